This design comes from an exercise in tuning for small area, a short achievable clock period and few clock cycles on the open sky130 flow, not from production work. The RTL was checked by simulation tests, not by an equivalence proof against the original design. Order is by start time. A run may have started before the one above it ended, and the first run may already hold edits. Not every run is shown, and edits may drop behaviour that the tests do not exercise. Power and IR drop assume default switching activity.

<file path="flow/run.sh">
#!/bin/bash
# synth_recipe.tcl (not shown) runs the flow's synth.tcl, then flattens the netlist and writes it again
# the make line also repeats each setting of config.mk as NAME=value (left out here)
make -C /OpenROAD-flow-scripts/flow DESIGN_CONFIG=/design/flow/config.mk WORK_HOME=/design/flow/orfs CLKGATE_MAP_FILE= SYNTH_SCRIPT=/design/flow/synth_recipe.tcl finish
</file>
<file path="flow/design.v">
module S_BOX1 (
    input [5:0] in_6,
    output reg [3:0] out_4
);
    wire [3:0] x = in_6[4:1];   
    wire [1:0] y = {in_6[5], in_6[0]}; 
    always @(*) begin
        case (y)
            2'b00: begin  
                case (x)
                    4'b0000: out_4 = 4'd14;  
                    4'b0001: out_4 = 4'd4;   
                    4'b0010: out_4 = 4'd13;  
                    4'b0011: out_4 = 4'd1;   
                    4'b0100: out_4 = 4'd2;   
                    4'b0101: out_4 = 4'd15;  
                    4'b0110: out_4 = 4'd11;  
                    4'b0111: out_4 = 4'd8;   
                    4'b1000: out_4 = 4'd3;   
                    4'b1001: out_4 = 4'd10;  
                    4'b1010: out_4 = 4'd6;   
                    4'b1011: out_4 = 4'd12;  
                    4'b1100: out_4 = 4'd5;   
                    4'b1101: out_4 = 4'd9;   
                    4'b1110: out_4 = 4'd0;   
                    4'b1111: out_4 = 4'd7;   
                endcase
            end
            2'b01: begin  
                case (x)
                    4'b0000: out_4 = 4'd0;   
                    4'b0001: out_4 = 4'd15;  
                    4'b0010: out_4 = 4'd7;   
                    4'b0011: out_4 = 4'd4;   
                    4'b0100: out_4 = 4'd14;  
                    4'b0101: out_4 = 4'd2;   
                    4'b0110: out_4 = 4'd13;  
                    4'b0111: out_4 = 4'd1;   
                    4'b1000: out_4 = 4'd10;  
                    4'b1001: out_4 = 4'd6;   
                    4'b1010: out_4 = 4'd12;  
                    4'b1011: out_4 = 4'd11;  
                    4'b1100: out_4 = 4'd9;   
                    4'b1101: out_4 = 4'd5;   
                    4'b1110: out_4 = 4'd3;   
                    4'b1111: out_4 = 4'd8;   
                endcase
            end
            2'b10: begin  
                case (x)
                    4'b0000: out_4 = 4'd4;   
                    4'b0001: out_4 = 4'd1;   
                    4'b0010: out_4 = 4'd14;  
                    4'b0011: out_4 = 4'd8;   
                    4'b0100: out_4 = 4'd13;  
                    4'b0101: out_4 = 4'd6;   
                    4'b0110: out_4 = 4'd2;   
                    4'b0111: out_4 = 4'd11;  
                    4'b1000: out_4 = 4'd15;  
                    4'b1001: out_4 = 4'd12;  
                    4'b1010: out_4 = 4'd9;   
                    4'b1011: out_4 = 4'd7;   
                    4'b1100: out_4 = 4'd3;   
                    4'b1101: out_4 = 4'd10;  
                    4'b1110: out_4 = 4'd5;   
                    4'b1111: out_4 = 4'd0;   
                endcase
            end
            2'b11: begin  
                case (x)
                    4'b0000: out_4 = 4'd15;  
                    4'b0001: out_4 = 4'd12;  
                    4'b0010: out_4 = 4'd8;   
                    4'b0011: out_4 = 4'd2;   
                    4'b0100: out_4 = 4'd4;   
                    4'b0101: out_4 = 4'd9;   
                    4'b0110: out_4 = 4'd1;   
                    4'b0111: out_4 = 4'd7;   
                    4'b1000: out_4 = 4'd5;   
                    4'b1001: out_4 = 4'd11;  
                    4'b1010: out_4 = 4'd3;   
                    4'b1011: out_4 = 4'd14;  
                    4'b1100: out_4 = 4'd10;  
                    4'b1101: out_4 = 4'd0;   
                    4'b1110: out_4 = 4'd6;   
                    4'b1111: out_4 = 4'd13;  
                endcase
            end
        endcase
    end
endmodule
module S_BOX2 (
    input [5:0] in_6,
    output reg [3:0] out_4
);
    wire [3:0] x = in_6[4:1];      
    wire [1:0] y = {in_6[5], in_6[0]};
    always @(*) begin
        case (y)
            2'b00: begin  
                case (x)
                    4'b0000: out_4 = 4'd15;  
                    4'b0001: out_4 = 4'd1;   
                    4'b0010: out_4 = 4'd8;   
                    4'b0011: out_4 = 4'd14;  
                    4'b0100: out_4 = 4'd6;   
                    4'b0101: out_4 = 4'd11;  
                    4'b0110: out_4 = 4'd3;   
                    4'b0111: out_4 = 4'd4;   
                    4'b1000: out_4 = 4'd9;   
                    4'b1001: out_4 = 4'd7;   
                    4'b1010: out_4 = 4'd2;   
                    4'b1011: out_4 = 4'd13;  
                    4'b1100: out_4 = 4'd12;  
                    4'b1101: out_4 = 4'd0;   
                    4'b1110: out_4 = 4'd5;   
                    4'b1111: out_4 = 4'd10;  
                endcase
            end
            2'b01: begin  
                case (x)
                    4'b0000: out_4 = 4'd3;   
                    4'b0001: out_4 = 4'd13;  
                    4'b0010: out_4 = 4'd4;   
                    4'b0011: out_4 = 4'd7;   
                    4'b0100: out_4 = 4'd15;  
                    4'b0101: out_4 = 4'd2;   
                    4'b0110: out_4 = 4'd8;   
                    4'b0111: out_4 = 4'd14;  
                    4'b1000: out_4 = 4'd12;  
                    4'b1001: out_4 = 4'd0;   
                    4'b1010: out_4 = 4'd1;   
                    4'b1011: out_4 = 4'd10;  
                    4'b1100: out_4 = 4'd6;   
                    4'b1101: out_4 = 4'd9;   
                    4'b1110: out_4 = 4'd11;  
                    4'b1111: out_4 = 4'd5;   
                endcase
            end
            2'b10: begin  
                case (x)
                    4'b0000: out_4 = 4'd0;   
                    4'b0001: out_4 = 4'd14;  
                    4'b0010: out_4 = 4'd7;   
                    4'b0011: out_4 = 4'd11;  
                    4'b0100: out_4 = 4'd10;  
                    4'b0101: out_4 = 4'd4;   
                    4'b0110: out_4 = 4'd13;  
                    4'b0111: out_4 = 4'd1;   
                    4'b1000: out_4 = 4'd5;   
                    4'b1001: out_4 = 4'd8;   
                    4'b1010: out_4 = 4'd12;  
                    4'b1011: out_4 = 4'd6;   
                    4'b1100: out_4 = 4'd9;   
                    4'b1101: out_4 = 4'd3;   
                    4'b1110: out_4 = 4'd2;   
                    4'b1111: out_4 = 4'd15;  
                endcase
            end
            2'b11: begin  
                case (x)
                    4'b0000: out_4 = 4'd13;  
                    4'b0001: out_4 = 4'd8;   
                    4'b0010: out_4 = 4'd10;  
                    4'b0011: out_4 = 4'd1;   
                    4'b0100: out_4 = 4'd3;   
                    4'b0101: out_4 = 4'd15;  
                    4'b0110: out_4 = 4'd4;   
                    4'b0111: out_4 = 4'd2;   
                    4'b1000: out_4 = 4'd11;  
                    4'b1001: out_4 = 4'd6;   
                    4'b1010: out_4 = 4'd7;   
                    4'b1011: out_4 = 4'd12;  
                    4'b1100: out_4 = 4'd0;   
                    4'b1101: out_4 = 4'd5;   
                    4'b1110: out_4 = 4'd14;  
                    4'b1111: out_4 = 4'd9;   
                endcase
            end
        endcase
    end
endmodule
module S_BOX3 (
    input [5:0] in_6,    
    output reg [3:0] out_4   
);
    wire [3:0] x = in_6[4:1];   
    wire [1:0] y = {in_6[5], in_6[0]};  
    always @(*) begin
        case (y)   
            2'b00: begin  
                case (x)   
                    4'b0000: out_4 = 4'd10;  
                    4'b0001: out_4 = 4'd0;   
                    4'b0010: out_4 = 4'd9;   
                    4'b0011: out_4 = 4'd14;  
                    4'b0100: out_4 = 4'd6;   
                    4'b0101: out_4 = 4'd3;   
                    4'b0110: out_4 = 4'd15;  
                    4'b0111: out_4 = 4'd5;   
                    4'b1000: out_4 = 4'd1;   
                    4'b1001: out_4 = 4'd13;  
                    4'b1010: out_4 = 4'd12;  
                    4'b1011: out_4 = 4'd7;   
                    4'b1100: out_4 = 4'd11;  
                    4'b1101: out_4 = 4'd4;   
                    4'b1110: out_4 = 4'd2;   
                    4'b1111: out_4 = 4'd8;   
                endcase
            end
            2'b01: begin  
                case (x)
                    4'b0000: out_4 = 4'd13;  
                    4'b0001: out_4 = 4'd7;   
                    4'b0010: out_4 = 4'd0;   
                    4'b0011: out_4 = 4'd9;   
                    4'b0100: out_4 = 4'd3;   
                    4'b0101: out_4 = 4'd4;   
                    4'b0110: out_4 = 4'd6;   
                    4'b0111: out_4 = 4'd10;  
                    4'b1000: out_4 = 4'd2;   
                    4'b1001: out_4 = 4'd8;   
                    4'b1010: out_4 = 4'd5;   
                    4'b1011: out_4 = 4'd14;  
                    4'b1100: out_4 = 4'd12;  
                    4'b1101: out_4 = 4'd11;  
                    4'b1110: out_4 = 4'd15;  
                    4'b1111: out_4 = 4'd1;   
                endcase
            end
            2'b10: begin  
                case (x)
                    4'b0000: out_4 = 4'd13;  
                    4'b0001: out_4 = 4'd6;   
                    4'b0010: out_4 = 4'd4;   
                    4'b0011: out_4 = 4'd9;   
                    4'b0100: out_4 = 4'd8;   
                    4'b0101: out_4 = 4'd15;  
                    4'b0110: out_4 = 4'd3;   
                    4'b0111: out_4 = 4'd0;   
                    4'b1000: out_4 = 4'd11;  
                    4'b1001: out_4 = 4'd1;   
                    4'b1010: out_4 = 4'd2;   
                    4'b1011: out_4 = 4'd12;  
                    4'b1100: out_4 = 4'd5;   
                    4'b1101: out_4 = 4'd10;  
                    4'b1110: out_4 = 4'd14;  
                    4'b1111: out_4 = 4'd7;   
                endcase
            end
            2'b11: begin  
                case (x)
                    4'b0000: out_4 = 4'd1;   
                    4'b0001: out_4 = 4'd10;  
                    4'b0010: out_4 = 4'd13;  
                    4'b0011: out_4 = 4'd0;   
                    4'b0100: out_4 = 4'd6;   
                    4'b0101: out_4 = 4'd9;   
                    4'b0110: out_4 = 4'd8;   
                    4'b0111: out_4 = 4'd7;   
                    4'b1000: out_4 = 4'd4;   
                    4'b1001: out_4 = 4'd15;  
                    4'b1010: out_4 = 4'd14;  
                    4'b1011: out_4 = 4'd3;   
                    4'b1100: out_4 = 4'd11;  
                    4'b1101: out_4 = 4'd5;   
                    4'b1110: out_4 = 4'd2;   
                    4'b1111: out_4 = 4'd12;  
                endcase
            end
        endcase
    end
endmodule
module S_BOX4 (
    input [5:0] in_6,    
    output reg [3:0] out_4   
);
    wire [3:0] x = in_6[4:1]; 
    wire [1:0] y = {in_6[5], in_6[0]}; 
    always @(*) begin
        case (y)   
            2'b00: begin  
                case (x)   
                    4'b0000: out_4 = 4'd7;  
                    4'b0001: out_4 = 4'd13; 
                    4'b0010: out_4 = 4'd14;
                    4'b0011: out_4 = 4'd3;  
                    4'b0100: out_4 = 4'd0; 
                    4'b0101: out_4 = 4'd6; 
                    4'b0110: out_4 = 4'd9; 
                    4'b0111: out_4 = 4'd10; 
                    4'b1000: out_4 = 4'd1; 
                    4'b1001: out_4 = 4'd2;  
                    4'b1010: out_4 = 4'd8; 
                    4'b1011: out_4 = 4'd5;  
                    4'b1100: out_4 = 4'd11; 
                    4'b1101: out_4 = 4'd12;
                    4'b1110: out_4 = 4'd4;  
                    4'b1111: out_4 = 4'd15; 
                endcase
            end
            2'b01: begin  
                case (x)
                    4'b0000: out_4 = 4'd13;
                    4'b0001: out_4 = 4'd8;
                    4'b0010: out_4 = 4'd11;
                    4'b0011: out_4 = 4'd5;
                    4'b0100: out_4 = 4'd6;
                    4'b0101: out_4 = 4'd15;
                    4'b0110: out_4 = 4'd0;
                    4'b0111: out_4 = 4'd3;
                    4'b1000: out_4 = 4'd4;
                    4'b1001: out_4 = 4'd7;
                    4'b1010: out_4 = 4'd2;
                    4'b1011: out_4 = 4'd12;
                    4'b1100: out_4 = 4'd1;
                    4'b1101: out_4 = 4'd10;
                    4'b1110: out_4 = 4'd14;
                    4'b1111: out_4 = 4'd9;
                endcase
            end
            2'b10: begin  
                case (x)
                    4'b0000: out_4 = 4'd10;
                    4'b0001: out_4 = 4'd6;
                    4'b0010: out_4 = 4'd9;
                    4'b0011: out_4 = 4'd0;
                    4'b0100: out_4 = 4'd12;
                    4'b0101: out_4 = 4'd11;
                    4'b0110: out_4 = 4'd7;
                    4'b0111: out_4 = 4'd13;
                    4'b1000: out_4 = 4'd15;
                    4'b1001: out_4 = 4'd1;
                    4'b1010: out_4 = 4'd3;
                    4'b1011: out_4 = 4'd14;
                    4'b1100: out_4 = 4'd5;
                    4'b1101: out_4 = 4'd2;
                    4'b1110: out_4 = 4'd8;
                    4'b1111: out_4 = 4'd4;
                endcase
            end
            2'b11: begin  
                case (x)
                    4'b0000: out_4 = 4'd3;
                    4'b0001: out_4 = 4'd15;
                    4'b0010: out_4 = 4'd0;
                    4'b0011: out_4 = 4'd6;
                    4'b0100: out_4 = 4'd10;
                    4'b0101: out_4 = 4'd1;
                    4'b0110: out_4 = 4'd13;
                    4'b0111: out_4 = 4'd8;
                    4'b1000: out_4 = 4'd9;
                    4'b1001: out_4 = 4'd4;
                    4'b1010: out_4 = 4'd5;
                    4'b1011: out_4 = 4'd11;
                    4'b1100: out_4 = 4'd12;
                    4'b1101: out_4 = 4'd7;
                    4'b1110: out_4 = 4'd2;
                    4'b1111: out_4 = 4'd14;
                endcase
            end
        endcase
    end
endmodule
module S_BOX5 (
    input [5:0] in_6,    
    output reg [3:0] out_4   
);
    wire [3:0] x = in_6[4:1]; 
    wire [1:0] y = {in_6[5], in_6[0]}; 
    always @(*) begin
        case (y)   
            2'b00: begin  
                case (x)   
                    4'b0000: out_4 = 4'd2;    
                    4'b0001: out_4 = 4'd12;   
                    4'b0010: out_4 = 4'd4;    
                    4'b0011: out_4 = 4'd1;    
                    4'b0100: out_4 = 4'd7;    
                    4'b0101: out_4 = 4'd10;   
                    4'b0110: out_4 = 4'd11;   
                    4'b0111: out_4 = 4'd6;    
                    4'b1000: out_4 = 4'd8;    
                    4'b1001: out_4 = 4'd5;    
                    4'b1010: out_4 = 4'd3;    
                    4'b1011: out_4 = 4'd15;   
                    4'b1100: out_4 = 4'd13;   
                    4'b1101: out_4 = 4'd0;    
                    4'b1110: out_4 = 4'd14;   
                    4'b1111: out_4 = 4'd9;    
                endcase
            end
            2'b01: begin  
                case (x)
                    4'b0000: out_4 = 4'd14;
                    4'b0001: out_4 = 4'd11;
                    4'b0010: out_4 = 4'd2;
                    4'b0011: out_4 = 4'd12;
                    4'b0100: out_4 = 4'd4;
                    4'b0101: out_4 = 4'd7;
                    4'b0110: out_4 = 4'd13;
                    4'b0111: out_4 = 4'd1;
                    4'b1000: out_4 = 4'd5;
                    4'b1001: out_4 = 4'd0;
                    4'b1010: out_4 = 4'd15;
                    4'b1011: out_4 = 4'd10;
                    4'b1100: out_4 = 4'd3;
                    4'b1101: out_4 = 4'd9;
                    4'b1110: out_4 = 4'd8;
                    4'b1111: out_4 = 4'd6;
                endcase
            end
            2'b10: begin  
                case (x)
                    4'b0000: out_4 = 4'd4;
                    4'b0001: out_4 = 4'd2;
                    4'b0010: out_4 = 4'd1;
                    4'b0011: out_4 = 4'd11;
                    4'b0100: out_4 = 4'd10;
                    4'b0101: out_4 = 4'd13;
                    4'b0110: out_4 = 4'd7;
                    4'b0111: out_4 = 4'd8;
                    4'b1000: out_4 = 4'd15;
                    4'b1001: out_4 = 4'd9;
                    4'b1010: out_4 = 4'd12;
                    4'b1011: out_4 = 4'd5;
                    4'b1100: out_4 = 4'd6;
                    4'b1101: out_4 = 4'd3;
                    4'b1110: out_4 = 4'd0;
                    4'b1111: out_4 = 4'd14;
                endcase
            end
            2'b11: begin  
                case (x)
                    4'b0000: out_4 = 4'd11;
                    4'b0001: out_4 = 4'd8;
                    4'b0010: out_4 = 4'd12;
                    4'b0011: out_4 = 4'd7;
                    4'b0100: out_4 = 4'd1;
                    4'b0101: out_4 = 4'd14;
                    4'b0110: out_4 = 4'd2;
                    4'b0111: out_4 = 4'd13;
                    4'b1000: out_4 = 4'd6;
                    4'b1001: out_4 = 4'd15;
                    4'b1010: out_4 = 4'd0;
                    4'b1011: out_4 = 4'd9;
                    4'b1100: out_4 = 4'd10;
                    4'b1101: out_4 = 4'd4;
                    4'b1110: out_4 = 4'd5;
                    4'b1111: out_4 = 4'd3;
                endcase
            end
        endcase
    end
endmodule
module S_BOX6 (
    input [5:0] in_6,    
    output reg [3:0] out_4   
);
    wire [3:0] x = in_6[4:1]; 
    wire [1:0] y = {in_6[5], in_6[0]}; 
    always @(*) begin
        case (y)   
            2'b00: begin  
                case (x)   
                    4'b0000: out_4 = 4'd12;   
                    4'b0001: out_4 = 4'd1;    
                    4'b0010: out_4 = 4'd10;   
                    4'b0011: out_4 = 4'd15;   
                    4'b0100: out_4 = 4'd9;    
                    4'b0101: out_4 = 4'd2;    
                    4'b0110: out_4 = 4'd6;    
                    4'b0111: out_4 = 4'd8;    
                    4'b1000: out_4 = 4'd0;    
                    4'b1001: out_4 = 4'd13;   
                    4'b1010: out_4 = 4'd3;    
                    4'b1011: out_4 = 4'd4;    
                    4'b1100: out_4 = 4'd14;   
                    4'b1101: out_4 = 4'd7;    
                    4'b1110: out_4 = 4'd5;    
                    4'b1111: out_4 = 4'd11;   
                endcase
            end
            2'b01: begin  
                case (x)
                    4'b0000: out_4 = 4'd10;
                    4'b0001: out_4 = 4'd15;
                    4'b0010: out_4 = 4'd4;
                    4'b0011: out_4 = 4'd2;
                    4'b0100: out_4 = 4'd7;
                    4'b0101: out_4 = 4'd12;
                    4'b0110: out_4 = 4'd9;
                    4'b0111: out_4 = 4'd5;
                    4'b1000: out_4 = 4'd6;
                    4'b1001: out_4 = 4'd1;
                    4'b1010: out_4 = 4'd13;
                    4'b1011: out_4 = 4'd14;
                    4'b1100: out_4 = 4'd0;
                    4'b1101: out_4 = 4'd11;
                    4'b1110: out_4 = 4'd3;
                    4'b1111: out_4 = 4'd8;
                endcase
            end
            2'b10: begin  
                case (x)
                    4'b0000: out_4 = 4'd9;
                    4'b0001: out_4 = 4'd14;
                    4'b0010: out_4 = 4'd15;
                    4'b0011: out_4 = 4'd5;
                    4'b0100: out_4 = 4'd2;
                    4'b0101: out_4 = 4'd8;
                    4'b0110: out_4 = 4'd12;
                    4'b0111: out_4 = 4'd3;
                    4'b1000: out_4 = 4'd7;
                    4'b1001: out_4 = 4'd0;
                    4'b1010: out_4 = 4'd4;
                    4'b1011: out_4 = 4'd10;
                    4'b1100: out_4 = 4'd1;
                    4'b1101: out_4 = 4'd13;
                    4'b1110: out_4 = 4'd11;
                    4'b1111: out_4 = 4'd6;
                endcase
            end
            2'b11: begin  
                case (x)
                    4'b0000: out_4 = 4'd4;
                    4'b0001: out_4 = 4'd3;
                    4'b0010: out_4 = 4'd2;
                    4'b0011: out_4 = 4'd12;
                    4'b0100: out_4 = 4'd9;
                    4'b0101: out_4 = 4'd5;
                    4'b0110: out_4 = 4'd15;
                    4'b0111: out_4 = 4'd10;
                    4'b1000: out_4 = 4'd11;
                    4'b1001: out_4 = 4'd14;
                    4'b1010: out_4 = 4'd1;
                    4'b1011: out_4 = 4'd7;
                    4'b1100: out_4 = 4'd6;
                    4'b1101: out_4 = 4'd0;
                    4'b1110: out_4 = 4'd8;
                    4'b1111: out_4 = 4'd13;
                endcase
            end
        endcase
    end
endmodule
module S_BOX7 (
    input [5:0] in_6,    
    output reg [3:0] out_4   
);
    wire [3:0] x = in_6[4:1]; 
    wire [1:0] y = {in_6[5], in_6[0]}; 
    always @(*) begin
        case (y)   
            2'b00: begin  
                case (x)   
                    4'b0000: out_4 = 4'd4;    
                    4'b0001: out_4 = 4'd11;   
                    4'b0010: out_4 = 4'd2;    
                    4'b0011: out_4 = 4'd14;   
                    4'b0100: out_4 = 4'd15;   
                    4'b0101: out_4 = 4'd0;    
                    4'b0110: out_4 = 4'd8;    
                    4'b0111: out_4 = 4'd13;   
                    4'b1000: out_4 = 4'd3;    
                    4'b1001: out_4 = 4'd12;   
                    4'b1010: out_4 = 4'd9;    
                    4'b1011: out_4 = 4'd7;    
                    4'b1100: out_4 = 4'd5;    
                    4'b1101: out_4 = 4'd10;   
                    4'b1110: out_4 = 4'd6;    
                    4'b1111: out_4 = 4'd1;    
                endcase
            end
            2'b01: begin  
                case (x)
                    4'b0000: out_4 = 4'd13;
                    4'b0001: out_4 = 4'd0;
                    4'b0010: out_4 = 4'd11;
                    4'b0011: out_4 = 4'd7;
                    4'b0100: out_4 = 4'd4;
                    4'b0101: out_4 = 4'd9;
                    4'b0110: out_4 = 4'd1;
                    4'b0111: out_4 = 4'd10;
                    4'b1000: out_4 = 4'd14;
                    4'b1001: out_4 = 4'd3;
                    4'b1010: out_4 = 4'd5;
                    4'b1011: out_4 = 4'd12;
                    4'b1100: out_4 = 4'd2;
                    4'b1101: out_4 = 4'd15;
                    4'b1110: out_4 = 4'd8;
                    4'b1111: out_4 = 4'd6;
                endcase
            end
            2'b10: begin  
                case (x)
                    4'b0000: out_4 = 4'd1;
                    4'b0001: out_4 = 4'd4;
                    4'b0010: out_4 = 4'd11;
                    4'b0011: out_4 = 4'd13;
                    4'b0100: out_4 = 4'd12;
                    4'b0101: out_4 = 4'd3;
                    4'b0110: out_4 = 4'd7;
                    4'b0111: out_4 = 4'd14;
                    4'b1000: out_4 = 4'd10;
                    4'b1001: out_4 = 4'd15;
                    4'b1010: out_4 = 4'd6;
                    4'b1011: out_4 = 4'd8;
                    4'b1100: out_4 = 4'd0;
                    4'b1101: out_4 = 4'd5;
                    4'b1110: out_4 = 4'd9;
                    4'b1111: out_4 = 4'd2;
                endcase
            end
            2'b11: begin  
                case (x)
                    4'b0000: out_4 = 4'd6;
                    4'b0001: out_4 = 4'd11;
                    4'b0010: out_4 = 4'd13;
                    4'b0011: out_4 = 4'd8;
                    4'b0100: out_4 = 4'd1;
                    4'b0101: out_4 = 4'd4;
                    4'b0110: out_4 = 4'd10;
                    4'b0111: out_4 = 4'd7;
                    4'b1000: out_4 = 4'd9;
                    4'b1001: out_4 = 4'd5;
                    4'b1010: out_4 = 4'd0;
                    4'b1011: out_4 = 4'd15;
                    4'b1100: out_4 = 4'd14;
                    4'b1101: out_4 = 4'd2;
                    4'b1110: out_4 = 4'd3;
                    4'b1111: out_4 = 4'd12;
                endcase
            end
        endcase
    end
endmodule
module S_BOX8 (
    input [5:0] in_6,    
    output reg [3:0] out_4   
);
    wire [3:0] x = in_6[4:1]; 
    wire [1:0] y = {in_6[5], in_6[0]}; 
    always @(*) begin
        case (y)   
            2'b00: begin  
                case (x)   
                    4'b0000: out_4 = 4'd13;   
                    4'b0001: out_4 = 4'd2;    
                    4'b0010: out_4 = 4'd8;    
                    4'b0011: out_4 = 4'd4;    
                    4'b0100: out_4 = 4'd6;    
                    4'b0101: out_4 = 4'd15;   
                    4'b0110: out_4 = 4'd11;   
                    4'b0111: out_4 = 4'd1;    
                    4'b1000: out_4 = 4'd10;   
                    4'b1001: out_4 = 4'd9;    
                    4'b1010: out_4 = 4'd3;    
                    4'b1011: out_4 = 4'd14;   
                    4'b1100: out_4 = 4'd5;    
                    4'b1101: out_4 = 4'd0;    
                    4'b1110: out_4 = 4'd12;   
                    4'b1111: out_4 = 4'd7;    
                endcase
            end
            2'b01: begin  
                case (x)
                    4'b0000: out_4 = 4'd1;
                    4'b0001: out_4 = 4'd15;
                    4'b0010: out_4 = 4'd13;
                    4'b0011: out_4 = 4'd8;
                    4'b0100: out_4 = 4'd10;
                    4'b0101: out_4 = 4'd3;
                    4'b0110: out_4 = 4'd7;
                    4'b0111: out_4 = 4'd4;
                    4'b1000: out_4 = 4'd12;
                    4'b1001: out_4 = 4'd5;
                    4'b1010: out_4 = 4'd6;
                    4'b1011: out_4 = 4'd11;
                    4'b1100: out_4 = 4'd0;
                    4'b1101: out_4 = 4'd14;
                    4'b1110: out_4 = 4'd9;
                    4'b1111: out_4 = 4'd2;
                endcase
            end
            2'b10: begin  
                case (x)
                    4'b0000: out_4 = 4'd7;
                    4'b0001: out_4 = 4'd11;
                    4'b0010: out_4 = 4'd4;
                    4'b0011: out_4 = 4'd1;
                    4'b0100: out_4 = 4'd9;
                    4'b0101: out_4 = 4'd12;
                    4'b0110: out_4 = 4'd14;
                    4'b0111: out_4 = 4'd2;
                    4'b1000: out_4 = 4'd0;
                    4'b1001: out_4 = 4'd6;
                    4'b1010: out_4 = 4'd10;
                    4'b1011: out_4 = 4'd13;
                    4'b1100: out_4 = 4'd15;
                    4'b1101: out_4 = 4'd3;
                    4'b1110: out_4 = 4'd5;
                    4'b1111: out_4 = 4'd8;
                endcase
            end
            2'b11: begin  
                case (x)
                    4'b0000: out_4 = 4'd2;
                    4'b0001: out_4 = 4'd1;
                    4'b0010: out_4 = 4'd14;
                    4'b0011: out_4 = 4'd7;
                    4'b0100: out_4 = 4'd4;
                    4'b0101: out_4 = 4'd10;
                    4'b0110: out_4 = 4'd8;
                    4'b0111: out_4 = 4'd13;
                    4'b1000: out_4 = 4'd15;
                    4'b1001: out_4 = 4'd12;
                    4'b1010: out_4 = 4'd9;
                    4'b1011: out_4 = 4'd0;
                    4'b1100: out_4 = 4'd3;
                    4'b1101: out_4 = 4'd5;
                    4'b1110: out_4 = 4'd6;
                    4'b1111: out_4 = 4'd11;
                endcase
            end
        endcase
    end
endmodule
module F (
    input [31:0] R,
    input [47:0] K,
    output reg[31:0] F_out
);
reg [47:0] R_48, R_48_xor;
reg [3:0] S_result [1:8];
S_BOX1 s1 (
    .in_6(R_48_xor[47:42]),
    .out_4(S_result[1])
);
S_BOX2 s2 (
    .in_6(R_48_xor[41:36]),
    .out_4(S_result[2])
);
S_BOX3 s3 (
    .in_6(R_48_xor[35:30]),
    .out_4(S_result[3])
);
S_BOX4 s4 (
    .in_6(R_48_xor[29:24]),
    .out_4(S_result[4])
);
S_BOX5 s5 (
    .in_6(R_48_xor[23:18]),
    .out_4(S_result[5])
);
S_BOX6 s6 (
    .in_6(R_48_xor[17:12]),
    .out_4(S_result[6])
);
S_BOX7 s7 (
    .in_6(R_48_xor[11:6]),
    .out_4(S_result[7])
);
S_BOX8 s8 (
    .in_6(R_48_xor[5:0]),
    .out_4(S_result[8])
);
always @(*) begin
    R_48 = expansion(R);
    R_48_xor = R_48 ^ K;
    F_out = P({S_result[1], S_result[2], S_result[3], S_result[4], S_result[5], S_result[6], S_result[7], S_result[8]});
end
function [31:0] P;
    input [31:0] in_32; 
    begin
        P[31] = in_32[16];
        P[30] = in_32[25];
        P[29] = in_32[12];
        P[28] = in_32[11];
        P[27] = in_32[3];
        P[26] = in_32[20];
        P[25] = in_32[4];
        P[24] = in_32[15];
        P[23] = in_32[31];
        P[22] = in_32[17];
        P[21] = in_32[9];
        P[20] = in_32[6];
        P[19] = in_32[27];
        P[18] = in_32[14];
        P[17] = in_32[1];
        P[16] = in_32[22];
        P[15] = in_32[30];
        P[14] = in_32[24];
        P[13] = in_32[8];
        P[12] = in_32[18];
        P[11] = in_32[0];
        P[10] = in_32[5];
        P[9]  = in_32[29];
        P[8]  = in_32[23];  
        P[7]  = in_32[13];
        P[6]  = in_32[19];
        P[5]  = in_32[2];
        P[4]  = in_32[26];
        P[3]  = in_32[10];
        P[2]  = in_32[21];
        P[1]  = in_32[28];
        P[0]  = in_32[7];
    end
endfunction
function [47:0] expansion;
    input [31:0] in_32; 
    begin
        expansion[47] = in_32[0];
        expansion[46] = in_32[31];
        expansion[45] = in_32[30];
        expansion[44] = in_32[29];
        expansion[43] = in_32[28];
        expansion[42] = in_32[27];
        expansion[41] = in_32[28];
        expansion[40] = in_32[27]; 
        expansion[39] = in_32[26];
        expansion[38] = in_32[25];
        expansion[37] = in_32[24];
        expansion[36] = in_32[23];
        expansion[35] = in_32[24];
        expansion[34] = in_32[23];
        expansion[33] = in_32[22];
        expansion[32] = in_32[21];
        expansion[31] = in_32[20];
        expansion[30] = in_32[19];
        expansion[29] = in_32[20];
        expansion[28] = in_32[19];
        expansion[27] = in_32[18];
        expansion[26] = in_32[17];
        expansion[25] = in_32[16];
        expansion[24] = in_32[15];
        expansion[23] = in_32[16];
        expansion[22] = in_32[15];
        expansion[21] = in_32[14];
        expansion[20] = in_32[13];
        expansion[19] = in_32[12];
        expansion[18] = in_32[11];
        expansion[17] = in_32[12];
        expansion[16] = in_32[11];
        expansion[15] = in_32[10];
        expansion[14] = in_32[9];
        expansion[13] = in_32[8];
        expansion[12] = in_32[7];
        expansion[11] = in_32[8];
        expansion[10] = in_32[7];
        expansion[9]  = in_32[6];
        expansion[8]  = in_32[5];
        expansion[7]  = in_32[4];
        expansion[6]  = in_32[3];
        expansion[5]  = in_32[4];
        expansion[4]  = in_32[3];
        expansion[3]  = in_32[2];
        expansion[2]  = in_32[1];
        expansion[1]  = in_32[0];
        expansion[0]  = in_32[31];
    end
endfunction
endmodule
module KEY (
    input [63:0] main_key,
    output reg [47:0] K1,
    output reg [47:0] K2,
    output reg [47:0] K3,
    output reg [47:0] K4,
    output reg [47:0] K5,
    output reg [47:0] K6,
    output reg [47:0] K7,
    output reg [47:0] K8,
    output reg [47:0] K9,
    output reg [47:0] K10,
    output reg [47:0] K11,
    output reg [47:0] K12,
    output reg [47:0] K13,
    output reg [47:0] K14,
    output reg [47:0] K15,
    output reg [47:0] K16
);
reg [55:0] cipher_key;
always @(*) begin
    cipher_key = PC1(main_key);
    K1 = PC2({cipher_key[54:28], cipher_key[55], cipher_key[26:0], cipher_key[27]});
    K2 = PC2({cipher_key[53:28], cipher_key[55:54], cipher_key[25:0], cipher_key[27:26]});
    K3 = PC2({cipher_key[51:28], cipher_key[55:52], cipher_key[23:0], cipher_key[27:24]});
    K4 = PC2({cipher_key[49:28], cipher_key[55:50], cipher_key[21:0], cipher_key[27:22]});
    K5 = PC2({cipher_key[47:28], cipher_key[55:48], cipher_key[19:0], cipher_key[27:20]});
    K6 = PC2({cipher_key[45:28], cipher_key[55:46], cipher_key[17:0], cipher_key[27:18]});
    K7 = PC2({cipher_key[43:28], cipher_key[55:44], cipher_key[15:0], cipher_key[27:16]});
    K8 = PC2({cipher_key[41:28], cipher_key[55:42], cipher_key[13:0], cipher_key[27:14]});
    K9 = PC2({cipher_key[40:28], cipher_key[55:41], cipher_key[12:0], cipher_key[27:13]});
    K10 = PC2({cipher_key[38:28], cipher_key[55:39], cipher_key[10:0], cipher_key[27:11]});
    K11 = PC2({cipher_key[36:28], cipher_key[55:37], cipher_key[8:0], cipher_key[27:9]});
    K12 = PC2({cipher_key[34:28], cipher_key[55:35], cipher_key[6:0], cipher_key[27:7]});
    K13 = PC2({cipher_key[32:28], cipher_key[55:33], cipher_key[4:0], cipher_key[27:5]});
    K14 = PC2({cipher_key[30:28], cipher_key[55:31], cipher_key[2:0], cipher_key[27:3]});
    K15 = PC2({cipher_key[28], cipher_key[55:29], cipher_key[0], cipher_key[27:1]});
    K16 = PC2(cipher_key);
end
function [55:0] PC1; 
    input [63:0] in_64;
    begin
        PC1[55] = in_64[7];
        PC1[54] = in_64[15];
        PC1[53] = in_64[23];
        PC1[52] = in_64[31];
        PC1[51] = in_64[39];
        PC1[50] = in_64[47];
        PC1[49] = in_64[55];
        PC1[48] = in_64[63];
        PC1[47] = in_64[6];
        PC1[46] = in_64[14];
        PC1[45] = in_64[22];
        PC1[44] = in_64[30];
        PC1[43] = in_64[38];
        PC1[42] = in_64[46];
        PC1[41] = in_64[54];
        PC1[40] = in_64[62];
        PC1[39] = in_64[5];
        PC1[38] = in_64[13];
        PC1[37] = in_64[21];
        PC1[36] = in_64[29];
        PC1[35] = in_64[37];
        PC1[34] = in_64[45];
        PC1[33] = in_64[53];
        PC1[32] = in_64[61];
        PC1[31] = in_64[4];
        PC1[30] = in_64[12];
        PC1[29] = in_64[20];
        PC1[28] = in_64[28];
        PC1[27] = in_64[1];
        PC1[26] = in_64[9];
        PC1[25] = in_64[17];
        PC1[24] = in_64[25];
        PC1[23] = in_64[33];
        PC1[22] = in_64[41];
        PC1[21] = in_64[49];
        PC1[20] = in_64[57];
        PC1[19] = in_64[2];
        PC1[18] = in_64[10];
        PC1[17] = in_64[18];
        PC1[16] = in_64[26];
        PC1[15] = in_64[34];
        PC1[14] = in_64[42];
        PC1[13] = in_64[50];
        PC1[12] = in_64[58];
        PC1[11] = in_64[3];
        PC1[10] = in_64[11];
        PC1[9]  = in_64[19];
        PC1[8]  = in_64[27];
        PC1[7]  = in_64[35];
        PC1[6]  = in_64[43];
        PC1[5]  = in_64[51];
        PC1[4]  = in_64[59];
        PC1[3]  = in_64[36];
        PC1[2]  = in_64[44];
        PC1[1]  = in_64[52];
        PC1[0]  = in_64[60];
    end
endfunction
function [47:0] PC2;
    input [55:0] in_56;
    begin
        PC2[47] = in_56[42];   
        PC2[46] = in_56[39];   
        PC2[45] = in_56[45];   
        PC2[44] = in_56[32];   
        PC2[43] = in_56[55];   
        PC2[42] = in_56[51];   
        PC2[41] = in_56[53];   
        PC2[40] = in_56[28];   
        PC2[39] = in_56[41];   
        PC2[38] = in_56[50];   
        PC2[37] = in_56[35];   
        PC2[36] = in_56[46];   
        PC2[35] = in_56[33];   
        PC2[34] = in_56[37];   
        PC2[33] = in_56[44];   
        PC2[32] = in_56[52];   
        PC2[31] = in_56[30];   
        PC2[30] = in_56[48];   
        PC2[29] = in_56[40];   
        PC2[28] = in_56[49];   
        PC2[27] = in_56[29];   
        PC2[26] = in_56[36];   
        PC2[25] = in_56[43];   
        PC2[24] = in_56[54];   
        PC2[23] = in_56[15];   
        PC2[22] = in_56[4];    
        PC2[21] = in_56[25];   
        PC2[20] = in_56[19];   
        PC2[19] = in_56[9];    
        PC2[18] = in_56[1];    
        PC2[17] = in_56[26];   
        PC2[16] = in_56[16];   
        PC2[15] = in_56[5];    
        PC2[14] = in_56[11];   
        PC2[13] = in_56[23];   
        PC2[12] = in_56[8];    
        PC2[11] = in_56[12];   
        PC2[10] = in_56[7];    
        PC2[9]  = in_56[17];   
        PC2[8]  = in_56[0];    
        PC2[7]  = in_56[22];   
        PC2[6]  = in_56[3];    
        PC2[5]  = in_56[10];   
        PC2[4]  = in_56[14];   
        PC2[3]  = in_56[6];    
        PC2[2]  = in_56[20];   
        PC2[1]  = in_56[27];   
        PC2[0]  = in_56[24];   
    end
endfunction
endmodule
`timescale 1ns/10ps
module IOTDF( clk, rst, in_en, iot_in, fn_sel, busy, valid, iot_out);
input          clk;
input          rst;
input          in_en;
input  [7:0]   iot_in;
input  [2:0]   fn_sel;
output         busy;
output         valid;
output [127:0] iot_out;
integer i, j;
localparam ENCRYPT = 3'b001;
localparam DECRYPT = 3'b010;
localparam CRC = 3'b011;
localparam TOP2MAX = 3'b100;
localparam LAST2MIN = 3'b101;
localparam BIGGER = 2'd0;
localparam EQUAL = 2'd1;
localparam SMALLER = 2'd2;
reg [7:0] iot_data_r [0:15];
reg [7:0] iot_in_buff;
reg in_en_buff;
reg [2:0]  fn_sel_reg;
reg busy_buff;
reg valid_buff;
reg [63:0] main_key_r;
reg [31:0] R_r, L_r;
reg [5:0] counter;
reg [2:0] crc_r;
reg  iot_dir_r;
reg first_round;
reg start;
reg [7:0] iot_compareA [0:15];
reg [7:0] iot_compareB [0:15];
reg [7:0] counter_compare;
reg [3:0] compare_addr_rd;
reg [3:0] counter_addr_rd;
reg [3:0] counter_addr_wr;
reg data_wen;
reg first_en_r;
reg output_ing, output_end;
reg [1:0] D_A_r;
reg [1:0] D_B_r;
reg en12, en123, en3, en45;
reg n_counter16;
reg [7:0] iot_data_r12, iot_data_r3, iot_data_r45;
reg busy_n;
reg valid_n;
wire [7:0] iot_data_msb = iot_data_r[counter_addr_wr];
reg [5:0] counter_n;
reg [63:0] plaintext_init;
reg [63:0] main_key_pre;
reg [47:0] K1, K2, K3, K4, K5, K6, K7, K8, K9, K10, K11, K12, K13, K14, K15, K16;
reg [47:0] K1_pre, K16_pre;
reg [31:0] R1, L1;
reg [31:0] R_into_F;
reg [31:0] R_n, L_n;
reg [31:0] R_F;
reg [47:0] K_using;
reg [127:0] iot_out_w;
reg [55:0] cipher_key_0;
reg [2:0] crc_n;
reg [7:0] compare1_n, compare2_n;
reg [1:0] D_A;
reg [1:0] D_B;
reg change1, change2, nochange;
wire gclk_10, gclk_123, gclk_3, gclk_45;
wire [127:0] iotA_bus;
wire [127:0] iotB_bus;
assign iotA_bus = {iot_compareA[15], iot_compareA[14], iot_compareA[13], iot_compareA[12],
                   iot_compareA[11], iot_compareA[10], iot_compareA[9],  iot_compareA[8],
                   iot_compareA[7],  iot_compareA[6],  iot_compareA[5],  iot_compareA[4],
                   iot_compareA[3],  iot_compareA[2],  iot_compareA[1],  iot_compareA[0]};
assign iotB_bus = {iot_compareB[15], iot_compareB[14], iot_compareB[13], iot_compareB[12],
                   iot_compareB[11], iot_compareB[10], iot_compareB[9],  iot_compareB[8],
                   iot_compareB[7],  iot_compareB[6],  iot_compareB[5],  iot_compareB[4],
                   iot_compareB[3],  iot_compareB[2],  iot_compareB[1],  iot_compareB[0]};
assign iot_out = iot_out_w;
F f0 (
    .R(R_r),
    .K(K_using),
    .F_out(R_F)
);
KEY u_key (
    .main_key(main_key_r),
    .K1(K1),
    .K2(K2),
    .K3(K3),
    .K4(K4),
    .K5(K5),
    .K6(K6),
    .K7(K7),
    .K8(K8),
    .K9(K9),
    .K10(K10),
    .K11(K11),
    .K12(K12),
    .K13(K13),
    .K14(K14),
    .K15(K15),
    .K16(K16)
);
wire [63:0] plaintext = {
    iot_data_r[7],
    iot_data_r[6],
    iot_data_r[5],
    iot_data_r[4],
    iot_data_r[3],
    iot_data_r[2],
    iot_data_r[1],
    iot_data_r[0]
};
wire [63:0] main_key = {
    iot_data_r[15],
    iot_data_r[14],
    iot_data_r[13],
    iot_data_r[12],
    iot_data_r[11],
    iot_data_r[10],
    iot_data_r[9],
    iot_data_r[8]
};
assign busy = busy_buff;
assign valid = valid_buff;
always @(posedge clk or posedge rst) begin
    if (rst) begin
        iot_in_buff <= 8'd0;
        in_en_buff <= 1'b0;
        fn_sel_reg <= 3'b0;
        busy_buff <= 1'b1;
        valid_buff <= 1'b0;
    end
    else begin
        if (in_en)
            iot_in_buff <= iot_in;
        in_en_buff <= in_en;
        fn_sel_reg <= fn_sel;
        busy_buff <= busy_n;
        valid_buff <= valid_n;
    end
end
assign gclk_10 = clk & en12;
assign gclk_123 = clk & en123;
assign gclk_3 = clk & en3;
assign gclk_45 = clk & en45;
always @(posedge clk or posedge rst) begin
    if (rst) begin
        en12 <= 1'b1;
        en123 <= 1'b1;
        en3 <= 1'b1;
        en45 <= 1'b1;
    end
    else begin
        en12 <= (fn_sel==ENCRYPT || fn_sel==DECRYPT);
        en123 <= (fn_sel==ENCRYPT || fn_sel==DECRYPT || fn_sel==CRC);
        en3 <= (fn_sel==CRC);
        en45 <= (fn_sel_reg==TOP2MAX || fn_sel==LAST2MIN);
    end
end
always @(posedge clk or posedge rst) begin
    if (rst) begin
        counter <= 'd0;
        iot_dir_r <= 1'b0;
    end
    else if (en123) begin
        counter <= counter_n;
        iot_dir_r <= (!n_counter16) ? ~iot_dir_r : iot_dir_r; 
    end
end
always @(posedge clk or posedge rst) begin
    if (rst) begin
        main_key_r <= 56'd0;
        R_r <= 32'd0;
        L_r <= 32'd0;
    end
    else if (en12) begin
        main_key_r <= (counter=='d16 || counter=='d33) ? main_key : main_key_r;    
        R_r <= R_n;
        L_r <= L_n;
    end
end
always @(posedge clk or posedge rst) begin
    if (rst) begin
        crc_r <= 'd0;
        first_round<=1'b1;
        start <= 1'b0;
        n_counter16 <= 1'b1;
    end
    else begin
        crc_r <= crc_n;
        first_round <= (counter=='d16) ? 1'b0 : first_round;
        start <= (in_en) ? 1'b1 : start;
        n_counter16 <= ((counter=='d15) && (fn_sel_reg==CRC)) ? 1'b0 : 1'b1;
    end
end
always @(posedge clk or posedge rst) begin
    if (rst) begin
        for (i=0; i<16; i=i+1 ) begin
            iot_data_r[i] <= 8'd0;
        end
    end
    else if (n_counter16)begin
        iot_data_r[counter_addr_wr] <= iot_in_buff;
    end
end
always @(*) begin
    case (fn_sel_reg)
        ENCRYPT, DECRYPT : counter_addr_wr = (counter[5:0] > 6'd16) ? counter[3:0]-3'd1 : counter[3:0];
        CRC : counter_addr_wr = (!iot_dir_r) ? counter[3:0] : 4'd15-counter[3:0];
        TOP2MAX, LAST2MIN : counter_addr_wr = counter_compare[3:0];
        default : counter_addr_wr = 4'd0;
    endcase
end
always @(posedge clk or posedge rst) begin
    if (rst) begin
        iot_data_r45 <= 8'd0;
    end
    else if (en45) begin
        iot_data_r45 <= iot_in_buff;
    end
end
always @(*) begin
    case (fn_sel_reg)
        ENCRYPT, DECRYPT: begin
            busy_n = (counter[5:0] == 'd13 || counter=='d30);
            valid_n = (counter == 'd32) ? 1'b1 : 1'b0;
            iot_out_w = {main_key_r, {final_permutation({L_r, R_r})}};
        end
        CRC : begin
            busy_n = (counter == 'd13) ? 1'b1 : 1'b0;     
            valid_n = (counter == 'd15 && !first_round) ? 1'b1 : 1'b0;
            iot_out_w = {125'b0, crc_r};
        end
        TOP2MAX, LAST2MIN : begin
            busy_n = (counter_compare==8'd125 || counter_compare==8'd126 || counter_compare==8'd127) ?1'b1 : 1'b0;
            valid_n = (counter_compare==8'd128 || counter_compare==8'd130) ? ~valid_buff : valid_buff;
            iot_out_w = (counter_compare==8'd130) ? iotB_bus : iotA_bus;
        end
        default : begin
            busy_n = 1'b1;
            valid_n = 1'b0;
            iot_out_w = 128'd0;
        end
    endcase
end
always @(*) begin
    plaintext_init = initial_permutation(plaintext);
    if (counter == 'd16 || counter == 'd33)     
        R_n = plaintext_init[31:0];   
    else if (counter[3:0] == 'd0)
        R_n = R_r;
    else
        R_n = R_F ^ L_r; 
    if (counter == 'd16 || counter == 'd33)     
        L_n = plaintext_init[63:32];
    else if (counter[3:0] == 'd0)
        L_n = R_F ^ L_r;
    else
        L_n = R_r;
    if (fn_sel_reg == ENCRYPT) begin     
        case (counter[3:0])
            4'd1: K_using = K1;
            4'd2: K_using = K2;
            4'd3: K_using = K3;
            4'd4: K_using = K4;
            4'd5: K_using = K5;
            4'd6: K_using = K6;
            4'd7: K_using = K7;
            4'd8: K_using = K8;
            4'd9: K_using = K9;
            4'd10: K_using = K10;
            4'd11: K_using = K11;
            4'd12: K_using = K12;
            4'd13: K_using = K13;
            4'd14: K_using = K14;
            4'd15: K_using = K15;
            4'd0: K_using = K16;
        endcase
    end
    else begin                           
        case (counter[3:0])
            4'd1: K_using = K16;
            4'd2: K_using = K15;
            4'd3: K_using = K14;
            4'd4: K_using = K13;
            4'd5: K_using = K12;
            4'd6: K_using = K11;
            4'd7: K_using = K10;
            4'd8: K_using = K9;
            4'd9: K_using = K8;
            4'd10: K_using = K7;
            4'd11: K_using = K6;
            4'd12: K_using = K5;
            4'd13: K_using = K4;
            4'd14: K_using = K3;
            4'd15: K_using = K2;
            4'd0: K_using = K1;
        endcase
    end
end
always @(*) begin
    counter_n = 'd0;
    case (fn_sel_reg)
        ENCRYPT, DECRYPT : begin
            if (counter == 'd33) 
                counter_n = 'd17;
            else if (start) 
                counter_n = counter + 'd1; 
        end
        CRC : begin
            if (counter == 'd16) 
                counter_n = 'd0;
            else if (start)
                counter_n = counter + 'd1; 
        end
    endcase
end
always @(*) begin
    if (counter=='d16) begin
        crc_n = 3'd0;
    end
    else if (counter == 'd15) begin
        crc_n[2] = crc_r[1] ^ crc_r[0] ^ iot_data_msb[6] ^ iot_data_msb[5] ^ iot_data_msb[3] ^ iot_data_msb[2] ^ iot_data_msb[0];
        crc_n[1] = crc_r[2] ^ crc_r[1] ^ iot_data_msb[7] ^ iot_data_msb[6] ^ iot_data_msb[4] ^ iot_data_msb[3] ^ iot_data_msb[1] ^ iot_data_msb[0];
        crc_n[0] = 1'b0;
    end
    else begin 
        crc_n[2] = crc_r[1] ^ crc_r[0] ^ iot_data_msb[6] ^ iot_data_msb[5] ^ iot_data_msb[3] ^ iot_data_msb[2];     
        crc_n[1] = crc_r[2] ^ crc_r[1] ^ iot_data_msb[7] ^ iot_data_msb[6] ^ iot_data_msb[4] ^ iot_data_msb[3] ^ iot_data_msb[1];
        crc_n[0] = iot_data_msb[0];
    end
end
always @(posedge clk or posedge rst) begin
    if (rst) begin
        for (i=0; i<16; i=i+1) begin
            iot_compareA[i] <= 8'd0;
            iot_compareB[i] <= 8'd0;
        end
    end
    else if (en45) begin
        if(output_ing) begin
            for (i=0; i<16; i=i+1) begin
                iot_compareA[i] <= iot_compareA[i];
                iot_compareB[i] <= iot_compareB[i];
            end
        end
        if (counter_compare==8'd0)begin
            for (i=0; i<16; i=i+1) begin
                iot_compareA[i] <= (fn_sel_reg==TOP2MAX) ? 8'd0 : 8'hff;
                iot_compareB[i] <= (fn_sel_reg==TOP2MAX) ? 8'd0 : 8'hff;
            end
        end
        else if (counter_compare[3:0]==4'd0) begin
            if (nochange) begin
                for (i=0; i<16; i=i+1) begin
                    iot_compareA[i] <= iot_compareA[i];             
                    iot_compareB[i] <= iot_compareB[i];     
                end    
            end
            else if (change2) begin
                for (i=0; i<16; i=i+1) begin
                    iot_compareA[i] <= iot_data_r[i];                
                    iot_compareB[i] <= iot_compareA[i];                
                end
            end
            else begin
                for (i=0; i<16; i=i+1) begin
                    iot_compareA[i] <= iot_compareA[i];                
                    iot_compareB[i] <= iot_data_r[i];                
                end
            end
        end
    end
end
always @(posedge clk or posedge rst) begin
    if (rst) begin
        D_A_r <= BIGGER;
        D_B_r <= BIGGER;
    end
    else begin
        if (D_A==BIGGER || (D_A==EQUAL&&D_A_r==BIGGER))
            D_A_r <= BIGGER;
        else if (D_A==EQUAL && D_A_r==EQUAL) 
            D_A_r <= EQUAL;
        else
            D_A_r <= SMALLER;
        if (D_B==BIGGER || (D_B==EQUAL&&D_B_r==BIGGER))
            D_B_r <= BIGGER;
        else if (D_B==EQUAL && D_B_r==EQUAL) 
            D_B_r <= EQUAL;
        else
            D_B_r <= SMALLER;
    end
end
always @(posedge clk or posedge rst) begin
    if (rst) begin
        counter_compare <= 8'd0;
        first_en_r <= 1'b0;
        output_ing <= 1'd0;
        output_end <= 1'd0;
        compare_addr_rd <= 4'd0;
    end
    else if (en45) begin
        first_en_r <= (in_en) ? in_en : first_en_r;          
        if (first_en_r)
            counter_compare <= (counter_compare==8'd130) ? 'd0 : counter_compare + 'd1;
        output_ing <= (counter_compare==8'd128) ? 1'b1 : 1'b0;
        output_end <= (counter_compare==8'd129) ? 1'b1 : 1'b0;
        compare_addr_rd <= counter_compare[3:0];
    end
end
always @(*) begin
    D_A = (iot_data_r45>iot_compareA[compare_addr_rd]) ? BIGGER : (iot_data_r45==iot_compareA[compare_addr_rd]) ? EQUAL : SMALLER;
    D_B = (iot_data_r45>iot_compareB[compare_addr_rd]) ? BIGGER : (iot_data_r45==iot_compareB[compare_addr_rd]) ? EQUAL : SMALLER;
    if (fn_sel_reg == TOP2MAX) begin
        change2 = (D_A==BIGGER) || (D_A==EQUAL&&D_A_r==BIGGER);
        nochange = (D_B==SMALLER) || (D_B==EQUAL&&D_B_r==SMALLER);
        change1 = ~(change2 | nochange);
    end
    else begin
        change2 = (D_A==SMALLER) || (D_A==EQUAL&&D_A_r==SMALLER);
        nochange = (D_B==BIGGER) || (D_B==EQUAL&&D_B_r==BIGGER);
        change1 = ~(change2 | nochange);
    end
end
function [63:0] initial_permutation; 
    input [63:0] in_64; 
    begin
        initial_permutation[63] = in_64[6];
        initial_permutation[62] = in_64[14];
        initial_permutation[61] = in_64[22];
        initial_permutation[60] = in_64[30];
        initial_permutation[59] = in_64[38];
        initial_permutation[58] = in_64[46];
        initial_permutation[57] = in_64[54];
        initial_permutation[56] = in_64[62];
        initial_permutation[55] = in_64[4];
        initial_permutation[54] = in_64[12];
        initial_permutation[53] = in_64[20];
        initial_permutation[52] = in_64[28];
        initial_permutation[51] = in_64[36];
        initial_permutation[50] = in_64[44];
        initial_permutation[49] = in_64[52];
        initial_permutation[48] = in_64[60];
        initial_permutation[47] = in_64[2];
        initial_permutation[46] = in_64[10];
        initial_permutation[45] = in_64[18];
        initial_permutation[44] = in_64[26];
        initial_permutation[43] = in_64[34];
        initial_permutation[42] = in_64[42];
        initial_permutation[41] = in_64[50];
        initial_permutation[40] = in_64[58];
        initial_permutation[39] = in_64[0];
        initial_permutation[38] = in_64[8];
        initial_permutation[37] = in_64[16];
        initial_permutation[36] = in_64[24];
        initial_permutation[35] = in_64[32];
        initial_permutation[34] = in_64[40];
        initial_permutation[33] = in_64[48];
        initial_permutation[32] = in_64[56];
        initial_permutation[31] = in_64[7];
        initial_permutation[30] = in_64[15];
        initial_permutation[29] = in_64[23];
        initial_permutation[28] = in_64[31];
        initial_permutation[27] = in_64[39];
        initial_permutation[26] = in_64[47];
        initial_permutation[25] = in_64[55];
        initial_permutation[24] = in_64[63];
        initial_permutation[23] = in_64[5];
        initial_permutation[22] = in_64[13];
        initial_permutation[21] = in_64[21];
        initial_permutation[20] = in_64[29];
        initial_permutation[19] = in_64[37];
        initial_permutation[18] = in_64[45];
        initial_permutation[17] = in_64[53];
        initial_permutation[16] = in_64[61];
        initial_permutation[15] = in_64[3];
        initial_permutation[14] = in_64[11];
        initial_permutation[13] = in_64[19];
        initial_permutation[12] = in_64[27];
        initial_permutation[11] = in_64[35];
        initial_permutation[10] = in_64[43];
        initial_permutation[9]  = in_64[51];
        initial_permutation[8]  = in_64[59];
        initial_permutation[7]  = in_64[1];
        initial_permutation[6]  = in_64[9];
        initial_permutation[5]  = in_64[17];
        initial_permutation[4]  = in_64[25];
        initial_permutation[3]  = in_64[33];
        initial_permutation[2]  = in_64[41];
        initial_permutation[1]  = in_64[49];
        initial_permutation[0]  = in_64[57];
    end
endfunction
function [63:0] final_permutation;
    input [63:0] in_64; 
    begin
        final_permutation[63] = in_64[24];
        final_permutation[62] = in_64[56];
        final_permutation[61] = in_64[16];
        final_permutation[60] = in_64[48];
        final_permutation[59] = in_64[8];
        final_permutation[58] = in_64[40];
        final_permutation[57] = in_64[0];
        final_permutation[56] = in_64[32];
        final_permutation[55] = in_64[25];
        final_permutation[54] = in_64[57];
        final_permutation[53] = in_64[17];
        final_permutation[52] = in_64[49];
        final_permutation[51] = in_64[9];
        final_permutation[50] = in_64[41];
        final_permutation[49] = in_64[1];
        final_permutation[48] = in_64[33];
        final_permutation[47] = in_64[26];
        final_permutation[46] = in_64[58];
        final_permutation[45] = in_64[18];
        final_permutation[44] = in_64[50];
        final_permutation[43] = in_64[10];
        final_permutation[42] = in_64[42];
        final_permutation[41] = in_64[2];
        final_permutation[40] = in_64[34];
        final_permutation[39] = in_64[27];
        final_permutation[38] = in_64[59];
        final_permutation[37] = in_64[19];
        final_permutation[36] = in_64[51];
        final_permutation[35] = in_64[11];
        final_permutation[34] = in_64[43];
        final_permutation[33] = in_64[3];
        final_permutation[32] = in_64[35];
        final_permutation[31] = in_64[28];
        final_permutation[30] = in_64[60];
        final_permutation[29] = in_64[20];
        final_permutation[28] = in_64[52];
        final_permutation[27] = in_64[12];
        final_permutation[26] = in_64[44];
        final_permutation[25] = in_64[4];
        final_permutation[24] = in_64[36];
        final_permutation[23] = in_64[29];
        final_permutation[22] = in_64[61];
        final_permutation[21] = in_64[21];
        final_permutation[20] = in_64[53];
        final_permutation[19] = in_64[13];
        final_permutation[18] = in_64[45];
        final_permutation[17] = in_64[5];
        final_permutation[16] = in_64[37];
        final_permutation[15] = in_64[30];
        final_permutation[14] = in_64[62];
        final_permutation[13] = in_64[22];
        final_permutation[12] = in_64[54];
        final_permutation[11] = in_64[14];
        final_permutation[10] = in_64[46];
        final_permutation[9]  = in_64[6];
        final_permutation[8]  = in_64[38];
        final_permutation[7]  = in_64[31];
        final_permutation[6]  = in_64[63];
        final_permutation[5]  = in_64[23];
        final_permutation[4]  = in_64[55];
        final_permutation[3]  = in_64[15];
        final_permutation[2]  = in_64[47];
        final_permutation[1]  = in_64[7];
        final_permutation[0]  = in_64[39];
    end
endfunction
function [55:0] PC1; 
    input [63:0] in_64;
    begin
        PC1[55] = in_64[7];
        PC1[54] = in_64[15];
        PC1[53] = in_64[23];
        PC1[52] = in_64[31];
        PC1[51] = in_64[39];
        PC1[50] = in_64[47];
        PC1[49] = in_64[55];
        PC1[48] = in_64[63];
        PC1[47] = in_64[6];
        PC1[46] = in_64[14];
        PC1[45] = in_64[22];
        PC1[44] = in_64[30];
        PC1[43] = in_64[38];
        PC1[42] = in_64[46];
        PC1[41] = in_64[54];
        PC1[40] = in_64[62];
        PC1[39] = in_64[5];
        PC1[38] = in_64[13];
        PC1[37] = in_64[21];
        PC1[36] = in_64[29];
        PC1[35] = in_64[37];
        PC1[34] = in_64[45];
        PC1[33] = in_64[53];
        PC1[32] = in_64[61];
        PC1[31] = in_64[4];
        PC1[30] = in_64[12];
        PC1[29] = in_64[20];
        PC1[28] = in_64[28];
        PC1[27] = in_64[1];
        PC1[26] = in_64[9];
        PC1[25] = in_64[17];
        PC1[24] = in_64[25];
        PC1[23] = in_64[33];
        PC1[22] = in_64[41];
        PC1[21] = in_64[49];
        PC1[20] = in_64[57];
        PC1[19] = in_64[2];
        PC1[18] = in_64[10];
        PC1[17] = in_64[18];
        PC1[16] = in_64[26];
        PC1[15] = in_64[34];
        PC1[14] = in_64[42];
        PC1[13] = in_64[50];
        PC1[12] = in_64[58];
        PC1[11] = in_64[3];
        PC1[10] = in_64[11];
        PC1[9]  = in_64[19];
        PC1[8]  = in_64[27];
        PC1[7]  = in_64[35];
        PC1[6]  = in_64[43];
        PC1[5]  = in_64[51];
        PC1[4]  = in_64[59];
        PC1[3]  = in_64[36];
        PC1[2]  = in_64[44];
        PC1[1]  = in_64[52];
        PC1[0]  = in_64[60];
    end
endfunction
function [47:0] PC2;
    input [55:0] in_56;
    begin
        PC2[47] = in_56[42];   
        PC2[46] = in_56[39];   
        PC2[45] = in_56[45];   
        PC2[44] = in_56[32];   
        PC2[43] = in_56[55];   
        PC2[42] = in_56[51];   
        PC2[41] = in_56[53];   
        PC2[40] = in_56[28];   
        PC2[39] = in_56[41];   
        PC2[38] = in_56[50];   
        PC2[37] = in_56[35];   
        PC2[36] = in_56[46];   
        PC2[35] = in_56[33];   
        PC2[34] = in_56[37];   
        PC2[33] = in_56[44];   
        PC2[32] = in_56[52];   
        PC2[31] = in_56[30];   
        PC2[30] = in_56[48];   
        PC2[29] = in_56[40];   
        PC2[28] = in_56[49];   
        PC2[27] = in_56[29];   
        PC2[26] = in_56[36];   
        PC2[25] = in_56[43];   
        PC2[24] = in_56[54];   
        PC2[23] = in_56[15];   
        PC2[22] = in_56[4];    
        PC2[21] = in_56[25];   
        PC2[20] = in_56[19];   
        PC2[19] = in_56[9];    
        PC2[18] = in_56[1];    
        PC2[17] = in_56[26];   
        PC2[16] = in_56[16];   
        PC2[15] = in_56[5];    
        PC2[14] = in_56[11];   
        PC2[13] = in_56[23];   
        PC2[12] = in_56[8];    
        PC2[11] = in_56[12];   
        PC2[10] = in_56[7];    
        PC2[9]  = in_56[17];   
        PC2[8]  = in_56[0];    
        PC2[7]  = in_56[22];   
        PC2[6]  = in_56[3];    
        PC2[5]  = in_56[10];   
        PC2[4]  = in_56[14];   
        PC2[3]  = in_56[6];    
        PC2[2]  = in_56[20];   
        PC2[1]  = in_56[27];   
        PC2[0]  = in_56[24];   
    end
endfunction
endmodule
</file>
<file path="flow/constraint.sdc">
create_clock -name core_clock -period 7.0 [get_ports {clk}]
set_input_delay 1.4000 -clock core_clock [delete_from_list [all_inputs] [get_ports {clk}]]
set_output_delay 1.4000 -clock core_clock [all_outputs]
set_load 0.01 [all_outputs]
</file>
<file path="flow/config.mk">
export PLATFORM = sky130hd
export DESIGN_NAME = IOTDF
export DESIGN_NICKNAME = IOTDF
export VERILOG_FILES = /design/flow/design.v
export SDC_FILE = /design/flow/constraint.sdc
export NUM_CORES = 4
export LEC_CHECK = 0
export CAP_MARGIN = 20
export CORE_MARGIN = 2
export CORE_UTILIZATION = 40
export SETUP_SLACK_MARGIN = 0.3
export SLEW_MARGIN = 20
</file>
==> results of run 1 <==
-- routing by layer --
| metal | GRT usage | up-vias |
|---|---|---|
| met3 | 0.159 | 1137 |
| met5 | 0.00528 | - |
| li1 | - | 21900 |
| met4 | 0.299 | 14 |
| met1 | 0.531 | 25800 |
| met2 | 0.580 | 4399 |
-- Yosys cell counts, types with 20 or more instances --
cell       instances  area (µm²)
o21ai_0          419        2100
a211oi_1          65         488
dfrtp_1          560       14000
o31ai_1          143        1070
nand2_1          743        2790
nand4_1           52         325
buf_1             42         158
a222oi_1          24         240
a31oi_1           77         482
xnor2_1           66         578
a22o_1            68         596
nor2_1           345        1290
o211ai_1          52         390
a211o_1           29         254
buf_4             34         255
mux4_2            26         586
a311oi_1          34         298
a21oi_1          446        2230
buf_2            121         606
mux2i_1          279        2790
a21o_1            23         173
o22ai_1           97         607
nand2b_1          30         188
buf_6             23         259
or3_1             28         175
clkbuf_1         435        1630
and3_1            43         269
inv_1             81         304
xor2_1            35         307
mux2_2           370        4170
and2_1            23         144
a32oi_1           20         175
a221o_1           23         230
ha_1              87        1090
a22oi_1          218        1640
o2bb2ai_1         48         420
nor3_1            79         395
a221oi_1          84         736
nand3_1          200        1000
a2111oi_0         42         368
-- cell families (layout without fill, tap and decap cells) --
logic type                 count (synthesis)  count (layout)  synth area share
muxes                                    678             678             0.156
other                                      0              11                 0
adders and majority gates                 87              87            0.0224
DFF                                      566             566             0.291
AOI/OAI and AO/OA                       2082            2082             0.288
buffers and inverters                    746             600            0.0669
and+or+nand+nor                         1652            1652             0.153
xor gates and xnor gates                 111             111            0.0217
-- cell usage in the layout (no fill, tap or decap), types with 26 or more instances in the layout --
cell             instances
a21oi_1                445
mux2i_1                279
nor2_1                 341
mux4_2                  26
a211o_1                 29
inv_1                   78
buf_4                  223
a311oi_1                33
nand2_1                740
xnor2_1                 64
o31ai_1                143
a2111oi_0               41
clkdlybuf4s50_1        143
a211oi_1                64
a22o_1                  68
clkbuf_16               62
and3_1                  42
or3_1                   28
o21ai_0                414
nor3_1                  71
nand3_1                199
a22oi_1                218
ha_1                    83
a31oi_1                 76
mux2_2                 370
a221oi_1                82
o22ai_1                 97
o2bb2ai_1               48
o211ai_1                52
nand2b_1                29
dfrtp_1                557
nand4_1                 52
xor2_1                  35
-- power groups by stage --
stage          combinational, mW  sequential, mW  clock, mW
2_1_floorplan               10.3            5.44          0
3_3_place_gp                14.4            6.96          0
3_5_place_dp                14.5            6.99          0
4_1_cts                     14.5            6.93       3.67
5_1_grt                     16.1            7.09       3.80
6_report                    15.1            7.14       3.67
-- metrics by stage --
| stage | setup slack (ns) | instances | hold slack [ns] |
|---|---|---|---|
| floorplan | -2.10 | 5922 | 0.442 |
| global placement | 0.865 | 7265 | 0.461 |
| detailed placement | 0.876 | 7266 | 0.463 |
| CTS | 0.851 | 7382 | 0.477 |
| global route | 0.369 | 7390 | 0.513 |
| finish | 0.574 | 7399 | 0.480 |
-- path summary, 6_finish.rpt --
kind,startpoint,endpoint
max,counter[0],R_r[24]
min,first_en_r,first_en_r
max reg2reg,counter[0],R_r[24]
min reg2reg,first_en_r,first_en_r
max in group asynchronous,rst,iot_data_r45[5]
min in group asynchronous,rst,iot_compareA[15][6]
-- worst register-to-register path, cell delays in order, from the launching register on --
cell and delay (ns):
dfrtp_1 0.59, inv_1 0.26, ha_4 0.43, nor3_2 0.61, nand2_2 0.53, nor2_1 0.29
nor2_1 0.08, a22oi_1 0.58, xnor2_1 0.26, buf_4 0.23, ha_1 0.43, inv_1 0.20
o21ai_0 0.11, o21ai_0 0.10, a2111oi_0 0.55, a2111oi_0 0.14, a31oi_1 0.53, xor2_1 0.13
a221oi_1 0.28
-- final cells by class --
class / instances / area [µm²]
antenna: 11 / 27.5
tap: 1612 / 2020
clock inverter: 38 / 541
sequential: 566 / 14200
multi-input combinational: 4610 / 31500
fill: 11900 / 66300
timing repair buffer: 395 / 3650
clock buffer: 78 / 1700
inverter: 89 / 338
==> metrics list, run 1 <==
- The routed layout has about 53k vias.
- Final worst-path cycle share: 0.918
* Post-Route Skew: roughly 0.048 ns
- In this run the worst hold path is classified as register to register.
- In this run the vertical extent of the chip is 353 µm.
- Dividing the detail-routed via count by the number of cells gives 7.20.
* Total power divided by cell area: 480 nW/µm²
- Detailed placement ended at an HPWL of 191000 µm.
- For the worst flop-to-flop path, the logic depth is 18.
- Largest incremental delay on the critical path: 0.59 ns
- Of the total power, the share spent switching nets is 0.509.
- The number of max-slew violations in the final report was 0.
- Max-cap violations in this run came to 0.
* Required time worst endpoint: 7.58 ns
* Count of final hold-check violations: 0
* Routed wire length: 272000 µm
- Total chip power: around 26 mW
- In the synthesized netlist the dominant register cell turns out to be dfrtp_1.
- Hold buffers post-CTS: 0
- Netlist cell types: 110
- The die covers 124000 µm².
* Max Buffers Root-to-Sink: 3
- In the final routed layout, each cell accounts on average for 36.8 µm.
- Worst-path fanout max: 60
- The initial utilization of the core area, before any placement, comes to 0.405.
* Register bit count reported by yosys: 566
* Nature of the critical path startpoint: register
* Sequential element share of the synthesized area: 0.291
- Of the total power, the clock network draws 0.142.
* ANT nets after route: 0
- Counting flops with a built-in enable in the synthesized netlist gives 0.
- Clock latency of the later-clocked register in the worst-skew pair: 0.69 ns
* DRC violations left: 0
- Worst setup path category: register to register
- Hold depth: 1
- Total stage count of the critical path: 18
* Core area: 120000 µm²
- GR Overflow Total: 0
- Number of design-rule violations left by the first detailed-router iteration: around 10k
- In the detailed route, the total length drawn on met2 is 108000 µm.
- Internal Dissipation: 12.7 mW
- In this run the cell area measured after placement is between 50000 and 60000 µm².
- Among cell families on the critical path, the largest total delay comes from compound AO/OA/AOI/OAI gates.
- Clock sink count: 566
- Routability-driven placement finished with a final weighted congestion of 1.10.
- Clock slew at the register clock pins of the worst setup and hold paths: roughly 0.070 ns
- Routed met3 length: 38600 µm
- The number of gates resized after CTS was 0.
- Post-layout instance area: between 50000 and 60000 µm²
* Cells along the critical path: inv_1, ha_4, nor3_2, nand2_2, nor2_1, nor2_1, a22oi_1, xnor2_1, buf_4, ha_1, inv_1, o21ai_0, o21ai_0, a2111oi_0, a2111oi_0, a31oi_1, xor2_1, a221oi_1
* Share of final-layout standard cells stronger than drive strength 1: 0.151
- The slowest stage of the critical path belongs to the cell dfrtp_1.
- Entering global routing, the biggest net connects 178 pins.
* Cells after Synth: between 5k and 6k
- Chip Width: 353 µm
- Of all flip-flops after synthesis, the portion carrying an async set or reset was 1.00.
- In the global route stage, overall resource usage came out at 0.419.
- The first global-routing pass estimated 381000 µm of wire.
* Number of global-route vias before repair: 48.4k
- Post-CTS Repair Setup Buffers: 0
* Unrepaired setup endpoints after global routing: no
- Static timing analysis puts the maximum clock frequency at 0.156 GHz.
- At the end of the flow the core is filled with cells to 0.448.
* # port buffers: 143
- VDD sags by at most 0.647 mV.
- For this design the top-level I/O count stands at 144.
- STA puts the critical path data arrival time at 7.00 ns.
- The worst path needs 6.43 ns of the cycle, external delays included.
- # rows: 127
- H-tree levels: 2
- Measured slew at the worst slew-check pin: 1.29 ns
* Critical Path End Type: register
- For this block, wires on met1 add up to 100000 µm.
- In this run the power spent charging and discharging nets is 13.2 mW.
- The share of total power dissipated in sequential elements is 0.276.
* Number of clock buffers inserted by TritonCTS: between 60 and 70
- TritonCTS built the clock tree.
- Mapped cell area: 48700 µm²
* Logic gate share of total power: 0.583
* Average instance area after synthesis: 8.22 µm²
* NumNets Final: 5824
* Largest registers in the final layout: iot_compareA x128, iot_compareB x128, iot_data_r x128
* Post-route setup TNS: 0 ns
- Headroom to the max-slew limit came out at 0.120.
- The first detailed-routing pass took 11 iterations.
* Count of yosys warnings during synthesis: 23
- Leak Pwr: about 22 nW
* Status: complete, no violations
- The critical path contains buffers and inverters numbering 3 combined.
- Synthesis produced a netlist with a net count of 6023.
- Clock root buffer master: clkbuf_16
* R2r setup slk: around 0.57 ns
- Setup violations remaining at the end of the flow were counted as 0.
* Relative area change from synthesis to final layout: 10.9%
- Number of antenna violations at the first check in global routing: 14
* Uppermost layer routed: met5
Testbench counts, summed over its fixed seeds: cycles 16,648.
==> inputs of run 2 (changes only) <==
--- a/flow/design.v
+++ b/flow/design.v
@@ -1015,7 +1015,6 @@
     end
 endfunction
 endmodule
-`timescale 1ns/10ps
 module IOTDF( clk, rst, in_en, iot_in, fn_sel, busy, valid, iot_out);
 input          clk;
 input          rst;
@@ -1025,671 +1024,483 @@
 output         busy;
 output         valid;
 output [127:0] iot_out;
-integer i, j;
-localparam ENCRYPT = 3'b001;
-localparam DECRYPT = 3'b010;
-localparam CRC = 3'b011;
-localparam TOP2MAX = 3'b100;
-localparam LAST2MIN = 3'b101;
-localparam BIGGER = 2'd0;
-localparam EQUAL = 2'd1;
-localparam SMALLER = 2'd2;
-reg [7:0] iot_data_r [0:15];
-reg [7:0] iot_in_buff;
-reg in_en_buff;
-reg [2:0]  fn_sel_reg;
-reg busy_buff;
-reg valid_buff;
-reg [63:0] main_key_r;
-reg [31:0] R_r, L_r;
-reg [5:0] counter;
-reg [2:0] crc_r;
-reg  iot_dir_r;
-reg first_round;
-reg start;
-reg [7:0] iot_compareA [0:15];
-reg [7:0] iot_compareB [0:15];
-reg [7:0] counter_compare;
-reg [3:0] compare_addr_rd;
-reg [3:0] counter_addr_rd;
-reg [3:0] counter_addr_wr;
-reg data_wen;
-reg first_en_r;
-reg output_ing, output_end;
-reg [1:0] D_A_r;
-reg [1:0] D_B_r;
-reg en12, en123, en3, en45;
-reg n_counter16;
-reg [7:0] iot_data_r12, iot_data_r3, iot_data_r45;
-reg busy_n;
-reg valid_n;
-wire [7:0] iot_data_msb = iot_data_r[counter_addr_wr];
-reg [5:0] counter_n;
-reg [63:0] plaintext_init;
-reg [63:0] main_key_pre;
-reg [47:0] K1, K2, K3, K4, K5, K6, K7, K8, K9, K10, K11, K12, K13, K14, K15, K16;
-reg [47:0] K1_pre, K16_pre;
-reg [31:0] R1, L1;
-reg [31:0] R_into_F;
-reg [31:0] R_n, L_n;
-reg [31:0] R_F;
-reg [47:0] K_using;
-reg [127:0] iot_out_w;
-reg [55:0] cipher_key_0;
-reg [2:0] crc_n;
-reg [7:0] compare1_n, compare2_n;
-reg [1:0] D_A;
-reg [1:0] D_B;
-reg change1, change2, nochange;
-wire gclk_10, gclk_123, gclk_3, gclk_45;
-wire [127:0] iotA_bus;
-wire [127:0] iotB_bus;
-assign iotA_bus = {iot_compareA[15], iot_compareA[14], iot_compareA[13], iot_compareA[12],
-                   iot_compareA[11], iot_compareA[10], iot_compareA[9],  iot_compareA[8],
-                   iot_compareA[7],  iot_compareA[6],  iot_compareA[5],  iot_compareA[4],
-                   iot_compareA[3],  iot_compareA[2],  iot_compareA[1],  iot_compareA[0]};
-assign iotB_bus = {iot_compareB[15], iot_compareB[14], iot_compareB[13], iot_compareB[12],
-                   iot_compareB[11], iot_compareB[10], iot_compareB[9],  iot_compareB[8],
-                   iot_compareB[7],  iot_compareB[6],  iot_compareB[5],  iot_compareB[4],
-                   iot_compareB[3],  iot_compareB[2],  iot_compareB[1],  iot_compareB[0]};
-assign iot_out = iot_out_w;
-F f0 (
-    .R(R_r),
-    .K(K_using),
-    .F_out(R_F)
-);
-KEY u_key (
-    .main_key(main_key_r),
-    .K1(K1),
-    .K2(K2),
-    .K3(K3),
-    .K4(K4),
-    .K5(K5),
-    .K6(K6),
-    .K7(K7),
-    .K8(K8),
-    .K9(K9),
-    .K10(K10),
-    .K11(K11),
-    .K12(K12),
-    .K13(K13),
-    .K14(K14),
-    .K15(K15),
-    .K16(K16)
-);
-wire [63:0] plaintext = {
-    iot_data_r[7],
-    iot_data_r[6],
-    iot_data_r[5],
-    iot_data_r[4],
-    iot_data_r[3],
-    iot_data_r[2],
-    iot_data_r[1],
-    iot_data_r[0]
-};
-wire [63:0] main_key = {
-    iot_data_r[15],
-    iot_data_r[14],
-    iot_data_r[13],
-    iot_data_r[12],
-    iot_data_r[11],
-    iot_data_r[10],
-    iot_data_r[9],
-    iot_data_r[8]
-};
-assign busy = busy_buff;
-assign valid = valid_buff;
+reg [127:0] A, B, D;
+reg m_des, m_dec, m_crc, m_mm, m_min;
+reg run;
+reg [4:0] cnt;
+reg busy_r, valid_r;
+reg [2:0] blk;
+reg pg, caseY;
+reg oA_a, oA_b, oA_d, oB_a, oB_b, oB_d;
+reg gA, lA, gB, lB;
+reg des_have;
+reg k_lde, k_ldd, k_l1, k_l2, k_r1, k_r2, k_h;
+assign iot_out = A;
+assign busy = busy_r;
+assign valid = valid_r;
+always @(posedge clk) begin
+    m_des <= (fn_sel == 3'd1) | (fn_sel == 3'd2);
+    m_dec <= (fn_sel == 3'd2);
+    m_crc <= (fn_sel == 3'd3);
+    m_mm  <= (fn_sel == 3'd4) | (fn_sel == 3'd5);
+    m_min <= (fn_sel == 3'd5);
+end
+wire adv = run | in_en;
+wire wrap = m_des ? cnt[4] : (cnt[3:0] == 4'd15);
+wire [4:0] cnt_n = adv ? (wrap ? 5'd0 : cnt + 5'd1) : cnt;
 always @(posedge clk or posedge rst) begin
     if (rst) begin
-        iot_in_buff <= 8'd0;
-        in_en_buff <= 1'b0;
-        fn_sel_reg <= 3'b0;
-        busy_buff <= 1'b1;
-        valid_buff <= 1'b0;
-    end
-    else begin
-        if (in_en)
-            iot_in_buff <= iot_in;
-        in_en_buff <= in_en;
-        fn_sel_reg <= fn_sel;
-        busy_buff <= busy_n;
-        valid_buff <= valid_n;
-    end
-end
-assign gclk_10 = clk & en12;
-assign gclk_123 = clk & en123;
-assign gclk_3 = clk & en3;
-assign gclk_45 = clk & en45;
-always @(posedge clk or posedge rst) begin
-    if (rst) begin
-        en12 <= 1'b1;
-        en123 <= 1'b1;
-        en3 <= 1'b1;
-        en45 <= 1'b1;
-    end
-    else begin
-        en12 <= (fn_sel==ENCRYPT || fn_sel==DECRYPT);
-        en123 <= (fn_sel==ENCRYPT || fn_sel==DECRYPT || fn_sel==CRC);
-        en3 <= (fn_sel==CRC);
-        en45 <= (fn_sel_reg==TOP2MAX || fn_sel==LAST2MIN);
-    end
-end
-always @(posedge clk or posedge rst) begin
-    if (rst) begin
-        counter <= 'd0;
-        iot_dir_r <= 1'b0;
-    end
-    else if (en123) begin
-        counter <= counter_n;
-        iot_dir_r <= (!n_counter16) ? ~iot_dir_r : iot_dir_r; 
-    end
-end
-always @(posedge clk or posedge rst) begin
-    if (rst) begin
-        main_key_r <= 56'd0;
-        R_r <= 32'd0;
-        L_r <= 32'd0;
-    end
-    else if (en12) begin
-        main_key_r <= (counter=='d16 || counter=='d33) ? main_key : main_key_r;    
-        R_r <= R_n;
-        L_r <= L_n;
-    end
-end
-always @(posedge clk or posedge rst) begin
-    if (rst) begin
-        crc_r <= 'd0;
-        first_round<=1'b1;
-        start <= 1'b0;
-        n_counter16 <= 1'b1;
-    end
-    else begin
-        crc_r <= crc_n;
-        first_round <= (counter=='d16) ? 1'b0 : first_round;
-        start <= (in_en) ? 1'b1 : start;
-        n_counter16 <= ((counter=='d15) && (fn_sel_reg==CRC)) ? 1'b0 : 1'b1;
-    end
-end
-always @(posedge clk or posedge rst) begin
-    if (rst) begin
-        for (i=0; i<16; i=i+1 ) begin
-            iot_data_r[i] <= 8'd0;
-        end
-    end
-    else if (n_counter16)begin
-        iot_data_r[counter_addr_wr] <= iot_in_buff;
-    end
-end
-always @(*) begin
-    case (fn_sel_reg)
-        ENCRYPT, DECRYPT : counter_addr_wr = (counter[5:0] > 6'd16) ? counter[3:0]-3'd1 : counter[3:0];
-        CRC : counter_addr_wr = (!iot_dir_r) ? counter[3:0] : 4'd15-counter[3:0];
-        TOP2MAX, LAST2MIN : counter_addr_wr = counter_compare[3:0];
-        default : counter_addr_wr = 4'd0;
-    endcase
+        run <= 1'b0;
+        cnt <= 5'd0;
+    end else begin
+        run <= adv;
+        cnt <= cnt_n;
+    end
+end
+always @(posedge clk)
+    D <= {iot_in, D[127:8]};
+wire [7:0] at = ({8{oA_a}} & A[7:0]) | ({8{oA_b}} & B[7:0]) | ({8{oA_d}} & D[7:0]);
+wire [7:0] bt = ({8{oB_a}} & A[7:0]) | ({8{oB_b}} & B[7:0]) | ({8{oB_d}} & D[7:0]);
+wire first = (cnt[3:0] == 4'd0);
+wire gtA = iot_in > at;
+wire ltA = iot_in < at;
+wire gtB = iot_in > bt;
+wire ltB = iot_in < bt;
+wire fgA = gtA | (~ltA & ~first & gA);
+wire flA = ltA | (~gtA & ~first & lA);
+wire fgB = gtB | (~ltB & ~first & gB);
+wire flB = ltB | (~gtB & ~first & lB);
+wire betA = m_min ? flA : fgA;
+wire betB = m_min ? flB : fgB;
+wire dec_t = m_mm & adv & (cnt[3:0] == 4'd15);
+always @(posedge clk) begin
+    gA <= fgA;
+    lA <= flA;
+    gB <= fgB;
+    lB <= flB;
 end
 always @(posedge clk or posedge rst) begin
     if (rst) begin
-        iot_data_r45 <= 8'd0;
-    end
-    else if (en45) begin
-        iot_data_r45 <= iot_in_buff;
-    end
-end
-always @(*) begin
-    case (fn_sel_reg)
-        ENCRYPT, DECRYPT: begin
-            busy_n = (counter[5:0] == 'd13 || counter=='d30);
-            valid_n = (counter == 'd32) ? 1'b1 : 1'b0;
-            iot_out_w = {main_key_r, {final_permutation({L_r, R_r})}};
-        end
-        CRC : begin
-            busy_n = (counter == 'd13) ? 1'b1 : 1'b0;     
-            valid_n = (counter == 'd15 && !first_round) ? 1'b1 : 1'b0;
-            iot_out_w = {125'b0, crc_r};
-        end
-        TOP2MAX, LAST2MIN : begin
-            busy_n = (counter_compare==8'd125 || counter_compare==8'd126 || counter_compare==8'd127) ?1'b1 : 1'b0;
-            valid_n = (counter_compare==8'd128 || counter_compare==8'd130) ? ~valid_buff : valid_buff;
-            iot_out_w = (counter_compare==8'd130) ? iotB_bus : iotA_bus;
-        end
-        default : begin
-            busy_n = 1'b1;
-            valid_n = 1'b0;
-            iot_out_w = 128'd0;
-        end
-    endcase
-end
-always @(*) begin
-    plaintext_init = initial_permutation(plaintext);
-    if (counter == 'd16 || counter == 'd33)     
-        R_n = plaintext_init[31:0];   
-    else if (counter[3:0] == 'd0)
-        R_n = R_r;
-    else
-        R_n = R_F ^ L_r; 
-    if (counter == 'd16 || counter == 'd33)     
-        L_n = plaintext_init[63:32];
-    else if (counter[3:0] == 'd0)
-        L_n = R_F ^ L_r;
-    else
-        L_n = R_r;
-    if (fn_sel_reg == ENCRYPT) begin     
-        case (counter[3:0])
-            4'd1: K_using = K1;
-            4'd2: K_using = K2;
-            4'd3: K_using = K3;
-            4'd4: K_using = K4;
-            4'd5: K_using = K5;
-            4'd6: K_using = K6;
-            4'd7: K_using = K7;
-            4'd8: K_using = K8;
-            4'd9: K_using = K9;
-            4'd10: K_using = K10;
-            4'd11: K_using = K11;
-            4'd12: K_using = K12;
-            4'd13: K_using = K13;
-            4'd14: K_using = K14;
-            4'd15: K_using = K15;
-            4'd0: K_using = K16;
-        endcase
-    end
-    else begin                           
-        case (counter[3:0])
-            4'd1: K_using = K16;
-            4'd2: K_using = K15;
-            4'd3: K_using = K14;
-            4'd4: K_using = K13;
-            4'd5: K_using = K12;
-            4'd6: K_using = K11;
-            4'd7: K_using = K10;
-            4'd8: K_using = K9;
-            4'd9: K_using = K8;
-            4'd10: K_using = K7;
-            4'd11: K_using = K6;
-            4'd12: K_using = K5;
-            4'd13: K_using = K4;
-            4'd14: K_using = K3;
-            4'd15: K_using = K2;
-            4'd0: K_using = K1;
+        {oA_a, oA_b, oA_d, oB_a, oB_b, oB_d} <= 6'd0;
+        blk <= 3'd0;
+        pg <= 1'b0;
+        caseY <= 1'b0;
+    end else if (dec_t) begin
+        blk <= blk + 3'd1;
+        if (blk == 3'd7) begin
+            pg <= 1'b1;
+            caseY <= betA;
+        end
+        case (blk)
+            3'd0: {oA_a, oA_b, oA_d, oB_a, oB_b, oB_d} <= 6'b010_001;
+            3'd1: {oA_a, oA_b, oA_d, oB_a, oB_b, oB_d} <= betB ? 6'b001_010 : 6'b010_001;
+            3'd7: {oA_a, oA_b, oA_d, oB_a, oB_b, oB_d} <= betA ? 6'b001_100 : (betB ? 6'b001_010 : 6'b010_010);
+            default: {oA_a, oA_b, oA_d, oB_a, oB_b, oB_d} <= betA ? 6'b001_100 : (betB ? 6'b100_001 : 6'b100_010);
         endcase
     end
 end
-always @(*) begin
-    counter_n = 'd0;
-    case (fn_sel_reg)
-        ENCRYPT, DECRYPT : begin
-            if (counter == 'd33) 
-                counter_n = 'd17;
-            else if (start) 
-                counter_n = counter + 'd1; 
-        end
-        CRC : begin
-            if (counter == 'd16) 
-                counter_n = 'd0;
-            else if (start)
-                counter_n = counter + 'd1; 
-        end
-    endcase
-end
-always @(*) begin
-    if (counter=='d16) begin
-        crc_n = 3'd0;
-    end
-    else if (counter == 'd15) begin
-        crc_n[2] = crc_r[1] ^ crc_r[0] ^ iot_data_msb[6] ^ iot_data_msb[5] ^ iot_data_msb[3] ^ iot_data_msb[2] ^ iot_data_msb[0];
-        crc_n[1] = crc_r[2] ^ crc_r[1] ^ iot_data_msb[7] ^ iot_data_msb[6] ^ iot_data_msb[4] ^ iot_data_msb[3] ^ iot_data_msb[1] ^ iot_data_msb[0];
-        crc_n[0] = 1'b0;
-    end
-    else begin 
-        crc_n[2] = crc_r[1] ^ crc_r[0] ^ iot_data_msb[6] ^ iot_data_msb[5] ^ iot_data_msb[3] ^ iot_data_msb[2];     
-        crc_n[1] = crc_r[2] ^ crc_r[1] ^ iot_data_msb[7] ^ iot_data_msb[6] ^ iot_data_msb[4] ^ iot_data_msb[3] ^ iot_data_msb[1];
-        crc_n[0] = iot_data_msb[0];
-    end
-end
+always @(posedge clk)
+    B <= {bt, B[127:8]};
+wire [63:0] RL = IPf(A[63:0]);
+wire [31:0] Rr = RL[63:32];
+wire [31:0] Lr = RL[31:0];
+wire [55:0] ck = PC1f(A[127:64]);
+wire [27:0] Cc = ck[55:28];
+wire [27:0] Dc = ck[27:0];
+wire [47:0] K = PC2f(ck);
+wire [31:0] fo;
+F f0 (.R(Rr), .K(K), .F_out(fo));
+wire [63:0] ipt = IPf(D[63:0]);
+wire [63:0] lr_next = k_ldd | k_lde ? FPf({ipt[31:0], ipt[63:32]}) : FPf({Lr ^ fo, Rr});
+wire [55:0] ckD = PC1f(D[127:64]);
+wire [55:0] ck_next =
+      ({56{k_ldd}} & ckD)
+    | ({56{k_lde}} & {ckD[54:28], ckD[55], ckD[26:0], ckD[27]})
+    | ({56{k_l1}}  & {Cc[26:0], Cc[27], Dc[26:0], Dc[27]})
+    | ({56{k_l2}}  & {Cc[25:0], Cc[27:26], Dc[25:0], Dc[27:26]})
+    | ({56{k_r1}}  & {Cc[0], Cc[27:1], Dc[0], Dc[27:1]})
+    | ({56{k_r2}}  & {Cc[1:0], Cc[27:2], Dc[1:0], Dc[27:2]})
+    | ({56{k_h}}   & ck);
+wire [63:0] par_mask = 64'h0101010101010101;
+wire [63:0] key_next = invPC1(ck_next) | (par_mask & ((k_ldd | k_lde) ? D[127:64] : A[127:64]));
+wire [3:0] c4 = cnt_n[3:0];
+wire ks1 = (c4 == 4'd0) | (c4 == 4'd7) | (c4 == 4'd14);
+wire ke15 = (c4 == 4'd15);
 always @(posedge clk or posedge rst) begin
     if (rst) begin
-        for (i=0; i<16; i=i+1) begin
-            iot_compareA[i] <= 8'd0;
-            iot_compareB[i] <= 8'd0;
-        end
-    end
-    else if (en45) begin
-        if(output_ing) begin
-            for (i=0; i<16; i=i+1) begin
-                iot_compareA[i] <= iot_compareA[i];
-                iot_compareB[i] <= iot_compareB[i];
-            end
-        end
-        if (counter_compare==8'd0)begin
-            for (i=0; i<16; i=i+1) begin
-                iot_compareA[i] <= (fn_sel_reg==TOP2MAX) ? 8'd0 : 8'hff;
-                iot_compareB[i] <= (fn_sel_reg==TOP2MAX) ? 8'd0 : 8'hff;
-            end
-        end
-        else if (counter_compare[3:0]==4'd0) begin
-            if (nochange) begin
-                for (i=0; i<16; i=i+1) begin
-                    iot_compareA[i] <= iot_compareA[i];             
-                    iot_compareB[i] <= iot_compareB[i];     
-                end    
-            end
-            else if (change2) begin
-                for (i=0; i<16; i=i+1) begin
-                    iot_compareA[i] <= iot_data_r[i];                
-                    iot_compareB[i] <= iot_compareA[i];                
-                end
-            end
-            else begin
-                for (i=0; i<16; i=i+1) begin
-                    iot_compareA[i] <= iot_compareA[i];                
-                    iot_compareB[i] <= iot_data_r[i];                
-                end
-            end
-        end
-    end
-end
-always @(posedge clk or posedge rst) begin
-    if (rst) begin
-        D_A_r <= BIGGER;
-        D_B_r <= BIGGER;
-    end
-    else begin
-        if (D_A==BIGGER || (D_A==EQUAL&&D_A_r==BIGGER))
-            D_A_r <= BIGGER;
-        else if (D_A==EQUAL && D_A_r==EQUAL) 
-            D_A_r <= EQUAL;
-        else
-            D_A_r <= SMALLER;
-        if (D_B==BIGGER || (D_B==EQUAL&&D_B_r==BIGGER))
-            D_B_r <= BIGGER;
-        else if (D_B==EQUAL && D_B_r==EQUAL) 
-            D_B_r <= EQUAL;
-        else
-            D_B_r <= SMALLER;
-    end
-end
-always @(posedge clk or posedge rst) begin
-    if (rst) begin
-        counter_compare <= 8'd0;
-        first_en_r <= 1'b0;
-        output_ing <= 1'd0;
-        output_end <= 1'd0;
-        compare_addr_rd <= 4'd0;
-    end
-    else if (en45) begin
-        first_en_r <= (in_en) ? in_en : first_en_r;          
-        if (first_en_r)
-            counter_compare <= (counter_compare==8'd130) ? 'd0 : counter_compare + 'd1;
-        output_ing <= (counter_compare==8'd128) ? 1'b1 : 1'b0;
-        output_end <= (counter_compare==8'd129) ? 1'b1 : 1'b0;
-        compare_addr_rd <= counter_compare[3:0];
-    end
+        des_have <= 1'b0;
+        busy_r <= 1'b0;
+        valid_r <= 1'b0;
+    end else begin
+        if (m_des & cnt[4])
+            des_have <= 1'b1;
+        busy_r <= m_des & (cnt_n == 5'd15);
+        valid_r <= m_mm ? dec_t & (((blk == 3'd7) & ~betA) | ((blk == 3'd0) & pg) | ((blk == 3'd1) & pg & caseY))
+                 : m_crc ? (cnt[3:0] == 4'd15)
+                 : m_des & des_have & (cnt == 5'd15);
+    end
+end
+always @(posedge clk) begin
+    k_ldd <= m_des & m_dec & cnt_n[4];
+    k_lde <= m_des & ~m_dec & cnt_n[4];
+    k_l1 <= ~m_dec & ~cnt_n[4] & ks1;
+    k_l2 <= ~m_dec & ~cnt_n[4] & ~ks1 & ~ke15;
+    k_h  <= ~m_dec & ~cnt_n[4] & ke15;
+    k_r1 <= m_dec & ~cnt_n[4] & (ks1 | ke15);
+    k_r2 <= m_dec & ~cnt_n[4] & ~ks1 & ~ke15;
+end
+wire [1:0] crc_next = (first ? 2'b00 : A[2:1]) ^ crcf(cnt[3:0], iot_in);
+always @(posedge clk) begin
+    if (m_des)
+        A <= {key_next, lr_next};
+    else if (m_crc)
+        A <= {8'd0, A[127:11], crc_next, A[8]};
+    else
+        A <= {at, A[127:8]};
 end
-always @(*) begin
-    D_A = (iot_data_r45>iot_compareA[compare_addr_rd]) ? BIGGER : (iot_data_r45==iot_compareA[compare_addr_rd]) ? EQUAL : SMALLER;
-    D_B = (iot_data_r45>iot_compareB[compare_addr_rd]) ? BIGGER : (iot_data_r45==iot_compareB[compare_addr_rd]) ? EQUAL : SMALLER;
-    if (fn_sel_reg == TOP2MAX) begin
-        change2 = (D_A==BIGGER) || (D_A==EQUAL&&D_A_r==BIGGER);
-        nochange = (D_B==SMALLER) || (D_B==EQUAL&&D_B_r==SMALLER);
-        change1 = ~(change2 | nochange);
+function [63:0] IPf;
+    input [63:0] x;
+    begin
+        IPf[0] = x[57];
+        IPf[1] = x[49];
+        IPf[2] = x[41];
+        IPf[3] = x[33];
+        IPf[4] = x[25];
+        IPf[5] = x[17];
+        IPf[6] = x[9];
+        IPf[7] = x[1];
+        IPf[8] = x[59];
+        IPf[9] = x[51];
+        IPf[10] = x[43];
+        IPf[11] = x[35];
+        IPf[12] = x[27];
+        IPf[13] = x[19];
+        IPf[14] = x[11];
+        IPf[15] = x[3];
+        IPf[16] = x[61];
+        IPf[17] = x[53];
+        IPf[18] = x[45];
+        IPf[19] = x[37];
+        IPf[20] = x[29];
+        IPf[21] = x[21];
+        IPf[22] = x[13];
+        IPf[23] = x[5];
+        IPf[24] = x[63];
+        IPf[25] = x[55];
+        IPf[26] = x[47];
+        IPf[27] = x[39];
+        IPf[28] = x[31];
+        IPf[29] = x[23];
+        IPf[30] = x[15];
+        IPf[31] = x[7];
+        IPf[32] = x[56];
+        IPf[33] = x[48];
+        IPf[34] = x[40];
+        IPf[35] = x[32];
+        IPf[36] = x[24];
+        IPf[37] = x[16];
+        IPf[38] = x[8];
+        IPf[39] = x[0];
+        IPf[40] = x[58];
+        IPf[41] = x[50];
+        IPf[42] = x[42];
+        IPf[43] = x[34];
+        IPf[44] = x[26];
+        IPf[45] = x[18];
+        IPf[46] = x[10];
+        IPf[47] = x[2];
+        IPf[48] = x[60];
+        IPf[49] = x[52];
+        IPf[50] = x[44];
+        IPf[51] = x[36];
+        IPf[52] = x[28];
+        IPf[53] = x[20];
+        IPf[54] = x[12];
+        IPf[55] = x[4];
+        IPf[56] = x[62];
+        IPf[57] = x[54];
+        IPf[58] = x[46];
+        IPf[59] = x[38];
+        IPf[60] = x[30];
+        IPf[61] = x[22];
+        IPf[62] = x[14];
+        IPf[63] = x[6];
     end
-    else begin
-        change2 = (D_A==SMALLER) || (D_A==EQUAL&&D_A_r==SMALLER);
-        nochange = (D_B==BIGGER) || (D_B==EQUAL&&D_B_r==BIGGER);
-        change1 = ~(change2 | nochange);
+endfunction
+function [63:0] FPf;
+    input [63:0] x;
+    begin
+        FPf[0] = x[39];
+        FPf[1] = x[7];
+        FPf[2] = x[47];
+        FPf[3] = x[15];
+        FPf[4] = x[55];
+        FPf[5] = x[23];
+        FPf[6] = x[63];
+        FPf[7] = x[31];
+        FPf[8] = x[38];
+        FPf[9] = x[6];
+        FPf[10] = x[46];
+        FPf[11] = x[14];
+        FPf[12] = x[54];
+        FPf[13] = x[22];
+        FPf[14] = x[62];
+        FPf[15] = x[30];
+        FPf[16] = x[37];
+        FPf[17] = x[5];
+        FPf[18] = x[45];
+        FPf[19] = x[13];
+        FPf[20] = x[53];
+        FPf[21] = x[21];
+        FPf[22] = x[61];
+        FPf[23] = x[29];
+        FPf[24] = x[36];
+        FPf[25] = x[4];
+        FPf[26] = x[44];
+        FPf[27] = x[12];
+        FPf[28] = x[52];
+        FPf[29] = x[20];
+        FPf[30] = x[60];
+        FPf[31] = x[28];
+        FPf[32] = x[35];
+        FPf[33] = x[3];
+        FPf[34] = x[43];
+        FPf[35] = x[11];
+        FPf[36] = x[51];
+        FPf[37] = x[19];
+        FPf[38] = x[59];
+        FPf[39] = x[27];
+        FPf[40] = x[34];
+        FPf[41] = x[2];
+        FPf[42] = x[42];
+        FPf[43] = x[10];
+        FPf[44] = x[50];
+        FPf[45] = x[18];
+        FPf[46] = x[58];
+        FPf[47] = x[26];
+        FPf[48] = x[33];
+        FPf[49] = x[1];
+        FPf[50] = x[41];
+        FPf[51] = x[9];
+        FPf[52] = x[49];
+        FPf[53] = x[17];
+        FPf[54] = x[57];
+        FPf[55] = x[25];
+        FPf[56] = x[32];
+        FPf[57] = x[0];
+        FPf[58] = x[40];
+        FPf[59] = x[8];
+        FPf[60] = x[48];
+        FPf[61] = x[16];
+        FPf[62] = x[56];
+        FPf[63] = x[24];
     end
-end
-function [63:0] initial_permutation; 
-    input [63:0] in_64; 
+endfunction
+function [55:0] PC1f;
+    input [63:0] x;
     begin
-        initial_permutation[63] = in_64[6];
-        initial_permutation[62] = in_64[14];
-        initial_permutation[61] = in_64[22];
-        initial_permutation[60] = in_64[30];
-        initial_permutation[59] = in_64[38];
-        initial_permutation[58] = in_64[46];
-        initial_permutation[57] = in_64[54];
-        initial_permutation[56] = in_64[62];
-        initial_permutation[55] = in_64[4];
-        initial_permutation[54] = in_64[12];
-        initial_permutation[53] = in_64[20];
-        initial_permutation[52] = in_64[28];
-        initial_permutation[51] = in_64[36];
-        initial_permutation[50] = in_64[44];
-        initial_permutation[49] = in_64[52];
-        initial_permutation[48] = in_64[60];
-        initial_permutation[47] = in_64[2];
-        initial_permutation[46] = in_64[10];
-        initial_permutation[45] = in_64[18];
-        initial_permutation[44] = in_64[26];
-        initial_permutation[43] = in_64[34];
-        initial_permutation[42] = in_64[42];
-        initial_permutation[41] = in_64[50];
-        initial_permutation[40] = in_64[58];
-        initial_permutation[39] = in_64[0];
-        initial_permutation[38] = in_64[8];
-        initial_permutation[37] = in_64[16];
-        initial_permutation[36] = in_64[24];
-        initial_permutation[35] = in_64[32];
-        initial_permutation[34] = in_64[40];
-        initial_permutation[33] = in_64[48];
-        initial_permutation[32] = in_64[56];
-        initial_permutation[31] = in_64[7];
-        initial_permutation[30] = in_64[15];
-        initial_permutation[29] = in_64[23];
-        initial_permutation[28] = in_64[31];
-        initial_permutation[27] = in_64[39];
-        initial_permutation[26] = in_64[47];
-        initial_permutation[25] = in_64[55];
-        initial_permutation[24] = in_64[63];
-        initial_permutation[23] = in_64[5];
-        initial_permutation[22] = in_64[13];
-        initial_permutation[21] = in_64[21];
-        initial_permutation[20] = in_64[29];
-        initial_permutation[19] = in_64[37];
-        initial_permutation[18] = in_64[45];
-        initial_permutation[17] = in_64[53];
-        initial_permutation[16] = in_64[61];
-        initial_permutation[15] = in_64[3];
-        initial_permutation[14] = in_64[11];
-        initial_permutation[13] = in_64[19];
-        initial_permutation[12] = in_64[27];
-        initial_permutation[11] = in_64[35];
-        initial_permutation[10] = in_64[43];
-        initial_permutation[9]  = in_64[51];
-        initial_permutation[8]  = in_64[59];
-        initial_permutation[7]  = in_64[1];
-        initial_permutation[6]  = in_64[9];
-        initial_permutation[5]  = in_64[17];
-        initial_permutation[4]  = in_64[25];
-        initial_permutation[3]  = in_64[33];
-        initial_permutation[2]  = in_64[41];
-        initial_permutation[1]  = in_64[49];
-        initial_permutation[0]  = in_64[57];
+        PC1f[0] = x[60];
+        PC1f[1] = x[52];
+        PC1f[2] = x[44];
+        PC1f[3] = x[36];
+        PC1f[4] = x[59];
+        PC1f[5] = x[51];
+        PC1f[6] = x[43];
+        PC1f[7] = x[35];
+        PC1f[8] = x[27];
+        PC1f[9] = x[19];
+        PC1f[10] = x[11];
+        PC1f[11] = x[3];
+        PC1f[12] = x[58];
+        PC1f[13] = x[50];
+        PC1f[14] = x[42];
+        PC1f[15] = x[34];
+        PC1f[16] = x[26];
+        PC1f[17] = x[18];
+        PC1f[18] = x[10];
+        PC1f[19] = x[2];
+        PC1f[20] = x[57];
+        PC1f[21] = x[49];
+        PC1f[22] = x[41];
+        PC1f[23] = x[33];
+        PC1f[24] = x[25];
+        PC1f[25] = x[17];
+        PC1f[26] = x[9];
+        PC1f[27] = x[1];
+        PC1f[28] = x[28];
+        PC1f[29] = x[20];
+        PC1f[30] = x[12];
+        PC1f[31] = x[4];
+        PC1f[32] = x[61];
+        PC1f[33] = x[53];
+        PC1f[34] = x[45];
+        PC1f[35] = x[37];
+        PC1f[36] = x[29];
+        PC1f[37] = x[21];
+        PC1f[38] = x[13];
+        PC1f[39] = x[5];
+        PC1f[40] = x[62];
+        PC1f[41] = x[54];
+        PC1f[42] = x[46];
+        PC1f[43] = x[38];
+        PC1f[44] = x[30];
+        PC1f[45] = x[22];
+        PC1f[46] = x[14];
+        PC1f[47] = x[6];
+        PC1f[48] = x[63];
+        PC1f[49] = x[55];
+        PC1f[50] = x[47];
+        PC1f[51] = x[39];
+        PC1f[52] = x[31];
+        PC1f[53] = x[23];
+        PC1f[54] = x[15];
+        PC1f[55] = x[7];
     end
 endfunction
-function [63:0] final_permutation;
-    input [63:0] in_64; 
+function [47:0] PC2f;
+    input [55:0] x;
     begin
-        final_permutation[63] = in_64[24];
-        final_permutation[62] = in_64[56];
-        final_permutation[61] = in_64[16];
-        final_permutation[60] = in_64[48];
-        final_permutation[59] = in_64[8];
-        final_permutation[58] = in_64[40];
-        final_permutation[57] = in_64[0];
-        final_permutation[56] = in_64[32];
-        final_permutation[55] = in_64[25];
-        final_permutation[54] = in_64[57];
-        final_permutation[53] = in_64[17];
-        final_permutation[52] = in_64[49];
-        final_permutation[51] = in_64[9];
-        final_permutation[50] = in_64[41];
-        final_permutation[49] = in_64[1];
-        final_permutation[48] = in_64[33];
-        final_permutation[47] = in_64[26];
-        final_permutation[46] = in_64[58];
-        final_permutation[45] = in_64[18];
-        final_permutation[44] = in_64[50];
-        final_permutation[43] = in_64[10];
-        final_permutation[42] = in_64[42];
-        final_permutation[41] = in_64[2];
-        final_permutation[40] = in_64[34];
-        final_permutation[39] = in_64[27];
-        final_permutation[38] = in_64[59];
-        final_permutation[37] = in_64[19];
-        final_permutation[36] = in_64[51];
-        final_permutation[35] = in_64[11];
-        final_permutation[34] = in_64[43];
-        final_permutation[33] = in_64[3];
-        final_permutation[32] = in_64[35];
-        final_permutation[31] = in_64[28];
-        final_permutation[30] = in_64[60];
-        final_permutation[29] = in_64[20];
-        final_permutation[28] = in_64[52];
-        final_permutation[27] = in_64[12];
-        final_permutation[26] = in_64[44];
-        final_permutation[25] = in_64[4];
-        final_permutation[24] = in_64[36];
-        final_permutation[23] = in_64[29];
-        final_permutation[22] = in_64[61];
-        final_permutation[21] = in_64[21];
-        final_permutation[20] = in_64[53];
-        final_permutation[19] = in_64[13];
-        final_permutation[18] = in_64[45];
-        final_permutation[17] = in_64[5];
-        final_permutation[16] = in_64[37];
-        final_permutation[15] = in_64[30];
-        final_permutation[14] = in_64[62];
-        final_permutation[13] = in_64[22];
-        final_permutation[12] = in_64[54];
-        final_permutation[11] = in_64[14];
-        final_permutation[10] = in_64[46];
-        final_permutation[9]  = in_64[6];
-        final_permutation[8]  = in_64[38];
-        final_permutation[7]  = in_64[31];
-        final_permutation[6]  = in_64[63];
-        final_permutation[5]  = in_64[23];
-        final_permutation[4]  = in_64[55];
-        final_permutation[3]  = in_64[15];
-        final_permutation[2]  = in_64[47];
-        final_permutation[1]  = in_64[7];
-        final_permutation[0]  = in_64[39];
+        PC2f[0] = x[24];
+        PC2f[1] = x[27];
+        PC2f[2] = x[20];
+        PC2f[3] = x[6];
+        PC2f[4] = x[14];
+        PC2f[5] = x[10];
+        PC2f[6] = x[3];
+        PC2f[7] = x[22];
+        PC2f[8] = x[0];
+        PC2f[9] = x[17];
+        PC2f[10] = x[7];
+        PC2f[11] = x[12];
+        PC2f[12] = x[8];
+        PC2f[13] = x[23];
+        PC2f[14] = x[11];
+        PC2f[15] = x[5];
+        PC2f[16] = x[16];
+        PC2f[17] = x[26];
+        PC2f[18] = x[1];
+        PC2f[19] = x[9];
+        PC2f[20] = x[19];
+        PC2f[21] = x[25];
+        PC2f[22] = x[4];
+        PC2f[23] = x[15];
+        PC2f[24] = x[54];
+        PC2f[25] = x[43];
+        PC2f[26] = x[36];
+        PC2f[27] = x[29];
+        PC2f[28] = x[49];
+        PC2f[29] = x[40];
+        PC2f[30] = x[48];
+        PC2f[31] = x[30];
+        PC2f[32] = x[52];
+        PC2f[33] = x[44];
+        PC2f[34] = x[37];
+        PC2f[35] = x[33];
+        PC2f[36] = x[46];
+        PC2f[37] = x[35];
+        PC2f[38] = x[50];
+        PC2f[39] = x[41];
+        PC2f[40] = x[28];
+        PC2f[41] = x[53];
+        PC2f[42] = x[51];
+        PC2f[43] = x[55];
+        PC2f[44] = x[32];
+        PC2f[45] = x[45];
+        PC2f[46] = x[39];
+        PC2f[47] = x[42];
     end
 endfunction
-function [55:0] PC1; 
-    input [63:0] in_64;
+function [63:0] invPC1;
+    input [55:0] x;
     begin
-        PC1[55] = in_64[7];
-        PC1[54] = in_64[15];
-        PC1[53] = in_64[23];
-        PC1[52] = in_64[31];
-        PC1[51] = in_64[39];
-        PC1[50] = in_64[47];
-        PC1[49] = in_64[55];
-        PC1[48] = in_64[63];
-        PC1[47] = in_64[6];
-        PC1[46] = in_64[14];
-        PC1[45] = in_64[22];
-        PC1[44] = in_64[30];
-        PC1[43] = in_64[38];
-        PC1[42] = in_64[46];
-        PC1[41] = in_64[54];
-        PC1[40] = in_64[62];
-        PC1[39] = in_64[5];
-        PC1[38] = in_64[13];
-        PC1[37] = in_64[21];
-        PC1[36] = in_64[29];
-        PC1[35] = in_64[37];
-        PC1[34] = in_64[45];
-        PC1[33] = in_64[53];
-        PC1[32] = in_64[61];
-        PC1[31] = in_64[4];
-        PC1[30] = in_64[12];
-        PC1[29] = in_64[20];
-        PC1[28] = in_64[28];
-        PC1[27] = in_64[1];
-        PC1[26] = in_64[9];
-        PC1[25] = in_64[17];
-        PC1[24] = in_64[25];
-        PC1[23] = in_64[33];
-        PC1[22] = in_64[41];
-        PC1[21] = in_64[49];
-        PC1[20] = in_64[57];
-        PC1[19] = in_64[2];
-        PC1[18] = in_64[10];
-        PC1[17] = in_64[18];
-        PC1[16] = in_64[26];
-        PC1[15] = in_64[34];
-        PC1[14] = in_64[42];
-        PC1[13] = in_64[50];
-        PC1[12] = in_64[58];
-        PC1[11] = in_64[3];
-        PC1[10] = in_64[11];
-        PC1[9]  = in_64[19];
-        PC1[8]  = in_64[27];
-        PC1[7]  = in_64[35];
-        PC1[6]  = in_64[43];
-        PC1[5]  = in_64[51];
-        PC1[4]  = in_64[59];
-        PC1[3]  = in_64[36];
-        PC1[2]  = in_64[44];
-        PC1[1]  = in_64[52];
-        PC1[0]  = in_64[60];
+        invPC1[0] = 1'b0;
+        invPC1[1] = x[27];
+        invPC1[2] = x[19];
+        invPC1[3] = x[11];
+        invPC1[4] = x[31];
+        invPC1[5] = x[39];
+        invPC1[6] = x[47];
+        invPC1[7] = x[55];
+        invPC1[8] = 1'b0;
+        invPC1[9] = x[26];
+        invPC1[10] = x[18];
+        invPC1[11] = x[10];
+        invPC1[12] = x[30];
+        invPC1[13] = x[38];
+        invPC1[14] = x[46];
+        invPC1[15] = x[54];
+        invPC1[16] = 1'b0;
+        invPC1[17] = x[25];
+        invPC1[18] = x[17];
+        invPC1[19] = x[9];
+        invPC1[20] = x[29];
+        invPC1[21] = x[37];
+        invPC1[22] = x[45];
+        invPC1[23] = x[53];
+        invPC1[24] = 1'b0;
+        invPC1[25] = x[24];
+        invPC1[26] = x[16];
+        invPC1[27] = x[8];
+        invPC1[28] = x[28];
+        invPC1[29] = x[36];
+        invPC1[30] = x[44];
+        invPC1[31] = x[52];
+        invPC1[32] = 1'b0;
+        invPC1[33] = x[23];
+        invPC1[34] = x[15];
+        invPC1[35] = x[7];
+        invPC1[36] = x[3];
+        invPC1[37] = x[35];
+        invPC1[38] = x[43];
+        invPC1[39] = x[51];
+        invPC1[40] = 1'b0;
+        invPC1[41] = x[22];
+        invPC1[42] = x[14];
+        invPC1[43] = x[6];
+        invPC1[44] = x[2];
+        invPC1[45] = x[34];
+        invPC1[46] = x[42];
+        invPC1[47] = x[50];
+        invPC1[48] = 1'b0;
+        invPC1[49] = x[21];
+        invPC1[50] = x[13];
+        invPC1[51] = x[5];
+        invPC1[52] = x[1];
+        invPC1[53] = x[33];
+        invPC1[54] = x[41];
+        invPC1[55] = x[49];
+        invPC1[56] = 1'b0;
+        invPC1[57] = x[20];
+        invPC1[58] = x[12];
+        invPC1[59] = x[4];
+        invPC1[60] = x[0];
+        invPC1[61] = x[32];
+        invPC1[62] = x[40];
+        invPC1[63] = x[48];
     end
 endfunction
-function [47:0] PC2;
-    input [55:0] in_56;
+function [1:0] crcf;
+    input [3:0] p;
+    input [7:0] b;
     begin
-        PC2[47] = in_56[42];   
-        PC2[46] = in_56[39];   
-        PC2[45] = in_56[45];   
-        PC2[44] = in_56[32];   
-        PC2[43] = in_56[55];   
-        PC2[42] = in_56[51];   
-        PC2[41] = in_56[53];   
-        PC2[40] = in_56[28];   
-        PC2[39] = in_56[41];   
-        PC2[38] = in_56[50];   
-        PC2[37] = in_56[35];   
-        PC2[36] = in_56[46];   
-        PC2[35] = in_56[33];   
-        PC2[34] = in_56[37];   
-        PC2[33] = in_56[44];   
-        PC2[32] = in_56[52];   
-        PC2[31] = in_56[30];   
-        PC2[30] = in_56[48];   
-        PC2[29] = in_56[40];   
-        PC2[28] = in_56[49];   
-        PC2[27] = in_56[29];   
-        PC2[26] = in_56[36];   
-        PC2[25] = in_56[43];   
-        PC2[24] = in_56[54];   
-        PC2[23] = in_56[15];   
-        PC2[22] = in_56[4];    
-        PC2[21] = in_56[25];   
-        PC2[20] = in_56[19];   
-        PC2[19] = in_56[9];    
-        PC2[18] = in_56[1];    
-        PC2[17] = in_56[26];   
-        PC2[16] = in_56[16];   
-        PC2[15] = in_56[5];    
-        PC2[14] = in_56[11];   
-        PC2[13] = in_56[23];   
-        PC2[12] = in_56[8];    
-        PC2[11] = in_56[12];   
-        PC2[10] = in_56[7];    
-        PC2[9]  = in_56[17];   
-        PC2[8]  = in_56[0];    
-        PC2[7]  = in_56[22];   
-        PC2[6]  = in_56[3];    
-        PC2[5]  = in_56[10];   
-        PC2[4]  = in_56[14];   
-        PC2[3]  = in_56[6];    
-        PC2[2]  = in_56[20];   
-        PC2[1]  = in_56[27];   
-        PC2[0]  = in_56[24];   
+        case (p)
+            4'd0: crcf = {^(b & 8'd109), ^(b & 8'd219)};
+            4'd1: crcf = {^(b & 8'd219), ^(b & 8'd182)};
+            4'd2: crcf = {^(b & 8'd182), ^(b & 8'd109)};
+            4'd3: crcf = {^(b & 8'd109), ^(b & 8'd219)};
+            4'd4: crcf = {^(b & 8'd219), ^(b & 8'd182)};
+            4'd5: crcf = {^(b & 8'd182), ^(b & 8'd109)};
+            4'd6: crcf = {^(b & 8'd109), ^(b & 8'd219)};
+            4'd7: crcf = {^(b & 8'd219), ^(b & 8'd182)};
+            4'd8: crcf = {^(b & 8'd182), ^(b & 8'd109)};
+            4'd9: crcf = {^(b & 8'd109), ^(b & 8'd219)};
+            4'd10: crcf = {^(b & 8'd219), ^(b & 8'd182)};
+            4'd11: crcf = {^(b & 8'd182), ^(b & 8'd109)};
+            4'd12: crcf = {^(b & 8'd109), ^(b & 8'd219)};
+            4'd13: crcf = {^(b & 8'd219), ^(b & 8'd182)};
+            4'd14: crcf = {^(b & 8'd182), ^(b & 8'd109)};
+            4'd15: crcf = {^(b & 8'd109), ^(b & 8'd219)};
+        endcase
     end
 endfunction
 endmodule
==> run 2 against run 1 <==
Net effect: die area shrank 59%; routed wire length shrank 77%; final cell count shrank 63%; sequential cell count shrank 146; first-iteration DRC count shrank 81%; cell area shrank 58%; fmax grew 73%; critical endpoint is now A[14]; largest cell class unchanged.
==> metrics list, run 2 <==
- The run finished with no timing, DRC or antenna violations.
* # setup viols final: 0
- The count of buffers added on input and output ports is 143.
- Counting every net in the synthesized netlist gives 2138.
- First drt pass iteration count: 10
- The number of max-slew violations in the final report came to 0.
- Largest incremental delay on the critical path: between 0.8 and 0.9 ns
- After synthesis, the netlist uses 80 different library cells.
* Pin count of the biggest net entering global routing: 72
* Source of the worst hold timing path: B[48]
- During synthesis, Yosys emitted a total of 19 warnings.
* Worst setup path category: register to register
* Total stage count of the critical path: 9
- Synth Flop Type: dfxtp_1
- Top cells by instance count after synthesis: dfxtp_1 (392), nand2_1 (242), a22oi_1 (116), clkbuf_1 (104), nor2_1 (104)
* Number of design-rule violations left by the first detailed-router iteration: about 1.9k
- Sequential element share of the synthesized area: 0.438
* Via total after detailed routing: 16.4k
* Arrival time of the worst setup path: 4.19 ns
- Adding up every negative setup slack in the final design gives 0 ns.
- In this run the post-CTS setup repair buffer count came out at 0.
* Cells after Synth: 2039
- Relative area change from synthesis to final layout: 16.9%
- Largest registers in the final layout: A x128, B x128, D x128
- Of the total synthesized cell area, the portion taken by XOR and XNOR cells is 0.0664.
- Per-cell routed wire length: 22.9 µm
* Most common library cell in the layout ignoring fill and taps: dfxtp_1
* Register bit count reported by yosys: 420
- # rows: a little over 80
- Of the available clock period, the critical path in the final layout requires 0.530.
- Post-detailed-placement half-perimeter wirelength: 43600 µm
- Synthesized-area fraction occupied by and/or/nand/nor cells: 0.119
- First-pass GRT wire length: 94900 µm
* Shortest period the worst path allows: about 3.7 ns
- Mapped cell area: 19600 µm²
* Nature of the critical path startpoint: register
- For the pin with the worst max-slew slack, the measured transition is 1.17 ns.
- Headroom to the max-slew limit came out at 0.212.
- Critical path startpoint: A[101]
- TritonCTS clock tree: yes
- Hold crit path type: register to register
* Ant diodes: 0
* Number of flops mapped to enable cells by yosys: 8
* GRT Util Overall: 0.242
* Total die area: 50800 µm²
- The tree is rooted in a clkbuf_16.
* DRC violations left: 0
- Number of vias per cell: 5.96
- The later pin in the worst-skew pair is clocked with a latency of 0.60 ns.
- Launching point of the worst reg2reg path: A[101]
- Among all cell types in the netlist, the one instantiated most often is dfxtp_1.
- Core area: about 49000 µm²
* Top-area cell type share of the netlist area: 0.400
- Gates resized during post-CTS repair numbered 0.
* Average instance area after synthesis: 9.62 µm²
* Weighted congestion at the end of routability-driven global placement: 0.890
- The H-tree was split into 2 levels.
- Max Buffers Root-to-Sink: 3
* Number of antenna violations at the first check in global routing: 0
- For this configuration, the core starts out at a cell density of 0.403.
* Chip Width: 225 µm
- Async SR Flop Fraction: 0.0476
- The number of failing hold endpoints at the final stage came to 0.
- Traced cell by cell, the critical path runs through xnor2_1, inv_1, ha_1, inv_1, mux4_2, mux4_2, xnor2_1, a21oi_1, a21o_1.
- The biggest area contributor in the post-synthesis netlist is dfxtp_1.
- Measured along the y axis, the die boundary spans 225 µm.
* Category of cells accounting for the largest share of critical-path delay: XOR/XNOR gates
- The share of the synthesized area in compound gates (AO/OA/AOI/OAI) came to 0.195.
* ANT nets after route: 0
- In the final layout, the share of cells above drive strength 1 is 0.0943.
- In this run the worst path has a maximum fanout of 14.
* Fmax: between 0.2 and 0.3 GHz
- At the worst endpoint, the required time is 7.48 ns.
* Post-Route Skew: 0.0275 ns
- Max-cap violation count: 0
- The slowest stage of the critical path belongs to the cell xnor2_1.
* Critical Path End Type: register
- The critical path contains buffers and inverters numbering 2 combined.
- The total overflow left after global routing is 0.
- In the post-synthesis netlist, the biggest area contributors are dfxtp_1 (40%), ha_1 (5.4%), nand2_1 (4.6%), a22oi_1 (4.4%), mux4_2 (3.7%).
- The portion of synthesized area spent on multiplexers is 0.0789.
* Highest-count cells in the layout ignoring fill and taps: dfxtp_1 (385), nand2_1 (242), clkdlybuf4s50_1 (143), a22oi_1 (116), nor2_1 (103)
- I/O pin total: 144
* Hold buffers post-CTS: 0
- The tree built by TritonCTS fans out to 420 sinks.
* R2R depth: 9
- Hold depth: 0
- Number of global-route vias before repair: 15.3k
- For this block, the routed nets add up to ~63000 µm of wire.
* Unrepaired setup endpoints after global routing: no
- Adder-cell share of the synthesized area: 0.0548
* NumNets Final: 2186
- Clock slew at the register clock pins of the worst setup and hold paths: 0.06 ns
- Dominant combinational cell family by area after synthesis: compound AO/OA/AOI/OAI gates
* Number of clock buffers inserted by TritonCTS: 46
run 2: cell types whose count changed in the layout (fill, tap and decap cells not counted), moves of 86 or more:
cell     change
dfxtp_1    +385
a22oi_1    -102
nor2_1     -238
o31ai_1    -134
nand3_1    -151
mux2i_1    -220
o21ai_0    -324
dfrtp_1    -537
o22ai_1     -86
buf_4      -204
nand2_1    -498
a21oi_1    -374
mux2_2     -356
run 2: final cells by class:
type	instances	area, µm²
Multi-Input combinational cell	1388	10100
Clock buffer	62	1320
Tap cell	622	778
Inverter	69	260
Timing Repair Buffer	162	1570
Sequential cell	420	8600
Fill cell	4558	25700
Clock inverter	21	253
run 2: metrics by stage:
stage	cell area, µm²	utilization	hold slack (ns)	std cells	worst slack (ns)
6_report	22900	0.471	0.322	2744	3.29
5_1_grt	22900	0.471	0.327	2744	3.08
4_1_cts	22900	0.470	0.325	2744	3.32
3_5_place_dp	21300	0.438	0.312	2661	3.08
3_3_place_gp	21300	0.438	0.310	2661	3.28
2_1_floorplan	19600	-	0.310	2039	3.88
run 2: path summary, 6_finish.rpt:
kind                       endpoint  slack, ns
max                           A[14]       3.29
min                           B[40]       0.32
max reg2reg                   A[14]       3.29
min reg2reg                   B[40]       0.32
max in group asynchronous      oB_b       5.25
min in group asynchronous       run       1.25
run 2: cells by family (layout without fill, tap and decap cells):
| group | after synthesis | after routing |
|---|---|---|
| buf+inv | 231 | 314 |
| fa+ha+maj | 86 | 86 |
| flops | 420 | 420 |
| compound gates | 541 | 541 |
| simple gates | 524 | 524 |
| mux | 108 | 108 |
| xor+xnor | 129 | 129 |
run 2: per-layer routing:
layer,vias up,GRT usage,wire length (µm)
met1,8005,0.336,27700
li1,7529,-,-
met5,-,0,0
met4,0,0.0923,2150
met3,122,0.0349,4390
met2,701,0.382,28600
Testbench counts for the RTL of run 2, summed over its fixed seeds: cycles 16,352.
Power of run 2 is not shown: the default activity estimate is doubtful for this run.
==> inputs of run 3 (changes only) <==
--- a/flow/config.mk
+++ b/flow/config.mk
@@ -8,5 +8,5 @@
 export CAP_MARGIN = 20
 export CORE_MARGIN = 2
 export CORE_UTILIZATION = 40
-export SETUP_SLACK_MARGIN = 0.3
+export SETUP_SLACK_MARGIN = 4.0
 export SLEW_MARGIN = 20
==> run 3 against run 2 <==
Net effect: utilization grew 2.2 points; register-to-register slack better by 0.69 ns; clock-buffer cell count fell by 3; largest cell class unchanged.
==> metrics list, run 3 <==
* Status: complete, no violations
* Highest-count cells in the layout ignoring fill and taps: dfxtp_1 (278), nand2_1 (241), a22oi_1 (116), nor2_1 (101), clkdlybuf4s50_1 (88)
- Largest incremental delay on the critical path: approximately 0.47 ns
* Number of antenna violations at the first check in global routing: 2
- For this design, the slowest cell found on the critical path is dfxtp_4.
* Post-detailed-placement half-perimeter wirelength: 43700 µm
- First drt pass iteration count: 8
* Shortest period the worst path allows: 3.02 ns
- Worst-path fanout max: 12
* Count of yosys warnings during synthesis: 19
- In this run, synthesis produced a sequential element count of 420.
* Weighted congestion at the end of routability-driven global placement: 0.899
- Once detail routing completed, the nets flagged for antenna violations numbered 0.
- Of all flip-flops after synthesis, the portion carrying an async set or reset was 0.0476.
- NumNets Final: 2243
- Number of vias per cell: 5.94
- Synthesis produced a netlist with a net count of ~2.1k.
* Number of global-route vias before repair: 15.5k
- Worst setup path category: register to register
- The first routing iteration left 1879 violations.
- TritonCTS built the clock tree.
* Required time worst endpoint: about 7.5 ns
- The library cell used most frequently in the layout, excluding fill and tap cells, is dfxtp_1.
- Pin placement for this block handled 144 I/O pins.
* Ant diodes: 0
- The number of max-slew violations in the final report came to 0.
- Average instance area after synthesis: between 9 and 10 µm²
* Clock latency of the later-clocked register in the worst-skew pair: 0.60 ns
- Setup violations remaining at the end of the flow were counted as 0.
* Largest area contributor in the netlist: dfxtp_1
* Hold crit path type: register to register
* First-pass GRT wire length: 97300 µm
- Across the routed clock network, the largest skew measured is 0.0325 ns.
* GR Overflow Total: 0
- At the worst endpoint, the arrival time is 3.50 ns.
* Top-area cell type share of the netlist area: 0.400
* Nature of the critical path startpoint: register
- The clock tree synthesis step divided the H-tree into 2 levels.
- Buffers & Inverters on Critical Path: 1
- In the final timing run, aggregate negative setup slack is 0 ns.
* Chip Width: 225 µm
- The die is 225 µm tall.
- The initial utilization of the core area, before any placement, comes to 0.403.
- The count of buffers added on input and output ports is ~140.
- In the final layout, the registers with the most flip-flops are A x128, B x128, D x128.
- Synth Flop Type: dfxtp_1
- Most common cell in the synthesized netlist: dfxtp_1
- After detailed routing, the average wire length per cell comes to 23.0 µm.
- # rows: 81
* Via total after detailed routing: 16.6k
- Final worst-path cycle share: 0.431
* DRC violations left: 0
* Clock root buffer master: clkbuf_16
- Max_slew headroom: 0.307
* Netlist cell types: 80
- CTS saw 420 sinks.
- Across the run, the number of max-cap violations was 0.
- Clock-pin slew was measured on the worst setup and hold paths at 0.07 ns.
- Entering global routing, the biggest net connects 80 pins.
- Number of flops mapped to enable cells by yosys: 8
- Counting instances in the post-synthesis netlist gives the leading cell types as dfxtp_1 (392), nand2_1 (242), a22oi_1 (116), clkbuf_1 (104), nor2_1 (104).
- Sorting the synthesized cells by area gives the leading types as dfxtp_1 (40%), ha_1 (5.4%), nand2_1 (4.6%), a22oi_1 (4.4%), mux4_2 (3.7%).
* Sequential element share of the synthesized area: 0.438
- The number of failing hold endpoints at the final stage is 0.
- The worst setup path is captured at a register.
- Number of clock buffers inserted by TritonCTS: 44
- Share of final-layout standard cells stronger than drive strength 1: 0.181
- The filler cells instantiated in the layout total 4493.
- The kind of cell with the highest combined delay along the critical path is compound AO/OA/AOI/OAI gates.
* Hold buffers post-CTS: 0
- The synthesized netlist occupies a cell area of ~20000 µm².
- The die covers between 50000 and 60000 µm².
- R2r setup slk: 3.98 ns
- No sink is reached through more buffers than the 3 on the longest clock path.
* Measured slew at the worst slew-check pin: about 1.0 ns
* Unrepaired setup endpoints after global routing: yes
- Cells along the critical path: xor2_4, ha_1, inv_1, maj3_1, a221oi_1, o221ai_1, xor2_1, a21oi_1, a31oi_1
- Cells after Synth: 2039
- Timing would allow up to around 0.33 GHz.
* Routed wire length: approximately 64000 µm
- For this run, the total global-route usage over all layers was measured as 0.249.
- The total area inside the core boundary comes to 48600 µm².
* Relative area change from synthesis to final layout: 22.3%
run 3: cell counts after synthesis:
No cell type changed its count.
run 3: what timing repair did:
item                       4_1_cts  5_1_grt
buffers inserted                45       12
setup endpoints to repair      140       44
gates resized for setup        230       52
pin swaps                        7        5
run 3: kinds of logic after synthesis:
group	synth area share
AO/OA/AOI/OAI	0.195
AND/OR/NAND/NOR	0.119
flip-flops	0.438
buffers and inverters	0.0477
XOR/XNOR	0.0664
multiplexers	0.0789
adder cells (fa/ha/maj)	0.0548
run 3: final timing paths:
| kind | from | endpoint | cells past startpoint |
|---|---|---|---|
| worst max-delay path | A[125] | A[2] | 9 |
| worst min-delay path | B[20] | B[12] | 0 |
| worst max register to register | A[125] | A[2] | 9 |
| worst min register to register | B[20] | B[12] | 0 |
| max in group asynchronous | rst | cnt[0] | 2 |
| min in group asynchronous | rst | blk[2] | 2 |
run 3: area by class of cell:
| type | count | area (µm²) | area share |
|---|---|---|---|
| sequential | 420 | 8910 | 0.372 |
| timing repair buffer | 221 | 2070 | 0.0862 |
| multi-input combinational | 1388 | 10500 | 0.436 |
| inverter | 69 | 260 | 0.0109 |
| tap | 622 | 778 | 0.0325 |
| clock buffer | 59 | 1240 | 0.0516 |
| clock inverter | 19 | 258 | 0.0108 |
run 3: per-layer routing:
layer | GRT usage | up-vias | wire, µm
li1 | - | 7646 | -
met1 | 0.339 | 8169 | 27500
met4 | 0.0850 | 0 | 2020
met3 | 0.0501 | 100 | 5280
met5 | 0 | - | 0
met2 | 0.394 | 709 | 29600
run 3: metrics by stage:
step | worst slack, ns | util | hold WS, ns | instance area [µm²] | cells
finish | 3.98 | 0.493 | 0.320 | 24000 | 2798
global route | 3.90 | 0.493 | 0.326 | 24000 | 2798
CTS | 3.90 | 0.484 | 0.320 | 23500 | 2785
detailed placement | 3.25 | 0.438 | 0.312 | 21300 | 2662
global placement | 3.33 | 0.438 | 0.310 | 21300 | 2662
floorplan | 4.01 | - | 0.310 | 19600 | 2039
Power of run 3 is not shown: the default activity estimate is doubtful for this run.
==> inputs of run 4 (changes only) <==
--- a/flow/config.mk
+++ b/flow/config.mk
@@ -8,5 +8,5 @@
 export CAP_MARGIN = 20
 export CORE_MARGIN = 2
 export CORE_UTILIZATION = 40
-export SETUP_SLACK_MARGIN = 4.0
+export SETUP_SLACK_MARGIN = 4.8
 export SLEW_MARGIN = 20
==> run 4 against run 3 <==
Net effect: largest cell class unchanged; global-route usage increased by 3.1 points; first-iteration DRC count up 19%; die area is the same; sequential cell count unchanged; critical endpoint is now oB_b; still clean; routed wire length rose by 14%; cell area increased by 21%; area after synthesis is the same.
==> metrics list, run 4 <==
- The Yosys step of the flow raised 19 warnings.
* Die outline height: 225 µm
* Number of fill cells: 3912
- Highest-count cells in the layout ignoring fill and taps: buf_4 (322), dfxtp_1 (265), nand2_1 (234), buf_6 (169), a22oi_1 (116)
- Hold buffers post-CTS: 0
- Measured slew at the worst slew-check pin: about 1.3 ns
- The area growth from synthesis to layout is 48.5%.
- Final Max Tran Viols: 0
- The worst hold path belongs to the class register to register.
- Counting instances, the worst hold path has a depth of 0.
- Average instance area after synthesis: slightly below 10 µm²
- Synth Flop Type: dfxtp_1
- After synthesis, the share of flip-flops with an asynchronous set or reset is 0.0476.
- # port buffers: 143
* TritonCTS clock tree: yes
* # setup viols final: 0
- At the worst endpoint, the required time is ~7.5 ns.
* Place WS: 3.22 ns
- dfxtp_1 is the most common cell in the netlist.
- Post-route setup TNS: 0 ns
- H-tree levels: 2
- Number of clock buffers inserted by TritonCTS: 44
* Cells after Synth: 2039
- The initial utilization of the core area, before any placement, comes to 0.403.
- Of the available clock period, the critical path in the final layout requires 0.384.
- After synthesis, the most frequently instantiated cells are dfxtp_1 (392), nand2_1 (242), a22oi_1 (116), clkbuf_1 (104), nor2_1 (104).
- First drt pass iteration count: 7
- Of the cells placed in the final design, the portion with a size suffix greater than 1 is 0.421.
- The initial antenna violation count is 3.
- After the first detailed-routing iteration, the DRC count stood at 2228.
- Core area: 48600 µm²
- Clock-pin slew was measured on the worst setup and hold paths at ~0.070 ns.
- GRT Util Overall: 0.280
- Weighted congestion at the end of routability-driven global placement: around 0.9
- Largest registers in the final layout: A x128, B x128, D x128
- Most common library cell in the layout ignoring fill and taps: buf_4
- The share of synthesized area in the top cell type comes to 0.400.
- The tree is rooted in a clkbuf_16.
- Max Buffers Root-to-Sink: 3
- NumNets Final: 2576
- Yosys attributes the largest share of cell area to dfxtp_1 (40%), ha_1 (5.4%), nand2_1 (4.6%), a22oi_1 (4.4%), mux4_2 (3.7%).
* Count of final hold-check violations: 0
- For this design, the sink count on the clock tree is 420.
- Across the run, the number of max-cap violations was 0.
- The synthesized netlist occupies a cell area of ~20000 µm².
- Netlist cell types: 80
- Clock latency of the later-clocked register in the worst-skew pair: 0.61 ns
* Unrepaired setup endpoints after global routing: yes
* Worst setup margin: 4.31 ns
- The worst setup path is captured at a register.
- For the final database, setup skew stands at around 0.042 ns.
* DRC violations left: 0
* Worst-path fanout max: 7
- Shortest period the worst path allows: 2.69 ns
* Sequential element share of the synthesized area: 0.438
- The number of nets in the synthesized netlist is 2138.
* Register bit count reported by yosys: 420
* Chip Width: roughly 230 µm
- Nature of the critical path startpoint: register
* Per-cell routed wire length: 23.4 µm
- The final layout contains routed wiring with a total length of 73400 µm.
- For this run, the top clock speed supported by timing is 0.372 GHz.
- Status: complete, no violations
- Number of global-route vias before repair: 17.6k
* Arrival time of the worst setup path: 3.20 ns
- The detail route stage leaves a number of antenna-violating nets equal to 0.
- R2R depth: 10
- After legalization and detailed placement, the total HPWL measured 44600 µm.
- GR Overflow Total: 0
* Number of flops mapped to enable cells by yosys: 8
- Largest area contributor in the netlist: dfxtp_1
- Entering global routing, the biggest net connects 82 pins.
- The first global-routing pass estimated around 110000 µm of wire.
- Worst setup path category: register to register
* I/O pin total: ~140
- Max_slew headroom: 0.135
- Via total after detailed routing: 18.5k
* Total die area: 50800 µm²
- After floorplanning, the core was divided into 81 placement rows.
- Number of vias per cell: 5.90
## run 4: cell counts after synthesis
Identical to the previous run, type by type.
## run 4: kinds of logic (layout without fill, tap and decap cells)
family / Yosys count / in the layout / share of synthesized area
AO/OA/AOI/OAI: 541 / 541 / 0.195
XOR/XNOR: 129 / 130 / 0.0664
adder cells (fa/ha/maj): 86 / 86 / 0.0548
buffers and inverters: 231 / 703 / 0.0477
flip-flops: 420 / 420 / 0.438
multiplexers: 108 / 108 / 0.0789
other: 0 / 1 / 0
AND/OR/NAND/NOR: 524 / 525 / 0.119
## run 4: layout make-up
class                      count  area (µm²)  area share
inverter                      69         344      0.0118
clock inverter                14         149     0.00511
multi-input combinational   1390       12200       0.419
clock buffer                  68        1330      0.0458
antenna                        1        2.50   0.0000859
timing repair buffer         552        5270       0.181
tap                          622         778      0.0267
sequential                   420        9040       0.310
## run 4: worst paths after layout
kind                       slack [ns]  endpoint  startpoint
max                              4.31      oB_b        oB_a
min                              0.32     B[12]       B[20]
max reg2reg                      4.31      oB_b        oB_a
min reg2reg                      0.32     B[12]       B[20]
max in group asynchronous        5.11      oB_b         rst
min in group asynchronous        1.28       run         rst
## run 4: worst max-delay path, stage by stage (launching register included)
cell	delay, ns
dfrtp_2	0.46
buf_4	0.16
a222oi_1	0.33
buf_4	0.22
ha_4	0.22
a21oi_1	0.24
a21oi_2	0.11
o21ai_2	0.22
mux2i_4	0.13
or3b_4	0.39
a31oi_1	0.13
## run 4: routing by layer
layer | vias to the layer above | global-route usage | share of wire
met5 | - | 0 | 0.00039
met4 | 2 | 0.137 | 0.058
met3 | 218 | 0.0523 | 0.083
met2 | 902 | 0.444 | 0.45
met1 | 9041 | 0.367 | 0.41
li1 | 8324 | - | -
## run 4: through the flow
step           instances  area (µm²)   util  hold WS, ns
2_1_floorplan       2039       20500      -        0.310
3_3_place_gp        2658       22000  0.452        0.310
3_5_place_dp        2658       22000  0.453        0.312
4_1_cts             3055       28000  0.575        0.324
5_1_grt             3135       29100  0.599        0.327
6_report            3136       29100  0.599        0.320
## run 4: timing repair
action | 4_1_cts | 5_1_grt
pin swaps | 118 | 94
setup endpoints to repair | 280 | 215
setup buffers | 315 | 78
gates cloned | 0 | 2
resized for setup | 1148 | 112
Power of run 4 is not shown: the default activity estimate is doubtful for this run.
==> inputs of run 5 (changes only) <==
--- a/flow/design.v
+++ b/flow/design.v
@@ -1024,7 +1024,8 @@
 output         busy;
 output         valid;
 output [127:0] iot_out;
-reg [127:0] A, B, D;
+reg [127:0] A, B;
+reg [135:0] D;    
 reg m_des, m_dec, m_crc, m_mm, m_min;
 reg run;
 reg [4:0] cnt;
@@ -1058,21 +1059,28 @@
     end
 end
 always @(posedge clk)
-    D <= {iot_in, D[127:8]};
+    D <= {iot_in, D[135:8]};
 wire [7:0] at = ({8{oA_a}} & A[7:0]) | ({8{oA_b}} & B[7:0]) | ({8{oA_d}} & D[7:0]);
 wire [7:0] bt = ({8{oB_a}} & A[7:0]) | ({8{oB_b}} & B[7:0]) | ({8{oB_d}} & D[7:0]);
 wire first = (cnt[3:0] == 4'd0);
-wire gtA = iot_in > at;
-wire ltA = iot_in < at;
-wire gtB = iot_in > bt;
-wire ltB = iot_in < bt;
-wire fgA = gtA | (~ltA & ~first & gA);
-wire flA = ltA | (~gtA & ~first & lA);
-wire fgB = gtB | (~ltB & ~first & gB);
-wire flB = ltB | (~gtB & ~first & lB);
+wire cfirst = (cnt[3:0] == 4'd1);
+reg gta, lta, gtb, ltb, gtd, ltd;
+always @(posedge clk) begin
+    {gta, lta} <= cmp8(iot_in, A[15:8]);
+    {gtb, ltb} <= cmp8(iot_in, B[15:8]);
+    {gtd, ltd} <= cmp8(iot_in, D[15:8]);
+end
+wire gtA = (oA_a & gta) | (oA_b & gtb) | (oA_d & gtd);
+wire ltA = (oA_a & lta) | (oA_b & ltb) | (oA_d & ltd);
+wire gtB = (oB_a & gta) | (oB_b & gtb) | (oB_d & gtd);
+wire ltB = (oB_a & lta) | (oB_b & ltb) | (oB_d & ltd);
+wire fgA = gtA | (~ltA & ~cfirst & gA);
+wire flA = ltA | (~gtA & ~cfirst & lA);
+wire fgB = gtB | (~ltB & ~cfirst & gB);
+wire flB = ltB | (~gtB & ~cfirst & lB);
 wire betA = m_min ? flA : fgA;
 wire betB = m_min ? flB : fgB;
-wire dec_t = m_mm & adv & (cnt[3:0] == 4'd15);
+wire dec_t = m_mm & run & first;
 always @(posedge clk) begin
     gA <= fgA;
     lA <= flA;
@@ -1110,9 +1118,10 @@
 wire [47:0] K = PC2f(ck);
 wire [31:0] fo;
 F f0 (.R(Rr), .K(K), .F_out(fo));
-wire [63:0] ipt = IPf(D[63:0]);
-wire [63:0] lr_next = k_ldd | k_lde ? FPf({ipt[31:0], ipt[63:32]}) : FPf({Lr ^ fo, Rr});
-wire [55:0] ckD = PC1f(D[127:64]);
+wire [63:0] ipt = IPf(D[71:8]);
+wire [63:0] lr_round = FPf({Lr ^ fo, Rr});
+wire [63:0] lr_load = FPf({ipt[31:0], ipt[63:32]});
+wire [55:0] ckD = PC1f(D[135:72]);
 wire [55:0] ck_next =
       ({56{k_ldd}} & ckD)
     | ({56{k_lde}} & {ckD[54:28], ckD[55], ckD[26:0], ckD[27]})
@@ -1122,7 +1131,8 @@
     | ({56{k_r2}}  & {Cc[1:0], Cc[27:2], Dc[1:0], Dc[27:2]})
     | ({56{k_h}}   & ck);
 wire [63:0] par_mask = 64'h0101010101010101;
-wire [63:0] key_next = invPC1(ck_next) | (par_mask & ((k_ldd | k_lde) ? D[127:64] : A[127:64]));
+wire [63:0] par_rot = {A[64], 7'd0, A[120:72]};
+wire [63:0] key_next = invPC1(ck_next) | (par_mask & ((k_ldd | k_lde) ? D[135:72] : par_rot));
 wire [3:0] c4 = cnt_n[3:0];
 wire ks1 = (c4 == 4'd0) | (c4 == 4'd7) | (c4 == 4'd14);
 wire ke15 = (c4 == 4'd15);
@@ -1150,14 +1160,41 @@
     k_r2 <= m_dec & ~cnt_n[4] & ~ks1 & ~ke15;
 end
 wire [1:0] crc_next = (first ? 2'b00 : A[2:1]) ^ crcf(cnt[3:0], iot_in);
+reg sel_rnd, sel_ld;
+always @(posedge clk) begin
+    sel_rnd <= m_des & ~cnt_n[4];
+    sel_ld <= m_des & cnt_n[4];
+end
+wire [127:0] A_ring = m_crc ? {8'd0, A[127:11], crc_next, A[8]} : {at, A[127:8]};
+wire [63:0] lr_other = sel_ld ? lr_load : A_ring[63:0];
 always @(posedge clk) begin
-    if (m_des)
-        A <= {key_next, lr_next};
-    else if (m_crc)
-        A <= {8'd0, A[127:11], crc_next, A[8]};
-    else
-        A <= {at, A[127:8]};
+    A[63:0] <= sel_rnd ? lr_round : lr_other;
+    A[127:64] <= m_des ? key_next : A_ring[127:64];
 end
+function [1:0] cmp8;
+    input [7:0] a;
+    input [7:0] b;
+    reg [7:0] g1, l1;
+    reg [3:0] g2, l2;
+    reg [1:0] g3, l3;
+    integer i;
+    begin
+        for (i = 0; i < 8; i = i + 1) begin
+            g1[i] = a[i] & ~b[i];
+            l1[i] = ~a[i] & b[i];
+        end
+        for (i = 0; i < 4; i = i + 1) begin
+            g2[i] = g1[2*i+1] | (~l1[2*i+1] & g1[2*i]);
+            l2[i] = l1[2*i+1] | (~g1[2*i+1] & l1[2*i]);
+        end
+        for (i = 0; i < 2; i = i + 1) begin
+            g3[i] = g2[2*i+1] | (~l2[2*i+1] & g2[2*i]);
+            l3[i] = l2[2*i+1] | (~g2[2*i+1] & l2[2*i]);
+        end
+        cmp8[1] = g3[1] | (~l3[1] & g3[0]);
+        cmp8[0] = l3[1] | (~g3[1] & l3[0]);
+    end
+endfunction
 function [63:0] IPf;
     input [63:0] x;
     begin
--- a/flow/config.mk
+++ b/flow/config.mk
@@ -8,5 +8,5 @@
 export CAP_MARGIN = 20
 export CORE_MARGIN = 2
 export CORE_UTILIZATION = 40
-export SETUP_SLACK_MARGIN = 4.8
+export SETUP_SLACK_MARGIN = 4.1
 export SLEW_MARGIN = 20
==> run 5 against run 4 <==
Net effect: first-iteration DRC count shrank 15%; clock-buffer cell count shrank 5; area after synthesis grew 1.8%; utilization shrank 10 points; critical path type is now register to output pin; highest routed layer is now met4; via count shrank 10%; register-to-register slack lost 0.07 ns; largest cell class unchanged; hold slack lost 0.00084 ns; routed wire length shrank 12%.
==> metrics list, run 5 <==
- Static timing analysis puts the maximum clock frequency at 0.346 GHz.
- Of the total synthesized cell area, the portion taken by XOR and XNOR cells is 0.0699.
- Largest incremental delay on the critical path: ~0.5 ns
* First drt pass iteration count: 7
- Via total after detailed routing: 16.5k
- Routed wire length: 64500 µm
* Initial Utilization: 0.406
- Shortest period the worst path allows: 2.89 ns
* Cells after Synth: 2030
- Number of design-rule violations left by the first detailed-router iteration: 1888
- Hold buffers post-CTS: 0
- At the end of routability-driven placement, the weighted congestion stood at about 0.93.
* Post-detailed-placement half-perimeter wirelength: 44100 µm
* Max-cap violation count: 0
* First-pass GRT wire length: 97700 µm
* DRC violations left: 0
- Clock sink count: 436
* NumNets Final: 2218
- STA puts the critical path data arrival time at 1.49 ns.
- For the final database, setup skew stands at ~0.023 ns.
* Max Buffers Root-to-Sink: 3
- Largest area contributor in the netlist: dfxtp_1
- Status: complete, no violations
- Average instance area after synthesis: slightly below 10 µm²
* Buffers & Inverters on Critical Path: 1
* Number of global-route vias before repair: 15.5k
- For this run, the total global-route usage over all layers was measured as 0.247.
- Async SR Flop Fraction: 0.0459
- Setup violations remaining at the end of the flow were counted as 0.
- Number of flops mapped to enable cells by yosys: 0
* Final Max Tran Viols: 0
- Clock latency of the later-clocked register in the worst-skew pair: around 0.60 ns
- Compound-cell area share of the yosys netlist: 0.211
- Synthesized netlist net count: 2115
- The worst pin sits at a relative slew slack of 0.270.
- The floorplan step defined a die boundary enclosing a little over 50000 µm².
* Most common library cell in the layout ignoring fill and taps: dfxtp_1
- Largest reg by FF count: D
- Count of yosys warnings during synthesis: 19
- In the post-synthesis netlist, the biggest area contributors are dfxtp_1 (42%), a22oi_1 (6.2%), ha_1 (4.4%), mux2i_1 (4.2%), xnor2_1 (3.7%).
- The top cell types in the final layout, fill and taps aside, are dfxtp_1 (302), a22oi_1 (164), dlygate4sd2_1 (124), nand2_1 (122), nand3_1 (93).
- Dominant combinational cell family by area after synthesis: compound AO/OA/AOI/OAI gates
- Buffers placed on the I/O ports in this run total 143.
* # rows: 81
- Sequential element share of the synthesized area: 0.442
* TritonCTS clock tree: yes
- Along the worst path, the maximum fanout reaches 5.
- Most common cell in the synthesized netlist: dfxtp_1
- Cells along the critical path: dlygate4sd2_1
- Required time worst endpoint: ~5.6 ns
- The largest registers in the layout are D x136, A x128, B x128.
- Netlist cell types: between 70 and 80
- Of the cells placed in the final design, the portion with a size suffix greater than 1 is 0.167.
- Hold crit path type: register to register
- I/O pin total: 144
* Top cells by instance count after synthesis: dfxtp_1 (416), a22oi_1 (164), nand2_1 (122), clkbuf_1 (95), nand3_1 (93)
* Measured slew at the worst slew-check pin: between 1 and 1.5 ns
* Placed cells: 2704
- The cell family contributing the most delay on the critical path is flip-flops.
* Per-cell routed wire length: 22.7 µm
- In this run the cell area of the synthesized design comes to 20000 µm².
- The register with the most flip-flops in the layout has 136 of them.
- The initial antenna violation count is 5.
- The root buffer cell chosen for the clock tree is clkbuf_16.
* Non-filler instance count after layout: approximately 2.8k
- STA classifies the critical path endpoint as an output pin.
- Die outline height: 227 µm
* Number of vias per cell: 5.84
- Relative area change from synthesis to final layout: 22.1%
- The number of clock buffers added by TritonCTS is 46.
- Hold timing on the final database bottoms out at a slack of 0.319 ns.
- Count of final hold-check violations: 0
* Final worst-path cycle share: 0.413
* H-tree levels: 2
* Unrepaired setup endpoints after global routing: yes
- Of the total synthesized cell area, the portion taken by AND, OR, NAND and NOR gates is 0.0996.
* Chip Width: 227 µm
- Nature of the critical path startpoint: register
- After floorplanning, the core was sized to cover 49200 µm².
- Of the total synthesized cell area, the portion taken by full adders, half adders and majority gates is 0.0550.
- By startpoint and endpoint, the worst setup path is classified as register to output pin.
- Cell at the slowest stage of the critical path: dfxtp_1
- Clock slew at the register clock pins of the worst setup and hold paths: 0.06 ns
* Synth Flop Type: dfxtp_1
* Pin count of the biggest net entering global routing: between 100 and 150
- In this run the remaining antenna-violating nets after routing total 0.
* Register bit count reported by yosys: 436
* Top-area cell type share of the netlist area: 0.417
* Share of synthesized area spent on multiplexers: 0.0756
- Post-route setup TNS: 0 ns
- GR Overflow Total: 0
-- run 5: worst paths after layout --
check,start,end,slack [ns],cells past startpoint
setup / recovery,A[26],iot_out[26],4.11,1
hold / removal,B[60],B[52],0.32,0
setup reg to reg,A[115],A[30],4.24,8
hold reg to reg,B[60],B[52],0.32,0
max in group asynchronous,rst,blk[2],5.25,2
min in group asynchronous,rst,cnt[0],1.25,2
-- run 5: cell type report --
type,instances,area [µm²]
diodes,2,5.00
fillers,4542,24800
inverters,73,278
flip-flops and latches,436,9140
multi-input cells,1363,10600
well taps,664,831
clock inverters,21,334
repair buffers,213,1840
clock buffers,63,1370
-- run 5: repair_timing --
| item | 4_1_cts | 5_1_grt |
|---|---|---|
| setup endpoints to repair | 161 | 31 |
| gates resized for setup | 314 | 42 |
| setup buffers | 31 | 14 |
| pin swaps | 0 | 3 |
-- run 5: per-layer routing --
layer  GRT usage  wire length [µm]  vias up
li1            -                 -     7669
met1       0.344             28300     8141
met2       0.385             29300      649
met3      0.0439              4850       89
met4      0.0837              2080        0
met5           0                 0        -
-- run 5: cells by family (layout without fill, tap and decap cells) --
kind of cell	after synthesis	in the layout
XOR/XNOR	147	147
multiplexers	119	119
AO/OA/AOI/OAI	589	589
flip-flops	436	436
buffers and inverters	231	370
other	0	2
adder cells (fa/ha/maj)	92	92
AND/OR/NAND/NOR	416	416
-- run 5: stage by stage --
step                      area [µm²]  setup slack, ns   util
after global routing           24400             4.07  0.496
after CTS                      24000             3.90  0.488
after floorplan                20000             4.10      -
final                          24400             4.11  0.496
after global placement         21800             3.42  0.443
after detailed placement       21800             3.38  0.443
-- run 5: worst reg2reg max path: stages (launching register included) --
cell and delay [ns]:
dfxtp_4 0.37, buf_4 0.17, xnor2_1 0.72, o21ai_0 0.19, nand2_1 0.11, o221ai_1 0.12, o311ai_1 0.58, xor2_1 0.22
a21oi_1 0.09
Testbench counts for the RTL of run 5, summed over its fixed seeds: cycles 16,368.
Power of run 5 is not shown: the default activity estimate is doubtful for this run.
==> inputs of run 6 (changes only) <==
==> flow/config.mk (replaced) <==
export PLATFORM = sky130hd
export DESIGN_NAME = IOTDF
export DESIGN_NICKNAME = IOTDF
export VERILOG_FILES = /design/flow/design.v
export SDC_FILE = /design/flow/constraint.sdc
export NUM_CORES = 4
export LEC_CHECK = 0
export ABC_AREA = 1
export CAP_MARGIN = 20
export CORE_MARGIN = 2
export CORE_UTILIZATION = 60
export CTS_CLUSTER_DIAMETER = 100
export CTS_CLUSTER_SIZE = 25
export SETUP_SLACK_MARGIN = 4.4
export SLEW_MARGIN = 20
==> run 6 against run 5 <==
Net effect: via count is 22% higher; critical path depth stayed put; critical endpoint is now iot_out[28]; non-clock buffer count up 34; still clean on timing, DRC and antenna; sequential share of layout area increased by 1.6 points; largest cell class unchanged; hold slack better by 0.0047 ns.
==> metrics list, run 6 <==
- OpenSTA, run right after detailed placement, puts the worst setup slack at 3.81 ns.
* # rows: 67
* Synth Flop Type: dfxtp_1
- The worst hold path belongs to the class register to register.
- Dividing the detail-routed via count by the number of cells gives 5.99.
* Shortest period the worst path allows: 2.59 ns
- Dominant combinational cell family by area after synthesis: simple AND/OR/NAND/NOR gates
- Number of antenna violations at the first check in global routing: 4
* Post-layout instance area: 23700 µm²
* Critical path startpoint: A[28]
- Routed wire length: 67900 µm
* Largest cells by area after synthesis: dfxtp_1 (41%), nand2_1 (15%), nand3_1 (6.3%), o21ai_0 (4.8%), inv_1 (4.7%)
* # setup viols final: 0
* Relative area change from synthesis to final layout: 15.3%
- Average instance area after synthesis: approximately 7.4 µm²
* R2R depth: 4
* NumNets Final: 3007
- Cell at the slowest stage of the critical path: dfxtp_4
- The number of max-slew violations in the final report is 0.
* Clock sink count: about 440
- Number of clock buffers inserted by TritonCTS: 21
* Compound-cell area share of the yosys netlist: 0.150
- Clock slew at the register clock pins of the worst setup and hold paths: 0.10 ns
* Worst-path fanout max: 2
- The largest registers in the layout are D x136, A x128, B x128.
* Most common library cell in the layout ignoring fill and taps: nand2_1
- Post-Route Skew: 0.0294 ns
- I/O pin total: 144
* Nature of the critical path startpoint: register
- Fmax: 0.386 GHz
* Share of synthesized area spent on multiplexers: 0.00384
- For hold timing, the worst endpoint is B[91].
- Number of flip-flops in the largest register: between 100 and 150
* First-pass GRT wire length: 104000 µm
- The startpoint identified for the worst register-to-register timing path is m_des.
- Adder-cell share of the synthesized area: 0.0432
* Initial Utilization: 0.611
* Top-area cell type share of the netlist area: 0.405
* Core area: 33600 µm²
- Measured slew at the worst slew-check pin: 1.19 ns
- Number of global-route vias before repair: 18.2k
- For this run the aggregate overflow at the end of global routing stands at 0.
- R2r setup slk: roughly 4.5 ns
- Buffers & Inverters on Critical Path: 1
- In the routed design, unresolved DRC markers number 0.
* Worst flop-to-flop path endpoint: A[81]
- The startpoint identified for the worst hold timing path is B[99].
- For this run, the number of Yosys warnings is 19.
- In this run the horizontal extent of the chip is 189 µm.
- Largest incremental delay on the critical path: between 0.3 and 0.4 ns
* Die outline height: 189 µm
* Number of flops mapped to enable cells by yosys: 0
- Of the total synthesized cell area, the portion taken by AND, OR, NAND and NOR gates is 0.260.
- By count the netlist is led by nand2_1 (848), dfxtp_1 (416), nand3_1 (257), inv_1 (256), o21ai_0 (199).
- Per-cell routed wire length: 20.1 µm
* Arrival time of the worst setup path: 1.19 ns
* Via total after detailed routing: 20.2k
- Largest area contributor in the netlist: dfxtp_1
- Required time worst endpoint: around 5.6 ns
- Once routing completed, OpenROAD measured the worst setup slack at 4.41 ns.
- Clock latency of the later-clocked register in the worst-skew pair: 0.56 ns
* Xor/xnor share of the synthesized area: 0.0339
- The run finished with no timing, DRC or antenna violations.
- Max-cap violation count: 0
* Register bit count reported by yosys: 436
- Highest-count cells in the layout ignoring fill and taps: nand2_1 (846), dfxtp_1 (292), nand3_1 (257), inv_1 (255), o21ai_0 (199)
* Cells after Synth: approximately 2.8k
- Clock root buffer master: clkbuf_16
* Max_slew headroom: 0.209
* Most common cell in the synthesized netlist: nand2_1
- Final worst-path cycle share: 0.370
* First drt pass iteration count: 7
- Weighted congestion at the end of routability-driven global placement: approximately 1
* Share of final-layout standard cells stronger than drive strength 1: 0.133
- Total die area: around 36000 µm²
- Detailed placement finished with a half-perimeter wire length of 47900 µm.
- Worst setup path category: register to output pin
- Hold depth: 0
* Sequential element share of the synthesized area: 0.430
- Entering global routing, the biggest net connects 95 pins.
* Category of cells accounting for the largest share of critical-path delay: flip-flops
* TritonCTS clock tree: yes
- Once detail routing completed, the nets flagged for antenna violations numbered 0.
* GRT Util Overall: 0.369
- Largest reg by FF count: D
* H-tree levels: 1
- Setup repair after global routing could not meet its margin everywhere.
* Critical Path End Type: output pin
- Netlist cell types: 49
- The count of buffers added on input and output ports is 143.
- Cells along the critical path: dlygate4sd2_1
- Counting every net in the synthesized netlist gives approximately 2.9k.
* Mapped cell area: about 21000 µm²
* Post-route setup TNS: 0 ns
- Async SR Flop Fraction: 0.0459
- Cell area after placement: 22000 µm²
* Number of design-rule violations left by the first detailed-router iteration: 3009
- The number of failing hold endpoints at the final stage is 0.
- Counting along the longest clock path gives a buffer depth of 3.
-- run 6: kinds of logic (layout without fill, tap and decap cells) --
group / after synthesis / in the layout
flip-flops: 436 / 436
AND/OR/NAND/NOR: 1294 / 1295
AO/OA/AOI/OAI: 511 / 511
other: 0 / 2
adder cells (fa/ha/maj): 71 / 71
XOR/XNOR: 68 / 68
multiplexers: 7 / 7
buffers and inverters: 390 / 540
-- run 6: worst max path at each step --
stage	end	cells after the start
6_report	iot_out[28]	1
3_5_place_dp	A[2]	14
2_1_floorplan	k_r1	10
4_1_cts	iot_out[65]	1
3_3_place_gp	A[2]	14
5_1_grt	k_r2	10
-- run 6: final cells by class --
cell class	instances	area, µm²
Sequential cell	436	9260
Fill cell	2735	9920
Inverter	264	991
Clock inverter	3	25.0
Clock buffer	26	544
Timing Repair Buffer	247	2030
Antenna cell	2	5.00
Tap cell	448	561
Multi-Input combinational cell	1952	10300
-- run 6: metrics by stage --
stage | hold WS [ns] | util | std cells
finish | 0.324 | 0.705 | 3378
global route | 0.333 | 0.705 | 3376
CTS | 0.327 | 0.697 | 3348
detailed placement | 0.312 | 0.655 | 3253
global placement | 0.310 | 0.655 | 3253
floorplan | 0.310 | - | 2777
-- run 6: repair_timing --
item / 4_1_cts / 5_1_grt
pin swaps: 0 / 2
gates resized for setup: 487 / 101
hold buffers: 0 / 0
setup endpoints to repair: 140 / 111
gates cloned: 0 / 1
setup buffers: 66 / 27
-- run 6: metal layers --
layer,routed length (µm),up-vias,GRT usage
li1,-,9425,-
met4,3380,2,0.156
met3,8490,182,0.0775
met2,29000,1243,0.558
met5,11,-,0
met1,27000,9374,0.514
Power of run 6 is not shown: the default activity estimate is doubtful for this run.
==> inputs of run 7 (changes only) <==
==> flow/flow/run.sh (new file) <==
#!/bin/bash
# The standard layout (standard.sh, standard synthesis unchanged), except that the
# port buffers that buffer_ports inserts are plain sky130 buf_2 cells instead of the
# resizer's default pick (a slow delay cell). Every input and output still gets a buffer.
set -uo pipefail
export BUFFER_PORTS_ARGS="-buffer_cell sky130_fd_sc_hd__buf_2"
bash standard.sh > standard_flow.log 2>&1
==> flow/standard.sh (new file) <==
#!/bin/bash
# synth_recipe.tcl (not shown) runs the flow's synth.tcl, then flattens the netlist and writes it again
# the make line also repeats each setting of config.mk as NAME=value (left out here)
make -C /OpenROAD-flow-scripts/flow DESIGN_CONFIG=/design/flow/config.mk WORK_HOME=/design/flow/orfs CLKGATE_MAP_FILE= SYNTH_SCRIPT=/design/flow/synth_recipe.tcl "${@:-finish}"
removed: flow/run.sh
==> run 7 against run 6 <==
Net effect: clock-buffer cell count grew 1; utilization shrank 4.0 points; via count shrank 1.7%; fmax shrank 0.72%; critical path depth is the same; global-route usage shrank 1.2 points; clock skew grew 0.0090 ns; final cell count shrank 2.4%; non-clock buffer count shrank 80; sequential cell count is the same.
==> metrics list, run 7 <==
* Top cells by instance count after synthesis: nand2_1 (848), dfxtp_1 (416), nand3_1 (257), inv_1 (256), o21ai_0 (199)
* Top-area cell type share of the netlist area: 0.405
* Clock root buffer master: clkbuf_16
- The floorplan has 67 rows.
* Nature of the critical path startpoint: register
* First drt pass iteration count: 10
- For this run, the top clock speed supported by timing is 0.384 GHz.
* Routed wire length: 65900 µm
- After synthesis, the share of flip-flops with an asynchronous set or reset is 0.0459.
- CTS built an H-tree with a depth of 1.
* TritonCTS clock tree: yes
- For this run, the number of Yosys warnings is 19.
- Of all cell types, the one taking the most synthesized area is dfxtp_1.
- Global routing finished with a remaining overflow of 0.
- STA classifies the critical path endpoint as an output pin.
* Highest-count cells in the layout ignoring fill and taps: nand2_1 (848), dfxtp_1 (314), nand3_1 (257), inv_1 (254), o21ai_0 (199)
- Unrepaired setup endpoints after global routing: yes
- Post-detailed-placement half-perimeter wirelength: 48600 µm
- Entering global routing, the biggest net connects 96 pins.
- After floorplanning, the core was sized to cover 33600 µm².
- Counting both buffers and inverters, the worst setup path holds a total of 1.
- For this configuration, the core starts out at a cell density of 0.611.
- Status: complete, no violations
* Cells along the critical path: buf_2
- Summing all flip-flop and latch instances after layout gives 9080 µm².
- Hold buffers post-CTS: 0
* Average instance area after synthesis: ~7.4 µm²
- When the netlist entered floorplanning its net count stood at 2862.
* I/O pin total: 144
* Arrival time of the worst setup path: 1.21 ns
* First-pass GRT wire length: 100000 µm
- Number of antenna violations at the first check in global routing: 1
* Required time worst endpoint: 5.60 ns
- Clock latency of the later-clocked register in the worst-skew pair: 0.57 ns
* ANT nets after route: 0
- NumNets Final: 2928
- At the end of the flow the core is filled with cells to 0.665.
- Total die area: approximately 36000 µm²
- The clock net in this run drives a total of 436 sinks.
- For this run, design rule violations remaining after detail routing come to 0.
* Shortest period the worst path allows: ~2.6 ns
* Per-cell routed wire length: around 20 µm
- By instance count, the leading cell after synthesis is nand2_1.
- Setup violations remaining at the end of the flow were counted as 0.
- Most common library cell in the layout ignoring fill and taps: nand2_1
* Worst-path fanout max: 6
- Summed over all failing endpoints, the final setup total negative slack is 0 ns.
* Max Buffers Root-to-Sink: 3
- Compared with the post-synthesis result, the final layout area differs by 8.80%.
- Broken down by cell family, the worst path's largest delay share belongs to flip-flops.
* Chip Width: approximately 190 µm
- Post-Route Skew: 0.0384 ns
* Number of fill cells: 2873
- GRT Util Overall: 0.358
- Among all flip-flop cells after synthesis, the most frequent one is dfxtp_1.
- By area the synthesized netlist is led by dfxtp_1 (41%), nand2_1 (15%), nand3_1 (6.3%), o21ai_0 (4.8%), inv_1 (4.7%).
* Number of vias per cell: roughly 6.0
- The number of max-slew violations in the final report was 0.
- Count of final hold-check violations: 0
- Final worst-path cycle share: 0.372
* Cells after Synth: 2777
* Share of final-layout standard cells stronger than drive strength 1: 0.123
* # port buffers: 143
- In the final layout, the registers with the most flip-flops are D x136, A x128, B x128.
- The setup path with the least slack is of type register to output pin.
- In this run the cell area of the synthesized design comes to 20500 µm².
- The via count of the first global-routing pass was 17.9k.
- Number of flops mapped to enable cells by yosys: 0
* Number of flip-flops in the largest register: 136
* Hold crit path type: register to register
- Largest reg by FF count: D
- After synthesis the netlist holds a flip-flop and latch count of 436.
- At the pin with the least slew margin, the transition time is 1.05 ns.
- Clock slew at the register clock pins of the worst setup and hold paths: ~0.11 ns
- Number of clock buffers inserted by TritonCTS: 22
- The netlist uses 49 different library cells.
- Number of design-rule violations left by the first detailed-router iteration: 2479
* Weighted congestion at the end of routability-driven global placement: 1.00
* Area used by multi-input combinational logic: 10200 µm²
* Cell at the slowest stage of the critical path: dfxtp_2
* Ant diodes: 0
- The tool flagged a number of max-cap violations equal to 0.
- Max_slew headroom: 0.298
- For this run, the slowest stage of the critical path takes 0.47 ns.
* Sequential element share of the synthesized area: 0.430
- Die outline height: 189 µm
* Via total after detailed routing: 19.9k
## run 7: path summary, 6_finish.rpt
| check | startpoint | end | slack, ns | depth (start not counted) |
|---|---|---|---|---|
| max | A[115] | iot_out[115] | 4.39 | 1 |
| min | B[59] | B[51] | 0.32 | 0 |
| max reg2reg | A[125] | A[2] | 4.56 | 13 |
| min reg2reg | B[59] | B[51] | 0.32 | 0 |
| max in group asynchronous | rst | valid_r | 5.56 | 2 |
| min in group asynchronous | rst | caseY | 0.95 | 2 |
## run 7: cell type report
type / count / share of cell area
Clock buffer: 27 / 0.0264
Clock inverter: 4 / 0.00207
Inverter: 264 / 0.0446
Multi-Input combinational cell: 1952 / 0.455
Sequential cell: 436 / 0.406
Tap cell: 448 / 0.0251
Timing Repair Buffer: 167 / 0.0410
## run 7: metal layers
| layer | vias up | global-route usage | part of all wire |
|---|---|---|---|
| met5 | - | 0 | 0.00020 |
| met4 | 2 | 0.159 | 0.050 |
| met3 | 196 | 0.0606 | 0.12 |
| met2 | 1277 | 0.536 | 0.42 |
| met1 | 9158 | 0.507 | 0.41 |
| li1 | 9253 | - | - |
## run 7: cells by family (layout without fill, tap and decap cells)
| kind of cell | Yosys count | in the layout | share of synthesized area |
|---|---|---|---|
| compound gates | 511 | 511 | 0.150 |
| xor+xnor | 68 | 68 | 0.0339 |
| fa+ha+maj | 71 | 71 | 0.0432 |
| buf+inv | 390 | 462 | 0.0788 |
| flops | 436 | 436 | 0.430 |
| mux | 7 | 7 | 0.00384 |
| simple gates | 1294 | 1295 | 0.260 |
## run 7: what timing repair did
item / 4_1_cts / 5_1_grt
pin swaps: 1 / 0
gates resized for setup: 134 / 27
hold endpoints to repair: 0 / 0
setup endpoints to repair: 92 / 43
setup buffers: 6 / 6
gates cloned: 1 / 0
## run 7: through the flow
stage                     std cells  setup slack, ns  instance area, µm²  hold slack (ns)
after detailed placement       3254             4.22               21300            0.312
final                          3298             4.39               22400            0.317
after global placement         3254             4.32               21300            0.310
after floorplan                2777             4.54               20500            0.310
after CTS                      3292             4.33               22200            0.319
after global routing           3298             4.38               22400            0.330
## run 7: worst register-to-register path, delay by kind of cell (launching register included)
kind                     cells  cell delay (ns)
AND/OR/NAND/NOR              9             0.94
flip-flops                   1             0.37
adder cells (fa/ha/maj)      1             0.34
XOR/XNOR                     1             0.41
buffers and inverters        2             0.29
Power of run 7 is not shown: the default activity estimate is doubtful for this run.
==> inputs of run 8 (changes only) <==
==> flow/design.v (replaced) <==
module S_BOX1(in_6, out_4);
  input [5:0] in_6;
  wire [5:0] in_6;
  output [3:0] out_4;
  wire [3:0] out_4;
  wire _000_;
  wire _001_;
  wire _002_;
  wire _003_;
  wire _004_;
  wire _005_;
  wire _006_;
  wire _007_;
  wire _008_;
  wire _009_;
  wire _010_;
  wire _011_;
  wire _012_;
  wire _013_;
  wire _014_;
  wire _015_;
  wire _016_;
  wire _017_;
  wire _018_;
  wire _019_;
  wire _020_;
  wire _021_;
  wire _022_;
  wire _023_;
  wire _024_;
  wire _025_;
  wire _026_;
  wire _027_;
  wire _028_;
  wire _029_;
  wire _030_;
  wire _031_;
  wire _032_;
  wire _033_;
  wire _034_;
  wire _035_;
  wire _036_;
  wire _037_;
  wire _038_;
  wire _039_;
  wire _040_;
  wire _041_;
  wire _042_;
  wire _043_;
  wire _044_;
  wire _045_;
  wire _046_;
  wire _047_;
  wire _048_;
  wire _049_;
  wire _050_;
  wire _051_;
  wire _052_;
  wire _053_;
  wire _054_;
  wire _055_;
  wire _056_;
  wire _057_;
  wire _058_;
  wire _059_;
  wire _060_;
  wire _061_;
  wire _062_;
  wire _063_;
  wire _064_;
  wire _065_;
  wire _066_;
  wire _067_;
  wire _068_;
  wire _069_;
  wire _070_;
  wire _071_;
  wire _072_;
  wire _073_;
  wire _074_;
  wire _075_;
  wire _076_;
  wire _077_;
  wire _078_;
  wire _079_;
  wire _080_;
  wire _081_;
  wire _082_;
  wire _083_;
  wire _084_;
  wire _085_;
  wire _086_;
  wire _087_;
  wire _088_;
  wire _089_;
  wire _090_;
  wire _091_;
  wire _092_;
  wire _093_;
  wire _094_;
  wire _095_;
  assign _010_ = in_6[3] & in_6[1];
  assign _011_ = in_6[1] ? in_6[2] : in_6[3];
  assign _012_ = _010_ | ~(_011_);
  assign _013_ = in_6[3] & ~(in_6[2]);
  assign _014_ = _012_ & ~(_013_);
  assign _015_ = ~in_6[4];
  assign _016_ = _014_ | _015_;
  assign _017_ = ~(in_6[2] | in_6[1]);
  assign _018_ = in_6[3] ? in_6[1] : _017_;
  assign _019_ = ~(_016_ & _018_);
  assign _020_ = _011_ & ~(_015_);
  assign _021_ = _020_ | in_6[5];
  assign _022_ = _019_ & ~(_021_);
  assign _023_ = ~(in_6[0] | in_6[5]);
  assign _024_ = _022_ | _023_;
  assign _025_ = in_6[0] & in_6[5];
  assign _026_ = in_6[2] | ~(in_6[1]);
  assign _027_ = _026_ & ~(_010_);
  assign _028_ = _015_ & ~(_013_);
  assign _029_ = ~(_027_ ^ _028_);
  assign _030_ = _029_ & ~(_017_);
  assign _031_ = in_6[2] & in_6[1];
  assign _032_ = _017_ & ~(in_6[3]);
  assign _033_ = ~(_031_ | _032_);
  assign _034_ = in_6[3] & in_6[2];
  assign _035_ = _033_ & ~(_034_);
  assign _036_ = in_6[4] ? _035_ : _030_;
  assign _037_ = _025_ & ~(_036_);
  assign _038_ = _024_ | _037_;
  assign _039_ = in_6[5] & ~(in_6[0]);
  assign _040_ = _035_ | _015_;
  assign _041_ = ~in_6[1];
  assign _042_ = _034_ | _041_;
  assign _043_ = ~(_042_ | _028_);
  assign _044_ = _040_ & ~(_043_);
  assign _045_ = _044_ | _010_;
  assign _046_ = _015_ & ~(_034_);
  assign _047_ = in_6[1] & ~(in_6[3]);
  assign _048_ = _046_ & ~(_047_);
  assign _049_ = _045_ & ~(_048_);
  assign _050_ = _039_ & ~(_049_);
  assign _051_ = _038_ | _050_;
  assign _052_ = ~in_6[2];
  assign _053_ = in_6[1] ? _052_ : _034_;
  assign _054_ = ~(_053_ | _032_);
  assign _055_ = ~(_054_ & in_6[4]);
  assign _056_ = _015_ & ~(_011_);
  assign _057_ = ~_023_;
  assign _058_ = _056_ | _057_;
  assign _059_ = _055_ & ~(_058_);
  assign out_4[2] = _051_ & ~(_059_);
  assign _060_ = _042_ ^ _028_;
  assign _061_ = _023_ & ~(_060_);
  assign _062_ = in_6[0] & ~(in_6[5]);
  assign _063_ = _053_ ^ _028_;
  assign _064_ = _062_ & ~(_063_);
  assign _065_ = _061_ | _064_;
  assign _066_ = _054_ | in_6[4];
  assign _067_ = ~_039_;
  assign _068_ = _020_ | _067_;
  assign _069_ = _066_ & ~(_068_);
  assign _070_ = _065_ | _069_;
  assign _071_ = in_6[2] ? _041_ : _018_;
  assign _072_ = _015_ ? _011_ : _071_;
  assign _073_ = _025_ & ~(_072_);
  assign out_4[3] = _070_ | _073_;
  assign _074_ = in_6[3] & ~(in_6[1]);
  assign _075_ = _074_ | _017_;
  assign _076_ = _028_ & ~(_075_);
  assign _077_ = _076_ | _057_;
  assign _078_ = _016_ & ~(_077_);
  assign _079_ = _015_ ? _033_ : _018_;
  assign _080_ = _025_ & ~(_079_);
  assign _081_ = _078_ | _080_;
  assign _082_ = ~_033_;
  assign _083_ = in_6[3] ? _052_ : _082_;
  assign _084_ = _083_ | _015_;
  assign _085_ = in_6[1] ? in_6[3] : in_6[2];
  assign _086_ = _015_ & ~(_085_);
  assign _087_ = _086_ | _067_;
  assign _088_ = _084_ & ~(_087_);
  assign _089_ = _081_ | _088_;
  assign _090_ = _035_ & ~(in_6[4]);
  assign _091_ = _045_ & ~(_090_);
  assign _092_ = _062_ & ~(_091_);
  assign out_4[1] = _089_ | _092_;
  assign _093_ = _046_ & ~(_018_);
  assign _094_ = _093_ | ~(_025_);
  assign _095_ = _016_ & ~(_094_);
  assign _000_ = _039_ & ~(_029_);
  assign _001_ = _095_ | _000_;
  assign _002_ = in_6[4] & ~(_018_);
  assign _003_ = _002_ & ~(_017_);
  assign _004_ = _023_ & ~(_003_);
  assign _005_ = _015_ & ~(_030_);
  assign _006_ = _004_ & ~(_005_);
  assign _007_ = _001_ | _006_;
  assign _008_ = in_6[4] ? _014_ : _083_;
  assign _009_ = _062_ & ~(_008_);
  assign out_4[0] = _007_ | _009_;
endmodule
module S_BOX2(in_6, out_4);
  input [5:0] in_6;
  wire [5:0] in_6;
  output [3:0] out_4;
  wire [3:0] out_4;
  wire _000_;
  wire _001_;
  wire _002_;
  wire _003_;
  wire _004_;
  wire _005_;
  wire _006_;
  wire _007_;
  wire _008_;
  wire _009_;
  wire _010_;
  wire _011_;
  wire _012_;
  wire _013_;
  wire _014_;
  wire _015_;
  wire _016_;
  wire _017_;
  wire _018_;
  wire _019_;
  wire _020_;
  wire _021_;
  wire _022_;
  wire _023_;
  wire _024_;
  wire _025_;
  wire _026_;
  wire _027_;
  wire _028_;
  wire _029_;
  wire _030_;
  wire _031_;
  wire _032_;
  wire _033_;
  wire _034_;
  wire _035_;
  wire _036_;
  wire _037_;
  wire _038_;
  wire _039_;
  wire _040_;
  wire _041_;
  wire _042_;
  wire _043_;
  wire _044_;
  wire _045_;
  wire _046_;
  wire _047_;
  wire _048_;
  wire _049_;
  wire _050_;
  wire _051_;
  wire _052_;
  wire _053_;
  wire _054_;
  wire _055_;
  wire _056_;
  wire _057_;
  wire _058_;
  wire _059_;
  wire _060_;
  wire _061_;
  wire _062_;
  wire _063_;
  wire _064_;
  wire _065_;
  wire _066_;
  wire _067_;
  wire _068_;
  wire _069_;
  wire _070_;
  wire _071_;
  wire _072_;
  wire _073_;
  wire _074_;
  wire _075_;
  wire _076_;
  wire _077_;
  wire _078_;
  wire _079_;
  wire _080_;
  wire _081_;
  wire _082_;
  wire _083_;
  wire _084_;
  wire _085_;
  wire _086_;
  wire _087_;
  wire _088_;
  wire _089_;
  wire _090_;
  wire _091_;
  wire _092_;
  wire _093_;
  wire _094_;
  wire _095_;
  wire _096_;
  wire _097_;
  wire _098_;
  wire _099_;
  wire _100_;
  wire _101_;
  wire _102_;
  wire _103_;
  wire _104_;
  wire _105_;
  wire _106_;
  wire _107_;
  wire _108_;
  wire _109_;
  wire _110_;
  wire _111_;
  wire _112_;
  wire _113_;
  wire _114_;
  wire _115_;
  wire _116_;
  wire _117_;
  wire _118_;
  wire _119_;
  wire _120_;
  wire _121_;
  wire _122_;
  wire _123_;
  wire _124_;
  wire _125_;
  wire _126_;
  wire _127_;
  wire _128_;
  wire _129_;
  wire _130_;
  wire _131_;
  wire _132_;
  wire _133_;
  wire _134_;
  wire _135_;
  wire _136_;
  wire _137_;
  wire _138_;
  wire _139_;
  wire _140_;
  wire _141_;
  wire _142_;
  wire _143_;
  wire _144_;
  wire _145_;
  wire _146_;
  wire _147_;
  wire _148_;
  wire _149_;
  wire _150_;
  wire _151_;
  wire _152_;
  wire _153_;
  wire _154_;
  wire _155_;
  wire _156_;
  wire _157_;
  wire _158_;
  wire _159_;
  wire _160_;
  wire _161_;
  wire _162_;
  wire _163_;
  wire _164_;
  wire _165_;
  wire _166_;
  wire _167_;
  wire _168_;
  wire _169_;
  wire _170_;
  wire _171_;
  wire _172_;
  wire _173_;
  wire _174_;
  wire _175_;
  wire _176_;
  wire _177_;
  wire _178_;
  wire _179_;
  wire _180_;
  wire _181_;
  wire _182_;
  wire _183_;
  wire _184_;
  wire _185_;
  wire _186_;
  wire _187_;
  wire _188_;
  wire _189_;
  wire _190_;
  wire _191_;
  wire _192_;
  wire _193_;
  wire _194_;
  wire _195_;
  wire _196_;
  wire _197_;
  wire _198_;
  wire _199_;
  wire _200_;
  wire _201_;
  wire _202_;
  wire _203_;
  wire _204_;
  wire _205_;
  wire _206_;
  wire _207_;
  wire _208_;
  wire _209_;
  wire _210_;
  wire _211_;
  wire _212_;
  wire _213_;
  wire _214_;
  wire _215_;
  wire _216_;
  wire _217_;
  wire _218_;
  wire _219_;
  wire _220_;
  wire _221_;
  wire _222_;
  wire _223_;
  wire _224_;
  wire _225_;
  wire _226_;
  wire _227_;
  wire _228_;
  wire _229_;
  wire _230_;
  wire _231_;
  wire _232_;
  wire _233_;
  wire _234_;
  wire _235_;
  wire _236_;
  wire _237_;
  wire _238_;
  wire _239_;
  wire _240_;
  wire _241_;
  wire _242_;
  wire _243_;
  wire _244_;
  wire _245_;
  wire _246_;
  wire _247_;
  wire _248_;
  wire _249_;
  wire _250_;
  wire _251_;
  wire _252_;
  wire _253_;
  wire _254_;
  wire _255_;
  wire _256_;
  wire _257_;
  wire _258_;
  wire _259_;
  wire _260_;
  wire _261_;
  wire _262_;
  wire _263_;
  wire _264_;
  wire _265_;
  wire _266_;
  wire _267_;
  wire _268_;
  wire _269_;
  wire _270_;
  wire _271_;
  wire _272_;
  wire _273_;
  wire _274_;
  wire _275_;
  wire _276_;
  wire _277_;
  wire _278_;
  wire _279_;
  wire _280_;
  wire _281_;
  wire _282_;
  wire _283_;
  wire _284_;
  wire _285_;
  wire _286_;
  wire _287_;
  wire _288_;
  wire _289_;
  wire _290_;
  wire _291_;
  wire _292_;
  wire _293_;
  wire _294_;
  wire _295_;
  wire _296_;
  wire _297_;
  wire _298_;
  wire _299_;
  wire _300_;
  wire _301_;
  wire _302_;
  wire _303_;
  wire _304_;
  wire _305_;
  wire _306_;
  wire _307_;
  wire _308_;
  wire _309_;
  wire _310_;
  wire _311_;
  wire _312_;
  wire _313_;
  wire _314_;
  wire _315_;
  wire _316_;
  wire _317_;
  wire _318_;
  wire _319_;
  wire _320_;
  wire _321_;
  wire _322_;
  wire _323_;
  wire _324_;
  wire _325_;
  wire _326_;
  wire _327_;
  wire _328_;
  wire _329_;
  wire _330_;
  wire _331_;
  wire _332_;
  wire _333_;
  assign _041_ = _074_ & _075_;
  assign _074_ = ~in_6[5];
  assign _075_ = ~in_6[0];
  assign _002_ = ~in_6[1];
  assign _003_ = _076_ & _077_;
  assign _076_ = ~in_6[2];
  assign _077_ = ~in_6[4];
  assign _000_ = ~in_6[4];
  assign _001_ = _078_ & _079_;
  assign _078_ = ~in_6[2];
  assign _079_ = ~in_6[1];
  assign _004_ = _080_ & _081_;
  assign _080_ = ~_000_;
  assign _081_ = ~_001_;
  assign _086_ = _082_ & _083_;
  assign _087_ = _084_ & _085_;
  assign _005_ = _086_ | _087_;
  assign _082_ = ~_002_;
  assign _083_ = ~_004_;
  assign _084_ = ~_003_;
  assign _085_ = ~_004_;
  assign _012_ = ~_005_;
  assign _007_ = ~in_6[3];
  assign _006_ = ~in_6[2];
  assign _008_ = _088_ & _089_;
  assign _088_ = ~_006_;
  assign _089_ = ~_002_;
  assign _093_ = _090_ & _091_;
  assign _010_ = _093_ & _092_;
  assign _090_ = ~_007_;
  assign _091_ = ~_001_;
  assign _092_ = ~_008_;
  assign _009_ = _094_ & _095_;
  assign _094_ = ~_001_;
  assign _095_ = ~_008_;
  assign _011_ = _096_ & _097_;
  assign _096_ = ~in_6[3];
  assign _097_ = ~_009_;
  assign _013_ = _010_ | _011_;
  assign _014_ = _098_ & _099_;
  assign _098_ = ~_012_;
  assign _099_ = ~_013_;
  assign _015_ = ~_014_;
  assign _016_ = _100_ | _101_;
  assign _100_ = ~_013_;
  assign _101_ = ~in_6[4];
  assign _047_ = _102_ | _103_;
  assign _102_ = ~_015_;
  assign _103_ = ~_016_;
  assign _017_ = _104_ & _105_;
  assign _104_ = ~in_6[1];
  assign _105_ = ~in_6[3];
  assign _019_ = _106_ & _107_;
  assign _106_ = ~_006_;
  assign _107_ = ~_017_;
  assign _018_ = _108_ & _109_;
  assign _108_ = ~_002_;
  assign _109_ = ~_007_;
  assign _020_ = _110_ & _111_;
  assign _110_ = ~_017_;
  assign _111_ = ~_018_;
  assign _120_ = _112_ & _113_;
  assign _121_ = _114_ & _115_;
  assign _122_ = _116_ & _117_;
  assign _123_ = _118_ & _119_;
  assign _124_ = _120_ | _121_;
  assign _125_ = _124_ | _122_;
  assign _021_ = _125_ | _123_;
  assign _112_ = ~_000_;
  assign _113_ = ~_020_;
  assign _114_ = ~_000_;
  assign _115_ = ~_003_;
  assign _116_ = ~_019_;
  assign _117_ = ~_020_;
  assign _118_ = ~_019_;
  assign _119_ = ~_003_;
  assign _022_ = _126_ & _127_;
  assign _126_ = ~_011_;
  assign _127_ = ~_021_;
  assign _023_ = _128_ | _129_;
  assign _128_ = ~_020_;
  assign _129_ = ~_003_;
  assign _133_ = _130_ & _131_;
  assign _038_ = _133_ | _132_;
  assign _130_ = ~_003_;
  assign _131_ = ~_022_;
  assign _132_ = ~_023_;
  assign _024_ = _134_ & _135_;
  assign _134_ = ~_000_;
  assign _135_ = ~_018_;
  assign _025_ = ~_019_;
  assign _039_ = _136_ | _137_;
  assign _136_ = ~_024_;
  assign _137_ = ~_025_;
  assign _026_ = ~in_6[5];
  assign _040_ = _138_ & _139_;
  assign _138_ = ~in_6[0];
  assign _139_ = ~_026_;
  assign _027_ = _140_ & _141_;
  assign _140_ = ~in_6[2];
  assign _141_ = ~in_6[3];
  assign _028_ = _142_ & _143_;
  assign _142_ = ~in_6[1];
  assign _143_ = ~_006_;
  assign _147_ = _144_ & _145_;
  assign _035_ = _147_ & _146_;
  assign _144_ = ~_000_;
  assign _145_ = ~_027_;
  assign _146_ = ~_028_;
  assign _029_ = ~in_6[0];
  assign _030_ = _148_ & _149_;
  assign _148_ = ~_026_;
  assign _149_ = ~_029_;
  assign _036_ = ~_030_;
  assign _031_ = ~_010_;
  assign _154_ = _150_ & _151_;
  assign _155_ = _152_ & _153_;
  assign _032_ = _154_ | _155_;
  assign _150_ = ~_007_;
  assign _151_ = ~_019_;
  assign _152_ = ~_001_;
  assign _153_ = ~_019_;
  assign _033_ = _156_ | _157_;
  assign _156_ = ~_031_;
  assign _157_ = ~_032_;
  assign _034_ = _158_ & _159_;
  assign _158_ = ~_027_;
  assign _159_ = ~_033_;
  assign _163_ = _160_ & _161_;
  assign _037_ = _163_ & _162_;
  assign _160_ = ~in_6[4];
  assign _161_ = ~_018_;
  assign _162_ = ~_034_;
  assign _167_ = _164_ & _165_;
  assign _042_ = _167_ & _166_;
  assign _164_ = ~_035_;
  assign _165_ = ~_036_;
  assign _166_ = ~_037_;
  assign _177_ = _168_ & _169_;
  assign _178_ = _177_ & _170_;
  assign _179_ = _171_ & _172_;
  assign _180_ = _179_ & _173_;
  assign _181_ = _174_ & _175_;
  assign _182_ = _181_ & _176_;
  assign _183_ = _178_ | _180_;
  assign _048_ = _183_ | _182_;
  assign _168_ = ~_038_;
  assign _169_ = ~_041_;
  assign _170_ = ~_042_;
  assign _171_ = ~_039_;
  assign _172_ = ~_041_;
  assign _173_ = ~_042_;
  assign _174_ = ~_040_;
  assign _175_ = ~_041_;
  assign _176_ = ~_042_;
  assign _043_ = ~_020_;
  assign _187_ = _184_ & _185_;
  assign _044_ = _187_ | _186_;
  assign _184_ = ~_043_;
  assign _185_ = ~_027_;
  assign _186_ = ~_038_;
  assign _045_ = _188_ & _189_;
  assign _188_ = ~in_6[5];
  assign _189_ = ~_029_;
  assign _194_ = _190_ | _191_;
  assign _195_ = _194_ | _192_;
  assign _046_ = _195_ | _193_;
  assign _190_ = ~_002_;
  assign _191_ = ~_000_;
  assign _192_ = ~in_6[2];
  assign _193_ = ~in_6[3];
  assign _199_ = _196_ | _197_;
  assign _049_ = _199_ | _198_;
  assign _196_ = ~_044_;
  assign _197_ = ~_045_;
  assign _198_ = ~_046_;
  assign _208_ = _200_ & _201_;
  assign _209_ = _202_ & _203_;
  assign _210_ = _204_ & _205_;
  assign _211_ = _206_ & _207_;
  assign _212_ = _208_ | _209_;
  assign _213_ = _212_ | _210_;
  assign out_4[1] = _213_ | _211_;
  assign _200_ = ~_041_;
  assign _201_ = ~_048_;
  assign _202_ = ~_041_;
  assign _203_ = ~_049_;
  assign _204_ = ~_047_;
  assign _205_ = ~_048_;
  assign _206_ = ~_047_;
  assign _207_ = ~_049_;
  assign _218_ = _214_ & _215_;
  assign _219_ = _218_ | _216_;
  assign _054_ = _219_ | _217_;
  assign _214_ = ~in_6[3];
  assign _215_ = ~_005_;
  assign _216_ = ~in_6[0];
  assign _217_ = ~_031_;
  assign _050_ = _220_ & _221_;
  assign _220_ = ~in_6[4];
  assign _221_ = ~_009_;
  assign _051_ = _222_ & _223_;
  assign _222_ = ~_000_;
  assign _223_ = ~_043_;
  assign _227_ = _224_ & _225_;
  assign _055_ = _227_ | _226_;
  assign _224_ = ~_050_;
  assign _225_ = ~_051_;
  assign _226_ = ~_029_;
  assign _231_ = _228_ & _229_;
  assign _052_ = _231_ & _230_;
  assign _228_ = ~_000_;
  assign _229_ = ~_017_;
  assign _230_ = ~_008_;
  assign _235_ = _232_ & _233_;
  assign _053_ = _235_ | _234_;
  assign _232_ = ~_052_;
  assign _233_ = ~_050_;
  assign _234_ = ~_029_;
  assign _240_ = _236_ & _237_;
  assign _241_ = _238_ & _239_;
  assign _056_ = _240_ | _241_;
  assign _236_ = ~_053_;
  assign _237_ = ~_026_;
  assign _238_ = ~_054_;
  assign _239_ = ~_026_;
  assign _248_ = _242_ & _243_;
  assign _249_ = _244_ & _245_;
  assign _250_ = _246_ & _247_;
  assign _251_ = _248_ | _249_;
  assign out_4[2] = _251_ | _250_;
  assign _242_ = ~_026_;
  assign _243_ = ~_056_;
  assign _244_ = ~_054_;
  assign _245_ = ~_056_;
  assign _246_ = ~_055_;
  assign _247_ = ~_056_;
  assign _057_ = ~_022_;
  assign _058_ = _252_ | _253_;
  assign _252_ = ~_016_;
  assign _253_ = ~_057_;
  assign _060_ = _254_ | _255_;
  assign _254_ = ~_058_;
  assign _255_ = ~_045_;
  assign _260_ = _256_ & _257_;
  assign _261_ = _260_ | _258_;
  assign _061_ = _261_ | _259_;
  assign _256_ = ~in_6[4];
  assign _257_ = ~_020_;
  assign _258_ = ~_040_;
  assign _259_ = ~_016_;
  assign _267_ = _262_ & _263_;
  assign _268_ = _267_ & _264_;
  assign _269_ = _268_ | _265_;
  assign _062_ = _269_ | _266_;
  assign _262_ = ~_000_;
  assign _263_ = ~_001_;
  assign _264_ = ~_008_;
  assign _265_ = ~_041_;
  assign _266_ = ~_057_;
  assign _273_ = _270_ & _271_;
  assign _059_ = _273_ | _272_;
  assign _270_ = ~in_6[4];
  assign _271_ = ~_001_;
  assign _272_ = ~_032_;
  assign _278_ = _274_ & _275_;
  assign _279_ = _278_ | _276_;
  assign _063_ = _279_ | _277_;
  assign _274_ = ~in_6[4];
  assign _275_ = ~_025_;
  assign _276_ = ~_030_;
  assign _277_ = ~_059_;
  assign _284_ = _280_ | _281_;
  assign _285_ = _284_ | _282_;
  assign out_4[3] = _285_ | _283_;
  assign _280_ = ~_060_;
  assign _281_ = ~_061_;
  assign _282_ = ~_062_;
  assign _283_ = ~_063_;
  assign _064_ = _286_ & _287_;
  assign _286_ = ~_036_;
  assign _287_ = ~_051_;
  assign _291_ = _288_ | _289_;
  assign _070_ = _291_ | _290_;
  assign _288_ = ~_015_;
  assign _289_ = ~_046_;
  assign _290_ = ~_064_;
  assign _295_ = _292_ & _293_;
  assign _065_ = _295_ | _294_;
  assign _292_ = ~_006_;
  assign _293_ = ~in_6[1];
  assign _294_ = ~_024_;
  assign _299_ = _296_ & _297_;
  assign _066_ = _299_ | _298_;
  assign _296_ = ~_028_;
  assign _297_ = ~_018_;
  assign _298_ = ~_000_;
  assign _303_ = _300_ | _301_;
  assign _071_ = _303_ | _302_;
  assign _300_ = ~_065_;
  assign _301_ = ~_026_;
  assign _302_ = ~_066_;
  assign _067_ = ~_001_;
  assign _308_ = _304_ & _305_;
  assign _309_ = _306_ & _307_;
  assign _068_ = _308_ | _309_;
  assign _304_ = ~_024_;
  assign _305_ = ~_003_;
  assign _306_ = ~_067_;
  assign _307_ = ~_003_;
  assign _313_ = _310_ & _311_;
  assign _072_ = _313_ | _312_;
  assign _310_ = ~_026_;
  assign _311_ = ~_068_;
  assign _312_ = ~_029_;
  assign _318_ = _314_ & _315_;
  assign _319_ = _316_ & _317_;
  assign _069_ = _318_ | _319_;
  assign _314_ = ~in_6[1];
  assign _315_ = ~_034_;
  assign _316_ = ~_068_;
  assign _317_ = ~_034_;
  assign _323_ = _320_ & _321_;
  assign _073_ = _323_ & _322_;
  assign _320_ = ~in_6[5];
  assign _321_ = ~in_6[0];
  assign _322_ = ~_069_;
  assign _330_ = _324_ & _325_;
  assign _331_ = _326_ & _327_;
  assign _332_ = _328_ & _329_;
  assign _333_ = _330_ | _331_;
  assign out_4[0] = _333_ | _332_;
  assign _324_ = ~_070_;
  assign _325_ = ~_073_;
  assign _326_ = ~_071_;
  assign _327_ = ~_073_;
  assign _328_ = ~_072_;
  assign _329_ = ~_073_;
endmodule
module S_BOX3(in_6, out_4);
  input [5:0] in_6;
  wire [5:0] in_6;
  output [3:0] out_4;
  wire [3:0] out_4;
  wire _000_;
  wire _001_;
  wire _002_;
  wire _003_;
  wire _004_;
  wire _005_;
  wire _006_;
  wire _007_;
  wire _008_;
  wire _009_;
  wire _010_;
  wire _011_;
  wire _012_;
  wire _013_;
  wire _014_;
  wire _015_;
  wire _016_;
  wire _017_;
  wire _018_;
  wire _019_;
  wire _020_;
  wire _021_;
  wire _022_;
  wire _023_;
  wire _024_;
  wire _025_;
  wire _026_;
  wire _027_;
  wire _028_;
  wire _029_;
  wire _030_;
  wire _031_;
  wire _032_;
  wire _033_;
  wire _034_;
  wire _035_;
  wire _036_;
  wire _037_;
  wire _038_;
  wire _039_;
  wire _040_;
  wire _041_;
  wire _042_;
  wire _043_;
  wire _044_;
  wire _045_;
  wire _046_;
  wire _047_;
  wire _048_;
  wire _049_;
  wire _050_;
  wire _051_;
  wire _052_;
  wire _053_;
  wire _054_;
  wire _055_;
  wire _056_;
  wire _057_;
  wire _058_;
  wire _059_;
  wire _060_;
  wire _061_;
  wire _062_;
  wire _063_;
  wire _064_;
  wire _065_;
  wire _066_;
  wire _067_;
  wire _068_;
  wire _069_;
  wire _070_;
  wire _071_;
  wire _072_;
  wire _073_;
  wire _074_;
  wire _075_;
  wire _076_;
  assign _000_ = in_6[0] & in_6[5];
  assign _001_ = ~_000_;
  assign _002_ = ~in_6[4];
  assign _003_ = ~(in_6[3] | in_6[1]);
  assign _004_ = _002_ & ~(_003_);
  assign _005_ = in_6[3] & in_6[1];
  assign _006_ = _004_ & ~(_005_);
  assign _007_ = _001_ | _006_;
  assign _008_ = in_6[3] & in_6[2];
  assign _009_ = ~(_008_ | _003_);
  assign _010_ = in_6[4] & ~(_009_);
  assign _011_ = in_6[0] & ~(in_6[5]);
  assign _012_ = ~_011_;
  assign _013_ = ~(in_6[0] | in_6[5]);
  assign _014_ = ~_013_;
  assign _015_ = in_6[1] ? in_6[3] : in_6[2];
  assign _016_ = _015_ ^ in_6[4];
  assign _017_ = _016_ ? _014_ : _012_;
  assign _018_ = ~((_007_ | _010_) & _017_);
  assign _019_ = ~(in_6[1] ^ in_6[2]);
  assign _020_ = ~in_6[3];
  assign _021_ = _019_ ^ _020_;
  assign _022_ = in_6[5] & ~(in_6[0]);
  assign _023_ = ~_022_;
  assign _024_ = ~((_021_ & _002_) | _023_);
  assign _025_ = in_6[1] ? in_6[2] : in_6[3];
  assign _026_ = _025_ & ~(_002_);
  assign _027_ = _015_ & ~(_002_);
  assign _028_ = ~_019_;
  assign _029_ = ~((_026_ | _027_) & (_028_ | _020_));
  assign _030_ = _024_ & _029_;
  assign out_4[0] = _018_ | _030_;
  assign _031_ = _003_ | _019_;
  assign _032_ = _002_ & ~(_031_);
  assign _033_ = _032_ | _001_;
  assign _034_ = in_6[1] & in_6[2];
  assign _035_ = ~_034_;
  assign _036_ = _003_ & ~(in_6[2]);
  assign _037_ = _036_ | in_6[4];
  assign _038_ = _035_ & ~(_037_);
  assign _039_ = _002_ & ~(_008_);
  assign _040_ = _019_ | in_6[3];
  assign _041_ = _039_ & _040_;
  assign _042_ = _025_ & ~(_005_);
  assign _043_ = ~(_041_ | _042_);
  assign _044_ = ~(_038_ | _043_);
  assign _045_ = ~((_020_ & in_6[2]) | _002_);
  assign _046_ = _042_ | ~(_045_);
  assign _047_ = _046_ & ~(_012_);
  assign _048_ = _037_ | ~(_031_);
  assign _049_ = _002_ & ~(_025_);
  assign _050_ = _049_ | _014_;
  assign _051_ = in_6[2] | ~(in_6[1]);
  assign _052_ = _045_ & _051_;
  assign _053_ = ~(_049_ | _026_);
  assign _054_ = ~((_050_ | _052_) & (_053_ | _023_));
  assign _055_ = ~((_047_ & _048_) | _054_);
  assign out_4[2] = ~((_033_ | _044_) & _055_);
  assign _056_ = ~((_019_ & _002_) | _001_);
  assign _057_ = _005_ | ~(in_6[2]);
  assign _058_ = ~((_057_ & _004_) | _014_);
  assign _059_ = ~(_056_ | _058_);
  assign _060_ = in_6[4] & ~(_021_);
  assign _061_ = _011_ & ~(_038_);
  assign _062_ = _010_ | _027_;
  assign _063_ = ~(_062_ & _031_);
  assign _064_ = _060_ | _041_;
  assign _065_ = ~((_061_ & _063_) | (_064_ & _022_));
  assign out_4[3] = ~((_059_ | _060_) & _065_);
  assign _066_ = in_6[2] & ~(in_6[4]);
  assign _067_ = ~(_066_ | _005_);
  assign _068_ = _036_ | ~(_067_);
  assign _069_ = _066_ & _005_;
  assign _070_ = _068_ & ~(_069_);
  assign _071_ = ~((_070_ | _001_) & (_043_ | _014_));
  assign _072_ = ~((_062_ | _032_) & _022_);
  assign _073_ = _071_ | ~(_072_);
  assign _074_ = ~((_035_ & _006_) | _060_);
  assign _075_ = ~_069_;
  assign _076_ = ~((_074_ & _075_) | _012_);
  assign out_4[1] = _073_ | _076_;
endmodule
module S_BOX4(in_6, out_4);
  input [5:0] in_6;
  wire [5:0] in_6;
  output [3:0] out_4;
  wire [3:0] out_4;
  wire _000_;
  wire _001_;
  wire _002_;
  wire _003_;
  wire _004_;
  wire _005_;
  wire _006_;
  wire _007_;
  wire _008_;
  wire _009_;
  wire _010_;
  wire _011_;
  wire _012_;
  wire _013_;
  wire _014_;
  wire _015_;
  wire _016_;
  wire _017_;
  wire _018_;
  wire _019_;
  wire _020_;
  wire _021_;
  wire _022_;
  wire _023_;
  wire _024_;
  wire _025_;
  wire _026_;
  wire _027_;
  wire _028_;
  wire _029_;
  wire _030_;
  wire _031_;
  wire _032_;
  wire _033_;
  wire _034_;
  wire _035_;
  wire _036_;
  wire _037_;
  wire _038_;
  wire _039_;
  wire _040_;
  wire _041_;
  wire _042_;
  wire _043_;
  wire _044_;
  wire _045_;
  wire _046_;
  wire _047_;
  wire _048_;
  wire _049_;
  wire _050_;
  wire _051_;
  wire _052_;
  wire _053_;
  wire _054_;
  wire _055_;
  wire _056_;
  wire _057_;
  wire _058_;
  wire _059_;
  wire _060_;
  wire _061_;
  wire _062_;
  wire _063_;
  wire _064_;
  wire _065_;
  wire _066_;
  wire _067_;
  wire _068_;
  wire _069_;
  wire _070_;
  wire _071_;
  assign _000_ = ~(in_6[0] | in_6[5]);
  assign _001_ = ~_000_;
  assign _002_ = in_6[1] & ~(in_6[2]);
  assign _003_ = _002_ | in_6[4];
  assign _004_ = ~(in_6[1] | in_6[3]);
  assign _005_ = _003_ | _004_;
  assign _006_ = in_6[2] & in_6[3];
  assign _007_ = in_6[4] & ~(_006_);
  assign _008_ = ~(in_6[2] | in_6[3]);
  assign _009_ = in_6[1] & ~(_008_);
  assign _010_ = _007_ & ~(_009_);
  assign _011_ = _005_ & ~(_010_);
  assign _012_ = _001_ | _011_;
  assign _013_ = in_6[1] & ~(in_6[3]);
  assign _014_ = ~in_6[1];
  assign _015_ = ~(_006_ & _014_);
  assign _016_ = _013_ | ~(_015_);
  assign _017_ = _016_ | _008_;
  assign _018_ = ~in_6[4];
  assign _019_ = _017_ | _018_;
  assign _020_ = ~in_6[2];
  assign _021_ = _013_ & ~(_020_);
  assign _022_ = _018_ & ~(_021_);
  assign _023_ = _020_ & ~(_013_);
  assign _024_ = _022_ & ~(_023_);
  assign _025_ = _019_ & ~(_024_);
  assign _026_ = in_6[0] & ~(_025_);
  assign _027_ = _026_ | in_6[5];
  assign _028_ = in_6[0] & in_6[5];
  assign _029_ = _002_ | _018_;
  assign _030_ = _029_ & _016_;
  assign _031_ = _019_ & ~(_030_);
  assign _032_ = _028_ & ~(_031_);
  assign _033_ = in_6[5] & ~(in_6[0]);
  assign _034_ = _014_ ? in_6[3] : _008_;
  assign _035_ = ~(_034_ | _006_);
  assign _036_ = _018_ & ~(_035_);
  assign _037_ = in_6[1] | ~(in_6[2]);
  assign _038_ = _037_ & ~(_029_);
  assign _039_ = ~(_036_ | _038_);
  assign _040_ = _033_ & ~(_039_);
  assign _041_ = _032_ | _040_;
  assign _042_ = _027_ & ~(_041_);
  assign out_4[2] = _012_ & ~(_042_);
  assign _043_ = _028_ & ~(_039_);
  assign _044_ = _000_ & ~(_025_);
  assign _045_ = _043_ | _044_;
  assign _046_ = _031_ & _033_;
  assign _047_ = in_6[0] & ~(in_6[5]);
  assign _048_ = _047_ & _011_;
  assign _049_ = _046_ | _048_;
  assign out_4[3] = _045_ | _049_;
  assign _050_ = _020_ & ~(_009_);
  assign _051_ = _022_ & ~(_050_);
  assign _052_ = _051_ | _010_;
  assign _053_ = _028_ & ~(_052_);
  assign _054_ = _008_ | _003_;
  assign _055_ = _015_ & ~(_054_);
  assign _056_ = in_6[4] & ~(_035_);
  assign _057_ = ~(_055_ | _056_);
  assign _058_ = _057_ & _033_;
  assign _059_ = _053_ | _058_;
  assign _060_ = ~(_034_ ^ _007_);
  assign _061_ = _060_ & ~(_001_);
  assign _062_ = _017_ & ~(in_6[4]);
  assign _063_ = _062_ | _038_;
  assign _064_ = _047_ & ~(_063_);
  assign _065_ = _061_ | _064_;
  assign out_4[1] = _059_ | _065_;
  assign _066_ = _063_ | _001_;
  assign _067_ = _047_ & ~(_060_);
  assign _068_ = _066_ & ~(_067_);
  assign _069_ = _033_ & ~(_052_);
  assign _070_ = _028_ & ~(_057_);
  assign _071_ = _069_ | _070_;
  assign out_4[0] = _068_ & ~(_071_);
endmodule
module S_BOX5(in_6, out_4);
  input [5:0] in_6;
  wire [5:0] in_6;
  output [3:0] out_4;
  wire [3:0] out_4;
  wire _000_;
  wire _001_;
  wire _002_;
  wire _003_;
  wire _004_;
  wire _005_;
  wire _006_;
  wire _007_;
  wire _008_;
  wire _009_;
  wire _010_;
  wire _011_;
  wire _012_;
  wire _013_;
  wire _014_;
  wire _015_;
  wire _016_;
  wire _017_;
  wire _018_;
  wire _019_;
  wire _020_;
  wire _021_;
  wire _022_;
  wire _023_;
  wire _024_;
  wire _025_;
  wire _026_;
  wire _027_;
  wire _028_;
  wire _029_;
  wire _030_;
  wire _031_;
  wire _032_;
  wire _033_;
  wire _034_;
  wire _035_;
  wire _036_;
  wire _037_;
  wire _038_;
  wire _039_;
  wire _040_;
  wire _041_;
  wire _042_;
  wire _043_;
  wire _044_;
  wire _045_;
  wire _046_;
  wire _047_;
  wire _048_;
  wire _049_;
  wire _050_;
  wire _051_;
  wire _052_;
  wire _053_;
  wire _054_;
  wire _055_;
  wire _056_;
  wire _057_;
  wire _058_;
  wire _059_;
  wire _060_;
  wire _061_;
  wire _062_;
  wire _063_;
  wire _064_;
  wire _065_;
  wire _066_;
  wire _067_;
  wire _068_;
  wire _069_;
  wire _070_;
  wire _071_;
  wire _072_;
  wire _073_;
  wire _074_;
  wire _075_;
  wire _076_;
  wire _077_;
  wire _078_;
  wire _079_;
  wire _080_;
  wire _081_;
  wire _082_;
  wire _083_;
  wire _084_;
  wire _085_;
  wire _086_;
  wire _087_;
  wire _088_;
  wire _089_;
  wire _090_;
  wire _091_;
  wire _092_;
  wire _093_;
  wire _094_;
  wire _095_;
  wire _096_;
  assign _010_ = ~(in_6[2] & in_6[1]);
  assign _012_ = in_6[2] | in_6[1];
  assign _013_ = _010_ & _012_;
  assign _014_ = ~in_6[3];
  assign _015_ = _013_ & ~(_014_);
  assign _016_ = in_6[2] & ~(in_6[3]);
  assign _017_ = ~(_015_ | _016_);
  assign _018_ = ~in_6[4];
  assign _019_ = ~(_017_ & _018_);
  assign _020_ = in_6[5] & ~(in_6[0]);
  assign _021_ = ~(in_6[1] ^ in_6[3]);
  assign _022_ = _021_ & ~(in_6[2]);
  assign _023_ = in_6[1] & ~(in_6[3]);
  assign _024_ = in_6[4] & ~(_023_);
  assign _025_ = _022_ | ~(_024_);
  assign _026_ = ~(_020_ & _025_);
  assign _027_ = _019_ & ~(_026_);
  assign _028_ = ~(in_6[2] & in_6[3]);
  assign _029_ = ~(_028_ & _024_);
  assign _030_ = in_6[2] ? in_6[3] : in_6[1];
  assign _031_ = ~(_030_ & _018_);
  assign _032_ = ~(_031_ & in_6[0]);
  assign _033_ = _029_ & ~(_032_);
  assign _034_ = ~(_033_ | in_6[5]);
  assign _035_ = _027_ | _034_;
  assign _036_ = ~(in_6[4] | in_6[3]);
  assign _037_ = _036_ & _013_;
  assign _038_ = ~(in_6[0] & in_6[5]);
  assign _039_ = ~(_037_ | _038_);
  assign _040_ = _010_ & ~(_033_);
  assign _041_ = _039_ & ~(_040_);
  assign _042_ = _035_ | _041_;
  assign _043_ = ~(_022_ | _015_);
  assign _044_ = ~(_043_ & in_6[4]);
  assign _045_ = ~_021_;
  assign _046_ = ~(in_6[2] | in_6[3]);
  assign _047_ = _046_ | in_6[4];
  assign _048_ = _045_ & ~(_047_);
  assign _049_ = ~(in_6[0] | in_6[5]);
  assign _050_ = ~_049_;
  assign _051_ = _048_ | _050_;
  assign _052_ = _044_ & ~(_051_);
  assign out_4[0] = _042_ & ~(_052_);
  assign _053_ = _030_ & _010_;
  assign _054_ = _018_ ? _043_ : _053_;
  assign _055_ = _020_ & ~(_054_);
  assign _056_ = in_6[2] & ~(in_6[4]);
  assign _057_ = _056_ ^ _021_;
  assign _058_ = _049_ & ~(_057_);
  assign _059_ = _055_ | _058_;
  assign _060_ = _046_ | _044_;
  assign _061_ = in_6[3] ? in_6[1] : in_6[2];
  assign _062_ = _018_ & ~(_061_);
  assign _063_ = _062_ | _038_;
  assign _064_ = _060_ & ~(_063_);
  assign _065_ = _059_ | _064_;
  assign _066_ = in_6[0] & ~(in_6[5]);
  assign _067_ = _045_ ? _047_ : _054_;
  assign _068_ = _066_ & ~(_067_);
  assign out_4[2] = _065_ | _068_;
  assign _069_ = ~(_048_ | _038_);
  assign _070_ = in_6[3] & ~(_012_);
  assign _071_ = _024_ & ~(_070_);
  assign _072_ = _069_ & ~(_071_);
  assign _073_ = _072_ | _049_;
  assign _074_ = _056_ ? _045_ : _036_;
  assign _075_ = in_6[4] & ~(_017_);
  assign _076_ = ~(_074_ | _075_);
  assign _077_ = _066_ & ~(_076_);
  assign _078_ = _073_ | _077_;
  assign _079_ = ~(_053_ & in_6[4]);
  assign _080_ = _079_ & ~(_071_);
  assign _081_ = _080_ | _015_;
  assign _082_ = in_6[2] & ~(in_6[1]);
  assign _083_ = ~(_082_ | _047_);
  assign _084_ = _081_ & ~(_083_);
  assign _085_ = _020_ & ~(_084_);
  assign _086_ = _078_ | _085_;
  assign _087_ = ~(in_6[1] & in_6[4]);
  assign _088_ = ~(_087_ & _053_);
  assign _089_ = in_6[4] & ~(_013_);
  assign _090_ = _089_ | _050_;
  assign _091_ = _088_ & ~(_090_);
  assign out_4[3] = _086_ & ~(_091_);
  assign _092_ = _019_ | _014_;
  assign _093_ = _075_ | ~(_039_);
  assign _094_ = _092_ & ~(_093_);
  assign _095_ = _021_ | in_6[4];
  assign _096_ = _024_ & ~(_082_);
  assign _000_ = _095_ & ~(_096_);
  assign _001_ = _020_ & ~(_000_);
  assign _002_ = _094_ | _001_;
  assign _003_ = ~(_054_ & _014_);
  assign _004_ = _096_ | _050_;
  assign _005_ = _003_ & ~(_004_);
  assign _006_ = _002_ | _005_;
  assign _007_ = in_6[1] ? in_6[2] : in_6[3];
  assign _008_ = _018_ & ~(_007_);
  assign _009_ = _060_ & ~(_008_);
  assign _011_ = _066_ & ~(_009_);
  assign out_4[1] = _006_ | _011_;
endmodule
module S_BOX6(in_6, out_4);
  input [5:0] in_6;
  wire [5:0] in_6;
  output [3:0] out_4;
  wire [3:0] out_4;
  wire _000_;
  wire _001_;
  wire _002_;
  wire _003_;
  wire _004_;
  wire _005_;
  wire _006_;
  wire _007_;
  wire _008_;
  wire _009_;
  wire _010_;
  wire _011_;
  wire _012_;
  wire _013_;
  wire _014_;
  wire _015_;
  wire _016_;
  wire _017_;
  wire _018_;
  wire _019_;
  wire _020_;
  wire _021_;
  wire _022_;
  wire _023_;
  wire _024_;
  wire _025_;
  wire _026_;
  wire _027_;
  wire _028_;
  wire _029_;
  wire _030_;
  wire _031_;
  wire _032_;
  wire _033_;
  wire _034_;
  wire _035_;
  wire _036_;
  wire _037_;
  wire _038_;
  wire _039_;
  wire _040_;
  wire _041_;
  wire _042_;
  wire _043_;
  wire _044_;
  wire _045_;
  wire _046_;
  wire _047_;
  wire _048_;
  wire _049_;
  wire _050_;
  wire _051_;
  wire _052_;
  wire _053_;
  wire _054_;
  wire _055_;
  wire _056_;
  wire _057_;
  wire _058_;
  wire _059_;
  wire _060_;
  wire _061_;
  wire _062_;
  wire _063_;
  wire _064_;
  wire _065_;
  wire _066_;
  wire _067_;
  wire _068_;
  wire _069_;
  wire _070_;
  wire _071_;
  wire _072_;
  wire _073_;
  wire _074_;
  wire _075_;
  wire _076_;
  wire _077_;
  wire _078_;
  wire _079_;
  wire _080_;
  wire _081_;
  wire _082_;
  wire _083_;
  wire _084_;
  wire _085_;
  wire _086_;
  wire _087_;
  wire _088_;
  wire _089_;
  wire _090_;
  wire _091_;
  wire _092_;
  wire _093_;
  wire _094_;
  assign _009_ = ~in_6[0];
  assign _010_ = in_6[5] & ~(_009_);
  assign _011_ = ~(in_6[1] & in_6[2]);
  assign _012_ = ~(in_6[1] | in_6[2]);
  assign _013_ = _011_ & ~(_012_);
  assign _014_ = _013_ ^ in_6[3];
  assign _015_ = _014_ & ~(in_6[4]);
  assign _016_ = _010_ & ~(_015_);
  assign _017_ = ~(_013_ & in_6[3]);
  assign _018_ = ~in_6[4];
  assign _019_ = _011_ & ~(_018_);
  assign _020_ = ~in_6[3];
  assign _021_ = in_6[1] | ~(_020_);
  assign _022_ = ~(_019_ & _021_);
  assign _023_ = in_6[1] | ~(in_6[3]);
  assign _024_ = in_6[1] & ~(in_6[2]);
  assign _025_ = _018_ & ~(_024_);
  assign _026_ = ~_025_;
  assign _027_ = _023_ & ~(_026_);
  assign _028_ = _022_ & ~(_027_);
  assign _029_ = ~(_028_ & _020_);
  assign _030_ = ~(_017_ & _029_);
  assign _031_ = ~(_030_ & _019_);
  assign _032_ = ~(_016_ & _031_);
  assign _033_ = in_6[3] & ~(_013_);
  assign _034_ = ~(_033_ & _018_);
  assign _035_ = in_6[5] & ~(in_6[0]);
  assign _036_ = in_6[1] & ~(in_6[3]);
  assign _037_ = _036_ | ~(_023_);
  assign _038_ = ~(_037_ & in_6[4]);
  assign _039_ = ~(_035_ & _038_);
  assign _040_ = _034_ & ~(_039_);
  assign _041_ = _018_ & ~(_014_);
  assign _042_ = in_6[2] | ~(_041_);
  assign _043_ = ~(_040_ & _042_);
  assign _044_ = ~(_037_ | _012_);
  assign _045_ = ~(_044_ | _033_);
  assign _046_ = _018_ & ~(_045_);
  assign _047_ = _029_ & ~(_046_);
  assign _048_ = in_6[0] & ~(in_6[5]);
  assign _049_ = _047_ | ~(_048_);
  assign _050_ = ~(_043_ & _049_);
  assign _051_ = _032_ & ~(_050_);
  assign _052_ = ~(in_6[0] | in_6[5]);
  assign _053_ = ~(_047_ & _011_);
  assign _054_ = ~(_036_ & in_6[2]);
  assign _055_ = ~(_053_ & _054_);
  assign _056_ = ~(_052_ & _055_);
  assign out_4[2] = ~(_051_ & _056_);
  assign _057_ = ~(_030_ & _052_);
  assign _058_ = _019_ & ~(_044_);
  assign _059_ = ~(_058_ | in_6[5]);
  assign _060_ = ~(_053_ & _025_);
  assign _061_ = ~(_059_ & _060_);
  assign _062_ = _021_ & ~(_026_);
  assign _063_ = in_6[2] & ~(_020_);
  assign _064_ = ~(_062_ | _063_);
  assign _065_ = _058_ & ~(in_6[3]);
  assign _066_ = _064_ & ~(_065_);
  assign _067_ = _066_ | ~(_010_);
  assign _068_ = _067_ & ~(_052_);
  assign _069_ = _014_ & ~(_018_);
  assign _070_ = _009_ & ~(_069_);
  assign _071_ = ~_013_;
  assign _072_ = _066_ | ~(_071_);
  assign _073_ = ~(_070_ & _072_);
  assign _074_ = ~(_068_ & _073_);
  assign _075_ = _061_ & ~(_074_);
  assign out_4[3] = _057_ & ~(_075_);
  assign _076_ = ~(_012_ | _036_);
  assign _077_ = _076_ & ~(in_6[4]);
  assign _078_ = _048_ & ~(_077_);
  assign _079_ = _069_ | ~(_078_);
  assign _080_ = _062_ | ~(_045_);
  assign _081_ = ~(_034_ & _052_);
  assign _082_ = _080_ & ~(_081_);
  assign _083_ = _079_ & ~(_082_);
  assign _084_ = ~(_076_ ^ _025_);
  assign _085_ = ~(_084_ & _010_);
  assign _086_ = _019_ & ~(_063_);
  assign _087_ = ~(_012_ & _020_);
  assign _088_ = ~(_086_ & _087_);
  assign _089_ = ~(_088_ & _035_);
  assign _090_ = ~(_089_ | _041_);
  assign _091_ = _085_ & ~(_090_);
  assign out_4[1] = ~(_083_ & _091_);
  assign _092_ = _046_ | ~(_013_);
  assign _093_ = ~(_092_ & _034_);
  assign _094_ = ~(_093_ & _048_);
  assign _000_ = ~(_010_ & _028_);
  assign _001_ = _052_ & ~(_077_);
  assign _002_ = _013_ | ~(_064_);
  assign _003_ = ~(_001_ & _002_);
  assign _004_ = ~(_000_ & _003_);
  assign _005_ = _094_ & ~(_004_);
  assign _006_ = ~(_065_ | _028_);
  assign _007_ = _006_ | ~(_087_);
  assign _008_ = ~(_007_ & _035_);
  assign out_4[0] = ~(_005_ & _008_);
endmodule
module S_BOX7(in_6, out_4);
  input [5:0] in_6;
  wire [5:0] in_6;
  output [3:0] out_4;
  wire [3:0] out_4;
  wire _000_;
  wire _001_;
  wire _002_;
  wire _003_;
  wire _004_;
  wire _005_;
  wire _006_;
  wire _007_;
  wire _008_;
  wire _009_;
  wire _010_;
  wire _011_;
  wire _012_;
  wire _013_;
  wire _014_;
  wire _015_;
  wire _016_;
  wire _017_;
  wire _018_;
  wire _019_;
  wire _020_;
  wire _021_;
  wire _022_;
  wire _023_;
  wire _024_;
  wire _025_;
  wire _026_;
  wire _027_;
  wire _028_;
  wire _029_;
  wire _030_;
  wire _031_;
  wire _032_;
  wire _033_;
  wire _034_;
  wire _035_;
  wire _036_;
  wire _037_;
  wire _038_;
  wire _039_;
  wire _040_;
  wire _041_;
  wire _042_;
  wire _043_;
  wire _044_;
  wire _045_;
  wire _046_;
  wire _047_;
  wire _048_;
  wire _049_;
  wire _050_;
  wire _051_;
  wire _052_;
  wire _053_;
  wire _054_;
  wire _055_;
  wire _056_;
  wire _057_;
  wire _058_;
  wire _059_;
  wire _060_;
  wire _061_;
  wire _062_;
  wire _063_;
  wire _064_;
  wire _065_;
  wire _066_;
  wire _067_;
  wire _068_;
  wire _069_;
  wire _070_;
  wire _071_;
  wire _072_;
  wire _073_;
  assign _000_ = in_6[0] | ~(in_6[5]);
  assign _001_ = in_6[1] & in_6[2];
  assign _002_ = in_6[1] ^ in_6[3];
  assign _003_ = ~(_001_ | _002_);
  assign _004_ = _003_ | in_6[4];
  assign _005_ = in_6[2] & ~(in_6[1]);
  assign _006_ = ~in_6[3];
  assign _007_ = _005_ ^ _006_;
  assign _008_ = ~in_6[1];
  assign _009_ = in_6[1] & ~(in_6[2]);
  assign _010_ = ~(_009_ | _005_);
  assign _011_ = ~in_6[4];
  assign _012_ = _010_ | _011_;
  assign _013_ = ~((_007_ & _008_) | _012_);
  assign _014_ = _004_ & ~(_013_);
  assign _015_ = _010_ | in_6[4];
  assign _016_ = ~(in_6[0] | in_6[5]);
  assign _017_ = ~_016_;
  assign _018_ = _015_ & ~(_017_);
  assign _019_ = _002_ | _011_;
  assign _020_ = _005_ | _011_;
  assign _021_ = _011_ & ~(_002_);
  assign _022_ = ~_021_;
  assign _023_ = ~((_020_ | _003_) & _022_);
  assign _024_ = in_6[0] & in_6[5];
  assign _025_ = ~((_018_ & _019_) | (_023_ & _024_));
  assign _026_ = ~((_000_ | _014_) & _025_);
  assign _027_ = in_6[0] & ~(in_6[5]);
  assign _028_ = ~(in_6[4] | in_6[2]);
  assign _029_ = ~((_028_ | _001_) & (_008_ | _006_));
  assign _030_ = ~(_029_ | _009_);
  assign _031_ = _019_ & ~(_030_);
  assign _032_ = _027_ & ~(_031_);
  assign out_4[2] = _026_ | _032_;
  assign _033_ = _022_ & ~(_030_);
  assign _034_ = in_6[1] & in_6[3];
  assign _035_ = in_6[2] & ~(_034_);
  assign _036_ = ~((_033_ | _035_) & _012_);
  assign _037_ = ~_024_;
  assign _038_ = _036_ | _037_;
  assign _039_ = ~(_035_ | _003_);
  assign _040_ = _005_ & ~(in_6[3]);
  assign _041_ = _039_ | _040_;
  assign _042_ = _011_ ? _002_ : _041_;
  assign _043_ = ~_027_;
  assign _044_ = _007_ & ~(_011_);
  assign _045_ = ~in_6[2];
  assign _046_ = in_6[1] ? _045_ : _007_;
  assign _047_ = _011_ & ~(_046_);
  assign _048_ = ~(_044_ | _047_);
  assign _049_ = ~((_042_ | _043_) & (_048_ | _000_));
  assign _050_ = _038_ & ~(_049_);
  assign out_4[3] = ~((_017_ | _014_) & _050_);
  assign _051_ = ~in_6[0];
  assign _052_ = _013_ | _051_;
  assign _053_ = _011_ & ~(_039_);
  assign _054_ = ~((_036_ & _046_) | _053_);
  assign _055_ = _051_ & ~(_054_);
  assign _056_ = ~in_6[5];
  assign _057_ = ~((_052_ | _053_) & (_055_ | _056_));
  assign _058_ = _041_ & ~(in_6[4]);
  assign _059_ = ~((_058_ | _044_) & _024_);
  assign out_4[0] = ~((_057_ & _059_) | (_055_ & _056_));
  assign _060_ = _011_ ? _045_ : _001_;
  assign _061_ = _060_ ^ _006_;
  assign _062_ = in_6[2] & ~(in_6[4]);
  assign _063_ = _029_ & ~(_000_);
  assign _064_ = ~((_061_ | _062_) & _063_);
  assign _065_ = ~((_061_ | _037_) & _017_);
  assign _066_ = _064_ & ~(_065_);
  assign _067_ = _058_ | _047_;
  assign _068_ = ~_035_;
  assign _069_ = _027_ & ~(_028_);
  assign _070_ = ~((_067_ | _068_) & _069_);
  assign _071_ = _041_ | _011_;
  assign _072_ = _071_ & ~(_017_);
  assign _073_ = _034_ | ~(_067_);
  assign out_4[1] = ~((_066_ & _070_) | (_072_ & _073_));
endmodule
module S_BOX8(in_6, out_4);
  input [5:0] in_6;
  wire [5:0] in_6;
  output [3:0] out_4;
  wire [3:0] out_4;
  wire _000_;
  wire _001_;
  wire _002_;
  wire _003_;
  wire _004_;
  wire _005_;
  wire _006_;
  wire _007_;
  wire _008_;
  wire _009_;
  wire _010_;
  wire _011_;
  wire _012_;
  wire _013_;
  wire _014_;
  wire _015_;
  wire _016_;
  wire _017_;
  wire _018_;
  wire _019_;
  wire _020_;
  wire _021_;
  wire _022_;
  wire _023_;
  wire _024_;
  wire _025_;
  wire _026_;
  wire _027_;
  wire _028_;
  wire _029_;
  wire _030_;
  wire _031_;
  wire _032_;
  wire _033_;
  wire _034_;
  wire _035_;
  wire _036_;
  wire _037_;
  wire _038_;
  wire _039_;
  wire _040_;
  wire _041_;
  wire _042_;
  wire _043_;
  wire _044_;
  wire _045_;
  wire _046_;
  wire _047_;
  wire _048_;
  wire _049_;
  wire _050_;
  wire _051_;
  wire _052_;
  wire _053_;
  wire _054_;
  wire _055_;
  wire _056_;
  wire _057_;
  wire _058_;
  wire _059_;
  wire _060_;
  wire _061_;
  wire _062_;
  wire _063_;
  wire _064_;
  wire _065_;
  wire _066_;
  wire _067_;
  wire _068_;
  wire _069_;
  wire _070_;
  wire _071_;
  wire _072_;
  wire _073_;
  wire _074_;
  wire _075_;
  wire _076_;
  wire _077_;
  wire _078_;
  wire _079_;
  wire _080_;
  wire _081_;
  wire _082_;
  wire _083_;
  wire _084_;
  wire _085_;
  assign _000_ = in_6[3] & ~(in_6[1]);
  assign _001_ = ~in_6[4];
  assign _002_ = _000_ | _001_;
  assign _003_ = ~in_6[2];
  assign _004_ = _002_ | _003_;
  assign _005_ = _000_ & ~(in_6[2]);
  assign _006_ = in_6[3] & ~(in_6[2]);
  assign _007_ = in_6[1] & ~(_006_);
  assign _008_ = ~(_005_ | _007_);
  assign _009_ = _001_ & ~(_008_);
  assign _010_ = _004_ & ~(_009_);
  assign _011_ = in_6[1] & ~(in_6[3]);
  assign _012_ = ~(_011_ | _002_);
  assign _013_ = ~(_009_ | _012_);
  assign _014_ = _007_ & ~(_013_);
  assign _015_ = _010_ | _014_;
  assign _016_ = in_6[1] & ~(in_6[2]);
  assign _017_ = in_6[3] & ~(in_6[4]);
  assign _018_ = _017_ ? in_6[2] : _016_;
  assign _019_ = _015_ & ~(_018_);
  assign _020_ = in_6[0] & in_6[5];
  assign _021_ = ~_020_;
  assign _022_ = _019_ | _021_;
  assign _023_ = ~(in_6[3] | in_6[1]);
  assign _024_ = _001_ ? in_6[3] : _023_;
  assign _025_ = _024_ | in_6[2];
  assign _026_ = in_6[5] & ~(in_6[0]);
  assign _027_ = ~_026_;
  assign _028_ = _024_ & ~(_003_);
  assign _029_ = _027_ | _028_;
  assign _030_ = _025_ & ~(_029_);
  assign _031_ = _000_ ^ _003_;
  assign _032_ = in_6[4] & ~(_031_);
  assign _033_ = _006_ & ~(_032_);
  assign _034_ = _004_ & ~(_033_);
  assign _035_ = ~in_6[0];
  assign _036_ = _034_ | _035_;
  assign _037_ = ~(_016_ | _000_);
  assign _038_ = in_6[0] | ~(in_6[4]);
  assign _039_ = _037_ & ~(_038_);
  assign _040_ = _039_ | in_6[5];
  assign _041_ = _001_ & ~(_037_);
  assign _042_ = _040_ | _041_;
  assign _043_ = _036_ & ~(_042_);
  assign _044_ = _030_ | _043_;
  assign out_4[1] = _022_ & ~(_044_);
  assign _045_ = _032_ | _021_;
  assign _046_ = _031_ & ~(in_6[4]);
  assign _047_ = ~(_045_ | _046_);
  assign _048_ = _013_ & ~(_027_);
  assign _049_ = _047_ | _048_;
  assign _050_ = ~in_6[5];
  assign _051_ = _023_ & ~(_046_);
  assign _052_ = ~(_051_ | _018_);
  assign _053_ = _052_ ^ _035_;
  assign _054_ = _050_ & ~(_053_);
  assign out_4[2] = _049_ | _054_;
  assign _055_ = in_6[4] ? _031_ : _037_;
  assign _056_ = _026_ & ~(_055_);
  assign _057_ = in_6[4] & ~(in_6[2]);
  assign _058_ = _057_ ^ in_6[3];
  assign _059_ = in_6[2] & ~(in_6[4]);
  assign _060_ = ~(_059_ | in_6[1]);
  assign _061_ = _058_ & ~(_060_);
  assign _062_ = ~(_061_ | _051_);
  assign _063_ = _020_ & ~(_062_);
  assign _064_ = _056_ | _063_;
  assign _065_ = ~(_058_ ^ _060_);
  assign _066_ = _065_ & ~(in_6[0]);
  assign _067_ = _050_ & ~(_066_);
  assign _068_ = _067_ & _065_;
  assign _069_ = _064_ | _068_;
  assign _070_ = _017_ | ~(_016_);
  assign _071_ = _070_ & ~(_051_);
  assign _072_ = _071_ | _034_;
  assign _073_ = in_6[0] | in_6[5];
  assign _074_ = _073_ | _005_;
  assign _075_ = _074_ | _014_;
  assign _076_ = _072_ & ~(_075_);
  assign out_4[3] = _069_ | _076_;
  assign _077_ = _062_ & ~(_027_);
  assign _078_ = _006_ | ~(_013_);
  assign _079_ = _001_ & ~(_007_);
  assign _080_ = _079_ | _021_;
  assign _081_ = _078_ & ~(_080_);
  assign _082_ = _077_ | _081_;
  assign _083_ = _046_ | _035_;
  assign _084_ = _078_ & ~(_083_);
  assign _085_ = _067_ & ~(_084_);
  assign out_4[0] = _082_ | _085_;
endmodule
module F (
    input [31:0] R,
    input [47:0] K,
    output reg[31:0] F_out
);
reg [47:0] R_48, R_48_xor;
reg [3:0] S_result [1:8];
S_BOX1 s1 (
    .in_6(R_48_xor[47:42]),
    .out_4(S_result[1])
);
S_BOX2 s2 (
    .in_6(R_48_xor[41:36]),
    .out_4(S_result[2])
);
S_BOX3 s3 (
    .in_6(R_48_xor[35:30]),
    .out_4(S_result[3])
);
S_BOX4 s4 (
    .in_6(R_48_xor[29:24]),
    .out_4(S_result[4])
);
S_BOX5 s5 (
    .in_6(R_48_xor[23:18]),
    .out_4(S_result[5])
);
S_BOX6 s6 (
    .in_6(R_48_xor[17:12]),
    .out_4(S_result[6])
);
S_BOX7 s7 (
    .in_6(R_48_xor[11:6]),
    .out_4(S_result[7])
);
S_BOX8 s8 (
    .in_6(R_48_xor[5:0]),
    .out_4(S_result[8])
);
always @(*) begin
    R_48 = expansion(R);
    R_48_xor = R_48 ^ K;
    F_out = P({S_result[1], S_result[2], S_result[3], S_result[4], S_result[5], S_result[6], S_result[7], S_result[8]});
end
function [31:0] P;
    input [31:0] in_32; 
    begin
        P[31] = in_32[16];
        P[30] = in_32[25];
        P[29] = in_32[12];
        P[28] = in_32[11];
        P[27] = in_32[3];
        P[26] = in_32[20];
        P[25] = in_32[4];
        P[24] = in_32[15];
        P[23] = in_32[31];
        P[22] = in_32[17];
        P[21] = in_32[9];
        P[20] = in_32[6];
        P[19] = in_32[27];
        P[18] = in_32[14];
        P[17] = in_32[1];
        P[16] = in_32[22];
        P[15] = in_32[30];
        P[14] = in_32[24];
        P[13] = in_32[8];
        P[12] = in_32[18];
        P[11] = in_32[0];
        P[10] = in_32[5];
        P[9]  = in_32[29];
        P[8]  = in_32[23];  
        P[7]  = in_32[13];
        P[6]  = in_32[19];
        P[5]  = in_32[2];
        P[4]  = in_32[26];
        P[3]  = in_32[10];
        P[2]  = in_32[21];
        P[1]  = in_32[28];
        P[0]  = in_32[7];
    end
endfunction
function [47:0] expansion;
    input [31:0] in_32; 
    begin
        expansion[47] = in_32[0];
        expansion[46] = in_32[31];
        expansion[45] = in_32[30];
        expansion[44] = in_32[29];
        expansion[43] = in_32[28];
        expansion[42] = in_32[27];
        expansion[41] = in_32[28];
        expansion[40] = in_32[27]; 
        expansion[39] = in_32[26];
        expansion[38] = in_32[25];
        expansion[37] = in_32[24];
        expansion[36] = in_32[23];
        expansion[35] = in_32[24];
        expansion[34] = in_32[23];
        expansion[33] = in_32[22];
        expansion[32] = in_32[21];
        expansion[31] = in_32[20];
        expansion[30] = in_32[19];
        expansion[29] = in_32[20];
        expansion[28] = in_32[19];
        expansion[27] = in_32[18];
        expansion[26] = in_32[17];
        expansion[25] = in_32[16];
        expansion[24] = in_32[15];
        expansion[23] = in_32[16];
        expansion[22] = in_32[15];
        expansion[21] = in_32[14];
        expansion[20] = in_32[13];
        expansion[19] = in_32[12];
        expansion[18] = in_32[11];
        expansion[17] = in_32[12];
        expansion[16] = in_32[11];
        expansion[15] = in_32[10];
        expansion[14] = in_32[9];
        expansion[13] = in_32[8];
        expansion[12] = in_32[7];
        expansion[11] = in_32[8];
        expansion[10] = in_32[7];
        expansion[9]  = in_32[6];
        expansion[8]  = in_32[5];
        expansion[7]  = in_32[4];
        expansion[6]  = in_32[3];
        expansion[5]  = in_32[4];
        expansion[4]  = in_32[3];
        expansion[3]  = in_32[2];
        expansion[2]  = in_32[1];
        expansion[1]  = in_32[0];
        expansion[0]  = in_32[31];
    end
endfunction
endmodule
module KEY (
    input [63:0] main_key,
    output reg [47:0] K1,
    output reg [47:0] K2,
    output reg [47:0] K3,
    output reg [47:0] K4,
    output reg [47:0] K5,
    output reg [47:0] K6,
    output reg [47:0] K7,
    output reg [47:0] K8,
    output reg [47:0] K9,
    output reg [47:0] K10,
    output reg [47:0] K11,
    output reg [47:0] K12,
    output reg [47:0] K13,
    output reg [47:0] K14,
    output reg [47:0] K15,
    output reg [47:0] K16
);
reg [55:0] cipher_key;
always @(*) begin
    cipher_key = PC1(main_key);
    K1 = PC2({cipher_key[54:28], cipher_key[55], cipher_key[26:0], cipher_key[27]});
    K2 = PC2({cipher_key[53:28], cipher_key[55:54], cipher_key[25:0], cipher_key[27:26]});
    K3 = PC2({cipher_key[51:28], cipher_key[55:52], cipher_key[23:0], cipher_key[27:24]});
    K4 = PC2({cipher_key[49:28], cipher_key[55:50], cipher_key[21:0], cipher_key[27:22]});
    K5 = PC2({cipher_key[47:28], cipher_key[55:48], cipher_key[19:0], cipher_key[27:20]});
    K6 = PC2({cipher_key[45:28], cipher_key[55:46], cipher_key[17:0], cipher_key[27:18]});
    K7 = PC2({cipher_key[43:28], cipher_key[55:44], cipher_key[15:0], cipher_key[27:16]});
    K8 = PC2({cipher_key[41:28], cipher_key[55:42], cipher_key[13:0], cipher_key[27:14]});
    K9 = PC2({cipher_key[40:28], cipher_key[55:41], cipher_key[12:0], cipher_key[27:13]});
    K10 = PC2({cipher_key[38:28], cipher_key[55:39], cipher_key[10:0], cipher_key[27:11]});
    K11 = PC2({cipher_key[36:28], cipher_key[55:37], cipher_key[8:0], cipher_key[27:9]});
    K12 = PC2({cipher_key[34:28], cipher_key[55:35], cipher_key[6:0], cipher_key[27:7]});
    K13 = PC2({cipher_key[32:28], cipher_key[55:33], cipher_key[4:0], cipher_key[27:5]});
    K14 = PC2({cipher_key[30:28], cipher_key[55:31], cipher_key[2:0], cipher_key[27:3]});
    K15 = PC2({cipher_key[28], cipher_key[55:29], cipher_key[0], cipher_key[27:1]});
    K16 = PC2(cipher_key);
end
function [55:0] PC1; 
    input [63:0] in_64;
    begin
        PC1[55] = in_64[7];
        PC1[54] = in_64[15];
        PC1[53] = in_64[23];
        PC1[52] = in_64[31];
        PC1[51] = in_64[39];
        PC1[50] = in_64[47];
        PC1[49] = in_64[55];
        PC1[48] = in_64[63];
        PC1[47] = in_64[6];
        PC1[46] = in_64[14];
        PC1[45] = in_64[22];
        PC1[44] = in_64[30];
        PC1[43] = in_64[38];
        PC1[42] = in_64[46];
        PC1[41] = in_64[54];
        PC1[40] = in_64[62];
        PC1[39] = in_64[5];
        PC1[38] = in_64[13];
        PC1[37] = in_64[21];
        PC1[36] = in_64[29];
        PC1[35] = in_64[37];
        PC1[34] = in_64[45];
        PC1[33] = in_64[53];
        PC1[32] = in_64[61];
        PC1[31] = in_64[4];
        PC1[30] = in_64[12];
        PC1[29] = in_64[20];
        PC1[28] = in_64[28];
        PC1[27] = in_64[1];
        PC1[26] = in_64[9];
        PC1[25] = in_64[17];
        PC1[24] = in_64[25];
        PC1[23] = in_64[33];
        PC1[22] = in_64[41];
        PC1[21] = in_64[49];
        PC1[20] = in_64[57];
        PC1[19] = in_64[2];
        PC1[18] = in_64[10];
        PC1[17] = in_64[18];
        PC1[16] = in_64[26];
        PC1[15] = in_64[34];
        PC1[14] = in_64[42];
        PC1[13] = in_64[50];
        PC1[12] = in_64[58];
        PC1[11] = in_64[3];
        PC1[10] = in_64[11];
        PC1[9]  = in_64[19];
        PC1[8]  = in_64[27];
        PC1[7]  = in_64[35];
        PC1[6]  = in_64[43];
        PC1[5]  = in_64[51];
        PC1[4]  = in_64[59];
        PC1[3]  = in_64[36];
        PC1[2]  = in_64[44];
        PC1[1]  = in_64[52];
        PC1[0]  = in_64[60];
    end
endfunction
function [47:0] PC2;
    input [55:0] in_56;
    begin
        PC2[47] = in_56[42];   
        PC2[46] = in_56[39];   
        PC2[45] = in_56[45];   
        PC2[44] = in_56[32];   
        PC2[43] = in_56[55];   
        PC2[42] = in_56[51];   
        PC2[41] = in_56[53];   
        PC2[40] = in_56[28];   
        PC2[39] = in_56[41];   
        PC2[38] = in_56[50];   
        PC2[37] = in_56[35];   
        PC2[36] = in_56[46];   
        PC2[35] = in_56[33];   
        PC2[34] = in_56[37];   
        PC2[33] = in_56[44];   
        PC2[32] = in_56[52];   
        PC2[31] = in_56[30];   
        PC2[30] = in_56[48];   
        PC2[29] = in_56[40];   
        PC2[28] = in_56[49];   
        PC2[27] = in_56[29];   
        PC2[26] = in_56[36];   
        PC2[25] = in_56[43];   
        PC2[24] = in_56[54];   
        PC2[23] = in_56[15];   
        PC2[22] = in_56[4];    
        PC2[21] = in_56[25];   
        PC2[20] = in_56[19];   
        PC2[19] = in_56[9];    
        PC2[18] = in_56[1];    
        PC2[17] = in_56[26];   
        PC2[16] = in_56[16];   
        PC2[15] = in_56[5];    
        PC2[14] = in_56[11];   
        PC2[13] = in_56[23];   
        PC2[12] = in_56[8];    
        PC2[11] = in_56[12];   
        PC2[10] = in_56[7];    
        PC2[9]  = in_56[17];   
        PC2[8]  = in_56[0];    
        PC2[7]  = in_56[22];   
        PC2[6]  = in_56[3];    
        PC2[5]  = in_56[10];   
        PC2[4]  = in_56[14];   
        PC2[3]  = in_56[6];    
        PC2[2]  = in_56[20];   
        PC2[1]  = in_56[27];   
        PC2[0]  = in_56[24];   
    end
endfunction
endmodule
module IOTDF( clk, rst, in_en, iot_in, fn_sel, busy, valid, iot_out);
input          clk;
input          rst;
input          in_en;
input  [7:0]   iot_in;
input  [2:0]   fn_sel;
output         busy;
output         valid;
output [127:0] iot_out;
reg [127:0] A, B;
reg [135:0] D;    
reg m_des, m_dec, m_crc, m_mm, m_min;
reg run;
reg [4:0] cnt;
reg busy_r, valid_r;
reg [2:0] blk;
reg pg, caseY;
reg oA_a, oA_b, oA_d, oB_a, oB_b, oB_d;
reg gA, lA, gB, lB;
reg des_have;
reg k_lde, k_ldd, k_l1, k_l1x, k_ring, k_l2, k_r1, k_r2, k_h, k_pld;
assign iot_out = A;
assign busy = busy_r;
assign valid = valid_r;
always @(posedge clk) begin
    m_des <= (fn_sel == 3'd1) | (fn_sel == 3'd2);
    m_dec <= (fn_sel == 3'd2);
    m_crc <= (fn_sel == 3'd3);
    m_mm  <= (fn_sel == 3'd4) | (fn_sel == 3'd5);
    m_min <= (fn_sel == 3'd5);
end
wire adv = run | in_en;
wire wrap = m_des ? cnt[4] : (cnt[3:0] == 4'd15);
wire [4:0] cnt_n = adv ? (wrap ? 5'd0 : cnt + 5'd1) : cnt;
always @(posedge clk or posedge rst) begin
    if (rst) begin
        run <= 1'b0;
        cnt <= 5'd0;
    end else begin
        run <= adv;
        cnt <= cnt_n;
    end
end
always @(posedge clk)
    D <= {iot_in, D[135:8]};
wire [7:0] at = ({8{oA_a}} & A[7:0]) | ({8{oA_b}} & B[7:0]) | ({8{oA_d}} & D[7:0]);
wire [7:0] bt = ({8{oB_a}} & A[7:0]) | ({8{oB_b}} & B[7:0]) | ({8{oB_d}} & D[7:0]);
wire first = (cnt[3:0] == 4'd0);
wire cfirst = (cnt[3:0] == 4'd1);
reg gta, lta, gtb, ltb, gtd, ltd;
always @(posedge clk) begin
    {gta, lta} <= cmp8(iot_in, A[15:8]);
    {gtb, ltb} <= cmp8(iot_in, B[15:8]);
    {gtd, ltd} <= cmp8(iot_in, D[15:8]);
end
wire gtA = (oA_a & gta) | (oA_b & gtb) | (oA_d & gtd);
wire ltA = (oA_a & lta) | (oA_b & ltb) | (oA_d & ltd);
wire gtB = (oB_a & gta) | (oB_b & gtb) | (oB_d & gtd);
wire ltB = (oB_a & lta) | (oB_b & ltb) | (oB_d & ltd);
wire fgA = gtA | (~ltA & ~cfirst & gA);
wire flA = ltA | (~gtA & ~cfirst & lA);
wire fgB = gtB | (~ltB & ~cfirst & gB);
wire flB = ltB | (~gtB & ~cfirst & lB);
wire betA = m_min ? flA : fgA;
wire betB = m_min ? flB : fgB;
wire dec_t = m_mm & run & first;
always @(posedge clk) begin
    gA <= fgA;
    lA <= flA;
    gB <= fgB;
    lB <= flB;
end
always @(posedge clk or posedge rst) begin
    if (rst) begin
        {oA_a, oA_b, oA_d, oB_a, oB_b, oB_d} <= 6'd0;
        blk <= 3'd0;
        pg <= 1'b0;
        caseY <= 1'b0;
    end else if (dec_t) begin
        blk <= blk + 3'd1;
        if (blk == 3'd7) begin
            pg <= 1'b1;
            caseY <= betA;
        end
        case (blk)
            3'd0: {oA_a, oA_b, oA_d, oB_a, oB_b, oB_d} <= 6'b010_001;
            3'd1: {oA_a, oA_b, oA_d, oB_a, oB_b, oB_d} <= betB ? 6'b001_010 : 6'b010_001;
            3'd7: {oA_a, oA_b, oA_d, oB_a, oB_b, oB_d} <= betA ? 6'b001_100 : (betB ? 6'b001_010 : 6'b010_010);
            default: {oA_a, oA_b, oA_d, oB_a, oB_b, oB_d} <= betA ? 6'b001_100 : (betB ? 6'b100_001 : 6'b100_010);
        endcase
    end
end
always @(posedge clk)
    B <= {bt, B[127:8]};
wire [63:0] RL = IPf(A[63:0]);
wire [31:0] Rr = RL[63:32];
wire [31:0] Lr = RL[31:0];
wire [55:0] ck = PC1f(A[127:64]);
wire [27:0] Cc = ck[55:28];
wire [27:0] Dc = ck[27:0];
wire [47:0] K = PC2f(ck);
wire [31:0] fo;
F f0 (.R(Rr), .K(K), .F_out(fo));
wire [63:0] ipt = IPf(D[71:8]);
wire [63:0] lr_round = FPf({Lr ^ fo, Rr});
wire [63:0] lr_load = FPf({ipt[31:0], ipt[63:32]});
wire [63:0] kn;
assign kn[0] = k_pld ? D[72] : A[72];
assign kn[1] = (k_ldd & D[73]) | (k_lde & D[81]) | (k_l2 & A[81]) | (k_r1 & A[124]) | (k_r2 & A[116]) | (k_h & A[65]) | (k_l1x & A[73]);
assign kn[2] = (k_ldd & D[74]) | (k_lde & D[82]) | (k_l2 & A[82]) | (k_r1 & A[121]) | (k_r2 & A[113]) | (k_h & A[66]) | (k_l1x & A[74]);
assign kn[3] = (k_ldd & D[75]) | (k_lde & D[83]) | (k_l2 & A[83]) | (k_r1 & A[122]) | (k_r2 & A[114]) | (k_h & A[67]) | (k_l1x & A[75]);
assign kn[4] = (k_ldd & D[76]) | (k_lde & D[84]) | (k_l2 & A[84]) | (k_r1 & A[125]) | (k_r2 & A[117]) | (k_h & A[68]) | (k_l1x & A[76]);
assign kn[5] = (k_ldd & D[77]) | (k_lde & D[85]) | (k_l2 & A[85]) | (k_r1 & A[126]) | (k_r2 & A[118]) | (k_h & A[69]) | (k_l1x & A[77]);
assign kn[6] = (k_ldd & D[78]) | (k_lde & D[86]) | (k_l2 & A[86]) | (k_r1 & A[127]) | (k_r2 & A[119]) | (k_h & A[70]) | (k_l1x & A[78]);
assign kn[7] = (k_ldd & D[79]) | (k_lde & D[87]) | (k_l2 & A[87]) | (k_r1 & A[92]) | (k_r2 & A[84]) | (k_h & A[71]) | (k_l1x & A[79]);
assign kn[8] = k_pld ? D[80] : A[80];
assign kn[9] = (k_ldd & D[81]) | (k_lde & D[89]) | (k_l2 & A[89]) | (k_r1 & A[65]) | (k_r2 & A[124]) | (k_h & A[73]) | (k_l1x & A[81]);
assign kn[10] = (k_ldd & D[82]) | (k_lde & D[90]) | (k_l2 & A[90]) | (k_r1 & A[66]) | (k_r2 & A[121]) | (k_h & A[74]) | (k_l1x & A[82]);
assign kn[11] = (k_ldd & D[83]) | (k_lde & D[91]) | (k_l2 & A[91]) | (k_r1 & A[67]) | (k_r2 & A[122]) | (k_h & A[75]) | (k_l1x & A[83]);
assign kn[12] = (k_ldd & D[84]) | (k_lde & D[92]) | (k_l2 & A[92]) | (k_r1 & A[68]) | (k_r2 & A[125]) | (k_h & A[76]) | (k_l1x & A[84]);
assign kn[13] = (k_ldd & D[85]) | (k_lde & D[93]) | (k_l2 & A[93]) | (k_r1 & A[69]) | (k_r2 & A[126]) | (k_h & A[77]) | (k_l1x & A[85]);
assign kn[14] = (k_ldd & D[86]) | (k_lde & D[94]) | (k_l2 & A[94]) | (k_r1 & A[70]) | (k_r2 & A[127]) | (k_h & A[78]) | (k_l1x & A[86]);
assign kn[15] = (k_ldd & D[87]) | (k_lde & D[95]) | (k_l2 & A[95]) | (k_r1 & A[71]) | (k_r2 & A[92]) | (k_h & A[79]) | (k_l1x & A[87]);
assign kn[16] = k_pld ? D[88] : A[88];
assign kn[17] = (k_ldd & D[89]) | (k_lde & D[97]) | (k_l2 & A[97]) | (k_r1 & A[73]) | (k_r2 & A[65]) | (k_h & A[81]) | (k_l1x & A[89]);
assign kn[18] = (k_ldd & D[90]) | (k_lde & D[98]) | (k_l2 & A[98]) | (k_r1 & A[74]) | (k_r2 & A[66]) | (k_h & A[82]) | (k_l1x & A[90]);
assign kn[19] = (k_ldd & D[91]) | (k_lde & D[99]) | (k_l2 & A[99]) | (k_r1 & A[75]) | (k_r2 & A[67]) | (k_h & A[83]) | (k_l1x & A[91]);
assign kn[20] = (k_ldd & D[92]) | (k_lde & D[100]) | (k_l2 & A[71]) | (k_r1 & A[76]) | (k_r2 & A[68]) | (k_h & A[84]) | (k_l1x & A[92]);
assign kn[21] = (k_ldd & D[93]) | (k_lde & D[101]) | (k_l2 & A[101]) | (k_r1 & A[77]) | (k_r2 & A[69]) | (k_h & A[85]) | (k_l1x & A[93]);
assign kn[22] = (k_ldd & D[94]) | (k_lde & D[102]) | (k_l2 & A[102]) | (k_r1 & A[78]) | (k_r2 & A[70]) | (k_h & A[86]) | (k_l1x & A[94]);
assign kn[23] = (k_ldd & D[95]) | (k_lde & D[103]) | (k_l2 & A[103]) | (k_r1 & A[79]) | (k_r2 & A[71]) | (k_h & A[87]) | (k_l1x & A[95]);
assign kn[24] = k_pld ? D[96] : A[96];
assign kn[25] = (k_ldd & D[97]) | (k_lde & D[105]) | (k_l2 & A[105]) | (k_r1 & A[81]) | (k_r2 & A[73]) | (k_h & A[89]) | (k_l1x & A[97]);
assign kn[26] = (k_ldd & D[98]) | (k_lde & D[106]) | (k_l2 & A[106]) | (k_r1 & A[82]) | (k_r2 & A[74]) | (k_h & A[90]) | (k_l1x & A[98]);
assign kn[27] = (k_ldd & D[99]) | (k_lde & D[107]) | (k_l2 & A[107]) | (k_r1 & A[83]) | (k_r2 & A[75]) | (k_h & A[91]) | (k_l1x & A[99]);
assign kn[28] = (k_ldd & D[100]) | (k_lde & D[79]) | (k_l2 & A[79]) | (k_r1 & A[84]) | (k_r2 & A[76]) | (k_h & A[92]) | (k_l1 & A[71]) | (k_ring & A[100]);
assign kn[29] = (k_ldd & D[101]) | (k_lde & D[109]) | (k_l2 & A[109]) | (k_r1 & A[85]) | (k_r2 & A[77]) | (k_h & A[93]) | (k_l1x & A[101]);
assign kn[30] = (k_ldd & D[102]) | (k_lde & D[110]) | (k_l2 & A[110]) | (k_r1 & A[86]) | (k_r2 & A[78]) | (k_h & A[94]) | (k_l1x & A[102]);
assign kn[31] = (k_ldd & D[103]) | (k_lde & D[111]) | (k_l2 & A[111]) | (k_r1 & A[87]) | (k_r2 & A[79]) | (k_h & A[95]) | (k_l1x & A[103]);
assign kn[32] = k_pld ? D[104] : A[104];
assign kn[33] = (k_ldd & D[105]) | (k_lde & D[113]) | (k_l2 & A[113]) | (k_r1 & A[89]) | (k_r2 & A[81]) | (k_h & A[97]) | (k_l1x & A[105]);
assign kn[34] = (k_ldd & D[106]) | (k_lde & D[114]) | (k_l2 & A[114]) | (k_r1 & A[90]) | (k_r2 & A[82]) | (k_h & A[98]) | (k_l1x & A[106]);
assign kn[35] = (k_ldd & D[107]) | (k_lde & D[115]) | (k_l2 & A[115]) | (k_r1 & A[91]) | (k_r2 & A[83]) | (k_h & A[99]) | (k_l1x & A[107]);
assign kn[36] = (k_ldd & D[108]) | (k_lde & D[116]) | (k_l2 & A[116]) | (k_r1 & A[123]) | (k_r2 & A[115]) | (k_h & A[100]) | (k_l1x & A[108]);
assign kn[37] = (k_ldd & D[109]) | (k_lde & D[117]) | (k_l2 & A[117]) | (k_r1 & A[93]) | (k_r2 & A[85]) | (k_h & A[101]) | (k_l1x & A[109]);
assign kn[38] = (k_ldd & D[110]) | (k_lde & D[118]) | (k_l2 & A[118]) | (k_r1 & A[94]) | (k_r2 & A[86]) | (k_h & A[102]) | (k_l1x & A[110]);
assign kn[39] = (k_ldd & D[111]) | (k_lde & D[119]) | (k_l2 & A[119]) | (k_r1 & A[95]) | (k_r2 & A[87]) | (k_h & A[103]) | (k_l1x & A[111]);
assign kn[40] = k_pld ? D[112] : A[112];
assign kn[41] = (k_ldd & D[113]) | (k_lde & D[121]) | (k_l2 & A[121]) | (k_r1 & A[97]) | (k_r2 & A[89]) | (k_h & A[105]) | (k_l1x & A[113]);
assign kn[42] = (k_ldd & D[114]) | (k_lde & D[122]) | (k_l2 & A[122]) | (k_r1 & A[98]) | (k_r2 & A[90]) | (k_h & A[106]) | (k_l1x & A[114]);
assign kn[43] = (k_ldd & D[115]) | (k_lde & D[123]) | (k_l2 & A[123]) | (k_r1 & A[99]) | (k_r2 & A[91]) | (k_h & A[107]) | (k_l1x & A[115]);
assign kn[44] = (k_ldd & D[116]) | (k_lde & D[124]) | (k_l2 & A[124]) | (k_r1 & A[100]) | (k_r2 & A[123]) | (k_h & A[108]) | (k_l1x & A[116]);
assign kn[45] = (k_ldd & D[117]) | (k_lde & D[125]) | (k_l2 & A[125]) | (k_r1 & A[101]) | (k_r2 & A[93]) | (k_h & A[109]) | (k_l1x & A[117]);
assign kn[46] = (k_ldd & D[118]) | (k_lde & D[126]) | (k_l2 & A[126]) | (k_r1 & A[102]) | (k_r2 & A[94]) | (k_h & A[110]) | (k_l1x & A[118]);
assign kn[47] = (k_ldd & D[119]) | (k_lde & D[127]) | (k_l2 & A[127]) | (k_r1 & A[103]) | (k_r2 & A[95]) | (k_h & A[111]) | (k_l1x & A[119]);
assign kn[48] = k_pld ? D[120] : A[120];
assign kn[49] = (k_ldd & D[121]) | (k_lde & D[129]) | (k_l2 & A[66]) | (k_r1 & A[105]) | (k_r2 & A[97]) | (k_h & A[113]) | (k_l1x & A[121]);
assign kn[50] = (k_ldd & D[122]) | (k_lde & D[130]) | (k_l2 & A[67]) | (k_r1 & A[106]) | (k_r2 & A[98]) | (k_h & A[114]) | (k_l1x & A[122]);
assign kn[51] = (k_ldd & D[123]) | (k_lde & D[131]) | (k_l2 & A[100]) | (k_r1 & A[107]) | (k_r2 & A[99]) | (k_h & A[115]) | (k_l1x & A[123]);
assign kn[52] = (k_ldd & D[124]) | (k_lde & D[132]) | (k_l2 & A[65]) | (k_r1 & A[108]) | (k_r2 & A[100]) | (k_h & A[116]) | (k_l1x & A[124]);
assign kn[53] = (k_ldd & D[125]) | (k_lde & D[133]) | (k_l2 & A[68]) | (k_r1 & A[109]) | (k_r2 & A[101]) | (k_h & A[117]) | (k_l1x & A[125]);
assign kn[54] = (k_ldd & D[126]) | (k_lde & D[134]) | (k_l2 & A[69]) | (k_r1 & A[110]) | (k_r2 & A[102]) | (k_h & A[118]) | (k_l1x & A[126]);
assign kn[55] = (k_ldd & D[127]) | (k_lde & D[135]) | (k_l2 & A[70]) | (k_r1 & A[111]) | (k_r2 & A[103]) | (k_h & A[119]) | (k_l1x & A[127]);
assign kn[56] = k_pld ? D[128] : (m_des ? A[64] : at[0]);
assign kn[57] = (k_ldd & D[129]) | (k_lde & D[74]) | (k_l2 & A[74]) | (k_r1 & A[113]) | (k_r2 & A[105]) | (k_h & A[121]) | (k_l1 & A[66]) | (k_ring & at[1]);
assign kn[58] = (k_ldd & D[130]) | (k_lde & D[75]) | (k_l2 & A[75]) | (k_r1 & A[114]) | (k_r2 & A[106]) | (k_h & A[122]) | (k_l1 & A[67]) | (k_ring & at[2]);
assign kn[59] = (k_ldd & D[131]) | (k_lde & D[108]) | (k_l2 & A[108]) | (k_r1 & A[115]) | (k_r2 & A[107]) | (k_h & A[123]) | (k_l1 & A[100]) | (k_ring & at[3]);
assign kn[60] = (k_ldd & D[132]) | (k_lde & D[73]) | (k_l2 & A[73]) | (k_r1 & A[116]) | (k_r2 & A[108]) | (k_h & A[124]) | (k_l1 & A[65]) | (k_ring & at[4]);
assign kn[61] = (k_ldd & D[133]) | (k_lde & D[76]) | (k_l2 & A[76]) | (k_r1 & A[117]) | (k_r2 & A[109]) | (k_h & A[125]) | (k_l1 & A[68]) | (k_ring & at[5]);
assign kn[62] = (k_ldd & D[134]) | (k_lde & D[77]) | (k_l2 & A[77]) | (k_r1 & A[118]) | (k_r2 & A[110]) | (k_h & A[126]) | (k_l1 & A[69]) | (k_ring & at[6]);
assign kn[63] = (k_ldd & D[135]) | (k_lde & D[78]) | (k_l2 & A[78]) | (k_r1 & A[119]) | (k_r2 & A[111]) | (k_h & A[127]) | (k_l1 & A[70]) | (k_ring & at[7]);
wire [3:0] c4 = cnt_n[3:0];
wire ks1 = (c4 == 4'd0) | (c4 == 4'd7) | (c4 == 4'd14);
wire ke15 = (c4 == 4'd15);
always @(posedge clk or posedge rst) begin
    if (rst) begin
        des_have <= 1'b0;
        busy_r <= 1'b0;
        valid_r <= 1'b0;
    end else begin
        if (m_des & cnt[4])
            des_have <= 1'b1;
        busy_r <= m_des & (cnt_n == 5'd15);
        valid_r <= m_mm ? dec_t & (((blk == 3'd7) & ~betA) | ((blk == 3'd0) & pg) | ((blk == 3'd1) & pg & caseY))
                 : m_crc ? (cnt[3:0] == 4'd15)
                 : m_des & des_have & (cnt == 5'd15);
    end
end
always @(posedge clk) begin
    k_ldd <= m_des & m_dec & cnt_n[4];
    k_lde <= m_des & ~m_dec & cnt_n[4];
    k_l1 <= m_des & ~m_dec & ~cnt_n[4] & ks1;
    k_l1x <= ~m_des | (~m_dec & ~cnt_n[4] & ks1);
    k_ring <= ~m_des;
    k_l2 <= m_des & ~m_dec & ~cnt_n[4] & ~ks1 & ~ke15;
    k_h  <= m_des & ~m_dec & ~cnt_n[4] & ke15;
    k_r1 <= m_des & m_dec & ~cnt_n[4] & (ks1 | ke15);
    k_r2 <= m_des & m_dec & ~cnt_n[4] & ~ks1 & ~ke15;
    k_pld <= m_des & cnt_n[4];
end
wire [1:0] crc_next = (first ? 2'b00 : A[2:1]) ^ crcf(cnt[3:0], iot_in);
reg sel_rnd, sel_ld;
always @(posedge clk) begin
    sel_rnd <= m_des & ~cnt_n[4];
    sel_ld <= m_des & cnt_n[4];
end
wire [63:0] A_ring = m_crc ? {A[71:11], crc_next, A[8]} : A[71:8];
wire [63:0] lr_other = sel_ld ? lr_load : A_ring;
always @(posedge clk) begin
    A[63:0] <= sel_rnd ? lr_round : lr_other;
    A[127:64] <= kn;
end
function [1:0] cmp8;
    input [7:0] a;
    input [7:0] b;
    reg [7:0] g1, l1;
    reg [3:0] g2, l2;
    reg [1:0] g3, l3;
    integer i;
    begin
        for (i = 0; i < 8; i = i + 1) begin
            g1[i] = a[i] & ~b[i];
            l1[i] = ~a[i] & b[i];
        end
        for (i = 0; i < 4; i = i + 1) begin
            g2[i] = g1[2*i+1] | (~l1[2*i+1] & g1[2*i]);
            l2[i] = l1[2*i+1] | (~g1[2*i+1] & l1[2*i]);
        end
        for (i = 0; i < 2; i = i + 1) begin
            g3[i] = g2[2*i+1] | (~l2[2*i+1] & g2[2*i]);
            l3[i] = l2[2*i+1] | (~g2[2*i+1] & l2[2*i]);
        end
        cmp8[1] = g3[1] | (~l3[1] & g3[0]);
        cmp8[0] = l3[1] | (~g3[1] & l3[0]);
    end
endfunction
function [63:0] IPf;
    input [63:0] x;
    begin
        IPf[0] = x[57];
        IPf[1] = x[49];
        IPf[2] = x[41];
        IPf[3] = x[33];
        IPf[4] = x[25];
        IPf[5] = x[17];
        IPf[6] = x[9];
        IPf[7] = x[1];
        IPf[8] = x[59];
        IPf[9] = x[51];
        IPf[10] = x[43];
        IPf[11] = x[35];
        IPf[12] = x[27];
        IPf[13] = x[19];
        IPf[14] = x[11];
        IPf[15] = x[3];
        IPf[16] = x[61];
        IPf[17] = x[53];
        IPf[18] = x[45];
        IPf[19] = x[37];
        IPf[20] = x[29];
        IPf[21] = x[21];
        IPf[22] = x[13];
        IPf[23] = x[5];
        IPf[24] = x[63];
        IPf[25] = x[55];
        IPf[26] = x[47];
        IPf[27] = x[39];
        IPf[28] = x[31];
        IPf[29] = x[23];
        IPf[30] = x[15];
        IPf[31] = x[7];
        IPf[32] = x[56];
        IPf[33] = x[48];
        IPf[34] = x[40];
        IPf[35] = x[32];
        IPf[36] = x[24];
        IPf[37] = x[16];
        IPf[38] = x[8];
        IPf[39] = x[0];
        IPf[40] = x[58];
        IPf[41] = x[50];
        IPf[42] = x[42];
        IPf[43] = x[34];
        IPf[44] = x[26];
        IPf[45] = x[18];
        IPf[46] = x[10];
        IPf[47] = x[2];
        IPf[48] = x[60];
        IPf[49] = x[52];
        IPf[50] = x[44];
        IPf[51] = x[36];
        IPf[52] = x[28];
        IPf[53] = x[20];
        IPf[54] = x[12];
        IPf[55] = x[4];
        IPf[56] = x[62];
        IPf[57] = x[54];
        IPf[58] = x[46];
        IPf[59] = x[38];
        IPf[60] = x[30];
        IPf[61] = x[22];
        IPf[62] = x[14];
        IPf[63] = x[6];
    end
endfunction
function [63:0] FPf;
    input [63:0] x;
    begin
        FPf[0] = x[39];
        FPf[1] = x[7];
        FPf[2] = x[47];
        FPf[3] = x[15];
        FPf[4] = x[55];
        FPf[5] = x[23];
        FPf[6] = x[63];
        FPf[7] = x[31];
        FPf[8] = x[38];
        FPf[9] = x[6];
        FPf[10] = x[46];
        FPf[11] = x[14];
        FPf[12] = x[54];
        FPf[13] = x[22];
        FPf[14] = x[62];
        FPf[15] = x[30];
        FPf[16] = x[37];
        FPf[17] = x[5];
        FPf[18] = x[45];
        FPf[19] = x[13];
        FPf[20] = x[53];
        FPf[21] = x[21];
        FPf[22] = x[61];
        FPf[23] = x[29];
        FPf[24] = x[36];
        FPf[25] = x[4];
        FPf[26] = x[44];
        FPf[27] = x[12];
        FPf[28] = x[52];
        FPf[29] = x[20];
        FPf[30] = x[60];
        FPf[31] = x[28];
        FPf[32] = x[35];
        FPf[33] = x[3];
        FPf[34] = x[43];
        FPf[35] = x[11];
        FPf[36] = x[51];
        FPf[37] = x[19];
        FPf[38] = x[59];
        FPf[39] = x[27];
        FPf[40] = x[34];
        FPf[41] = x[2];
        FPf[42] = x[42];
        FPf[43] = x[10];
        FPf[44] = x[50];
        FPf[45] = x[18];
        FPf[46] = x[58];
        FPf[47] = x[26];
        FPf[48] = x[33];
        FPf[49] = x[1];
        FPf[50] = x[41];
        FPf[51] = x[9];
        FPf[52] = x[49];
        FPf[53] = x[17];
        FPf[54] = x[57];
        FPf[55] = x[25];
        FPf[56] = x[32];
        FPf[57] = x[0];
        FPf[58] = x[40];
        FPf[59] = x[8];
        FPf[60] = x[48];
        FPf[61] = x[16];
        FPf[62] = x[56];
        FPf[63] = x[24];
    end
endfunction
function [55:0] PC1f;
    input [63:0] x;
    begin
        PC1f[0] = x[60];
        PC1f[1] = x[52];
        PC1f[2] = x[44];
        PC1f[3] = x[36];
        PC1f[4] = x[59];
        PC1f[5] = x[51];
        PC1f[6] = x[43];
        PC1f[7] = x[35];
        PC1f[8] = x[27];
        PC1f[9] = x[19];
        PC1f[10] = x[11];
        PC1f[11] = x[3];
        PC1f[12] = x[58];
        PC1f[13] = x[50];
        PC1f[14] = x[42];
        PC1f[15] = x[34];
        PC1f[16] = x[26];
        PC1f[17] = x[18];
        PC1f[18] = x[10];
        PC1f[19] = x[2];
        PC1f[20] = x[57];
        PC1f[21] = x[49];
        PC1f[22] = x[41];
        PC1f[23] = x[33];
        PC1f[24] = x[25];
        PC1f[25] = x[17];
        PC1f[26] = x[9];
        PC1f[27] = x[1];
        PC1f[28] = x[28];
        PC1f[29] = x[20];
        PC1f[30] = x[12];
        PC1f[31] = x[4];
        PC1f[32] = x[61];
        PC1f[33] = x[53];
        PC1f[34] = x[45];
        PC1f[35] = x[37];
        PC1f[36] = x[29];
        PC1f[37] = x[21];
        PC1f[38] = x[13];
        PC1f[39] = x[5];
        PC1f[40] = x[62];
        PC1f[41] = x[54];
        PC1f[42] = x[46];
        PC1f[43] = x[38];
        PC1f[44] = x[30];
        PC1f[45] = x[22];
        PC1f[46] = x[14];
        PC1f[47] = x[6];
        PC1f[48] = x[63];
        PC1f[49] = x[55];
        PC1f[50] = x[47];
        PC1f[51] = x[39];
        PC1f[52] = x[31];
        PC1f[53] = x[23];
        PC1f[54] = x[15];
        PC1f[55] = x[7];
    end
endfunction
function [47:0] PC2f;
    input [55:0] x;
    begin
        PC2f[0] = x[24];
        PC2f[1] = x[27];
        PC2f[2] = x[20];
        PC2f[3] = x[6];
        PC2f[4] = x[14];
        PC2f[5] = x[10];
        PC2f[6] = x[3];
        PC2f[7] = x[22];
        PC2f[8] = x[0];
        PC2f[9] = x[17];
        PC2f[10] = x[7];
        PC2f[11] = x[12];
        PC2f[12] = x[8];
        PC2f[13] = x[23];
        PC2f[14] = x[11];
        PC2f[15] = x[5];
        PC2f[16] = x[16];
        PC2f[17] = x[26];
        PC2f[18] = x[1];
        PC2f[19] = x[9];
        PC2f[20] = x[19];
        PC2f[21] = x[25];
        PC2f[22] = x[4];
        PC2f[23] = x[15];
        PC2f[24] = x[54];
        PC2f[25] = x[43];
        PC2f[26] = x[36];
        PC2f[27] = x[29];
        PC2f[28] = x[49];
        PC2f[29] = x[40];
        PC2f[30] = x[48];
        PC2f[31] = x[30];
        PC2f[32] = x[52];
        PC2f[33] = x[44];
        PC2f[34] = x[37];
        PC2f[35] = x[33];
        PC2f[36] = x[46];
        PC2f[37] = x[35];
        PC2f[38] = x[50];
        PC2f[39] = x[41];
        PC2f[40] = x[28];
        PC2f[41] = x[53];
        PC2f[42] = x[51];
        PC2f[43] = x[55];
        PC2f[44] = x[32];
        PC2f[45] = x[45];
        PC2f[46] = x[39];
        PC2f[47] = x[42];
    end
endfunction
function [63:0] invPC1;
    input [55:0] x;
    begin
        invPC1[0] = 1'b0;
        invPC1[1] = x[27];
        invPC1[2] = x[19];
        invPC1[3] = x[11];
        invPC1[4] = x[31];
        invPC1[5] = x[39];
        invPC1[6] = x[47];
        invPC1[7] = x[55];
        invPC1[8] = 1'b0;
        invPC1[9] = x[26];
        invPC1[10] = x[18];
        invPC1[11] = x[10];
        invPC1[12] = x[30];
        invPC1[13] = x[38];
        invPC1[14] = x[46];
        invPC1[15] = x[54];
        invPC1[16] = 1'b0;
        invPC1[17] = x[25];
        invPC1[18] = x[17];
        invPC1[19] = x[9];
        invPC1[20] = x[29];
        invPC1[21] = x[37];
        invPC1[22] = x[45];
        invPC1[23] = x[53];
        invPC1[24] = 1'b0;
        invPC1[25] = x[24];
        invPC1[26] = x[16];
        invPC1[27] = x[8];
        invPC1[28] = x[28];
        invPC1[29] = x[36];
        invPC1[30] = x[44];
        invPC1[31] = x[52];
        invPC1[32] = 1'b0;
        invPC1[33] = x[23];
        invPC1[34] = x[15];
        invPC1[35] = x[7];
        invPC1[36] = x[3];
        invPC1[37] = x[35];
        invPC1[38] = x[43];
        invPC1[39] = x[51];
        invPC1[40] = 1'b0;
        invPC1[41] = x[22];
        invPC1[42] = x[14];
        invPC1[43] = x[6];
        invPC1[44] = x[2];
        invPC1[45] = x[34];
        invPC1[46] = x[42];
        invPC1[47] = x[50];
        invPC1[48] = 1'b0;
        invPC1[49] = x[21];
        invPC1[50] = x[13];
        invPC1[51] = x[5];
        invPC1[52] = x[1];
        invPC1[53] = x[33];
        invPC1[54] = x[41];
        invPC1[55] = x[49];
        invPC1[56] = 1'b0;
        invPC1[57] = x[20];
        invPC1[58] = x[12];
        invPC1[59] = x[4];
        invPC1[60] = x[0];
        invPC1[61] = x[32];
        invPC1[62] = x[40];
        invPC1[63] = x[48];
    end
endfunction
function [1:0] crcf;
    input [3:0] p;
    input [7:0] b;
    begin
        case (p)
            4'd0: crcf = {^(b & 8'd109), ^(b & 8'd219)};
            4'd1: crcf = {^(b & 8'd219), ^(b & 8'd182)};
            4'd2: crcf = {^(b & 8'd182), ^(b & 8'd109)};
            4'd3: crcf = {^(b & 8'd109), ^(b & 8'd219)};
            4'd4: crcf = {^(b & 8'd219), ^(b & 8'd182)};
            4'd5: crcf = {^(b & 8'd182), ^(b & 8'd109)};
            4'd6: crcf = {^(b & 8'd109), ^(b & 8'd219)};
            4'd7: crcf = {^(b & 8'd219), ^(b & 8'd182)};
            4'd8: crcf = {^(b & 8'd182), ^(b & 8'd109)};
            4'd9: crcf = {^(b & 8'd109), ^(b & 8'd219)};
            4'd10: crcf = {^(b & 8'd219), ^(b & 8'd182)};
            4'd11: crcf = {^(b & 8'd182), ^(b & 8'd109)};
            4'd12: crcf = {^(b & 8'd109), ^(b & 8'd219)};
            4'd13: crcf = {^(b & 8'd219), ^(b & 8'd182)};
            4'd14: crcf = {^(b & 8'd182), ^(b & 8'd109)};
            4'd15: crcf = {^(b & 8'd109), ^(b & 8'd219)};
        endcase
    end
endfunction
endmodule
==> run 8 against run 7 <==
Net effect: global-route usage fell by 1.1 points; area after synthesis decreased by 9.1%; clock-buffer cell count fell by 1; register-to-register slack got worse by 0.06 ns; non-clock buffer count fell by 6; highest routed layer is now met4; sequential cell count up 2; synthesized cell count down 13%; critical endpoint is now iot_out[95].
==> metrics list, run 8 <==
* Status: complete, no violations
* Average instance area after synthesis: 7.71 µm²
- Measured slew at the worst slew-check pin: roughly 1.1 ns
- Counting instances, the worst hold path has a depth of 0.
- In the finished design, the share of the clock period the worst path needs comes to 0.376.
- On the critical path, the stage with the largest delay is an instance of dfxtp_2.
- The register with the most flip-flops in the layout has 136 of them.
- Of all nets on the critical path, the largest fanout is 7.
- Post-Route Skew: 0.0285 ns
- dfxtp_1 takes more of the synthesized area than any other cell.
- Fmax: 0.380 GHz
- Number of flops mapped to enable cells by yosys: 0
* R2r setup slk: roughly 4.5 ns
- Across every metal layer, demand over resource in global routing totals 0.347.
- TritonCTS built the clock tree.
* Most common library cell in the layout ignoring fill and taps: nand2_1
* Clock root buffer master: clkbuf_16
- The die is between 150 and 200 µm tall.
- Shortest period the worst path allows: 2.63 ns
- Of the total synthesized cell area, the portion taken by XOR and XNOR cells is 0.0385.
* Register bit count reported by yosys: 438
- Clock latency on the worst-skew pair, taken at its later pin, is approximately 0.55 ns.
- In the post-synthesis netlist, the cell with the most instances is nand2_1.
* Arrival time of the worst setup path: roughly 1.2 ns
- Largest registers in the final layout: D x136, A x128, B x128
- The number of max-slew violations in the final report is 0.
- Largest incremental delay on the critical path: 0.49 ns
* Via total after detailed routing: 17.4k
- The worst register-to-register path begins at sel_ld.
* Count of yosys warnings during synthesis: 11
- Traced cell by cell, the critical path runs through buf_2.
- Global routing finished with a remaining overflow of 0.
- Category of cells accounting for the largest share of critical-path delay: flip-flops
- In this run the deepest clock path goes through 3 buffers.
- The floorplan has 64 rows.
* # setup viols final: 0
- The final layout contains routed wiring with a total length of 58700 µm.
* Initial Utilization: 0.611
- Post-detailed-placement half-perimeter wirelength: 42900 µm
* Total die area: around 33000 µm²
- Number of global-route vias before repair: 15.9k
- The endpoint identified for the worst register-to-register timing path is A[62].
- TritonCTS created 21 clock buffers.
- First-pass GRT wire length: 89600 µm
- The min-delay analysis places its worst path in the category register to register.
* ANT nets after route: 0
* Max_slew headroom: 0.244
- Source of the worst hold timing path: B[119]
- The path with the worst hold slack has its endpoint at B[111].
- Setup repair after global routing could not meet its margin everywhere.
- Dividing the detail-routed via count by the number of cells gives 5.98.
- Count of final hold-check violations: 0
- R2R depth: 5
- # port buffers: about 140
- Largest reg by FF count: D
- Top-area cell type share of the netlist area: 0.448
- After synthesis, the cell types taking the most area are dfxtp_1 (45%), nand2_1 (15%), inv_1 (4.1%), nand3_1 (3.8%), nor2_1 (3.3%).
- Mapped cell area: 18700 µm²
- Synthesized-area fraction occupied by and/or/nand/nor cells: 0.253
- Core area: between 30000 and 40000 µm²
- Synth Flop Type: dfxtp_1
- Relative area change from synthesis to final layout: 10.0%
- Sequential element share of the synthesized area: 0.475
* Share of final-layout standard cells stronger than drive strength 1: 0.135
- Of the total synthesized cell area, the portion taken by full adders, half adders and majority gates is 0.0268.
* Nature of the critical path startpoint: register
- Max-cap violations in this run came to 0.
- Worst setup path category: register to output pin
- I/O pin total: 144
- Hold buffers post-CTS: 0
- Highest-count cells in the layout ignoring fill and taps: nand2_1 (722), dfxtp_1 (320), inv_1 (202), nor2_1 (161), buf_2 (143)
* Critical Path End Type: output pin
- Clock slew at the register clock pins of the worst setup and hold paths: 0.09 ns
- The synthesized netlist contains 53 unique library cells.
- STA puts the critical path data required time at 5.60 ns.
* Synthesized netlist net count: 2475
- Cells after Synth: approximately 2.4k
- After detailed routing, the number of remaining DRC violations is 0.
* Share of synthesized area spent on multiplexers: 0
- By count the netlist is led by nand2_1 (723), dfxtp_1 (418), inv_1 (203), nor2_1 (163), nand3_1 (140).
- Chip Width: 180 µm
- Counting both buffers and inverters, the worst setup path holds a total of 1.
* Pin count of the biggest net entering global routing: 77
- In the final timing run, aggregate negative setup slack is 0 ns.
* Dominant combinational cell family by area after synthesis: simple AND/OR/NAND/NOR gates
- For this block, the initial DRC count from the detailed router was around 2.4k.
- Counting every sink on the clock net gives between 400 and 500.
- The congestion estimate from routability-driven global placement came to approximately 1.0.
- Per-cell routed wire length: around 20 µm
- In this run the number of H-tree levels came out at 1.
- Compound-cell area share of the yosys netlist: 0.142
- The net count of the finished layout is 2563.
- The initial antenna violation count was 1.
- For this run, asynchronously set or reset flops after synthesis account for 0.0457.
* First drt pass iteration count: 6
-- run 8: cell types whose count changed in the layout (fill, tap and decap cells not counted), moves of 35 or more --
cell      change
nand2_1     -126
nand3_1     -117
o21ai_0      -85
inv_1        -52
nor2_1       +50
nand4_1      +40
o211ai_1     -35
-- run 8: kinds of logic (layout without fill, tap and decap cells) --
kind of cell | count (synthesis) | count (layout)
DFF | 438 | 438
other | 0 | 1
adders and majority gates | 40 | 40
and+or+nand+nor | 1138 | 1138
xor gates and xnor gates | 70 | 70
buffers and inverters | 311 | 404
AOI/OAI and AO/OA | 424 | 424
-- run 8: through the flow --
stage	instance area [µm²]	hold WS, ns	setup WS (ns)	util	cells
global placement	19600	0.310	4.23	0.639	2873
global route	20500	0.339	4.34	0.671	2910
floorplan	18700	0.310	4.53	-	2421
finish	20500	0.330	4.37	0.672	2911
CTS	20300	0.334	4.30	0.664	2901
detailed placement	19600	0.312	4.22	0.639	2873
-- run 8: repair_timing --
action,in CTS,in global routing
setup buffers,0,8
setup endpoints to repair,88,57
pin swaps,0,2
resized for setup,112,46
-- run 8: worst max path at each step --
stage / start / cells after the start / endpoint / slack, ns
after global placement: iot_in[0] / 14 / A[2] / 4.23
after global routing: A[95] / 1 / iot_out[95] / 4.34
after detailed placement: iot_in[1] / 12 / A[1] / 4.22
final: A[95] / 1 / iot_out[95] / 4.37
after CTS: A[71] / 1 / iot_out[71] / 4.30
after floorplan: iot_in[0] / 13 / A[2] / 4.53
-- run 8: final cells by class --
| type | instances | area [µm²] |
|---|---|---|
| diodes | 1 | 2.50 |
| clock buffers | 26 | 554 |
| clock inverters | 2 | 20.0 |
| fillers | 2613 | 10000 |
| inverters | 215 | 813 |
| multi-input cells | 1672 | 8670 |
| flip-flops and latches | 438 | 9120 |
| well taps | 396 | 495 |
| repair buffers | 161 | 863 |
-- run 8: metal layers --
layer,wire [µm],vias to the layer above,global-route usage
met1,24200,8067,0.486
met4,2220,0,0.124
li1,-,8170,-
met2,25700,1020,0.537
met3,6530,143,0.0671
met5,0,-,0
Testbench counts for the RTL of run 8, summed over its fixed seeds: cycles 16,368.
Power of run 8 is not shown: the default activity estimate is doubtful for this run.
==> inputs of run 9 (changes only) <==
--- a/flow/design.v
+++ b/flow/design.v
@@ -2249,7 +2249,6 @@
 reg oA_a, oA_b, oA_d, oB_a, oB_b, oB_d;
 reg gA, lA, gB, lB;
 reg des_have;
-reg k_lde, k_ldd, k_l1, k_l1x, k_ring, k_l2, k_r1, k_r2, k_h, k_pld;
 assign iot_out = A;
 assign busy = busy_r;
 assign valid = valid_r;
@@ -2400,7 +2399,7 @@
 assign kn[61] = (k_ldd & D[133]) | (k_lde & D[76]) | (k_l2 & A[76]) | (k_r1 & A[117]) | (k_r2 & A[109]) | (k_h & A[125]) | (k_l1 & A[68]) | (k_ring & at[5]);
 assign kn[62] = (k_ldd & D[134]) | (k_lde & D[77]) | (k_l2 & A[77]) | (k_r1 & A[118]) | (k_r2 & A[110]) | (k_h & A[126]) | (k_l1 & A[69]) | (k_ring & at[6]);
 assign kn[63] = (k_ldd & D[135]) | (k_lde & D[78]) | (k_l2 & A[78]) | (k_r1 & A[119]) | (k_r2 & A[111]) | (k_h & A[127]) | (k_l1 & A[70]) | (k_ring & at[7]);
-wire [3:0] c4 = cnt_n[3:0];
+wire [3:0] c4 = cnt[3:0];
 wire ks1 = (c4 == 4'd0) | (c4 == 4'd7) | (c4 == 4'd14);
 wire ke15 = (c4 == 4'd15);
 always @(posedge clk or posedge rst) begin
@@ -2417,24 +2416,19 @@
                  : m_des & des_have & (cnt == 5'd15);
     end
 end
-always @(posedge clk) begin
-    k_ldd <= m_des & m_dec & cnt_n[4];
-    k_lde <= m_des & ~m_dec & cnt_n[4];
-    k_l1 <= m_des & ~m_dec & ~cnt_n[4] & ks1;
-    k_l1x <= ~m_des | (~m_dec & ~cnt_n[4] & ks1);
-    k_ring <= ~m_des;
-    k_l2 <= m_des & ~m_dec & ~cnt_n[4] & ~ks1 & ~ke15;
-    k_h  <= m_des & ~m_dec & ~cnt_n[4] & ke15;
-    k_r1 <= m_des & m_dec & ~cnt_n[4] & (ks1 | ke15);
-    k_r2 <= m_des & m_dec & ~cnt_n[4] & ~ks1 & ~ke15;
-    k_pld <= m_des & cnt_n[4];
-end
+wire k_ldd = m_des & m_dec & cnt[4];
+wire k_lde = m_des & ~m_dec & cnt[4];
+wire k_l1 = m_des & ~m_dec & ~cnt[4] & ks1;
+wire k_l1x = ~m_des | (~m_dec & ~cnt[4] & ks1);
+wire k_ring = ~m_des;
+wire k_l2 = m_des & ~m_dec & ~cnt[4] & ~ks1 & ~ke15;
+wire k_h  = m_des & ~m_dec & ~cnt[4] & ke15;
+wire k_r1 = m_des & m_dec & ~cnt[4] & (ks1 | ke15);
+wire k_r2 = m_des & m_dec & ~cnt[4] & ~ks1 & ~ke15;
+wire k_pld = m_des & cnt[4];
 wire [1:0] crc_next = (first ? 2'b00 : A[2:1]) ^ crcf(cnt[3:0], iot_in);
-reg sel_rnd, sel_ld;
-always @(posedge clk) begin
-    sel_rnd <= m_des & ~cnt_n[4];
-    sel_ld <= m_des & cnt_n[4];
-end
+wire sel_rnd = m_des & ~cnt[4];
+wire sel_ld = m_des & cnt[4];
 wire [63:0] A_ring = m_crc ? {A[71:11], crc_next, A[8]} : A[71:8];
 wire [63:0] lr_other = sel_ld ? lr_load : A_ring;
 always @(posedge clk) begin
==> flow/flow/run.sh (replaced) <==
#!/bin/bash
# The standard layout (standard.sh, standard synthesis unchanged), except that the
# port buffers that buffer_ports inserts are plain sky130 buf_1 cells instead of the
# resizer's default pick (a slow delay cell). Every input and output still gets a buffer.
set -uo pipefail
export BUFFER_PORTS_ARGS="-buffer_cell sky130_fd_sc_hd__buf_1"
bash standard.sh > standard_flow.log 2>&1
==> run 9 against run 8 <==
Net effect: still clean on timing, DRC and antenna; cell area decreased by 1.3%; clock-buffer cell count unchanged; clock skew grew 0.0023 ns; fmax up 0.53%; area after synthesis fell by 1.4%; routed wire length increased by 1.5%; die area fell by 1.4%; utilization fell by 0.55 points; first-iteration DRC count down 1.9%; highest routed layer unchanged.
==> metrics list, run 9 <==
- Number of design-rule violations left by the first detailed-router iteration: 2362
* Top cells by instance count after synthesis: nand2_1 (714), dfxtp_1 (407), inv_1 (247), nor2_1 (140), nand3_1 (130)
- Clock latency of the later-clocked register in the worst-skew pair: 0.55 ns
* Non-filler instance count after layout: between 2k and 3k
- Mapped cell area: around 18000 µm²
- Per-cell routed wire length: 20.6 µm
- Of the total synthesized cell area, the portion taken by AND, OR, NAND and NOR gates is 0.236.
- Final worst-path cycle share: 0.374
* # rows: 64
- At the worst endpoint, the arrival time is 1.22 ns.
* Clock slew at the register clock pins of the worst setup and hold paths: 0.10 ns
- Setup violations remaining at the end of the flow were counted as 0.
- The number of antenna diodes in the final layout is 0.
- R2r setup slk: 4.54 ns
* Adder-cell share of the synthesized area: 0.0272
- Routed wire length: 59500 µm
- Share of final-layout standard cells stronger than drive strength 1: 0.0907
* Cells along the critical path: buf_1
* Compound-cell area share of the yosys netlist: 0.155
- The number of max-slew violations in the final report came to 0.
- Synthesized netlist net count: 2427
- In this run, post-CTS hold repair placed 0 buffers.
- Number of vias per cell: 6.07
* Cell at the slowest stage of the critical path: dfxtp_1
- The worst register-to-register path ends at A[78].
* Worst hold endpoint: D[82]
* Chip Width: 179 µm
* Largest registers in the final layout: D x136, A x128, B x128
- For this run, the number of Yosys warnings is 11.
* Core area: 30400 µm²
- The library cells used most frequently in the layout, excluding fill and tap cells, are nand2_1 (712), dfxtp_1 (314), inv_1 (243), nor2_1 (139), buf_1 (130).
- Counting the fill cells in the layout gives ~2.6k.
* NumNets Final: 2541
- DRC violations left: 0
- Die outline height: 179 µm
- Shortest period the worst path allows: 2.62 ns
- TritonCTS built the clock tree.
* Number of clock buffers inserted by TritonCTS: 21
- nand2_1 is the most common cell in the netlist.
- The worst register-to-register path begins at cnt[4].
- For the pin with the worst max-slew slack, the measured transition is 0.985 ns.
- On the worst path, the slowest cell contributes a delay of about 0.5 ns.
- Count of final hold-check violations: 0
- Critical Path End Type: output pin
- Clock root buffer master: clkbuf_16
- Status: complete, no violations
- Across the routed clock network, the largest skew measured is 0.0308 ns.
- The initial utilization of the core area, before any placement, comes to 0.605.
- For the worst setup path, the data required time is ~5.6 ns.
- Cells after Synth: 2373
* Unrepaired setup endpoints after global routing: yes
* Clock sink count: 427
* Number of flops mapped to enable cells by yosys: 0
- Detailed routing inserted a total of 17.5k vias.
* Max_slew headroom: 0.343
* H-tree levels: 1
- Of the post-synthesis cell area, the dominant cell type holds 0.443.
* Fmax: roughly 0.38 GHz
* Category of cells accounting for the largest share of critical-path delay: flip-flops
* Post-route setup TNS: 0 ns
- Largest area contributor in the netlist: dfxtp_1
* Most common library cell in the layout ignoring fill and taps: nand2_1
* GRT Util Overall: 0.359
- R2R depth: 9
- Synth Flop Type: dfxtp_1
- Relative area change from synthesis to final layout: 10.1%
- By area the synthesized netlist is led by dfxtp_1 (44%), nand2_1 (15%), inv_1 (5.0%), nand3_1 (3.5%), o21ai_0 (3.0%).
* Placed cells: 2841
- Hold depth: 0
- Summed over all layers, the global routing overflow is 0.
- Along the worst path, the maximum fanout reaches 3.
- First drt pass iteration count: 6
- The via count of the first global-routing pass was 15.6k.
* Number of flip-flops in the largest register: about 140
- In this run the most critical hold path is launched from D[90].
- The first global-routing pass estimated 88300 µm of wire.
- Async SR Flop Fraction: 0.0468
- # port buffers: between 100 and 150
* Place WS: 2.79 ns
* Sequential element share of the synthesized area: 0.470
* Average instance area after synthesis: 7.76 µm²
- Hold crit path type: register to register
- After synthesis, the share of cell area in mux cells is 0.
- Worst setup margin: between 4 and 5 ns
- The critical path in this run is classified as register to output pin.
* I/O pin total: around 140
- Dominant combinational cell family by area after synthesis: simple AND/OR/NAND/NOR gates
- Max Buffers Root-to-Sink: 3
- Register bit count reported by yosys: 427
- Counting both buffers and inverters, the worst setup path holds a total of 1.
- At the end of routability-driven placement, the weighted congestion stood at 0.980.
- Largest reg by FF count: D
- ANT nets after route: 0
- Number of antenna violations at the first check in global routing: 0
- Post-detailed-placement half-perimeter wirelength: between 40000 and 50000 µm
- Of the total synthesized cell area, the portion taken by XOR and XNOR cells is 0.0368.
* Final core utilization: 0.666
- The worst setup path is launched from a register.
- Across the run, the number of max-cap violations was 0.
- Entering global routing, the biggest net connects 67 pins.
- Total die area: ~32000 µm²
- In this run, distinct cell masters in the synthesized netlist total 53.
-- run 9: cell types whose count changed in the layout (fill, tap and decap cells not counted), moves of 17 or more --
cell / previous run / this run
o2111ai_1: 8 / 37
o211ai_1: 16 / 40
o22ai_1: 7 / 27
nand4_1: 59 / 18
a22o_1: 32 / 0
inv_1: 202 / 243
a22oi_1: 17 / 35
a21oi_1: 115 / 71
buf_1: 0 / 130
buf_2: 143 / 4
nor2_1: 161 / 139
o221ai_1: 1 / 18
-- run 9: metal layers --
metal | global-route usage | vias to the layer above | routed length, µm
li1 | - | 8068 | -
met1 | 0.507 | 8143 | 24100
met2 | 0.544 | 1127 | 25600
met3 | 0.0645 | 204 | 7120
met4 | 0.142 | 0 | 2700
met5 | 0 | - | 0
-- run 9: what timing repair did --
action                                  4_1_cts  5_1_grt
gates resized for setup                     132       61
cloned                                        0        1
setup buffers                                 6       12
pin swaps                                     0        3
endpoints found under the setup margin      197      102
-- run 9: kinds of logic after synthesis --
kind of cell,Yosys count
compound gates,434
xor+xnor,65
fa+ha+maj,40
buf+inv,343
flops,427
simple gates,1064
-- run 9: cell type report --
class	instances	area, µm²	share of cell area
flip-flops and latches	427	8880	0.438
multi-input cells	1603	8460	0.417
inverters	264	1050	0.0516
repair buffers	169	793	0.0391
clock buffers	26	544	0.0269
well taps	396	495	0.0244
clock inverters	2	38.8	0.00191
repair inverters	1	7.51	0.000370
-- run 9: worst max path at each step --
stage | from | endpoint | slack (ns) | depth (start not counted)
global placement | m_des | A[78] | 2.88 | 11
CTS | A[58] | iot_out[58] | 4.39 | 1
global route | A[20] | iot_out[20] | 4.34 | 1
floorplan | iot_in[0] | A[2] | 4.41 | 11
detailed placement | m_des | A[118] | 2.79 | 11
finish | A[20] | iot_out[20] | 4.38 | 1
-- run 9: metrics by stage --
| stage | hold WS, ns | cell area (µm²) |
|---|---|---|
| after floorplan | 0.310 | 18400 |
| after global placement | 0.310 | 19100 |
| after detailed placement | 0.312 | 19100 |
| after CTS | 0.326 | 20000 |
| after global routing | 0.328 | 20300 |
| final | 0.324 | 20300 |
Testbench counts for the RTL of run 9, summed over its fixed seeds: cycles 16,368.
Power of run 9 is not shown: the default activity estimate is doubtful for this run.
==> inputs of run 10 (changes only) <==
==> flow/flow/run.sh (replaced) <==
#!/bin/bash
# The standard layout (standard.sh, standard synthesis unchanged) with two changes:
#  - the port buffers that buffer_ports inserts are plain sky130 buf_1 cells instead of the
#    resizer's default pick (a slow delay cell); every input and output still gets a buffer;
#  - before floorplanning, every cell that synthesis upsized is set back to the smallest drive
#    strength of its family (flow/downsize.tcl); the flow's timing repair upsizes what needs it.
set -uo pipefail
HERE=$(cd "$(dirname "$0")" && pwd)
export BUFFER_PORTS_ARGS="-buffer_cell sky130_fd_sc_hd__buf_1"
export PRE_FLOORPLAN_TCL="$HERE/downsize.tcl"
bash standard.sh > standard_flow.log 2>&1
==> flow/flow/downsize.tcl (new file) <==
# Resize every standard cell that synthesis gave a drive strength above the smallest to the
# smallest drive strength of the same cell family (same function and pins). Timing repair
# later in the flow upsizes the cells that need it.
set db [ord::get_db]
set block [ord::get_db_block]
set swapped 0
foreach inst [$block getInsts] {
  set m [$inst getMaster]
  set n [$m getName]
  if {![regexp {^(sky130_fd_sc_hd__[a-z0-9]+)_([0-9]+)$} $n -> base drv]} { continue }
  set best $m
  set barea [expr {[$m getWidth] * [$m getHeight]}]
  foreach d {0 1 2} {
    if {$d >= $drv} { break }
    set c [$db findMaster ${base}_$d]
    if {$c eq "NULL" || $c eq ""} { continue }
    set a [expr {[$c getWidth] * [$c getHeight]}]
    if {$a < $barea} { set best $c; set barea $a }
  }
  if {$best ne $m} {
    if {[$inst swapMaster $best]} { incr swapped }
  }
}
puts "downsize: swapped $swapped instances to a smaller drive strength"
==> run 10 against run 9 <==
Net effect: still clean on timing, DRC and antenna; setup slack lost 0.0047 ns; register-to-register slack lost 0.09 ns; cell area shrank 0.38%; first-iteration DRC count grew 5.1%; final cell count shrank 0.14%; non-clock buffer count grew 2; global-route usage grew 1.5 points; critical path depth is the same; synthesized cell count is the same; routed wire length grew 1.2%; fmax shrank 0.18%.
==> metrics list, run 10 <==
- Max Buffers Root-to-Sink: 3
* Hold depth: 0
- STA classifies the critical path endpoint as an output pin.
* Required time worst endpoint: 5.60 ns
- Critical path startpoint: A[20]
- Weighted congestion at the end of routability-driven global placement: 0.967
- # port buffers: about 140
- The root buffer cell chosen for the clock tree is clkbuf_16.
* H-tree levels: 1
- In the final routed layout, each cell accounts on average for 20.9 µm.
* Number of flip-flops in the largest register: 136
- The library cells used most frequently in the layout, excluding fill and tap cells, are nand2_1 (716), dfxtp_1 (311), inv_1 (239), nor2_1 (142), nand3_1 (131).
- Number of fill cells: 2478
* Worst-path fanout max: 3
- First-pass GRT wire length: 91000 µm
- Largest incremental delay on the critical path: 0.50 ns
* First drt pass iteration count: 7
- Via total after detailed routing: 17.5k
* # setup viols final: 0
* Hold buffers post-CTS: 0
* Met3 Use GR: 0.0895
* Measured slew at the worst slew-check pin: 0.814 ns
- Status: complete, no violations
* Clock latency of the later-clocked register in the worst-skew pair: 0.56 ns
- Hold crit path type: register to register
* Post-detailed-placement half-perimeter wirelength: roughly 44000 µm
- The routed design has 60200 µm of wire.
- The path with the worst hold slack has its endpoint at B[38].
* DRC violations left: 0
- Yosys printed 11 warnings.
* Ant diodes: 0
* Cells after Synth: 2373
- Broken down by cell family, the worst path's largest delay share belongs to flip-flops.
- R2R depth: 11
- TritonCTS clock tree: yes
* Number of clock buffers inserted by TritonCTS: 21
- Core area: 29700 µm²
- From left edge to right edge, the die measures between 150 and 200 µm.
- The worst register-to-register path ends at A[127].
* Cell at the slowest stage of the critical path: dfxtp_2
- Synthesized netlist net count: roughly 2.4k
* Max_slew headroom: 0.457
- The register with the most flip-flops in the final layout is D.
- Based on the critical path, the design can be clocked at up to 0.381 GHz.
* Most common library cell in the layout ignoring fill and taps: nand2_1
* Number of global-route vias before repair: around 16k
- Counting both buffers and inverters, the worst setup path holds a total of 1.
- Clock sink count: 427
- Share of final-layout standard cells stronger than drive strength 1: 0.0878
- Of the available clock period, the critical path in the final layout requires 0.375.
- Entering global routing, the biggest net connects 67 pins.
- Shortest period the worst path allows: 2.62 ns
- Cells along the critical path: buf_1
* Count of final hold-check violations: 0
- Setup repair after global routing could not meet its margin everywhere.
- Worst setup path category: register to output pin
* GR Overflow Total: 0
* # rows: 63
* ANT nets after route: 0
* Number of vias per cell: 6.07
- Summed over all failing endpoints, the final setup total negative slack is 0 ns.
* Largest registers in the final layout: D x136, A x128, B x128
- Top Usage Layer GRT: met2
- Source of the worst hold timing path: B[46]
- GRT Util Overall: 0.374
* Total die area: ~32000 µm²
* Max-cap violation count: 0
- Post-Route Skew: 0.0340 ns
- The final layout contains 2543 nets.
- Arrival time of the worst setup path: 1.22 ns
- GR Util met2: 0.545
- I/O pin total: 144
- Nature of the critical path startpoint: register
- Clock-pin slew was measured on the worst setup and hold paths at 0.10 ns.
- Met1 demand-to-capacity share in global routing: 0.524
* Die outline height: 178 µm
- The worst register-to-register path begins at m_des.
- Initial Utilization: 0.610
- Number of design-rule violations left by the first detailed-router iteration: 2483
* Number of antenna violations at the first check in global routing: 0
- Final Max Tran Viols: 0
* R2r setup slk: ~4.5 ns
run 10: how the worst max path moves through the flow:
stage	to	slack (ns)	depth (start not counted)
final	iot_out[20]	4.38	1
after global routing	A[48]	4.35	12
after CTS	A[106]	4.34	11
after detailed placement	A[91]	3.04	9
after global placement	A[127]	3.16	11
after floorplan	A[2]	4.41	11
run 10: final cells by class:
| type | instances | area, µm² | area share |
|---|---|---|---|
| Clock inverter | 2 | 38.8 | 0.00192 |
| Multi-Input combinational cell | 1603 | 8390 | 0.416 |
| Inverter | 264 | 1040 | 0.0517 |
| Timing Repair inverter | 1 | 7.51 | 0.000372 |
| Clock buffer | 26 | 544 | 0.0270 |
| Timing Repair Buffer | 171 | 796 | 0.0394 |
| Sequential cell | 427 | 8880 | 0.440 |
| Tap cell | 390 | 488 | 0.0242 |
run 10: routing by layer:
metal | vias up | wire (µm) | part of all wire
li1 | 8074 | - | -
met1 | 8067 | 24300 | 0.40
met2 | 1138 | 24800 | 0.41
met3 | 238 | 7880 | 0.13
met4 | 0 | 3250 | 0.054
met5 | - | 0 | 0
run 10: what timing repair did:
action,CTS,global route
gates cloned,0,1
endpoints found under the setup margin,155,118
buffers inserted,4,13
pin swaps,3,7
resized for setup,144,85
run 10: stage by stage:
stage | std cells | cell area (µm²) | hold WS, ns | util | worst slack [ns]
after floorplan | 2373 | 18100 | 0.310 | - | 4.41
after global placement | 2838 | 18900 | 0.310 | 0.638 | 3.16
after detailed placement | 2838 | 18900 | 0.312 | 0.638 | 3.04
after CTS | 2870 | 19900 | 0.326 | 0.668 | 4.34
after global routing | 2884 | 20200 | 0.331 | 0.679 | 4.35
final | 2884 | 20200 | 0.323 | 0.679 | 4.38
Power of run 10 is not shown: the default activity estimate is doubtful for this run.
==> inputs of run 11 (changes only) <==
--- a/flow/design.v
+++ b/flow/design.v
@@ -2276,24 +2276,25 @@
 wire [7:0] at = ({8{oA_a}} & A[7:0]) | ({8{oA_b}} & B[7:0]) | ({8{oA_d}} & D[7:0]);
 wire [7:0] bt = ({8{oB_a}} & A[7:0]) | ({8{oB_b}} & B[7:0]) | ({8{oB_d}} & D[7:0]);
 wire first = (cnt[3:0] == 4'd0);
+wire dec_t;
 wire cfirst = (cnt[3:0] == 4'd1);
-reg gta, lta, gtb, ltb, gtd, ltd;
+wire [5:0] op_now = {oA_a, oA_b, oA_d, oB_a, oB_b, oB_d};
+reg [5:0] op_new;
+wire [5:0] op_nx = dec_t ? op_new : op_now;
+wire [7:0] at_nx = ({8{op_nx[5]}} & A[15:8]) | ({8{op_nx[4]}} & B[15:8]) | ({8{op_nx[3]}} & D[15:8]);
+wire [7:0] bt_nx = ({8{op_nx[2]}} & A[15:8]) | ({8{op_nx[1]}} & B[15:8]) | ({8{op_nx[0]}} & D[15:8]);
+reg gtA, ltA, gtB, ltB;
 always @(posedge clk) begin
-    {gta, lta} <= cmp8(iot_in, A[15:8]);
-    {gtb, ltb} <= cmp8(iot_in, B[15:8]);
-    {gtd, ltd} <= cmp8(iot_in, D[15:8]);
+    {gtA, ltA} <= cmp8(iot_in, at_nx);
+    {gtB, ltB} <= cmp8(iot_in, bt_nx);
 end
-wire gtA = (oA_a & gta) | (oA_b & gtb) | (oA_d & gtd);
-wire ltA = (oA_a & lta) | (oA_b & ltb) | (oA_d & ltd);
-wire gtB = (oB_a & gta) | (oB_b & gtb) | (oB_d & gtd);
-wire ltB = (oB_a & lta) | (oB_b & ltb) | (oB_d & ltd);
 wire fgA = gtA | (~ltA & ~cfirst & gA);
 wire flA = ltA | (~gtA & ~cfirst & lA);
 wire fgB = gtB | (~ltB & ~cfirst & gB);
 wire flB = ltB | (~gtB & ~cfirst & lB);
 wire betA = m_min ? flA : fgA;
 wire betB = m_min ? flB : fgB;
-wire dec_t = m_mm & run & first;
+assign dec_t = m_mm & run & first;
 always @(posedge clk) begin
     gA <= fgA;
     lA <= flA;
@@ -2312,14 +2313,17 @@
             pg <= 1'b1;
             caseY <= betA;
         end
-        case (blk)
-            3'd0: {oA_a, oA_b, oA_d, oB_a, oB_b, oB_d} <= 6'b010_001;
-            3'd1: {oA_a, oA_b, oA_d, oB_a, oB_b, oB_d} <= betB ? 6'b001_010 : 6'b010_001;
-            3'd7: {oA_a, oA_b, oA_d, oB_a, oB_b, oB_d} <= betA ? 6'b001_100 : (betB ? 6'b001_010 : 6'b010_010);
-            default: {oA_a, oA_b, oA_d, oB_a, oB_b, oB_d} <= betA ? 6'b001_100 : (betB ? 6'b100_001 : 6'b100_010);
-        endcase
+        {oA_a, oA_b, oA_d, oB_a, oB_b, oB_d} <= op_new;
     end
 end
+always @(*) begin
+    case (blk)
+        3'd0: op_new = 6'b010_001;
+        3'd1: op_new = betB ? 6'b001_010 : 6'b010_001;
+        3'd7: op_new = betA ? 6'b001_100 : (betB ? 6'b001_010 : 6'b010_010);
+        default: op_new = betA ? 6'b001_100 : (betB ? 6'b100_001 : 6'b100_010);
+    endcase
+end
 always @(posedge clk)
     B <= {bt, B[127:8]};
 wire [63:0] RL = IPf(A[63:0]);
==> run 11 against run 10 <==
Net effect: fmax decreased by 0.79%; final cell count shrank 1.0%; routed wire length fell by 2.4%; clock skew is 0.014 ns lower; hold slack worse by 0.0020 ns; global-route usage shrank 0.73 points; first-iteration DRC count grew 4.5%.
==> metrics list, run 11 <==
* Number of fill cells: between 2k and 2.5k
* Buffers & Inverters on Critical Path: 1
* NumNets Final: ~2.5k
* Number of vias per cell: 6.11
- In this run the worst path has a maximum fanout of 7.
* H-tree levels: 1
- Setup violations remaining at the end of the flow were counted as 0.
* Die outline height: 177 µm
- Shortest period the worst path allows: approximately 2.6 ns
- Final worst-path cycle share: 0.378
- First-pass GRT wire length: 90000 µm
- The congestion estimate from routability-driven global placement came to 0.968.
* First drt pass iteration count: 8
* Post-route setup TNS: 0 ns
* Number of flip-flops in the largest register: 136
* Most common library cell in the layout ignoring fill and taps: nand2_1
* Highest-count cells in the layout ignoring fill and taps: nand2_1 (697), dfxtp_1 (313), inv_1 (220), nand3_1 (166), buf_1 (133)
- Traced cell by cell, the critical path runs through buf_1.
- Critical path startpoint: A[83]
- Once detail routing completed, the nets flagged for antenna violations numbered 0.
- In the final layout, the registers with the most flip-flops are D x136, A x128, B x128.
- Timing analysis after detailed placement gives a worst setup slack of 3.50 ns.
* Measured slew at the worst slew-check pin: between 0.8 and 0.9 ns
- The startpoint identified for the worst hold timing path is B[30].
- Number of design-rule violations left by the first detailed-router iteration: approximately 2.6k
- In the routed design, unresolved DRC markers number 0.
- The via count of the first global-routing pass is ~16k.
- The floorplan has 63 rows.
- The worst register-to-register path begins at cnt[0].
- On the final layout, the worst clock skew is 0.0203 ns.
- The floorplan step set the die width to about 180 µm.
- Pin count of the biggest net entering global routing: between 90 and 100
- Ant diodes: 0
- Unrepaired setup endpoints after global routing: yes
- Across all layers, the routed design uses roughly 17k vias.
* Core area: 29600 µm²
- Max Buffers Root-to-Sink: 3
- Clock root buffer master: clkbuf_16
* Initial Utilization: 0.609
- The worst path meets setup with ~4.4 ns of slack.
- Worst setup path category: register to output pin
* Max-cap violation count: 0
* Count of final hold-check violations: 0
- Count of yosys warnings during synthesis: 11
- The number of max-slew violations in the final report is 0.
- At the worst endpoint, the arrival time is 1.24 ns.
- For this run, the total global-route usage over all layers was measured as 0.367.
- Routed wire length: 58800 µm
- Share of final-layout standard cells stronger than drive strength 1: 0.111
- Clock latency of the later-clocked register in the worst-skew pair: 0.55 ns
- The largest single stage delay on the critical path is 0.51 ns.
* Clock sink count: 425
- After technology mapping, the gate count stands at around 2.3k.
- Clock slew at the register clock pins of the worst setup and hold paths: ~0.1 ns
* Nature of the critical path startpoint: register
- Synthesized netlist net count: approximately 2.4k
* Max_slew headroom: 0.449
* GR Overflow Total: 0
- I/O pin total: 144
* Critical Path End Type: output pin
- The count of buffers added on input and output ports is between 100 and 150.
- The initial antenna violation count is 1.
- Per-cell routed wire length: roughly 20 µm
- Status: complete, no violations
* Total die area: 31400 µm²
- Among all stages on the critical path, the largest delay is contributed by dfxtp_2.
- The wire-length estimate of the detail-placed layout is 40900 µm.
- Category of cells accounting for the largest share of critical-path delay: flip-flops
- TritonCTS built the clock tree.
* Fmax: 0.378 GHz
- The min-delay analysis places its worst path in the category register to register.
* Largest reg by FF count: D
- At the worst endpoint, the required time is 5.60 ns.
- Buffers inserted to repair hold after CTS numbered 0.
- TritonCTS created 20 clock buffers.
## run 11: cell type report
cell class / count / area [µm²] / area share
clock buffer: 25 / 541 / 0.0263
tap: 390 / 488 / 0.0237
multi-input combinational: 1585 / 8780 / 0.426
timing repair inverter: 1 / 7.51 / 0.000365
sequential: 425 / 8830 / 0.429
timing repair buffer: 192 / 1030 / 0.0501
inverter: 237 / 915 / 0.0444
## run 11: through the flow
| stage | utilization | cells | hold slack (ns) | area (µm²) |
|---|---|---|---|---|
| 3_5_place_dp | 0.639 | 2789 | 0.312 | 18900 |
| 5_1_grt | 0.697 | 2855 | 0.331 | 20600 |
| 3_3_place_gp | 0.639 | 2789 | 0.311 | 18900 |
| 6_report | 0.697 | 2855 | 0.321 | 20600 |
| 2_1_floorplan | - | 2323 | 0.310 | 18000 |
| 4_1_cts | 0.675 | 2831 | 0.328 | 20000 |
## run 11: layer usage
layer / GRT usage / wire length (µm) / up-vias
met5: 0 / 0 / -
met4: 0.181 / 3320 / 0
met3: 0.0758 / 6710 / 258
met2: 0.565 / 25600 / 1130
met1: 0.490 / 23100 / 8032
li1: - / - / 8016
## run 11: worst paths after layout
path | to | slack [ns] | depth (start not counted)
max | iot_out[83] | 4.36 | 1
min | B[22] | 0.32 | 0
max reg2reg | gtB | 4.37 | 17
min reg2reg | B[22] | 0.32 | 0
max in group asynchronous | cnt[2] | 5.49 | 2
min in group asynchronous | blk[2] | 0.96 | 2
## run 11: what timing repair did
| action | in CTS | in global routing |
|---|---|---|
| setup endpoints to repair | 214 | 132 |
| pin swaps | 9 | 12 |
| cloned | 4 | 2 |
| buffers inserted | 13 | 22 |
| gates resized for setup | 151 | 114 |
Testbench counts for the RTL of run 11, summed over its fixed seeds: cycles 16,368.
Power of run 11 is not shown: the default activity estimate is doubtful for this run.

-- port drivers added, routing unchanged --
Ports are ideal in the flow. The routed layouts listed here were re-timed in OpenROAD. Step 1: set_driving_cell puts a clkbuf_16 on clk and a buf_2 on each other input, an assumption about the parent block. Step 2 moves the port delays by t, midway between the first and last clock arrival at a register: inputs arrive t later, outputs are due t later. That takes back most of the time a late clock gives input paths. Slacks: no drivers / after step 1 / after step 2; pairs: no drivers / after step 1.
run	t (ns)	setup slack, ns	hold WS [ns]
run 1	0.739	0.574 / 0.574 / 0.574	0.480 / 0.480 / 0.480
run 2	0.643	3.293 / 3.293 / 3.026	0.322 / 0.322 / 0.322
run 3	0.639	3.982 / 3.939 / 3.497	0.320 / 0.320 / 0.320
run 4	0.643	4.312 / 4.312 / 3.768	0.320 / 0.320 / 0.320
run 5	0.646	4.112 / 4.055 / 3.549	0.319 / 0.319 / 0.319
run 6	0.598	4.412 / 4.360 / 3.936	0.324 / 0.324 / 0.324
run 7	0.607	4.394 / 4.339 / 4.185	0.317 / 0.317 / 0.317
run 8	0.590	4.368 / 4.315 / 4.220	0.330 / 0.330 / 0.330
run 9	0.589	4.382 / 4.328 / 3.914	0.324 / 0.324 / 0.324
run 10	0.593	4.377 / 4.325 / 3.955	0.323 / 0.323 / 0.323
run 11	0.593	4.356 / 4.301 / 4.001	0.321 / 0.321 / 0.321
After both steps setup and hold are still met in every run listed. For run 5, which loses most, drivers alone change the setup slack by -0.057 ns; drivers and shift together by -0.563 ns.
